What follows belongs to an exercise in optimizing a design on an open flow for small area and a short achievable clock period; a production flow would make more cautious choices. Where RTL was checked, it was by simulation tests only, not by an equivalence proof against the original. The runs stand in the order in which they began. Some may have run side by side, so a run need not build on the results above it, and the first need not be the original design. Not every run is shown, and edits may drop behaviour that the tests do not exercise. For runs 1 to 15, 18 to 21, 23, 24, 26 to 29, 32, 35, 40 and 43, only the layout was checked, not whether the RTL still works. Power is estimated from default activity; no workload was simulated.

**design/flow/run.sh**
```bash
#!/bin/bash
# synth_recipe.tcl (not shown) runs the flow's synth.tcl, then flattens the netlist and writes it again
# the make line also repeats each setting of config.mk as NAME=value (left out here)
make -C /OpenROAD-flow-scripts/flow DESIGN_CONFIG=/design/flow/config.mk WORK_HOME=/design/flow/orfs CLKGATE_MAP_FILE= SYNTH_SCRIPT=/design/flow/synth_recipe.tcl finish
```
**design/flow/config.mk**
```make
export PLATFORM = sky130hd
export DESIGN_NAME = cordic_top
export DESIGN_NICKNAME = cordic_top
export VERILOG_FILES = /design/flow/design.v
export SDC_FILE = /design/flow/constraint.sdc
export NUM_CORES = 4
export LEC_CHECK = 0
export CAP_MARGIN = 20
export CORE_MARGIN = 2
export CORE_UTILIZATION = 45
export SLEW_MARGIN = 20
```
**design/flow/constraint.sdc**
```tcl
create_clock -name core_clock -period 3.3 [get_ports {clk}]
set_input_delay 0.6600 -clock core_clock [delete_from_list [all_inputs] [get_ports {clk}]]
set_output_delay 0.6600 -clock core_clock [all_outputs]
set_load 0.01 [all_outputs]
```
**design/flow/design.v**
```verilog
module CORDIC_pipelined #(parameter int LENGTH = 8, parameter logic signed[15:0] GAIN = 16'sd9949, parameter logic [16*LENGTH-1:0] ATAN_LUT = '0)(
    input clk,
    input logic signed[15:0] angle,
    output logic signed[15:0] sin, cos
);
logic signed[15:0] angle_diff_regs[LENGTH:0];
logic signed[15:0] x_regs[LENGTH:0];
logic signed[15:0] y_regs[LENGTH:0];
assign cos = x_regs[LENGTH];
assign sin = y_regs[LENGTH];
always_ff @(posedge clk) begin
    x_regs[0] <= GAIN;
    y_regs[0] <= '0;
    angle_diff_regs[0] <= ~angle + 1;  
    for (int i = 0; i < LENGTH; i++) begin
        if (angle_diff_regs[i] < 0) begin
            angle_diff_regs[i+1] <= angle_diff_regs[i] + $signed(ATAN_LUT[16*i +: 16]);
            x_regs[i+1] <= x_regs[i] - (y_regs[i] >>> i);
            y_regs[i+1] <= y_regs[i] + (x_regs[i] >>> i);
        end
        else begin
            angle_diff_regs[i+1] <= angle_diff_regs[i] - $signed(ATAN_LUT[16*i +: 16]);
            x_regs[i+1] <= x_regs[i] + (y_regs[i] >>> i);
            y_regs[i+1] <= y_regs[i] - (x_regs[i] >>> i);
        end
    end
end
endmodule
module cordic_top (
    input  logic clk,
    input  logic signed[15:0] angle,
    output logic signed[15:0] sin, cos
);
    localparam int LENGTH = 8;
    localparam logic [16*LENGTH-1:0] ATAN_LUT = {
        16'sd127,    
        16'sd255,    
        16'sd511,    
        16'sd1022,   
        16'sd2037,   
        16'sd4013,   
        16'sd7596,   
        16'sd12867   
    };
    localparam logic signed[15:0] GAIN = 16'sd9949;
    CORDIC_pipelined #(.GAIN(GAIN), .LENGTH(LENGTH), .ATAN_LUT(ATAN_LUT)) dut_basic(
        .clk(clk),
        .angle(angle),
        .sin(sin),
        .cos(cos)
    );
endmodule
```
==> results.sh, run 1 <==
export IMPL_outcome="no timing/DRC/antenna violations"
export IMPL_antenna_found_initial=0
export IMPL_drive_gt1_frac=0.0767
export IMPL_synth_most_common_cell="dfxtp_1"
export IMPL_synthTopCellsByCount="332 x dfxtp_1, 315 x ha_1, 245 x xnor2_1"
export IMPL_fmax_ghz=0.319
export IMPL_vias_per_cell=5.27
export IMPL_synthTopCellsByArea="dfxtp_1 31%, ha_1 18%, xnor2_1 9.9%"
export IMPL_gp_congestion=0.894
export IMPL_final_setup_tns_ns=0
export IMPL_initial_core_util=0.456
export IMPL_tightest_slew_ns=0.623
export IMPL_overflow=0
export IMPL_rsz0062_at_grt="no"
export IMPL_grt_use_total=0.190
export IMPL_min_period_ns=3.13
export IMPL_core_region_area_sq_um=47600
export IMPL_grt_pass1_vias=16700
export IMPL_critPathLaunchType="flip-flop"
export IMPL_drv_slew=0
export IMPL_critPathMaxFanout=3
export IMPL_cts_root_buf="clkbuf_16"
export IMPL_synth_top_area_frac=0.306
export IMPL_avgRoutedWirePerCell_um=15.0
export IMPL_async_flop_share=0
export IMPL_rows=80
export IMPL_post_route_period_util=0.949
export IMPL_cts_sinks=332
export IMPL_setup_worst_path_class="reg -> reg"
export IMPL_syn_area_sq_um=21700
export IMPL_clk_latency_ns=0.57
export IMPL_htree_levels=2
export IMPL_grt_max_degree=30
export IMPL_drt_iter0_drc=563
export IMPL_final_fill_count=4427
export IMPL_drc=0
export IMPL_die_h_um=224
export IMPL_postRouteAntennaNets=0
export IMPL_ctsLongestPathBuffers=3
export IMPL_crit_arrival_ns=3.63
export IMPL_fin_skew_ns=0.0110
export IMPL_synth_top_flop_cell="dfxtp_1"
export IMPL_synth_edf_count=0
export IMPL_via_count=16600
export IMPL_setup_viol=0
export IMPL_hold_viol=0
export IMPL_synth_distinct_cells=77
export IMPL_grt_pass1_wl_mm=78.2
export IMPL_postSynthAreaPerCell_sq_um=9.10
export IMPL_drt_wl_total_mm=47.3
export IMPL_relSlewSlack=0.581
export IMPL_antenna_cells=0
export IMPL_synth_cells=2387
export IMPL_areaGrowthSynthToFinish_pct=14.1
export IMPL_crit_path_end_kind="flip-flop"
export IMPL_holdBufCountCts=0
export IMPL_die_w_um=224
export IMPL_maxCapViolations=0
export IMPL_cts_tree="yes"
export IMPL_ys_ff_latch=332
export IMPL_io_pins=49
export IMPL_synth_seq_area_share=0.306
export IMPL_holdCritPathClass="reg -> reg"
export IMPL_dpl_hpwl_mm=38.7
export IMPL_dieArea_sq_um=50000
export IMPL_required_ns=3.80
export IMPL_holdWs_ns=0.327
export IMPL_synth_warnings=4
export IMPL_clk_pin_slew_worst_paths_ns=0.05
export IMPL_drt_first_pass_iters=5
export IMPL_cts_buffers_inserted=40
export IMPL_synth_fp_nets=2740
export IMPL_yosysTopAreaCell="dfxtp_1"
export IMPL_reg2reg_slack_ns=0.17
export IMPL_io_buffers=48
export IMPL_final_nets=2866
cell type report:
class                           instances  area (sq um)  area share
Timing Repair Buffer                  111           978      0.0395
Multi-Input combinational cell       1910         14600       0.589
Sequential cell                       332          6650       0.268
Inverter                              118           443      0.0179
Clock inverter                         16           199     0.00802
Clock buffer                           56          1150      0.0464
Tap cell                              615           769      0.0310
sequential cells by signal, summed over array words and instances, names as in the netlist:
signal and count:
dut_basic.x_regs 107, dut_basic.angle_diff_regs 113, dut_basic.y_regs 112
critical path: stages (launching register included):
cell      delay [ns]
dfxtp_1         0.33
inv_1           0.05
ha_1            0.27
mux2_2          0.30
fa_1            0.46
a211oi_1        0.25
o21bai_1        0.14
a31oi_2         0.37
o22ai_1         0.20
nor4_2          0.24
o41ai_1         0.14
a21oi_1         0.18
xnor2_1         0.13
per-stage QoR:
stage          utilization  setup WS (ns)  instance area, sq um  std cells
6_report             0.520          0.168                 24800       3158
3_5_place_dp         0.490         0.0402                 23400       3084
3_3_place_gp         0.490         0.0632                 23400       3084
4_1_cts              0.518         0.0102                 24700       3156
2_1_floorplan            -          0.187                 21700       2387
5_1_grt              0.520        0.00595                 24800       3158
worst paths after layout:
kind	startpoint	to	cells after the start
min reg2reg	dut_basic.angle_diff_regs[1][1]	dut_basic.angle_diff_regs[2][1]	0
min	dut_basic.angle_diff_regs[1][1]	dut_basic.angle_diff_regs[2][1]	0
max reg2reg	dut_basic.x_regs[4][4]	dut_basic.y_regs[5][14]	12
max	dut_basic.x_regs[4][4]	dut_basic.y_regs[5][14]	12
cell families after synthesis:
family                   after synthesis  share of synthesized area
AO/OA/AOI/OAI                        632                      0.186
XOR/XNOR                             359                      0.145
adder cells (fa/ha/maj)              336                      0.201
buffers and inverters                145                     0.0252
flip-flops                           332                      0.306
multiplexers                          21                     0.0105
other                                  1                   0.000173
AND/OR/NAND/NOR                      561                      0.126
timing repair:
action	CTS	global route
endpoints found under the setup margin	0	15
endpoints found under the hold margin	0	0
setup buffers	0	2
gates resized for setup	0	18
cell usage in the layout, fill, tap and decap left out, drive strengths merged, types with 8 or more instances in the layout:
| cell | n |
|---|---|
| o21ai | 84 |
| o211ai | 15 |
| o21bai | 26 |
| a31oi | 26 |
| or4 | 12 |
| o31ai | 9 |
| clkbuf | 56 |
| clkdlybuf4s50 | 48 |
| o21a | 56 |
| nand4 | 15 |
| inv | 122 |
| a21o | 87 |
| nand3 | 23 |
| a211oi | 25 |
| o41ai | 12 |
| ha | 315 |
| nor3 | 75 |
| dfxtp | 332 |
| fa | 21 |
| a21oi | 241 |
| buf | 63 |
| nor4 | 9 |
| nand2 | 95 |
| nand2b | 37 |
| clkinv | 8 |
| nor2b | 29 |
| xnor2 | 245 |
| and2 | 10 |
| xor2 | 113 |
| nor2 | 217 |
| mux2 | 14 |
routing by layer:
layer	global-route usage	vias up	part of all wire
li1	-	8712	-
met1	0.194	7577	0.40
met2	0.377	240	0.53
met3	0.0256	112	0.025
met4	0.0899	0	0.044
met5	0	-	0
Power of run 1 is left out: the tool's default activity adds up to more than one toggle a clock period on the data nets, which glitch-free logic cannot reach.
--- run 2: outline of the changes from run 1 ---
design/flow/design.v: 52 -> 2423 lines; modules unchanged: 0
  CORDIC_pipelined: edited, 28 -> 55 lines, not shown
  cordic_rom: new, 2356 lines, shown in part
  cordic_top: edited, 24 -> 12 lines
==> module cordic_rom as of run 2, first 26 of 2356 lines <==
module cordic_rom(d, q);
  input [7:0] d;
  wire [7:0] d;
  output [31:0] q;
  wire [31:0] q;
  wire _0_;
  wire _1000_;
  wire _1001_;
  wire _1002_;
  wire _1003_;
  wire _1004_;
  wire _1005_;
  wire _1006_;
  wire _1007_;
  wire _1008_;
  wire _1009_;
  wire _100_;
  wire _1010_;
  wire _1011_;
  wire _1012_;
  wire _1013_;
  wire _1014_;
  wire _1015_;
  wire _1016_;
  wire _1017_;
  wire _1018_;
==> module cordic_top as of run 2 <==
module cordic_top (
    input  logic clk,
    input  logic signed[15:0] angle,
    output logic signed[15:0] sin, cos
);
    CORDIC_pipelined dut_basic(
        .clk(clk),
        .angle(angle),
        .sin(sin),
        .cos(cos)
    );
endmodule
--- a/design/flow/config.mk
+++ b/design/flow/config.mk
@@ -6,4 +6,5 @@
 export NUM_CORES = 4
 export LEC_CHECK = 0
+export ABC_AREA = 1
 export CAP_MARGIN = 20
 export CORE_MARGIN = 2
==> run 2 against run 1 <==
  * Still clean on timing, DRC and antenna
  * Global-route usage up 25 points
  * Final area down 42%
  * Clock skew up 0.0066 ns
  * Via count down 16%
  * Register-to-register slack better by 0.15 ns
  * Worst hold slack better by 0.0035 ns
  * Largest cell class unchanged
==> results.sh, run 2 <==
export IMPL_via_count=14100
export IMPL_synth_warnings=1
export IMPL_synthTopCellsByCount="339 x nand2_1, 176 x inv_1, 173 x nor2_1"
export IMPL_clk_latency_ns=0.44
export IMPL_final_cell_mix="339 x nand2_1, 179 x buf_4, 176 x inv_1"
export IMPL_gp_congestion=1.16
export IMPL_setup_viol=0
export IMPL_synth_top_area_frac=0.283
export IMPL_grt_pass1_vias=13600
export IMPL_postSynthAreaPerCell_sq_um=6.93
export IMPL_tightest_slew_ns=0.998
export IMPL_overflow=0
export IMPL_rr_startpoint="dut_basic.d7_q[2]"
export IMPL_rows=58
export IMPL_holdCritPathClass="reg -> reg"
export IMPL_syn_area_sq_um=11600
export IMPL_outcome="no timing/DRC/antenna violations"
export IMPL_synth_most_common_cell="nand2_1"
export IMPL_cts_buffers_inserted=17
export IMPL_avgRoutedWirePerCell_um=26.7
export IMPL_top_usage_layer="met2"
export IMPL_htree_levels=4
export IMPL_initial_core_util=0.460
export IMPL_grt_use_total=0.441
export IMPL_layout_cells_non_filler=2234
export IMPL_rsz0062_at_grt="no"
export IMPL_synth_fp_nets=1795
export IMPL_drc=0
export IMPL_antenna_found_initial=4
export IMPL_hold_viol=0
export IMPL_drt_iter0_drc=1789
export IMPL_post_route_period_util=0.903
export IMPL_post_route_util=0.569
export IMPL_synth_top_flop_cell="dfxtp_1"
export IMPL_fmax_ghz=0.335
export IMPL_io_buffers=48
export IMPL_use_met2=0.704
export IMPL_grt_pass1_wl_mm=85.8
export IMPL_ctsLongestPathBuffers=2
export IMPL_drive_gt1_frac=0.141
export IMPL_final_common_cell="nand2_1"
export IMPL_min_period_ns=2.98
export IMPL_synth_seq_area_share=0.283
export IMPL_synth_edf_count=0
export IMPL_critPathLaunchType="flip-flop"
export IMPL_core_region_area_sq_um=25300
export IMPL_final_nets=2007
export IMPL_drv_slew=0
export IMPL_maxCapViolations=0
export IMPL_io_pins=49
export IMPL_holdWs_ns=0.331
export IMPL_cts_resized_gates=0
export IMPL_synth_cells=1676
export IMPL_setup_worst_path_class="reg -> reg"
export IMPL_cts_setup_buffers=0
export IMPL_vias_per_cell=6.29
export IMPL_synthTopCellsByArea="dfxtp_1 28%, nand2_1 11%, ha_1 10%"
export IMPL_async_flop_share=0
export IMPL_cts_sinks=164
export IMPL_postRouteAntennaNets=0
export IMPL_cts_root_buf="clkbuf_16"
export IMPL_ys_ff_latch=164
export IMPL_fin_skew_ns=0.0176
export IMPL_setup_worst_path_start="dut_basic.d7_q[2]"
export IMPL_relSlewSlack=0.335
export IMPL_die_h_um=165
export IMPL_drt_first_pass_iters=10
export IMPL_die_w_um=165
export IMPL_met1_usage=0.511
export IMPL_required_ns=3.64
export IMPL_critPathMaxFanout=8
export IMPL_grt_use_met3=0.128
export IMPL_place_inst=2199
export IMPL_synth_distinct_cells=57
export IMPL_areaGrowthSynthToFinish_pct=23.8
export IMPL_dpl_hpwl_mm=47.1
export IMPL_clk_pin_slew_worst_paths_ns=0.08
export IMPL_grt_max_degree=35
export IMPL_holdBufCountCts=0
export IMPL_cts_tree="yes"
export IMPL_hold_start="dut_basic.d3_q[2]"
export IMPL_crit_arrival_ns=3.32
export IMPL_crit_path_end_kind="flip-flop"
export IMPL_yosysTopAreaCell="dfxtp_1"
export IMPL_drt_wl_total_mm=59.7
export IMPL_final_setup_tns_ns=0
export IMPL_dieArea_sq_um=27100
-- run 2: layout make-up --
cell class / instances / area, sq um
diodes: 3 / 7.51
clock buffers: 17 / 425
clock inverters: 15 / 198
fillers: 2342 / 10900
inverters: 188 / 706
multi-input cells: 1287 / 7460
flip-flops and latches: 164 / 3280
well taps: 330 / 413
repair buffers: 230 / 1880
-- run 2: worst max-delay path, stage by stage, from the launching register on --
cell,delay [ns]
dfxtp_1,0.48
inv_1,0.22
ha_1,0.34
nand2_1,0.22
nor2_1,0.11
o31ai_1,0.35
nand2_1,0.25
o21ai_0,0.44
buf_4,0.20
nor2_1,0.04
buf_4,0.14
o21ai_0,0.09
-- run 2: cells by family after synthesis --
logic type | share of synthesized area
AND/OR/NAND/NOR | 0.276
buffers and inverters | 0.0749
XOR/XNOR | 0.0573
AO/OA/AOI/OAI | 0.196
adder cells (fa/ha/maj) | 0.113
flip-flops | 0.283
-- run 2: path summary, 6_finish.rpt --
kind | end | slack, ns | depth (start not counted)
setup / recovery | dut_basic.sin[3] | 0.32 | 11
hold / removal | dut_basic.d4_q[3] | 0.33 | 0
setup reg to reg | dut_basic.sin[3] | 0.32 | 11
hold reg to reg | dut_basic.d4_q[3] | 0.33 | 0
-- run 2: stage by stage --
stage | setup slack [ns] | cell area (sq um)
after global routing | 0.277 | 14400
after floorplan | 0.801 | 11600
after global placement | 0.430 | 13700
after CTS | 0.481 | 14400
after detailed placement | 0.486 | 13700
final | 0.319 | 14400
-- run 2: metal layers --
layer | part of all wire | up-vias
met2 | 0.44 | 1089
met5 | 0 | -
met3 | 0.12 | 293
met4 | 0.081 | 0
met1 | 0.36 | 6556
li1 | - | 6121
Power of run 2 is not shown: the default activity estimate is doubtful for this run.
==> inputs of run 3 (changes only) <==
--- a/design/flow/config.mk
+++ b/design/flow/config.mk
@@ -6,5 +6,4 @@
 export NUM_CORES = 4
 export LEC_CHECK = 0
-export ABC_AREA = 1
 export CAP_MARGIN = 20
 export CORE_MARGIN = 2
==> run 3 against run 2 <==
  * The layout now fails its checks (setup timing)
  * Critical path type unchanged
  * Via count decreased by 9.5%
  * Count of clock-buffer cells in the layout did not move
  * Wire length is 21% lower
  * Worst hold slack worse by 0.0071 ns
  * Non-clock buffer count down 35
  * Clock skew shrank 0.0021 ns
  * Die area is 0.51% higher
  * Sequential share of layout area grew 0.47 points
  * Maximum frequency fell by 28%
==> results.sh, run 3 <==
export IMPL_critPathLaunchType="flip-flop"
export IMPL_cts_sinks=164
export IMPL_drt_wl_total_mm=46.8
export IMPL_setup_worst_path_class="reg -> reg"
export IMPL_register_area_sq_um=3300
export IMPL_drv_slew=0
export IMPL_post_route_util=0.558
export IMPL_relSlewSlack=0.388
export IMPL_reg2reg_slack_ns=-0.86
export IMPL_final_common_cell="nor2_1"
export IMPL_synth_mux_area_frac=0.00804
export IMPL_synth_compound_area_frac=0.285
export IMPL_crit_path_end_kind="flip-flop"
export IMPL_synth_cells=1549
export IMPL_overflow=0
export IMPL_synth_distinct_cells=85
export IMPL_synth_xor_area_share=0.0626
export IMPL_final_setup_tns_ns=-5.19
export IMPL_required_ns=3.67
export IMPL_final_fill_count=2331
export IMPL_setup_ws_ns=-0.859
export IMPL_grt_pass1_wl_mm=69.8
export IMPL_min_period_ns=4.16
export IMPL_ys_ff_latch=164
export IMPL_synth_most_common_cell="nor2_1"
export IMPL_cts_root_buf="clkbuf_16"
export IMPL_holdBufCountCts=0
export IMPL_synthTopCellsByCount="180 x nor2_1, 164 x dfxtp_1, 146 x a21oi_1"
export IMPL_final_nets=1782
export IMPL_cts_tree="yes"
export IMPL_cts_buffers_inserted=17
export IMPL_synth_fp_nets=1668
export IMPL_rows=58
export IMPL_yosysTopAreaCell="dfxtp_1"
export IMPL_synth_top_family_by_area="compound AO/OA/AOI/OAI gates"
export IMPL_synth_warnings=1
export IMPL_dieArea_sq_um=27200
export IMPL_gp_congestion=1.10
export IMPL_htree_levels=4
export IMPL_synth_edf_count=0
export IMPL_synthAdderAreaFrac=0.113
export IMPL_multi_input_area_sq_um=7860
export IMPL_clk_pin_slew_worst_paths_ns=0.08
export IMPL_synth_top_area_frac=0.281
export IMPL_setup_viol=10
export IMPL_io_buffers=48
export IMPL_post_route_period_util=1.26
export IMPL_synthTopCellsByArea="dfxtp_1 28%, ha_1 10%, a21oi_1 6.3%"
export IMPL_die_w_um=165
export IMPL_fin_skew_ns=0.0155
export IMPL_core_region_area_sq_um=25300
export IMPL_avgRoutedWirePerCell_um=23.3
export IMPL_crit_path_max_incr_delay_ns=0.52
export IMPL_final_cell_mix="179 x nor2_1, 158 x dfxtp_1, 146 x a21oi_1"
export IMPL_areaGrowthSynthToFinish_pct=21.1
export IMPL_antenna_found_initial=1
export IMPL_drt_first_pass_iters=11
export IMPL_io_pins=49
export IMPL_grt_use_total=0.344
export IMPL_drc=0
export IMPL_vias_per_cell=6.34
export IMPL_holdCritPathClass="reg -> reg"
export IMPL_tightest_slew_ns=0.908
export IMPL_synth_simple_area_share=0.194
export IMPL_synth_top_flop_cell="dfxtp_1"
export IMPL_synth_seq_area_share=0.281
export IMPL_async_flop_share=0
export IMPL_check_failures="setup timing"
export IMPL_dpl_hpwl_mm=33.8
export IMPL_postRouteAntennaNets=0
export IMPL_die_h_um=165
export IMPL_hold_viol=0
export IMPL_fmax_ghz=0.240
export IMPL_crit_arrival_ns=4.53
export IMPL_rsz0062_at_grt="yes"
export IMPL_clk_latency_ns=0.44
export IMPL_crit_slowest_cell="or4_4"
export IMPL_drt_iter0_drc=1977
export IMPL_syn_area_sq_um=11700
export IMPL_crit_buf_inv=1
export IMPL_crit_family="simple AND/OR/NAND/NOR gates"
export IMPL_initial_core_util=0.461
export IMPL_drive_gt1_frac=0.134
export IMPL_ctsLongestPathBuffers=2
export IMPL_critPathMaxFanout=3
export IMPL_outcome="complete, but fails checks"
export IMPL_grt_max_degree=134
export IMPL_postSynthAreaPerCell_sq_um=7.54
export IMPL_grt_pass1_vias=11800
export IMPL_maxCapViolations=0
export IMPL_via_count=12700
export IMPL_path_cells="or4_4 -> or4_4 -> nor2_4 -> xnor2_4 -> clkinv_4 -> ha_4 -> a21o_1 -> a21o_1 -> a211o_1 -> and4_1 -> or3_4 -> o211ai_4 -> a21boi_2 -> o41ai_2 -> mux2i_1 -> xnor2_1"
## run 3: layout make-up
type	count	share of cell area
multi-input combinational	1216	0.556
timing repair buffer	195	0.119
clock buffer	17	0.0301
antenna	1	0.000177
sequential	164	0.233
tap	330	0.0292
clock inverter	15	0.0137
inverter	69	0.0187
## run 3: path summary, 6_finish.rpt
kind                        end  cells past startpoint              start
min reg2reg   dut_basic.d5_q[2]                      0  dut_basic.d4_q[1]
max reg2reg  dut_basic.z1_q[13]                     16   dut_basic.a_q[3]
max          dut_basic.z1_q[13]                     16   dut_basic.a_q[3]
min           dut_basic.d5_q[2]                      0  dut_basic.d4_q[1]
## run 3: stage by stage
step	std cells	instance area, sq um	hold WS (ns)	setup WS [ns]
after global placement	1961	13300	0.310	-0.804
after detailed placement	1961	13300	0.312	-0.831
final	2007	14100	0.324	-0.859
after CTS	1999	14000	0.324	-0.834
after floorplan	1549	11700	0.310	-0.924
after global routing	2006	14100	0.330	-0.995
## run 3: timing repair
| item | 4_1_cts | 5_1_grt |
|---|---|---|
| gates resized for setup | 14 | 7 |
| setup buffers | 6 | 7 |
| setup endpoints to repair | 10 | 10 |
| pin swaps | 8 | 7 |
## run 3: routing by layer
metal | share of wire | vias up | global-route usage
met5 | 0.0014 | - | 0
met4 | 0.053 | 4 | 0.166
met3 | 0.14 | 211 | 0.132
met2 | 0.40 | 906 | 0.487
met1 | 0.41 | 5781 | 0.456
li1 | - | 5823 | -
## run 3: cells by family (layout without fill, tap and decap cells)
kind of cell / count (synthesis) / in the layout
other: 0 / 1
muxes: 8 / 8
buffers and inverters: 169 / 296
AOI/OAI and AO/OA: 526 / 526
DFF: 164 / 164
and+or+nand+nor: 498 / 498
adders and majority gates: 103 / 103
xor gates and xnor gates: 81 / 81
Power of run 3 is not shown: the default activity estimate is doubtful for this run.
## Run 4: large edit since run 3, in outline
design/flow/design.v: 2423 -> 1703 lines; modules unchanged: 1
  CORDIC_pipelined: edited, 55 -> 79 lines, not shown
  cordic_rom: edited, 2356 -> 1612 lines, shown in part
==> module cordic_rom as of run 4, first 56 of 1612 lines <==
module cordic_rom(d, q);
  input [7:0] d;
  wire [7:0] d;
  output [31:0] q;
  wire [31:0] q;
  wire _0_;
  wire _100_;
  wire _101_;
  wire _102_;
  wire _103_;
  wire _104_;
  wire _105_;
  wire _106_;
  wire _107_;
  wire _108_;
  wire _109_;
  wire _10_;
  wire _110_;
  wire _111_;
  wire _112_;
  wire _113_;
  wire _114_;
  wire _115_;
  wire _116_;
  wire _117_;
  wire _118_;
  wire _119_;
  wire _11_;
  wire _120_;
  wire _121_;
  wire _122_;
  wire _123_;
  wire _124_;
  wire _125_;
  wire _126_;
  wire _127_;
  wire _128_;
  wire _129_;
  wire _12_;
  wire _130_;
  wire _131_;
  wire _132_;
  wire _133_;
  wire _134_;
  wire _135_;
  wire _136_;
  wire _137_;
  wire _138_;
  wire _139_;
  wire _13_;
  wire _140_;
  wire _141_;
  wire _142_;
  wire _143_;
  wire _144_;
  wire _145_;
==> run 4 against run 3 <==
  * Area after synthesis decreased by 19%
  * Via count is 29% lower
  * Critical path type unchanged
  * The run now finishes clean
  * Maximum frequency increased by 34%
  * First-iteration DRC count decreased by 45%
  * Final area shrank 20%
  * Flip-flop and latch count is the same
  * Cell count shrank 25%
==> results.sh, run 4 <==
export IMPL_synth_top_flop_cell="dfxtp_1"
export IMPL_final_setup_tns_ns=0
export IMPL_async_flop_share=0
export IMPL_synth_warnings=1
export IMPL_initial_core_util=0.454
export IMPL_grt_pass1_vias=8306
export IMPL_clk_pin_slew_worst_paths_ns=0.07
export IMPL_cts_root_buf="clkbuf_16"
export IMPL_grt_max_degree=54
export IMPL_io_buffers=48
export IMPL_drc=0
export IMPL_synthTopCellsByCount="164 x dfxtp_1, 97 x xnor2_1, 94 x nand2_1"
export IMPL_synth_cells=1156
export IMPL_syn_area_sq_um=9460
export IMPL_dieArea_sq_um=22200
export IMPL_postSynthAreaPerCell_sq_um=8.18
export IMPL_fmax_ghz=0.322
export IMPL_drt_wl_total_mm=32.2
export IMPL_ys_ff_latch=164
export IMPL_critPathMaxFanout=6
export IMPL_hold_viol=0
export IMPL_via_count=9087
export IMPL_yosysTopAreaCell="dfxtp_1"
export IMPL_required_ns=3.66
export IMPL_areaGrowthSynthToFinish_pct=19.5
export IMPL_grt_pass1_wl_mm=48.8
export IMPL_drt_first_pass_iters=6
export IMPL_drive_gt1_frac=0.129
export IMPL_total_power_w=0.0131
export IMPL_holdCritPathClass="reg -> reg"
export IMPL_fin_skew_ns=0.0115
export IMPL_core_region_area_sq_um=20800
export IMPL_holdBufCountCts=0
export IMPL_synth_top_area_frac=0.347
export IMPL_synth_fp_nets=1193
export IMPL_ctsLongestPathBuffers=2
export IMPL_leakage_nw=4.44
export IMPL_final_cell_mix="160 x dfxtp_1, 97 x xnor2_1, 94 x nand2_1"
export IMPL_cts_tree="yes"
export IMPL_dpl_hpwl_mm=23.7
export IMPL_synth_seq_area_share=0.347
export IMPL_relSlewSlack=0.331
export IMPL_antenna_found_initial=2
export IMPL_p_per_area_nw_per_um2=1160
export IMPL_maxCapViolations=0
export IMPL_avgRoutedWirePerCell_um=21.2
export IMPL_crit_arrival_ns=3.46
export IMPL_outcome="no timing/DRC/antenna violations"
export IMPL_die_w_um=149
export IMPL_vias_per_cell=6.00
export IMPL_drt_iter0_drc=1080
export IMPL_grt_use_total=0.291
export IMPL_cts_buffers_inserted=17
export IMPL_tightest_slew_ns=0.998
export IMPL_clk_latency_ns=0.43
export IMPL_final_nets=1263
export IMPL_postRouteAntennaNets=0
export IMPL_die_h_um=149
export IMPL_synth_most_common_cell="dfxtp_1"
export IMPL_overflow=0
export IMPL_post_route_period_util=0.940
export IMPL_synth_distinct_cells=81
export IMPL_io_pins=49
export IMPL_setup_worst_path_class="reg -> reg"
export IMPL_cts_sinks=164
export IMPL_setup_viol=0
export IMPL_gp_congestion=1.01
export IMPL_critPathLaunchType="flip-flop"
export IMPL_synthTopCellsByArea="dfxtp_1 35%, xnor2_1 9.0%, a21oi_1 4.1%"
export IMPL_rows=53
export IMPL_rsz0062_at_grt="no"
export IMPL_crit_path_end_kind="flip-flop"
export IMPL_ir_drop_mv=0.491
export IMPL_final_common_cell="dfxtp_1"
export IMPL_htree_levels=4
export IMPL_drv_slew=0
export IMPL_min_period_ns=3.10
export IMPL_synth_edf_count=0
run 4: repair_timing:
action | in CTS | in global routing
resized for setup | 0 | 9
setup buffers | 0 | 0
setup endpoints to repair | 0 | 11
run 4: final cells by class:
cell class	count	area, sq um
inverters	36	135
repair buffers	138	1210
clock buffers	20	457
clock inverters	12	136
multi-input cells	869	5730
flip-flops and latches	164	3290
diodes	1	2.50
well taps	275	344
fillers	2021	9520
run 4: cells by family after synthesis:
logic type,after synthesis,share of synthesized area
simple gates,387,0.211
compound gates,312,0.217
buf+inv,123,0.0524
fa+ha+maj,20,0.0265
xor+xnor,138,0.132
flops,164,0.347
mux,12,0.0131
run 4: layer usage:
metal / share of wire / vias to the layer above / GRT usage
li1: - / 4248 / -
met1: 0.42 / 4169 / 0.394
met2: 0.41 / 553 / 0.419
met3: 0.13 / 115 / 0.107
met4: 0.040 / 2 / 0.117
met5: 0.00040 / - / 0
run 4: power by group:
part           internal [W]  total [W]  switching (W)  leakage, nW
Combinational       0.00322    0.00782        0.00460         2.78
Sequential          0.00284    0.00332       0.000471         1.38
Clock               0.00111    0.00198       0.000874        0.285
Total               0.00717     0.0131        0.00595         4.44
run 4: path summary, 6_finish.rpt:
path                                         from           endpoint  slack [ns]  depth (start not counted)
worst min-delay path            dut_basic.e6_q[5]  dut_basic.e7_q[6]        0.33                          0
worst min register to register  dut_basic.e6_q[5]  dut_basic.e7_q[6]        0.33                          0
worst max-delay path             dut_basic.a_q[0]  dut_basic.u1_q[1]        0.20                         13
worst max register to register   dut_basic.a_q[0]  dut_basic.u1_q[1]        0.20                         13
run 4: worst max-delay path: stages, from the launching register on:
cell	delay, ns
dfxtp_1	0.33
nor4_2	0.29
and4_1	0.22
ha_1	0.25
inv_2	0.13
ha_2	0.21
and4b_2	0.23
a41o_1	0.26
o22ai_2	0.20
a31oi_2	0.14
nor3_4	0.27
xor2_4	0.18
buf_4	0.17
xor2_1	0.13
run 4: per-stage QoR:
| stage | worst slack, ns | utilization | hold slack (ns) | area (sq um) | std cells |
|---|---|---|---|---|---|
| after floorplan | 0.0134 | - | 0.310 | 9460 | 1156 |
| after detailed placement | 0.0794 | 0.512 | 0.312 | 10700 | 1482 |
| after global placement | 0.132 | 0.512 | 0.310 | 10700 | 1482 |
| final | 0.198 | 0.543 | 0.326 | 11300 | 1515 |
| after global routing | 0.0191 | 0.543 | 0.330 | 11300 | 1514 |
| after CTS | 0.0595 | 0.541 | 0.326 | 11300 | 1514 |
==> inputs of run 5 (changes only) <==
--- a/design/flow/config.mk
+++ b/design/flow/config.mk
@@ -6,4 +6,5 @@
 export NUM_CORES = 4
 export LEC_CHECK = 0
+export ABC_AREA = 1
 export CAP_MARGIN = 20
 export CORE_MARGIN = 2
==> run 5 against run 4 <==
  * Clock power up 5%
  * Highest routed layer is now met4
  * Final area down 4.8%
  * Utilization up 1.2 points
  * Area after synthesis down 6.2%
  * Non-clock buffer count down 7
  * Setup slack better by 0.083 ns
  * Flip-flop and latch count unchanged
==> results.sh, run 5 <==
export IMPL_outcome="no timing/DRC/antenna violations"
export IMPL_fin_skew_ns=0.0134
export IMPL_avgRoutedWirePerCell_um=21.0
export IMPL_crit_arrival_ns=3.35
export IMPL_postLayoutCellArea_sq_um=10800
export IMPL_synth_most_common_cell="nand2_1"
export IMPL_multi_input_area_sq_um=4880
export IMPL_setup_viol=0
export IMPL_areaGrowthSynthToFinish_pct=21.3
export IMPL_synth_top_area_frac=0.370
export IMPL_die_h_um=144
export IMPL_grt_use_total=0.336
export IMPL_initial_core_util=0.457
export IMPL_synth_mux_area_frac=0.00113
export IMPL_synth_top_family_by_area="simple AND/OR/NAND/NOR gates"
export IMPL_drv_slew=0
export IMPL_maxCapViolations=0
export IMPL_total_power_w=0.0117
export IMPL_gp_congestion=1.12
export IMPL_die_w_um=144
export IMPL_clk_latency_ns=0.44
export IMPL_grt_pass1_vias=8558
export IMPL_holdWs_ns=0.326
export IMPL_overflow=0
export IMPL_ir_drop_mv=0.521
export IMPL_p_comb_frac=0.543
export IMPL_synth_fp_nets=1263
export IMPL_grt_max_degree=26
export IMPL_drt_first_pass_iters=14
export IMPL_tightest_slew_ns=0.773
export IMPL_synth_compound_area_frac=0.122
export IMPL_crit_path_end_kind="flip-flop"
export IMPL_postSynthAreaPerCell_sq_um=7.24
export IMPL_holdPathStages=0
export IMPL_cts_sinks=164
export IMPL_antenna_found_initial=1
export IMPL_postRouteAntennaNets=0
export IMPL_relSlewSlack=0.484
export IMPL_htree_levels=4
export IMPL_synth_distinct_cells=51
export IMPL_synthAdderAreaFrac=0.0282
export IMPL_critPathMaxFanout=15
export IMPL_synthTopCellsByCount="285 x nand2_1, 164 x dfxtp_1, 135 x inv_1"
export IMPL_final_fill_count=1861
export IMPL_required_ns=3.63
export IMPL_ctsLongestPathBuffers=2
export IMPL_clk_pin_slew_worst_paths_ns=0.08
export IMPL_drc=0
export IMPL_layout_cells_non_filler=1611
export IMPL_place_inst=1579
export IMPL_syn_area_sq_um=8870
export IMPL_synth_simple_area_share=0.261
export IMPL_async_flop_share=0
export IMPL_io_pins=49
export IMPL_final_common_cell="nand2_1"
export IMPL_grt_pass1_wl_mm=51.5
export IMPL_p_per_area_nw_per_um2=1090
export IMPL_synth_seq_area_share=0.370
export IMPL_ys_ff_latch=164
export IMPL_synth_warnings=1
export IMPL_holdCritPathClass="reg -> reg"
export IMPL_fmax_ghz=0.331
export IMPL_drt_iter0_drc=1174
export IMPL_io_buffers=48
export IMPL_yosysTopAreaCell="dfxtp_1"
export IMPL_drt_wl_total_mm=33.8
export IMPL_swShare=0.456
export IMPL_cts_buffers_inserted=17
export IMPL_cts_tree="yes"
export IMPL_cts_root_buf="clkbuf_16"
export IMPL_critPathLaunchType="flip-flop"
export IMPL_antenna_cells=0
export IMPL_via_count=8960
export IMPL_synth_xor_area_share=0.135
export IMPL_leakage_nw=5.11
export IMPL_final_nets=1370
export IMPL_final_setup_tns_ns=0
export IMPL_rsz0062_at_grt="no"
export IMPL_power_internal_w=0.00638
export IMPL_post_route_period_util=0.915
export IMPL_final_cell_mix="285 x nand2_1, 164 x dfxtp_1, 135 x inv_1"
export IMPL_p_clk_frac=0.178
export IMPL_dpl_hpwl_mm=26.0
export IMPL_register_area_sq_um=3280
export IMPL_min_period_ns=3.02
export IMPL_synthTopCellsByArea="dfxtp_1 37%, nand2_1 12%, xor2_1 8.1%"
export IMPL_seqPwrFrac=0.279
export IMPL_holdBufCountCts=0
export IMPL_p_switching_w=0.00534
export IMPL_rows=51
export IMPL_placed_area_sq_um=10100
export IMPL_vias_per_cell=5.56
export IMPL_cts_setup_buffers=0
export IMPL_dieArea_sq_um=20900
export IMPL_hold_viol=0
export IMPL_setup_worst_path_class="reg -> reg"
export IMPL_drive_gt1_frac=0.105
export IMPL_core_region_area_sq_um=19400
export IMPL_synth_cells=1226
export IMPL_worstRegToRegCells=20
export IMPL_synth_top_flop_cell="dfxtp_1"
export IMPL_synth_edf_count=0
-- run 5: cell count changes after synthesis, moves of 23 or more --
cell / previous run / this run
nand2_1: 94 / 285
inv_1: 35 / 135
xnor2_1: 97 / 51
xor2_1: 38 / 82
clkbuf_1: 60 / 21
a21oi_1: 78 / 42
nand3_1: 40 / 73
nor2_1: 87 / 117
nand2b_1: 28 / 0
nor2b_1: 23 / 0
-- run 5: layout make-up --
class | count | share of cell area
multi-input combinational | 880 | 0.454
inverter | 139 | 0.0485
timing repair buffer | 131 | 0.103
sequential | 164 | 0.305
clock inverter | 15 | 0.0199
tap | 265 | 0.0308
clock buffer | 17 | 0.0395
-- run 5: final timing paths --
check / from / to / slack, ns
hold reg to reg: dut_basic.e2_q[1] / dut_basic.e3_q[2] / 0.33
setup reg to reg: dut_basic.a_q[5] / dut_basic.u1_q[3] / 0.28
setup / recovery: dut_basic.a_q[5] / dut_basic.u1_q[3] / 0.28
hold / removal: dut_basic.e2_q[1] / dut_basic.e3_q[2] / 0.33
-- run 5: stage by stage --
stage               worst slack (ns)   util
floorplan                      0.213      -
global placement               0.344  0.521
detailed placement             0.299  0.521
CTS                            0.244  0.554
global route                 0.00611  0.555
finish                         0.281  0.555
-- run 5: critical path, cell delays in order (launching register included) --
cell	delay (ns)
dfxtp_1	0.32
nor4_1	0.27
nand2_1	0.10
nor2_1	0.11
ha_1	0.26
inv_2	0.10
ha_1	0.25
xnor2_1	0.20
nor2_1	0.09
nor2_2	0.13
nand2_2	0.09
nand2_2	0.07
nand2_2	0.07
o21ai_2	0.19
nand2_2	0.11
nand2_4	0.11
nand2_2	0.07
nand2_2	0.09
nand2_4	0.12
nand2_1	0.10
nand2_1	0.06
-- run 5: cells by family after synthesis --
logic type,after synthesis
xor+xnor,135
flops,164
simple gates,548
compound gates,176
fa+ha+maj,20
mux,1
buf+inv,182
-- run 5: per-layer routing --
metal | global-route usage | vias to the layer above | part of all wire
met3 | 0.0970 | 157 | 0.12
met5 | 0 | - | 0
met4 | 0.185 | 0 | 0.066
met2 | 0.517 | 601 | 0.43
li1 | - | 4193 | -
met1 | 0.422 | 4009 | 0.39
-- run 5: what timing repair did --
item / 4_1_cts / 5_1_grt
resized for setup: 0 / 2
endpoints found under the setup margin: 0 / 14
endpoints found under the hold margin: 0 / 0
-- run 5: power by group through the flow --
stage | clock (W) | combinational [W] | sequential (W)
after floorplan | 0 | 0.00364 | 0.00330
after global placement | 0 | 0.00622 | 0.00329
after detailed placement | 0 | 0.00613 | 0.00331
after CTS | 0.00211 | 0.00616 | 0.00327
after global routing | 0.00220 | 0.00686 | 0.00337
final | 0.00208 | 0.00637 | 0.00327
==> inputs of run 6 (changes only) <==
--- a/design/flow/design.v
+++ b/design/flow/design.v
@@ -5,4 +5,5 @@
 );
 logic [15:0] a_q;
+logic s_q;
 logic [14:0] u1_q;
 logic [1:0] e1_q;    
@@ -19,6 +20,8 @@
 logic [7:0] e7_q;
 logic [31:0] rom_d;
+logic s_in;
+assign s_in = angle[15] ^ (|angle[14:0]);
 logic s0;
-assign s0 = a_q[15] ^ (|a_q[14:0]);
+assign s0 = s_q;
 logic [16:0] v0;
 assign v0 = (s0 ? {1'b0, a_q} : {~a_q[15], ~a_q}) - (s0 ? 17'd12868 : 17'd12866);
@@ -61,4 +64,5 @@
 always_ff @(posedge clk) begin
     a_q <= angle;
+    s_q <= s_in;
     u1_q <= u1;
     e1_q <= {s0, v0[16]};
--- a/design/flow/config.mk
+++ b/design/flow/config.mk
@@ -6,7 +6,8 @@
 export NUM_CORES = 4
 export LEC_CHECK = 0
-export ABC_AREA = 1
+export ABC_CLOCK_PERIOD_IN_PS = 2000
 export CAP_MARGIN = 20
 export CORE_MARGIN = 2
 export CORE_UTILIZATION = 45
+export SETUP_SLACK_MARGIN = 1.3
 export SLEW_MARGIN = 20
==> run 6 against run 5 <==
  * Setup slack improved by 0.35 ns
  * Die area rose by 4.9%
  * Flip-flop and latch count up 1
  * Final area up 30%
  * Wire length increased by 13%
  * Count of clock-buffer cells in the layout up 1
  * Maximum frequency up 13%
  * Non-clock buffer count rose by 134
  * Area after synthesis rose by 5.1%
  * Synthesized cell count fell by 6.8%
  * Cell count rose by 1.3%
==> results.sh, run 6 <==
export IMPL_outcome="no timing/DRC/antenna violations"
export IMPL_drive_gt1_frac=0.356
export IMPL_crit_slowest_cell="dfxtp_4"
export IMPL_grt_use_total=0.338
export IMPL_required_ns=3.64
export IMPL_yosysTopAreaCell="dfxtp_1"
export IMPL_final_common_cell="dfxtp_1"
export IMPL_min_period_ns=2.67
export IMPL_holdCritPathClass="reg -> reg"
export IMPL_synth_cells=1143
export IMPL_setup_viol=0
export IMPL_grt_pass1_vias=9587
export IMPL_final_nets=1386
export IMPL_initial_core_util=0.459
export IMPL_clk_pin_slew_worst_paths_ns=0.08
export IMPL_crit_arrival_ns=3.01
export IMPL_register_area_sq_um=3330
export IMPL_synth_fp_nets=1180
export IMPL_htree_levels=4
export IMPL_antenna_cells=0
export IMPL_crit_path_max_incr_delay_ns=0.45
export IMPL_synthTopCellsByArea="dfxtp_1 35%, xnor2_1 9.9%, o21ai_0 4.2%"
export IMPL_areaGrowthSynthToFinish_pct=49.8
export IMPL_cts_root_buf="clkbuf_16"
export IMPL_grt_pass1_wl_mm=56.1
export IMPL_syn_area_sq_um=9320
export IMPL_via_count=10200
export IMPL_postRouteAntennaNets=0
export IMPL_gp_congestion=1.12
export IMPL_ys_ff_latch=165
export IMPL_drc=0
export IMPL_drt_first_pass_iters=10
export IMPL_io_buffers=48
export IMPL_fin_skew_ns=0.0199
export IMPL_vias_per_cell=6.25
export IMPL_core_region_area_sq_um=20300
export IMPL_die_w_um=148
export IMPL_rows=52
export IMPL_multi_input_area_sq_um=6900
export IMPL_postSynthAreaPerCell_sq_um=8.16
export IMPL_synthTopCellsByCount="165 x dfxtp_1, 105 x nand2_1, 105 x xnor2_1"
export IMPL_antenna_found_initial=1
export IMPL_drv_slew=0
export IMPL_drt_iter0_drc=1390
export IMPL_ctsLongestPathBuffers=2
export IMPL_dieArea_sq_um=21900
export IMPL_drt_wl_total_mm=38.1
export IMPL_critPathMaxFanout=6
export IMPL_synth_top_area_frac=0.354
export IMPL_crit_buf_inv=3
export IMPL_relSlewSlack=0.341
export IMPL_cts_sinks=165
export IMPL_synth_most_common_cell="dfxtp_1"
export IMPL_crit_family="compound AO/OA/AOI/OAI gates"
export IMPL_die_h_um=148
export IMPL_cts_buffers_inserted=17
export IMPL_cts_tree="yes"
export IMPL_fmax_ghz=0.375
export IMPL_holdBufCountCts=0
export IMPL_critPathLaunchType="flip-flop"
export IMPL_synth_edf_count=0
export IMPL_rsz0062_at_grt="yes"
export IMPL_io_pins=49
export IMPL_hold_viol=0
export IMPL_clk_latency_ns=0.44
export IMPL_final_setup_tns_ns=0
export IMPL_final_fill_count=1568
export IMPL_avgRoutedWirePerCell_um=23.3
export IMPL_maxCapViolations=0
export IMPL_post_route_period_util=0.808
export IMPL_async_flop_share=0
export IMPL_synth_seq_area_share=0.354
export IMPL_synth_top_flop_cell="dfxtp_1"
export IMPL_crit_path_end_kind="flip-flop"
export IMPL_setup_worst_path_class="reg -> reg"
export IMPL_synth_warnings=1
export IMPL_overflow=0
export IMPL_tightest_slew_ns=0.983
export IMPL_grt_max_degree=40
export IMPL_synth_distinct_cells=83
export IMPL_dpl_hpwl_mm=23.8
export IMPL_final_cell_mix="156 x dfxtp_1, 144 x buf_4, 98 x xnor2_1"
export IMPL_path_cells="inv_4 -> buf_12 -> ha_4 -> inv_2 -> nor2_2 -> o211ai_1 -> o2111ai_2 -> o32ai_2 -> mux2i_2 -> mux2_4 -> a221oi_2"
==> run 6: changes by cell type in the layout (fill, tap and decap cells not counted), moves of 14 or more <==
cell / before / now
xor2_1: 82 / 31
buf_12: 0 / 14
nor2_1: 116 / 84
nand2_1: 285 / 87
nand3_1: 73 / 42
buf_6: 0 / 46
xnor2_1: 51 / 98
a21oi_1: 42 / 57
ha_1: 20 / 6
nand2b_1: 0 / 16
inv_1: 135 / 16
ha_4: 0 / 14
buf_4: 83 / 144
==> run 6: cells by family after synthesis <==
kind of cell | count (synthesis) | share of synthesized area
AO/OA/AOI/OAI | 314 | 0.224
XOR/XNOR | 139 | 0.136
adder cells (fa/ha/maj) | 20 | 0.0268
buffers and inverters | 112 | 0.0487
flip-flops | 165 | 0.354
multiplexers | 11 | 0.0121
AND/OR/NAND/NOR | 382 | 0.198
==> run 6: area by class of cell <==
type	instances	area share
clock buffers	18	0.0307
clock inverters	14	0.0113
inverters	33	0.0133
multi-input cells	867	0.494
flip-flops and latches	165	0.239
well taps	270	0.0242
repair buffers	265	0.188
==> run 6: stage by stage <==
stage               setup WS, ns  hold WS [ns]  std cells  cell area [sq um]   util
finish                     0.634         0.314       1632              14000  0.688
global route               0.615         0.331       1632              14000  0.688
CTS                        0.764         0.326       1607              13400  0.659
detailed placement         0.503         0.312       1455              10700  0.527
global placement           0.521         0.311       1455              10700  0.527
floorplan                  0.697         0.309       1143               9790      -
==> run 6: routing by layer <==
| metal | vias to the layer above | global-route usage | part of all wire |
|---|---|---|---|
| li1 | 4490 | - | - |
| met1 | 4582 | 0.421 | 0.37 |
| met2 | 796 | 0.471 | 0.40 |
| met3 | 335 | 0.160 | 0.15 |
| met4 | 4 | 0.195 | 0.083 |
| met5 | - | 0.0386 | 0.0016 |
==> run 6: worst paths after layout <==
path / startpoint / end / slack, ns / cells past startpoint
max: dut_basic.e7_q[5] / dut_basic.cos[6] / 0.63 / 11
min reg2reg: dut_basic.e5_q[1] / dut_basic.e6_q[2] / 0.31 / 0
min: dut_basic.e5_q[1] / dut_basic.e6_q[2] / 0.31 / 0
max reg2reg: dut_basic.e7_q[5] / dut_basic.cos[6] / 0.63 / 11
==> run 6: worst register-to-register path: stages (launching register included) <==
cell and delay [ns]:
dfxtp_4 0.45, inv_4 0.07, buf_12 0.12, ha_4 0.24, inv_2 0.19, nor2_2 0.10
o211ai_1 0.12, o2111ai_2 0.18, o32ai_2 0.22, mux2i_2 0.33, mux2_4 0.33, a221oi_2 0.22
==> run 6: timing repair <==
item | CTS | global route
endpoints found under the hold margin | 0 | 0
cloned | 6 | 0
setup buffers | 114 | 25
setup endpoints to repair | 63 | 83
pin swaps | 98 | 60
resized for setup | 244 | 106
Power of run 6 is not shown: the default activity estimate is doubtful for this run.
## Run 7: large edit since run 6, in outline
design/flow/design.v: 1707 -> 1565 lines; modules unchanged: 1
  CORDIC_pipelined: edited, 83 -> 83 lines, not shown
  cordic_rom: edited, 1612 -> 1470 lines, shown in part
==> module cordic_rom as of run 7, first 35 of 1470 lines <==
module cordic_rom(d, q);
  input [7:0] d;
  wire [7:0] d;
  output [31:0] q;
  wire [31:0] q;
  wire _0_;
  wire _100_;
  wire _101_;
  wire _102_;
  wire _103_;
  wire _104_;
  wire _105_;
  wire _106_;
  wire _107_;
  wire _108_;
  wire _109_;
  wire _10_;
  wire _110_;
  wire _111_;
  wire _112_;
  wire _113_;
  wire _114_;
  wire _115_;
  wire _116_;
  wire _117_;
  wire _118_;
  wire _119_;
  wire _11_;
  wire _120_;
  wire _121_;
  wire _122_;
  wire _123_;
  wire _124_;
  wire _125_;
  wire _126_;
--- a/design/flow/config.mk
+++ b/design/flow/config.mk
@@ -6,8 +6,7 @@
 export NUM_CORES = 4
 export LEC_CHECK = 0
-export ABC_CLOCK_PERIOD_IN_PS = 2000
+export ABC_AREA = 1
 export CAP_MARGIN = 20
 export CORE_MARGIN = 2
 export CORE_UTILIZATION = 45
-export SETUP_SLACK_MARGIN = 1.3
 export SLEW_MARGIN = 20
==> run 7 against run 6 <==
  * Area after synthesis decreased by 2.7%
  * Highest routed layer is now met4
  * Worst hold slack gained 0.00078 ns
  * Critical endpoint is now dut_basic.sin[8]
  * Via count fell by 18%
  * Non-clock buffer count is 191 lower
  * Flip-flop and latch count fell by 9
  * Wire length shrank 28%
  * Utilization decreased by 16 points
  * Cell count fell by 2.6%
  * Still clean
  * Sequential share of layout area up 6.2 points
==> results.sh, run 7 <==
export IMPL_drv_slew=0
export IMPL_postLayoutCellArea_sq_um=10400
export IMPL_grt_use_total=0.259
export IMPL_synthTopCellsByArea="dfxtp_1 34%, nand2_1 14%, xor2_1 9.0%"
export IMPL_place_inst=1558
export IMPL_rsz0062_at_grt="no"
export IMPL_clk_pin_slew_worst_paths_ns=0.08
export IMPL_hold_start="dut_basic.e6_q[5]"
export IMPL_relSlewSlack=0.478
export IMPL_drive_gt1_frac=0.0792
export IMPL_holdBufCountCts=0
export IMPL_drt_first_pass_iters=6
export IMPL_cts_setup_buffers=0
export IMPL_crit_family="simple AND/OR/NAND/NOR gates"
export IMPL_synth_top_flop_cell="dfxtp_1"
export IMPL_final_setup_tns_ns=0
export IMPL_synth_distinct_cells=50
export IMPL_drc=0
export IMPL_holdWs_ns=0.315
export IMPL_vias_per_cell=5.28
export IMPL_dpl_hpwl_mm=20.9
export IMPL_final_common_cell="nand2_1"
export IMPL_cts_tree="yes"
export IMPL_initial_core_util=0.462
export IMPL_core_region_area_sq_um=19700
export IMPL_syn_area_sq_um=9070
export IMPL_grt_pass1_vias=7865
export IMPL_reg2reg_slack_ns=0.98
export IMPL_synth_seq_area_share=0.344
export IMPL_drt_wl_total_mm=27.6
export IMPL_holdCritPathClass="reg -> reg"
export IMPL_fmax_ghz=0.430
export IMPL_postSynthAreaPerCell_sq_um=7.19
export IMPL_path_cells="inv_2 -> ha_1 -> nand2_1 -> nand3_1 -> nand2_1 -> nand2_1 -> nand2_1 -> nand2_1 -> nand3_1 -> nand2_1 -> nand2_1 -> nand2_1 -> nand3_1"
export IMPL_async_flop_share=0
export IMPL_antenna_found_initial=0
export IMPL_crit_buf_inv=1
export IMPL_placed_area_sq_um=9810
export IMPL_rows=51
export IMPL_outcome="no timing/DRC/antenna violations"
export IMPL_clk_latency_ns=0.44
export IMPL_required_ns=3.62
export IMPL_top_layer="met4"
export IMPL_worstReg2RegEnd="dut_basic.sin[8]"
export IMPL_synth_top_area_frac=0.344
export IMPL_cts_sinks=156
export IMPL_worstRegToRegCells=13
export IMPL_met2WireLength_mm=11.8
export IMPL_gp_congestion=1.12
export IMPL_layout_cells_non_filler=1590
export IMPL_synth_warnings=1
export IMPL_synth_most_common_cell="nand2_1"
export IMPL_htree_levels=4
export IMPL_critPathMaxFanout=12
export IMPL_crit_path_max_incr_delay_ns=0.33
export IMPL_cts_buffers_inserted=17
export IMPL_synth_fp_nets=1303
export IMPL_dieArea_sq_um=21300
export IMPL_hold_viol=0
export IMPL_die_w_um=146
export IMPL_areaGrowthSynthToFinish_pct=14.5
export IMPL_min_period_ns=2.32
export IMPL_post_route_period_util=0.704
export IMPL_ys_ff_latch=156
export IMPL_wl_met3_mm=2.74
export IMPL_critPathLaunchType="flip-flop"
export IMPL_die_h_um=146
export IMPL_grt_max_degree=39
export IMPL_cts_resized_gates=0
export IMPL_io_pins=49
export IMPL_largest_reg_flops=16
export IMPL_postRouteAntennaNets=0
export IMPL_crit_path_end_kind="flip-flop"
export IMPL_cts_root_buf="clkbuf_16"
export IMPL_yosysTopAreaCell="dfxtp_1"
export IMPL_io_buffers=48
export IMPL_crit_top_cell="nand2_1"
export IMPL_setup_worst_path_class="reg -> reg"
export IMPL_m1WireLength_mm=11.8
export IMPL_holdPathStages=0
export IMPL_rr_startpoint="dut_basic.e7_q[2]"
export IMPL_crit_arrival_ns=2.65
export IMPL_drt_iter0_drc=797
export IMPL_fin_skew_ns=0.0124
export IMPL_synth_edf_count=0
export IMPL_avgRoutedWirePerCell_um=17.4
export IMPL_grt_pass1_wl_mm=43.1
export IMPL_setup_viol=0
export IMPL_final_cell_mix="347 x nand2_1, 156 x dfxtp_1, 133 x nand3_1"
export IMPL_crit_slowest_cell="dfxtp_1"
export IMPL_hold_end="dut_basic.e7_q[6]"
export IMPL_ctsLongestPathBuffers=2
export IMPL_antenna_cells=0
export IMPL_overflow=0
export IMPL_tightest_slew_ns=0.782
export IMPL_via_count=8399
export IMPL_synthTopCellsByCount="347 x nand2_1, 156 x dfxtp_1, 133 x nand3_1"
export IMPL_maxCapViolations=0
export IMPL_final_nets=1354
export IMPL_synth_cells=1261
-- run 7: changes by cell type after synthesis, moves of 33 or more --
cell,change
nand3_1,+84
a21oi_1,-37
nand2_1,+242
clkbuf_1,-33
xor2_1,+62
inv_1,+74
xnor2_1,-59
-- run 7: final cells by class --
type | count | area, sq um
clock buffer | 17 | 425
inverter | 112 | 423
sequential | 156 | 3120
timing repair buffer | 74 | 676
tap | 265 | 332
fill | 2025 | 9270
clock inverter | 15 | 149
multi-input combinational | 951 | 5260
-- run 7: metrics by stage --
step                      worst slack (ns)   util
after floorplan                       1.34      -
after global placement               0.875  0.499
after detailed placement             0.815  0.499
after CTS                             1.09  0.528
after global routing                 0.846  0.528
final                                0.976  0.528
-- run 7: worst max-delay path by stage --
stage	start	end	cells after the start
finish	dut_basic.e7_q[2]	dut_basic.sin[8]	13
global route	dut_basic.e7_q[2]	dut_basic.sin[8]	13
global placement	angle[8]	dut_basic.u0_q[2]	8
floorplan	dut_basic.e7_q[2]	dut_basic.sin[5]	12
CTS	dut_basic.e7_q[2]	dut_basic.sin[8]	13
detailed placement	angle[7]	dut_basic.u0_q[5]	8
-- run 7: logic make-up (layout without fill, tap and decap cells) --
family                   count (synthesis)  count (layout)  share of synthesized area
buffers and inverters                  154             218                     0.0764
adder cells (fa/ha/maj)                 25              25                     0.0345
XOR/XNOR                               149             149                      0.153
AND/OR/NAND/NOR                        639             639                      0.305
AO/OA/AOI/OAI                          138             138                     0.0862
flip-flops                             156             156                      0.344
-- run 7: per-layer routing --
metal	GRT usage	up-vias
met5	0	-
met4	0.122	0
met3	0.0806	99
met2	0.392	436
met1	0.337	3719
li1	-	4145
Power of run 7 is not shown: the default activity estimate is doubtful for this run.
==> inputs of run 8 (changes only) <==
--- a/design/flow/config.mk
+++ b/design/flow/config.mk
@@ -6,7 +6,7 @@
 export NUM_CORES = 4
 export LEC_CHECK = 0
-export ABC_AREA = 1
 export CAP_MARGIN = 20
 export CORE_MARGIN = 2
 export CORE_UTILIZATION = 45
+export SETUP_SLACK_MARGIN = 0.6
 export SLEW_MARGIN = 20
==> run 8 against run 7 <==
  * Critical endpoint is now dut_basic.sin[5]
  * Critical path depth is 5 lower
  * Final area is 2.1% higher
  * Utilization is 1.5 points higher
  * Critical path type unchanged
  * Maximum frequency is 16% lower
==> results.sh, run 8 <==
export IMPL_outcome="no timing/DRC/antenna violations"
export IMPL_synth_top_flop_cell="dfxtp_1"
export IMPL_areaGrowthSynthToFinish_pct=18.1
export IMPL_worstReg2RegEnd="dut_basic.sin[5]"
export IMPL_die_h_um=145
export IMPL_grt_pass1_wl_mm=43.3
export IMPL_tightest_slew_ns=0.910
export IMPL_setup_worst_path_class="reg -> reg"
export IMPL_register_area_sq_um=3130
export IMPL_htree_levels=4
export IMPL_drt_iter0_drc=1164
export IMPL_yosysTopAreaCell="dfxtp_1"
export IMPL_critPathLaunchType="flip-flop"
export IMPL_grt_pass1_vias=7813
export IMPL_overflow=0
export IMPL_drt_wl_total_mm=27.5
export IMPL_layout_cells_non_filler=1384
export IMPL_cts_buffers_inserted=17
export IMPL_multi_input_area_sq_um=5560
export IMPL_endpoint="dut_basic.sin[5]"
export IMPL_initial_core_util=0.460
export IMPL_async_flop_share=0
export IMPL_final_cell_mix="152 x dfxtp_1, 123 x xnor2_1, 76 x nor2_1"
export IMPL_rr_startpoint="dut_basic.e7_q[0]"
export IMPL_io_buffers=48
export IMPL_setup_worst_path_start="dut_basic.e7_q[0]"
export IMPL_final_common_cell="dfxtp_1"
export IMPL_die_w_um=145
export IMPL_grt_use_total=0.258
export IMPL_core_region_area_sq_um=19500
export IMPL_setup_viol=0
export IMPL_ys_ff_latch=156
export IMPL_drt_first_pass_iters=6
export IMPL_preCtsSetupSlack_ns=0.187
export IMPL_crit_arrival_ns=2.97
export IMPL_min_period_ns=2.76
export IMPL_vias_per_cell=6.00
export IMPL_via_count=8306
export IMPL_holdCritPathClass="reg -> reg"
export IMPL_clk_pin_slew_worst_paths_ns=0.07
export IMPL_reg2reg_slack_ns=0.54
export IMPL_synth_seq_area_share=0.348
export IMPL_maxCapViolations=0
export IMPL_postRouteAntennaNets=0
export IMPL_cts_tree="yes"
export IMPL_final_setup_tns_ns=0
export IMPL_cts_sinks=156
export IMPL_avgRoutedWirePerCell_um=19.8
export IMPL_synth_edf_count=0
export IMPL_required_ns=3.51
export IMPL_rsz0062_at_grt="yes"
export IMPL_synth_warnings=1
export IMPL_post_route_period_util=0.837
export IMPL_relSlewSlack=0.392
export IMPL_worstRegToRegCells=8
export IMPL_place_inst=1350
export IMPL_synth_top_area_frac=0.348
export IMPL_antenna_cells=0
export IMPL_largest_reg_flops=16
export IMPL_final_nets=1148
export IMPL_synth_cells=1068
export IMPL_drv_slew=0
export IMPL_holdBufCountCts=0
export IMPL_hold_start="dut_basic.e6_q[6]"
export IMPL_io_pins=49
export IMPL_fin_skew_ns=0.0224
export IMPL_final_fill_count=1891
export IMPL_dieArea_sq_um=21100
export IMPL_syn_area_sq_um=8980
export IMPL_clk_latency_ns=0.42
export IMPL_drive_gt1_frac=0.113
export IMPL_postSynthAreaPerCell_sq_um=8.41
export IMPL_drc=0
export IMPL_synthTopCellsByCount="156 x dfxtp_1, 123 x xnor2_1, 76 x nor2_1"
export IMPL_fmax_ghz=0.362
export IMPL_crit_path_end_kind="flip-flop"
export IMPL_synth_distinct_cells=75
export IMPL_hold_viol=0
export IMPL_synthTopCellsByArea="dfxtp_1 35%, xnor2_1 12%, o21ai_0 3.6%"
export IMPL_antenna_found_initial=0
export IMPL_gp_congestion=1.08
export IMPL_grt_max_degree=100
export IMPL_cts_root_buf="clkbuf_16"
export IMPL_holdWs_ns=0.321
export IMPL_critPathMaxFanout=20
export IMPL_setup_ws_ns=0.539
export IMPL_synth_most_common_cell="dfxtp_1"
export IMPL_rows=51
export IMPL_synth_fp_nets=1110
export IMPL_dpl_hpwl_mm=19.4
export IMPL_ctsLongestPathBuffers=2
## run 8: changes by cell type in the layout (fill, tap and decap cells not counted), moves of 27 or more
| cell | before | now |
|---|---|---|
| nand3_1 | 133 | 36 |
| xor2_1 | 93 | 30 |
| xnor2_1 | 46 | 123 |
| nand2b_1 | 0 | 27 |
| nand2_1 | 347 | 72 |
| inv_1 | 103 | 22 |
## run 8: area by class of cell
type | instances | share of cell area
clock buffer | 18 | 0.0405
clock inverter | 14 | 0.0164
inverter | 24 | 0.00861
multi-input combinational | 812 | 0.524
sequential | 156 | 0.295
tap | 265 | 0.0313
timing repair buffer | 95 | 0.0838
## run 8: per-layer routing
layer,up-vias,global-route usage,routed length (um)
met1,3767,0.356,11700
met4,0,0.107,1020
met5,-,0,0
met2,524,0.369,11400
met3,90,0.0858,3320
li1,3925,-,-
## run 8: how the worst min path moves through the flow
stage                        endpoint  slack, ns  depth (start not counted)
floorplan           dut_basic.e1_q[1]       0.31                          0
global placement    dut_basic.e7_q[6]       0.31                          0
detailed placement  dut_basic.e5_q[2]       0.31                          0
CTS                 dut_basic.e7_q[7]       0.32                          0
global route        dut_basic.e7_q[7]       0.33                          0
finish              dut_basic.e7_q[7]       0.32                          0
## run 8: logic make-up after synthesis
group,after synthesis,share of synthesized area
adder cells (fa/ha/maj),25,0.0348
AO/OA/AOI/OAI,309,0.235
buffers and inverters,101,0.0450
AND/OR/NAND/NOR,314,0.174
XOR/XNOR,155,0.154
multiplexers,8,0.00975
flip-flops,156,0.348
## run 8: metrics by stage
stage                util  area (sq um)
finish              0.543         10600
global placement    0.506          9890
floorplan               -          8990
detailed placement  0.506          9890
global route        0.543         10600
CTS                 0.537         10500
## run 8: worst max-delay path, cell delays in order, from the launching register on
cell and delay [ns]:
dfxtp_2 0.43, buf_4 0.31, ha_1 0.34, nor2_1 0.11
a22oi_2 0.26, nor2_1 0.06, a2bb2o_1 0.36, o311ai_0 0.36
o311ai_0 0.32
## run 8: what timing repair did
action	in CTS	in global routing
resized for setup	1	19
setup endpoints to repair	1	30
buffers inserted	0	1
hold endpoints to repair	0	0
pin swaps	0	5
gates cloned	0	1
Power of run 8 is not shown: the default activity estimate is doubtful for this run.
==> inputs of run 9 (changes only) <==
--- a/design/flow/design.v
+++ b/design/flow/design.v
@@ -4,81 +4,41 @@
     output logic signed[15:0] sin, cos
 );
-logic [14:0] u0_q;
-logic s_q;
-logic [14:0] u1_q;
-logic [1:0] e1_q;    
-logic [13:0] u2_q;
-logic [2:0] e2_q;    
-logic [12:0] u3_q;
-logic [3:0] e3_q;    
-logic [11:0] u4_q;
-logic [4:0] e4_q;    
-logic [10:0] u5_q;
-logic [5:0] e5_q;    
-logic [8:0] u6_q;
-logic [6:0] e6_q;    
-logic [7:0] e7_q;
-logic [31:0] rom_d;
 logic [15:0] t_in;
 assign t_in = angle - 16'd1;
-logic s0;
-assign s0 = s_q;
+logic [14:0] u0_q;
+logic d0_q;
+logic [14:0] u1;
+logic [14:0] u1_q;
+logic [1:0] i1_q;    
 logic [15:0] v0;
 assign v0 = {1'b0, u0_q} - 16'd12867;
 logic [14:0] f1;
 assign f1 = v0[14:0] ^ {15{v0[15]}};
-logic [14:0] u1;
 assign u1 = f1;
-logic [15:0] v1;
-assign v1 = {1'b0, u1_q} - 16'd7596;
-logic [13:0] f2;
-assign f2 = v1[13:0] ^ {14{v1[15]}};
-logic [13:0] u2;
-assign u2 = f2;
-logic [14:0] v2;
-assign v2 = {1'b0, u2_q} - 15'd4013;
-logic [13:0] f3;
-assign f3 = v2[13:0] ^ {14{v2[14]}};
-logic [12:0] u3;
-assign u3 = {|f3[13:12], f3[11:0]};
-logic [13:0] v3;
-assign v3 = {1'b0, u3_q} - 14'd2037;
-logic [12:0] f4;
-assign f4 = v3[12:0] ^ {13{v3[13]}};
-logic [11:0] u4;
-assign u4 = {|f4[12:11], f4[10:0]};
-logic [12:0] v4;
-assign v4 = {1'b0, u4_q} - 13'd1022;
-logic [11:0] f5;
-assign f5 = v4[11:0] ^ {12{v4[12]}};
-logic [10:0] u5;
-assign u5 = {|f5[11:10], f5[9:0]};
-logic [11:0] v5;
-assign v5 = {1'b0, u5_q} - 12'd511;
-logic [10:0] f6;
-assign f6 = v5[10:0] ^ {11{v5[11]}};
-logic [8:0] u6;
-assign u6 = {|f6[10:8], f6[7:0]};
-logic [9:0] v6;
-assign v6 = {1'b0, u6_q} - 10'd255;
+logic [6:0] lpos;
+cordic_lpos lpos_i (.d(u1_q[14:7]), .q(lpos));
+logic [7:0] h_q;
+logic c_q;
+logic [1:0] iq_q;
+logic [5:0] late;
+cordic_qtab qtab_i (.d({h_q, c_q}), .q(late));
+logic [7:0] x0_q, x1_q, x2_q, x3_q, x4_q;    
+logic [31:0] rom_d;
+cordic_rom rom_i (.d(x4_q), .q(rom_d));
 always_ff @(posedge clk) begin
     u0_q <= t_in[14:0] ^ {15{t_in[15]}};
-    s_q <= ~t_in[15];
+    d0_q <= ~t_in[15];
     u1_q <= u1;
-    e1_q <= {s0, v0[15]};
-    u2_q <= u2;
-    e2_q <= {e1_q, v1[15]};
-    u3_q <= u3;
-    e3_q <= {e2_q, v2[14] ^ e2_q[0]};
-    u4_q <= u4;
-    e4_q <= {e3_q, v3[13] ^ e3_q[0]};
-    u5_q <= u5;
-    e5_q <= {e4_q, v4[12] ^ e4_q[0]};
-    u6_q <= u6;
-    e6_q <= {e5_q, v5[11] ^ e5_q[0]};
-    e7_q <= {e6_q, v6[9] ^ e6_q[0]};
+    i1_q <= {d0_q, v0[15]};
+    h_q <= u1_q[14:7];
+    c_q <= u1_q[6:0] >= lpos;
+    iq_q <= i1_q;
+    x0_q <= {iq_q, late};
+    x1_q <= x0_q;
+    x2_q <= x1_q;
+    x3_q <= x2_q;
+    x4_q <= x3_q;
     {sin, cos} <= rom_d;
 end
-cordic_rom rom_i (.d(e7_q), .q(rom_d));
 endmodule
 module cordic_rom(d, q);
@@ -1552,4 +1512,257 @@
   assign q[31] = q[30];
 endmodule
+module cordic_lpos(d, q);
+  input [7:0] d;
+  wire [7:0] d;
+  output [6:0] q;
+  wire [6:0] q;
+  wire _0_;
+  wire _10_;
+  wire _11_;
+  wire _12_;
+  wire _13_;
+  wire _14_;
+  wire _15_;
+  wire _16_;
+  wire _17_;
+  wire _18_;
+  wire _19_;
+  wire _1_;
+  wire _20_;
+  wire _21_;
+  wire _22_;
+  wire _23_;
+  wire _24_;
+  wire _25_;
+  wire _26_;
+  wire _27_;
+  wire _28_;
+  wire _29_;
+  wire _2_;
+  wire _30_;
+  wire _31_;
+  wire _32_;
+  wire _33_;
+  wire _34_;
+  wire _35_;
+  wire _36_;
+  wire _37_;
+  wire _38_;
+  wire _39_;
+  wire _3_;
+  wire _40_;
+  wire _41_;
+  wire _42_;
+  wire _43_;
+  wire _44_;
+  wire _45_;
+  wire _46_;
+  wire _47_;
+  wire _48_;
+  wire _49_;
+  wire _4_;
+  wire _50_;
+  wire _51_;
+  wire _52_;
+  wire _53_;
+  wire _54_;
+  wire _55_;
+  wire _56_;
+  wire _57_;
+  wire _58_;
+  wire _59_;
+  wire _5_;
+  wire _60_;
+  wire _61_;
+  wire _62_;
+  wire _63_;
+  wire _64_;
+  wire _6_;
+  wire _7_;
+  wire _8_;
+  wire _9_;
+  assign _14_ = _15_ | _16_;
+  assign _13_ = _14_ | ~(_18_);
+  assign q[6] = _13_ & ~(d[7]);
+  assign _12_ = q[6] | ~(_20_);
+  assign _11_ = d[6] & ~(_19_);
+  assign q[5] = _12_ & ~(_11_);
+  assign _10_ = _19_ | ~(q[6]);
+  assign q[4] = _20_ & ~(_10_);
+  assign q[3] = ~_21_;
+  assign _9_ = _25_ & ~(d[7]);
+  assign _8_ = d[4] & ~(d[2]);
+  assign _7_ = d[3] & ~(_8_);
+  assign _6_ = _9_ & ~(_7_);
+  assign _5_ = _6_ | _12_;
+  assign _4_ = ~(_47_ & _48_);
+  assign _3_ = ~d[3];
+  assign _2_ = _3_ & ~(_46_);
+  assign _1_ = _4_ & ~(_2_);
+  assign _0_ = _28_ & ~(_1_);
+  assign _64_ = d[1] & ~(d[6]);
+  assign _63_ = _37_ & ~(_64_);
+  assign _62_ = _63_ & ~(_25_);
+  assign _61_ = _62_ | _27_;
+  assign _60_ = _61_ | _0_;
+  assign q[2] = _5_ & ~(_60_);
+  assign _59_ = d[2] & d[4];
+  assign _58_ = _59_ | _3_;
+  assign _57_ = _9_ & ~(_58_);
+  assign _56_ = _4_ & ~(_46_);
+  assign _55_ = _56_ ^ _58_;
+  assign _54_ = q[6] & ~(_55_);
+  assign q[1] = _54_ | _57_;
+  assign _53_ = _9_ & _34_;
+  assign _52_ = _37_ | d[2];
+  assign _51_ = ~(_52_ & d[1]);
+  assign _50_ = q[6] & ~(_51_);
+  assign q[0] = _50_ | _53_;
+  assign _49_ = ~d[5];
+  assign _48_ = d[2] & d[1];
+  assign _47_ = ~(d[5] ^ d[0]);
+  assign _46_ = ~(_47_ | _48_);
+  assign _45_ = d[6] | ~(d[2]);
+  assign _44_ = _45_ | ~(_46_);
+  assign _43_ = d[5] | d[0];
+  assign _42_ = d[6] & ~(_43_);
+  assign _41_ = d[6] | ~(d[0]);
+  assign _40_ = _42_ | ~(_41_);
+  assign _39_ = d[2] | ~(d[1]);
+  assign _38_ = _40_ & ~(_39_);
+  assign _37_ = d[3] & d[4];
+  assign _36_ = d[0] | ~(d[5]);
+  assign _35_ = d[6] & ~(_36_);
+  assign _34_ = ~(d[2] | d[1]);
+  assign _33_ = _37_ & ~(_34_);
+  assign _32_ = _35_ & ~(_33_);
+  assign _31_ = _32_ | ~(_37_);
+  assign _30_ = _31_ | _38_;
+  assign _29_ = _30_ | ~(_44_);
+  assign _28_ = d[3] | d[4];
+  assign _27_ = _46_ & ~(_28_);
+  assign _26_ = _27_ | ~(_35_);
+  assign _25_ = ~(_43_ | d[6]);
+  assign _24_ = _25_ | _37_;
+  assign _23_ = _26_ & ~(_24_);
+  assign _22_ = _23_ | d[7];
+  assign _21_ = _22_ | ~(_29_);
+  assign _20_ = _21_ | _49_;
+  assign _19_ = _33_ ^ _49_;
+  assign _18_ = _19_ | _41_;
+  assign _17_ = _45_ | _36_;
+  assign _16_ = _33_ & ~(_17_);
+  assign _15_ = _32_ | _42_;
+endmodule
+module cordic_qtab(d, q);
+  input [8:0] d;
+  wire [8:0] d;
+  output [5:0] q;
+  wire [5:0] q;
+  wire _0_;
+  wire _10_;
+  wire _11_;
+  wire _12_;
+  wire _13_;
+  wire _14_;
+  wire _15_;
+  wire _16_;
+  wire _17_;
+  wire _18_;
+  wire _19_;
+  wire _1_;
+  wire _20_;
+  wire _21_;
+  wire _22_;
+  wire _23_;
+  wire _24_;
+  wire _25_;
+  wire _26_;
+  wire _27_;
+  wire _28_;
+  wire _29_;
+  wire _2_;
+  wire _30_;
+  wire _31_;
+  wire _32_;
+  wire _33_;
+  wire _34_;
+  wire _35_;
+  wire _36_;
+  wire _37_;
+  wire _38_;
+  wire _39_;
+  wire _3_;
+  wire _40_;
+  wire _41_;
+  wire _42_;
+  wire _43_;
+  wire _44_;
+  wire _45_;
+  wire _46_;
+  wire _47_;
+  wire _48_;
+  wire _4_;
+  wire _5_;
+  wire _6_;
+  wire _7_;
+  wire _8_;
+  wire _9_;
+  assign q[1] = _38_ ? _37_ : _35_;
+  assign _34_ = _42_ & ~(_44_);
+  assign q[0] = _38_ & ~(_34_);
+  assign q[5] = ~(_45_ | _17_);
+  assign _33_ = ~d[6];
+  assign _32_ = ~(d[4] & d[5]);
+  assign _31_ = ~d[3];
+  assign _30_ = ~(d[0] | d[1]);
+  assign _29_ = _30_ & ~(d[2]);
+  assign _28_ = _29_ | _31_;
+  assign _27_ = ~(d[0] & d[1]);
+  assign _26_ = d[2] & ~(_27_);
+  assign _25_ = _31_ & ~(_26_);
+  assign _24_ = d[6] & ~(_25_);
+  assign _23_ = _28_ & ~(_24_);
+  assign _22_ = ~d[4];
+  assign _21_ = ~(_25_ | _32_);
+  assign _20_ = _21_ | _22_;
+  assign _19_ = _23_ & ~(_20_);
+  assign _18_ = _22_ & ~(_23_);
+  assign _17_ = d[7] | d[8];
+  assign _16_ = _17_ | _18_;
+  assign _15_ = _16_ | _19_;
+  assign _14_ = d[2] & ~(_30_);
+  assign _13_ = _31_ & ~(_14_);
+  assign _12_ = _13_ ^ d[4];
+  assign _11_ = ~d[7];
+  assign _10_ = d[6] & ~(_32_);
+  assign _9_ = _10_ | d[8];
+  assign _8_ = _9_ | _11_;
+  assign _7_ = _12_ & ~(_8_);
+  assign _6_ = _15_ & ~(_7_);
+  assign _5_ = ~(_6_ | _32_);
+  assign _4_ = _5_ | _33_;
+  assign _3_ = _5_ & ~(d[6]);
+  assign _2_ = _3_ | d[8];
+  assign q[4] = _4_ & ~(_2_);
+  assign _1_ = _6_ | _22_;
+  assign _0_ = d[5] | d[8];
+  assign _48_ = _1_ & ~(_0_);
+  assign q[3] = _48_ | _5_;
+  assign q[2] = ~_6_;
+  assign _47_ = ~(_12_ | d[8]);
+  assign _46_ = _47_ | ~(_6_);
+  assign _45_ = _10_ & ~(_25_);
+  assign _44_ = _11_ & ~(_45_);
+  assign _43_ = _33_ & ~(_21_);
+  assign _42_ = ~(_14_ | _29_);
+  assign _41_ = _27_ ^ d[2];
+  assign _40_ = _43_ ? _42_ : _41_;
+  assign _39_ = _44_ & ~(_40_);
+  assign _38_ = _46_ & ~(_39_);
+  assign _37_ = _14_ ^ d[3];
+  assign _36_ = _29_ ^ d[3];
+  assign _35_ = _36_ & ~(_9_);
+endmodule
 module cordic_top (
     input  logic clk,
--- a/design/flow/config.mk
+++ b/design/flow/config.mk
@@ -6,7 +6,7 @@
 export NUM_CORES = 4
 export LEC_CHECK = 0
+export ABC_AREA = 1
 export CAP_MARGIN = 20
 export CORE_MARGIN = 2
 export CORE_UTILIZATION = 45
-export SETUP_SLACK_MARGIN = 0.6
 export SLEW_MARGIN = 20
==> run 9 against run 8 <==
  * Still clean on timing, DRC and antenna
  * Synthesized cell count rose by 1.9%
  * Cell count decreased by 1.6%
  * Maximum frequency decreased by 0.53%
==> results.sh, run 9 <==
export IMPL_setup_viol=0
export IMPL_synth_cells=1088
export IMPL_synth_seq_area_share=0.319
export IMPL_drt_wl_total_mm=25.3
export IMPL_cts_buffers_inserted=17
export IMPL_setup_worst_path_class="reg -> reg"
export IMPL_avgRoutedWirePerCell_um=18.6
export IMPL_cts_sinks=115
export IMPL_final_setup_tns_ns=0
export IMPL_grt_pass1_vias=7183
export IMPL_die_h_um=131
export IMPL_hold_viol=0
export IMPL_drv_slew=0
export IMPL_initial_core_util=0.458
export IMPL_cts_resized_gates=0
export IMPL_io_buffers=48
export IMPL_dieArea_sq_um=17100
export IMPL_tightest_slew_ns=0.689
export IMPL_synthTopCellsByCount="347 x nand2_1, 126 x nand3_1, 115 x dfxtp_1"
export IMPL_rsz0062_at_grt="no"
export IMPL_cts_setup_buffers=0
export IMPL_clk_latency_ns=0.42
export IMPL_ys_ff_latch=115
export IMPL_final_common_cell="nand2_1"
export IMPL_required_ns=3.62
export IMPL_synth_distinct_cells=44
export IMPL_critPathLaunchType="flip-flop"
export IMPL_drc=0
export IMPL_synthAdderAreaFrac=0.0659
export IMPL_cts_tree="yes"
export IMPL_postRouteAntennaNets=0
export IMPL_crit_arrival_ns=3.10
export IMPL_synth_fp_nets=1143
export IMPL_antenna_found_initial=0
export IMPL_ctsLongestPathBuffers=2
export IMPL_postSynthAreaPerCell_sq_um=6.64
export IMPL_crit_path_end_kind="flip-flop"
export IMPL_holdBufCountCts=0
export IMPL_synth_compound_area_frac=0.101
export IMPL_cts_root_buf="clkbuf_16"
export IMPL_antenna_cells=0
export IMPL_holdCritPathClass="reg -> reg"
export IMPL_grt_pass1_wl_mm=39.6
export IMPL_drt_iter0_drc=756
export IMPL_maxCapViolations=0
export IMPL_synth_top_flop_cell="dfxtp_1"
export IMPL_yosysTopAreaCell="dfxtp_1"
export IMPL_die_w_um=131
export IMPL_syn_area_sq_um=7220
export IMPL_final_cell_mix="347 x nand2_1, 126 x nand3_1, 113 x dfxtp_1"
export IMPL_drt_first_pass_iters=6
export IMPL_critPathMaxFanout=8
export IMPL_via_count=7492
export IMPL_synth_most_common_cell="nand2_1"
export IMPL_final_nets=1189
export IMPL_largest_reg_flops=16
export IMPL_synth_top_family_by_area="simple AND/OR/NAND/NOR gates"
export IMPL_rows=46
export IMPL_outcome="no timing/DRC/antenna violations"
export IMPL_clk_pin_slew_worst_paths_ns=0.06
export IMPL_grt_max_degree=43
export IMPL_gp_congestion=1.07
export IMPL_synth_mux_area_frac=0
export IMPL_fmax_ghz=0.360
export IMPL_async_flop_share=0
export IMPL_vias_per_cell=5.50
export IMPL_core_region_area_sq_um=15800
export IMPL_synth_edf_count=0
export IMPL_fin_skew_ns=0.00682
export IMPL_drive_gt1_frac=0.0812
export IMPL_synth_warnings=1
export IMPL_overflow=0
export IMPL_min_period_ns=2.78
export IMPL_io_pins=49
export IMPL_synthTopCellsByArea="dfxtp_1 32%, nand2_1 18%, nand3_1 8.7%"
export IMPL_areaGrowthSynthToFinish_pct=17.5
export IMPL_post_route_period_util=0.841
export IMPL_synth_xor_area_share=0.0678
export IMPL_grt_use_total=0.310
export IMPL_final_fill_count=1657
export IMPL_synth_simple_area_share=0.364
export IMPL_htree_levels=4
export IMPL_dpl_hpwl_mm=18.9
export IMPL_relSlewSlack=0.539
export IMPL_synth_top_area_frac=0.319
run 9: final cells by class:
class | count | area (sq um) | area share
inverter | 101 | 382 | 0.0450
clock inverter | 12 | 156 | 0.0184
multi-input combinational | 834 | 4320 | 0.509
tap | 216 | 270 | 0.0319
timing repair buffer | 65 | 608 | 0.0717
sequential | 115 | 2300 | 0.272
clock buffer | 19 | 443 | 0.0522
run 9: logic make-up after synthesis:
family | Yosys count
adders and majority gates | 38
AOI/OAI and AO/OA | 130
buffers and inverters | 139
DFF | 115
xor gates and xnor gates | 52
and+or+nand+nor | 614
run 9: per-layer routing:
metal,wire length (um),GRT usage
met2,11400,0.491
met4,1390,0.179
met3,2400,0.0770
met1,10200,0.385
met5,0,0
run 9: worst max-delay path: stages, from the launching register on:
cell and delay, ns:
dfxtp_1 0.43, buf_4 0.22, inv_2 0.13, ha_1 0.43, ha_1 0.24, nor2_1 0.31, inv_1 0.11, nand2_1 0.17
nand3_1 0.14, o21ai_0 0.18, nand2_1 0.09, nand2_1 0.08, nand2_1 0.05, nand2_1 0.05, nand2_1 0.04
run 9: worst paths after layout:
path                          start                end  slack, ns  cells after the start
hold reg to reg   dut_basic.x2_q[1]  dut_basic.x3_q[1]       0.32                      0
hold / removal    dut_basic.x2_q[1]  dut_basic.x3_q[1]       0.32                      0
setup reg to reg  dut_basic.x4_q[0]   dut_basic.sin[2]       0.52                     14
setup / recovery  dut_basic.x4_q[0]   dut_basic.sin[2]       0.52                     14
run 9: through the flow:
step	std cells	instance area, sq um	util	setup slack, ns	hold slack [ns]
after floorplan	1088	7220	-	1.06	0.310
after global placement	1331	7880	0.500	0.566	0.310
after detailed placement	1331	7880	0.500	0.676	0.312
after CTS	1362	8480	0.538	0.645	0.319
after global routing	1362	8480	0.538	0.380	0.329
final	1362	8480	0.538	0.525	0.321
Power of run 9 is not shown: the default activity estimate is doubtful for this run.
--- run 10: outline of the changes from run 9 ---
design/flow/design.v: 1778 -> 1104 lines; modules unchanged: 2
  CORDIC_pipelined: edited, 43 -> 827 lines, shown in part
  cordic_lpos: edited, 143 -> 155 lines, not shown
  removed: cordic_rom
==> module CORDIC_pipelined, changes in run 10, first 13 of 811 lines <==
@@ -20,10 +20,761 @@
 logic [7:0] h_q;
 logic c_q;
+logic [6:0] lo_q, lp_q;
+assign c_q = lo_q >= lp_q;
 logic [1:0] iq_q;
 logic [5:0] late;
 cordic_qtab qtab_i (.d({h_q, c_q}), .q(late));
-logic [7:0] x0_q, x1_q, x2_q, x3_q, x4_q;    
+logic [7:0] x0_q, x1_q, x2_q, x3_q;    
 logic [31:0] rom_d;
-cordic_rom rom_i (.d(x4_q), .q(rom_d));
+logic [32:0] rc_q;
==> run 10 against run 9 <==
  * Area after synthesis rose by 9.3%
  * Critical endpoint is now dut_basic.x0_q[1]
  * Setup slack improved by 0.36 ns
  * First-iteration DRC count decreased by 0.79%
  * Synthesized cell count grew 7.3%
  * Still clean on timing, DRC and antenna
  * Count of clock-buffer cells in the layout grew 2
  * Utilization shrank 0.74 points
  * Worst hold slack better by 0.0052 ns
  * Register-to-register slack better by 0.36 ns
  * Wire length is 2.5% higher
  * Clock skew increased by 0.0043 ns
  * Sequential share of layout area increased by 6.3 points
==> results.sh, run 10 <==
export IMPL_cts_setup_buffers=0
export IMPL_final_setup_tns_ns=0
export IMPL_postSynthAreaPerCell_sq_um=6.76
export IMPL_synthTopCellsByArea="dfxtp_1 39%, nand2_1 18%, nand3_1 7.9%"
export IMPL_cts_resized_gates=0
export IMPL_yosysTopAreaCell="dfxtp_1"
export IMPL_cts_tree="yes"
export IMPL_crit_path_max_incr_delay_ns=0.31
export IMPL_crit_top_cell="nand2_1"
export IMPL_min_period_ns=2.42
export IMPL_ys_ff_latch=153
export IMPL_setup_ws_ns=0.883
export IMPL_hold_start="dut_basic.x2_q[6]"
export IMPL_preCtsSetupSlack_ns=0.677
export IMPL_io_pins=49
export IMPL_hold_viol=0
export IMPL_top_layer="met4"
export IMPL_synth_distinct_cells=42
export IMPL_synth_cells=1167
export IMPL_wl_met3_mm=1.77
export IMPL_largest_reg_flops=33
export IMPL_p_per_area_nw_per_um2=1120
export IMPL_final_common_cell="nand2_1"
export IMPL_vias_per_cell=5.33
export IMPL_layout_cells_non_filler=1450
export IMPL_crit_arrival_ns=2.74
export IMPL_drt_wl_total_mm=26.0
export IMPL_holdWs_ns=0.326
export IMPL_antenna_cells=0
export IMPL_place_inst=1418
export IMPL_async_flop_share=0
export IMPL_postLayoutCellArea_sq_um=9140
export IMPL_drc=0
export IMPL_placed_area_sq_um=8570
export IMPL_dpl_hpwl_mm=19.7
export IMPL_fmax_ghz=0.414
export IMPL_initial_core_util=0.458
export IMPL_overflow=0
export IMPL_synth_edf_count=0
export IMPL_holdCritPathClass="reg -> reg"
export IMPL_grt_pass1_vias=7398
export IMPL_final_cell_mix="369 x nand2_1, 153 x dfxtp_1, 126 x inv_1"
export IMPL_m1WireLength_mm=10.4
export IMPL_synth_fp_nets=1208
export IMPL_synth_top_flop_cell="dfxtp_1"
export IMPL_rows=48
export IMPL_post_route_period_util=0.733
export IMPL_crit_family="simple AND/OR/NAND/NOR gates"
export IMPL_drt_iter0_drc=750
export IMPL_clk_pin_slew_worst_paths_ns=0.07
export IMPL_fin_skew_ns=0.0111
export IMPL_postRouteAntennaNets=0
export IMPL_met2WireLength_mm=11.9
export IMPL_maxCapViolations=0
export IMPL_core_region_area_sq_um=17200
export IMPL_drt_first_pass_iters=8
export IMPL_setup_worst_path_class="reg -> reg"
export IMPL_tightest_slew_ns=0.598
export IMPL_drive_gt1_frac=0.0506
export IMPL_crit_path_end_kind="flip-flop"
export IMPL_die_h_um=136
export IMPL_synthTopCellsByCount="369 x nand2_1, 153 x dfxtp_1, 126 x inv_1"
export IMPL_reg2reg_slack_ns=0.88
export IMPL_cts_sinks=153
export IMPL_rsz0062_at_grt="no"
export IMPL_synth_warnings=1
export IMPL_areaGrowthSynthToFinish_pct=15.8
export IMPL_ctsLongestPathBuffers=2
export IMPL_grt_max_degree=41
export IMPL_critPathMaxFanout=2
export IMPL_ir_drop_mv=0.457
export IMPL_holdBufCountCts=0
export IMPL_syn_area_sq_um=7890
export IMPL_antenna_found_initial=0
export IMPL_avgRoutedWirePerCell_um=17.9
export IMPL_grt_use_total=0.292
export IMPL_rr_startpoint="dut_basic.lp_q[2]"
export IMPL_relSlewSlack=0.597
export IMPL_crit_buf_inv=3
export IMPL_setup_worst_path_start="dut_basic.lp_q[2]"
export IMPL_clk_latency_ns=0.42
export IMPL_drv_slew=0
export IMPL_crit_slowest_cell="dfxtp_1"
export IMPL_setup_viol=0
export IMPL_synth_top_area_frac=0.388
export IMPL_io_buffers=48
export IMPL_gp_congestion=1.04
export IMPL_grt_pass1_wl_mm=40.6
export IMPL_path_cells="inv_1 -> ha_1 -> nand2_1 -> o21ai_0 -> nand4_1 -> o2111ai_1 -> nor2_1 -> inv_1 -> ha_1 -> inv_1 -> ha_1 -> xor2_1 -> or2_2 -> nand3_1 -> nand2_1 -> nand2_1 -> nand2_1"
export IMPL_outcome="no timing/DRC/antenna violations"
export IMPL_htree_levels=4
export IMPL_dieArea_sq_um=18600
export IMPL_via_count=7728
export IMPL_leakage_nw=4.55
export IMPL_cts_buffers_inserted=17
export IMPL_synth_seq_area_share=0.388
export IMPL_critPathLaunchType="flip-flop"
export IMPL_die_w_um=136
export IMPL_final_nets=1253
export IMPL_synth_most_common_cell="nand2_1"
export IMPL_required_ns=3.62
export IMPL_cts_root_buf="clkbuf_16"
run 10: cells by family after synthesis:
logic type / Yosys count / share of synthesized area
fa+ha+maj: 24 / 0.0380
compound gates: 135 / 0.0927
flops: 153 / 0.388
xor+xnor: 51 / 0.0590
buf+inv: 168 / 0.0873
simple gates: 636 / 0.335
run 10: worst paths after layout:
kind,to,cells after the start
worst max-delay path,dut_basic.x0_q[1],17
worst min-delay path,dut_basic.x3_q[6],0
worst max register to register,dut_basic.x0_q[1],17
worst min register to register,dut_basic.x3_q[6],0
run 10: worst reg2reg max path, delay by kind of cell, from the launching register on:
| kind | cells | cell delay, ns |
|---|---|---|
| buffers and inverters | 3 | 0.15 |
| AND/OR/NAND/NOR | 8 | 0.81 |
| AO/OA/AOI/OAI | 2 | 0.28 |
| adder cells (fa/ha/maj) | 3 | 0.60 |
| flip-flops | 1 | 0.31 |
| XOR/XNOR | 1 | 0.16 |
run 10: per-stage QoR:
stage           util  power (W)
2_1_floorplan      -    0.00633
3_3_place_gp   0.497    0.00832
3_5_place_dp   0.497    0.00824
4_1_cts        0.530     0.0101
5_1_grt        0.530     0.0110
6_report       0.530     0.0102
run 10: metal layers:
layer,global-route usage,up-vias
li1,-,3802
met1,0.350,3439
met2,0.468,387
met3,0.0608,100
met4,0.203,0
met5,0,-
run 10: cell type report:
| cell class | instances | area, sq um |
|---|---|---|
| sequential | 153 | 3060 |
| timing repair buffer | 63 | 593 |
| multi-input combinational | 846 | 4140 |
| inverter | 131 | 492 |
| tap | 225 | 282 |
| fill | 1731 | 8090 |
| clock buffer | 21 | 470 |
| clock inverter | 11 | 101 |
run 10: power by group:
group / total (W) / internal, W / switching [W]
sequential: 0.00314 / 0.00254 / 0.000596
clock: 0.00186 / 0.00105 / 0.000815
combinational: 0.00523 / 0.00173 / 0.00350
total: 0.0102 / 0.00533 / 0.00491
==> inputs of run 11 (changes only) <==
==> design/flow/design.v: back to that of run 9 <==
--- a/design/flow/config.mk
+++ b/design/flow/config.mk
@@ -6,5 +6,4 @@
 export NUM_CORES = 4
 export LEC_CHECK = 0
-export ABC_AREA = 1
 export CAP_MARGIN = 20
 export CORE_MARGIN = 2
==> run 11 against run 10 <==
  * First-iteration DRC count increased by 19%
  * Setup slack got worse by 0.44 ns
  * Wire length rose by 4.9%
  * Critical path depth is 9 lower
  * Register-to-register slack worse by 0.44 ns
  * Worst hold slack worse by 0.0024 ns
  * Area after synthesis down 7.0%
  * Non-clock buffer count is 57 higher
==> results.sh, run 11 <==
export IMPL_outcome="no timing/DRC/antenna violations"
export IMPL_synth_warnings=1
export IMPL_setup_worst_path_class="reg -> reg"
export IMPL_io_buffers=48
export IMPL_dieArea_sq_um=17400
export IMPL_die_h_um=132
export IMPL_synth_distinct_cells=77
export IMPL_holdCritPathClass="reg -> reg"
export IMPL_cts_resized_gates=0
export IMPL_wl_met3_mm=2.53
export IMPL_maxCapViolations=0
export IMPL_cts_setup_buffers=0
export IMPL_holdBufCountCts=0
export IMPL_die_w_um=132
export IMPL_required_ns=3.61
export IMPL_setup_ws_ns=0.440
export IMPL_final_setup_tns_ns=0
export IMPL_antenna_cells=0
export IMPL_rsz0062_at_grt="no"
export IMPL_preCtsSetupSlack_ns=0.322
export IMPL_critPathMaxFanout=15
export IMPL_postRouteAntennaNets=0
export IMPL_cts_sinks=115
export IMPL_m1WireLength_mm=10.1
export IMPL_synth_most_common_cell="dfxtp_1"
export IMPL_final_common_cell="dfxtp_1"
export IMPL_drt_iter0_drc=892
export IMPL_cts_buffers_inserted=17
export IMPL_syn_area_sq_um=7340
export IMPL_synthTopCellsByCount="115 x dfxtp_1, 66 x o21ai_0, 65 x a21oi_1, 65 x nor2_1, 51 x nand2_1"
export IMPL_dpl_hpwl_mm=19.4
export IMPL_via_count=7668
export IMPL_clk_latency_ns=0.42
export IMPL_gp_congestion=1.01
export IMPL_relSlewSlack=0.310
export IMPL_vias_per_cell=6.38
export IMPL_crit_path_max_incr_delay_ns=0.56
export IMPL_drt_wl_total_mm=27.2
export IMPL_holdWs_ns=0.323
export IMPL_grt_pass1_vias=7356
export IMPL_ys_ff_latch=115
export IMPL_async_flop_share=0
export IMPL_final_fill_count=1487
export IMPL_hold_start="dut_basic.x2_q[1]"
export IMPL_drt_first_pass_iters=5
export IMPL_tightest_slew_ns=1.03
export IMPL_fmax_ghz=0.350
export IMPL_avgRoutedWirePerCell_um=22.7
export IMPL_grt_use_total=0.308
export IMPL_min_period_ns=2.86
export IMPL_setup_worst_path_start="dut_basic.x4_q[1]"
export IMPL_synth_cells=905
export IMPL_path_cells="buf_4 -> ha_1 -> or4_1 -> a21oi_1 -> a22oi_1 -> nor2_1 -> nor3_1 -> a211o_1"
export IMPL_largest_reg_flops=16
export IMPL_core_region_area_sq_um=15900
export IMPL_htree_levels=4
export IMPL_hold_viol=0
export IMPL_cts_root_buf="clkbuf_16"
export IMPL_fin_skew_ns=0.0158
export IMPL_synth_top_flop_cell="dfxtp_1"
export IMPL_crit_arrival_ns=3.17
export IMPL_crit_path_end_kind="flip-flop"
export IMPL_crit_slowest_cell="or4_1"
export IMPL_rr_startpoint="dut_basic.x4_q[1]"
export IMPL_post_route_period_util=0.867
export IMPL_initial_core_util=0.460
export IMPL_grt_max_degree=91
export IMPL_synth_seq_area_share=0.314
export IMPL_drc=0
export IMPL_ctsLongestPathBuffers=2
export IMPL_critPathLaunchType="flip-flop"
export IMPL_antenna_found_initial=1
export IMPL_io_pins=49
export IMPL_final_cell_mix="111 x dfxtp_1, 69 x buf_4, 66 x o21ai_0"
export IMPL_drv_slew=0
export IMPL_final_nets=1027
export IMPL_grt_pass1_wl_mm=41.5
export IMPL_synth_fp_nets=960
export IMPL_rows=46
export IMPL_synth_edf_count=0
export IMPL_overflow=0
export IMPL_drive_gt1_frac=0.133
export IMPL_areaGrowthSynthToFinish_pct=22.5
export IMPL_clk_pin_slew_worst_paths_ns=0.06
export IMPL_setup_viol=0
export IMPL_cts_tree="yes"
export IMPL_met2WireLength_mm=12.9
export IMPL_synth_top_area_frac=0.314
export IMPL_yosysTopAreaCell="dfxtp_1"
export IMPL_synthTopCellsByArea="dfxtp_1 31%, ha_1 6.5%, xnor2_1 6.0%"
export IMPL_postSynthAreaPerCell_sq_um=8.11
export IMPL_top_layer="met5"
run 11: cell count changes after synthesis, moves of 38 or more:
cell / previous run / this run
clkbuf_1: 8 / 50
dfxtp_1: 153 / 115
inv_1: 126 / 27
nand2_1: 369 / 51
nand3_1: 124 / 16
nor2_1: 106 / 65
run 11: per-layer routing:
metal	up-vias	global-route usage
met2	503	0.504
met4	2	0.205
met3	122	0.0660
met5	-	0
li1	3466	-
met1	3575	0.363
run 11: layout make-up:
| cell class | count | area (sq um) | area share |
|---|---|---|---|
| Multi-Input combinational cell | 689 | 4630 | 0.515 |
| Clock buffer | 17 | 425 | 0.0473 |
| Timing Repair Buffer | 120 | 1060 | 0.118 |
| Clock inverter | 15 | 195 | 0.0217 |
| Inverter | 29 | 109 | 0.0121 |
| Sequential cell | 115 | 2310 | 0.256 |
| Tap cell | 216 | 270 | 0.0300 |
run 11: kinds of logic after synthesis:
group / synth area share
adders and majority gates: 0.0648
DFF: 0.314
AOI/OAI and AO/OA: 0.287
xor gates and xnor gates: 0.0750
buffers and inverters: 0.0562
and+or+nand+nor: 0.198
muxes: 0.00562
run 11: path summary, 6_finish.rpt:
| check | endpoint | slack (ns) | cells past startpoint |
|---|---|---|---|
| setup / recovery | dut_basic.sin[8] | 0.44 | 8 |
| hold / removal | dut_basic.x3_q[1] | 0.32 | 0 |
| setup reg to reg | dut_basic.sin[8] | 0.44 | 8 |
| hold reg to reg | dut_basic.x3_q[1] | 0.32 | 0 |
run 11: metrics by stage:
step | utilization | area [sq um] | std cells
3_5_place_dp | 0.525 | 8370 | 1169
5_1_grt | 0.564 | 9000 | 1201
2_1_floorplan | - | 7340 | 905
3_3_place_gp | 0.525 | 8370 | 1169
6_report | 0.564 | 9000 | 1201
4_1_cts | 0.564 | 8990 | 1201
run 11: critical path: cells and delay by family, from the launching register on:
kind | cells | cell delay, ns
simple gates | 3 | 0.80
buf+inv | 1 | 0.21
fa+ha+maj | 1 | 0.38
compound gates | 3 | 1.06
flops | 1 | 0.31
Power of run 11 is not shown: the default activity estimate is doubtful for this run.
==> inputs of run 12 (changes only) <==
--- a/design/flow/config.mk
+++ b/design/flow/config.mk
@@ -6,6 +6,8 @@
 export NUM_CORES = 4
 export LEC_CHECK = 0
+export ABC_AREA = 1
 export CAP_MARGIN = 20
 export CORE_MARGIN = 2
 export CORE_UTILIZATION = 45
+export SETUP_SLACK_MARGIN = 0.8
 export SLEW_MARGIN = 20
==> run 12 against run 11 <==
  * Still clean
  * Register-to-register slack improved by 0.46 ns
  * Flip-flop and latch count did not move
  * Die area fell by 1.6%
  * Area after synthesis fell by 1.7%
  * Worst hold slack got worse by 0.0035 ns
  * Sequential share of layout area rose by 1.3 points
  * Cell count rose by 14%
  * Critical path type unchanged
  * Critical endpoint is now dut_basic.c_q
==> results.sh, run 12 <==
export IMPL_rsz0062_at_grt="yes"
export IMPL_gp_congestion=1.07
export IMPL_overflow=0
export IMPL_fmax_ghz=0.417
export IMPL_largest_reg_flops=16
export IMPL_cts_root_buf="clkbuf_16"
export IMPL_outcome="no timing/DRC/antenna violations"
export IMPL_grt_pass1_wl_mm=39.7
export IMPL_clk_pin_slew_worst_paths_ns=0.06
export IMPL_setup_worst_path_class="reg -> reg"
export IMPL_placed_area_sq_um=7880
export IMPL_synthTopCellsByArea="dfxtp_1 32%, nand2_1 18%, nand3_1 8.7%"
export IMPL_avgRoutedWirePerCell_um=18.7
export IMPL_relSlewSlack=0.529
export IMPL_synth_cells=1088
export IMPL_holdCritPathClass="reg -> reg"
export IMPL_final_cell_mix="347 x nand2_1, 126 x nand3_1, 107 x dfxtp_1"
export IMPL_hold_viol=0
export IMPL_drive_gt1_frac=0.0973
export IMPL_dpl_hpwl_mm=18.9
export IMPL_crit_path_end_kind="flip-flop"
export IMPL_synth_seq_area_share=0.319
export IMPL_syn_area_sq_um=7220
export IMPL_critPathMaxFanout=3
export IMPL_drt_iter0_drc=725
export IMPL_die_w_um=131
export IMPL_maxCapViolations=0
export IMPL_final_nets=1194
export IMPL_vias_per_cell=5.52
export IMPL_io_buffers=48
export IMPL_tightest_slew_ns=0.703
export IMPL_crit_arrival_ns=2.67
export IMPL_dieArea_sq_um=17100
export IMPL_async_flop_share=0
export IMPL_htree_levels=4
export IMPL_met1_usage=0.386
export IMPL_use_met2=0.494
export IMPL_grt_use_met3=0.0770
export IMPL_cts_sinks=115
export IMPL_synth_top_flop_cell="dfxtp_1"
export IMPL_yosysTopAreaCell="dfxtp_1"
export IMPL_core_region_area_sq_um=15800
export IMPL_postRouteAntennaNets=0
export IMPL_preCtsSetupSlack_ns=0.676
export IMPL_drc=0
export IMPL_required_ns=3.58
export IMPL_postLayoutCellArea_sq_um=8570
export IMPL_post_route_period_util=0.726
export IMPL_setup_ws_ns=0.903
export IMPL_setup_viol=0
export IMPL_rows=46
export IMPL_holdBufCountCts=0
export IMPL_grt_max_degree=43
export IMPL_grt_pass1_vias=7207
export IMPL_top_usage_layer="met2"
export IMPL_clk_latency_ns=0.42
export IMPL_synth_top_area_frac=0.319
export IMPL_hold_end="dut_basic.x3_q[1]"
export IMPL_fin_skew_ns=0.00732
export IMPL_synth_distinct_cells=44
export IMPL_worstRegToRegCells=14
export IMPL_worstReg2RegEnd="dut_basic.c_q"
export IMPL_die_h_um=131
export IMPL_final_setup_tns_ns=0
export IMPL_via_count=7547
export IMPL_ctsLongestPathBuffers=2
export IMPL_min_period_ns=2.40
export IMPL_grt_use_total=0.311
export IMPL_synth_most_common_cell="nand2_1"
export IMPL_holdPathStages=0
export IMPL_synth_edf_count=0
export IMPL_synth_fp_nets=1143
export IMPL_postSynthAreaPerCell_sq_um=6.64
export IMPL_synthTopCellsByCount="347 x nand2_1, 126 x nand3_1, 115 x dfxtp_1"
export IMPL_cts_tree="yes"
export IMPL_hold_start="dut_basic.x2_q[1]"
export IMPL_areaGrowthSynthToFinish_pct=18.6
export IMPL_initial_core_util=0.458
export IMPL_drt_wl_total_mm=25.5
export IMPL_rr_startpoint="dut_basic.u1_q[7]"
export IMPL_cts_buffers_inserted=17
export IMPL_drt_first_pass_iters=6
export IMPL_io_pins=49
export IMPL_antenna_cells=0
export IMPL_reg2reg_slack_ns=0.90
export IMPL_synth_warnings=1
export IMPL_drv_slew=0
export IMPL_antenna_found_initial=0
export IMPL_critPathLaunchType="flip-flop"
export IMPL_ys_ff_latch=115
export IMPL_final_common_cell="nand2_1"
-- run 12: changes by cell type after synthesis, moves of 21 or more --
cell | before | now
o21ai_0 | 66 | 27
nor2_1 | 65 | 87
xnor2_1 | 50 | 13
o21ai_1 | 0 | 21
nand3_1 | 16 | 126
xor2_1 | 11 | 36
clkbuf_1 | 50 | 11
nand2b_1 | 28 | 0
nand2_1 | 51 | 347
nor3_1 | 31 | 6
nor2b_1 | 23 | 0
inv_1 | 27 | 85
-- run 12: stage by stage --
step	hold WS, ns	utilization	std cells
after global routing	0.329	0.543	1367
after floorplan	0.310	-	1088
final	0.320	0.543	1367
after CTS	0.319	0.541	1366
after global placement	0.310	0.500	1331
after detailed placement	0.312	0.500	1331
-- run 12: worst max-delay path by stage --
stage / from / endpoint / cells past startpoint
2_1_floorplan: dut_basic.u1_q[12] / dut_basic.c_q / 13
3_3_place_gp: dut_basic.x4_q[0] / dut_basic.sin[2] / 14
3_5_place_dp: dut_basic.x4_q[0] / dut_basic.sin[2] / 14
4_1_cts: dut_basic.u1_q[7] / dut_basic.c_q / 13
5_1_grt: dut_basic.u1_q[7] / dut_basic.c_q / 15
6_report: dut_basic.u1_q[7] / dut_basic.c_q / 14
-- run 12: kinds of logic after synthesis --
family | share of synthesized area
AND/OR/NAND/NOR | 0.364
AO/OA/AOI/OAI | 0.101
buffers and inverters | 0.0832
flip-flops | 0.319
adder cells (fa/ha/maj) | 0.0659
XOR/XNOR | 0.0678
-- run 12: metal layers --
layer,wire length [um],vias to the layer above
li1,-,3616
met1,10100,3396
met2,11500,426
met3,2560,109
met4,1310,0
met5,0,-
-- run 12: repair_timing --
item	4_1_cts	5_1_grt
endpoints found under the setup margin	4	8
pin swaps	2	3
buffers inserted	4	1
resized for setup	7	9
-- run 12: critical path, cell delays in order, from the launching register on --
cell and delay [ns]:
dfxtp_2 0.35, inv_2 0.06, ha_4 0.24, ha_2 0.19, nand2_1 0.08, nand3_1 0.07, a31oi_1 0.19, nand3_1 0.15
buf_4 0.17, nand2_1 0.06, nand2_1 0.05, ha_1 0.30, nand2_1 0.09, o21a_1 0.13, o221ai_1 0.13
-- run 12: final cells by class --
type	count	area, sq um
Fill cell	1647	7200
Multi-Input combinational cell	834	4360
Sequential cell	115	2310
Timing Repair Buffer	70	646
Clock buffer	19	443
Inverter	101	382
Tap cell	216	270
Clock inverter	12	156
Power of run 12 is not shown: the default activity estimate is doubtful for this run.
==> inputs of run 13 (changes only) <==
--- a/design/flow/config.mk
+++ b/design/flow/config.mk
@@ -10,4 +10,4 @@
 export CORE_MARGIN = 2
 export CORE_UTILIZATION = 45
-export SETUP_SLACK_MARGIN = 0.8
+export SETUP_SLACK_MARGIN = 1.2
 export SLEW_MARGIN = 20
==> run 13 against run 12 <==
  * Wire length decreased by 3.9%
  * Synthesized cell count unchanged
  * Maximum frequency increased by 10%
  * Global-route usage decreased by 0.77 points
  * Die area unchanged
  * Critical endpoint unchanged
  * Highest routed layer unchanged
==> results.sh, run 13 <==
export IMPL_antenna_cells=0
export IMPL_largest_reg_flops=16
export IMPL_fmax_ghz=0.460
export IMPL_min_period_ns=2.17
export IMPL_grt_pass1_vias=7186
export IMPL_syn_area_sq_um=7220
export IMPL_crit_path_end_kind="flip-flop"
export IMPL_maxCapViolations=0
export IMPL_synth_edf_count=0
export IMPL_hold_start="dut_basic.x3_q[0]"
export IMPL_setup_worst_path_start="dut_basic.u1_q[12]"
export IMPL_relSlewSlack=0.606
export IMPL_synth_distinct_cells=44
export IMPL_cts_tree="yes"
export IMPL_final_setup_tns_ns=0
export IMPL_clk_latency_ns=0.43
export IMPL_cts_root_buf="clkbuf_16"
export IMPL_htree_levels=4
export IMPL_ctsLongestPathBuffers=2
export IMPL_drive_gt1_frac=0.142
export IMPL_cts_sinks=115
export IMPL_postRouteAntennaNets=0
export IMPL_rows=46
export IMPL_grt_use_total=0.303
export IMPL_drt_first_pass_iters=6
export IMPL_rr_startpoint="dut_basic.u1_q[12]"
export IMPL_required_ns=3.60
export IMPL_overflow=0
export IMPL_die_w_um=131
export IMPL_holdCritPathClass="reg -> reg"
export IMPL_areaGrowthSynthToFinish_pct=22.4
export IMPL_critPathMaxFanout=3
export IMPL_synth_top_flop_cell="dfxtp_1"
export IMPL_synth_warnings=1
export IMPL_final_nets=1200
export IMPL_final_cell_mix="333 x nand2_1, 121 x nand3_1, 105 x dfxtp_1"
export IMPL_io_buffers=48
export IMPL_fin_skew_ns=0.0141
export IMPL_dieArea_sq_um=17100
export IMPL_setup_viol=0
export IMPL_final_common_cell="nand2_1"
export IMPL_yosysTopAreaCell="dfxtp_1"
export IMPL_critPathLaunchType="flip-flop"
export IMPL_outcome="no timing/DRC/antenna violations"
export IMPL_synth_seq_area_share=0.319
export IMPL_setup_worst_path_class="reg -> reg"
export IMPL_io_pins=49
export IMPL_synth_top_area_frac=0.319
export IMPL_synth_most_common_cell="nand2_1"
export IMPL_drt_wl_total_mm=24.5
export IMPL_dpl_hpwl_mm=18.2
export IMPL_drc=0
export IMPL_synthTopCellsByCount="347 x nand2_1, 126 x nand3_1, 115 x dfxtp_1"
export IMPL_via_count=7484
export IMPL_synth_cells=1088
export IMPL_rsz0062_at_grt="yes"
export IMPL_tightest_slew_ns=0.591
export IMPL_hold_viol=0
export IMPL_avgRoutedWirePerCell_um=17.9
export IMPL_ys_ff_latch=115
export IMPL_clk_pin_slew_worst_paths_ns=0.06
export IMPL_vias_per_cell=5.45
export IMPL_postSynthAreaPerCell_sq_um=6.64
export IMPL_initial_core_util=0.458
export IMPL_core_region_area_sq_um=15800
export IMPL_grt_pass1_wl_mm=39.0
export IMPL_drv_slew=0
export IMPL_synthTopCellsByArea="dfxtp_1 32%, nand2_1 18%, nand3_1 8.7%"
export IMPL_synth_fp_nets=1143
export IMPL_crit_arrival_ns=2.48
export IMPL_drt_iter0_drc=839
export IMPL_async_flop_share=0
export IMPL_grt_max_degree=36
export IMPL_die_h_um=131
export IMPL_gp_congestion=1.07
export IMPL_antenna_found_initial=0
export IMPL_cts_buffers_inserted=17
export IMPL_post_route_period_util=0.659
run 13: cell counts after synthesis:
Identical to the previous run, type by type.
run 13: critical path, cell delays in order, from the launching register on:
cell and delay (ns):
dfxtp_4 0.36, inv_4 0.05, ha_4 0.24, ha_4 0.16
buf_6 0.11, nand3_2 0.06, nand4_1 0.11, nand3_2 0.13
nand4_1 0.11, ha_1 0.35, a21oi_2 0.15, o21a_1 0.14
o221ai_2 0.09
run 13: metal layers:
metal,vias to the layer above,track usage,part of all wire
met4,0,0.175,0.058
met1,3352,0.370,0.40
met5,-,0,0
met2,406,0.489,0.46
met3,100,0.0757,0.086
li1,3626,-,-
run 13: repair_timing:
item | 4_1_cts | 5_1_grt
setup endpoints to repair | 40 | 26
setup buffers | 12 | 2
endpoints found under the hold margin | 0 | 0
resized for setup | 38 | 39
hold buffers | 0 | 0
pin swaps | 12 | 9
run 13: path summary, 6_finish.rpt:
check | to | slack (ns) | depth (start not counted)
worst min-delay path | dut_basic.x4_q[0] | 0.31 | 0
worst min register to register | dut_basic.x4_q[0] | 0.31 | 0
worst max-delay path | dut_basic.c_q | 1.13 | 12
worst max register to register | dut_basic.c_q | 1.13 | 12
run 13: metrics by stage:
stage               instances  instance area [sq um]  hold slack, ns   util  setup slack [ns]
floorplan                1088                   7250           0.310      -              1.21
global placement         1328                   7900           0.310  0.501             0.742
detailed placement       1328                   7900           0.312  0.501             0.705
CTS                      1371                   8670           0.316  0.550              1.15
global route             1373                   8830           0.322  0.560             0.987
finish                   1373                   8830           0.312  0.560              1.13
run 13: cells by family (layout without fill, tap and decap cells):
family	after synthesis	in the layout	synth area share
buffers and inverters	139	208	0.0832
AND/OR/NAND/NOR	614	614	0.364
AO/OA/AOI/OAI	130	130	0.101
XOR/XNOR	52	52	0.0678
adder cells (fa/ha/maj)	38	38	0.0659
flip-flops	115	115	0.319
run 13: cell type report:
type	count	area (sq um)
clock buffers	17	425
clock inverters	14	106
fillers	1594	6940
inverters	101	394
multi-input cells	834	4580
flip-flops and latches	115	2320
well taps	216	270
repair buffers	76	731
Power of run 13 is not shown: the default activity estimate is doubtful for this run.
==> run 14: too many edits to list; what changed since run 13 <==
design/flow/design.v: 1778 -> 1020 lines; modules unchanged: 1
  CORDIC_pipelined: edited, 43 -> 831 lines, shown in part
  cordic_htab: new, 177 lines, not shown
  removed: cordic_rom, cordic_lpos, cordic_qtab
==> module CORDIC_pipelined, changes in run 14, first 17 of 823 lines <==
@@ -17,13 +17,767 @@
 assign u1 = f1;
 logic [6:0] lpos;
-cordic_lpos lpos_i (.d(u1_q[14:7]), .q(lpos));
-logic [7:0] h_q;
+logic [5:0] q0;
+logic [5:0] tg;
+cordic_htab htab_i (.d(u1_q[14:7]), .q({lpos, q0, tg}));
+logic [5:0] q0_q;
+logic [5:0] tg_q;
 logic c_q;
+logic [6:0] lo_q, lp_q;
+assign c_q = lo_q >= lp_q;
 logic [1:0] iq_q;
 logic [5:0] late;
-cordic_qtab qtab_i (.d({h_q, c_q}), .q(late));
-logic [7:0] x0_q, x1_q, x2_q, x3_q, x4_q;    
--- a/design/flow/config.mk
+++ b/design/flow/config.mk
@@ -10,4 +10,4 @@
 export CORE_MARGIN = 2
 export CORE_UTILIZATION = 45
-export SETUP_SLACK_MARGIN = 1.2
+export SETUP_SLACK_MARGIN = 1.0
 export SLEW_MARGIN = 20
==> run 14 against run 13 <==
  * Still clean
  * Maximum frequency is 2.9% lower
  * Area after synthesis rose by 4.4%
  * Non-clock buffer count up 1
  * Via count down 1.9%
  * Global-route usage down 0.61 points
  * First-iteration DRC count decreased by 1.2%
  * Largest cell class unchanged
==> results.sh, run 14 <==
export IMPL_clk_pin_slew_worst_paths_ns=0.07
export IMPL_synth_seq_area_share=0.417
export IMPL_dpl_hpwl_mm=19.3
export IMPL_gp_congestion=1.10
export IMPL_ctsLongestPathBuffers=2
export IMPL_synth_top_family_by_area="simple AND/OR/NAND/NOR gates"
export IMPL_die_h_um=133
export IMPL_holdPathStages=0
export IMPL_synth_top_flop_cell="dfxtp_1"
export IMPL_die_w_um=133
export IMPL_maxCapViolations=0
export IMPL_synth_warnings=1
export IMPL_synth_distinct_cells=50
export IMPL_worstRegToRegCells=9
export IMPL_areaGrowthSynthToFinish_pct=21.7
export IMPL_holdCritPathClass="reg -> reg"
export IMPL_final_common_cell="nand2_1"
export IMPL_synth_top_area_frac=0.417
export IMPL_grt_use_total=0.297
export IMPL_outcome="no timing/DRC/antenna violations"
export IMPL_drive_gt1_frac=0.107
export IMPL_core_region_area_sq_um=16500
export IMPL_hold_viol=0
export IMPL_syn_area_sq_um=7530
export IMPL_reg2reg_slack_ns=1.06
export IMPL_via_count=7340
export IMPL_tightest_slew_ns=0.835
export IMPL_postRouteAntennaNets=0
export IMPL_setup_viol=0
export IMPL_critPathLaunchType="flip-flop"
export IMPL_async_flop_share=0
export IMPL_drt_wl_total_mm=25.9
export IMPL_synth_xor_area_share=0.0772
export IMPL_crit_arrival_ns=2.54
export IMPL_antenna_found_initial=0
export IMPL_rows=47
export IMPL_drv_slew=0
export IMPL_ys_ff_latch=157
export IMPL_hold_end="dut_basic.x0_q[6]"
export IMPL_synth_most_common_cell="nand2_1"
export IMPL_cts_buffers_inserted=17
export IMPL_synth_edf_count=0
export IMPL_cts_tree="yes"
export IMPL_grt_pass1_wl_mm=40.1
export IMPL_io_buffers=48
export IMPL_relSlewSlack=0.442
export IMPL_postSynthAreaPerCell_sq_um=7.43
export IMPL_rr_startpoint="dut_basic.rc_q[3]"
export IMPL_critPathMaxFanout=29
export IMPL_synthTopCellsByCount="206 x nand2_1, 157 x dfxtp_1, 126 x inv_1"
export IMPL_preCtsSetupSlack_ns=0.395
export IMPL_setup_ws_ns=1.06
export IMPL_synth_compound_area_frac=0.171
export IMPL_required_ns=3.60
export IMPL_final_nets=1110
export IMPL_final_setup_tns_ns=0
export IMPL_antenna_cells=0
export IMPL_setup_worst_path_start="dut_basic.rc_q[3]"
export IMPL_drt_first_pass_iters=7
export IMPL_synth_simple_area_share=0.221
export IMPL_io_pins=49
export IMPL_worstReg2RegEnd="dut_basic.cos[2]"
export IMPL_synthTopCellsByArea="dfxtp_1 42%, nand2_1 10%, inv_1 6.3%"
export IMPL_grt_pass1_vias=7061
export IMPL_synth_fp_nets=1048
export IMPL_holdBufCountCts=0
export IMPL_fmax_ghz=0.447
export IMPL_final_cell_mix="202 x nand2_1, 151 x dfxtp_1, 123 x inv_1"
export IMPL_htree_levels=4
export IMPL_cts_sinks=157
export IMPL_fin_skew_ns=0.0108
export IMPL_clk_latency_ns=0.44
export IMPL_vias_per_cell=5.61
export IMPL_post_route_period_util=0.678
export IMPL_crit_path_end_kind="flip-flop"
export IMPL_synthAdderAreaFrac=0.0282
export IMPL_hold_start="dut_basic.iq_q[0]"
export IMPL_overflow=0
export IMPL_setup_worst_path_class="reg -> reg"
export IMPL_largest_reg_flops=33
export IMPL_drt_iter0_drc=829
export IMPL_grt_max_degree=53
export IMPL_avgRoutedWirePerCell_um=19.8
export IMPL_dieArea_sq_um=17800
export IMPL_drc=0
export IMPL_min_period_ns=2.24
export IMPL_synth_cells=1014
export IMPL_yosysTopAreaCell="dfxtp_1"
export IMPL_initial_core_util=0.458
export IMPL_cts_root_buf="clkbuf_16"
export IMPL_rsz0062_at_grt="yes"
export IMPL_synth_mux_area_frac=0
[run 14: repair_timing]
| action | CTS | global route |
|---|---|---|
| endpoints found under the setup margin | 17 | 31 |
| cloned | 1 | 1 |
| gates resized for setup | 16 | 41 |
| pin swaps | 8 | 6 |
| buffers inserted | 4 | 5 |
| hold endpoints to repair | 0 | 0 |
[run 14: stage by stage]
step	hold WS (ns)	cells	util	area, sq um
after floorplan	0.310	1014	-	7530
after global placement	0.310	1266	0.503	8290
after detailed placement	0.312	1266	0.503	8290
after CTS	0.329	1303	0.546	9000
after global routing	0.331	1309	0.557	9170
final	0.326	1309	0.557	9170
[run 14: critical path: stages (launching register included)]
cell      delay [ns]
dfxtp_2         0.37
buf_8           0.19
nand2_2         0.16
inv_1           0.13
nor2_1          0.21
inv_1           0.19
nor4_1          0.35
a211oi_1        0.15
o21ai_1         0.22
o21ai_0         0.11
[run 14: per-layer routing]
layer / global-route usage / routed length (um) / share of wire
met5: 0 / 0 / 0
met4: 0.185 / 1760 / 0.068
met3: 0.0696 / 2130 / 0.082
met2: 0.500 / 12300 / 0.48
met1: 0.342 / 9660 / 0.37
[run 14: layout make-up]
cell class | instances | area, sq um
clock buffer | 18 | 439
fill | 1586 | 7300
inverter | 129 | 490
clock inverter | 14 | 190
timing repair buffer | 77 | 756
sequential | 157 | 3150
timing repair inverter | 1 | 7.51
tap | 220 | 275
multi-input combinational | 693 | 3860
[run 14: how the worst max path moves through the flow]
stage / to / slack [ns] / cells after the start
floorplan: dut_basic.u0_q[12] / 1.04 / 10
finish: dut_basic.cos[2] / 1.06 / 9
global route: dut_basic.lp_q[2] / 0.98 / 14
global placement: dut_basic.u0_q[0] / 0.46 / 11
detailed placement: dut_basic.u0_q[1] / 0.39 / 11
CTS: dut_basic.u0_q[12] / 0.99 / 9
[run 14: logic make-up (layout without fill, tap and decap cells)]
kind of cell,after synthesis,count (layout)
compound gates,215,215
xor+xnor,60,60
fa+ha+maj,17,17
buf+inv,164,239
flops,157,157
simple gates,401,401
Power of run 14 is not shown: the default activity estimate is doubtful for this run.
==> inputs of run 15 (changes only) <==
==> design/flow/design.v: back to that of run 9 <==
--- a/design/flow/config.mk
+++ b/design/flow/config.mk
@@ -10,4 +10,4 @@
 export CORE_MARGIN = 2
 export CORE_UTILIZATION = 45
-export SETUP_SLACK_MARGIN = 1.0
+export SETUP_SLACK_MARGIN = 1.5
 export SLEW_MARGIN = 20
==> run 15 against run 14 <==
  * Via count up 7.0%
  * Wire length up 3.8%
  * Final area up 11%
  * Clock skew down 0.0047 ns
  * Synthesized cell count up 7.3%
  * Flip-flop and latch count down 42
  * Count of clock-buffer cells in the layout up 1
  * Maximum frequency up 3.1%
  * Critical path depth up 4
  * Critical path type unchanged
  * Largest cell class unchanged
  * Highest routed layer unchanged
==> results.sh, run 15 <==
export IMPL_crit_path_end_kind="flip-flop"
export IMPL_maxCapViolations=0
export IMPL_critPathLaunchType="flip-flop"
export IMPL_synthTopCellsByCount="347 x nand2_1, 126 x nand3_1, 115 x dfxtp_1"
export IMPL_final_fill_count=1439
export IMPL_postSynthAreaPerCell_sq_um=6.64
export IMPL_tightest_slew_ns=0.627
export IMPL_grt_pass1_vias=7507
export IMPL_htree_levels=4
export IMPL_grt_use_total=0.319
export IMPL_io_pins=49
export IMPL_gp_congestion=1.04
export IMPL_dieArea_sq_um=17100
export IMPL_synth_fp_nets=1143
export IMPL_top_usage_layer="met2"
export IMPL_min_period_ns=2.17
export IMPL_relSlewSlack=0.582
export IMPL_critPathMaxFanout=3
export IMPL_synth_seq_area_share=0.319
export IMPL_grt_max_degree=42
export IMPL_clk_pin_slew_worst_paths_ns=0.06
export IMPL_hold_viol=0
export IMPL_holdCritPathClass="reg -> reg"
export IMPL_cts_buffers_inserted=17
export IMPL_post_route_util=0.645
export IMPL_synthTopCellsByArea="dfxtp_1 32%, nand2_1 18%, nand3_1 8.7%"
export IMPL_io_buffers=48
export IMPL_synth_edf_count=0
export IMPL_grt_pass1_wl_mm=40.6
export IMPL_post_route_period_util=0.658
export IMPL_preCtsSetupSlack_ns=0.686
export IMPL_async_flop_share=0
export IMPL_fmax_ghz=0.460
export IMPL_reg2reg_slack_ns=1.13
export IMPL_outcome="no timing/DRC/antenna violations"
export IMPL_setup_viol=0
export IMPL_die_w_um=131
export IMPL_overflow=0
export IMPL_core_region_area_sq_um=15800
export IMPL_multi_input_area_sq_um=5360
export IMPL_syn_area_sq_um=7220
export IMPL_drt_first_pass_iters=7
export IMPL_use_met2=0.511
export IMPL_setup_ws_ns=1.13
export IMPL_synth_warnings=1
export IMPL_postRouteAntennaNets=0
export IMPL_register_area_sq_um=2330
export IMPL_rows=46
export IMPL_met1_usage=0.374
export IMPL_cts_tree="yes"
export IMPL_layout_cells_non_filler=1413
export IMPL_synth_distinct_cells=44
export IMPL_vias_per_cell=5.56
export IMPL_setup_worst_path_class="reg -> reg"
export IMPL_antenna_cells=0
export IMPL_synth_cells=1088
export IMPL_drc=0
export IMPL_fin_skew_ns=0.00608
export IMPL_grt_use_met3=0.0790
export IMPL_avgRoutedWirePerCell_um=19.0
export IMPL_rr_startpoint="dut_basic.u1_q[12]"
export IMPL_initial_core_util=0.458
export IMPL_yosysTopAreaCell="dfxtp_1"
export IMPL_via_count=7853
export IMPL_final_common_cell="nand2_1"
export IMPL_antenna_found_initial=0
export IMPL_drv_slew=0
export IMPL_largest_reg_flops=16
export IMPL_holdPathStages=0
export IMPL_drive_gt1_frac=0.291
export IMPL_worstReg2RegEnd="dut_basic.c_q"
export IMPL_crit_arrival_ns=2.53
export IMPL_required_ns=3.66
export IMPL_hold_end="dut_basic.x1_q[7]"
export IMPL_final_cell_mix="284 x nand2_1, 103 x dfxtp_1, 102 x nand3_1"
export IMPL_drt_iter0_drc=703
export IMPL_rsz0062_at_grt="yes"
export IMPL_synth_most_common_cell="nand2_1"
export IMPL_holdBufCountCts=0
export IMPL_hold_start="dut_basic.x0_q[7]"
export IMPL_ys_ff_latch=115
export IMPL_synth_top_area_frac=0.319
export IMPL_die_h_um=131
export IMPL_place_inst=1325
export IMPL_final_nets=1239
export IMPL_cts_root_buf="clkbuf_16"
export IMPL_worstRegToRegCells=13
export IMPL_clk_latency_ns=0.43
export IMPL_areaGrowthSynthToFinish_pct=40.8
export IMPL_drt_wl_total_mm=26.9
export IMPL_final_setup_tns_ns=0
export IMPL_cts_sinks=115
export IMPL_ctsLongestPathBuffers=2
export IMPL_dpl_hpwl_mm=18.6
export IMPL_synth_top_flop_cell="dfxtp_1"
-- run 15: cell count changes after synthesis, sizes merged, moves of 13 or more --
cell,change
nand2,+145
nand3,+82
dfxtp,-42
o21ai,-41
inv,-30
ha,+21
buf,+17
nor2,-16
clkbuf,-14
nand4,+13
o22ai,-13
-- run 15: kinds of logic (layout without fill, tap and decap cells) --
| family | count (synthesis) | count (layout) | share of synthesized area |
|---|---|---|---|
| simple gates | 614 | 614 | 0.364 |
| buf+inv | 139 | 248 | 0.0832 |
| compound gates | 130 | 130 | 0.101 |
| flops | 115 | 115 | 0.319 |
| xor+xnor | 52 | 52 | 0.0678 |
| fa+ha+maj | 38 | 38 | 0.0659 |
-- run 15: area by class of cell --
class,count,area share
inverters,101,0.0438
clock buffers,19,0.0445
well taps,216,0.0266
clock inverters,13,0.0165
multi-input cells,834,0.527
repair buffers,115,0.112
flip-flops and latches,115,0.230
-- run 15: metrics by stage --
stage / area (sq um) / hold WS [ns]
after global placement: 7940 / 0.310
after floorplan: 7320 / 0.309
after CTS: 9380 / 0.322
final: 10200 / 0.323
after global routing: 10200 / 0.326
after detailed placement: 7940 / 0.312
-- run 15: worst max-delay path: stages (launching register included) --
cell and delay [ns]:
dfxtp_4 0.36, inv_4 0.04, ha_4 0.24, ha_4 0.16, nand2_2 0.07, nand3_2 0.08
a31oi_4 0.22, buf_4 0.13, buf_4 0.09, buf_4 0.10, nand2_2 0.07, ha_4 0.27
nand4_1 0.11, o221ai_2 0.17
-- run 15: timing repair --
item | CTS | global route
resized for setup | 190 | 165
cloned | 2 | 1
pin swaps | 43 | 70
buffers inserted | 35 | 18
endpoints found under the setup margin | 77 | 43
-- run 15: worst max-delay path by stage --
stage,start,endpoint,slack (ns),cells after the start
3_5_place_dp,angle[2],dut_basic.u0_q[10],0.69,7
4_1_cts,dut_basic.u1_q[12],dut_basic.c_q,1.13,13
6_report,dut_basic.u1_q[12],dut_basic.c_q,1.13,13
2_1_floorplan,dut_basic.u1_q[12],dut_basic.c_q,1.26,13
5_1_grt,dut_basic.u1_q[7],dut_basic.c_q,1.02,14
3_3_place_gp,angle[3],dut_basic.u0_q[9],0.75,7
-- run 15: routing by layer --
metal  wire [um]  share of wire
met1       10500           0.39
met2       12300           0.46
met3        1950          0.073
met4        2090          0.078
met5           0              0
Power of run 15 is not shown: the default activity estimate is doubtful for this run.
## Run 16: large edit since run 15, in outline
design/flow/design.v: 1778 -> 1019 lines; modules unchanged: 1
  CORDIC_pipelined: edited, 43 -> 832 lines, not shown
  cordic_htab: new, 175 lines, not shown
  removed: cordic_rom, cordic_lpos, cordic_qtab
--- a/design/flow/config.mk
+++ b/design/flow/config.mk
@@ -10,4 +10,4 @@
 export CORE_MARGIN = 2
 export CORE_UTILIZATION = 45
-export SETUP_SLACK_MARGIN = 1.5
+export SETUP_SLACK_MARGIN = 1.2
 export SLEW_MARGIN = 20
==> run 16 against run 15 <==
  * Still clean on timing, DRC and antenna
  * Critical path depth decreased by 5
  * Register-to-register slack improved by 0.11 ns
  * Sequential share of layout area grew 13 points
==> results.sh, run 16 <==
export IMPL_outcome="no timing/DRC/antenna violations"
export IMPL_postRouteAntennaNets=0
export IMPL_tightest_slew_ns=0.611
export IMPL_synth_distinct_cells=50
export IMPL_met1_usage=0.352
export IMPL_die_h_um=136
export IMPL_critPathLaunchType="flip-flop"
export IMPL_grt_max_degree=45
export IMPL_drt_first_pass_iters=8
export IMPL_htree_levels=4
export IMPL_hold_start="dut_basic.x1_q[7]"
export IMPL_grt_use_met3=0.0593
export IMPL_grt_use_total=0.295
export IMPL_crit_buf_inv=2
export IMPL_avgRoutedWirePerCell_um=19.8
export IMPL_ctsLongestPathBuffers=2
export IMPL_synth_seq_area_share=0.421
export IMPL_ys_ff_latch=165
export IMPL_holdCritPathClass="reg -> reg"
export IMPL_required_ns=3.62
export IMPL_worstRegToRegCells=8
export IMPL_final_cell_mix="245 x nand2_1, 157 x dfxtp_1, 113 x inv_1"
export IMPL_grt_pass1_vias=7055
export IMPL_gp_congestion=1.10
export IMPL_cts_root_buf="clkbuf_16"
export IMPL_synth_xor_area_share=0.0748
export IMPL_async_flop_share=0
export IMPL_drt_wl_total_mm=26.3
export IMPL_io_buffers=48
export IMPL_yosysTopAreaCell="dfxtp_1"
export IMPL_drc=0
export IMPL_core_region_area_sq_um=17200
export IMPL_synthTopCellsByCount="249 x nand2_1, 165 x dfxtp_1, 114 x inv_1"
export IMPL_setup_viol=0
export IMPL_fin_skew_ns=0.0139
export IMPL_crit_path_max_incr_delay_ns=0.45
export IMPL_holdBufCountCts=0
export IMPL_rows=48
export IMPL_io_pins=49
export IMPL_synthAdderAreaFrac=0.0319
export IMPL_synth_mux_area_frac=0
export IMPL_final_fill_count=1728
export IMPL_reg2reg_slack_ns=1.24
export IMPL_via_count=7487
export IMPL_min_period_ns=2.06
export IMPL_final_nets=1128
export IMPL_cts_sinks=165
export IMPL_top_usage_layer="met2"
export IMPL_synth_compound_area_frac=0.145
export IMPL_clk_latency_ns=0.44
export IMPL_drt_iter0_drc=940
export IMPL_setup_worst_path_class="reg -> reg"
export IMPL_holdPathStages=0
export IMPL_largest_reg_flops=33
export IMPL_antenna_found_initial=0
export IMPL_grt_pass1_wl_mm=40.4
export IMPL_drv_slew=0
export IMPL_crit_top_cell="nand3_1"
export IMPL_synth_edf_count=0
export IMPL_worstReg2RegEnd="dut_basic.cos[1]"
export IMPL_drive_gt1_frac=0.0870
export IMPL_synth_most_common_cell="nand2_1"
export IMPL_postSynthAreaPerCell_sq_um=7.48
export IMPL_synth_top_flop_cell="dfxtp_1"
export IMPL_synth_top_area_frac=0.421
export IMPL_antenna_cells=0
export IMPL_cts_tree="yes"
export IMPL_initial_core_util=0.457
export IMPL_synth_top_family_by_area="simple AND/OR/NAND/NOR gates"
export IMPL_dpl_hpwl_mm=19.7
export IMPL_final_common_cell="nand2_1"
export IMPL_use_met2=0.477
export IMPL_fmax_ghz=0.486
export IMPL_clk_pin_slew_worst_paths_ns=0.07
export IMPL_dieArea_sq_um=18500
export IMPL_path_cells="inv_4 -> nand2_1 -> inv_1 -> o21ai_1 -> a21boi_0 -> nand3_1 -> nand3_1 -> o21ai_0"
export IMPL_synth_fp_nets=1086
export IMPL_syn_area_sq_um=7840
export IMPL_maxCapViolations=0
export IMPL_post_route_period_util=0.624
export IMPL_areaGrowthSynthToFinish_pct=17.9
export IMPL_final_setup_tns_ns=0
export IMPL_cts_buffers_inserted=17
export IMPL_synth_simple_area_share=0.247
export IMPL_critPathMaxFanout=19
export IMPL_synthTopCellsByArea="dfxtp_1 42%, nand2_1 12%, o21ai_0 5.6%"
export IMPL_crit_path_end_kind="flip-flop"
export IMPL_vias_per_cell=5.63
export IMPL_overflow=0
export IMPL_crit_slowest_cell="dfxtp_2"
export IMPL_hold_end="dut_basic.x2_q[7]"
export IMPL_rr_startpoint="dut_basic.rc_q[3]"
export IMPL_relSlewSlack=0.588
export IMPL_rsz0062_at_grt="yes"
export IMPL_die_w_um=136
export IMPL_crit_arrival_ns=2.38
export IMPL_crit_family="compound AO/OA/AOI/OAI gates"
export IMPL_synth_warnings=1
export IMPL_hold_viol=0
export IMPL_synth_cells=1049
==> run 16: changes by cell type in the layout (fill, tap and decap cells not counted), sizes merged, moves of 23 or more <==
| cell | previous run | this run |
|---|---|---|
| dfxtp | 115 | 165 |
| nand2 | 353 | 255 |
| nand3 | 126 | 68 |
| buf | 65 | 11 |
| inv | 101 | 124 |
| dlygate4sd2 | 43 | 0 |
| o21ai | 49 | 94 |
| clkdlybuf4s50 | 3 | 48 |
==> run 16: how the worst max path moves through the flow <==
stage | cells after the start | slack, ns | end | startpoint
after floorplan | 16 | 1.47 | dut_basic.lp_q[4] | dut_basic.u1_q[12]
after global placement | 8 | 1.00 | dut_basic.sin[11] | dut_basic.rc_q[3]
after detailed placement | 15 | 1.10 | dut_basic.lp_q[4] | dut_basic.u1_q[12]
after CTS | 8 | 1.10 | dut_basic.sin[11] | dut_basic.rc_q[3]
after global routing | 11 | 1.14 | dut_basic.sin[8] | dut_basic.rc_q[3]
final | 8 | 1.24 | dut_basic.cos[1] | dut_basic.rc_q[3]
==> run 16: repair_timing <==
action	4_1_cts	5_1_grt
gates resized for setup	6	37
buffers inserted	0	2
setup endpoints to repair	14	32
cloned	0	1
==> run 16: per-layer routing <==
| metal | part of all wire | wire, um | vias to the layer above |
|---|---|---|---|
| met2 | 0.46 | 12000 | 430 |
| met3 | 0.080 | 2110 | 150 |
| li1 | - | - | 3513 |
| met4 | 0.081 | 2130 | 0 |
| met5 | 0 | 0 | - |
| met1 | 0.38 | 10000 | 3394 |
==> run 16: metrics by stage <==
step / utilization / instance area (sq um) / hold slack (ns) / setup WS [ns] / cells
2_1_floorplan: - / 7840 / 0.310 / 1.47 / 1049
3_3_place_gp: 0.495 / 8500 / 0.310 / 1.00 / 1294
3_5_place_dp: 0.495 / 8500 / 0.312 / 1.10 / 1294
4_1_cts: 0.531 / 9110 / 0.327 / 1.10 / 1326
5_1_grt: 0.539 / 9250 / 0.329 / 1.14 / 1329
6_report: 0.539 / 9250 / 0.323 / 1.24 / 1329
==> run 16: cells by family after synthesis <==
group                      count (synthesis)
and+or+nand+nor                          454
xor gates and xnor gates                  61
AOI/OAI and AO/OA                        195
buffers and inverters                    154
DFF                                      165
adders and majority gates                 20
==> run 16: final cells by class <==
class / count / area (sq um) / area share
inverter: 117 / 442 / 0.0477
timing repair buffer: 60 / 617 / 0.0667
clock buffer: 20 / 457 / 0.0494
multi-input combinational: 730 / 3980 / 0.431
tap: 225 / 282 / 0.0304
clock inverter: 12 / 155 / 0.0168
sequential: 165 / 3320 / 0.358
Power of run 16 is not shown: the default activity estimate is doubtful for this run.
==> inputs of run 17 (changes only) <==
--- a/design/flow/config.mk
+++ b/design/flow/config.mk
@@ -10,4 +10,4 @@
 export CORE_MARGIN = 2
 export CORE_UTILIZATION = 45
-export SETUP_SLACK_MARGIN = 1.2
+export SETUP_SLACK_MARGIN = 1.4
 export SLEW_MARGIN = 20
==> run 17 against run 16 <==
  * Setup slack better by 0.15 ns
  * Count of clock-buffer cells in the layout unchanged
  * Critical endpoint is now dut_basic.cos[5]
  * Flip-flop and latch count unchanged
  * Maximum frequency up 7.8%
  * Area after synthesis unchanged
  * Critical path depth unchanged
  * Global-route usage up 0.28 points
  * Wire length up 2.3%
  * Still clean on timing, DRC and antenna
  * Critical path type unchanged
  * Non-clock buffer count up 17
  * Register-to-register slack better by 0.15 ns
==> results.sh, run 17 <==
export IMPL_dpl_hpwl_mm=19.7
export IMPL_vias_per_cell=5.64
export IMPL_drc=0
export IMPL_holdBufCountCts=0
export IMPL_critPathLaunchType="flip-flop"
export IMPL_outcome="no timing/DRC/antenna violations"
export IMPL_yosysTopAreaCell="dfxtp_1"
export IMPL_holdCritPathClass="reg -> reg"
export IMPL_cts_root_buf="clkbuf_16"
export IMPL_synth_edf_count=0
export IMPL_drt_wl_total_mm=26.9
export IMPL_setup_worst_path_start="dut_basic.rc_q[3]"
export IMPL_synth_most_common_cell="nand2_1"
export IMPL_min_period_ns=1.91
export IMPL_final_nets=1145
export IMPL_postLayoutCellArea_sq_um=9640
export IMPL_ctsLongestPathBuffers=2
export IMPL_initial_core_util=0.457
export IMPL_fmax_ghz=0.524
export IMPL_post_route_period_util=0.579
export IMPL_largest_reg_flops=33
export IMPL_async_flop_share=0
export IMPL_synth_distinct_cells=50
export IMPL_io_pins=49
export IMPL_layout_cells_non_filler=1346
export IMPL_relSlewSlack=0.587
export IMPL_drt_iter0_drc=831
export IMPL_crit_path_end_kind="flip-flop"
export IMPL_rsz0062_at_grt="yes"
export IMPL_synth_top_area_frac=0.421
export IMPL_drive_gt1_frac=0.149
export IMPL_antenna_found_initial=0
export IMPL_drv_slew=0
export IMPL_postRouteAntennaNets=0
export IMPL_maxCapViolations=0
export IMPL_crit_arrival_ns=2.30
export IMPL_grt_pass1_vias=7124
export IMPL_place_inst=1294
export IMPL_core_region_area_sq_um=17200
export IMPL_die_w_um=136
export IMPL_critPathMaxFanout=8
export IMPL_fin_skew_ns=0.0153
export IMPL_areaGrowthSynthToFinish_pct=23.0
export IMPL_rows=48
export IMPL_cts_buffers_inserted=17
export IMPL_setup_worst_path_class="reg -> reg"
export IMPL_synthTopCellsByCount="249 x nand2_1, 165 x dfxtp_1, 114 x inv_1"
export IMPL_setup_viol=0
export IMPL_synth_top_flop_cell="dfxtp_1"
export IMPL_avgRoutedWirePerCell_um=20.0
export IMPL_tightest_slew_ns=0.619
export IMPL_required_ns=3.69
export IMPL_dieArea_sq_um=18500
export IMPL_placed_area_sq_um=8500
export IMPL_grt_use_total=0.298
export IMPL_postSynthAreaPerCell_sq_um=7.48
export IMPL_clk_pin_slew_worst_paths_ns=0.08
export IMPL_post_route_util=0.561
export IMPL_synth_warnings=1
export IMPL_antenna_cells=0
export IMPL_drt_first_pass_iters=8
export IMPL_ys_ff_latch=165
export IMPL_grt_max_degree=45
export IMPL_hold_start="dut_basic.x1_q[7]"
export IMPL_io_buffers=48
export IMPL_final_setup_tns_ns=0
export IMPL_overflow=0
export IMPL_final_fill_count=1704
export IMPL_final_cell_mix="232 x nand2_1, 149 x dfxtp_1, 108 x inv_1"
export IMPL_htree_levels=4
export IMPL_gp_congestion=1.10
export IMPL_synth_seq_area_share=0.421
export IMPL_synthTopCellsByArea="dfxtp_1 42%, nand2_1 12%, o21ai_0 5.6%"
export IMPL_cts_tree="yes"
export IMPL_hold_viol=0
export IMPL_rr_startpoint="dut_basic.rc_q[3]"
export IMPL_syn_area_sq_um=7840
export IMPL_grt_pass1_wl_mm=40.6
export IMPL_cts_sinks=165
export IMPL_synth_cells=1049
export IMPL_clk_latency_ns=0.44
export IMPL_via_count=7597
export IMPL_synth_fp_nets=1086
export IMPL_final_common_cell="nand2_1"
export IMPL_die_h_um=136
## run 17: cell counts after synthesis
Identical to the previous run, type by type.
## run 17: cells by family after synthesis
kind of cell | count (synthesis) | share of synthesized area
buf+inv | 154 | 0.0802
fa+ha+maj | 20 | 0.0319
xor+xnor | 61 | 0.0748
simple gates | 454 | 0.247
compound gates | 195 | 0.145
flops | 165 | 0.421
## run 17: what timing repair did
| item | CTS | global route |
|---|---|---|
| pin swaps | 1 | 19 |
| resized for setup | 71 | 88 |
| setup endpoints to repair | 69 | 58 |
| gates cloned | 0 | 2 |
| setup buffers | 2 | 16 |
## run 17: metrics by stage
stage / worst slack, ns / hold WS (ns)
6_report: 1.39 / 0.323
5_1_grt: 1.34 / 0.329
4_1_cts: 1.39 / 0.327
3_5_place_dp: 1.10 / 0.312
3_3_place_gp: 1.00 / 0.310
2_1_floorplan: 1.47 / 0.310
## run 17: metal layers
metal,part of all wire,routed length (um),vias to the layer above,track usage
met2,0.46,12300,437,0.478
li1,-,-,3538,-
met1,0.38,10100,3470,0.352
met4,0.084,2250,0,0.206
met3,0.084,2270,152,0.0686
met5,0,0,-,0
## run 17: area by class of cell
| cell class | instances | area, sq um | share of cell area |
|---|---|---|---|
| Clock buffer | 20 | 457 | 0.0474 |
| Timing Repair Buffer | 77 | 746 | 0.0773 |
| Clock inverter | 12 | 155 | 0.0161 |
| Sequential cell | 165 | 3340 | 0.346 |
| Multi-Input combinational cell | 730 | 4220 | 0.437 |
| Tap cell | 225 | 282 | 0.0292 |
| Inverter | 117 | 450 | 0.0467 |
## run 17: worst max-delay path, stage by stage (launching register included)
cell	delay (ns)
dfxtp_4	0.42
buf_12	0.16
nand2_1	0.16
o21ai_1	0.42
o21bai_1	0.20
o21ai_0	0.12
a21oi_1	0.21
o211ai_1	0.11
nand2_1	0.07
## run 17: path summary, 6_finish.rpt
path / endpoint / slack [ns] / cells past startpoint
setup / recovery: dut_basic.cos[5] / 1.39 / 8
hold / removal: dut_basic.x2_q[7] / 0.32 / 0
setup reg to reg: dut_basic.cos[5] / 1.39 / 8
hold reg to reg: dut_basic.x2_q[7] / 0.32 / 0
Power of run 17 is not shown: the default activity estimate is doubtful for this run.
==> inputs of run 18 (changes only) <==
==> design/flow/design.v: back to that of run 9 <==
--- a/design/flow/config.mk
+++ b/design/flow/config.mk
@@ -10,4 +10,6 @@
 export CORE_MARGIN = 2
 export CORE_UTILIZATION = 45
-export SETUP_SLACK_MARGIN = 1.4
+export CTS_BUF_LIST = sky130_fd_sc_hd__clkbuf_8
+export CTS_CLUSTER_SIZE = 30
+export SETUP_SLACK_MARGIN = 1.2
 export SLEW_MARGIN = 20
==> run 18 against run 17 <==
  * Still clean
  * Global-route usage increased by 0.36 points
  * Wire length decreased by 8.4%
  * Flip-flop and latch count decreased by 50
  * First-iteration DRC count increased by 4.9%
  * Count of clock-buffer cells in the layout decreased by 3
  * Critical path type unchanged
==> results.sh, run 18 <==
export IMPL_required_ns=3.63
export IMPL_outcome="no timing/DRC/antenna violations"
export IMPL_preCtsSetupSlack_ns=0.705
export IMPL_async_flop_share=0
export IMPL_synth_top_flop_cell="dfxtp_1"
export IMPL_synth_distinct_cells=44
export IMPL_setup_ws_ns=1.14
export IMPL_crit_family="adder cells"
export IMPL_grt_use_total=0.301
export IMPL_via_count=7506
export IMPL_die_w_um=131
export IMPL_final_cell_mix="334 x nand2_1, 121 x nand3_1, 105 x dfxtp_1"
export IMPL_setup_viol=0
export IMPL_ys_ff_latch=115
export IMPL_synth_warnings=1
export IMPL_holdBufCountCts=0
export IMPL_overflow=0
export IMPL_synthTopCellsByArea="dfxtp_1 32%, nand2_1 18%, nand3_1 8.7%"
export IMPL_avgRoutedWirePerCell_um=17.9
export IMPL_grt_pass1_wl_mm=38.7
export IMPL_reg2reg_slack_ns=1.14
export IMPL_die_h_um=131
export IMPL_drt_wl_total_mm=24.7
export IMPL_fin_skew_ns=0.0211
export IMPL_relSlewSlack=0.534
export IMPL_clk_pin_slew_worst_paths_ns=0.09
export IMPL_core_region_area_sq_um=15800
export IMPL_cts_sinks=115
export IMPL_maxCapViolations=0
export IMPL_synth_top_family_by_area="simple AND/OR/NAND/NOR gates"
export IMPL_drc=0
export IMPL_synth_most_common_cell="nand2_1"
export IMPL_rsz0062_at_grt="yes"
export IMPL_syn_area_sq_um=7220
export IMPL_synth_xor_area_share=0.0678
export IMPL_worst_path_stages=12
export IMPL_final_nets=1204
export IMPL_setup_worst_path_class="reg -> reg"
export IMPL_htree_levels=4
export IMPL_critPathMaxFanout=3
export IMPL_hold_viol=0
export IMPL_synthTopCellsByCount="347 x nand2_1, 126 x nand3_1, 115 x dfxtp_1"
export IMPL_io_buffers=48
export IMPL_cts_buffers_inserted=17
export IMPL_ctsLongestPathBuffers=2
export IMPL_synth_seq_area_share=0.319
export IMPL_dieArea_sq_um=17100
export IMPL_io_pins=49
export IMPL_clk_latency_ns=0.47
export IMPL_drive_gt1_frac=0.145
export IMPL_synth_edf_count=0
export IMPL_crit_slowest_cell="dfxtp_2"
export IMPL_synth_fp_nets=1143
export IMPL_crit_buf_inv=2
export IMPL_synth_simple_area_share=0.364
export IMPL_dpl_hpwl_mm=18.2
export IMPL_critPathLaunchType="flip-flop"
export IMPL_postRouteAntennaNets=0
export IMPL_rows=46
export IMPL_final_common_cell="nand2_1"
export IMPL_cts_root_buf="clkbuf_8"
export IMPL_grt_pass1_vias=7205
export IMPL_worstRegToRegCells=12
export IMPL_drt_first_pass_iters=6
export IMPL_endpoint="dut_basic.c_q"
export IMPL_path_cells="inv_2 -> ha_4 -> ha_4 -> buf_6 -> nand3_2 -> nand4_1 -> nand3_2 -> nand4_1 -> ha_1 -> a21oi_2 -> o21a_1 -> o221ai_2"
export IMPL_crit_arrival_ns=2.49
export IMPL_largest_reg_flops=16
export IMPL_yosysTopAreaCell="dfxtp_1"
export IMPL_synth_compound_area_frac=0.101
export IMPL_synth_cells=1088
export IMPL_post_route_util=0.551
export IMPL_setup_worst_path_start="dut_basic.u1_q[7]"
export IMPL_gp_congestion=1.07
export IMPL_initial_core_util=0.458
export IMPL_synth_mux_area_frac=0
export IMPL_rr_startpoint="dut_basic.u1_q[7]"
export IMPL_synth_top_area_frac=0.319
export IMPL_grt_max_degree=36
export IMPL_vias_per_cell=5.45
export IMPL_post_route_period_util=0.654
export IMPL_drv_slew=0
export IMPL_crit_path_end_kind="flip-flop"
export IMPL_holdCritPathClass="reg -> reg"
export IMPL_final_setup_tns_ns=0
export IMPL_min_period_ns=2.16
export IMPL_postSynthAreaPerCell_sq_um=6.64
export IMPL_crit_path_max_incr_delay_ns=0.35
export IMPL_antenna_cells=0
export IMPL_synthAdderAreaFrac=0.0659
export IMPL_areaGrowthSynthToFinish_pct=20.3
export IMPL_fmax_ghz=0.463
export IMPL_cts_tree="yes"
export IMPL_worstReg2RegEnd="dut_basic.c_q"
export IMPL_drt_iter0_drc=872
export IMPL_tightest_slew_ns=0.697
export IMPL_antenna_found_initial=0
[run 18: cell count changes after synthesis, sizes merged, moves of 14 or more]
cell	before	now
nand2	255	353
o211ai	21	7
dfxtp	165	115
nand3	68	126
o21ai	94	49
nor3	20	6
inv	116	98
a21oi	39	53
ha	20	38
[run 18: kinds of logic after synthesis]
family          Yosys count
xor+xnor                 52
simple gates            614
buf+inv                 139
fa+ha+maj                38
flops                   115
compound gates          130
[run 18: metal layers]
layer  track usage  up-vias  part of all wire
met5             0        -                 0
met4         0.178        0             0.062
met3        0.0708      113             0.079
met2         0.491      373              0.45
met1         0.363     3379              0.40
li1              -     3641                 -
[run 18: through the flow]
stage | cells | hold WS [ns] | cell area, sq um
floorplan | 1088 | 0.310 | 7250
global placement | 1328 | 0.310 | 7900
detailed placement | 1328 | 0.312 | 7900
CTS | 1371 | 0.311 | 8480
global route | 1377 | 0.318 | 8690
finish | 1377 | 0.303 | 8690
[run 18: how the worst min path moves through the flow]
stage / depth (start not counted) / to / startpoint / slack [ns]
floorplan: 0 / dut_basic.i1_q[1] / dut_basic.d0_q / 0.31
global placement: 0 / dut_basic.x3_q[0] / dut_basic.x2_q[0] / 0.31
detailed placement: 0 / dut_basic.x1_q[2] / dut_basic.x0_q[2] / 0.31
CTS: 0 / dut_basic.x4_q[0] / dut_basic.x3_q[0] / 0.31
global route: 0 / dut_basic.x2_q[4] / dut_basic.x1_q[4] / 0.32
finish: 0 / dut_basic.x4_q[0] / dut_basic.x3_q[0] / 0.30
[run 18: final cells by class]
type,count,area (sq um)
clock inverters,14,106
clock buffers,17,234
inverters,101,400
well taps,216,270
multi-input cells,834,4600
flip-flops and latches,115,2320
fillers,1632,7080
repair buffers,80,757
[run 18: repair_timing]
action / CTS / global route
setup buffers: 12 / 6
gates resized for setup: 38 / 41
endpoints found under the hold margin: 0 / 0
pin swaps: 12 / 13
setup endpoints to repair: 38 / 25
Power of run 18 is not shown: the default activity estimate is doubtful for this run.
## Run 19: large edit since run 18, in outline
design/flow/design.v: 1778 -> 1093 lines; modules unchanged: 3
  CORDIC_pipelined: edited, 43 -> 828 lines, shown in part
  removed: cordic_rom
==> module CORDIC_pipelined, changes in run 19, first 21 of 821 lines <==
@@ -5,5 +5,6 @@
 );
 logic [15:0] t_in;
-assign t_in = angle - 16'd1;
+logic [15:0] a_q;
+assign t_in = a_q - 16'd1;
 logic [14:0] u0_q;
 logic d0_q;
@@ -20,11 +21,763 @@
 logic [7:0] h_q;
 logic c_q;
+logic [6:0] lo_q, lp_q;
+assign c_q = lo_q >= lp_q;
 logic [1:0] iq_q;
 logic [5:0] late;
 cordic_qtab qtab_i (.d({h_q, c_q}), .q(late));
-logic [7:0] x0_q, x1_q, x2_q, x3_q, x4_q;    
+logic [7:0] x0_q, x1_q, x2_q;    
 logic [31:0] rom_d;
-cordic_rom rom_i (.d(x4_q), .q(rom_d));
+logic [32:0] rc_q;
--- a/design/flow/config.mk
+++ b/design/flow/config.mk
@@ -11,5 +11,4 @@
 export CORE_UTILIZATION = 45
 export CTS_BUF_LIST = sky130_fd_sc_hd__clkbuf_8
-export CTS_CLUSTER_SIZE = 30
-export SETUP_SLACK_MARGIN = 1.2
+export SETUP_SLACK_MARGIN = 1.4
 export SLEW_MARGIN = 20
==> run 19 against run 18 <==
  * Still clean on timing, DRC and antenna
  * Maximum frequency fell by 8.2%
  * Flip-flop and latch count is 46 higher
  * Area after synthesis is 11% higher
  * Via count increased by 6.7%
  * Critical path depth is 4 higher
  * Utilization decreased by 0.25 points
  * Critical path type unchanged
  * Critical endpoint is now dut_basic.x0_q[1]
==> results.sh, run 19 <==
export IMPL_relSlewSlack=0.661
export IMPL_placed_area_sq_um=8800
export IMPL_setup_worst_path_class="reg -> reg"
export IMPL_cts_tree="yes"
export IMPL_path_cells="inv_2 -> ha_4 -> nand2_1 -> or3_1 -> nand3_2 -> nor2_2 -> inv_1 -> ha_2 -> inv_2 -> ha_4 -> xor2_2 -> or2_4 -> nand3_2 -> nand2_2 -> nand2_1 -> nand2_1"
export IMPL_antenna_cells=0
export IMPL_grt_max_degree=50
export IMPL_synthTopCellsByCount="370 x nand2_1, 161 x dfxtp_1, 134 x nand3_1"
export IMPL_preCtsSetupSlack_ns=0.857
export IMPL_synthTopCellsByArea="dfxtp_1 40%, nand2_1 17%, nand3_1 8.4%"
export IMPL_drt_first_pass_iters=5
export IMPL_min_period_ns=2.35
export IMPL_final_cell_mix="358 x nand2_1, 149 x dfxtp_1, 131 x nand3_1"
export IMPL_required_ns=3.66
export IMPL_setup_viol=0
export IMPL_final_nets=1271
export IMPL_synth_distinct_cells=36
export IMPL_synth_edf_count=0
export IMPL_clk_latency_ns=0.46
export IMPL_dpl_hpwl_mm=21.2
export IMPL_die_w_um=137
export IMPL_fmax_ghz=0.425
export IMPL_drc=0
export IMPL_critPathLaunchType="flip-flop"
export IMPL_outcome="no timing/DRC/antenna violations"
export IMPL_postLayoutCellArea_sq_um=9480
export IMPL_initial_core_util=0.461
export IMPL_avgRoutedWirePerCell_um=18.9
export IMPL_critPathMaxFanout=3
export IMPL_top_usage_layer="met2"
export IMPL_syn_area_sq_um=7980
export IMPL_holdCritPathClass="reg -> reg"
export IMPL_final_setup_tns_ns=0
export IMPL_drt_wl_total_mm=27.9
export IMPL_yosysTopAreaCell="dfxtp_1"
export IMPL_post_route_period_util=0.713
export IMPL_synth_top_area_frac=0.404
export IMPL_crit_arrival_ns=2.71
export IMPL_vias_per_cell=5.45
export IMPL_io_buffers=48
export IMPL_synth_warnings=1
export IMPL_crit_path_end_kind="flip-flop"
export IMPL_crit_top_cell="nand2_1"
export IMPL_final_common_cell="nand2_1"
export IMPL_clk_pin_slew_worst_paths_ns=0.09
export IMPL_grt_pass1_wl_mm=42.6
export IMPL_largest_reg_flops=33
export IMPL_hold_viol=0
export IMPL_postRouteAntennaNets=0
export IMPL_cts_buffers_inserted=17
export IMPL_maxCapViolations=0
export IMPL_synth_fp_nets=1211
export IMPL_rows=48
export IMPL_drt_iter0_drc=679
export IMPL_dieArea_sq_um=18800
export IMPL_met1_usage=0.361
export IMPL_fin_skew_ns=0.0158
export IMPL_via_count=8010
export IMPL_tightest_slew_ns=0.504
export IMPL_io_pins=49
export IMPL_htree_levels=4
export IMPL_crit_path_max_incr_delay_ns=0.38
export IMPL_cts_sinks=161
export IMPL_core_region_area_sq_um=17300
export IMPL_areaGrowthSynthToFinish_pct=18.8
export IMPL_ctsLongestPathBuffers=2
export IMPL_synth_top_flop_cell="dfxtp_1"
export IMPL_synth_cells=1172
export IMPL_rsz0062_at_grt="yes"
export IMPL_use_met2=0.501
export IMPL_drive_gt1_frac=0.109
export IMPL_cts_root_buf="clkbuf_8"
export IMPL_setup_ws_ns=0.948
export IMPL_gp_congestion=1.02
export IMPL_postSynthAreaPerCell_sq_um=6.81
export IMPL_drv_slew=0
export IMPL_die_h_um=137
export IMPL_grt_pass1_vias=7653
export IMPL_synth_most_common_cell="nand2_1"
export IMPL_async_flop_share=0
export IMPL_overflow=0
export IMPL_grt_use_total=0.307
export IMPL_antenna_found_initial=0
export IMPL_synth_seq_area_share=0.404
export IMPL_crit_slowest_cell="or3_1"
export IMPL_grt_use_met3=0.0585
export IMPL_ys_ff_latch=161
-- run 19: cells by family (layout without fill, tap and decap cells) --
logic type      count (synthesis)  in the layout  synth area share
compound gates                133            133            0.0898
xor+xnor                       52             52            0.0571
fa+ha+maj                      22             22            0.0345
buf+inv                       163            236            0.0823
flops                         161            161             0.404
simple gates                  641            641             0.332
-- run 19: stage by stage --
step / util / hold slack (ns) / std cells
2_1_floorplan: - / 0.310 / 1172
3_5_place_dp: 0.509 / 0.312 / 1436
6_report: 0.548 / 0.331 / 1470
4_1_cts: 0.538 / 0.330 / 1468
5_1_grt: 0.548 / 0.336 / 1470
3_3_place_gp: 0.509 / 0.310 / 1436
-- run 19: path summary, 6_finish.rpt --
path                           from           endpoint  slack (ns)  cells after the start
setup reg to reg  dut_basic.lp_q[4]  dut_basic.x0_q[1]        0.95                     16
hold / removal    dut_basic.x1_q[7]  dut_basic.x2_q[7]        0.33                      0
hold reg to reg   dut_basic.x1_q[7]  dut_basic.x2_q[7]        0.33                      0
setup / recovery  dut_basic.lp_q[4]  dut_basic.x0_q[1]        0.95                     16
-- run 19: per-layer routing --
| layer | share of wire | routed length (um) |
|---|---|---|
| met5 | 0 | 0 |
| met4 | 0.070 | 1950 |
| met3 | 0.063 | 1750 |
| met2 | 0.47 | 13100 |
| met1 | 0.40 | 11100 |
-- run 19: layout make-up --
class | instances | area, sq um
inverters | 126 | 480
multi-input cells | 848 | 4360
clock inverters | 14 | 190
repair buffers | 78 | 683
clock buffers | 18 | 248
well taps | 225 | 282
fillers | 1733 | 7810
flip-flops and latches | 161 | 3240
-- run 19: repair_timing --
action | CTS | global route
pin swaps | 12 | 6
hold buffers | 0 | 0
gates resized for setup | 65 | 55
setup endpoints to repair | 66 | 37
setup buffers | 0 | 2
-- run 19: worst max-delay path: cells and delay by family, from the launching register on --
family                   cells  cell delay (ns)
adder cells (fa/ha/maj)      3             0.57
XOR/XNOR                     1             0.17
AND/OR/NAND/NOR              9             1.06
buffers and inverters        3             0.13
flip-flops                   1             0.33
Power of run 19 is not shown: the default activity estimate is doubtful for this run.
==> run 20: too many edits to list; what changed since run 19 <==
design/flow/design.v: 1093 -> 1032 lines; modules unchanged: 1
  CORDIC_pipelined: edited, 828 -> 845 lines, shown in part
  cordic_htab: new, 175 lines, not shown
  removed: cordic_lpos, cordic_qtab
==> module CORDIC_pipelined, changes in run 20, first 21 of 600 lines <==
@@ -18,6 +18,9 @@
 assign u1 = f1;
 logic [6:0] lpos;
-cordic_lpos lpos_i (.d(u1_q[14:7]), .q(lpos));
-logic [7:0] h_q;
+logic [5:0] q0;
+logic [5:0] tg;
+cordic_htab htab_i (.d(u1_q[14:7]), .q({lpos, q0, tg}));
+logic [5:0] q0_q;
+logic [5:0] tg_q;
 logic c_q;
 logic [6:0] lo_q, lp_q;
@@ -25,14 +28,18 @@
 logic [1:0] iq_q;
 logic [5:0] late;
-cordic_qtab qtab_i (.d({h_q, c_q}), .q(late));
+assign late = {(q0_q[5] ^ (c_q & tg_q[5])), (q0_q[4] ^ (c_q & tg_q[4])), (q0_q[3] ^ (c_q & tg_q[3])), (q0_q[2] ^ (c_q & tg_q[2])), (q0_q[1] ^ (c_q & tg_q[1])), (q0_q[0] ^ (c_q & tg_q[0]))};
 logic [7:0] x0_q, x1_q, x2_q;    
 logic [31:0] rom_d;
-logic [32:0] rc_q;
+logic [45:0] rc_q;
==> run 20 against run 19 <==
  * Utilization decreased by 0.51 points
  * Via count decreased by 5.9%
  * Critical endpoint is now dut_basic.cos[1]
  * Highest routed layer unchanged
  * Maximum frequency increased by 24%
  * Critical path type unchanged
  * Count of clock-buffer cells in the layout decreased by 1
==> results.sh, run 20 <==
export IMPL_outcome="no timing/DRC/antenna violations"
export IMPL_synthTopCellsByCount="212 x nand2_1, 178 x dfxtp_1, 131 x inv_1"
export IMPL_drt_iter0_drc=599
export IMPL_reg2reg_slack_ns=1.40
export IMPL_tightest_slew_ns=0.645
export IMPL_fmax_ghz=0.525
export IMPL_grt_pass1_vias=7748
export IMPL_synth_fp_nets=1101
export IMPL_final_fill_count=1764
export IMPL_drt_first_pass_iters=6
export IMPL_largest_reg_flops=46
export IMPL_via_count=7534
export IMPL_ctsLongestPathBuffers=2
export IMPL_async_flop_share=0
export IMPL_avgRoutedWirePerCell_um=20.7
export IMPL_post_route_period_util=0.577
export IMPL_clk_pin_slew_worst_paths_ns=0.12
export IMPL_postRouteAntennaNets=0
export IMPL_die_h_um=138
export IMPL_io_pins=49
export IMPL_final_common_cell="nand2_1"
export IMPL_synth_top_flop_cell="dfxtp_1"
export IMPL_synth_most_common_cell="nand2_1"
export IMPL_overflow=0
export IMPL_hold_start="dut_basic.u1_q[4]"
export IMPL_clk_latency_ns=0.48
export IMPL_setup_worst_path_start="dut_basic.rc_q[4]"
export IMPL_synth_distinct_cells=49
export IMPL_min_period_ns=1.90
export IMPL_endpoint="dut_basic.cos[1]"
export IMPL_synth_warnings=1
export IMPL_synth_simple_area_share=0.224
export IMPL_areaGrowthSynthToFinish_pct=19.5
export IMPL_dpl_hpwl_mm=21.5
export IMPL_worstReg2RegEnd="dut_basic.cos[1]"
export IMPL_holdCritPathClass="reg -> reg"
export IMPL_synthAdderAreaFrac=0.0339
export IMPL_crit_arrival_ns=2.34
export IMPL_synth_top_family_by_area="simple AND/OR/NAND/NOR gates"
export IMPL_critPathLaunchType="flip-flop"
export IMPL_grt_pass1_wl_mm=43.8
export IMPL_drc=0
export IMPL_drv_slew=0
export IMPL_dieArea_sq_um=19100
export IMPL_synth_seq_area_share=0.439
export IMPL_io_buffers=48
export IMPL_hold_viol=0
export IMPL_initial_core_util=0.455
export IMPL_rsz0062_at_grt="yes"
export IMPL_rr_startpoint="dut_basic.rc_q[4]"
export IMPL_maxCapViolations=0
export IMPL_relSlewSlack=0.570
export IMPL_ys_ff_latch=178
export IMPL_htree_levels=4
export IMPL_synth_edf_count=0
export IMPL_cts_tree="yes"
export IMPL_gp_congestion=1.10
export IMPL_worstRegToRegCells=8
export IMPL_synthTopCellsByArea="dfxtp_1 44%, nand2_1 9.8%, inv_1 6.1%"
export IMPL_synth_xor_area_share=0.0768
export IMPL_synth_mux_area_frac=0
export IMPL_yosysTopAreaCell="dfxtp_1"
export IMPL_postSynthAreaPerCell_sq_um=7.64
export IMPL_die_w_um=138
export IMPL_setup_worst_path_class="reg -> reg"
export IMPL_synth_compound_area_frac=0.140
export IMPL_fin_skew_ns=0.0231
export IMPL_grt_max_degree=33
export IMPL_cts_buffers_inserted=17
export IMPL_drt_wl_total_mm=28.4
export IMPL_synth_top_area_frac=0.439
export IMPL_synth_cells=1062
export IMPL_antenna_found_initial=0
export IMPL_final_nets=1168
export IMPL_antenna_cells=0
export IMPL_core_region_area_sq_um=17800
export IMPL_vias_per_cell=5.50
export IMPL_grt_use_total=0.303
export IMPL_cts_root_buf="clkbuf_8"
export IMPL_crit_path_end_kind="flip-flop"
export IMPL_critPathMaxFanout=14
export IMPL_cts_sinks=178
export IMPL_syn_area_sq_um=8110
export IMPL_rows=49
export IMPL_setup_viol=0
export IMPL_final_cell_mix="198 x nand2_1, 161 x dfxtp_1, 128 x inv_1"
export IMPL_drive_gt1_frac=0.146
export IMPL_required_ns=3.74
export IMPL_final_setup_tns_ns=0
[run 20: logic make-up after synthesis]
group	count (synthesis)
AND/OR/NAND/NOR	427
AO/OA/AOI/OAI	196
flip-flops	178
buffers and inverters	176
XOR/XNOR	63
adder cells (fa/ha/maj)	22
[run 20: routing by layer]
metal / global-route usage / up-vias / share of wire
met1: 0.329 / 3420 / 0.36
met2: 0.506 / 403 / 0.47
li1: - / 3573 / -
met3: 0.0762 / 138 / 0.077
met5: 0 / - / 0
met4: 0.234 / 0 / 0.086
[run 20: worst min path at each step]
| stage | endpoint | cells after the start |
|---|---|---|
| global placement | dut_basic.x1_q[6] | 0 |
| floorplan | dut_basic.i1_q[1] | 0 |
| detailed placement | dut_basic.rc_q[5] | 0 |
| CTS | dut_basic.rc_q[5] | 0 |
| finish | dut_basic.lo_q[4] | 0 |
| global route | dut_basic.lo_q[4] | 0 |
[run 20: repair_timing]
action,4_1_cts,5_1_grt
resized for setup,65,83
hold buffers,0,0
buffers inserted,6,8
pin swaps,2,14
setup endpoints to repair,95,43
[run 20: critical path, stage by stage, from the launching register on]
cell and delay, ns:
dfxtp_2 0.35, buf_4 0.21, nor2_2 0.28, a21oi_1 0.07, o21ai_0 0.46, inv_1 0.15
o311ai_1 0.15, nand3_1 0.12, nand2_1 0.07
[run 20: per-stage QoR]
step / hold slack, ns / setup WS, ns / utilization / cells / area (sq um)
floorplan: 0.310 / 1.44 / - / 1062 / 8110
global placement: 0.310 / 1.00 / 0.497 / 1325 / 8860
detailed placement: 0.312 / 1.08 / 0.497 / 1325 / 8860
CTS: 0.332 / 1.38 / 0.526 / 1363 / 9390
global route: 0.333 / 1.33 / 0.543 / 1371 / 9690
finish: 0.324 / 1.40 / 0.543 / 1371 / 9690
[run 20: layout make-up]
| class | count | area (sq um) | area share |
|---|---|---|---|
| Timing Repair Buffer | 81 | 733 | 0.0757 |
| Clock inverter | 15 | 189 | 0.0195 |
| Multi-Input combinational cell | 708 | 4100 | 0.423 |
| Sequential cell | 178 | 3590 | 0.371 |
| Inverter | 143 | 554 | 0.0572 |
| Tap cell | 229 | 287 | 0.0296 |
| Clock buffer | 17 | 234 | 0.0241 |
Power of run 20 is not shown: the default activity estimate is doubtful for this run.
==> inputs of run 21 (changes only) <==
--- a/design/flow/design.v
+++ b/design/flow/design.v
@@ -5,6 +5,5 @@
 );
 logic [15:0] t_in;
-logic [15:0] a_q;
-assign t_in = a_q - 16'd1;
+assign t_in = angle - 16'd1;
 logic [14:0] u0_q;
 logic d0_q;
@@ -29,45 +28,45 @@
 logic [5:0] late;
 assign late = {(q0_q[5] ^ (c_q & tg_q[5])), (q0_q[4] ^ (c_q & tg_q[4])), (q0_q[3] ^ (c_q & tg_q[3])), (q0_q[2] ^ (c_q & tg_q[2])), (q0_q[1] ^ (c_q & tg_q[1])), (q0_q[0] ^ (c_q & tg_q[0]))};
-logic [7:0] x0_q, x1_q, x2_q;    
+logic [7:0] x0_q, x1_q, x2_q, x3_q;    
 logic [31:0] rom_d;
 logic [45:0] rc_q;
 logic rn114, rn132, rn215, rn46, rn80, rn689, rn40, rn69, rn107, rn369, rn131, rn99, rn335, rn124, rn310, rn79, rn101, rn563, rn460, rn233, rn243, rn143, rn139, rn662, rn60, rn93, rn425, rn316, rn411, rn247, rn135, rn349, rn113, rn70, rn557, rn223, rn184, rn116, rn121, rn371, rn610, rn691, rn533, rn571, rn333, rn239, rn127, rn442, rn100, rn632, rn109, rn483, rn188, rn140, rn674, rn163, rn268, rn648, rn53, rn311, rn631, rn548, rn81, rn253, rn363, rn174, rn108, rn152, rn660, rn358, rn370, rn266, rn205, rn255, rn157, rn343, rn302, rn348, rn690, rn513, rn565, rn544, rn605, rn204, rn94, rn303, rn556, rn550, rn270, rn95, rn77, rn141, rn647, rn122, rn71, rn627, rn57, rn731, rn717, rn144, rn329, rn350, rn461, rn577, rn171, rn125, rn115, rn133, rn756, rn694, rn532, rn644, rn443, rn484, rn102, rn419, rn365, rn320, rn242, rn592, rn209, rn50, rn269, rn189, rn657, rn164, rn732, rn645, rn378, rn42, rn590, rn364, rn211, rn176, rn201, rn664, rn683, rn667, rn638, rn142, rn359, rn372, rn549, rn611, rn195, rn41, rn267, rn220, rn90, rn158, rn376, rn110, rn742, rn663, rn578, rn653, rn429, rn642, rn606, rn297, rn334, rn312, rn558, rn344, rn76, rn252, rn256, rn258, rn172, rn224, rn566, rn82, rn96, rn206, rn59, rn97, rn476, rn453, rn713, rn668, rn382, rn628, rn295, rn185, rn51, rn117, rn462, rn739, rn725, rn718, rn695, rn145, rn554, rn134, rn698, rn304, rn534, rn704, rn677, rn543, rn420, rn342, rn244, rn271, rn103, rn432, rn339, rn692, rn444, rn637, rn366, rn280, rn196, rn321, rn298, rn43, rn518, rn737, rn675, rn624, rn633, rn336, rn525, rn591, rn531, rn529, rn221, rn210, rn508, rn136, rn44, rn279, rn202, rn478, rn551, rn276, rn379, rn665, rn623, rn360, rn612, rn240, rn584, rn263, rn190, rn523, rn91, rn111, rn743, rn377, rn330, rn351, rn257, rn579, rn541, rn559, rn118, rn98, rn314, rn289, rn709, rn669, rn658, rn394, rn383, rn313, rn323, rn83, rn317, rn179, rn305, rn254, rn173, rn231, rn52, rn225, rn226, rn178, rn61, rn467, rn56, rn740, rn696, rn684, rn387, rn402, rn288, rn146, rn78, rn733, rn463, rn652, rn699, rn572, rn361, rn545, rn707, rn153, rn345, rn274, rn272, rn693, rn245, rn433, rn639, rn367, rn299, rn197, rn283, rn515, rn524, rn352, rn540, rn535, rn530, rn212, rn509, rn104, rn738, rn676, rn659, rn281, rn728, rn373, rn607, rn593, rn198, rn222, rn137, rn479, rn384, rn666, rn630, rn400, rn318, rn45, rn625, rn241, rn264, rn552, rn92, rn492, rn744, rn380, rn191, rn654, rn331, rn560, rn472, rn749, rn705, rn25, rn315, rn629, rn585, rn564, rn730, rn322, rn259, rn249, rn526, rn180, rn119, rn489, rn72, rn741, rn710, rn685, rn649, rn324, rn84, rn207, rn227, rn175, rn468, rn456, rn58, rn54, rn186, rn714, rn697, rn403, rn636, rn147, rn734, rn614, rn165, rn678, rn583, rn469, rn154, rn388, rn306, rn362, rn546, rn708, rn573, rn458, rn640, rn555, rn519, rn232, rn290, rn300, rn246, rn284, rn332, rn598, rn661, rn353, rn516, rn374, rn542, rn536, rn213, rn510, rn138, rn480, rn719, rn385, rn670, rn392, rn47, rn681, rn587, rn199, rn105, rn454, rn390, rn671, rn646, rn265, rn567, rn427, rn192, rn346, rn260, rn561, rn490, rn473, rn706, rn414, rn319, rn325, rn126, rn85, rn580, rn527, rn228, rn120, rn445, rn62, rn55, rn745, rn726, rn296, rn250, rn73, rn604, rn177, rn208, rn410, rn187, rn615, rn166, rn679, rn650, rn39, rn586, rn753, rn470, rn711, rn368, rn155, rn389, rn620, rn574, rn48, rn459, rn398, rn520, rn234, rn408, rn375, rn307, rn291, rn285, rn337, rn354, rn273, rn621, rn599, rn547, rn159, rn720, rn406, rn248, rn634, rn537, rn481, rn455, rn386, rn396, rn200, rn106, rn148, rn588, rn347, rn514, rn501, rn715, rn415, rn128, rn568, rn229, rn485, rn446, rn63, rn434, rn428, rn301, rn282, rn123, rn86, rn754, rn735, rn261, rn562, rn491, rn326, rn167, rn686, rn608, rn181, rn214, rn412, rn193, rn700, rn528, rn727, rn24, rn395, rn680, rn651, rn616, rn712, rn500, rn596, rn471, rn391, rn156, rn477, rn450, rn464, rn399, rn641, rn575, rn49, rn409, rn381, rn292, rn672, rn521, rn401, rn393, rn338, rn355, rn203, rn112, rn622, rn251, rn286, rn635, rn275, rn435, rn407, rn397, rn626, rn553, rn160, rn421, rn517, rn505, rn235, rn457, rn424, rn497, rn486, rn439, rn64, rn589, rn600, rn581, rn569, rn493, rn416, rn327, rn129, rn168, rn609, rn182, rn701, rn538, rn506, rn447, rn430, rn423, rn755, rn746, rn413, rn417, rn216, rn729, rn617, rn723, rn502, rn404, rn597, rn474, rn74, rn23, rn308, rn482, rn451, rn465, rn262, rn87, rn356, rn422, rn293, rn287, rn426, rn22, rn340, rn277, rn643, rn161, rn511, rn26, rn236, rn673, rn576, rn436, rn19, rn21, rn716, rn721, rn65, rn594, rn570, rn522, rn494, rn418, rn130, rn438, rn498, rn487, rn440, rn747, rn38, rn169, rn613, rn183, rn217, rn682, rn10, rn507, rn736, rn405, rn655, rn448, rn618, rn503, rn601, rn309, rn466, rn341, rn75, rn431, rn722, rn278, rn294, rn582, rn724, rn539, rn18, rn237, rn149, rn17, rn441, rn66, rn595, rn495, rn162, rn37, rn512, rn499, rn488, rn750, rn748, rn35, rn602, rn230, rn194, rn687, rn656, rn619, rn20, rn449, rn328, rn67, rn357, rn475, rn437, rn150, rn88, rn170, rn504, rn496, rn28, rn751, rn603, rn12, rn238, rn218, rn702, rn688, rn33, rn452, rn68, rn13, rn36, rn16, rn27, rn151, rn89, rn752, rn219, rn14, rn11, rn703, rn15, rn30, rn31, rn32, rn29, rn34;
-assign rn114 = ~x2_q[4];
-assign rn132 = ~x2_q[2];
-assign rn80 = ~x2_q[3];
-assign rn689 = ~x2_q[0];
-assign rn69 = ~(x2_q[2] | x2_q[1]);
-assign rn131 = ~(x2_q[1] & x2_q[0]);
-assign rn99 = ~(x2_q[1] | x2_q[0]);
-assign rn124 = ~(x2_q[2] & x2_q[1]);
-assign rn310 = ~(x2_q[0] | x2_q[3]);
-assign rn101 = x2_q[3] | ~x2_q[2];
-assign rn460 = x2_q[2] | ~x2_q[1];
-assign rn143 = x2_q[2] & ~x2_q[1];
-assign rn139 = x2_q[0] & ~x2_q[2];
-assign rn662 = x2_q[1] | ~x2_q[0];
-assign rn60 = x2_q[0] & ~x2_q[1];
-assign rn93 = x2_q[1] & ~x2_q[0];
-assign rn425 = x2_q[0] | ~x2_q[2];
-assign rn135 = x2_q[2] | x2_q[1];
-assign rn349 = x2_q[2] & x2_q[3];
-assign rn113 = x2_q[2] & x2_q[0];
-assign rn70 = x2_q[0] | x2_q[3];
-assign rn223 = x2_q[1] & x2_q[0];
-assign rn116 = x2_q[0] & x2_q[3];
-assign rn333 = x2_q[1] ? x2_q[2] : x2_q[0];
-assign rn109 = x2_q[2] & ~rn131;
+assign rn114 = ~x3_q[4];
+assign rn132 = ~x3_q[2];
+assign rn80 = ~x3_q[3];
+assign rn689 = ~x3_q[0];
+assign rn69 = ~(x3_q[2] | x3_q[1]);
+assign rn131 = ~(x3_q[1] & x3_q[0]);
+assign rn99 = ~(x3_q[1] | x3_q[0]);
+assign rn124 = ~(x3_q[2] & x3_q[1]);
+assign rn310 = ~(x3_q[0] | x3_q[3]);
+assign rn101 = x3_q[3] | ~x3_q[2];
+assign rn460 = x3_q[2] | ~x3_q[1];
+assign rn143 = x3_q[2] & ~x3_q[1];
+assign rn139 = x3_q[0] & ~x3_q[2];
+assign rn662 = x3_q[1] | ~x3_q[0];
+assign rn60 = x3_q[0] & ~x3_q[1];
+assign rn93 = x3_q[1] & ~x3_q[0];
+assign rn425 = x3_q[0] | ~x3_q[2];
+assign rn135 = x3_q[2] | x3_q[1];
+assign rn349 = x3_q[2] & x3_q[3];
+assign rn113 = x3_q[2] & x3_q[0];
+assign rn70 = x3_q[0] | x3_q[3];
+assign rn223 = x3_q[1] & x3_q[0];
+assign rn116 = x3_q[0] & x3_q[3];
+assign rn333 = x3_q[1] ? x3_q[2] : x3_q[0];
+assign rn109 = x3_q[2] & ~rn131;
 assign rn483 = rn689 & ~rn124;
 assign rn674 = rn80 & ~rn69;
 assign rn648 = rn132 & ~rn99;
-assign rn266 = x2_q[3] & ~rn460;
+assign rn266 = x3_q[3] & ~rn460;
 assign rn157 = rn662 & ~rn93;
-assign rn343 = x2_q[2] & ~rn662;
+assign rn343 = x3_q[2] & ~rn662;
 assign rn513 = rn132 & ~rn60;
 assign rn303 = rn60 | rn93;
 assign rn141 = rn132 & ~rn223;
-assign rn647 = rn425 | x2_q[1];
+assign rn647 = rn425 | x3_q[1];
 assign rn171 = rn116 | rn114;
-assign rn644 = x2_q[3] ? rn132 : rn135;
+assign rn644 = x3_q[3] ? rn132 : rn135;
 assign rn172 = rn513 | rn343;
 assign rn82 = rn648 | ~rn647;
@@ -782,5 +781,4 @@
 assign rom_d = {rn40, rn40, rn39, rn38, rn37, rn36, rn35, rn34, rn33, rn32, rn31, rn30, rn29, rn28, rn27, rn26, rn25, rn24, rn23, rn22, rn21, rn20, rn19, rn18, rn17, rn16, rn15, rn14, rn13, rn12, rn11, rn10};
 always_ff @(posedge clk) begin
-    a_q <= angle;
     u0_q <= t_in[14:0] ^ {15{t_in[15]}};
     d0_q <= ~t_in[15];
@@ -795,12 +793,13 @@
     x1_q <= x0_q;
     x2_q <= x1_q;
-    rc_q[0] <= x2_q[0];
-    rc_q[1] <= x2_q[1];
-    rc_q[2] <= x2_q[2];
-    rc_q[3] <= x2_q[3];
-    rc_q[4] <= x2_q[4];
-    rc_q[5] <= x2_q[5];
-    rc_q[6] <= x2_q[6];
-    rc_q[7] <= x2_q[7];
+    x3_q <= x2_q;
+    rc_q[0] <= x3_q[0];
+    rc_q[1] <= x3_q[1];
+    rc_q[2] <= x3_q[2];
+    rc_q[3] <= x3_q[3];
+    rc_q[4] <= x3_q[4];
+    rc_q[5] <= x3_q[5];
+    rc_q[6] <= x3_q[6];
+    rc_q[7] <= x3_q[7];
     rc_q[8] <= rn171;
     rc_q[9] <= rn114;
==> run 21 against run 20 <==
  * Cell count down 0.73%
  * Setup slack got worse by 0.085 ns
  * Highest routed layer unchanged
  * Still clean
  * First-iteration DRC count up 44%
==> results.sh, run 21 <==
export IMPL_htree_levels=4
export IMPL_reg2reg_slack_ns=1.31
export IMPL_avgRoutedWirePerCell_um=19.4
export IMPL_cts_buffers_inserted=17
export IMPL_synth_most_common_cell="nand2_1"
export IMPL_setup_worst_path_class="reg -> reg"
export IMPL_drv_slew=0
export IMPL_rr_startpoint="dut_basic.rc_q[4]"
export IMPL_drt_first_pass_iters=5
export IMPL_ys_ff_latch=170
export IMPL_outcome="no timing/DRC/antenna violations"
export IMPL_tightest_slew_ns=0.685
export IMPL_synth_edf_count=0
export IMPL_min_period_ns=1.99
export IMPL_rsz0062_at_grt="yes"
export IMPL_crit_path_max_incr_delay_ns=0.34
export IMPL_io_pins=49
export IMPL_gp_congestion=1.07
export IMPL_ctsLongestPathBuffers=2
export IMPL_fin_skew_ns=0.0180
export IMPL_fmax_ghz=0.503
export IMPL_synth_distinct_cells=49
export IMPL_clk_pin_slew_worst_paths_ns=0.10
export IMPL_relSlewSlack=0.542
export IMPL_final_nets=1162
export IMPL_cts_tree="yes"
export IMPL_rows=48
export IMPL_postSynthAreaPerCell_sq_um=7.54
export IMPL_maxCapViolations=0
export IMPL_grt_use_total=0.286
export IMPL_clk_latency_ns=0.46
export IMPL_drc=0
export IMPL_final_cell_mix="199 x nand2_1, 158 x dfxtp_1, 126 x inv_1"
export IMPL_io_buffers=48
export IMPL_die_w_um=137
export IMPL_critPathMaxFanout=20
export IMPL_layout_cells_non_filler=1361
export IMPL_endpoint="dut_basic.cos[3]"
export IMPL_synthTopCellsByCount="212 x nand2_1, 170 x dfxtp_1, 131 x inv_1"
export IMPL_synth_seq_area_share=0.428
export IMPL_initial_core_util=0.460
export IMPL_largest_reg_flops=46
export IMPL_setup_worst_path_start="dut_basic.rc_q[4]"
export IMPL_drt_iter0_drc=861
export IMPL_path_cells="inv_4 -> nand2_1 -> o21ai_0 -> o21ai_0 -> nand3_1 -> nand2_1 -> nor3_1 -> o31ai_1"
export IMPL_place_inst=1312
export IMPL_drt_wl_total_mm=26.4
export IMPL_worstRegToRegCells=8
export IMPL_postRouteAntennaNets=0
export IMPL_crit_slowest_cell="dfxtp_1"
export IMPL_grt_pass1_vias=7053
export IMPL_via_count=7444
export IMPL_holdBufCountCts=0
export IMPL_final_fill_count=1670
export IMPL_async_flop_share=0
export IMPL_drive_gt1_frac=0.143
export IMPL_cts_sinks=170
export IMPL_crit_path_end_kind="flip-flop"
export IMPL_antenna_cells=0
export IMPL_grt_pass1_wl_mm=39.4
export IMPL_yosysTopAreaCell="dfxtp_1"
export IMPL_synth_top_flop_cell="dfxtp_1"
export IMPL_antenna_found_initial=0
export IMPL_synth_warnings=1
export IMPL_dieArea_sq_um=18700
export IMPL_critPathLaunchType="flip-flop"
export IMPL_core_region_area_sq_um=17300
export IMPL_hold_viol=0
export IMPL_synth_top_area_frac=0.428
export IMPL_die_h_um=137
export IMPL_synthTopCellsByArea="dfxtp_1 43%, nand2_1 10%, inv_1 6.2%"
export IMPL_worstReg2RegEnd="dut_basic.cos[3]"
export IMPL_syn_area_sq_um=7950
export IMPL_final_setup_tns_ns=0
export IMPL_cts_root_buf="clkbuf_8"
export IMPL_post_route_period_util=0.603
export IMPL_dpl_hpwl_mm=19.9
export IMPL_vias_per_cell=5.47
export IMPL_synth_fp_nets=1093
export IMPL_grt_max_degree=46
export IMPL_areaGrowthSynthToFinish_pct=19.7
export IMPL_required_ns=3.66
export IMPL_overflow=0
export IMPL_synth_cells=1054
export IMPL_setup_viol=0
export IMPL_final_common_cell="nand2_1"
export IMPL_holdCritPathClass="reg -> reg"
export IMPL_crit_arrival_ns=2.34
[run 21: stage by stage]
stage / utilization / worst slack (ns) / hold slack [ns] / area [sq um]
finish: 0.550 / 1.31 / 0.328 / 9520
global route: 0.550 / 1.29 / 0.338 / 9520
CTS: 0.534 / 1.38 / 0.334 / 9240
detailed placement: 0.503 / 0.695 / 0.312 / 8690
global placement: 0.503 / 0.736 / 0.310 / 8690
floorplan: - / 1.32 / 0.310 / 7960
[run 21: worst min-delay path by stage]
stage	from	to	depth (start not counted)
2_1_floorplan	dut_basic.d0_q	dut_basic.i1_q[1]	0
3_3_place_gp	dut_basic.x0_q[2]	dut_basic.x1_q[2]	0
3_5_place_dp	dut_basic.u1_q[2]	dut_basic.lo_q[2]	0
4_1_cts	dut_basic.x2_q[5]	dut_basic.x3_q[5]	0
5_1_grt	dut_basic.x2_q[5]	dut_basic.x3_q[5]	0
6_report	dut_basic.x2_q[5]	dut_basic.x3_q[5]	0
[run 21: logic make-up after synthesis]
kind of cell	Yosys count	share of synthesized area
AO/OA/AOI/OAI	196	0.143
XOR/XNOR	63	0.0784
adder cells (fa/ha/maj)	22	0.0346
buffers and inverters	176	0.0873
flip-flops	170	0.428
AND/OR/NAND/NOR	427	0.229
[run 21: final cells by class]
| class | count | area [sq um] | area share |
|---|---|---|---|
| clock buffer | 18 | 248 | 0.0260 |
| clock inverter | 14 | 170 | 0.0179 |
| inverter | 143 | 549 | 0.0577 |
| multi-input combinational | 708 | 4080 | 0.429 |
| sequential | 170 | 3430 | 0.360 |
| tap | 225 | 282 | 0.0296 |
| timing repair buffer | 83 | 762 | 0.0801 |
[run 21: timing repair]
item / 4_1_cts / 5_1_grt
setup endpoints to repair: 92 / 48
gates cloned: 1 / 0
pin swaps: 7 / 16
gates resized for setup: 77 / 66
buffers inserted: 5 / 11
[run 21: critical path: cells and delay by family, from the launching register on]
family          cells  cell delay, ns
flops               1            0.34
compound gates      3            0.66
buf+inv             1            0.24
simple gates        4            0.63
[run 21: routing by layer]
layer	track usage	routed length, um
met1	0.344	10400
met2	0.465	12100
met3	0.0533	1940
met4	0.191	1840
met5	0	0
Power of run 21 is not shown: the default activity estimate is doubtful for this run.
==> inputs of run 22 (changes only) <==
==> design/flow/design.v: back to that of run 16 <==
--- a/design/flow/config.mk
+++ b/design/flow/config.mk
@@ -11,4 +11,4 @@
 export CORE_UTILIZATION = 45
 export CTS_BUF_LIST = sky130_fd_sc_hd__clkbuf_8
-export SETUP_SLACK_MARGIN = 1.4
+export SETUP_SLACK_MARGIN = 1.3
 export SLEW_MARGIN = 20
==> run 22 against run 21 <==
  * Sequential share of layout area is 0.075 points lower
  * Clock skew is 0.0036 ns higher
  * Setup slack better by 0.016 ns
  * Via count is 1.4% higher
  * Die area is 1.3% lower
  * Synthesized cell count is 0.47% lower
  * Final area is 2.7% lower
  * Count of clock-buffer cells in the layout is 1 higher
  * Global-route usage is 1.2 points higher
==> results.sh, run 22 <==
export IMPL_outcome="no timing/DRC/antenna violations"
export IMPL_fmax_ghz=0.507
export IMPL_final_nets=1141
export IMPL_synthTopCellsByArea="dfxtp_1 42%, nand2_1 12%, o21ai_0 5.6%"
export IMPL_dpl_hpwl_mm=19.7
export IMPL_antenna_cells=0
export IMPL_rsz0062_at_grt="yes"
export IMPL_yosysTopAreaCell="dfxtp_1"
export IMPL_crit_arrival_ns=2.36
export IMPL_final_setup_tns_ns=0
export IMPL_cts_buffers_inserted=17
export IMPL_holdBufCountCts=0
export IMPL_grt_max_degree=45
export IMPL_synth_edf_count=0
export IMPL_ys_ff_latch=165
export IMPL_clk_latency_ns=0.47
export IMPL_synth_top_flop_cell="dfxtp_1"
export IMPL_multi_input_area_sq_um=4050
export IMPL_synth_fp_nets=1086
export IMPL_crit_path_end_kind="flip-flop"
export IMPL_drt_wl_total_mm=26.8
export IMPL_fin_skew_ns=0.0216
export IMPL_met2WireLength_mm=12.0
export IMPL_setup_viol=0
export IMPL_hold_viol=0
export IMPL_die_w_um=136
export IMPL_synth_seq_area_share=0.421
export IMPL_postRouteAntennaNets=0
export IMPL_grt_pass1_wl_mm=40.6
export IMPL_rows=48
export IMPL_wl_met3_mm=2.43
export IMPL_synth_warnings=1
export IMPL_postSynthAreaPerCell_sq_um=7.48
export IMPL_preCtsSetupSlack_ns=1.10
export IMPL_setup_ws_ns=1.33
export IMPL_ctsLongestPathBuffers=2
export IMPL_drt_first_pass_iters=10
export IMPL_grt_pass1_vias=7151
export IMPL_cts_tree="yes"
export IMPL_io_pins=49
export IMPL_holdCritPathClass="reg -> reg"
export IMPL_final_common_cell="nand2_1"
export IMPL_m1WireLength_mm=10.1
export IMPL_relSlewSlack=0.472
export IMPL_top_layer="met5"
export IMPL_required_ns=3.69
export IMPL_io_buffers=48
export IMPL_final_fill_count=1762
export IMPL_dieArea_sq_um=18500
export IMPL_synth_most_common_cell="nand2_1"
export IMPL_drive_gt1_frac=0.118
export IMPL_setup_worst_path_class="reg -> reg"
export IMPL_areaGrowthSynthToFinish_pct=18.1
export IMPL_tightest_slew_ns=0.783
export IMPL_synth_distinct_cells=50
export IMPL_register_area_sq_um=3330
export IMPL_critPathLaunchType="flip-flop"
export IMPL_gp_congestion=1.10
export IMPL_clk_pin_slew_worst_paths_ns=0.10
export IMPL_final_cell_mix="238 x nand2_1, 154 x dfxtp_1, 111 x inv_1"
export IMPL_synth_cells=1049
export IMPL_vias_per_cell=5.63
export IMPL_min_period_ns=1.97
export IMPL_die_h_um=136
export IMPL_syn_area_sq_um=7840
export IMPL_post_route_util=0.539
export IMPL_via_count=7550
export IMPL_post_route_period_util=0.598
export IMPL_core_region_area_sq_um=17200
export IMPL_synthTopCellsByCount="249 x nand2_1, 165 x dfxtp_1, 114 x inv_1"
export IMPL_cts_root_buf="clkbuf_8"
export IMPL_maxCapViolations=0
export IMPL_drt_iter0_drc=809
export IMPL_largest_reg_flops=33
export IMPL_synth_top_area_frac=0.421
export IMPL_htree_levels=4
export IMPL_drc=0
export IMPL_overflow=0
export IMPL_drv_slew=0
export IMPL_avgRoutedWirePerCell_um=20.0
export IMPL_critPathMaxFanout=16
export IMPL_cts_sinks=165
export IMPL_async_flop_share=0
export IMPL_grt_use_total=0.298
export IMPL_initial_core_util=0.457
export IMPL_antenna_found_initial=1
run 22: layout make-up:
cell class                 count  area share
multi-input combinational    730       0.438
sequential                   165       0.359
timing repair buffer          73      0.0786
inverter                     117      0.0486
tap                          225      0.0304
clock buffer                  19      0.0282
clock inverter                13      0.0172
run 22: repair_timing:
| item | in CTS | in global routing |
|---|---|---|
| setup endpoints to repair | 50 | 54 |
| pin swaps | 0 | 7 |
| setup buffers | 0 | 15 |
| gates cloned | 0 | 1 |
| resized for setup | 44 | 64 |
run 22: worst max-delay path, cell delays in order, from the launching register on:
cell,delay (ns)
dfxtp_4,0.43
buf_12,0.18
nor2_2,0.07
inv_2,0.11
nand2_1,0.12
nand2_2,0.12
nand4_1,0.26
o21ai_1,0.17
nand2_1,0.09
nand3_1,0.09
o21ai_0,0.08
o21ai_0,0.19
run 22: cell families after synthesis:
family	count (synthesis)	synth area share
AND/OR/NAND/NOR	454	0.247
buffers and inverters	154	0.0802
AO/OA/AOI/OAI	195	0.145
XOR/XNOR	61	0.0748
flip-flops	165	0.421
adder cells (fa/ha/maj)	20	0.0319
run 22: routing by layer:
metal | vias to the layer above | GRT usage
li1 | 3533 | -
met1 | 3445 | 0.348
met2 | 426 | 0.470
met3 | 144 | 0.0790
met4 | 2 | 0.222
met5 | - | 0
run 22: worst paths after layout:
check / startpoint / endpoint / slack, ns / cells past startpoint
setup reg to reg: dut_basic.rc_q[3] / dut_basic.cos[2] / 1.33 / 11
setup / recovery: dut_basic.rc_q[3] / dut_basic.cos[2] / 1.33 / 11
hold / removal: dut_basic.x1_q[7] / dut_basic.x2_q[7] / 0.33 / 0
hold reg to reg: dut_basic.x1_q[7] / dut_basic.x2_q[7] / 0.33 / 0
run 22: through the flow:
step | instance area (sq um) | hold WS, ns | cells
floorplan | 7840 | 0.310 | 1049
global placement | 8500 | 0.310 | 1294
detailed placement | 8500 | 0.312 | 1294
CTS | 8940 | 0.333 | 1326
global route | 9260 | 0.335 | 1342
finish | 9260 | 0.331 | 1342
Power of run 22 is not shown: the default activity estimate is doubtful for this run.
==> run 23: too many edits to list; what changed since run 22 <==
design/flow/design.v: 1019 -> 1455 lines; modules unchanged: 1
  CORDIC_pipelined: edited, 832 -> 50 lines, not shown
  cordic_rom: new, 1216 lines, shown in part
  cordic_htab: edited, 175 -> 177 lines, not shown
==> module cordic_rom as of run 23, first 37 of 1216 lines <==
module cordic_rom(d, q);
  input [7:0] d;
  wire [7:0] d;
  output [31:0] q;
  wire [31:0] q;
  wire _0_;
  wire _100_;
  wire _101_;
  wire _102_;
  wire _103_;
  wire _104_;
  wire _105_;
  wire _106_;
  wire _107_;
  wire _108_;
  wire _109_;
  wire _10_;
  wire _110_;
  wire _111_;
  wire _112_;
  wire _113_;
  wire _114_;
  wire _115_;
  wire _116_;
  wire _117_;
  wire _118_;
  wire _119_;
  wire _11_;
  wire _120_;
  wire _121_;
  wire _122_;
  wire _123_;
  wire _124_;
  wire _125_;
  wire _126_;
  wire _127_;
  wire _128_;
--- a/design/flow/config.mk
+++ b/design/flow/config.mk
@@ -11,4 +11,4 @@
 export CORE_UTILIZATION = 45
 export CTS_BUF_LIST = sky130_fd_sc_hd__clkbuf_8
-export SETUP_SLACK_MARGIN = 1.3
+export SETUP_SLACK_MARGIN = 1.4
 export SLEW_MARGIN = 20
==> run 23 against run 22 <==
  * Wire length is 6.0% higher
  * Flip-flop and latch count is 33 lower
  * Clock skew is 0.0050 ns higher
  * Sequential share of layout area is 10 points lower
  * First-iteration DRC count is 4.8% higher
==> results.sh, run 23 <==
export IMPL_initial_core_util=0.464
export IMPL_crit_path_max_incr_delay_ns=0.39
export IMPL_final_nets=1217
export IMPL_ys_ff_latch=132
export IMPL_cts_sinks=132
export IMPL_drc=0
export IMPL_crit_buf_inv=3
export IMPL_synth_cells=1031
export IMPL_antenna_found_initial=1
export IMPL_worstRegToRegCells=11
export IMPL_min_period_ns=2.17
export IMPL_hold_end="dut_basic.x3_q[5]"
export IMPL_outcome="no timing/DRC/antenna violations"
export IMPL_maxCapViolations=0
export IMPL_synthTopCellsByCount="199 x nand2_1, 132 x dfxtp_1, 128 x nor2_1"
export IMPL_rsz0062_at_grt="yes"
export IMPL_htree_levels=4
export IMPL_synth_warnings=1
export IMPL_crit_path_end_kind="flip-flop"
export IMPL_hold_start="dut_basic.x2_q[5]"
export IMPL_required_ns=3.62
export IMPL_drt_first_pass_iters=8
export IMPL_setup_worst_path_class="reg -> reg"
export IMPL_ctsLongestPathBuffers=2
export IMPL_post_route_period_util=0.657
export IMPL_final_setup_tns_ns=0
export IMPL_postRouteAntennaNets=0
export IMPL_grt_max_degree=59
export IMPL_grt_use_total=0.317
export IMPL_post_route_util=0.649
export IMPL_rr_startpoint="dut_basic.x4_q[0]"
export IMPL_gp_congestion=1.05
export IMPL_path_cells="clkinvlp_4 -> buf_12 -> ha_4 -> inv_6 -> nor2_1 -> nor2_1 -> nor2_1 -> o21ai_0 -> o211ai_1 -> o211ai_1 -> nand2_1"
export IMPL_crit_arrival_ns=2.49
export IMPL_synth_top_area_frac=0.356
export IMPL_areaGrowthSynthToFinish_pct=40.0
export IMPL_synthTopCellsByArea="dfxtp_1 36%, nand2_1 10%, nor2_1 6.5%"
export IMPL_vias_per_cell=5.77
export IMPL_hold_viol=0
export IMPL_critPathMaxFanout=6
export IMPL_synth_seq_area_share=0.356
export IMPL_relSlewSlack=0.577
export IMPL_core_region_area_sq_um=16000
export IMPL_holdBufCountCts=0
export IMPL_tightest_slew_ns=0.630
export IMPL_synth_distinct_cells=51
export IMPL_synth_top_flop_cell="dfxtp_1"
export IMPL_die_w_um=132
export IMPL_crit_slowest_cell="dfxtp_4"
export IMPL_postSynthAreaPerCell_sq_um=7.20
export IMPL_synth_edf_count=0
export IMPL_fin_skew_ns=0.0266
export IMPL_antenna_cells=0
export IMPL_drv_slew=0
export IMPL_via_count=8066
export IMPL_io_buffers=48
export IMPL_rows=46
export IMPL_dpl_hpwl_mm=19.7
export IMPL_clk_latency_ns=0.46
export IMPL_cts_buffers_inserted=17
export IMPL_avgRoutedWirePerCell_um=20.3
export IMPL_die_h_um=132
export IMPL_drt_wl_total_mm=28.4
export IMPL_worstReg2RegEnd="dut_basic.cos[6]"
export IMPL_clk_pin_slew_worst_paths_ns=0.09
export IMPL_crit_family="simple AND/OR/NAND/NOR gates"
export IMPL_reg2reg_slack_ns=1.13
export IMPL_holdCritPathClass="reg -> reg"
export IMPL_cts_root_buf="clkbuf_8"
export IMPL_final_cell_mix="169 x nand2_1, 118 x dfxtp_1, 97 x buf_4"
export IMPL_fmax_ghz=0.461
export IMPL_yosysTopAreaCell="dfxtp_1"
export IMPL_critPathLaunchType="flip-flop"
export IMPL_cts_tree="yes"
export IMPL_setup_worst_path_start="dut_basic.x4_q[0]"
export IMPL_drt_iter0_drc=848
export IMPL_grt_pass1_wl_mm=42.8
export IMPL_grt_pass1_vias=7717
export IMPL_setup_viol=0
export IMPL_io_pins=49
export IMPL_final_common_cell="nand2_1"
export IMPL_largest_reg_flops=16
export IMPL_crit_top_cell="nor2_1"
export IMPL_syn_area_sq_um=7420
export IMPL_async_flop_share=0
export IMPL_holdPathStages=0
export IMPL_dieArea_sq_um=17500
export IMPL_synth_most_common_cell="nand2_1"
export IMPL_drive_gt1_frac=0.316
export IMPL_overflow=0
export IMPL_synth_fp_nets=1079
[run 23: cell types whose count changed after synthesis, moves of 10 or more]
cell / previous run / this run
a21oi_1: 39 / 59
buf_2: 12 / 0
clkbuf_1: 13 / 30
dfxtp_1: 165 / 132
ha_1: 20 / 30
inv_1: 114 / 99
nand2_1: 249 / 199
nand3_1: 65 / 51
nor2_1: 87 / 128
o21ai_0: 87 / 69
o21ai_1: 6 / 20
[run 23: per-layer routing]
| metal | vias to the layer above | wire [um] | global-route usage |
|---|---|---|---|
| met5 | - | 0 | 0 |
| met4 | 0 | 2130 | 0.214 |
| met3 | 154 | 2500 | 0.0681 |
| met2 | 483 | 13400 | 0.526 |
| met1 | 3703 | 10400 | 0.366 |
| li1 | 3726 | - | - |
[run 23: worst reg2reg max path, stage by stage, from the launching register on]
cell	delay, ns
dfxtp_4	0.39
clkinvlp_4	0.11
buf_12	0.15
ha_4	0.27
inv_6	0.10
nor2_1	0.07
nor2_1	0.32
nor2_1	0.11
o21ai_0	0.17
o211ai_1	0.11
o211ai_1	0.12
nand2_1	0.10
[run 23: through the flow]
step / std cells / instance area [sq um] / worst slack [ns] / hold WS (ns)
after detailed placement: 1276 / 8300 / 0.488 / 0.312
after CTS: 1360 / 9540 / 1.13 / 0.325
after global placement: 1276 / 8300 / 0.570 / 0.310
after floorplan: 1031 / 7540 / 1.06 / 0.309
final: 1398 / 10400 / 1.13 / 0.317
after global routing: 1398 / 10400 / 1.08 / 0.335
[run 23: final cells by class]
| cell class | instances | area, sq um |
|---|---|---|
| clock inverter | 13 | 170 |
| tap | 216 | 270 |
| clock buffer | 19 | 262 |
| sequential | 132 | 2680 |
| inverter | 108 | 437 |
| timing repair buffer | 164 | 1450 |
| multi-input combinational | 746 | 5120 |
| fill | 1450 | 5620 |
[run 23: cell families after synthesis]
logic type | share of synthesized area
AOI/OAI and AO/OA | 0.200
xor gates and xnor gates | 0.0808
adders and majority gates | 0.0533
buffers and inverters | 0.0806
DFF | 0.356
muxes | 0.00135
and+or+nand+nor | 0.227
[run 23: worst max path at each step]
stage | endpoint | cells past startpoint | slack [ns]
2_1_floorplan | dut_basic.u0_q[12] | 10 | 1.06
3_3_place_gp | dut_basic.u0_q[0] | 11 | 0.57
3_5_place_dp | dut_basic.u0_q[2] | 11 | 0.49
4_1_cts | dut_basic.sin[3] | 9 | 1.13
5_1_grt | dut_basic.cos[1] | 11 | 1.08
6_report | dut_basic.cos[6] | 11 | 1.13
[run 23: what timing repair did]
item / 4_1_cts / 5_1_grt
pin swaps: 44 / 75
gates resized for setup: 183 / 146
endpoints found under the setup margin: 98 / 67
gates cloned: 2 / 0
buffers inserted: 50 / 38
Power of run 23 is not shown: the default activity estimate is doubtful for this run.
==> inputs of run 24 (changes only) <==
--- a/design/flow/design.v
+++ b/design/flow/design.v
@@ -5,5 +5,6 @@
 );
 logic [15:0] t_in;
-assign t_in = angle - 16'd1;
+logic [15:0] a_q;
+assign t_in = a_q - 16'd1;
 logic [14:0] u0_q;
 logic d0_q;
@@ -28,8 +29,9 @@
 logic [5:0] late;
 assign late = {(q0_q[5] ^ (c_q & tg_q[5])), (q0_q[4] ^ (c_q & tg_q[4])), (q0_q[3] ^ (c_q & tg_q[3])), (q0_q[2] ^ (c_q & tg_q[2])), (q0_q[1] ^ (c_q & tg_q[1])), (q0_q[0] ^ (c_q & tg_q[0]))};
-logic [7:0] x0_q, x1_q, x2_q, x3_q, x4_q;    
+logic [7:0] x0_q, x1_q, x2_q, x3_q;    
 logic [31:0] rom_d;
-cordic_rom rom_i (.d(x4_q), .q(rom_d));
+cordic_rom rom_i (.d(x3_q), .q(rom_d));
 always_ff @(posedge clk) begin
+    a_q <= angle;
     u0_q <= t_in[14:0] ^ {15{t_in[15]}};
     d0_q <= ~t_in[15];
@@ -45,5 +47,4 @@
     x2_q <= x1_q;
     x3_q <= x2_q;
-    x4_q <= x3_q;
     {sin, cos} <= rom_d;
 end
@@ -1342,103 +1343,101 @@
   wire _73_;
   wire _74_;
-  wire _75_;
   wire _7_;
   wire _8_;
   wire _9_;
-  assign _24_ = ~(d[0] | d[5]);
-  assign _23_ = _24_ | d[6];
-  assign _22_ = _25_ & ~(_23_);
-  assign _21_ = _27_ & ~(_22_);
-  assign _20_ = ~(_21_ | _40_);
-  assign q[17] = _20_ & ~(_29_);
-  assign _19_ = _42_ | _26_;
-  assign _18_ = _19_ & _32_;
-  assign q[0] = _18_ | _38_;
-  assign _17_ = ~d[1];
-  assign _16_ = _21_ ^ _17_;
-  assign q[1] = q[0] & ~(_16_);
-  assign _15_ = _37_ | _43_;
-  assign _14_ = _15_ | ~(q[1]);
-  assign q[4] = ~(_14_ | _47_);
-  assign q[5] = q[4] & ~(_26_);
-  assign _13_ = q[0] & ~(_21_);
-  assign q[18] = _13_ & ~(q[5]);
-  assign _12_ = _30_ | ~(_25_);
+  assign _23_ = ~d[5];
+  assign _22_ = ~_47_;
+  assign q[0] = _25_ | _28_;
+  assign _21_ = _30_ & ~(_23_);
+  assign q[11] = _34_ & ~(_21_);
+  assign _20_ = q[11] & _29_;
+  assign _19_ = _20_ | _24_;
+  assign _18_ = d[6] & d[5];
+  assign _17_ = _18_ & ~(_47_);
+  assign _16_ = _17_ | d[7];
+  assign _15_ = d[1] & ~(_16_);
+  assign q[6] = _15_ ^ _19_;
+  assign q[1] = q[0] & ~(q[6]);
+  assign _14_ = ~(_42_ | _46_);
+  assign _13_ = ~(_14_ & q[1]);
+  assign q[4] = _22_ & ~(_13_);
+  assign q[5] = q[4] & ~(_23_);
+  assign q[18] = _24_ & ~(q[5]);
+  assign _12_ = _21_ | _37_;
   assign q[16] = q[18] & ~(_12_);
-  assign _11_ = _41_ | _48_;
-  assign _10_ = _17_ & ~(_11_);
-  assign _9_ = q[0] & ~(_10_);
-  assign _8_ = ~_47_;
-  assign _7_ = _21_ & ~(_8_);
-  assign _6_ = _7_ | _40_;
-  assign _5_ = _6_ | ~(_9_);
-  assign _4_ = _5_ & ~(_29_);
-  assign q[15] = _4_ | q[4];
-  assign _3_ = _40_ | ~(d[4]);
-  assign _2_ = d[6] & ~(_19_);
-  assign _1_ = _2_ | d[7];
-  assign _0_ = d[6] & d[1];
-  assign _75_ = _45_ & ~(_0_);
-  assign _74_ = _75_ | _1_;
-  assign _73_ = _74_ | ~(_14_);
-  assign _72_ = _8_ & ~(_73_);
-  assign _71_ = ~(d[5] | d[7]);
-  assign _70_ = ~_71_;
-  assign _69_ = _72_ ? _26_ : _70_;
-  assign _68_ = _69_ | d[6];
-  assign _67_ = _68_ & ~(_37_);
-  assign _66_ = ~d[3];
-  assign _65_ = _40_ ^ _66_;
-  assign _64_ = _65_ ^ _67_;
-  assign q[13] = _9_ & ~(_64_);
-  assign _63_ = _17_ & ~(q[13]);
-  assign _62_ = d[3] & ~(_63_);
-  assign _61_ = _62_ | _3_;
-  assign _60_ = d[3] & ~(_40_);
-  assign _59_ = d[4] ? _40_ : _60_;
-  assign _58_ = _59_ & q[13];
-  assign _57_ = _58_ | _29_;
-  assign q[14] = _61_ & ~(_57_);
-  assign _56_ = _42_ | d[5];
-  assign _55_ = _56_ & ~(_15_);
-  assign q[12] = q[1] & ~(_55_);
-  assign q[11] = _25_ & ~(_39_);
-  assign q[10] = ~_69_;
-  assign _54_ = _73_ | _66_;
+  assign _11_ = d[2] & ~(d[1]);
+  assign _10_ = ~(_11_ | _47_);
+  assign _9_ = _28_ & ~(_10_);
+  assign _8_ = _9_ | ~(_13_);
+  assign _7_ = _47_ & ~(_23_);
+  assign _6_ = _8_ & ~(_7_);
+  assign q[15] = _37_ ? d[5] : _6_;
+  assign _5_ = d[3] & ~(_41_);
+  assign _4_ = _5_ | d[4];
+  assign _3_ = ~(_5_ | _40_);
+  assign _2_ = _11_ & ~(_47_);
+  assign _1_ = ~(_2_ | _3_);
+  assign _0_ = ~(_1_ | d[1]);
+  assign _74_ = _22_ & ~(_0_);
+  assign _73_ = _4_ & ~(_74_);
+  assign _72_ = _28_ & ~(_73_);
+  assign _71_ = ~(_34_ | _42_);
+  assign _70_ = ~(_71_ | _29_);
+  assign _69_ = ~(_70_ & _1_);
+  assign _68_ = d[4] & ~(_40_);
+  assign _67_ = _68_ | _38_;
+  assign _66_ = _69_ & ~(_67_);
+  assign q[14] = _66_ | _72_;
+  assign _65_ = _70_ ^ _1_;
+  assign q[13] = q[0] & ~(_65_);
+  assign _64_ = _23_ & ~(_47_);
+  assign _63_ = _14_ & ~(_64_);
+  assign q[12] = q[1] & ~(_63_);
+  assign _62_ = ~(d[6] & d[1]);
+  assign _61_ = _62_ & ~(d[2]);
+  assign _60_ = _61_ | _16_;
+  assign _59_ = _60_ | ~(_13_);
+  assign _58_ = _22_ & ~(_59_);
+  assign _57_ = _58_ | _23_;
+  assign _56_ = _64_ & ~(_59_);
+  assign _55_ = _56_ | d[7];
+  assign q[10] = _57_ & ~(_55_);
+  assign _54_ = _59_ | ~(d[3]);
   assign _53_ = d[4] | d[7];
   assign _52_ = _54_ & ~(_53_);
-  assign q[9] = _52_ | _72_;
+  assign q[9] = _52_ | _58_;
   assign _51_ = ~(d[3] | d[7]);
-  assign q[8] = _73_ ? _51_ : d[3];
-  assign _50_ = _15_ & ~(q[11]);
-  assign _49_ = ~(_50_ | _74_);
-  assign q[7] = q[1] ? _15_ : _49_;
-  assign q[6] = _16_ & ~(_1_);
-  assign q[3] = d[3] & ~(_14_);
-  assign q[2] = ~_14_;
-  assign _48_ = ~(d[0] ^ d[5]);
+  assign q[8] = _59_ ? _51_ : d[3];
+  assign _50_ = q[1] & ~(_14_);
+  assign _49_ = _42_ & ~(q[11]);
+  assign _48_ = ~(_49_ | _59_);
+  assign q[7] = _48_ | _50_;
+  assign q[3] = d[3] & ~(_13_);
+  assign q[2] = ~_13_;
   assign _47_ = ~(d[3] & d[4]);
-  assign _46_ = d[2] & ~(_47_);
-  assign _45_ = ~d[2];
-  assign _44_ = _47_ | _45_;
-  assign _43_ = ~(d[2] | d[1]);
-  assign _42_ = _43_ | _47_;
-  assign _41_ = d[5] ? _44_ : _42_;
-  assign _40_ = _48_ ? _46_ : _41_;
-  assign _39_ = d[6] | d[7];
-  assign _38_ = ~(_39_ | _40_);
-  assign _37_ = d[2] & d[1];
-  assign _36_ = d[4] | ~(d[5]);
-  assign _35_ = _36_ | d[3];
-  assign _34_ = _35_ | _37_;
-  assign _33_ = d[0] | ~(d[6]);
-  assign _32_ = ~(_33_ | d[7]);
-  assign _31_ = ~(_32_ & _42_);
-  assign _30_ = _34_ & ~(_31_);
-  assign _29_ = ~(_30_ | _38_);
-  assign _28_ = _44_ & ~(d[6]);
-  assign _27_ = _28_ | d[0];
-  assign _26_ = ~d[5];
-  assign _25_ = _44_ | _26_;
+  assign _46_ = ~(d[2] | d[1]);
+  assign _45_ = _46_ | _47_;
+  assign _44_ = d[0] | d[7];
+  assign _43_ = d[6] & ~(_44_);
+  assign _42_ = d[2] & d[1];
+  assign _41_ = d[5] & ~(_42_);
+  assign _40_ = _41_ & ~(d[3]);
+  assign _39_ = _40_ & ~(d[4]);
+  assign _38_ = _39_ | ~(_43_);
+  assign _37_ = _45_ & ~(_38_);
+  assign _36_ = _37_ & ~(d[5]);
+  assign _35_ = ~(d[0] | d[5]);
+  assign _34_ = ~(d[6] | d[7]);
+  assign _33_ = d[0] ^ d[5];
+  assign _32_ = ~(d[2] | d[0]);
+  assign _31_ = _32_ | _45_;
+  assign _30_ = d[2] & ~(_47_);
+  assign _29_ = _33_ ? _31_ : _30_;
+  assign _28_ = _34_ & ~(_29_);
+  assign _27_ = _28_ & ~(_35_);
+  assign q[17] = _27_ | _36_;
+  assign _26_ = d[5] & ~(_45_);
+  assign _25_ = _43_ & ~(_26_);
+  assign _24_ = _25_ | _27_;
 endmodule
 module cordic_top (
==> run 24 against run 23 <==
  * Non-clock buffer count decreased by 50
  * First-iteration DRC count increased by 1.4%
  * Cell count increased by 0.50%
  * Via count increased by 1.2%
  * Clock skew decreased by 0.0032 ns
  * Synthesized cell count increased by 5.3%
  * Register-to-register slack improved by 0.05 ns
==> results.sh, run 24 <==
export IMPL_outcome="no timing/DRC/antenna violations"
export IMPL_postLayoutCellArea_sq_um=9870
export IMPL_ys_ff_latch=140
export IMPL_endpoint="dut_basic.cos[6]"
export IMPL_min_period_ns=2.12
export IMPL_rows=47
export IMPL_overflow=0
export IMPL_synth_fp_nets=1137
export IMPL_cts_tree="yes"
export IMPL_maxCapViolations=0
export IMPL_final_fill_count=1566
export IMPL_clk_latency_ns=0.46
export IMPL_setup_worst_path_class="reg -> reg"
export IMPL_drv_slew=0
export IMPL_synthTopCellsByArea="dfxtp_1 36%, nand2_1 13%, o21ai_0 6.6%"
export IMPL_final_common_cell="nand2_1"
export IMPL_dieArea_sq_um=18300
export IMPL_postRouteAntennaNets=0
export IMPL_critPathMaxFanout=5
export IMPL_die_w_um=135
export IMPL_grt_pass1_wl_mm=45.1
export IMPL_antenna_found_initial=0
export IMPL_final_nets=1223
export IMPL_crit_arrival_ns=2.51
export IMPL_io_buffers=48
export IMPL_areaGrowthSynthToFinish_pct=27.4
export IMPL_via_count=8159
export IMPL_final_cell_mix="227 x nand2_1, 129 x dfxtp_1, 95 x inv_1"
export IMPL_drt_iter0_drc=860
export IMPL_postSynthAreaPerCell_sq_um=7.13
export IMPL_setup_ws_ns=1.18
export IMPL_rsz0062_at_grt="yes"
export IMPL_ctsLongestPathBuffers=2
export IMPL_cts_buffers_inserted=17
export IMPL_rr_startpoint="dut_basic.x3_q[2]"
export IMPL_grt_use_total=0.333
export IMPL_synth_cells=1086
export IMPL_fmax_ghz=0.471
export IMPL_placed_area_sq_um=8490
export IMPL_drt_first_pass_iters=5
export IMPL_synth_most_common_cell="nand2_1"
export IMPL_synth_top_area_frac=0.362
export IMPL_synth_distinct_cells=53
export IMPL_required_ns=3.68
export IMPL_core_region_area_sq_um=16700
export IMPL_multi_input_area_sq_um=4850
export IMPL_yosysTopAreaCell="dfxtp_1"
export IMPL_critPathLaunchType="flip-flop"
export IMPL_holdBufCountCts=0
export IMPL_post_route_period_util=0.643
export IMPL_async_flop_share=0
export IMPL_avgRoutedWirePerCell_um=21.5
export IMPL_dpl_hpwl_mm=21.8
export IMPL_fin_skew_ns=0.0234
export IMPL_relSlewSlack=0.347
export IMPL_synth_edf_count=0
export IMPL_setup_worst_path_start="dut_basic.x3_q[2]"
export IMPL_gp_congestion=1.05
export IMPL_preCtsSetupSlack_ns=0.827
export IMPL_antenna_cells=0
export IMPL_final_setup_tns_ns=0
export IMPL_setup_viol=0
export IMPL_io_pins=49
export IMPL_crit_path_end_kind="flip-flop"
export IMPL_vias_per_cell=5.81
export IMPL_die_h_um=135
export IMPL_synth_warnings=1
export IMPL_drive_gt1_frac=0.225
export IMPL_worstRegToRegCells=7
export IMPL_hold_viol=0
export IMPL_synthTopCellsByCount="259 x nand2_1, 140 x dfxtp_1, 112 x inv_1"
export IMPL_cts_root_buf="clkbuf_8"
export IMPL_worstReg2RegEnd="dut_basic.cos[6]"
export IMPL_grt_pass1_vias=7723
export IMPL_syn_area_sq_um=7740
export IMPL_cts_sinks=140
export IMPL_tightest_slew_ns=0.979
export IMPL_grt_max_degree=35
export IMPL_synth_seq_area_share=0.362
export IMPL_holdCritPathClass="reg -> reg"
export IMPL_reg2reg_slack_ns=1.18
export IMPL_register_area_sq_um=2840
export IMPL_clk_pin_slew_worst_paths_ns=0.10
export IMPL_htree_levels=4
export IMPL_synth_top_flop_cell="dfxtp_1"
export IMPL_drt_wl_total_mm=30.2
export IMPL_initial_core_util=0.464
export IMPL_drc=0
[run 24: cell count changes in the layout (fill, tap and decap cells not counted), moves of 9 or more]
| cell | previous run | this run |
|---|---|---|
| clkdlybuf4s50_1 | 6 | 16 |
| nor2_4 | 22 | 12 |
| o21ai_0 | 44 | 65 |
| nor2_1 | 83 | 70 |
| nand3_1 | 39 | 63 |
| inv_1 | 81 | 95 |
| nor2_2 | 25 | 16 |
| buf_4 | 97 | 54 |
| dfxtp_1 | 118 | 129 |
| nand2_1 | 169 | 227 |
[run 24: critical path: stages (launching register included)]
cell and delay, ns:
dfxtp_4 0.44, clkinv_8 0.08, buf_4 0.15, a21oi_1 0.38, o21ai_0 0.24, a21oi_1 0.41
o41ai_1 0.16, o21ai_0 0.20
[run 24: logic make-up (layout without fill, tap and decap cells)]
family / count (synthesis) / after routing / share of synthesized area
AND/OR/NAND/NOR: 458 / 459 / 0.248
buffers and inverters: 169 / 267 / 0.0889
XOR/XNOR: 56 / 56 / 0.0711
flip-flops: 140 / 140 / 0.362
AO/OA/AOI/OAI: 229 / 229 / 0.174
adder cells (fa/ha/maj): 34 / 34 / 0.0559
[run 24: how the worst min path moves through the flow]
stage	from	to	slack (ns)	cells past startpoint
after CTS	dut_basic.u1_q[0]	dut_basic.lo_q[0]	0.32	0
final	dut_basic.u1_q[0]	dut_basic.lo_q[0]	0.31	0
after global routing	dut_basic.x1_q[1]	dut_basic.x2_q[1]	0.32	0
after floorplan	dut_basic.x2_q[0]	dut_basic.x3_q[0]	0.31	0
after global placement	dut_basic.x2_q[5]	dut_basic.x3_q[5]	0.31	0
after detailed placement	dut_basic.x2_q[0]	dut_basic.x3_q[0]	0.31	0
[run 24: area by class of cell]
class                   count  share of cell area
repair buffers            114               0.103
multi-input cells         778               0.491
clock buffers              18              0.0251
well taps                 220              0.0279
clock inverters            14              0.0148
flip-flops and latches    140               0.287
inverters                 121              0.0506
[run 24: timing repair]
item                       in CTS  in global routing
setup endpoints to repair      76                 64
gates resized for setup       162                 98
gates cloned                    0                  1
pin swaps                      23                 40
setup buffers                  25                 15
[run 24: through the flow]
step / hold slack [ns] / util / cells
floorplan: 0.310 / - / 1086
global placement: 0.310 / 0.508 / 1332
detailed placement: 0.312 / 0.508 / 1332
CTS: 0.317 / 0.565 / 1389
global route: 0.321 / 0.591 / 1405
finish: 0.307 / 0.591 / 1405
[run 24: metal layers]
metal,track usage,share of wire,up-vias
met1,0.379,0.36,3790
met5,0,0,-
met2,0.551,0.48,489
li1,-,-,3753
met4,0.232,0.076,0
met3,0.0808,0.083,127
Power of run 24 is not shown: the default activity estimate is doubtful for this run.
==> inputs of run 25 (changes only) <==
==> design/flow/design.v: back to that of run 16 <==
--- a/design/flow/config.mk
+++ b/design/flow/config.mk
@@ -11,4 +11,4 @@
 export CORE_UTILIZATION = 45
 export CTS_BUF_LIST = sky130_fd_sc_hd__clkbuf_8
-export SETUP_SLACK_MARGIN = 1.4
+export SETUP_SLACK_MARGIN = 1.5
 export SLEW_MARGIN = 20
==> run 25 against run 24 <==
  * Critical endpoint is now dut_basic.cos[2]
  * Sequential share of layout area is 4.9 points higher
  * Area after synthesis is 1.3% higher
  * Highest routed layer unchanged
  * Cell count is 2.2% lower
  * Worst hold slack better by 0.025 ns
  * Non-clock buffer count is 10 lower
  * Count of clock-buffer cells in the layout is 1 higher
  * Maximum frequency is 14% higher
  * Register-to-register slack better by 0.26 ns
  * Final area is 1.1% higher
  * First-iteration DRC count is 14% lower
  * Clock skew is 0.0022 ns higher
  * Via count is 3.9% lower
==> results.sh, run 25 <==
export IMPL_rr_startpoint="dut_basic.rc_q[23]"
export IMPL_io_pins=49
export IMPL_crit_family="simple AND/OR/NAND/NOR gates"
export IMPL_yosysTopAreaCell="dfxtp_1"
export IMPL_largest_reg_flops=33
export IMPL_htree_levels=4
export IMPL_synth_most_common_cell="nand2_1"
export IMPL_async_flop_share=0
export IMPL_drc=0
export IMPL_fmax_ghz=0.536
export IMPL_overflow=0
export IMPL_synth_top_area_frac=0.421
export IMPL_relSlewSlack=0.603
export IMPL_hold_start="dut_basic.x2_q[7]"
export IMPL_drt_iter0_drc=737
export IMPL_final_nets=1173
export IMPL_drt_first_pass_iters=6
export IMPL_synth_cells=1049
export IMPL_crit_path_end_kind="flip-flop"
export IMPL_syn_area_sq_um=7840
export IMPL_synthTopCellsByArea="dfxtp_1 42%, nand2_1 12%, o21ai_0 5.6%"
export IMPL_antenna_cells=0
export IMPL_areaGrowthSynthToFinish_pct=27.1
export IMPL_setup_worst_path_class="reg -> reg"
export IMPL_worstReg2RegEnd="dut_basic.cos[2]"
export IMPL_synth_fp_nets=1086
export IMPL_fin_skew_ns=0.0256
export IMPL_tightest_slew_ns=0.595
export IMPL_cts_sinks=165
export IMPL_synth_distinct_cells=50
export IMPL_postSynthAreaPerCell_sq_um=7.48
export IMPL_reg2reg_slack_ns=1.43
export IMPL_holdWs_ns=0.332
export IMPL_final_setup_tns_ns=0
export IMPL_post_route_period_util=0.565
export IMPL_drive_gt1_frac=0.222
export IMPL_vias_per_cell=5.70
export IMPL_hold_viol=0
export IMPL_die_h_um=136
export IMPL_synth_seq_area_share=0.421
export IMPL_multi_input_area_sq_um=4460
export IMPL_clk_latency_ns=0.47
export IMPL_postRouteAntennaNets=0
export IMPL_min_period_ns=1.87
export IMPL_required_ns=3.66
export IMPL_initial_core_util=0.457
export IMPL_drv_slew=0
export IMPL_critPathMaxFanout=5
export IMPL_antenna_found_initial=0
export IMPL_clk_pin_slew_worst_paths_ns=0.11
export IMPL_avgRoutedWirePerCell_um=21.7
export IMPL_ctsLongestPathBuffers=2
export IMPL_crit_arrival_ns=2.22
export IMPL_placed_area_sq_um=8500
export IMPL_rows=48
export IMPL_hold_end="dut_basic.rc_q[7]"
export IMPL_holdCritPathClass="reg -> reg"
export IMPL_synth_top_flop_cell="dfxtp_1"
export IMPL_gp_congestion=1.07
export IMPL_crit_buf_inv=1
export IMPL_worstRegToRegCells=9
export IMPL_cts_tree="yes"
export IMPL_path_cells="inv_1 -> nand2_2 -> nand2_4 -> nand2_1 -> nand2_1 -> o21ai_1 -> o21ai_0 -> nand3_1 -> o21ai_0"
export IMPL_holdPathStages=0
export IMPL_crit_path_max_incr_delay_ns=0.36
export IMPL_synth_edf_count=0
export IMPL_critPathLaunchType="flip-flop"
export IMPL_ys_ff_latch=165
export IMPL_register_area_sq_um=3350
export IMPL_rsz0062_at_grt="yes"
export IMPL_drt_wl_total_mm=29.8
export IMPL_setup_viol=0
export IMPL_dieArea_sq_um=18500
export IMPL_io_buffers=48
export IMPL_cts_buffers_inserted=17
export IMPL_via_count=7838
export IMPL_final_common_cell="nand2_1"
export IMPL_synthTopCellsByCount="249 x nand2_1, 165 x dfxtp_1, 114 x inv_1"
export IMPL_crit_slowest_cell="dfxtp_1"
export IMPL_grt_max_degree=39
export IMPL_outcome="no timing/DRC/antenna violations"
export IMPL_dpl_hpwl_mm=20.6
export IMPL_grt_use_total=0.315
export IMPL_final_fill_count=1604
export IMPL_grt_pass1_vias=7307
export IMPL_maxCapViolations=0
export IMPL_synth_warnings=1
export IMPL_die_w_um=136
export IMPL_cts_root_buf="clkbuf_8"
export IMPL_postLayoutCellArea_sq_um=9970
export IMPL_grt_pass1_wl_mm=42.8
export IMPL_core_region_area_sq_um=17200
export IMPL_final_cell_mix="214 x nand2_1, 143 x dfxtp_1, 97 x inv_1"
export IMPL_holdBufCountCts=0
-- run 25: logic make-up after synthesis --
| kind of cell | count (synthesis) | synth area share |
|---|---|---|
| AO/OA/AOI/OAI | 195 | 0.145 |
| XOR/XNOR | 61 | 0.0748 |
| adder cells (fa/ha/maj) | 20 | 0.0319 |
| buffers and inverters | 154 | 0.0802 |
| flip-flops | 165 | 0.421 |
| AND/OR/NAND/NOR | 454 | 0.247 |
-- run 25: worst register-to-register path: stages, from the launching register on --
cell     delay, ns
dfxtp_1       0.36
inv_1         0.07
nand2_2       0.21
nand2_4       0.11
nand2_1       0.28
nand2_1       0.14
o21ai_1       0.22
o21ai_0       0.12
nand3_1       0.13
o21ai_0       0.12
-- run 25: layout make-up --
class | instances | area share
Multi-Input combinational cell | 731 | 0.448
Inverter | 117 | 0.0465
Sequential cell | 165 | 0.336
Timing Repair Buffer | 104 | 0.102
Clock inverter | 13 | 0.0130
Clock buffer | 19 | 0.0262
Tap cell | 225 | 0.0282
-- run 25: through the flow --
stage	worst slack [ns]	util	cells
floorplan	1.51	-	1049
global placement	0.932	0.495	1295
detailed placement	1.03	0.495	1295
CTS	1.46	0.541	1347
global route	1.35	0.581	1374
finish	1.43	0.581	1374
-- run 25: how the worst max path moves through the flow --
stage               slack [ns]          startpoint  cells after the start                end
detailed placement        1.03   dut_basic.rc_q[3]                     12   dut_basic.sin[7]
global placement          0.93   dut_basic.rc_q[3]                     12   dut_basic.sin[8]
floorplan                 1.51  dut_basic.u1_q[12]                     16  dut_basic.lp_q[4]
CTS                       1.46   dut_basic.rc_q[3]                      9   dut_basic.sin[7]
finish                    1.43  dut_basic.rc_q[23]                      9   dut_basic.cos[2]
global route              1.35  dut_basic.u1_q[14]                     12  dut_basic.lp_q[4]
-- run 25: metal layers --
metal  part of all wire  vias to the layer above  routed length [um]  track usage
met5                  0                        -                   0            0
met4              0.068                        0                2040        0.216
met3              0.082                      124                2450       0.0623
met2               0.48                      452               14400        0.526
met1               0.37                     3664               10900        0.364
li1                   -                     3598                   -            -
-- run 25: repair_timing --
| item | 4_1_cts | 5_1_grt |
|---|---|---|
| pin swaps | 15 | 36 |
| buffers inserted | 18 | 24 |
| setup endpoints to repair | 98 | 70 |
| gates resized for setup | 115 | 141 |
| gates cloned | 2 | 3 |
Power of run 25 is not shown: the default activity estimate is doubtful for this run.
==> inputs of run 26 (changes only) <==
--- a/design/flow/design.v
+++ b/design/flow/design.v
@@ -4,16 +4,15 @@
     output logic signed[15:0] sin, cos
 );
-logic [15:0] t_in;
-logic [15:0] a_q;
-assign t_in = a_q - 16'd1;
-logic [14:0] u0_q;
+logic s_in;
+assign s_in = angle[15] ^ (|angle[14:0]);
+logic [16:0] b_q;
 logic d0_q;
 logic [14:0] u1;
 logic [14:0] u1_q;
 logic [1:0] i1_q;    
-logic [15:0] v0;
-assign v0 = {1'b0, u0_q} - 16'd12867;
+logic [16:0] v0;
+assign v0 = b_q - (d0_q ? 17'd12868 : 17'd12866);
 logic [14:0] f1;
-assign f1 = v0[14:0] ^ {15{v0[15]}};
+assign f1 = v0[14:0] ^ {15{v0[16]}};
 assign u1 = f1;
 logic [6:0] lpos;
@@ -29,33 +28,33 @@
 logic [5:0] late;
 assign late = {(q0_q[5] ^ (c_q & tg_q[5])), (q0_q[4] ^ (c_q & tg_q[4])), (q0_q[3] ^ (c_q & tg_q[3])), (q0_q[2] ^ (c_q & tg_q[2])), (q0_q[1] ^ (c_q & tg_q[1])), (q0_q[0] ^ (c_q & tg_q[0]))};
-logic [7:0] x0_q, x1_q, x2_q;    
+logic [7:0] x0_q, x1_q, x2_q, x3_q;    
 logic [31:0] rom_d;
 logic [32:0] rc_q;
 logic rn114, rn132, rn215, rn46, rn80, rn689, rn40, rn69, rn107, rn369, rn131, rn99, rn335, rn124, rn310, rn79, rn101, rn563, rn460, rn233, rn243, rn143, rn139, rn662, rn60, rn93, rn425, rn316, rn411, rn247, rn135, rn349, rn113, rn70, rn557, rn223, rn184, rn116, rn121, rn371, rn610, rn691, rn533, rn571, rn333, rn239, rn127, rn442, rn100, rn632, rn109, rn483, rn188, rn140, rn674, rn163, rn268, rn648, rn53, rn311, rn631, rn548, rn81, rn253, rn363, rn174, rn108, rn152, rn660, rn358, rn370, rn266, rn205, rn255, rn157, rn343, rn302, rn348, rn690, rn513, rn565, rn544, rn605, rn204, rn94, rn303, rn556, rn550, rn270, rn95, rn77, rn141, rn647, rn122, rn71, rn627, rn57, rn731, rn717, rn144, rn329, rn350, rn461, rn577, rn171, rn125, rn115, rn133, rn756, rn694, rn532, rn644, rn443, rn484, rn102, rn419, rn365, rn320, rn242, rn592, rn209, rn50, rn269, rn189, rn657, rn164, rn732, rn645, rn378, rn42, rn590, rn364, rn211, rn176, rn201, rn664, rn683, rn667, rn638, rn142, rn359, rn372, rn549, rn611, rn195, rn41, rn267, rn220, rn90, rn158, rn376, rn110, rn742, rn663, rn578, rn653, rn429, rn642, rn606, rn297, rn334, rn312, rn558, rn344, rn76, rn252, rn256, rn258, rn172, rn224, rn566, rn82, rn96, rn206, rn59, rn97, rn476, rn453, rn713, rn668, rn382, rn628, rn295, rn185, rn51, rn117, rn462, rn739, rn725, rn718, rn695, rn145, rn554, rn134, rn698, rn304, rn534, rn704, rn677, rn543, rn420, rn342, rn244, rn271, rn103, rn432, rn339, rn692, rn444, rn637, rn366, rn280, rn196, rn321, rn298, rn43, rn518, rn737, rn675, rn624, rn633, rn336, rn525, rn591, rn531, rn529, rn221, rn210, rn508, rn136, rn44, rn279, rn202, rn478, rn551, rn276, rn379, rn665, rn623, rn360, rn612, rn240, rn584, rn263, rn190, rn523, rn91, rn111, rn743, rn377, rn330, rn351, rn257, rn579, rn541, rn559, rn118, rn98, rn314, rn289, rn709, rn669, rn658, rn394, rn383, rn313, rn323, rn83, rn317, rn179, rn305, rn254, rn173, rn231, rn52, rn225, rn226, rn178, rn61, rn467, rn56, rn740, rn696, rn684, rn387, rn402, rn288, rn146, rn78, rn733, rn463, rn652, rn699, rn572, rn361, rn545, rn707, rn153, rn345, rn274, rn272, rn693, rn245, rn433, rn639, rn367, rn299, rn197, rn283, rn515, rn524, rn352, rn540, rn535, rn530, rn212, rn509, rn104, rn738, rn676, rn659, rn281, rn728, rn373, rn607, rn593, rn198, rn222, rn137, rn479, rn384, rn666, rn630, rn400, rn318, rn45, rn625, rn241, rn264, rn552, rn92, rn492, rn744, rn380, rn191, rn654, rn331, rn560, rn472, rn749, rn705, rn25, rn315, rn629, rn585, rn564, rn730, rn322, rn259, rn249, rn526, rn180, rn119, rn489, rn72, rn741, rn710, rn685, rn649, rn324, rn84, rn207, rn227, rn175, rn468, rn456, rn58, rn54, rn186, rn714, rn697, rn403, rn636, rn147, rn734, rn614, rn165, rn678, rn583, rn469, rn154, rn388, rn306, rn362, rn546, rn708, rn573, rn458, rn640, rn555, rn519, rn232, rn290, rn300, rn246, rn284, rn332, rn598, rn661, rn353, rn516, rn374, rn542, rn536, rn213, rn510, rn138, rn480, rn719, rn385, rn670, rn392, rn47, rn681, rn587, rn199, rn105, rn454, rn390, rn671, rn646, rn265, rn567, rn427, rn192, rn346, rn260, rn561, rn490, rn473, rn706, rn414, rn319, rn325, rn126, rn85, rn580, rn527, rn228, rn120, rn445, rn62, rn55, rn745, rn726, rn296, rn250, rn73, rn604, rn177, rn208, rn410, rn187, rn615, rn166, rn679, rn650, rn39, rn586, rn753, rn470, rn711, rn368, rn155, rn389, rn620, rn574, rn48, rn459, rn398, rn520, rn234, rn408, rn375, rn307, rn291, rn285, rn337, rn354, rn273, rn621, rn599, rn547, rn159, rn720, rn406, rn248, rn634, rn537, rn481, rn455, rn386, rn396, rn200, rn106, rn148, rn588, rn347, rn514, rn501, rn715, rn415, rn128, rn568, rn229, rn485, rn446, rn63, rn434, rn428, rn301, rn282, rn123, rn86, rn754, rn735, rn261, rn562, rn491, rn326, rn167, rn686, rn608, rn181, rn214, rn412, rn193, rn700, rn528, rn727, rn24, rn395, rn680, rn651, rn616, rn712, rn500, rn596, rn471, rn391, rn156, rn477, rn450, rn464, rn399, rn641, rn575, rn49, rn409, rn381, rn292, rn672, rn521, rn401, rn393, rn338, rn355, rn203, rn112, rn622, rn251, rn286, rn635, rn275, rn435, rn407, rn397, rn626, rn553, rn160, rn421, rn517, rn505, rn235, rn457, rn424, rn497, rn486, rn439, rn64, rn589, rn600, rn581, rn569, rn493, rn416, rn327, rn129, rn168, rn609, rn182, rn701, rn538, rn506, rn447, rn430, rn423, rn755, rn746, rn413, rn417, rn216, rn729, rn617, rn723, rn502, rn404, rn597, rn474, rn74, rn23, rn308, rn482, rn451, rn465, rn262, rn87, rn356, rn422, rn293, rn287, rn426, rn22, rn340, rn277, rn643, rn161, rn511, rn26, rn236, rn673, rn576, rn436, rn19, rn21, rn716, rn721, rn65, rn594, rn570, rn522, rn494, rn418, rn130, rn438, rn498, rn487, rn440, rn747, rn38, rn169, rn613, rn183, rn217, rn682, rn10, rn507, rn736, rn405, rn655, rn448, rn618, rn503, rn601, rn309, rn466, rn341, rn75, rn431, rn722, rn278, rn294, rn582, rn724, rn539, rn18, rn237, rn149, rn17, rn441, rn66, rn595, rn495, rn162, rn37, rn512, rn499, rn488, rn750, rn748, rn35, rn602, rn230, rn194, rn687, rn656, rn619, rn20, rn449, rn328, rn67, rn357, rn475, rn437, rn150, rn88, rn170, rn504, rn496, rn28, rn751, rn603, rn12, rn238, rn218, rn702, rn688, rn33, rn452, rn68, rn13, rn36, rn16, rn27, rn151, rn89, rn752, rn219, rn14, rn11, rn703, rn15, rn30, rn31, rn32, rn29, rn34;
-assign rn132 = ~x2_q[2];
-assign rn69 = ~(x2_q[2] | x2_q[1]);
-assign rn131 = ~(x2_q[1] & x2_q[0]);
-assign rn99 = ~(x2_q[1] | x2_q[0]);
-assign rn124 = ~(x2_q[2] & x2_q[1]);
-assign rn101 = x2_q[3] | ~x2_q[2];
-assign rn460 = x2_q[2] | ~x2_q[1];
-assign rn143 = x2_q[2] & ~x2_q[1];
-assign rn139 = x2_q[0] & ~x2_q[2];
-assign rn662 = x2_q[1] | ~x2_q[0];
-assign rn60 = x2_q[0] & ~x2_q[1];
-assign rn93 = x2_q[1] & ~x2_q[0];
-assign rn425 = x2_q[0] | ~x2_q[2];
-assign rn135 = x2_q[2] | x2_q[1];
-assign rn70 = x2_q[0] | x2_q[3];
-assign rn223 = x2_q[1] & x2_q[0];
-assign rn116 = x2_q[0] & x2_q[3];
-assign rn109 = x2_q[2] & ~rn131;
-assign rn266 = x2_q[3] & ~rn460;
-assign rn343 = x2_q[2] & ~rn662;
+assign rn132 = ~x3_q[2];
+assign rn69 = ~(x3_q[2] | x3_q[1]);
+assign rn131 = ~(x3_q[1] & x3_q[0]);
+assign rn99 = ~(x3_q[1] | x3_q[0]);
+assign rn124 = ~(x3_q[2] & x3_q[1]);
+assign rn101 = x3_q[3] | ~x3_q[2];
+assign rn460 = x3_q[2] | ~x3_q[1];
+assign rn143 = x3_q[2] & ~x3_q[1];
+assign rn139 = x3_q[0] & ~x3_q[2];
+assign rn662 = x3_q[1] | ~x3_q[0];
+assign rn60 = x3_q[0] & ~x3_q[1];
+assign rn93 = x3_q[1] & ~x3_q[0];
+assign rn425 = x3_q[0] | ~x3_q[2];
+assign rn135 = x3_q[2] | x3_q[1];
+assign rn70 = x3_q[0] | x3_q[3];
+assign rn223 = x3_q[1] & x3_q[0];
+assign rn116 = x3_q[0] & x3_q[3];
+assign rn109 = x3_q[2] & ~rn131;
+assign rn266 = x3_q[3] & ~rn460;
+assign rn343 = x3_q[2] & ~rn662;
 assign rn513 = rn132 & ~rn60;
 assign rn303 = rn60 | rn93;
 assign rn141 = rn132 & ~rn223;
-assign rn647 = rn425 | x2_q[1];
-assign rn644 = x2_q[3] ? rn132 : rn135;
+assign rn647 = rn425 | x3_q[1];
+assign rn644 = x3_q[3] ? rn132 : rn135;
 assign rn114 = ~rc_q[4];
 assign rn215 = ~rc_q[6];
@@ -782,9 +781,8 @@
 assign rom_d = {rn40, rn40, rn39, rn38, rn37, rn36, rn35, rn34, rn33, rn32, rn31, rn30, rn29, rn28, rn27, rn26, rn25, rn24, rn23, rn22, rn21, rn20, rn19, rn18, rn17, rn16, rn15, rn14, rn13, rn12, rn11, rn10};
 always_ff @(posedge clk) begin
-    a_q <= angle;
-    u0_q <= t_in[14:0] ^ {15{t_in[15]}};
-    d0_q <= ~t_in[15];
+    b_q <= s_in ? {1'b0, angle} : {~angle[15], ~angle};
+    d0_q <= s_in;
     u1_q <= u1;
-    i1_q <= {d0_q, v0[15]};
+    i1_q <= {d0_q, v0[16]};
     q0_q <= q0;
     tg_q <= tg;
@@ -795,12 +793,13 @@
     x1_q <= x0_q;
     x2_q <= x1_q;
-    rc_q[0] <= x2_q[0];
-    rc_q[1] <= x2_q[1];
-    rc_q[2] <= x2_q[2];
-    rc_q[3] <= x2_q[3];
-    rc_q[4] <= x2_q[4];
-    rc_q[5] <= x2_q[5];
-    rc_q[6] <= x2_q[6];
-    rc_q[7] <= x2_q[7];
+    x3_q <= x2_q;
+    rc_q[0] <= x3_q[0];
+    rc_q[1] <= x3_q[1];
+    rc_q[2] <= x3_q[2];
+    rc_q[3] <= x3_q[3];
+    rc_q[4] <= x3_q[4];
+    rc_q[5] <= x3_q[5];
+    rc_q[6] <= x3_q[6];
+    rc_q[7] <= x3_q[7];
     rc_q[8] <= rn99;
     rc_q[9] <= rn132;
@@ -908,101 +907,103 @@
   wire _73_;
   wire _74_;
+  wire _75_;
   wire _7_;
   wire _8_;
   wire _9_;
-  assign _23_ = ~d[5];
-  assign _22_ = ~_47_;
-  assign q[0] = _25_ | _28_;
-  assign _21_ = _30_ & ~(_23_);
-  assign q[11] = _34_ & ~(_21_);
-  assign _20_ = q[11] & _29_;
-  assign _19_ = _20_ | _24_;
-  assign _18_ = d[6] & d[5];
-  assign _17_ = _18_ & ~(_47_);
-  assign _16_ = _17_ | d[7];
-  assign _15_ = d[1] & ~(_16_);
-  assign q[6] = _15_ ^ _19_;
-  assign q[1] = q[0] & ~(q[6]);
-  assign _14_ = ~(_42_ | _46_);
-  assign _13_ = ~(_14_ & q[1]);
-  assign q[4] = _22_ & ~(_13_);
-  assign q[5] = q[4] & ~(_23_);
-  assign q[18] = _24_ & ~(q[5]);
-  assign _12_ = _21_ | _37_;
+  assign _24_ = ~(d[0] | d[5]);
+  assign _23_ = _24_ | d[6];
+  assign _22_ = _25_ & ~(_23_);
+  assign _21_ = _27_ & ~(_22_);
+  assign _20_ = ~(_21_ | _40_);
+  assign q[17] = _20_ & ~(_29_);
+  assign _19_ = _42_ | _26_;
+  assign _18_ = _19_ & _32_;
+  assign q[0] = _18_ | _38_;
+  assign _17_ = ~d[1];
+  assign _16_ = _21_ ^ _17_;
+  assign q[1] = q[0] & ~(_16_);
+  assign _15_ = _37_ | _43_;
+  assign _14_ = _15_ | ~(q[1]);
+  assign q[4] = ~(_14_ | _47_);
+  assign q[5] = q[4] & ~(_26_);
+  assign _13_ = q[0] & ~(_21_);
+  assign q[18] = _13_ & ~(q[5]);
+  assign _12_ = _30_ | ~(_25_);
   assign q[16] = q[18] & ~(_12_);
-  assign _11_ = d[2] & ~(d[1]);
-  assign _10_ = ~(_11_ | _47_);
-  assign _9_ = _28_ & ~(_10_);
-  assign _8_ = _9_ | ~(_13_);
-  assign _7_ = _47_ & ~(_23_);
-  assign _6_ = _8_ & ~(_7_);
-  assign q[15] = _37_ ? d[5] : _6_;
-  assign _5_ = d[3] & ~(_41_);
-  assign _4_ = _5_ | d[4];
-  assign _3_ = ~(_5_ | _40_);
-  assign _2_ = _11_ & ~(_47_);
-  assign _1_ = ~(_2_ | _3_);
-  assign _0_ = ~(_1_ | d[1]);
-  assign _74_ = _22_ & ~(_0_);
-  assign _73_ = _4_ & ~(_74_);
-  assign _72_ = _28_ & ~(_73_);
-  assign _71_ = ~(_34_ | _42_);
-  assign _70_ = ~(_71_ | _29_);
-  assign _69_ = ~(_70_ & _1_);
-  assign _68_ = d[4] & ~(_40_);
-  assign _67_ = _68_ | _38_;
-  assign _66_ = _69_ & ~(_67_);
-  assign q[14] = _66_ | _72_;
-  assign _65_ = _70_ ^ _1_;
-  assign q[13] = q[0] & ~(_65_);
-  assign _64_ = _23_ & ~(_47_);
-  assign _63_ = _14_ & ~(_64_);
-  assign q[12] = q[1] & ~(_63_);
-  assign _62_ = ~(d[6] & d[1]);
-  assign _61_ = _62_ & ~(d[2]);
-  assign _60_ = _61_ | _16_;
-  assign _59_ = _60_ | ~(_13_);
-  assign _58_ = _22_ & ~(_59_);
-  assign _57_ = _58_ | _23_;
-  assign _56_ = _64_ & ~(_59_);
-  assign _55_ = _56_ | d[7];
-  assign q[10] = _57_ & ~(_55_);
-  assign _54_ = _59_ | ~(d[3]);
+  assign _11_ = _41_ | _48_;
+  assign _10_ = _17_ & ~(_11_);
+  assign _9_ = q[0] & ~(_10_);
+  assign _8_ = ~_47_;
+  assign _7_ = _21_ & ~(_8_);
+  assign _6_ = _7_ | _40_;
+  assign _5_ = _6_ | ~(_9_);
+  assign _4_ = _5_ & ~(_29_);
+  assign q[15] = _4_ | q[4];
+  assign _3_ = _40_ | ~(d[4]);
+  assign _2_ = d[6] & ~(_19_);
+  assign _1_ = _2_ | d[7];
+  assign _0_ = d[6] & d[1];
+  assign _75_ = _45_ & ~(_0_);
+  assign _74_ = _75_ | _1_;
+  assign _73_ = _74_ | ~(_14_);
+  assign _72_ = _8_ & ~(_73_);
+  assign _71_ = ~(d[5] | d[7]);
+  assign _70_ = ~_71_;
+  assign _69_ = _72_ ? _26_ : _70_;
+  assign _68_ = _69_ | d[6];
+  assign _67_ = _68_ & ~(_37_);
+  assign _66_ = ~d[3];
+  assign _65_ = _40_ ^ _66_;
+  assign _64_ = _65_ ^ _67_;
+  assign q[13] = _9_ & ~(_64_);
+  assign _63_ = _17_ & ~(q[13]);
+  assign _62_ = d[3] & ~(_63_);
+  assign _61_ = _62_ | _3_;
+  assign _60_ = d[3] & ~(_40_);
+  assign _59_ = d[4] ? _40_ : _60_;
+  assign _58_ = _59_ & q[13];
+  assign _57_ = _58_ | _29_;
+  assign q[14] = _61_ & ~(_57_);
+  assign _56_ = _42_ | d[5];
+  assign _55_ = _56_ & ~(_15_);
+  assign q[12] = q[1] & ~(_55_);
+  assign q[11] = _25_ & ~(_39_);
+  assign q[10] = ~_69_;
+  assign _54_ = _73_ | _66_;
   assign _53_ = d[4] | d[7];
   assign _52_ = _54_ & ~(_53_);
-  assign q[9] = _52_ | _58_;
+  assign q[9] = _52_ | _72_;
   assign _51_ = ~(d[3] | d[7]);
-  assign q[8] = _59_ ? _51_ : d[3];
-  assign _50_ = q[1] & ~(_14_);
-  assign _49_ = _42_ & ~(q[11]);
-  assign _48_ = ~(_49_ | _59_);
-  assign q[7] = _48_ | _50_;
-  assign q[3] = d[3] & ~(_13_);
-  assign q[2] = ~_13_;
+  assign q[8] = _73_ ? _51_ : d[3];
+  assign _50_ = _15_ & ~(q[11]);
+  assign _49_ = ~(_50_ | _74_);
+  assign q[7] = q[1] ? _15_ : _49_;
+  assign q[6] = _16_ & ~(_1_);
+  assign q[3] = d[3] & ~(_14_);
+  assign q[2] = ~_14_;
+  assign _48_ = ~(d[0] ^ d[5]);
   assign _47_ = ~(d[3] & d[4]);
-  assign _46_ = ~(d[2] | d[1]);
-  assign _45_ = _46_ | _47_;
-  assign _44_ = d[0] | d[7];
-  assign _43_ = d[6] & ~(_44_);
-  assign _42_ = d[2] & d[1];
-  assign _41_ = d[5] & ~(_42_);
-  assign _40_ = _41_ & ~(d[3]);
-  assign _39_ = _40_ & ~(d[4]);
-  assign _38_ = _39_ | ~(_43_);
-  assign _37_ = _45_ & ~(_38_);
-  assign _36_ = _37_ & ~(d[5]);
-  assign _35_ = ~(d[0] | d[5]);
-  assign _34_ = ~(d[6] | d[7]);
-  assign _33_ = d[0] ^ d[5];
-  assign _32_ = ~(d[2] | d[0]);
-  assign _31_ = _32_ | _45_;
-  assign _30_ = d[2] & ~(_47_);
-  assign _29_ = _33_ ? _31_ : _30_;
-  assign _28_ = _34_ & ~(_29_);
-  assign _27_ = _28_ & ~(_35_);
-  assign q[17] = _27_ | _36_;
-  assign _26_ = d[5] & ~(_45_);
-  assign _25_ = _43_ & ~(_26_);
-  assign _24_ = _25_ | _27_;
+  assign _46_ = d[2] & ~(_47_);
+  assign _45_ = ~d[2];
+  assign _44_ = _47_ | _45_;
+  assign _43_ = ~(d[2] | d[1]);
+  assign _42_ = _43_ | _47_;
+  assign _41_ = d[5] ? _44_ : _42_;
+  assign _40_ = _48_ ? _46_ : _41_;
+  assign _39_ = d[6] | d[7];
+  assign _38_ = ~(_39_ | _40_);
+  assign _37_ = d[2] & d[1];
+  assign _36_ = d[4] | ~(d[5]);
+  assign _35_ = _36_ | d[3];
+  assign _34_ = _35_ | _37_;
+  assign _33_ = d[0] | ~(d[6]);
+  assign _32_ = ~(_33_ | d[7]);
+  assign _31_ = ~(_32_ & _42_);
+  assign _30_ = _34_ & ~(_31_);
+  assign _29_ = ~(_30_ | _38_);
+  assign _28_ = _44_ & ~(d[6]);
+  assign _27_ = _28_ | d[0];
+  assign _26_ = ~d[5];
+  assign _25_ = _44_ | _26_;
 endmodule
 module cordic_top (
--- a/design/flow/config.mk
+++ b/design/flow/config.mk
@@ -11,4 +11,4 @@
 export CORE_UTILIZATION = 45
 export CTS_BUF_LIST = sky130_fd_sc_hd__clkbuf_8
-export SETUP_SLACK_MARGIN = 1.5
+export SETUP_SLACK_MARGIN = 1.3
 export SLEW_MARGIN = 20
==> run 26 against run 25 <==
  * Final area down 5.3%
  * Setup slack worse by 0.23 ns
  * First-iteration DRC count down 2.0%
  * Highest routed layer unchanged
==> results.sh, run 26 <==
export IMPL_synthTopCellsByCount="198 x nand2_1, 159 x dfxtp_1, 122 x inv_1"
export IMPL_final_cell_mix="173 x nand2_1, 139 x dfxtp_1, 110 x inv_1"
export IMPL_register_area_sq_um=3220
export IMPL_setup_ws_ns=1.20
export IMPL_final_common_cell="nand2_1"
export IMPL_initial_core_util=0.464
export IMPL_crit_slowest_cell="dfxtp_2"
export IMPL_reg2reg_slack_ns=1.20
export IMPL_synth_top_area_frac=0.431
export IMPL_preCtsSetupSlack_ns=0.852
export IMPL_crit_path_max_incr_delay_ns=0.34
export IMPL_overflow=0
export IMPL_critPathMaxFanout=10
export IMPL_fin_skew_ns=0.0285
export IMPL_htree_levels=4
export IMPL_m1WireLength_mm=9.76
export IMPL_drt_first_pass_iters=7
export IMPL_drv_slew=0
export IMPL_vias_per_cell=5.71
export IMPL_core_region_area_sq_um=15900
export IMPL_crit_arrival_ns=2.48
export IMPL_path_cells="inv_2 -> ha_2 -> or2_1 -> a21oi_2 -> nand2_2 -> a21oi_4 -> nand2_2 -> nand2_4 -> a21oi_4 -> nor2_4 -> xor2_4 -> buf_12 -> xor2_2"
export IMPL_setup_viol=0
export IMPL_clk_pin_slew_worst_paths_ns=0.09
export IMPL_drive_gt1_frac=0.207
export IMPL_holdCritPathClass="reg -> reg"
export IMPL_min_period_ns=2.10
export IMPL_fmax_ghz=0.477
export IMPL_gp_congestion=1.06
export IMPL_placed_area_sq_um=8170
export IMPL_drc=0
export IMPL_clk_latency_ns=0.47
export IMPL_dieArea_sq_um=17500
export IMPL_synth_top_flop_cell="dfxtp_1"
export IMPL_die_w_um=132
export IMPL_outcome="no timing/DRC/antenna violations"
export IMPL_met2WireLength_mm=12.7
export IMPL_final_setup_tns_ns=0
export IMPL_post_route_period_util=0.635
export IMPL_grt_pass1_wl_mm=40.4
export IMPL_cts_root_buf="clkbuf_8"
export IMPL_async_flop_share=0
export IMPL_tightest_slew_ns=0.634
export IMPL_hold_viol=0
export IMPL_grt_use_total=0.303
export IMPL_synth_fp_nets=1013
export IMPL_cts_tree="yes"
export IMPL_yosysTopAreaCell="dfxtp_1"
export IMPL_top_layer="met4"
export IMPL_largest_reg_flops=33
export IMPL_ctsLongestPathBuffers=2
export IMPL_synth_cells=978
export IMPL_grt_pass1_vias=7174
export IMPL_synthTopCellsByArea="dfxtp_1 43%, nand2_1 10%, inv_1 6.2%"
export IMPL_cts_buffers_inserted=17
export IMPL_postRouteAntennaNets=0
export IMPL_die_h_um=132
export IMPL_synth_warnings=1
export IMPL_avgRoutedWirePerCell_um=20.6
export IMPL_setup_worst_path_class="reg -> reg"
export IMPL_io_buffers=48
export IMPL_relSlewSlack=0.577
export IMPL_holdBufCountCts=0
export IMPL_drt_iter0_drc=722
export IMPL_io_pins=49
export IMPL_critPathLaunchType="flip-flop"
export IMPL_final_fill_count=1525
export IMPL_via_count=7432
export IMPL_drt_wl_total_mm=26.8
export IMPL_required_ns=3.68
export IMPL_synth_edf_count=0
export IMPL_synth_seq_area_share=0.431
export IMPL_areaGrowthSynthToFinish_pct=27.7
export IMPL_postSynthAreaPerCell_sq_um=7.56
export IMPL_crit_family="simple AND/OR/NAND/NOR gates"
export IMPL_antenna_found_initial=0
export IMPL_rows=46
export IMPL_maxCapViolations=0
export IMPL_synth_distinct_cells=51
export IMPL_cts_sinks=159
export IMPL_postLayoutCellArea_sq_um=9440
export IMPL_dpl_hpwl_mm=19.3
export IMPL_final_nets=1109
export IMPL_rsz0062_at_grt="yes"
export IMPL_crit_path_end_kind="flip-flop"
export IMPL_grt_max_degree=31
export IMPL_wl_met3_mm=2.20
export IMPL_synth_most_common_cell="nand2_1"
export IMPL_ys_ff_latch=159
export IMPL_antenna_cells=0
export IMPL_crit_buf_inv=2
export IMPL_syn_area_sq_um=7390
export IMPL_multi_input_area_sq_um=4030
==> run 26: changes by cell type after synthesis, moves of 7 or more <==
| cell | delta |
|---|---|
| nand2_1 | -51 |
| xor2_1 | -10 |
| nor2_2 | -7 |
| clkbuf_1 | +12 |
| buf_2 | -11 |
| inv_1 | +8 |
| nand3_1 | -19 |
| nor2_1 | +15 |
| o311ai_0 | +7 |
==> run 26: area by class of cell <==
| cell class | count | share of cell area |
|---|---|---|
| clock buffer | 18 | 0.0262 |
| tap | 216 | 0.0286 |
| clock inverter | 13 | 0.0159 |
| timing repair buffer | 110 | 0.111 |
| multi-input combinational | 663 | 0.427 |
| sequential | 159 | 0.341 |
| inverter | 123 | 0.0500 |
==> run 26: per-layer routing <==
layer  track usage  up-vias
li1              -     3418
met1         0.350     3407
met2         0.508      457
met3        0.0588      150
met4         0.205        0
met5             0        -
==> run 26: worst paths after layout <==
check,start,to,cells past startpoint
setup / recovery,dut_basic.d0_q,dut_basic.u1_q[11],13
hold / removal,dut_basic.x3_q[5],dut_basic.rc_q[5],0
setup reg to reg,dut_basic.d0_q,dut_basic.u1_q[11],13
hold reg to reg,dut_basic.x3_q[5],dut_basic.rc_q[5],0
==> run 26: cells by family (layout without fill, tap and decap cells) <==
group	Yosys count	in the layout	share of synthesized area
AO/OA/AOI/OAI	209	209	0.172
adder cells (fa/ha/maj)	18	18	0.0315
AND/OR/NAND/NOR	382	382	0.212
buffers and inverters	156	264	0.0821
flip-flops	159	159	0.431
XOR/XNOR	54	54	0.0716
==> run 26: per-stage QoR <==
step	instances	util	hold WS, ns
finish	1302	0.592	0.329
global route	1302	0.592	0.334
CTS	1280	0.558	0.332
detailed placement	1229	0.513	0.312
global placement	1229	0.513	0.309
floorplan	978	-	0.310
==> run 26: timing repair <==
item	4_1_cts	5_1_grt
gates resized for setup	80	132
hold endpoints to repair	0	0
pin swaps	11	33
gates cloned	0	2
setup buffers	20	20
endpoints found under the setup margin	65	71
Power of run 26 is not shown: the default activity estimate is doubtful for this run.
==> run 27: too many edits to list; what changed since run 26 <==
design/flow/design.v: 1020 -> 1710 lines; modules unchanged: 2
  CORDIC_pipelined: edited, 831 -> 51 lines, not shown
  cordic_rom: new, 1470 lines, shown in part
==> module cordic_rom as of run 27, first 56 of 1470 lines <==
module cordic_rom(d, q);
  input [7:0] d;
  wire [7:0] d;
  output [31:0] q;
  wire [31:0] q;
  wire _0_;
  wire _100_;
  wire _101_;
  wire _102_;
  wire _103_;
  wire _104_;
  wire _105_;
  wire _106_;
  wire _107_;
  wire _108_;
  wire _109_;
  wire _10_;
  wire _110_;
  wire _111_;
  wire _112_;
  wire _113_;
  wire _114_;
  wire _115_;
  wire _116_;
  wire _117_;
  wire _118_;
  wire _119_;
  wire _11_;
  wire _120_;
  wire _121_;
  wire _122_;
  wire _123_;
  wire _124_;
  wire _125_;
  wire _126_;
  wire _127_;
  wire _128_;
  wire _129_;
  wire _12_;
  wire _130_;
  wire _131_;
  wire _132_;
  wire _133_;
  wire _134_;
  wire _135_;
  wire _136_;
  wire _137_;
  wire _138_;
  wire _139_;
  wire _13_;
  wire _140_;
  wire _141_;
  wire _142_;
  wire _143_;
  wire _144_;
  wire _145_;
==> run 27 against run 26 <==
  * Wire length is 3.9% lower
  * Count of clock-buffer cells in the layout unchanged
  * Final area rose by 5.3%
  * Worst hold slack lost 0.0067 ns
  * Clock skew decreased by 0.016 ns
  * Utilization is 3.6 points higher
  * Register-to-register slack got worse by 0.07 ns
  * First-iteration DRC count grew 17%
  * Setup slack worse by 0.074 ns
  * Critical path type unchanged
==> results.sh, run 27 <==
export IMPL_drt_first_pass_iters=8
export IMPL_ctsLongestPathBuffers=2
export IMPL_synth_top_area_frac=0.386
export IMPL_met2WireLength_mm=12.3
export IMPL_worst_path_stages=11
export IMPL_fin_skew_ns=0.0123
export IMPL_syn_area_sq_um=7250
export IMPL_async_flop_share=0
export IMPL_synth_edf_count=0
export IMPL_antenna_cells=0
export IMPL_cts_root_buf="clkbuf_8"
export IMPL_required_ns=3.65
export IMPL_multi_input_area_sq_um=4640
export IMPL_gp_congestion=1.08
export IMPL_min_period_ns=2.17
export IMPL_cts_sinks=140
export IMPL_critPathMaxFanout=6
export IMPL_register_area_sq_um=2830
export IMPL_wl_met3_mm=2.16
export IMPL_die_w_um=131
export IMPL_post_route_util=0.628
export IMPL_htree_levels=4
export IMPL_worstRegToRegCells=11
export IMPL_rows=46
export IMPL_holdCritPathClass="reg -> reg"
export IMPL_drive_gt1_frac=0.293
export IMPL_synthTopCellsByCount="160 x nand2_1, 140 x dfxtp_1, 119 x nor2_1"
export IMPL_cts_tree="yes"
export IMPL_outcome="no timing/DRC/antenna violations"
export IMPL_grt_use_total=0.303
export IMPL_path_cells="inv_4 -> ha_4 -> inv_4 -> ha_4 -> nor2_2 -> or2_4 -> o21ai_4 -> nand2_1 -> nand2_2 -> nand3_1 -> a32o_1"
export IMPL_grt_pass1_vias=7214
export IMPL_final_nets=1124
export IMPL_crit_family="adder cells"
export IMPL_synthTopCellsByArea="dfxtp_1 39%, nand2_1 8.3%, nor2_1 6.2%"
export IMPL_holdPathStages=0
export IMPL_io_pins=49
export IMPL_synth_seq_area_share=0.386
export IMPL_final_common_cell="nand2_1"
export IMPL_clk_latency_ns=0.46
export IMPL_setup_worst_path_class="reg -> reg"
export IMPL_areaGrowthSynthToFinish_pct=37.0
export IMPL_fmax_ghz=0.461
export IMPL_via_count=7429
export IMPL_synth_fp_nets=1014
export IMPL_drc=0
export IMPL_grt_max_degree=39
export IMPL_ys_ff_latch=140
export IMPL_overflow=0
export IMPL_synth_warnings=1
export IMPL_synth_cells=964
export IMPL_top_layer="met4"
export IMPL_core_region_area_sq_um=15800
export IMPL_drt_iter0_drc=844
export IMPL_m1WireLength_mm=9.32
export IMPL_setup_viol=0
export IMPL_crit_path_max_incr_delay_ns=0.41
export IMPL_postSynthAreaPerCell_sq_um=7.52
export IMPL_placed_area_sq_um=8030
export IMPL_crit_slowest_cell="dfxtp_4"
export IMPL_relSlewSlack=0.579
export IMPL_final_fill_count=1356
export IMPL_rsz0062_at_grt="yes"
export IMPL_dpl_hpwl_mm=18.2
export IMPL_final_setup_tns_ns=0
export IMPL_clk_pin_slew_worst_paths_ns=0.09
export IMPL_synth_most_common_cell="nand2_1"
export IMPL_synth_distinct_cells=51
export IMPL_critPathLaunchType="flip-flop"
export IMPL_die_h_um=131
export IMPL_antenna_found_initial=0
export IMPL_drt_wl_total_mm=25.8
export IMPL_holdBufCountCts=0
export IMPL_hold_viol=0
export IMPL_postLayoutCellArea_sq_um=9940
export IMPL_crit_arrival_ns=2.52
export IMPL_tightest_slew_ns=0.630
export IMPL_drv_slew=0
export IMPL_dieArea_sq_um=17100
export IMPL_post_route_period_util=0.657
export IMPL_maxCapViolations=0
export IMPL_postRouteAntennaNets=0
export IMPL_initial_core_util=0.458
export IMPL_synth_top_flop_cell="dfxtp_1"
export IMPL_final_cell_mix="135 x nand2_1, 128 x dfxtp_1, 90 x inv_1"
export IMPL_io_buffers=48
export IMPL_grt_pass1_wl_mm=38.9
export IMPL_avgRoutedWirePerCell_um=19.8
export IMPL_crit_path_end_kind="flip-flop"
export IMPL_vias_per_cell=5.70
export IMPL_yosysTopAreaCell="dfxtp_1"
export IMPL_crit_buf_inv=2
export IMPL_cts_buffers_inserted=17
run 27: repair_timing:
item	CTS	global route
buffers inserted	42	17
pin swaps	33	34
gates resized for setup	203	109
endpoints found under the setup margin	67	90
hold endpoints to repair	0	0
gates cloned	1	0
run 27: routing by layer:
metal  vias up  track usage
li1       3418            -
met1      3411        0.344
met2       444        0.502
met3       156       0.0672
met4         0        0.223
met5         -            0
run 27: worst reg2reg max path, cell delays in order, from the launching register on:
cell and delay (ns):
dfxtp_4 0.41, inv_4 0.08, ha_4 0.32, inv_4 0.05, ha_4 0.27, nor2_2 0.04, or2_4 0.25, o21ai_4 0.18
nand2_1 0.09, nand2_2 0.08, nand3_1 0.07, a32o_1 0.24
run 27: logic make-up after synthesis:
kind of cell	count (synthesis)	synth area share
buffers and inverters	155	0.0844
muxes	1	0.00138
and+or+nand+nor	370	0.218
DFF	140	0.386
adders and majority gates	33	0.0569
xor gates and xnor gates	61	0.0825
AOI/OAI and AO/OA	204	0.171
run 27: worst paths after layout:
| path | start | end | slack [ns] |
|---|---|---|---|
| setup reg to reg | dut_basic.x3_q[0] | dut_basic.cos[5] | 1.13 |
| hold / removal | dut_basic.x2_q[5] | dut_basic.x3_q[5] | 0.32 |
| hold reg to reg | dut_basic.x2_q[5] | dut_basic.x3_q[5] | 0.32 |
| setup / recovery | dut_basic.x3_q[0] | dut_basic.cos[5] | 1.13 |
run 27: layout make-up:
| type | count | area share |
|---|---|---|
| Clock buffer | 18 | 0.0249 |
| Clock inverter | 14 | 0.0258 |
| Inverter | 120 | 0.0492 |
| Multi-Input combinational cell | 669 | 0.467 |
| Sequential cell | 140 | 0.285 |
| Tap cell | 216 | 0.0272 |
| Timing Repair Buffer | 126 | 0.121 |
run 27: through the flow:
step / hold WS, ns / cells / setup WS [ns]
2_1_floorplan: 0.309 / 964 / 1.23
3_3_place_gp: 0.311 / 1211 / 0.445
3_5_place_dp: 0.312 / 1211 / 0.470
4_1_cts: 0.329 / 1286 / 1.16
5_1_grt: 0.331 / 1303 / 1.08
6_report: 0.323 / 1303 / 1.13
Power of run 27 is not shown: the default activity estimate is doubtful for this run.
==> inputs of run 28 (changes only) <==
--- a/design/flow/config.mk
+++ b/design/flow/config.mk
@@ -11,4 +11,4 @@
 export CORE_UTILIZATION = 45
 export CTS_BUF_LIST = sky130_fd_sc_hd__clkbuf_8
-export SETUP_SLACK_MARGIN = 1.3
+export SETUP_SLACK_MARGIN = 1.4
 export SLEW_MARGIN = 20
==> run 28 against run 27 <==
  * Critical path type unchanged
  * Via count grew 1.4%
  * Worst hold slack improved by 0.0046 ns
  * Sequential share of layout area decreased by 0.75 points
  * Area after synthesis unchanged
  * Register-to-register slack got worse by 0.02 ns
  * Critical endpoint unchanged
  * Still clean
  * Non-clock buffer count is 19 higher
  * Utilization up 1.7 points
  * Count of clock-buffer cells in the layout is 1 lower
  * Global-route usage rose by 0.66 points
  * Flip-flop and latch count is the same
  * Final area is 2.7% higher
==> results.sh, run 28 <==
export IMPL_outcome="no timing/DRC/antenna violations"
export IMPL_cts_tree="yes"
export IMPL_grt_pass1_vias=7051
export IMPL_hold_start="dut_basic.x1_q[3]"
export IMPL_fin_skew_ns=0.0157
export IMPL_synth_warnings=1
export IMPL_holdBufCountCts=0
export IMPL_synth_top_flop_cell="dfxtp_1"
export IMPL_async_flop_share=0
export IMPL_holdPathStages=0
export IMPL_rsz0062_at_grt="yes"
export IMPL_setup_worst_path_start="dut_basic.x3_q[0]"
export IMPL_post_route_period_util=0.662
export IMPL_drive_gt1_frac=0.333
export IMPL_crit_arrival_ns=2.53
export IMPL_final_fill_count=1354
export IMPL_clk_pin_slew_worst_paths_ns=0.08
export IMPL_final_nets=1143
export IMPL_ctsLongestPathBuffers=2
export IMPL_critPathLaunchType="flip-flop"
export IMPL_drv_slew=0
export IMPL_initial_core_util=0.458
export IMPL_critPathMaxFanout=7
export IMPL_min_period_ns=2.19
export IMPL_vias_per_cell=5.70
export IMPL_synth_top_area_frac=0.386
export IMPL_synth_simple_area_share=0.218
export IMPL_yosysTopAreaCell="dfxtp_1"
export IMPL_io_buffers=48
export IMPL_synth_seq_area_share=0.386
export IMPL_final_setup_tns_ns=0
export IMPL_antenna_found_initial=0
export IMPL_avgRoutedWirePerCell_um=20.3
export IMPL_required_ns=3.65
export IMPL_gp_congestion=1.07
export IMPL_crit_path_end_kind="flip-flop"
export IMPL_dieArea_sq_um=17100
export IMPL_final_common_cell="nand2_1"
export IMPL_synth_compound_area_frac=0.171
export IMPL_crit_family="compound AO/OA/AOI/OAI gates"
export IMPL_cts_sinks=140
export IMPL_grt_pass1_wl_mm=39.1
export IMPL_setup_worst_path_class="reg -> reg"
export IMPL_antenna_cells=0
export IMPL_crit_buf_inv=5
export IMPL_synth_most_common_cell="nand2_1"
export IMPL_areaGrowthSynthToFinish_pct=40.8
export IMPL_synth_cells=964
export IMPL_final_cell_mix="126 x nand2_1, 125 x dfxtp_1, 84 x inv_1"
export IMPL_grt_max_degree=40
export IMPL_synthTopCellsByCount="160 x nand2_1, 140 x dfxtp_1, 119 x nor2_1"
export IMPL_drt_iter0_drc=870
export IMPL_synth_mux_area_frac=0.00138
export IMPL_holdCritPathClass="reg -> reg"
export IMPL_postRouteAntennaNets=0
export IMPL_synth_edf_count=0
export IMPL_synth_fp_nets=1014
export IMPL_crit_top_cell="buf_4"
export IMPL_maxCapViolations=0
export IMPL_tightest_slew_ns=0.699
export IMPL_worst_path_stages=10
export IMPL_ys_ff_latch=140
export IMPL_io_pins=49
export IMPL_die_w_um=131
export IMPL_cts_root_buf="clkbuf_8"
export IMPL_die_h_um=131
export IMPL_drc=0
export IMPL_syn_area_sq_um=7250
export IMPL_synth_top_family_by_area="simple AND/OR/NAND/NOR gates"
export IMPL_setup_viol=0
export IMPL_synthAdderAreaFrac=0.0569
export IMPL_grt_use_total=0.310
export IMPL_rows=46
export IMPL_rr_startpoint="dut_basic.x3_q[0]"
export IMPL_synthTopCellsByArea="dfxtp_1 39%, nand2_1 8.3%, nor2_1 6.2%"
export IMPL_synth_xor_area_share=0.0825
export IMPL_relSlewSlack=0.532
export IMPL_path_cells="buf_12 -> ha_4 -> buf_4 -> o21ai_2 -> inv_1 -> a211oi_2 -> buf_4 -> buf_4 -> o2111ai_1 -> a32o_1"
export IMPL_drt_wl_total_mm=26.8
export IMPL_dpl_hpwl_mm=18.9
export IMPL_cts_buffers_inserted=17
export IMPL_htree_levels=4
export IMPL_via_count=7534
export IMPL_overflow=0
export IMPL_synth_distinct_cells=51
export IMPL_fmax_ghz=0.458
export IMPL_crit_path_max_incr_delay_ns=0.40
export IMPL_drt_first_pass_iters=8
export IMPL_postSynthAreaPerCell_sq_um=7.52
export IMPL_core_region_area_sq_um=15800
export IMPL_crit_slowest_cell="dfxtp_4"
export IMPL_clk_latency_ns=0.45
export IMPL_hold_viol=0
export IMPL_worstRegToRegCells=10
[run 28: layout make-up]
type	instances	area, sq um	area share
Tap cell	216	270	0.0265
Clock buffer	17	234	0.0229
Timing Repair Buffer	145	1340	0.132
Inverter	120	497	0.0486
Sequential cell	140	2830	0.278
Multi-Input combinational cell	669	4890	0.479
Clock inverter	14	144	0.0141
[run 28: repair_timing]
action                     CTS  global route
pin swaps                   25            69
resized for setup          160           207
setup endpoints to repair  101            64
gates cloned                 1             1
buffers inserted            31            43
[run 28: path summary, 6_finish.rpt]
kind	endpoint	slack (ns)
setup reg to reg	dut_basic.cos[5]	1.11
hold reg to reg	dut_basic.x2_q[3]	0.33
hold / removal	dut_basic.x2_q[3]	0.33
setup / recovery	dut_basic.cos[5]	1.11
[run 28: layer usage]
metal | wire length, um | GRT usage
met1 | 9420 | 0.345
met3 | 2420 | 0.0831
met2 | 13000 | 0.530
met4 | 1910 | 0.185
met5 | 0 | 0
[run 28: per-stage QoR]
step                      cells   util  setup slack, ns  hold slack (ns)  cell area [sq um]
after CTS                  1277  0.575             1.16            0.330               9100
after global routing       1321  0.645             1.04            0.330              10200
after floorplan             964      -             1.25            0.309               7340
after global placement     1214  0.511            0.134            0.310               8080
final                      1321  0.645             1.11            0.327              10200
after detailed placement   1214  0.511            0.257            0.312               8080
[run 28: cell families (layout without fill, tap and decap cells)]
logic type,count (synthesis),after routing
and+or+nand+nor,370,370
adders and majority gates,33,33
DFF,140,140
muxes,1,1
xor gates and xnor gates,61,61
buffers and inverters,155,296
AOI/OAI and AO/OA,204,204
Power of run 28 is not shown: the default activity estimate is doubtful for this run.
==> inputs of run 29 (changes only) <==
==> design/flow/design.v: back to that of run 14 <==
--- a/design/flow/config.mk
+++ b/design/flow/config.mk
@@ -11,4 +11,4 @@
 export CORE_UTILIZATION = 45
 export CTS_BUF_LIST = sky130_fd_sc_hd__clkbuf_8
-export SETUP_SLACK_MARGIN = 1.4
+export SETUP_SLACK_MARGIN = 1.3
 export SLEW_MARGIN = 20
==> run 29 against run 28 <==
  * Cell count rose by 2.0%
  * Area after synthesis rose by 3.9%
  * Still clean on timing, DRC and antenna
  * Utilization fell by 5.9 points
  * Via count rose by 0.61%
  * Maximum frequency rose by 6.7%
  * Worst hold slack got worse by 0.00079 ns
  * Setup slack improved by 0.14 ns
  * Count of clock-buffer cells in the layout did not move
  * Critical endpoint is now dut_basic.cos[4]
  * Largest cell class unchanged
  * Final area fell by 5.5%
==> results.sh, run 29 <==
export IMPL_critPathMaxFanout=3
export IMPL_synth_top_area_frac=0.417
export IMPL_relSlewSlack=0.624
export IMPL_crit_path_max_incr_delay_ns=0.38
export IMPL_worstReg2RegEnd="dut_basic.cos[4]"
export IMPL_grt_max_degree=37
export IMPL_antenna_found_initial=0
export IMPL_yosysTopAreaCell="dfxtp_1"
export IMPL_layout_cells_non_filler=1348
export IMPL_fmax_ghz=0.488
export IMPL_holdPathStages=0
export IMPL_post_route_period_util=0.621
export IMPL_drt_first_pass_iters=7
export IMPL_synth_distinct_cells=50
export IMPL_areaGrowthSynthToFinish_pct=28.0
export IMPL_clk_latency_ns=0.46
export IMPL_synth_top_flop_cell="dfxtp_1"
export IMPL_cts_buffers_inserted=17
export IMPL_avgRoutedWirePerCell_um=20.7
export IMPL_hold_end="dut_basic.x1_q[4]"
export IMPL_crit_slowest_cell="dfxtp_2"
export IMPL_hold_viol=0
export IMPL_path_cells="inv_2 -> nor2_4 -> clkinvlp_4 -> buf_4 -> nor2_1 -> a22o_1 -> nand2_1 -> a32o_1"
export IMPL_cts_tree="yes"
export IMPL_synth_most_common_cell="nand2_1"
export IMPL_cts_root_buf="clkbuf_8"
export IMPL_holdCritPathClass="reg -> reg"
export IMPL_worstRegToRegCells=8
export IMPL_place_inst=1269
export IMPL_holdBufCountCts=0
export IMPL_synth_cells=1014
export IMPL_io_pins=49
export IMPL_rr_startpoint="dut_basic.rc_q[4]"
export IMPL_grt_use_total=0.315
export IMPL_initial_core_util=0.458
export IMPL_gp_congestion=1.08
export IMPL_synth_warnings=1
export IMPL_crit_arrival_ns=2.39
export IMPL_core_region_area_sq_um=16500
export IMPL_critPathLaunchType="flip-flop"
export IMPL_final_setup_tns_ns=0
export IMPL_ctsLongestPathBuffers=2
export IMPL_grt_pass1_vias=7386
export IMPL_final_nets=1149
export IMPL_die_h_um=133
export IMPL_antenna_cells=0
export IMPL_clk_pin_slew_worst_paths_ns=0.11
export IMPL_io_buffers=48
export IMPL_synth_seq_area_share=0.417
export IMPL_grt_pass1_wl_mm=42.1
export IMPL_drive_gt1_frac=0.193
export IMPL_postLayoutCellArea_sq_um=9650
export IMPL_hold_start="dut_basic.x0_q[4]"
export IMPL_final_fill_count=1515
export IMPL_rows=47
export IMPL_outcome="no timing/DRC/antenna violations"
export IMPL_synth_edf_count=0
export IMPL_min_period_ns=2.05
export IMPL_drt_wl_total_mm=27.9
export IMPL_cts_sinks=157
export IMPL_register_area_sq_um=3170
export IMPL_vias_per_cell=5.62
export IMPL_dpl_hpwl_mm=20.0
export IMPL_drv_slew=0
export IMPL_setup_ws_ns=1.25
export IMPL_required_ns=3.65
export IMPL_synthTopCellsByCount="206 x nand2_1, 157 x dfxtp_1, 126 x inv_1"
export IMPL_async_flop_share=0
export IMPL_synthTopCellsByArea="dfxtp_1 42%, nand2_1 10%, inv_1 6.3%"
export IMPL_postSynthAreaPerCell_sq_um=7.43
export IMPL_setup_worst_path_class="reg -> reg"
export IMPL_setup_viol=0
export IMPL_maxCapViolations=0
export IMPL_placed_area_sq_um=8310
export IMPL_reg2reg_slack_ns=1.25
export IMPL_crit_path_end_kind="flip-flop"
export IMPL_rsz0062_at_grt="yes"
export IMPL_ys_ff_latch=157
export IMPL_largest_reg_flops=33
export IMPL_drc=0
export IMPL_post_route_util=0.586
export IMPL_syn_area_sq_um=7530
export IMPL_final_common_cell="nand2_1"
export IMPL_overflow=0
export IMPL_dieArea_sq_um=17800
export IMPL_via_count=7580
export IMPL_htree_levels=4
export IMPL_synth_fp_nets=1048
export IMPL_preCtsSetupSlack_ns=0.404
export IMPL_postRouteAntennaNets=0
export IMPL_multi_input_area_sq_um=4090
export IMPL_drt_iter0_drc=697
export IMPL_fin_skew_ns=0.0172
export IMPL_die_w_um=133
export IMPL_tightest_slew_ns=0.557
export IMPL_final_cell_mix="187 x nand2_1, 142 x dfxtp_1, 116 x inv_1"
export IMPL_holdWs_ns=0.326
-- run 29: cell types whose count changed in the layout (fill, tap and decap cells not counted), moves of 8 or more --
cell | before | now
dfxtp_1 | 125 | 142
ha_4 | 14 | 2
inv_2 | 22 | 8
nand2_1 | 126 | 187
dlygate4sd2_1 | 32 | 8
a21oi_2 | 14 | 4
o21ai_0 | 34 | 68
nor2_1 | 72 | 98
nand2_2 | 28 | 20
nor2_4 | 29 | 7
buf_4 | 81 | 56
o22ai_1 | 7 | 16
dlymetal6s2s_1 | 0 | 19
inv_1 | 84 | 116
-- run 29: area by class of cell --
type / instances / share of cell area
clock buffer: 17 / 0.0243
inverter: 129 / 0.0515
timing repair buffer: 116 / 0.122
multi-input combinational: 693 / 0.424
tap: 220 / 0.0285
timing repair inverter: 1 / 0.000778
sequential: 157 / 0.329
clock inverter: 15 / 0.0195
-- run 29: worst max path at each step --
stage / start / end / slack, ns / cells after the start
2_1_floorplan: angle[1] / dut_basic.u0_q[12] / 1.06 / 10
3_3_place_gp: angle[2] / dut_basic.u0_q[0] / 0.49 / 11
3_5_place_dp: angle[2] / dut_basic.u0_q[8] / 0.40 / 11
4_1_cts: angle[2] / dut_basic.u0_q[10] / 1.29 / 12
5_1_grt: dut_basic.u1_q[8] / dut_basic.lp_q[2] / 1.21 / 14
6_report: dut_basic.rc_q[4] / dut_basic.cos[4] / 1.25 / 8
-- run 29: routing by layer --
| metal | vias to the layer above | GRT usage | wire length [um] |
|---|---|---|---|
| met3 | 148 | 0.0628 | 2360 |
| met5 | - | 0 | 0 |
| met1 | 3444 | 0.361 | 10100 |
| met4 | 0 | 0.250 | 2470 |
| li1 | 3518 | - | - |
| met2 | 470 | 0.513 | 13000 |
-- run 29: what timing repair did --
item	CTS	global route
cloned	3	0
setup buffers	23	21
pin swaps	20	26
resized for setup	109	102
setup endpoints to repair	61	76
endpoints found under the hold margin	0	0
-- run 29: kinds of logic after synthesis --
| logic type | after synthesis | synth area share |
|---|---|---|
| XOR/XNOR | 60 | 0.0772 |
| flip-flops | 157 | 0.417 |
| AO/OA/AOI/OAI | 215 | 0.171 |
| adder cells (fa/ha/maj) | 17 | 0.0282 |
| buffers and inverters | 164 | 0.0852 |
| AND/OR/NAND/NOR | 401 | 0.221 |
-- run 29: worst max-delay path, delay by kind of cell (launching register included) --
kind | cells | cell delay, ns
compound gates | 2 | 0.50
buf+inv | 3 | 0.44
flops | 1 | 0.38
simple gates | 3 | 0.61
Power of run 29 is not shown: the default activity estimate is doubtful for this run.
==> inputs of run 30 (changes only) <==
==> design/flow/design.v: back to that of run 16 <==
==> design/flow/flow/run.sh (new file) <==
#!/bin/bash
# The standard layout (standard.sh: the standard flow's synthesis and ORFS flow, unchanged), except
# that the port buffers ORFS puts on every input and output are plain buffers
# (sky130_fd_sc_hd__buf_2) instead of the delay buffer buffer_ports picks by default.
set -euo pipefail
export BUFFER_PORTS_ARGS="-buffer_cell sky130_fd_sc_hd__buf_2"
bash standard.sh > standard.log 2>&1
==> design/flow/standard.sh (new file) <==
#!/bin/bash
# synth_recipe.tcl (not shown) runs the flow's synth.tcl, then flattens the netlist and writes it again
# the make line also repeats each setting of config.mk as NAME=value (left out here)
make -C /OpenROAD-flow-scripts/flow DESIGN_CONFIG=/design/flow/config.mk WORK_HOME=/design/flow/orfs CLKGATE_MAP_FILE= SYNTH_SCRIPT=/design/flow/synth_recipe.tcl "${@:-finish}"
removed: design/flow/run.sh
==> run 30 against run 29 <==
  * Still clean
  * Cell count about the same
  * Maximum frequency rose by 2.5%
  * Synthesized cell count is 3.5% higher
  * Critical path depth rose by 1
  * First-iteration DRC count is 4.9% higher
  * Setup slack gained 0.050 ns
  * Final area decreased by 6.3%
  * Count of clock-buffer cells in the layout unchanged
  * Highest routed layer unchanged
==> results.sh, run 30 <==
export IMPL_cts_sinks=165
export IMPL_drc=0
export IMPL_via_count=7545
export IMPL_holdPathStages=1
export IMPL_setup_worst_path_class="reg -> reg"
export IMPL_cts_root_buf="clkbuf_8"
export IMPL_drv_slew=0
export IMPL_initial_core_util=0.457
export IMPL_drt_iter0_drc=731
export IMPL_preCtsSetupSlack_ns=0.961
export IMPL_io_pins=49
export IMPL_gp_congestion=1.08
export IMPL_async_flop_share=0
export IMPL_critPathMaxFanout=14
export IMPL_postSynthAreaPerCell_sq_um=7.48
export IMPL_dieArea_sq_um=18500
export IMPL_maxCapViolations=0
export IMPL_required_ns=3.64
export IMPL_areaGrowthSynthToFinish_pct=15.2
export IMPL_post_route_period_util=0.606
export IMPL_cts_tree="yes"
export IMPL_rows=48
export IMPL_antenna_found_initial=0
export IMPL_synth_edf_count=0
export IMPL_core_region_area_sq_um=17200
export IMPL_avgRoutedWirePerCell_um=19.9
export IMPL_synth_top_area_frac=0.421
export IMPL_postRouteAntennaNets=0
export IMPL_clk_pin_slew_worst_paths_ns=0.10
export IMPL_cts_buffers_inserted=17
export IMPL_io_buffers=48
export IMPL_final_cell_mix="237 x nand2_1, 155 x dfxtp_1, 112 x inv_1"
export IMPL_synth_distinct_cells=50
export IMPL_grt_pass1_wl_mm=41.0
export IMPL_synthTopCellsByArea="dfxtp_1 42%, nand2_1 12%, o21ai_0 5.6%"
export IMPL_final_fill_count=1749
export IMPL_synth_seq_area_share=0.421
export IMPL_die_w_um=136
export IMPL_holdCritPathClass="in -> reg"
export IMPL_tightest_slew_ns=0.801
export IMPL_rr_startpoint="dut_basic.rc_q[3]"
export IMPL_grt_max_degree=40
export IMPL_drive_gt1_frac=0.171
export IMPL_crit_path_end_kind="flip-flop"
export IMPL_fmax_ghz=0.500
export IMPL_postLayoutCellArea_sq_um=9040
export IMPL_multi_input_area_sq_um=4100
export IMPL_setup_viol=0
export IMPL_path_cells="buf_8 -> inv_4 -> buf_6 -> or2_4 -> nand2_1 -> nor3_2 -> o21ai_1 -> a211oi_1 -> o21ai_0"
export IMPL_setup_ws_ns=1.30
export IMPL_synth_most_common_cell="nand2_1"
export IMPL_synth_fp_nets=1086
export IMPL_rsz0062_at_grt="yes"
export IMPL_drt_first_pass_iters=6
export IMPL_holdBufCountCts=0
export IMPL_final_nets=1145
export IMPL_hold_start="angle[2]"
export IMPL_outcome="no timing/DRC/antenna violations"
export IMPL_crit_slowest_cell="dfxtp_2"
export IMPL_fin_skew_ns=0.0203
export IMPL_hold_end="dut_basic.a_q[2]"
export IMPL_relSlewSlack=0.460
export IMPL_grt_use_total=0.301
export IMPL_final_common_cell="nand2_1"
export IMPL_synth_warnings=1
export IMPL_critPathLaunchType="flip-flop"
export IMPL_clk_latency_ns=0.47
export IMPL_synth_cells=1049
export IMPL_vias_per_cell=5.60
export IMPL_ctsLongestPathBuffers=2
export IMPL_htree_levels=4
export IMPL_dpl_hpwl_mm=20.6
export IMPL_hold_viol=0
export IMPL_reg2reg_slack_ns=1.30
export IMPL_worstRegToRegCells=9
export IMPL_drt_wl_total_mm=26.9
export IMPL_grt_pass1_vias=7323
export IMPL_ys_ff_latch=165
export IMPL_die_h_um=136
export IMPL_crit_path_max_incr_delay_ns=0.36
export IMPL_crit_arrival_ns=2.34
export IMPL_synth_top_flop_cell="dfxtp_1"
export IMPL_overflow=0
export IMPL_register_area_sq_um=3320
export IMPL_synthTopCellsByCount="249 x nand2_1, 165 x dfxtp_1, 114 x inv_1"
export IMPL_syn_area_sq_um=7840
export IMPL_worstReg2RegEnd="dut_basic.cos[2]"
export IMPL_largest_reg_flops=33
export IMPL_yosysTopAreaCell="dfxtp_1"
export IMPL_min_period_ns=2.00
export IMPL_placed_area_sq_um=8300
export IMPL_final_setup_tns_ns=0
run 30: critical path, delay by kind of cell (launching register included):
| kind | cells | cell delay [ns] |
|---|---|---|
| compound gates | 3 | 0.53 |
| simple gates | 3 | 0.48 |
| buf+inv | 3 | 0.50 |
| flops | 1 | 0.36 |
run 30: stage by stage:
step,std cells,hold WS [ns],util
2_1_floorplan,1049,0.310,-
3_3_place_gp,1302,0.310,0.483
3_5_place_dp,1302,0.312,0.483
4_1_cts,1334,0.256,0.509
5_1_grt,1346,0.258,0.526
6_report,1347,0.287,0.526
run 30: worst max-delay path by stage:
stage,startpoint,end,depth (start not counted)
4_1_cts,dut_basic.rc_q[5],dut_basic.sin[10],8
6_report,dut_basic.rc_q[3],dut_basic.cos[2],9
5_1_grt,dut_basic.rc_q[3],dut_basic.sin[1],8
2_1_floorplan,dut_basic.u1_q[12],dut_basic.lp_q[4],16
3_5_place_dp,dut_basic.rc_q[3],dut_basic.cos[2],9
3_3_place_gp,dut_basic.rc_q[3],dut_basic.cos[2],9
run 30: layer usage:
layer	up-vias	GRT usage	routed length, um
li1	3542	-	-
met1	3415	0.335	9990
met2	428	0.488	12400
met3	160	0.0712	1970
met4	0	0.249	2520
met5	-	0	0
run 30: cells by family (layout without fill, tap and decap cells):
kind of cell | after synthesis | after routing | share of synthesized area
buffers and inverters | 154 | 225 | 0.0802
XOR/XNOR | 61 | 61 | 0.0748
AO/OA/AOI/OAI | 195 | 195 | 0.145
AND/OR/NAND/NOR | 454 | 455 | 0.247
other | 0 | 1 | 0
adder cells (fa/ha/maj) | 20 | 20 | 0.0319
flip-flops | 165 | 165 | 0.421
run 30: area by class of cell:
cell class	count	share of cell area
Clock inverter	15	0.0173
Sequential cell	165	0.368
Tap cell	225	0.0312
Timing Repair Buffer	76	0.0543
Multi-Input combinational cell	731	0.454
Clock buffer	17	0.0259
Antenna cell	1	0.000277
Inverter	117	0.0493
run 30: timing repair:
item | 4_1_cts | 5_1_grt
pin swaps | 0 | 10
setup endpoints to repair | 32 | 47
gates resized for setup | 22 | 66
cloned | 0 | 1
setup buffers | 0 | 11
Power of run 30 is not shown: the default activity estimate is doubtful for this run.
==> inputs of run 31 (changes only) <==
--- a/design/flow/config.mk
+++ b/design/flow/config.mk
@@ -13,2 +13,3 @@
 export SETUP_SLACK_MARGIN = 1.3
 export SLEW_MARGIN = 20
+export TNS_END_PERCENT = 0
==> run 31 against run 30 <==
  * Still clean
  * Clock skew is 0.0015 ns higher
  * Area after synthesis unchanged
  * Wire length is 0.37% lower
  * Global-route usage hardly changed
  * Setup slack worse by 0.046 ns
  * Maximum frequency decreased by 2.3%
  * Via count down 0.38%
  * Flip-flop and latch count did not move
  * Register-to-register slack worse by 0.05 ns
  * Critical path depth decreased by 1
  * Cell count decreased by 0.45%
  * Sequential share of layout area is 0.51 points higher
==> results.sh, run 31 <==
export IMPL_maxCapViolations=0
export IMPL_holdCritPathClass="in -> reg"
export IMPL_cts_sinks=165
export IMPL_overflow=0
export IMPL_hold_viol=0
export IMPL_setup_viol=0
export IMPL_top_layer="met4"
export IMPL_yosysTopAreaCell="dfxtp_1"
export IMPL_rsz0062_at_grt="yes"
export IMPL_rr_startpoint="dut_basic.rc_q[4]"
export IMPL_hold_start="angle[2]"
export IMPL_synth_edf_count=0
export IMPL_outcome="no timing/DRC/antenna violations"
export IMPL_syn_area_sq_um=7840
export IMPL_drv_slew=0
export IMPL_cts_tree="yes"
export IMPL_fmax_ghz=0.489
export IMPL_synth_top_flop_cell="dfxtp_1"
export IMPL_final_setup_tns_ns=0
export IMPL_fin_skew_ns=0.0218
export IMPL_drc=0
export IMPL_clk_latency_ns=0.47
export IMPL_wl_met3_mm=1.89
export IMPL_place_inst=1302
export IMPL_min_period_ns=2.05
export IMPL_synthTopCellsByArea="dfxtp_1 42%, nand2_1 12%, o21ai_0 5.6%"
export IMPL_post_route_period_util=0.620
export IMPL_setup_worst_path_class="reg -> reg"
export IMPL_required_ns=3.70
export IMPL_critPathLaunchType="flip-flop"
export IMPL_final_nets=1139
export IMPL_worstReg2RegEnd="dut_basic.sin[2]"
export IMPL_ctsLongestPathBuffers=2
export IMPL_crit_path_end_kind="flip-flop"
export IMPL_postRouteAntennaNets=0
export IMPL_reg2reg_slack_ns=1.25
export IMPL_die_w_um=136
export IMPL_io_pins=49
export IMPL_dieArea_sq_um=18500
export IMPL_drive_gt1_frac=0.146
export IMPL_drt_wl_total_mm=26.8
export IMPL_setup_worst_path_start="dut_basic.rc_q[4]"
export IMPL_setup_ws_ns=1.25
export IMPL_post_route_util=0.518
export IMPL_async_flop_share=0
export IMPL_drt_first_pass_iters=6
export IMPL_synth_fp_nets=1086
export IMPL_drt_iter0_drc=649
export IMPL_grt_pass1_wl_mm=41.0
export IMPL_grt_pass1_vias=7289
export IMPL_ys_ff_latch=165
export IMPL_critPathMaxFanout=13
export IMPL_initial_core_util=0.457
export IMPL_relSlewSlack=0.462
export IMPL_htree_levels=4
export IMPL_postSynthAreaPerCell_sq_um=7.48
export IMPL_antenna_found_initial=0
export IMPL_avgRoutedWirePerCell_um=20.0
export IMPL_via_count=7516
export IMPL_rows=48
export IMPL_synth_most_common_cell="nand2_1"
export IMPL_grt_max_degree=40
export IMPL_vias_per_cell=5.60
export IMPL_die_h_um=136
export IMPL_crit_arrival_ns=2.45
export IMPL_synth_warnings=1
export IMPL_synth_seq_area_share=0.421
export IMPL_synth_distinct_cells=50
export IMPL_layout_cells_non_filler=1341
export IMPL_worstRegToRegCells=8
export IMPL_cts_buffers_inserted=17
export IMPL_m1WireLength_mm=10.0
export IMPL_tightest_slew_ns=0.799
export IMPL_met2WireLength_mm=12.3
export IMPL_core_region_area_sq_um=17200
export IMPL_cts_root_buf="clkbuf_8"
export IMPL_areaGrowthSynthToFinish_pct=13.3
export IMPL_largest_reg_flops=33
export IMPL_synth_top_area_frac=0.421
export IMPL_dpl_hpwl_mm=20.6
export IMPL_grt_use_total=0.301
export IMPL_preCtsSetupSlack_ns=0.961
export IMPL_endpoint="dut_basic.sin[2]"
export IMPL_synth_cells=1049
export IMPL_synthTopCellsByCount="249 x nand2_1, 165 x dfxtp_1, 114 x inv_1"
export IMPL_final_cell_mix="244 x nand2_1, 158 x dfxtp_1, 115 x inv_1"
export IMPL_io_buffers=48
export IMPL_clk_pin_slew_worst_paths_ns=0.10
export IMPL_gp_congestion=1.08
export IMPL_final_common_cell="nand2_1"
[run 31: how the worst min path moves through the flow]
| stage | endpoint | slack, ns | cells past startpoint |
|---|---|---|---|
| final | dut_basic.a_q[2] | 0.29 | 1 |
| after CTS | dut_basic.a_q[15] | 0.26 | 1 |
| after detailed placement | dut_basic.lo_q[2] | 0.31 | 0 |
| after floorplan | dut_basic.i1_q[1] | 0.31 | 0 |
| after global placement | dut_basic.x1_q[2] | 0.31 | 0 |
| after global routing | dut_basic.a_q[13] | 0.26 | 1 |
[run 31: logic make-up after synthesis]
family          count (synthesis)  synth area share
compound gates                195             0.145
xor+xnor                       61            0.0748
fa+ha+maj                      20            0.0319
buf+inv                       154            0.0802
flops                         165             0.421
simple gates                  454             0.247
[run 31: per-stage QoR]
stage               instance area, sq um  hold WS [ns]
floorplan                           7840         0.310
global placement                    8300         0.310
detailed placement                  8300         0.312
CTS                                 8720         0.256
global route                        8890         0.258
finish                              8890         0.287
[run 31: timing repair]
item,CTS,global route
gates resized for setup,13,40
setup buffers,0,5
hold buffers,0,0
pin swaps,0,2
setup endpoints to repair,32,51
gates cloned,0,1
[run 31: layout make-up]
class	count	area [sq um]
diodes	1	2.50
clock buffers	17	234
clock inverters	15	156
fillers	1757	8290
inverters	117	445
multi-input cells	731	4040
flip-flops and latches	165	3310
well taps	225	282
repair buffers	70	417
[run 31: critical path: stages, from the launching register on]
cell and delay (ns):
dfxtp_2 0.45, buf_4 0.25, buf_4 0.24, nand2_1 0.18, nor3_1 0.46, o21ai_0 0.17, nand2_1 0.09, nand2_1 0.04
o21ai_0 0.08
[run 31: layer usage]
metal | vias up | global-route usage
li1 | 3528 | -
met1 | 3413 | 0.334
met2 | 411 | 0.490
met3 | 164 | 0.0735
met4 | 0 | 0.244
met5 | - | 0
Power of run 31 is not shown: the default activity estimate is doubtful for this run.
--- run 32: outline of the changes from run 31 ---
design/flow/design.v: 1019 -> 1034 lines; modules unchanged: 1
  CORDIC_pipelined: edited, 832 -> 845 lines, shown in part
  cordic_htab: edited, 175 -> 177 lines, not shown
==> module CORDIC_pipelined as of run 32, first 7 of 845 lines <==
module CORDIC_pipelined (
    input clk,
    input logic signed[15:0] angle,
    output logic signed[15:0] sin, cos
);
logic [15:0] t_in;
logic [15:0] a_q;
==> design/flow/flow/run.sh (replaced) <==
#!/bin/bash
# The standard layout (standard.sh: the standard flow's synthesis and ORFS flow, unchanged), except:
# - the port buffers ORFS puts on every input and output are plain buffers
#   (sky130_fd_sc_hd__buf_2) instead of the delay buffer buffer_ports picks by default;
# - clock tree synthesis gets ORFS's usual arguments plus -dont_use_dummy_load, so it
#   adds no load-only inverters to the clock tree.
set -euo pipefail
export BUFFER_PORTS_ARGS="-buffer_cell sky130_fd_sc_hd__buf_2"
export CTS_ARGS="-sink_clustering_enable -repair_clock_nets -buf_list sky130_fd_sc_hd__clkbuf_8 -dont_use_dummy_load"
bash standard.sh > standard.log 2>&1
--- a/design/flow/config.mk
+++ b/design/flow/config.mk
@@ -13,3 +13,2 @@
 export SETUP_SLACK_MARGIN = 1.3
 export SLEW_MARGIN = 20
-export TNS_END_PERCENT = 0
==> run 32 against run 31 <==
  * Maximum frequency up 1.1%
  * Area after synthesis up 1.9%
  * Utilization up 1.9 points
  * Critical path depth up 1
  * Flip-flop and latch count up 13
  * Cell count down 1.5%
  * Final area up 4.7%
  * Critical path type unchanged
  * Largest cell class unchanged
  * Highest routed layer unchanged
==> results.sh, run 32 <==
export IMPL_ys_ff_latch=178
export IMPL_cts_buffers_inserted=17
export IMPL_holdCritPathClass="in -> reg"
export IMPL_critPathLaunchType="flip-flop"
export IMPL_preCtsSetupSlack_ns=0.940
export IMPL_drt_wl_total_mm=28.3
export IMPL_fmax_ghz=0.494
export IMPL_setup_worst_path_class="reg -> reg"
export IMPL_drv_slew=0
export IMPL_io_pins=49
export IMPL_synth_seq_area_share=0.446
export IMPL_largest_reg_flops=46
export IMPL_synth_distinct_cells=49
export IMPL_final_cell_mix="162 x dfxtp_1, 149 x nand2_1, 133 x inv_1"
export IMPL_cts_sinks=178
export IMPL_final_setup_tns_ns=0
export IMPL_synth_fp_nets=1066
export IMPL_dieArea_sq_um=18800
export IMPL_yosysTopAreaCell="dfxtp_1"
export IMPL_overflow=0
export IMPL_syn_area_sq_um=7990
export IMPL_tightest_slew_ns=0.667
export IMPL_avgRoutedWirePerCell_um=21.5
export IMPL_clk_latency_ns=0.47
export IMPL_final_common_cell="dfxtp_1"
export IMPL_drc=0
export IMPL_synth_cells=1030
export IMPL_critPathMaxFanout=4
export IMPL_synth_warnings=1
export IMPL_ctsLongestPathBuffers=2
export IMPL_hold_viol=0
export IMPL_postSynthAreaPerCell_sq_um=7.76
export IMPL_min_period_ns=2.02
export IMPL_via_count=7616
export IMPL_outcome="no timing/DRC/antenna violations"
export IMPL_fin_skew_ns=0.0401
export IMPL_path_cells="inv_1 -> o21ai_4 -> o2111ai_2 -> nand3_1 -> o311ai_0 -> nand2_1 -> nand2_1 -> nand2_1 -> o211ai_1"
export IMPL_antenna_found_initial=0
export IMPL_io_buffers=48
export IMPL_drt_first_pass_iters=6
export IMPL_clk_pin_slew_worst_paths_ns=0.11
export IMPL_crit_path_end_kind="flip-flop"
export IMPL_cts_root_buf="clkbuf_8"
export IMPL_post_route_period_util=0.613
export IMPL_crit_path_max_incr_delay_ns=0.48
export IMPL_setup_ws_ns=1.28
export IMPL_async_flop_share=0
export IMPL_postRouteAntennaNets=0
export IMPL_vias_per_cell=5.77
export IMPL_core_region_area_sq_um=17400
export IMPL_cts_tree="yes"
export IMPL_maxCapViolations=0
export IMPL_synthTopCellsByCount="178 x dfxtp_1, 170 x nand2_1, 140 x inv_1"
export IMPL_synthTopCellsByArea="dfxtp_1 45%, nand2_1 8.0%, inv_1 6.6%"
export IMPL_initial_core_util=0.460
export IMPL_grt_pass1_vias=7275
export IMPL_synth_top_flop_cell="dfxtp_1"
export IMPL_synth_most_common_cell="dfxtp_1"
export IMPL_setup_viol=0
export IMPL_areaGrowthSynthToFinish_pct=16.5
export IMPL_grt_use_total=0.307
export IMPL_final_nets=1134
export IMPL_rows=48
export IMPL_synth_edf_count=0
export IMPL_crit_arrival_ns=2.33
export IMPL_grt_pass1_wl_mm=41.9
export IMPL_required_ns=3.61
export IMPL_die_w_um=137
export IMPL_relSlewSlack=0.554
export IMPL_crit_top_cell="nand2_1"
export IMPL_synth_top_area_frac=0.446
export IMPL_die_h_um=137
export IMPL_drive_gt1_frac=0.195
export IMPL_rsz0062_at_grt="yes"
export IMPL_grt_max_degree=49
export IMPL_htree_levels=4
export IMPL_crit_slowest_cell="dfxtp_1"
export IMPL_holdBufCountCts=0
export IMPL_drt_iter0_drc=722
export IMPL_dpl_hpwl_mm=20.9
export IMPL_antenna_cells=0
export IMPL_gp_congestion=1.11
==> run 32: per-stage QoR <==
| stage | area, sq um | hold WS, ns | std cells | utilization |
|---|---|---|---|---|
| CTS | 8960 | 0.262 | 1317 | 0.516 |
| finish | 9310 | 0.284 | 1321 | 0.536 |
| floorplan | 8000 | 0.310 | 1030 | - |
| detailed placement | 8530 | 0.312 | 1291 | 0.491 |
| global route | 9310 | 0.251 | 1321 | 0.536 |
| global placement | 8530 | 0.310 | 1291 | 0.491 |
==> run 32: critical path, delay by kind of cell, from the launching register on <==
kind | cells | cell delay [ns]
simple gates | 4 | 0.44
compound gates | 4 | 0.81
flops | 1 | 0.48
buf+inv | 1 | 0.17
==> run 32: area by class of cell <==
class	instances	area (sq um)
multi-input combinational	675	4140
timing repair buffer	81	520
clock buffer	17	234
sequential	178	3590
fill	1653	8050
inverter	145	549
tap	225	282
==> run 32: per-layer routing <==
| layer | vias to the layer above | global-route usage | share of wire |
|---|---|---|---|
| met2 | 449 | 0.537 | 0.49 |
| met1 | 3506 | 0.327 | 0.35 |
| met4 | 0 | 0.207 | 0.083 |
| met5 | - | 0 | 0 |
| li1 | 3502 | - | - |
| met3 | 159 | 0.0736 | 0.084 |
==> run 32: cells by family after synthesis <==
kind of cell | count (synthesis) | share of synthesized area
simple gates | 380 | 0.202
compound gates | 215 | 0.161
buf+inv | 178 | 0.0868
flops | 178 | 0.446
xor+xnor | 60 | 0.0738
fa+ha+maj | 19 | 0.0298
==> run 32: worst paths after layout <==
| kind | cells past startpoint | slack [ns] | to | from |
|---|---|---|---|---|
| max | 9 | 1.28 | dut_basic.sin[8] | dut_basic.rc_q[21] |
| min | 1 | 0.28 | dut_basic.a_q[2] | angle[2] |
| max reg2reg | 9 | 1.28 | dut_basic.sin[8] | dut_basic.rc_q[21] |
| min reg2reg | 0 | 0.31 | dut_basic.x1_q[1] | dut_basic.x0_q[1] |
==> run 32: timing repair <==
action / 4_1_cts / 5_1_grt
pin swaps: 10 / 24
endpoints found under the hold margin: 0 / 0
gates cloned: 0 / 1
setup buffers: 9 / 3
gates resized for setup: 42 / 96
endpoints found under the setup margin: 60 / 58
Power of run 32 is not shown: the default activity estimate is doubtful for this run.
==> inputs of run 33 (changes only) <==
==> design/flow/design.v: back to that of run 16 <==
--- a/design/flow/flow/run.sh
+++ b/design/flow/flow/run.sh
@@ -7,4 +7,4 @@
 set -euo pipefail
 export BUFFER_PORTS_ARGS="-buffer_cell sky130_fd_sc_hd__buf_2"
-export CTS_ARGS="-sink_clustering_enable -repair_clock_nets -buf_list sky130_fd_sc_hd__clkbuf_8 -dont_use_dummy_load"
+export CTS_ARGS="-sink_clustering_enable -repair_clock_nets -buf_list sky130_fd_sc_hd__clkbuf_8 -dont_use_dummy_load -sink_clustering_size 30 -sink_clustering_max_diameter 200"
 bash standard.sh > standard.log 2>&1
==> run 33 against run 32 <==
  * Synthesized cell count is 1.8% higher
  * Area after synthesis decreased by 1.8%
  * Flip-flop and latch count is 13 lower
  * Largest cell class unchanged
  * Final area down 3.8%
  * Count of clock-buffer cells in the layout is the same
==> results.sh, run 33 <==
export IMPL_outcome="no timing/DRC/antenna violations"
export IMPL_crit_slowest_cell="dfxtp_1"
export IMPL_crit_arrival_ns=2.36
export IMPL_final_nets=1152
export IMPL_cts_tree="yes"
export IMPL_die_w_um=136
export IMPL_setup_worst_path_class="reg -> reg"
export IMPL_areaGrowthSynthToFinish_pct=14.2
export IMPL_rows=48
export IMPL_synth_cells=1049
export IMPL_synthAdderAreaFrac=0.0319
export IMPL_clk_latency_ns=0.45
export IMPL_tightest_slew_ns=0.785
export IMPL_synth_top_area_frac=0.421
export IMPL_final_cell_mix="239 x nand2_1, 156 x dfxtp_1, 109 x inv_1"
export IMPL_ctsLongestPathBuffers=2
export IMPL_critPathMaxFanout=18
export IMPL_setup_viol=0
export IMPL_fmax_ghz=0.500
export IMPL_crit_path_end_kind="flip-flop"
export IMPL_synth_warnings=1
export IMPL_required_ns=3.66
export IMPL_synth_seq_area_share=0.421
export IMPL_ys_ff_latch=165
export IMPL_fin_skew_ns=0.0285
export IMPL_io_pins=49
export IMPL_dpl_hpwl_mm=20.6
export IMPL_min_period_ns=2.00
export IMPL_critPathLaunchType="flip-flop"
export IMPL_synth_top_flop_cell="dfxtp_1"
export IMPL_largest_reg_flops=33
export IMPL_hold_viol=0
export IMPL_drv_slew=0
export IMPL_layout_cells_non_filler=1338
export IMPL_antenna_found_initial=0
export IMPL_holdCritPathClass="in -> reg"
export IMPL_htree_levels=4
export IMPL_synth_fp_nets=1086
export IMPL_dieArea_sq_um=18500
export IMPL_drt_wl_total_mm=26.8
export IMPL_grt_pass1_wl_mm=40.5
export IMPL_yosysTopAreaCell="dfxtp_1"
export IMPL_synth_compound_area_frac=0.145
export IMPL_grt_pass1_vias=7228
export IMPL_rsz0062_at_grt="yes"
export IMPL_final_common_cell="nand2_1"
export IMPL_postRouteAntennaNets=0
export IMPL_path_cells="buf_12 -> nor2_2 -> inv_2 -> nand2_1 -> nand2_2 -> nand4_1 -> o21ai_0 -> nand2_1 -> nand3_1 -> o21ai_0 -> o21ai_0"
export IMPL_avgRoutedWirePerCell_um=20.0
export IMPL_antenna_cells=0
export IMPL_synth_most_common_cell="nand2_1"
export IMPL_synthTopCellsByArea="dfxtp_1 42%, nand2_1 12%, o21ai_0 5.6%"
export IMPL_async_flop_share=0
export IMPL_cts_root_buf="clkbuf_8"
export IMPL_vias_per_cell=5.61
export IMPL_initial_core_util=0.457
export IMPL_crit_path_max_incr_delay_ns=0.41
export IMPL_crit_top_cell="o21ai_0"
export IMPL_synth_mux_area_frac=0
export IMPL_post_route_period_util=0.606
export IMPL_synthTopCellsByCount="249 x nand2_1, 165 x dfxtp_1, 114 x inv_1"
export IMPL_relSlewSlack=0.471
export IMPL_place_inst=1302
export IMPL_cts_sinks=165
export IMPL_maxCapViolations=0
export IMPL_crit_family="simple AND/OR/NAND/NOR gates"
export IMPL_placed_area_sq_um=8300
export IMPL_synth_simple_area_share=0.247
export IMPL_die_h_um=136
export IMPL_overflow=0
export IMPL_synth_distinct_cells=50
export IMPL_io_buffers=48
export IMPL_crit_buf_inv=2
export IMPL_via_count=7503
export IMPL_drt_iter0_drc=644
export IMPL_drive_gt1_frac=0.169
export IMPL_postLayoutCellArea_sq_um=8950
export IMPL_final_setup_tns_ns=0
export IMPL_grt_max_degree=40
export IMPL_cts_buffers_inserted=17
export IMPL_synth_edf_count=0
export IMPL_core_region_area_sq_um=17200
export IMPL_synth_xor_area_share=0.0748
export IMPL_postSynthAreaPerCell_sq_um=7.48
export IMPL_holdBufCountCts=0
export IMPL_gp_congestion=1.08
export IMPL_drc=0
export IMPL_grt_use_total=0.297
export IMPL_clk_pin_slew_worst_paths_ns=0.09
export IMPL_syn_area_sq_um=7840
export IMPL_synth_top_family_by_area="simple AND/OR/NAND/NOR gates"
export IMPL_drt_first_pass_iters=6
-- run 33: worst register-to-register path: stages (launching register included) --
cell	delay, ns
dfxtp_1	0.41
buf_12	0.19
nor2_2	0.07
inv_2	0.15
nand2_1	0.17
nand2_2	0.18
nand4_1	0.19
o21ai_0	0.14
nand2_1	0.10
nand3_1	0.07
o21ai_0	0.07
o21ai_0	0.20
-- run 33: kinds of logic (layout without fill, tap and decap cells) --
logic type / Yosys count / in the layout
AND/OR/NAND/NOR: 454 / 455
AO/OA/AOI/OAI: 195 / 195
flip-flops: 165 / 165
buffers and inverters: 154 / 217
XOR/XNOR: 61 / 61
adder cells (fa/ha/maj): 20 / 20
-- run 33: final cells by class --
type                       count  area, sq um
clock buffer                  17          234
fill                        1763         8220
inverter                     117          449
multi-input combinational    731         4130
sequential                   165         3320
tap                          225          282
timing repair buffer          83          543
-- run 33: metal layers --
metal / part of all wire / GRT usage / wire length (um) / up-vias
met5: 0 / 0 / 0 / -
met4: 0.094 / 0.256 / 2500 / 0
met2: 0.46 / 0.480 / 12300 / 404
met3: 0.073 / 0.0652 / 1940 / 152
li1: - / - / - / 3536
met1: 0.37 / 0.330 / 9990 / 3411
-- run 33: what timing repair did --
item	4_1_cts	5_1_grt
cloned	0	1
gates resized for setup	19	68
pin swaps	0	14
endpoints found under the setup margin	30	43
setup buffers	0	18
-- run 33: through the flow --
stage / utilization / hold slack, ns / setup WS (ns)
6_report: 0.521 / 0.298 / 1.30
5_1_grt: 0.521 / 0.275 / 1.24
4_1_cts: 0.499 / 0.265 / 1.25
3_5_place_dp: 0.483 / 0.312 / 0.961
3_3_place_gp: 0.483 / 0.310 / 0.834
2_1_floorplan: - / 0.310 / 1.47
-- run 33: final timing paths --
path,startpoint,end,slack [ns],cells after the start
min reg2reg,dut_basic.i1_q[0],dut_basic.iq_q[0],0.31,0
max reg2reg,dut_basic.rc_q[3],dut_basic.cos[2],1.30,11
max,dut_basic.rc_q[3],dut_basic.cos[2],1.30,11
min,angle[2],dut_basic.a_q[2],0.30,1
Power of run 33 is not shown: the default activity estimate is doubtful for this run.
==> inputs of run 34 (changes only) <==
--- a/design/flow/flow/run.sh
+++ b/design/flow/flow/run.sh
@@ -7,4 +7,4 @@
 set -euo pipefail
 export BUFFER_PORTS_ARGS="-buffer_cell sky130_fd_sc_hd__buf_2"
-export CTS_ARGS="-sink_clustering_enable -repair_clock_nets -buf_list sky130_fd_sc_hd__clkbuf_8 -dont_use_dummy_load -sink_clustering_size 30 -sink_clustering_max_diameter 200"
+export CTS_ARGS="-sink_clustering_enable -repair_clock_nets -buf_list sky130_fd_sc_hd__clkbuf_8 -dont_use_dummy_load"
 bash standard.sh > standard.log 2>&1
==> run 34 against run 33 <==
  * Critical endpoint unchanged
  * Area after synthesis is the same
  * Via count is the same
  * Global-route usage is the same
  * Still clean on timing, DRC and antenna
  * Setup slack is the same
  * Largest cell class unchanged
  * Wire length is the same
  * Cell count is the same
==> results.sh, run 34 <==
export IMPL_dieArea_sq_um=18500
export IMPL_cts_sinks=165
export IMPL_hold_viol=0
export IMPL_setup_ws_ns=1.30
export IMPL_grt_pass1_wl_mm=40.5
export IMPL_largest_reg_flops=33
export IMPL_crit_path_max_incr_delay_ns=0.41
export IMPL_synth_seq_area_share=0.421
export IMPL_rr_startpoint="dut_basic.rc_q[3]"
export IMPL_clk_latency_ns=0.45
export IMPL_fmax_ghz=0.500
export IMPL_die_w_um=136
export IMPL_path_cells="buf_12 -> nor2_2 -> inv_2 -> nand2_1 -> nand2_2 -> nand4_1 -> o21ai_0 -> nand2_1 -> nand3_1 -> o21ai_0 -> o21ai_0"
export IMPL_ys_ff_latch=165
export IMPL_use_met2=0.480
export IMPL_dpl_hpwl_mm=20.6
export IMPL_clk_pin_slew_worst_paths_ns=0.09
export IMPL_drt_iter0_drc=644
export IMPL_areaGrowthSynthToFinish_pct=14.2
export IMPL_synth_xor_area_share=0.0748
export IMPL_hold_start="angle[2]"
export IMPL_synth_top_family_by_area="simple AND/OR/NAND/NOR gates"
export IMPL_synth_simple_area_share=0.247
export IMPL_postLayoutCellArea_sq_um=8950
export IMPL_grt_pass1_vias=7228
export IMPL_synth_edf_count=0
export IMPL_ctsLongestPathBuffers=2
export IMPL_grt_max_degree=40
export IMPL_postSynthAreaPerCell_sq_um=7.48
export IMPL_yosysTopAreaCell="dfxtp_1"
export IMPL_core_region_area_sq_um=17200
export IMPL_synth_fp_nets=1086
export IMPL_via_count=7503
export IMPL_synth_warnings=1
export IMPL_layout_cells_non_filler=1338
export IMPL_initial_core_util=0.457
export IMPL_crit_slowest_cell="dfxtp_1"
export IMPL_final_setup_tns_ns=0
export IMPL_cts_root_buf="clkbuf_8"
export IMPL_vias_per_cell=5.61
export IMPL_setup_worst_path_start="dut_basic.rc_q[3]"
export IMPL_drt_wl_total_mm=26.8
export IMPL_crit_path_end_kind="flip-flop"
export IMPL_avgRoutedWirePerCell_um=20.0
export IMPL_final_cell_mix="239 x nand2_1, 156 x dfxtp_1, 109 x inv_1"
export IMPL_drive_gt1_frac=0.169
export IMPL_preCtsSetupSlack_ns=0.961
export IMPL_antenna_found_initial=0
export IMPL_required_ns=3.66
export IMPL_io_buffers=48
export IMPL_critPathLaunchType="flip-flop"
export IMPL_met1_usage=0.330
export IMPL_critPathMaxFanout=18
export IMPL_cts_tree="yes"
export IMPL_holdCritPathClass="in -> reg"
export IMPL_setup_viol=0
export IMPL_setup_worst_path_class="reg -> reg"
export IMPL_synth_cells=1049
export IMPL_crit_top_cell="o21ai_0"
export IMPL_synth_most_common_cell="nand2_1"
export IMPL_drv_slew=0
export IMPL_outcome="no timing/DRC/antenna violations"
export IMPL_tightest_slew_ns=0.785
export IMPL_maxCapViolations=0
export IMPL_htree_levels=4
export IMPL_synthTopCellsByCount="249 x nand2_1, 165 x dfxtp_1, 114 x inv_1"
export IMPL_placed_area_sq_um=8300
export IMPL_synth_compound_area_frac=0.145
export IMPL_rows=48
export IMPL_synth_distinct_cells=50
export IMPL_synth_mux_area_frac=0
export IMPL_drt_first_pass_iters=6
export IMPL_synthAdderAreaFrac=0.0319
export IMPL_async_flop_share=0
export IMPL_synthTopCellsByArea="dfxtp_1 42%, nand2_1 12%, o21ai_0 5.6%"
export IMPL_fin_skew_ns=0.0285
export IMPL_rsz0062_at_grt="yes"
export IMPL_syn_area_sq_um=7840
export IMPL_top_usage_layer="met2"
export IMPL_crit_arrival_ns=2.36
export IMPL_min_period_ns=2.00
export IMPL_cts_buffers_inserted=17
export IMPL_final_common_cell="nand2_1"
export IMPL_final_nets=1152
export IMPL_holdBufCountCts=0
export IMPL_antenna_cells=0
export IMPL_synth_top_flop_cell="dfxtp_1"
export IMPL_die_h_um=136
export IMPL_gp_congestion=1.08
export IMPL_grt_use_total=0.297
export IMPL_io_pins=49
export IMPL_grt_use_met3=0.0652
export IMPL_postRouteAntennaNets=0
export IMPL_place_inst=1302
export IMPL_relSlewSlack=0.471
export IMPL_overflow=0
export IMPL_synth_top_area_frac=0.421
export IMPL_drc=0
export IMPL_post_route_period_util=0.606
-- run 34: cell counts in the layout (fill, tap and decap cells not counted) --
Identical to the previous run, type by type.
-- run 34: routing by layer --
metal,vias up,wire length [um]
met5,-,0
met4,0,2500
met1,3411,9990
met2,404,12300
met3,152,1940
li1,3536,-
-- run 34: what timing repair did --
item / 4_1_cts / 5_1_grt
resized for setup: 19 / 68
endpoints found under the setup margin: 30 / 43
pin swaps: 0 / 14
cloned: 0 / 1
setup buffers: 0 / 18
-- run 34: critical path: cells and delay by family (launching register included) --
| kind | cells | cell delay (ns) |
|---|---|---|
| flip-flops | 1 | 0.41 |
| AND/OR/NAND/NOR | 6 | 0.78 |
| AO/OA/AOI/OAI | 3 | 0.41 |
| buffers and inverters | 2 | 0.33 |
-- run 34: stage by stage --
stage                     utilization  hold WS (ns)
final                           0.521         0.298
after global routing            0.521         0.275
after CTS                       0.499         0.265
after detailed placement        0.483         0.312
after global placement          0.483         0.310
after floorplan                     -         0.310
-- run 34: area by class of cell --
type,count,area (sq um)
fill,1763,8220
timing repair buffer,83,543
sequential,165,3320
tap,225,282
inverter,117,449
multi-input combinational,731,4130
clock buffer,17,234
-- run 34: final timing paths --
kind | cells past startpoint | endpoint | slack, ns
setup / recovery | 11 | dut_basic.cos[2] | 1.30
hold / removal | 1 | dut_basic.a_q[2] | 0.30
setup reg to reg | 11 | dut_basic.cos[2] | 1.30
hold reg to reg | 0 | dut_basic.iq_q[0] | 0.31
-- run 34: cell families after synthesis --
| group | Yosys count |
|---|---|
| simple gates | 454 |
| compound gates | 195 |
| flops | 165 |
| buf+inv | 154 |
| xor+xnor | 61 |
| fa+ha+maj | 20 |
Power of run 34 is not shown: the default activity estimate is doubtful for this run.
## Run 35: large edit since run 34, in outline
design/flow/design.v: 1019 -> 1045 lines; modules unchanged: 1
  CORDIC_pipelined: edited, 832 -> 820 lines, shown in part
  cordic_htab: edited, 175 -> 213 lines, not shown
==> module CORDIC_pipelined as of run 35, first 29 of 820 lines <==
module CORDIC_pipelined (
    input clk,
    input logic signed[15:0] angle,
    output logic signed[15:0] sin, cos
);
logic [15:0] t_in;
logic [15:0] a_q;
assign t_in = a_q - 16'd1;
logic [14:0] u0_q;
logic d0_q;
logic [14:0] u1;
logic [14:0] u1_q;
logic [1:0] i1_q;    
logic [15:0] v0;
assign v0 = {1'b0, u0_q} - 16'd12867;
logic [14:0] f1;
assign f1 = v0[14:0] ^ {15{v0[15]}};
assign u1 = f1;
logic [6:0] lpos;
logic [5:0] q0;
logic [5:0] tg;
cordic_htab htab_i (.d(u1_q[14:7]), .q({lpos, q0, tg}));
logic [5:0] q0_q;
logic [5:0] tg_q;
logic c_q;
logic [6:0] lo_q, lp_q;
assign c_q = lo_q >= lp_q;
logic [1:0] iq_q;
logic [5:0] late;
==> run 35 against run 34 <==
  * Area after synthesis is 1.6% higher
  * Final area grew 4.1%
  * Die area is 1.6% higher
  * Critical endpoint is now dut_basic.sin[2]
  * Highest routed layer unchanged
==> results.sh, run 35 <==
export IMPL_async_flop_share=0
export IMPL_fin_skew_ns=0.0361
export IMPL_maxCapViolations=0
export IMPL_avgRoutedWirePerCell_um=23.6
export IMPL_cts_tree="yes"
export IMPL_drive_gt1_frac=0.215
export IMPL_holdPathStages=1
export IMPL_cts_root_buf="clkbuf_8"
export IMPL_postSynthAreaPerCell_sq_um=7.49
export IMPL_areaGrowthSynthToFinish_pct=17.0
export IMPL_synth_edf_count=0
export IMPL_postLayoutCellArea_sq_um=9330
export IMPL_clk_latency_ns=0.47
export IMPL_drt_iter0_drc=810
export IMPL_critPathMaxFanout=5
export IMPL_syn_area_sq_um=7970
export IMPL_crit_arrival_ns=2.40
export IMPL_worstRegToRegCells=11
export IMPL_dpl_hpwl_mm=25.4
export IMPL_drt_wl_total_mm=32.5
export IMPL_outcome="no timing/DRC/antenna violations"
export IMPL_die_h_um=137
export IMPL_synth_fp_nets=1096
export IMPL_synthTopCellsByCount="245 x nand2_1, 167 x dfxtp_1, 128 x nor2_1"
export IMPL_fmax_ghz=0.495
export IMPL_core_region_area_sq_um=17300
export IMPL_synth_cells=1065
export IMPL_setup_worst_path_class="reg -> reg"
export IMPL_grt_pass1_vias=7755
export IMPL_cts_sinks=167
export IMPL_largest_reg_flops=35
export IMPL_vias_per_cell=5.72
export IMPL_synthTopCellsByArea="dfxtp_1 42%, nand2_1 12%, nor2_1 6.0%"
export IMPL_synth_top_flop_cell="dfxtp_1"
export IMPL_ys_ff_latch=167
export IMPL_grt_max_degree=19
export IMPL_synth_warnings=1
export IMPL_crit_path_end_kind="flip-flop"
export IMPL_die_w_um=137
export IMPL_placed_area_sq_um=8540
export IMPL_relSlewSlack=0.399
export IMPL_rsz0062_at_grt="yes"
export IMPL_antenna_cells=0
export IMPL_holdCritPathClass="in -> reg"
export IMPL_synth_most_common_cell="nand2_1"
export IMPL_final_setup_tns_ns=0
export IMPL_drc=0
export IMPL_synth_top_area_frac=0.419
export IMPL_holdBufCountCts=0
export IMPL_tightest_slew_ns=0.901
export IMPL_final_common_cell="nand2_1"
export IMPL_holdWs_ns=0.279
export IMPL_via_count=7872
export IMPL_min_period_ns=2.02
export IMPL_post_route_period_util=0.612
export IMPL_synth_distinct_cells=57
export IMPL_yosysTopAreaCell="dfxtp_1"
export IMPL_final_cell_mix="233 x nand2_1, 147 x dfxtp_1, 113 x nor2_1"
export IMPL_critPathLaunchType="flip-flop"
export IMPL_io_pins=49
export IMPL_hold_viol=0
export IMPL_postRouteAntennaNets=0
export IMPL_drv_slew=0
export IMPL_drt_first_pass_iters=6
export IMPL_gp_congestion=1.11
export IMPL_reg2reg_slack_ns=1.28
export IMPL_rows=48
export IMPL_grt_use_total=0.359
export IMPL_setup_ws_ns=1.28
export IMPL_cts_buffers_inserted=17
export IMPL_grt_pass1_wl_mm=48.0
export IMPL_preCtsSetupSlack_ns=0.437
export IMPL_setup_viol=0
export IMPL_initial_core_util=0.461
export IMPL_io_buffers=48
export IMPL_required_ns=3.68
export IMPL_clk_pin_slew_worst_paths_ns=0.10
export IMPL_synth_seq_area_share=0.419
export IMPL_htree_levels=4
export IMPL_dieArea_sq_um=18800
export IMPL_antenna_found_initial=0
export IMPL_overflow=0
export IMPL_final_nets=1185
export IMPL_ctsLongestPathBuffers=2
==> run 35: changes by cell type after synthesis, moves of 14 or more <==
cell | previous run | this run
inv_2 | 2 | 16
xor2_1 | 42 | 26
o211ai_1 | 21 | 7
o21ai_0 | 87 | 65
nor2_1 | 87 | 128
==> run 35: worst paths after layout <==
kind	from	endpoint
setup / recovery	dut_basic.rc_q[4]	dut_basic.sin[2]
hold / removal	angle[9]	dut_basic.a_q[9]
setup reg to reg	dut_basic.rc_q[4]	dut_basic.sin[2]
hold reg to reg	dut_basic.x0_q[3]	dut_basic.x1_q[3]
==> run 35: cell type report <==
class	instances	area (sq um)
Fill cell	1696	7970
Multi-Input combinational cell	748	4290
Sequential cell	167	3390
Timing Repair Buffer	95	637
Inverter	125	495
Tap cell	225	282
Clock buffer	17	234
==> run 35: layer usage <==
| metal | up-vias | share of wire | track usage |
|---|---|---|---|
| met1 | 3656 | 0.37 | 0.422 |
| met2 | 465 | 0.46 | 0.575 |
| met4 | 0 | 0.082 | 0.262 |
| li1 | 3602 | - | - |
| met3 | 149 | 0.083 | 0.0793 |
| met5 | - | 0 | 0 |
==> run 35: logic make-up (layout without fill, tap and decap cells) <==
logic type / after synthesis / count (layout) / share of synthesized area
mux: 1 / 1 / 0.00126
fa+ha+maj: 14 / 14 / 0.0220
simple gates: 503 / 503 / 0.271
buf+inv: 150 / 237 / 0.0777
compound gates: 169 / 169 / 0.124
xor+xnor: 61 / 61 / 0.0854
flops: 167 / 167 / 0.419
==> run 35: worst max-delay path, stage by stage, from the launching register on <==
cell	delay, ns
dfxtp_4	0.37
buf_4	0.15
ha_4	0.20
inv_1	0.08
nor2_1	0.05
inv_1	0.16
o21ai_0	0.15
nor4_1	0.34
o21ai_1	0.13
nand2_1	0.14
nand3_1	0.08
o21ai_1	0.10
==> run 35: repair_timing <==
item                                    CTS  global route
hold endpoints to repair                  0             0
pin swaps                                 4            16
resized for setup                        46            77
setup buffers                            10            11
endpoints found under the setup margin   33            27
==> run 35: metrics by stage <==
| step | std cells | util |
|---|---|---|
| 2_1_floorplan | 1065 | - |
| 3_3_place_gp | 1339 | 0.494 |
| 3_5_place_dp | 1339 | 0.494 |
| 4_1_cts | 1366 | 0.520 |
| 5_1_grt | 1377 | 0.539 |
| 6_report | 1377 | 0.539 |
Power of run 35 is not shown: the default activity estimate is doubtful for this run.
==> inputs of run 36 (changes only) <==
==> design/flow/design.v: back to that of run 16 <==
==> design/flow/flow/run.sh (replaced) <==
#!/bin/bash
# The standard layout (standard.sh: the standard flow's synthesis and ORFS flow, unchanged), except:
# - the port buffers ORFS puts on every input and output are plain buffers
#   (sky130_fd_sc_hd__buf_1) instead of the delay buffer buffer_ports picks by default;
# - clock tree synthesis gets ORFS's usual arguments plus -dont_use_dummy_load, so it
#   adds no load-only inverters to the clock tree.
set -euo pipefail
export BUFFER_PORTS_ARGS="-buffer_cell sky130_fd_sc_hd__buf_1"
export CTS_ARGS="-sink_clustering_enable -repair_clock_nets -buf_list sky130_fd_sc_hd__clkbuf_8 -dont_use_dummy_load"
bash standard.sh > standard.log 2>&1
==> run 36 against run 35 <==
  * Area after synthesis shrank 1.6%
  * Setup slack improved by 0.026 ns
  * Global-route usage fell by 5.9 points
  * Worst hold slack improved by 0.0070 ns
  * Wire length shrank 17%
  * First-iteration DRC count is 1.1% lower
  * Cell count fell by 3.5%
  * Register-to-register slack improved by 0.03 ns
  * Non-clock buffer count shrank 20
==> results.sh, run 36 <==
export IMPL_synthTopCellsByArea="dfxtp_1 42%, nand2_1 12%, o21ai_0 5.6%"
export IMPL_antenna_found_initial=0
export IMPL_relSlewSlack=0.503
export IMPL_synth_top_flop_cell="dfxtp_1"
export IMPL_synth_fp_nets=1086
export IMPL_synth_cells=1049
export IMPL_dieArea_sq_um=18500
export IMPL_outcome="no timing/DRC/antenna violations"
export IMPL_cts_sinks=165
export IMPL_drt_first_pass_iters=6
export IMPL_cts_root_buf="clkbuf_8"
export IMPL_drt_iter0_drc=801
export IMPL_crit_path_max_incr_delay_ns=0.38
export IMPL_die_w_um=136
export IMPL_clk_pin_slew_worst_paths_ns=0.09
export IMPL_synth_most_common_cell="nand2_1"
export IMPL_synth_top_area_frac=0.421
export IMPL_post_route_period_util=0.604
export IMPL_drv_slew=0
export IMPL_core_region_area_sq_um=17200
export IMPL_synthTopCellsByCount="249 x nand2_1, 165 x dfxtp_1, 114 x inv_1"
export IMPL_avgRoutedWirePerCell_um=20.3
export IMPL_rows=48
export IMPL_setup_viol=0
export IMPL_holdBufCountCts=0
export IMPL_vias_per_cell=5.65
export IMPL_grt_pass1_vias=7035
export IMPL_drc=0
export IMPL_io_buffers=48
export IMPL_yosysTopAreaCell="dfxtp_1"
export IMPL_postSynthAreaPerCell_sq_um=7.48
export IMPL_reg2reg_slack_ns=1.31
export IMPL_final_nets=1143
export IMPL_synth_seq_area_share=0.421
export IMPL_cts_buffers_inserted=17
export IMPL_drive_gt1_frac=0.117
export IMPL_clk_latency_ns=0.46
export IMPL_htree_levels=4
export IMPL_cts_tree="yes"
export IMPL_placed_area_sq_um=8230
export IMPL_synth_warnings=1
export IMPL_required_ns=3.62
export IMPL_setup_worst_path_class="reg -> reg"
export IMPL_dpl_hpwl_mm=20.5
export IMPL_min_period_ns=1.99
export IMPL_syn_area_sq_um=7840
export IMPL_gp_congestion=1.12
export IMPL_antenna_cells=0
export IMPL_die_h_um=136
export IMPL_fin_skew_ns=0.0336
export IMPL_critPathLaunchType="flip-flop"
export IMPL_drt_wl_total_mm=26.9
export IMPL_overflow=0
export IMPL_final_common_cell="nand2_1"
export IMPL_io_pins=49
export IMPL_ys_ff_latch=165
export IMPL_synth_edf_count=0
export IMPL_grt_max_degree=50
export IMPL_ctsLongestPathBuffers=2
export IMPL_postRouteAntennaNets=0
export IMPL_synth_distinct_cells=50
export IMPL_maxCapViolations=0
export IMPL_largest_reg_flops=33
export IMPL_critPathMaxFanout=5
export IMPL_post_route_util=0.512
export IMPL_path_cells="inv_1 -> nand2_2 -> nand2_4 -> nand2_1 -> nand2_1 -> a21boi_0 -> nand3_1 -> nand3_1 -> o21ai_0"
export IMPL_via_count=7513
export IMPL_grt_pass1_wl_mm=40.8
export IMPL_hold_viol=0
export IMPL_holdCritPathClass="in -> reg"
export IMPL_initial_core_util=0.457
export IMPL_crit_arrival_ns=2.31
export IMPL_crit_path_end_kind="flip-flop"
export IMPL_crit_slowest_cell="dfxtp_1"
export IMPL_final_cell_mix="236 x nand2_1, 152 x dfxtp_1, 111 x inv_1"
export IMPL_final_setup_tns_ns=0
export IMPL_postLayoutCellArea_sq_um=8790
export IMPL_areaGrowthSynthToFinish_pct=12.1
export IMPL_grt_use_total=0.300
export IMPL_rsz0062_at_grt="yes"
export IMPL_tightest_slew_ns=0.741
export IMPL_async_flop_share=0
export IMPL_fmax_ghz=0.501
## run 36: cell count changes in the layout (fill, tap and decap cells not counted), moves of 16 or more
cell / change
buf_1: +48
nor2_1: -39
xor2_1: +16
o21ai_0: +21
buf_2: -48
buf_4: -20
## run 36: final timing paths
check | startpoint | to | depth (start not counted)
worst min register to register | dut_basic.x1_q[4] | dut_basic.x2_q[4] | 0
worst max register to register | dut_basic.rc_q[23] | dut_basic.cos[1] | 9
worst max-delay path | dut_basic.rc_q[23] | dut_basic.cos[1] | 9
worst min-delay path | angle[2] | dut_basic.a_q[2] | 1
## run 36: area by class of cell
type	instances	area, sq um
multi-input cells	730	4090
well taps	225	282
inverters	117	442
flip-flops and latches	165	3340
clock buffers	17	234
fillers	1803	8390
repair buffers	75	409
## run 36: stage by stage
step	hold WS, ns	cells	setup slack, ns
after global placement	0.310	1300	0.727
after global routing	0.254	1329	1.23
after detailed placement	0.312	1300	0.775
after floorplan	0.310	1049	1.47
final	0.286	1329	1.31
after CTS	0.263	1319	1.24
## run 36: metal layers
metal  vias to the layer above  wire length (um)  global-route usage
met5                         -                 0                   0
met4                         0              1960               0.198
met3                       129              2280              0.0708
met2                       413             12600               0.494
met1                      3455             10100               0.348
li1                       3516                 -                   -
## run 36: worst max-delay path: cells and delay by family (launching register included)
kind	cells	cell delay [ns]
buffers and inverters	1	0.08
flip-flops	1	0.38
AND/OR/NAND/NOR	6	0.98
AO/OA/AOI/OAI	2	0.44
## run 36: cells by family (layout without fill, tap and decap cells)
kind of cell,Yosys count,in the layout,synth area share
AOI/OAI and AO/OA,195,195,0.145
xor gates and xnor gates,61,61,0.0748
adders and majority gates,20,20,0.0319
buffers and inverters,154,209,0.0802
DFF,165,165,0.421
and+or+nand+nor,454,454,0.247
## run 36: repair_timing
item,CTS,global route
endpoints found under the hold margin,0,0
gates resized for setup,18,71
pin swaps,1,12
setup buffers,2,10
endpoints found under the setup margin,40,31
gates cloned,0,0
Power of run 36 is not shown: the default activity estimate is doubtful for this run.
==> inputs of run 37 (changes only) <==
==> design/flow/flow/run.sh (replaced) <==
#!/bin/bash
# The standard layout (standard.sh: the standard flow's synthesis and ORFS flow, unchanged), except:
# - the port buffers ORFS puts on every input and output are plain buffers
#   (sky130_fd_sc_hd__buf_2) instead of the delay buffer buffer_ports picks by default;
# - clock tree synthesis gets ORFS's usual arguments plus -dont_use_dummy_load, so it
#   adds no load-only inverters to the clock tree.
set -euo pipefail
export BUFFER_PORTS_ARGS="-buffer_cell sky130_fd_sc_hd__buf_2"
export CTS_ARGS="-sink_clustering_enable -repair_clock_nets -buf_list sky130_fd_sc_hd__clkbuf_8 -dont_use_dummy_load"
bash standard.sh > standard.log 2>&1
--- a/design/flow/config.mk
+++ b/design/flow/config.mk
@@ -11,4 +11,4 @@
 export CORE_UTILIZATION = 45
 export CTS_BUF_LIST = sky130_fd_sc_hd__clkbuf_8
-export SETUP_SLACK_MARGIN = 1.3
+export SETUP_SLACK_MARGIN = 1.2
 export SLEW_MARGIN = 20
==> run 37 against run 36 <==
  * First-iteration DRC count fell by 14%
  * Register-to-register slack lost 0.13 ns
  * Final area is 1.3% lower
  * Setup slack lost 0.13 ns
  * Maximum frequency shrank 6.3%
  * Area after synthesis did not move
  * Wire length is 1.6% lower
  * Synthesized cell count is the same
  * Sequential share of layout area is 0.25 points higher
  * Worst hold slack better by 0.017 ns
  * Via count down 0.69%
  * Utilization down 0.66 points
==> results.sh, run 37 <==
export IMPL_outcome="no timing/DRC/antenna violations"
export IMPL_async_flop_share=0
export IMPL_largest_reg_flops=33
export IMPL_areaGrowthSynthToFinish_pct=10.6
export IMPL_postLayoutCellArea_sq_um=8680
export IMPL_holdPathStages=1
export IMPL_grt_pass1_vias=7220
export IMPL_synth_most_common_cell="nand2_1"
export IMPL_grt_max_degree=40
export IMPL_clk_pin_slew_worst_paths_ns=0.09
export IMPL_path_cells="buf_4 -> nand2_1 -> o21ai_1 -> o21bai_1 -> o21ai_0 -> a21oi_1 -> o211ai_1 -> nand2_1"
export IMPL_cts_sinks=165
export IMPL_hold_start="angle[2]"
export IMPL_final_setup_tns_ns=0
export IMPL_synth_distinct_cells=50
export IMPL_drive_gt1_frac=0.133
export IMPL_ys_ff_latch=165
export IMPL_post_route_util=0.505
export IMPL_cts_tree="yes"
export IMPL_met2WireLength_mm=12.2
export IMPL_cts_root_buf="clkbuf_8"
export IMPL_final_cell_mix="244 x nand2_1, 157 x dfxtp_1, 111 x inv_1"
export IMPL_fin_skew_ns=0.0279
export IMPL_clk_latency_ns=0.45
export IMPL_drc=0
export IMPL_htree_levels=4
export IMPL_grt_use_total=0.297
export IMPL_synth_edf_count=0
export IMPL_initial_core_util=0.457
export IMPL_antenna_cells=0
export IMPL_postRouteAntennaNets=0
export IMPL_dieArea_sq_um=18500
export IMPL_critPathLaunchType="flip-flop"
export IMPL_rows=48
export IMPL_synth_warnings=1
export IMPL_avgRoutedWirePerCell_um=20.0
export IMPL_final_nets=1137
export IMPL_crit_top_cell="nand2_1"
export IMPL_crit_path_end_kind="flip-flop"
export IMPL_final_common_cell="nand2_1"
export IMPL_synthTopCellsByArea="dfxtp_1 42%, nand2_1 12%, o21ai_0 5.6%"
export IMPL_io_buffers=48
export IMPL_top_layer="met4"
export IMPL_postSynthAreaPerCell_sq_um=7.48
export IMPL_holdCritPathClass="in -> reg"
export IMPL_cts_buffers_inserted=17
export IMPL_crit_slowest_cell="o21ai_1"
export IMPL_critPathMaxFanout=18
export IMPL_rr_startpoint="dut_basic.rc_q[3]"
export IMPL_crit_path_max_incr_delay_ns=0.49
export IMPL_setup_worst_path_class="reg -> reg"
export IMPL_core_region_area_sq_um=17200
export IMPL_rsz0062_at_grt="yes"
export IMPL_placed_area_sq_um=8300
export IMPL_synth_seq_area_share=0.421
export IMPL_via_count=7461
export IMPL_worstRegToRegCells=8
export IMPL_synth_top_area_frac=0.421
export IMPL_place_inst=1302
export IMPL_required_ns=3.67
export IMPL_maxCapViolations=0
export IMPL_setup_worst_path_start="dut_basic.rc_q[3]"
export IMPL_drt_first_pass_iters=6
export IMPL_yosysTopAreaCell="dfxtp_1"
export IMPL_hold_viol=0
export IMPL_relSlewSlack=0.456
export IMPL_min_period_ns=2.13
export IMPL_synth_top_flop_cell="dfxtp_1"
export IMPL_syn_area_sq_um=7840
export IMPL_synthTopCellsByCount="249 x nand2_1, 165 x dfxtp_1, 114 x inv_1"
export IMPL_gp_congestion=1.08
export IMPL_synth_fp_nets=1086
export IMPL_die_w_um=136
export IMPL_post_route_period_util=0.645
export IMPL_final_fill_count=1789
export IMPL_drt_iter0_drc=687
export IMPL_tightest_slew_ns=0.808
export IMPL_setup_viol=0
export IMPL_layout_cells_non_filler=1323
export IMPL_io_pins=49
export IMPL_crit_arrival_ns=2.50
export IMPL_overflow=0
export IMPL_synth_cells=1049
export IMPL_dpl_hpwl_mm=20.6
export IMPL_m1WireLength_mm=9.92
export IMPL_antenna_found_initial=0
export IMPL_fmax_ghz=0.470
export IMPL_drt_wl_total_mm=26.5
export IMPL_die_h_um=136
export IMPL_ctsLongestPathBuffers=2
export IMPL_wl_met3_mm=1.88
export IMPL_vias_per_cell=5.64
export IMPL_grt_pass1_wl_mm=40.5
export IMPL_drv_slew=0
==> run 37: cell counts after synthesis <==
No cell type changed its count.
==> run 37: metal layers <==
layer	track usage	vias to the layer above
li1	-	3499
met1	0.330	3375
met4	0.251	0
met5	0	-
met2	0.483	425
met3	0.0634	162
==> run 37: final cells by class <==
type | count | area (sq um) | area share
multi-input combinational | 730 | 4000 | 0.461
sequential | 165 | 3320 | 0.382
inverter | 117 | 445 | 0.0513
timing repair buffer | 69 | 402 | 0.0463
tap | 225 | 282 | 0.0324
clock buffer | 17 | 234 | 0.0270
==> run 37: kinds of logic after synthesis <==
family	count (synthesis)	synth area share
and+or+nand+nor	454	0.247
AOI/OAI and AO/OA	195	0.145
DFF	165	0.421
buffers and inverters	154	0.0802
xor gates and xnor gates	61	0.0748
adders and majority gates	20	0.0319
==> run 37: what timing repair did <==
item / in CTS / in global routing
hold buffers: 0 / 0
resized for setup: 8 / 38
setup endpoints to repair: 17 / 28
setup buffers: 0 / 4
endpoints found under the hold margin: 0 / 0
==> run 37: worst paths after layout <==
kind                                          end  slack [ns]
worst max register to register   dut_basic.cos[5]        1.17
worst min-delay path             dut_basic.a_q[2]        0.30
worst max-delay path             dut_basic.cos[5]        1.17
worst min register to register  dut_basic.iq_q[0]        0.31
==> run 37: critical path, delay by kind of cell, from the launching register on <==
family | cells | cell delay, ns
simple gates | 2 | 0.28
compound gates | 5 | 1.15
flops | 1 | 0.36
buf+inv | 1 | 0.28
==> run 37: stage by stage <==
step,hold slack [ns],setup slack [ns]
after global placement,0.310,0.834
final,0.304,1.17
after detailed placement,0.312,0.961
after CTS,0.265,1.16
after floorplan,0.310,1.47
after global routing,0.275,1.16
Power of run 37 is not shown: the default activity estimate is doubtful for this run.
==> inputs of run 38 (changes only) <==
==> design/flow/flow/run.sh (replaced) <==
#!/bin/bash
# The standard layout (standard.sh: the standard flow's synthesis and ORFS flow, unchanged), except:
# - the port buffers ORFS puts on every input and output are plain buffers
#   (sky130_fd_sc_hd__buf_1) instead of the delay buffer buffer_ports picks by default;
# - clock tree synthesis gets ORFS's usual arguments plus -dont_use_dummy_load, so it
#   adds no load-only inverters to the clock tree.
set -euo pipefail
export BUFFER_PORTS_ARGS="-buffer_cell sky130_fd_sc_hd__buf_1"
export CTS_ARGS="-sink_clustering_enable -repair_clock_nets -buf_list sky130_fd_sc_hd__clkbuf_8 -dont_use_dummy_load"
bash standard.sh > standard.log 2>&1
--- a/design/flow/config.mk
+++ b/design/flow/config.mk
@@ -11,4 +11,4 @@
 export CORE_UTILIZATION = 45
 export CTS_BUF_LIST = sky130_fd_sc_hd__clkbuf_8
-export SETUP_SLACK_MARGIN = 1.2
+export SETUP_SLACK_MARGIN = 1.4
 export SLEW_MARGIN = 20
==> run 38 against run 37 <==
  * Still clean
  * Area after synthesis did not move
  * Global-route usage increased by 0.52 points
  * Utilization increased by 2.2 points
  * Count of clock-buffer cells in the layout stayed put
  * Via count is 1.2% higher
  * Maximum frequency is 12% higher
  * Synthesized cell count stayed put
  * Final area grew 4.4%
  * Setup slack improved by 0.23 ns
  * Sequential share of layout area down 1.3 points
  * Cell count increased by 1.4%
==> results.sh, run 38 <==
export IMPL_postRouteAntennaNets=0
export IMPL_tightest_slew_ns=0.701
export IMPL_synth_top_area_frac=0.421
export IMPL_final_nets=1155
export IMPL_die_h_um=136
export IMPL_final_common_cell="nand2_1"
export IMPL_cts_buffers_inserted=17
export IMPL_clk_latency_ns=0.45
export IMPL_synth_edf_count=0
export IMPL_setup_worst_path_start="dut_basic.rc_q[22]"
export IMPL_post_route_period_util=0.576
export IMPL_relSlewSlack=0.530
export IMPL_via_count=7549
export IMPL_dieArea_sq_um=18500
export IMPL_io_buffers=48
export IMPL_min_period_ns=1.90
export IMPL_yosysTopAreaCell="dfxtp_1"
export IMPL_async_flop_share=0
export IMPL_synth_warnings=1
export IMPL_ys_ff_latch=165
export IMPL_holdCritPathClass="in -> reg"
export IMPL_dpl_hpwl_mm=20.5
export IMPL_areaGrowthSynthToFinish_pct=15.5
export IMPL_final_cell_mix="227 x nand2_1, 149 x dfxtp_1, 106 x inv_1"
export IMPL_rows=48
export IMPL_grt_use_total=0.302
export IMPL_syn_area_sq_um=7840
export IMPL_fin_skew_ns=0.0324
export IMPL_hold_end="dut_basic.a_q[2]"
export IMPL_cts_tree="yes"
export IMPL_synth_seq_area_share=0.421
export IMPL_setup_viol=0
export IMPL_setup_worst_path_class="reg -> reg"
export IMPL_largest_reg_flops=33
export IMPL_maxCapViolations=0
export IMPL_initial_core_util=0.457
export IMPL_synth_top_flop_cell="dfxtp_1"
export IMPL_reg2reg_slack_ns=1.40
export IMPL_final_setup_tns_ns=0
export IMPL_crit_slowest_cell="dfxtp_1"
export IMPL_drt_iter0_drc=747
export IMPL_worstRegToRegCells=9
export IMPL_vias_per_cell=5.63
export IMPL_required_ns=3.64
export IMPL_outcome="no timing/DRC/antenna violations"
export IMPL_synthTopCellsByCount="249 x nand2_1, 165 x dfxtp_1, 114 x inv_1"
export IMPL_critPathLaunchType="flip-flop"
export IMPL_crit_path_max_incr_delay_ns=0.55
export IMPL_drc=0
export IMPL_holdPathStages=1
export IMPL_drive_gt1_frac=0.151
export IMPL_drt_wl_total_mm=27.2
export IMPL_hold_start="angle[2]"
export IMPL_fmax_ghz=0.527
export IMPL_grt_pass1_wl_mm=41.0
export IMPL_ctsLongestPathBuffers=2
export IMPL_holdBufCountCts=0
export IMPL_path_cells="inv_1 -> nand2_1 -> nor2_1 -> inv_1 -> nand3_1 -> a31oi_1 -> o21ai_0 -> nand3_1 -> o21ai_0"
export IMPL_core_region_area_sq_um=17200
export IMPL_grt_max_degree=50
export IMPL_synth_cells=1049
export IMPL_grt_pass1_vias=7012
export IMPL_antenna_found_initial=0
export IMPL_synthTopCellsByArea="dfxtp_1 42%, nand2_1 12%, o21ai_0 5.6%"
export IMPL_io_pins=49
export IMPL_overflow=0
export IMPL_htree_levels=4
export IMPL_rsz0062_at_grt="yes"
export IMPL_worstReg2RegEnd="dut_basic.cos[2]"
export IMPL_crit_arrival_ns=2.24
export IMPL_critPathMaxFanout=5
export IMPL_drv_slew=0
export IMPL_clk_pin_slew_worst_paths_ns=0.09
export IMPL_final_fill_count=1780
export IMPL_synth_fp_nets=1086
export IMPL_hold_viol=0
export IMPL_cts_root_buf="clkbuf_8"
export IMPL_antenna_cells=0
export IMPL_drt_first_pass_iters=9
export IMPL_die_w_um=136
export IMPL_gp_congestion=1.12
export IMPL_synth_most_common_cell="nand2_1"
export IMPL_rr_startpoint="dut_basic.rc_q[22]"
export IMPL_avgRoutedWirePerCell_um=20.3
export IMPL_postSynthAreaPerCell_sq_um=7.48
export IMPL_crit_path_end_kind="flip-flop"
export IMPL_cts_sinks=165
export IMPL_synth_distinct_cells=50
==> run 38: how the worst max path moves through the flow <==
stage | end | depth (start not counted)
after global placement | dut_basic.cos[6] | 9
after detailed placement | dut_basic.cos[1] | 9
after global routing | dut_basic.sin[8] | 11
after CTS | dut_basic.cos[1] | 9
final | dut_basic.cos[2] | 9
after floorplan | dut_basic.lp_q[4] | 16
==> run 38: what timing repair did <==
action,in CTS,in global routing
buffers inserted,5,19
pin swaps,2,20
resized for setup,39,107
endpoints found under the setup margin,44,45
==> run 38: layout make-up <==
class | instances | area [sq um] | share of cell area
multi-input cells | 730 | 4230 | 0.466
flip-flops and latches | 165 | 3340 | 0.369
repair buffers | 87 | 532 | 0.0587
inverters | 117 | 447 | 0.0493
well taps | 225 | 282 | 0.0311
clock buffers | 17 | 234 | 0.0258
==> run 38: cells by family (layout without fill, tap and decap cells) <==
logic type / count (synthesis) / count (layout) / synth area share
AOI/OAI and AO/OA: 195 / 195 / 0.145
and+or+nand+nor: 454 / 454 / 0.247
buffers and inverters: 154 / 221 / 0.0802
xor gates and xnor gates: 61 / 61 / 0.0748
adders and majority gates: 20 / 20 / 0.0319
DFF: 165 / 165 / 0.421
==> run 38: routing by layer <==
metal | global-route usage | wire length (um)
met1 | 0.358 | 10200
met2 | 0.493 | 12700
met3 | 0.0649 | 2120
met4 | 0.196 | 2190
met5 | 0 | 0
==> run 38: worst max-delay path: cells and delay by family, from the launching register on <==
kind,cells,cell delay [ns]
AO/OA/AOI/OAI,3,0.38
AND/OR/NAND/NOR,4,0.50
flip-flops,1,0.55
buffers and inverters,2,0.37
==> run 38: per-stage QoR <==
stage	cell area, sq um	utilization	setup WS [ns]	instances	hold WS (ns)
after detailed placement	8230	0.479	0.775	1300	0.312
final	9060	0.528	1.40	1341	0.289
after floorplan	7840	-	1.47	1049	0.310
after global placement	8230	0.479	0.727	1300	0.310
after global routing	9060	0.528	1.35	1341	0.254
after CTS	8600	0.501	1.38	1322	0.263
Power of run 38 is not shown: the default activity estimate is doubtful for this run.
==> inputs of run 39 (changes only) <==
--- a/design/flow/config.mk
+++ b/design/flow/config.mk
@@ -9,5 +9,5 @@
 export CAP_MARGIN = 20
 export CORE_MARGIN = 2
-export CORE_UTILIZATION = 45
+export CORE_UTILIZATION = 55
 export CTS_BUF_LIST = sky130_fd_sc_hd__clkbuf_8
 export SETUP_SLACK_MARGIN = 1.4
==> run 39 against run 38 <==
  * Flip-flop and latch count did not move
  * Still clean on timing, DRC and antenna
  * Sequential share of layout area increased by 0.17 points
  * Non-clock buffer count up 2
  * Count of clock-buffer cells in the layout unchanged
  * Utilization grew 12 points
  * Maximum frequency down 6.2%
==> results.sh, run 39 <==
export IMPL_outcome="no timing/DRC/antenna violations"
export IMPL_synth_top_area_frac=0.421
export IMPL_drt_wl_total_mm=28.9
export IMPL_worstRegToRegCells=8
export IMPL_drive_gt1_frac=0.151
export IMPL_synth_distinct_cells=50
export IMPL_fmax_ghz=0.494
export IMPL_initial_core_util=0.565
export IMPL_required_ns=3.65
export IMPL_cts_root_buf="clkbuf_8"
export IMPL_avgRoutedWirePerCell_um=22.2
export IMPL_die_h_um=123
export IMPL_synth_most_common_cell="nand2_1"
export IMPL_holdCritPathClass="in -> reg"
export IMPL_relSlewSlack=0.580
export IMPL_crit_family="simple AND/OR/NAND/NOR gates"
export IMPL_vias_per_cell=6.08
export IMPL_dieArea_sq_um=15200
export IMPL_grt_use_total=0.365
export IMPL_antenna_found_initial=0
export IMPL_gp_congestion=1.08
export IMPL_async_flop_share=0
export IMPL_cts_buffers_inserted=17
export IMPL_rows=43
export IMPL_die_w_um=123
export IMPL_tightest_slew_ns=0.629
export IMPL_grt_pass1_wl_mm=40.5
export IMPL_placed_area_sq_um=8170
export IMPL_crit_top_cell="inv_1"
export IMPL_synth_cells=1049
export IMPL_critPathMaxFanout=3
export IMPL_ys_ff_latch=165
export IMPL_postRouteAntennaNets=0
export IMPL_synthTopCellsByArea="dfxtp_1 42%, nand2_1 12%, o21ai_0 5.6%"
export IMPL_final_common_cell="nand2_1"
export IMPL_synth_fp_nets=1086
export IMPL_core_region_area_sq_um=13900
export IMPL_drc=0
export IMPL_crit_path_max_incr_delay_ns=0.33
export IMPL_synth_warnings=1
export IMPL_synthTopCellsByCount="249 x nand2_1, 165 x dfxtp_1, 114 x inv_1"
export IMPL_final_nets=1158
export IMPL_holdPathStages=1
export IMPL_path_cells="inv_1 -> ha_1 -> nand3_1 -> nor3_2 -> inv_1 -> nor3_1 -> xor2_1 -> xor2_2"
export IMPL_largest_reg_flops=33
export IMPL_setup_worst_path_class="reg -> reg"
export IMPL_clk_latency_ns=0.47
export IMPL_drt_first_pass_iters=7
export IMPL_post_route_period_util=0.614
export IMPL_htree_levels=4
export IMPL_dpl_hpwl_mm=20.3
export IMPL_grt_max_degree=36
export IMPL_crit_arrival_ns=2.38
export IMPL_critPathLaunchType="flip-flop"
export IMPL_hold_viol=0
export IMPL_crit_buf_inv=2
export IMPL_worst_path_stages=8
export IMPL_overflow=0
export IMPL_io_buffers=48
export IMPL_maxCapViolations=0
export IMPL_areaGrowthSynthToFinish_pct=15.0
export IMPL_cts_tree="yes"
export IMPL_rsz0062_at_grt="yes"
export IMPL_synth_top_flop_cell="dfxtp_1"
export IMPL_grt_pass1_vias=7242
export IMPL_ctsLongestPathBuffers=2
export IMPL_setup_viol=0
export IMPL_syn_area_sq_um=7840
export IMPL_postLayoutCellArea_sq_um=9020
export IMPL_clk_pin_slew_worst_paths_ns=0.10
export IMPL_synth_edf_count=0
export IMPL_crit_path_end_kind="flip-flop"
export IMPL_final_cell_mix="232 x nand2_1, 150 x dfxtp_1, 105 x inv_1"
export IMPL_postSynthAreaPerCell_sq_um=7.48
export IMPL_crit_slowest_cell="dfxtp_1"
export IMPL_yosysTopAreaCell="dfxtp_1"
export IMPL_io_pins=49
export IMPL_synth_seq_area_share=0.421
export IMPL_min_period_ns=2.03
export IMPL_drt_iter0_drc=808
export IMPL_antenna_cells=0
export IMPL_via_count=7898
export IMPL_final_setup_tns_ns=0
export IMPL_fin_skew_ns=0.0291
export IMPL_drv_slew=0
export IMPL_cts_sinks=165
-- run 39: cell counts after synthesis --
Identical to the previous run, type by type.
-- run 39: worst paths after layout --
| check | start | to | slack (ns) |
|---|---|---|---|
| min | angle[2] | dut_basic.a_q[2] | 0.28 |
| max reg2reg | dut_basic.a_q[1] | dut_basic.u0_q[8] | 1.27 |
| max | dut_basic.a_q[1] | dut_basic.u0_q[8] | 1.27 |
| min reg2reg | dut_basic.x0_q[0] | dut_basic.x1_q[0] | 0.32 |
-- run 39: kinds of logic (layout without fill, tap and decap cells) --
group	count (synthesis)	count (layout)	synth area share
buffers and inverters	154	223	0.0802
AO/OA/AOI/OAI	195	195	0.145
XOR/XNOR	61	61	0.0748
AND/OR/NAND/NOR	454	455	0.247
adder cells (fa/ha/maj)	20	20	0.0319
flip-flops	165	165	0.421
-- run 39: final cells by class --
cell class | instances | area [sq um]
Multi-Input combinational cell | 731 | 4250
Clock buffer | 17 | 234
Sequential cell | 165 | 3340
Inverter | 117 | 449
Timing Repair Buffer | 89 | 519
Tap cell | 180 | 225
Fill cell | 1164 | 4860
-- run 39: what timing repair did --
action                                  4_1_cts  5_1_grt
endpoints found under the setup margin       48       61
pin swaps                                     4       17
cloned                                        0        1
buffers inserted                              8       18
gates resized for setup                      35       94
hold buffers                                  0        0
-- run 39: routing by layer --
| layer | track usage | routed length [um] | share of wire |
|---|---|---|---|
| met5 | 0 | 0 | 0 |
| met2 | 0.594 | 13700 | 0.47 |
| met3 | 0.0899 | 2930 | 0.10 |
| met1 | 0.417 | 9920 | 0.34 |
| met4 | 0.263 | 2350 | 0.082 |
-- run 39: stage by stage --
stage | util | setup slack (ns) | hold WS (ns) | std cells
floorplan | - | 1.47 | 0.310 | 1049
global placement | 0.589 | 0.785 | 0.310 | 1255
detailed placement | 0.589 | 0.852 | 0.312 | 1255
CTS | 0.615 | 1.34 | 0.262 | 1280
global route | 0.650 | 1.23 | 0.261 | 1299
finish | 0.650 | 1.27 | 0.282 | 1299
-- run 39: worst reg2reg max path, cell delays in order (launching register included) --
cell	delay [ns]
dfxtp_1	0.33
inv_1	0.13
ha_1	0.22
nand3_1	0.16
nor3_2	0.23
inv_1	0.13
nor3_1	0.29
xor2_1	0.32
xor2_2	0.11
Power of run 39 is not shown: the default activity estimate is doubtful for this run.
==> inputs of run 40 (changes only) <==
==> design/flow/design.v: back to that of run 14 <==
--- a/design/flow/config.mk
+++ b/design/flow/config.mk
@@ -9,5 +9,5 @@
 export CAP_MARGIN = 20
 export CORE_MARGIN = 2
-export CORE_UTILIZATION = 55
+export CORE_UTILIZATION = 45
 export CTS_BUF_LIST = sky130_fd_sc_hd__clkbuf_8
 export SETUP_SLACK_MARGIN = 1.4
==> run 40 against run 39 <==
  * Die area grew 17%
  * Count of clock-buffer cells in the layout did not move
  * Via count is 2.5% lower
  * Critical path depth grew 1
  * Wire length down 3.1%
  * Non-clock buffer count rose by 29
  * Critical path type unchanged
  * Area after synthesis decreased by 4.0%
==> results.sh, run 40 <==
export IMPL_syn_area_sq_um=7530
export IMPL_synth_fp_nets=1048
export IMPL_final_fill_count=1582
export IMPL_reg2reg_slack_ns=1.34
export IMPL_synth_most_common_cell="nand2_1"
export IMPL_io_buffers=48
export IMPL_drt_wl_total_mm=28.0
export IMPL_antenna_cells=0
export IMPL_gp_congestion=1.11
export IMPL_overflow=0
export IMPL_setup_worst_path_class="reg -> reg"
export IMPL_async_flop_share=0
export IMPL_rsz0062_at_grt="yes"
export IMPL_worstReg2RegEnd="dut_basic.sin[5]"
export IMPL_via_count=7701
export IMPL_relSlewSlack=0.673
export IMPL_outcome="no timing/DRC/antenna violations"
export IMPL_holdCritPathClass="reg -> reg"
export IMPL_dieArea_sq_um=17800
export IMPL_synth_warnings=1
export IMPL_tightest_slew_ns=0.487
export IMPL_rr_startpoint="dut_basic.rc_q[8]"
export IMPL_io_pins=49
export IMPL_synth_xor_area_share=0.0772
export IMPL_synth_distinct_cells=50
export IMPL_fmax_ghz=0.511
export IMPL_initial_core_util=0.458
export IMPL_synth_cells=1014
export IMPL_maxCapViolations=0
export IMPL_postRouteAntennaNets=0
export IMPL_final_common_cell="nand2_1"
export IMPL_drt_first_pass_iters=6
export IMPL_crit_slowest_cell="dfxtp_2"
export IMPL_final_cell_mix="175 x nand2_1, 138 x dfxtp_1, 106 x inv_1"
export IMPL_setup_ws_ns=1.34
export IMPL_critPathLaunchType="flip-flop"
export IMPL_core_region_area_sq_um=16500
export IMPL_crit_arrival_ns=2.27
export IMPL_synth_seq_area_share=0.417
export IMPL_cts_sinks=157
export IMPL_antenna_found_initial=0
export IMPL_cts_buffers_inserted=17
export IMPL_final_setup_tns_ns=0
export IMPL_clk_pin_slew_worst_paths_ns=0.07
export IMPL_setup_viol=0
export IMPL_grt_max_degree=37
export IMPL_clk_latency_ns=0.47
export IMPL_hold_start="dut_basic.x3_q[7]"
export IMPL_drt_iter0_drc=690
export IMPL_post_route_period_util=0.593
export IMPL_post_route_util=0.572
export IMPL_synth_top_flop_cell="dfxtp_1"
export IMPL_postSynthAreaPerCell_sq_um=7.43
export IMPL_cts_tree="yes"
export IMPL_crit_path_max_incr_delay_ns=0.43
export IMPL_rows=47
export IMPL_hold_end="dut_basic.rc_q[7]"
export IMPL_cts_root_buf="clkbuf_8"
export IMPL_dpl_hpwl_mm=20.2
export IMPL_synth_top_family_by_area="simple AND/OR/NAND/NOR gates"
export IMPL_ctsLongestPathBuffers=2
export IMPL_synthTopCellsByCount="206 x nand2_1, 157 x dfxtp_1, 126 x inv_1"
export IMPL_die_h_um=133
export IMPL_avgRoutedWirePerCell_um=21.0
export IMPL_htree_levels=4
export IMPL_synth_simple_area_share=0.221
export IMPL_grt_pass1_vias=7334
export IMPL_synthTopCellsByArea="dfxtp_1 42%, nand2_1 10%, inv_1 6.3%"
export IMPL_die_w_um=133
export IMPL_crit_buf_inv=2
export IMPL_yosysTopAreaCell="dfxtp_1"
export IMPL_areaGrowthSynthToFinish_pct=25.0
export IMPL_grt_use_total=0.313
export IMPL_vias_per_cell=5.77
export IMPL_ys_ff_latch=157
export IMPL_synth_edf_count=0
export IMPL_critPathMaxFanout=5
export IMPL_holdPathStages=0
export IMPL_synth_mux_area_frac=0
export IMPL_hold_viol=0
export IMPL_synth_compound_area_frac=0.171
export IMPL_holdBufCountCts=0
export IMPL_fin_skew_ns=0.0346
export IMPL_drc=0
export IMPL_min_period_ns=1.96
export IMPL_crit_family="compound AO/OA/AOI/OAI gates"
export IMPL_path_cells="inv_1 -> nand2_1 -> nand2_1 -> inv_1 -> nor2_2 -> o21ai_2 -> o22ai_2 -> o311ai_1 -> o21ai_0"
export IMPL_grt_pass1_wl_mm=41.5
export IMPL_drive_gt1_frac=0.232
export IMPL_required_ns=3.62
export IMPL_synthAdderAreaFrac=0.0282
export IMPL_largest_reg_flops=33
export IMPL_synth_top_area_frac=0.417
export IMPL_worstRegToRegCells=9
export IMPL_drv_slew=0
export IMPL_final_nets=1150
export IMPL_preCtsSetupSlack_ns=0.808
export IMPL_crit_path_end_kind="flip-flop"
run 40: cell count changes after synthesis, sizes merged, moves of 6 or more:
| cell | before | now |
|---|---|---|
| buf | 23 | 10 |
| dfxtp | 165 | 157 |
| nand2 | 255 | 208 |
| nand4 | 10 | 4 |
| nand3 | 68 | 44 |
| xor2 | 49 | 37 |
| o22ai | 5 | 16 |
| clkbuf | 14 | 25 |
| inv | 116 | 128 |
| xnor2 | 12 | 23 |
| a31oi | 14 | 8 |
| nor2 | 95 | 120 |
run 40: worst max path at each step:
stage                       from            endpoint  depth (start not counted)
4_1_cts        dut_basic.rc_q[3]    dut_basic.sin[5]                          9
3_5_place_dp            angle[2]   dut_basic.u0_q[4]                         11
2_1_floorplan           angle[1]  dut_basic.u0_q[12]                         10
3_3_place_gp   dut_basic.rc_q[0]    dut_basic.cos[3]                          7
6_report       dut_basic.rc_q[8]    dut_basic.sin[5]                          9
5_1_grt        dut_basic.u1_q[8]   dut_basic.lp_q[2]                         16
run 40: logic make-up after synthesis:
group / after synthesis
DFF: 157
AOI/OAI and AO/OA: 215
buffers and inverters: 164
adders and majority gates: 17
xor gates and xnor gates: 60
and+or+nand+nor: 401
run 40: area by class of cell:
type | count | area [sq um] | area share
flip-flops and latches | 157 | 3190 | 0.339
well taps | 220 | 275 | 0.0292
inverters | 129 | 494 | 0.0525
clock buffers | 17 | 234 | 0.0249
repair buffers | 118 | 871 | 0.0925
multi-input cells | 693 | 4350 | 0.462
run 40: routing by layer:
metal,vias to the layer above,GRT usage,part of all wire
li1,3502,-,-
met1,3518,0.346,0.35
met2,538,0.532,0.48
met3,143,0.0772,0.094
met4,0,0.216,0.074
met5,-,0,0
run 40: repair_timing:
action | 4_1_cts | 5_1_grt
pin swaps | 13 | 36
setup endpoints to repair | 61 | 62
resized for setup | 103 | 151
buffers inserted | 22 | 28
cloned | 1 | 1
run 40: through the flow:
step           cell area (sq um)  std cells  hold WS [ns]
2_1_floorplan               7560       1014         0.310
3_3_place_gp                7990       1265         0.310
3_5_place_dp                7990       1265         0.312
4_1_cts                     8710       1305         0.316
5_1_grt                     9420       1334         0.315
6_report                    9420       1334         0.315
Power of run 40 is not shown: the default activity estimate is doubtful for this run.
==> inputs of run 41 (changes only) <==
==> design/flow/design.v: back to that of run 16 <==
--- a/design/flow/config.mk
+++ b/design/flow/config.mk
@@ -11,4 +11,5 @@
 export CORE_UTILIZATION = 45
 export CTS_BUF_LIST = sky130_fd_sc_hd__clkbuf_8
+export PLACE_DENSITY = 0.8
 export SETUP_SLACK_MARGIN = 1.4
 export SLEW_MARGIN = 20
==> run 41 against run 40 <==
  * Critical path type unchanged
  * Still clean
  * Highest routed layer unchanged
  * Via count down 2.5%
  * Clock skew up 0.00072 ns
  * Area after synthesis up 4.1%
  * Largest cell class unchanged
  * Die area up 4.0%
==> results.sh, run 41 <==
export IMPL_rows=48
export IMPL_grt_max_degree=42
export IMPL_final_fill_count=1690
export IMPL_largest_reg_flops=33
export IMPL_vias_per_cell=5.61
export IMPL_areaGrowthSynthToFinish_pct=15.1
export IMPL_fin_skew_ns=0.0354
export IMPL_avgRoutedWirePerCell_um=20.0
export IMPL_synth_cells=1049
export IMPL_m1WireLength_mm=10.2
export IMPL_holdCritPathClass="in -> reg"
export IMPL_fmax_ghz=0.519
export IMPL_dieArea_sq_um=18500
export IMPL_htree_levels=4
export IMPL_postRouteAntennaNets=0
export IMPL_ctsLongestPathBuffers=2
export IMPL_synth_top_flop_cell="dfxtp_1"
export IMPL_met2WireLength_mm=13.1
export IMPL_clk_pin_slew_worst_paths_ns=0.09
export IMPL_tightest_slew_ns=0.639
export IMPL_relSlewSlack=0.571
export IMPL_synth_simple_area_share=0.247
export IMPL_synth_mux_area_frac=0
export IMPL_hold_viol=0
export IMPL_antenna_cells=0
export IMPL_worstRegToRegCells=12
export IMPL_critPathMaxFanout=6
export IMPL_synth_fp_nets=1086
export IMPL_drt_wl_total_mm=26.8
export IMPL_async_flop_share=0
export IMPL_maxCapViolations=0
export IMPL_holdPathStages=1
export IMPL_synth_compound_area_frac=0.145
export IMPL_io_buffers=48
export IMPL_synthTopCellsByCount="249 x nand2_1, 165 x dfxtp_1, 114 x inv_1"
export IMPL_outcome="no timing/DRC/antenna violations"
export IMPL_synth_distinct_cells=50
export IMPL_synth_xor_area_share=0.0748
export IMPL_reg2reg_slack_ns=1.37
export IMPL_postLayoutCellArea_sq_um=9030
export IMPL_final_common_cell="nand2_1"
export IMPL_synth_most_common_cell="nand2_1"
export IMPL_final_setup_tns_ns=0
export IMPL_synthAdderAreaFrac=0.0319
export IMPL_die_w_um=136
export IMPL_critPathLaunchType="flip-flop"
export IMPL_clk_latency_ns=0.46
export IMPL_top_layer="met4"
export IMPL_drt_iter0_drc=691
export IMPL_gp_congestion=1.06
export IMPL_synth_warnings=1
export IMPL_core_region_area_sq_um=17200
export IMPL_drv_slew=0
export IMPL_postSynthAreaPerCell_sq_um=7.48
export IMPL_multi_input_area_sq_um=4220
export IMPL_syn_area_sq_um=7840
export IMPL_cts_buffers_inserted=17
export IMPL_cts_root_buf="clkbuf_8"
export IMPL_crit_path_end_kind="flip-flop"
export IMPL_rsz0062_at_grt="yes"
export IMPL_grt_pass1_vias=6957
export IMPL_synth_seq_area_share=0.421
export IMPL_via_count=7509
export IMPL_setup_worst_path_class="reg -> reg"
export IMPL_register_area_sq_um=3340
export IMPL_yosysTopAreaCell="dfxtp_1"
export IMPL_io_pins=49
export IMPL_placed_area_sq_um=8230
export IMPL_cts_tree="yes"
export IMPL_antenna_found_initial=0
export IMPL_grt_pass1_wl_mm=39.3
export IMPL_crit_arrival_ns=2.25
export IMPL_post_route_period_util=0.584
export IMPL_synth_top_family_by_area="simple AND/OR/NAND/NOR gates"
export IMPL_final_cell_mix="233 x nand2_1, 148 x dfxtp_1, 105 x inv_1"
export IMPL_synth_edf_count=0
export IMPL_initial_core_util=0.457
export IMPL_drive_gt1_frac=0.151
export IMPL_overflow=0
export IMPL_die_h_um=136
export IMPL_wl_met3_mm=1.89
export IMPL_ys_ff_latch=165
export IMPL_drc=0
export IMPL_drt_first_pass_iters=5
export IMPL_synthTopCellsByArea="dfxtp_1 42%, nand2_1 12%, o21ai_0 5.6%"
export IMPL_synth_top_area_frac=0.421
export IMPL_final_nets=1153
export IMPL_setup_viol=0
export IMPL_required_ns=3.62
export IMPL_dpl_hpwl_mm=19.8
export IMPL_holdWs_ns=0.300
export IMPL_cts_sinks=165
export IMPL_grt_use_total=0.286
export IMPL_min_period_ns=1.93
[run 41: path summary, 6_finish.rpt]
kind,from,endpoint
min,angle[0],dut_basic.a_q[0]
max reg2reg,dut_basic.rc_q[3],dut_basic.sin[8]
max,dut_basic.rc_q[3],dut_basic.sin[8]
min reg2reg,dut_basic.x0_q[6],dut_basic.x1_q[6]
[run 41: what timing repair did]
item / 4_1_cts / 5_1_grt
hold buffers: 0 / 0
endpoints found under the setup margin: 39 / 50
cloned: 0 / 3
pin swaps: 3 / 22
resized for setup: 29 / 109
endpoints found under the hold margin: 0 / 0
buffers inserted: 4 / 15
[run 41: metal layers]
layer	global-route usage	vias up
met1	0.337	3445
met4	0.163	0
li1	-	3552
met2	0.480	410
met5	0	-
met3	0.0641	102
[run 41: logic make-up after synthesis]
| family | after synthesis |
|---|---|
| flops | 165 |
| xor+xnor | 61 |
| simple gates | 454 |
| fa+ha+maj | 20 |
| buf+inv | 154 |
| compound gates | 195 |
[run 41: area by class of cell]
type | instances | area share
clock buffers | 17 | 0.0259
inverters | 117 | 0.0499
multi-input cells | 732 | 0.467
flip-flops and latches | 165 | 0.370
well taps | 225 | 0.0312
repair buffers | 83 | 0.0559
[run 41: stage by stage]
| stage | setup slack [ns] | std cells | utilization |
|---|---|---|---|
| detailed placement | 1.06 | 1300 | 0.479 |
| global route | 1.32 | 1339 | 0.526 |
| CTS | 1.31 | 1321 | 0.499 |
| global placement | 0.965 | 1300 | 0.479 |
| finish | 1.37 | 1339 | 0.526 |
| floorplan | 1.47 | 1049 | - |
[run 41: worst max-delay path, cell delays in order, from the launching register on]
cell and delay (ns):
dfxtp_4 0.39, buf_6 0.15, buf_8 0.13, nor2_4 0.10, o211ai_1 0.26, nand2_1 0.17
nand2_1 0.06, nand2_1 0.07, nand2_2 0.07, o21ai_2 0.19, nand2_1 0.07, nand2_1 0.06
o211ai_1 0.08
Power of run 41 is not shown: the default activity estimate is doubtful for this run.
==> inputs of run 42 (changes only) <==
--- a/design/flow/flow/run.sh
+++ b/design/flow/flow/run.sh
@@ -7,4 +7,4 @@
 set -euo pipefail
 export BUFFER_PORTS_ARGS="-buffer_cell sky130_fd_sc_hd__buf_1"
-export CTS_ARGS="-sink_clustering_enable -repair_clock_nets -buf_list sky130_fd_sc_hd__clkbuf_8 -dont_use_dummy_load"
+export CTS_ARGS="-sink_clustering_enable -repair_clock_nets -buf_list sky130_fd_sc_hd__clkbuf_8 -dont_use_dummy_load -sink_buffer_max_cap_derate 0.03"
 bash standard.sh > standard.log 2>&1
--- a/design/flow/config.mk
+++ b/design/flow/config.mk
@@ -11,5 +11,4 @@
 export CORE_UTILIZATION = 45
 export CTS_BUF_LIST = sky130_fd_sc_hd__clkbuf_8
-export PLACE_DENSITY = 0.8
 export SETUP_SLACK_MARGIN = 1.4
 export SLEW_MARGIN = 20
==> run 42 against run 41 <==
  * Still clean on timing, DRC and antenna
  * Non-clock buffer count grew 4
  * Global-route usage grew 1.6 points
  * Die area is the same
  * Register-to-register slack improved by 0.03 ns
  * Maximum frequency increased by 1.4%
  * Utilization rose by 0.20 points
  * Final area up 0.37%
  * Count of clock-buffer cells in the layout is the same
  * Clock skew fell by 0.0029 ns
  * Worst hold slack worse by 0.011 ns
  * First-iteration DRC count grew 8.1%
  * Critical path type unchanged
  * Highest routed layer unchanged
==> results.sh, run 42 <==
export IMPL_areaGrowthSynthToFinish_pct=15.5
export IMPL_setup_worst_path_class="reg -> reg"
export IMPL_vias_per_cell=5.63
export IMPL_clk_pin_slew_worst_paths_ns=0.09
export IMPL_outcome="no timing/DRC/antenna violations"
export IMPL_die_w_um=136
export IMPL_crit_buf_inv=2
export IMPL_drt_iter0_drc=747
export IMPL_holdCritPathClass="in -> reg"
export IMPL_endpoint="dut_basic.cos[2]"
export IMPL_synth_edf_count=0
export IMPL_antenna_cells=0
export IMPL_syn_area_sq_um=7840
export IMPL_die_h_um=136
export IMPL_synth_top_area_frac=0.421
export IMPL_synthTopCellsByCount="249 x nand2_1, 165 x dfxtp_1, 114 x inv_1"
export IMPL_ys_ff_latch=165
export IMPL_synth_seq_area_share=0.421
export IMPL_crit_path_max_incr_delay_ns=0.55
export IMPL_hold_viol=0
export IMPL_gp_congestion=1.12
export IMPL_avgRoutedWirePerCell_um=20.3
export IMPL_dieArea_sq_um=18500
export IMPL_final_cell_mix="227 x nand2_1, 149 x dfxtp_1, 106 x inv_1"
export IMPL_crit_arrival_ns=2.24
export IMPL_maxCapViolations=0
export IMPL_overflow=0
export IMPL_worst_path_stages=9
export IMPL_yosysTopAreaCell="dfxtp_1"
export IMPL_synthTopCellsByArea="dfxtp_1 42%, nand2_1 12%, o21ai_0 5.6%"
export IMPL_synth_top_flop_cell="dfxtp_1"
export IMPL_setup_viol=0
export IMPL_via_count=7549
export IMPL_crit_slowest_cell="dfxtp_1"
export IMPL_rsz0062_at_grt="yes"
export IMPL_ctsLongestPathBuffers=2
export IMPL_min_period_ns=1.90
export IMPL_reg2reg_slack_ns=1.40
export IMPL_drive_gt1_frac=0.151
export IMPL_core_region_area_sq_um=17200
export IMPL_initial_core_util=0.457
export IMPL_cts_sinks=165
export IMPL_tightest_slew_ns=0.701
export IMPL_drc=0
export IMPL_synth_distinct_cells=50
export IMPL_grt_pass1_vias=7012
export IMPL_synth_fp_nets=1086
export IMPL_layout_cells_non_filler=1341
export IMPL_final_common_cell="nand2_1"
export IMPL_largest_reg_flops=33
export IMPL_grt_pass1_wl_mm=41.0
export IMPL_final_setup_tns_ns=0
export IMPL_cts_root_buf="clkbuf_8"
export IMPL_critPathMaxFanout=5
export IMPL_async_flop_share=0
export IMPL_crit_path_end_kind="flip-flop"
export IMPL_drt_first_pass_iters=9
export IMPL_holdBufCountCts=0
export IMPL_drt_wl_total_mm=27.2
export IMPL_final_nets=1155
export IMPL_antenna_found_initial=0
export IMPL_io_buffers=48
export IMPL_crit_family="flip-flops"
export IMPL_critPathLaunchType="flip-flop"
export IMPL_postRouteAntennaNets=0
export IMPL_cts_buffers_inserted=17
export IMPL_grt_max_degree=50
export IMPL_relSlewSlack=0.530
export IMPL_postSynthAreaPerCell_sq_um=7.48
export IMPL_synth_most_common_cell="nand2_1"
export IMPL_drv_slew=0
export IMPL_synth_cells=1049
export IMPL_place_inst=1300
export IMPL_htree_levels=4
export IMPL_io_pins=49
export IMPL_fin_skew_ns=0.0324
export IMPL_fmax_ghz=0.527
export IMPL_rows=48
export IMPL_cts_tree="yes"
export IMPL_worstRegToRegCells=9
export IMPL_post_route_period_util=0.576
export IMPL_required_ns=3.64
export IMPL_grt_use_total=0.302
export IMPL_worstReg2RegEnd="dut_basic.cos[2]"
export IMPL_rr_startpoint="dut_basic.rc_q[22]"
export IMPL_setup_worst_path_start="dut_basic.rc_q[22]"
export IMPL_path_cells="inv_1 -> nand2_1 -> nor2_1 -> inv_1 -> nand3_1 -> a31oi_1 -> o21ai_0 -> nand3_1 -> o21ai_0"
export IMPL_clk_latency_ns=0.45
export IMPL_synth_warnings=1
export IMPL_dpl_hpwl_mm=20.5
==> run 42: worst min-delay path by stage <==
| stage | depth (start not counted) | from | end | slack, ns |
|---|---|---|---|---|
| 2_1_floorplan | 0 | dut_basic.d0_q | dut_basic.i1_q[1] | 0.31 |
| 3_3_place_gp | 0 | dut_basic.x0_q[3] | dut_basic.x1_q[3] | 0.31 |
| 3_5_place_dp | 0 | dut_basic.u1_q[1] | dut_basic.lo_q[1] | 0.31 |
| 4_1_cts | 1 | angle[2] | dut_basic.a_q[2] | 0.26 |
| 5_1_grt | 1 | angle[13] | dut_basic.a_q[13] | 0.25 |
| 6_report | 1 | angle[2] | dut_basic.a_q[2] | 0.29 |
==> run 42: logic make-up (layout without fill, tap and decap cells) <==
family,Yosys count,count (layout),share of synthesized area
xor+xnor,61,61,0.0748
compound gates,195,195,0.145
buf+inv,154,221,0.0802
simple gates,454,454,0.247
flops,165,165,0.421
fa+ha+maj,20,20,0.0319
==> run 42: metrics by stage <==
| step | instance area [sq um] | hold slack [ns] | setup slack (ns) | utilization |
|---|---|---|---|---|
| finish | 9060 | 0.289 | 1.40 | 0.528 |
| CTS | 8600 | 0.263 | 1.38 | 0.501 |
| floorplan | 7840 | 0.310 | 1.47 | - |
| detailed placement | 8230 | 0.312 | 0.775 | 0.479 |
| global placement | 8230 | 0.310 | 0.727 | 0.479 |
| global route | 9060 | 0.254 | 1.35 | 0.528 |
==> run 42: area by class of cell <==
cell class | instances | area (sq um)
Fill cell | 1780 | 8120
Multi-Input combinational cell | 730 | 4230
Sequential cell | 165 | 3340
Timing Repair Buffer | 87 | 532
Inverter | 117 | 447
Tap cell | 225 | 282
Clock buffer | 17 | 234
==> run 42: timing repair <==
item / in CTS / in global routing
pin swaps: 2 / 20
resized for setup: 39 / 107
buffers inserted: 5 / 19
endpoints found under the setup margin: 44 / 45
cloned: 0 / 0
==> run 42: routing by layer <==
metal  track usage  up-vias  wire [um]
met2         0.493      446      12700
met1         0.358     3418      10200
met3        0.0649      142       2120
met4         0.196        0       2190
li1              -     3543          -
met5             0        -          0
Power of run 42 is not shown: the default activity estimate is doubtful for this run.
==> inputs of run 43 (changes only) <==
==> design/flow/design.v: back to that of run 20 <==
--- a/design/flow/flow/run.sh
+++ b/design/flow/flow/run.sh
@@ -7,4 +7,4 @@
 set -euo pipefail
 export BUFFER_PORTS_ARGS="-buffer_cell sky130_fd_sc_hd__buf_1"
-export CTS_ARGS="-sink_clustering_enable -repair_clock_nets -buf_list sky130_fd_sc_hd__clkbuf_8 -dont_use_dummy_load -sink_buffer_max_cap_derate 0.03"
+export CTS_ARGS="-sink_clustering_enable -repair_clock_nets -buf_list sky130_fd_sc_hd__clkbuf_8 -dont_use_dummy_load"
 bash standard.sh > standard.log 2>&1
==> run 43 against run 42 <==
  * Sequential share of layout area grew 2.0 points
  * Area after synthesis is 3.4% higher
  * Setup slack worse by 0.019 ns
  * Critical endpoint is now dut_basic.cos[3]
  * Highest routed layer unchanged
==> results.sh, run 43 <==
export IMPL_postRouteAntennaNets=0
export IMPL_yosysTopAreaCell="dfxtp_1"
export IMPL_final_nets=1171
export IMPL_io_pins=49
export IMPL_drv_slew=0
export IMPL_cts_root_buf="clkbuf_8"
export IMPL_synth_distinct_cells=49
export IMPL_clk_pin_slew_worst_paths_ns=0.10
export IMPL_final_cell_mix="200 x nand2_1, 162 x dfxtp_1, 129 x inv_1"
export IMPL_worst_path_stages=7
export IMPL_crit_buf_inv=1
export IMPL_largest_reg_flops=46
export IMPL_synth_cells=1062
export IMPL_tightest_slew_ns=0.607
export IMPL_via_count=7657
export IMPL_grt_max_degree=33
export IMPL_synth_seq_area_share=0.439
export IMPL_drt_first_pass_iters=7
export IMPL_htree_levels=4
export IMPL_grt_pass1_vias=7404
export IMPL_synth_warnings=1
export IMPL_required_ns=3.66
export IMPL_dieArea_sq_um=19100
export IMPL_crit_family="compound AO/OA/AOI/OAI gates"
export IMPL_maxCapViolations=0
export IMPL_dpl_hpwl_mm=22.0
export IMPL_holdPathStages=1
export IMPL_async_flop_share=0
export IMPL_post_route_period_util=0.581
export IMPL_synth_top_flop_cell="dfxtp_1"
export IMPL_relSlewSlack=0.595
export IMPL_cts_sinks=178
export IMPL_synthTopCellsByArea="dfxtp_1 44%, nand2_1 9.8%, inv_1 6.1%"
export IMPL_drive_gt1_frac=0.138
export IMPL_outcome="no timing/DRC/antenna violations"
export IMPL_crit_slowest_cell="dfxtp_4"
export IMPL_crit_path_end_kind="flip-flop"
export IMPL_drt_wl_total_mm=29.0
export IMPL_min_period_ns=1.92
export IMPL_synth_top_area_frac=0.439
export IMPL_drt_iter0_drc=756
export IMPL_crit_path_max_incr_delay_ns=0.46
export IMPL_setup_viol=0
export IMPL_multi_input_area_sq_um=4100
export IMPL_io_buffers=48
export IMPL_fin_skew_ns=0.0378
export IMPL_initial_core_util=0.455
export IMPL_hold_viol=0
export IMPL_ctsLongestPathBuffers=2
export IMPL_antenna_cells=0
export IMPL_postSynthAreaPerCell_sq_um=7.64
export IMPL_final_common_cell="nand2_1"
export IMPL_rsz0062_at_grt="yes"
export IMPL_final_fill_count=1808
export IMPL_drc=0
export IMPL_syn_area_sq_um=8110
export IMPL_path_cells="buf_4 -> nand2_1 -> o21ai_0 -> nand3_1 -> nand2_1 -> nor3_1 -> o31ai_1"
export IMPL_register_area_sq_um=3600
export IMPL_die_w_um=138
export IMPL_worstRegToRegCells=7
export IMPL_setup_worst_path_class="reg -> reg"
export IMPL_rows=49
export IMPL_gp_congestion=1.04
export IMPL_cts_tree="yes"
export IMPL_avgRoutedWirePerCell_um=21.3
export IMPL_core_region_area_sq_um=17800
export IMPL_synthTopCellsByCount="212 x nand2_1, 178 x dfxtp_1, 131 x inv_1"
export IMPL_vias_per_cell=5.63
export IMPL_postLayoutCellArea_sq_um=9260
export IMPL_synth_most_common_cell="nand2_1"
export IMPL_die_h_um=138
export IMPL_areaGrowthSynthToFinish_pct=14.2
export IMPL_placed_area_sq_um=8550
export IMPL_grt_use_total=0.302
export IMPL_overflow=0
export IMPL_ys_ff_latch=178
export IMPL_clk_latency_ns=0.48
export IMPL_holdCritPathClass="in -> reg"
export IMPL_antenna_found_initial=0
export IMPL_final_setup_tns_ns=0
export IMPL_grt_pass1_wl_mm=43.6
export IMPL_crit_top_cell="nand2_1"
export IMPL_fmax_ghz=0.521
export IMPL_synth_edf_count=0
export IMPL_cts_buffers_inserted=17
export IMPL_critPathMaxFanout=11
export IMPL_crit_arrival_ns=2.27
export IMPL_synth_fp_nets=1101
export IMPL_critPathLaunchType="flip-flop"
## run 43: cell families after synthesis
| family | Yosys count | synth area share |
|---|---|---|
| AOI/OAI and AO/OA | 196 | 0.140 |
| xor gates and xnor gates | 63 | 0.0768 |
| adders and majority gates | 22 | 0.0339 |
| buffers and inverters | 176 | 0.0856 |
| DFF | 178 | 0.439 |
| and+or+nand+nor | 427 | 0.224 |
## run 43: stage by stage
step | util | hold WS (ns) | setup slack [ns] | std cells
6_report | 0.519 | 0.275 | 1.38 | 1359
3_5_place_dp | 0.479 | 0.312 | 0.986 | 1324
2_1_floorplan | - | 0.310 | 1.44 | 1062
3_3_place_gp | 0.479 | 0.310 | 0.928 | 1324
5_1_grt | 0.519 | 0.250 | 1.32 | 1359
4_1_cts | 0.502 | 0.254 | 1.32 | 1347
## run 43: path summary, 6_finish.rpt
path	start	slack [ns]	endpoint
worst max-delay path	dut_basic.rc_q[3]	1.38	dut_basic.cos[3]
worst min-delay path	angle[13]	0.28	dut_basic.a_q[13]
worst max register to register	dut_basic.rc_q[3]	1.38	dut_basic.cos[3]
worst min register to register	dut_basic.x1_q[6]	0.29	dut_basic.x2_q[6]
## run 43: routing by layer
metal | GRT usage | wire, um | vias to the layer above
met5 | 0 | 0 | -
met4 | 0.213 | 2410 | 0
met3 | 0.0634 | 2280 | 139
met2 | 0.515 | 13700 | 436
met1 | 0.338 | 10600 | 3512
li1 | - | - | 3570
## run 43: cell type report
cell class,instances,share of cell area
Sequential cell,178,0.389
Multi-Input combinational cell,708,0.443
Timing Repair Buffer,84,0.0526
Tap cell,229,0.0309
Inverter,143,0.0599
Clock buffer,17,0.0253
## run 43: what timing repair did
| action | 4_1_cts | 5_1_grt |
|---|---|---|
| setup buffers | 6 | 12 |
| endpoints found under the setup margin | 74 | 39 |
| resized for setup | 36 | 78 |
| hold buffers | 0 | 0 |
| pin swaps | 1 | 13 |
Power of run 43 is not shown: the default activity estimate is doubtful for this run.
==> run 44: too many edits to list; what changed since run 43 <==
design/flow/design.v: 1032 -> 1023 lines; modules unchanged: 2
  CORDIC_pipelined: edited, 845 -> 836 lines, not shown
--- a/design/flow/config.mk
+++ b/design/flow/config.mk
@@ -11,4 +11,5 @@
 export CORE_UTILIZATION = 45
 export CTS_BUF_LIST = sky130_fd_sc_hd__clkbuf_8
+export PLACE_DENSITY = 0.8
 export SETUP_SLACK_MARGIN = 1.4
 export SLEW_MARGIN = 20
==> run 44 against run 43 <==
  * Still clean
  * Global-route usage shrank 1.3 points
  * Critical path depth grew 1
  * Synthesized cell count decreased by 0.38%
  * Via count is essentially flat
  * Die area decreased by 2.6%
  * Register-to-register slack lost 0.02 ns
  * Wire length fell by 7.2%
  * Cell count down 0.15%
  * Area after synthesis fell by 2.7%
  * Critical endpoint is now dut_basic.sin[9]
==> results.sh, run 44 <==
export IMPL_outcome="no timing/DRC/antenna violations"
export IMPL_setup_viol=0
export IMPL_fmax_ghz=0.515
export IMPL_avgRoutedWirePerCell_um=19.8
export IMPL_holdPathStages=1
export IMPL_synthTopCellsByCount="229 x nand2_1, 169 x dfxtp_1, 136 x inv_1"
export IMPL_drt_first_pass_iters=9
export IMPL_top_usage_layer="met2"
export IMPL_die_h_um=136
export IMPL_largest_reg_flops=37
export IMPL_cts_buffers_inserted=17
export IMPL_grt_max_degree=51
export IMPL_dieArea_sq_um=18600
export IMPL_hold_viol=0
export IMPL_crit_path_end_kind="flip-flop"
export IMPL_synth_edf_count=0
export IMPL_via_count=7664
export IMPL_grt_pass1_vias=7329
export IMPL_synth_warnings=1
export IMPL_syn_area_sq_um=7890
export IMPL_core_region_area_sq_um=17200
export IMPL_final_nets=1171
export IMPL_synth_distinct_cells=45
export IMPL_die_w_um=136
export IMPL_clk_pin_slew_worst_paths_ns=0.10
export IMPL_async_flop_share=0
export IMPL_drive_gt1_frac=0.176
export IMPL_setup_worst_path_class="reg -> reg"
export IMPL_overflow=0
export IMPL_drt_wl_total_mm=26.9
export IMPL_maxCapViolations=0
export IMPL_ys_ff_latch=169
export IMPL_htree_levels=4
export IMPL_antenna_cells=0
export IMPL_postRouteAntennaNets=0
export IMPL_grt_pass1_wl_mm=40.1
export IMPL_cts_root_buf="clkbuf_8"
export IMPL_required_ns=3.68
export IMPL_synth_fp_nets=1095
export IMPL_grt_use_total=0.289
export IMPL_areaGrowthSynthToFinish_pct=18.5
export IMPL_crit_arrival_ns=2.32
export IMPL_worstRegToRegCells=8
export IMPL_drv_slew=0
export IMPL_dpl_hpwl_mm=19.7
export IMPL_fin_skew_ns=0.0317
export IMPL_initial_core_util=0.458
export IMPL_holdBufCountCts=0
export IMPL_critPathLaunchType="flip-flop"
export IMPL_synth_cells=1058
export IMPL_relSlewSlack=0.590
export IMPL_post_route_period_util=0.588
export IMPL_final_common_cell="nand2_1"
export IMPL_grt_use_met3=0.0716
export IMPL_vias_per_cell=5.65
export IMPL_ctsLongestPathBuffers=2
export IMPL_rows=48
export IMPL_synthTopCellsByArea="dfxtp_1 43%, nand2_1 11%, inv_1 6.5%"
export IMPL_cts_tree="yes"
export IMPL_drc=0
export IMPL_io_pins=49
export IMPL_rsz0062_at_grt="yes"
export IMPL_drt_iter0_drc=727
export IMPL_final_fill_count=1621
export IMPL_min_period_ns=1.94
export IMPL_clk_latency_ns=0.46
export IMPL_final_setup_tns_ns=0
export IMPL_antenna_found_initial=1
export IMPL_synth_top_flop_cell="dfxtp_1"
export IMPL_io_buffers=48
export IMPL_critPathMaxFanout=5
export IMPL_postSynthAreaPerCell_sq_um=7.46
export IMPL_tightest_slew_ns=0.608
export IMPL_synth_seq_area_share=0.429
export IMPL_holdCritPathClass="in -> reg"
export IMPL_final_cell_mix="200 x nand2_1, 153 x dfxtp_1, 120 x inv_1"
export IMPL_cts_sinks=169
export IMPL_synth_top_area_frac=0.429
export IMPL_yosysTopAreaCell="dfxtp_1"
export IMPL_use_met2=0.460
export IMPL_synth_most_common_cell="nand2_1"
export IMPL_gp_congestion=1.11
export IMPL_met1_usage=0.363
-- run 44: cell types whose count changed after synthesis, moves of 4 or more --
cell	delta
nor2_1	-5
o21ai_0	+9
nand3_1	+4
o21ai_1	-18
nand2_1	+17
inv_2	-12
nand4_1	+4
inv_1	+5
dfxtp_1	-9
-- run 44: through the flow --
stage | setup slack (ns) | hold WS (ns) | instances | instance area (sq um) | util
floorplan | 1.43 | 0.310 | 1058 | 7900 | -
global placement | 0.726 | 0.310 | 1308 | 8280 | 0.480
detailed placement | 0.844 | 0.312 | 1308 | 8280 | 0.480
CTS | 1.33 | 0.260 | 1338 | 8810 | 0.511
global route | 1.33 | 0.249 | 1357 | 9350 | 0.543
finish | 1.36 | 0.279 | 1357 | 9350 | 0.543
-- run 44: layout make-up --
type	instances	area [sq um]	area share
clock buffers	17	234	0.0250
inverters	137	536	0.0573
multi-input cells	718	4290	0.458
flip-flops and latches	169	3410	0.365
well taps	225	282	0.0301
repair buffers	91	604	0.0646
-- run 44: worst paths after layout --
kind                                         start                end  slack, ns
worst max-delay path            dut_basic.rc_q[26]   dut_basic.sin[9]       1.36
worst min-delay path                      angle[4]   dut_basic.a_q[4]       0.28
worst max register to register  dut_basic.rc_q[26]   dut_basic.sin[9]       1.36
worst min register to register   dut_basic.x2_q[6]  dut_basic.rc_q[6]       0.31
-- run 44: cells by family (layout without fill, tap and decap cells) --
logic type	count (synthesis)	in the layout	synth area share
compound gates	189	189	0.138
xor+xnor	61	61	0.0753
fa+ha+maj	20	20	0.0317
buf+inv	173	245	0.0870
flops	169	169	0.429
simple gates	446	448	0.239
-- run 44: critical path: stages, from the launching register on --
cell     delay (ns)
dfxtp_1        0.30
inv_1          0.30
nand2_1        0.26
nor2_2         0.30
o21ai_2        0.15
o22ai_2        0.24
nand2_1        0.07
o21ai_0        0.10
xor2_1         0.15
-- run 44: timing repair --
| item | CTS | global route |
|---|---|---|
| resized for setup | 61 | 132 |
| endpoints found under the setup margin | 57 | 66 |
| pin swaps | 5 | 29 |
| buffers inserted | 12 | 17 |
| gates cloned | 1 | 2 |
-- run 44: metal layers --
layer  wire [um]  vias to the layer above
met3        2720                      126
met5          13                        -
met4        1480                        2
li1            -                     3563
met1       10600                     3484
met2       12100                      489
Power of run 44 is not shown: the default activity estimate is doubtful for this run.
==> inputs of run 45 (changes only) <==
--- a/design/flow/config.mk
+++ b/design/flow/config.mk
@@ -11,5 +11,4 @@
 export CORE_UTILIZATION = 45
 export CTS_BUF_LIST = sky130_fd_sc_hd__clkbuf_8
-export PLACE_DENSITY = 0.8
 export SETUP_SLACK_MARGIN = 1.4
 export SLEW_MARGIN = 20
==> run 45 against run 44 <==
  * Wire length fell by 2.3%
  * Cell count decreased by 1.5%
  * Setup slack improved by 0.036 ns
  * Critical path depth did not move
  * Flip-flop and latch count stayed put
  * Maximum frequency grew 1.9%
  * Via count shrank 2.7%
  * Sequential share of layout area increased by 1.2 points
  * Worst hold slack improved by 0.0027 ns
  * Die area is the same
  * Critical path type unchanged
==> results.sh, run 45 <==
export IMPL_antenna_found_initial=0
export IMPL_final_setup_tns_ns=0
export IMPL_top_layer="met4"
export IMPL_grt_max_degree=51
export IMPL_hold_viol=0
export IMPL_synth_edf_count=0
export IMPL_fin_skew_ns=0.0410
export IMPL_crit_path_end_kind="flip-flop"
export IMPL_die_h_um=136
export IMPL_largest_reg_flops=37
export IMPL_synthTopCellsByCount="229 x nand2_1, 169 x dfxtp_1, 136 x inv_1"
export IMPL_dpl_hpwl_mm=19.9
export IMPL_synth_fp_nets=1095
export IMPL_m1WireLength_mm=10.1
export IMPL_ctsLongestPathBuffers=2
export IMPL_final_fill_count=1659
export IMPL_areaGrowthSynthToFinish_pct=14.5
export IMPL_placed_area_sq_um=8270
export IMPL_synthTopCellsByArea="dfxtp_1 43%, nand2_1 11%, inv_1 6.5%"
export IMPL_critPathLaunchType="flip-flop"
export IMPL_io_buffers=48
export IMPL_crit_path_max_incr_delay_ns=0.39
export IMPL_async_flop_share=0
export IMPL_required_ns=3.63
export IMPL_crit_arrival_ns=2.24
export IMPL_io_pins=49
export IMPL_clk_latency_ns=0.47
export IMPL_tightest_slew_ns=0.562
export IMPL_rr_startpoint="dut_basic.rc_q[4]"
export IMPL_post_route_util=0.524
export IMPL_synth_top_area_frac=0.429
export IMPL_holdPathStages=1
export IMPL_worstReg2RegEnd="dut_basic.cos[5]"
export IMPL_syn_area_sq_um=7890
export IMPL_hold_start="angle[6]"
export IMPL_relSlewSlack=0.620
export IMPL_dieArea_sq_um=18600
export IMPL_cts_tree="yes"
export IMPL_maxCapViolations=0
export IMPL_synth_top_flop_cell="dfxtp_1"
export IMPL_setup_worst_path_class="reg -> reg"
export IMPL_drt_first_pass_iters=6
export IMPL_synth_warnings=1
export IMPL_postRouteAntennaNets=0
export IMPL_htree_levels=4
export IMPL_drt_iter0_drc=774
export IMPL_path_cells="buf_12 -> o21ai_0 -> inv_1 -> o21ai_0 -> o22ai_1 -> nand3_1 -> nand3_1 -> a22oi_1"
export IMPL_synth_seq_area_share=0.429
export IMPL_cts_sinks=169
export IMPL_cts_buffers_inserted=17
export IMPL_rsz0062_at_grt="yes"
export IMPL_final_cell_mix="204 x nand2_1, 156 x dfxtp_1, 123 x inv_1"
export IMPL_drc=0
export IMPL_core_region_area_sq_um=17200
export IMPL_final_common_cell="nand2_1"
export IMPL_rows=48
export IMPL_grt_use_total=0.290
export IMPL_crit_buf_inv=2
export IMPL_wl_met3_mm=1.94
export IMPL_final_nets=1151
export IMPL_ys_ff_latch=169
export IMPL_drive_gt1_frac=0.137
export IMPL_vias_per_cell=5.58
export IMPL_drv_slew=0
export IMPL_crit_slowest_cell="dfxtp_1"
export IMPL_hold_end="dut_basic.a_q[6]"
export IMPL_setup_viol=0
export IMPL_postSynthAreaPerCell_sq_um=7.46
export IMPL_worstRegToRegCells=8
export IMPL_clk_pin_slew_worst_paths_ns=0.09
export IMPL_grt_pass1_vias=6939
export IMPL_crit_family="compound AO/OA/AOI/OAI gates"
export IMPL_avgRoutedWirePerCell_um=19.7
export IMPL_critPathMaxFanout=39
export IMPL_overflow=0
export IMPL_synth_cells=1058
export IMPL_fmax_ghz=0.525
export IMPL_drt_wl_total_mm=26.3
export IMPL_die_w_um=136
export IMPL_postLayoutCellArea_sq_um=9040
export IMPL_synth_most_common_cell="nand2_1"
export IMPL_synth_distinct_cells=45
export IMPL_yosysTopAreaCell="dfxtp_1"
export IMPL_cts_root_buf="clkbuf_8"
export IMPL_reg2reg_slack_ns=1.40
export IMPL_via_count=7457
export IMPL_grt_pass1_wl_mm=39.6
export IMPL_post_route_period_util=0.577
export IMPL_holdCritPathClass="in -> reg"
export IMPL_initial_core_util=0.458
export IMPL_met2WireLength_mm=12.3
export IMPL_outcome="no timing/DRC/antenna violations"
export IMPL_holdBufCountCts=0
export IMPL_min_period_ns=1.90
export IMPL_antenna_cells=0
export IMPL_gp_congestion=1.09
export IMPL_holdWs_ns=0.282
-- run 45: logic make-up after synthesis --
kind of cell,after synthesis,synth area share
flip-flops,169,0.429
XOR/XNOR,61,0.0753
buffers and inverters,173,0.0870
AND/OR/NAND/NOR,446,0.239
adder cells (fa/ha/maj),20,0.0317
AO/OA/AOI/OAI,189,0.138
-- run 45: worst max-delay path by stage --
stage | slack (ns) | from | cells after the start | end
3_3_place_gp | 0.94 | dut_basic.rc_q[4] | 9 | dut_basic.sin[10]
5_1_grt | 1.34 | dut_basic.rc_q[4] | 8 | dut_basic.sin[4]
2_1_floorplan | 1.43 | dut_basic.u1_q[12] | 16 | dut_basic.lp_q[4]
6_report | 1.40 | dut_basic.rc_q[4] | 8 | dut_basic.cos[5]
4_1_cts | 1.39 | dut_basic.u1_q[7] | 15 | dut_basic.lp_q[4]
3_5_place_dp | 0.99 | dut_basic.u1_q[12] | 15 | dut_basic.lp_q[4]
-- run 45: cell type report --
class                      instances  area, sq um  share of cell area
timing repair buffer              71          419              0.0464
tap                              225          282              0.0311
clock buffer                      17          234              0.0259
multi-input combinational        718         4170               0.462
sequential                       169         3410               0.377
inverter                         137          524              0.0580
-- run 45: metrics by stage --
stage          setup slack [ns]  cells
4_1_cts                    1.39   1329
2_1_floorplan              1.43   1058
5_1_grt                    1.34   1337
6_report                   1.40   1337
3_3_place_gp              0.941   1307
3_5_place_dp              0.988   1307
-- run 45: timing repair --
action	in CTS	in global routing
setup buffers	5	5
gates cloned	0	3
pin swaps	1	19
resized for setup	46	98
setup endpoints to repair	50	59
-- run 45: per-layer routing --
layer,vias up,track usage
met5,-,0
met4,0,0.207
met3,123,0.0552
met2,394,0.474
met1,3410,0.341
li1,3530,-
Power of run 45 is not shown: the default activity estimate is doubtful for this run.
==> inputs of run 46 (changes only) <==
--- a/design/flow/config.mk
+++ b/design/flow/config.mk
@@ -11,4 +11,4 @@
 export CORE_UTILIZATION = 45
 export CTS_BUF_LIST = sky130_fd_sc_hd__clkbuf_8
-export SETUP_SLACK_MARGIN = 1.4
+export SETUP_SLACK_MARGIN = 1.5
 export SLEW_MARGIN = 20
==> run 46 against run 45 <==
  * Count of clock-buffer cells in the layout is the same
  * Highest routed layer unchanged
  * Wire length grew 7.1%
  * Cell count grew 2.5%
  * Non-clock buffer count grew 33
  * Worst hold slack is essentially flat
  * Flip-flop and latch count is the same
  * Maximum frequency grew 0.75%
  * Global-route usage grew 0.79 points
  * Setup slack gained 0.014 ns
  * Clock skew shrank 0.0092 ns
  * Register-to-register slack is essentially flat
  * Die area is the same
==> results.sh, run 46 <==
export IMPL_outcome="no timing/DRC/antenna violations"
export IMPL_synth_most_common_cell="nand2_1"
export IMPL_crit_family="compound AO/OA/AOI/OAI gates"
export IMPL_setup_viol=0
export IMPL_crit_arrival_ns=2.27
export IMPL_synth_simple_area_share=0.239
export IMPL_rows=48
export IMPL_syn_area_sq_um=7890
export IMPL_maxCapViolations=0
export IMPL_drt_wl_total_mm=28.2
export IMPL_critPathMaxFanout=8
export IMPL_cts_buffers_inserted=17
export IMPL_io_buffers=48
export IMPL_grt_use_total=0.298
export IMPL_final_cell_mix="189 x nand2_1, 147 x dfxtp_1, 119 x inv_1"
export IMPL_synthTopCellsByArea="dfxtp_1 43%, nand2_1 11%, inv_1 6.5%"
export IMPL_holdCritPathClass="in -> reg"
export IMPL_register_area_sq_um=3430
export IMPL_crit_buf_inv=2
export IMPL_ctsLongestPathBuffers=2
export IMPL_initial_core_util=0.458
export IMPL_drv_slew=0
export IMPL_fin_skew_ns=0.0318
export IMPL_antenna_cells=0
export IMPL_final_nets=1184
export IMPL_async_flop_share=0
export IMPL_synth_distinct_cells=45
export IMPL_synth_top_area_frac=0.429
export IMPL_crit_top_cell="o21ai_1"
export IMPL_multi_input_area_sq_um=4430
export IMPL_dpl_hpwl_mm=20.4
export IMPL_vias_per_cell=5.63
export IMPL_final_common_cell="nand2_1"
export IMPL_cts_sinks=169
export IMPL_crit_path_max_incr_delay_ns=0.43
export IMPL_synth_top_family_by_area="simple AND/OR/NAND/NOR gates"
export IMPL_min_period_ns=1.89
export IMPL_clk_pin_slew_worst_paths_ns=0.09
export IMPL_htree_levels=4
export IMPL_relSlewSlack=0.626
export IMPL_path_cells="clkinvlp_4 -> clkbuf_16 -> nand2_2 -> nand2_1 -> o21ai_0 -> o311ai_1 -> nand3_1 -> o21ai_1 -> o21ai_1"
export IMPL_crit_slowest_cell="dfxtp_4"
export IMPL_gp_congestion=1.10
export IMPL_drt_iter0_drc=731
export IMPL_drt_first_pass_iters=5
export IMPL_synth_warnings=1
export IMPL_antenna_found_initial=0
export IMPL_setup_worst_path_class="reg -> reg"
export IMPL_synth_edf_count=0
export IMPL_avgRoutedWirePerCell_um=20.6
export IMPL_crit_path_end_kind="flip-flop"
export IMPL_yosysTopAreaCell="dfxtp_1"
export IMPL_final_setup_tns_ns=0
export IMPL_synthAdderAreaFrac=0.0317
export IMPL_rsz0062_at_grt="yes"
export IMPL_cts_tree="yes"
export IMPL_synth_fp_nets=1095
export IMPL_tightest_slew_ns=0.561
export IMPL_synth_cells=1058
export IMPL_grt_pass1_vias=7238
export IMPL_via_count=7709
export IMPL_holdBufCountCts=0
export IMPL_grt_max_degree=34
export IMPL_cts_root_buf="clkbuf_8"
export IMPL_largest_reg_flops=37
export IMPL_ys_ff_latch=169
export IMPL_die_w_um=136
export IMPL_drc=0
export IMPL_grt_pass1_wl_mm=41.0
export IMPL_synth_top_flop_cell="dfxtp_1"
export IMPL_required_ns=3.68
export IMPL_io_pins=49
export IMPL_synth_mux_area_frac=0
export IMPL_core_region_area_sq_um=17200
export IMPL_clk_latency_ns=0.47
export IMPL_synth_seq_area_share=0.429
export IMPL_post_route_period_util=0.573
export IMPL_dieArea_sq_um=18600
export IMPL_areaGrowthSynthToFinish_pct=21.5
export IMPL_fmax_ghz=0.529
export IMPL_hold_viol=0
export IMPL_postSynthAreaPerCell_sq_um=7.46
export IMPL_overflow=0
export IMPL_postRouteAntennaNets=0
export IMPL_final_fill_count=1646
export IMPL_critPathLaunchType="flip-flop"
export IMPL_drive_gt1_frac=0.216
export IMPL_synth_xor_area_share=0.0753
export IMPL_die_h_um=136
export IMPL_synth_compound_area_frac=0.138
export IMPL_synthTopCellsByCount="229 x nand2_1, 169 x dfxtp_1, 136 x inv_1"
==> run 46: cell counts after synthesis <==
Identical to the previous run, type by type.
==> run 46: cells by family (layout without fill, tap and decap cells) <==
logic type,count (synthesis),in the layout
compound gates,189,189
xor+xnor,61,61
fa+ha+maj,20,20
buf+inv,173,258
flops,169,169
simple gates,446,448
==> run 46: path summary, 6_finish.rpt <==
path	from	end	slack, ns	cells past startpoint
setup reg to reg	dut_basic.rc_q[4]	dut_basic.cos[2]	1.41	9
hold reg to reg	dut_basic.u1_q[3]	dut_basic.lo_q[3]	0.32	0
hold / removal	angle[12]	dut_basic.a_q[12]	0.28	1
setup / recovery	dut_basic.rc_q[4]	dut_basic.cos[2]	1.41	9
==> run 46: final cells by class <==
| class | count | share of cell area |
|---|---|---|
| clock buffer | 17 | 0.0244 |
| sequential | 169 | 0.358 |
| tap | 225 | 0.0294 |
| multi-input combinational | 718 | 0.462 |
| timing repair buffer | 104 | 0.0713 |
| inverter | 137 | 0.0551 |
==> run 46: what timing repair did <==
item / in CTS / in global routing
pin swaps: 9 / 41
gates cloned: 0 / 4
setup endpoints to repair: 63 / 63
setup buffers: 10 / 28
gates resized for setup: 63 / 167
==> run 46: through the flow <==
step	worst slack [ns]	instance area (sq um)	hold WS, ns	util	std cells
final	1.41	9590	0.281	0.556	1370
after global routing	1.38	9590	0.258	0.556	1370
after CTS	1.43	8800	0.263	0.511	1338
after detailed placement	0.858	8330	0.312	0.484	1311
after global placement	0.797	8330	0.310	0.484	1311
after floorplan	1.50	7930	0.310	-	1058
==> run 46: metal layers <==
| metal | track usage | wire length, um | share of wire | up-vias |
|---|---|---|---|---|
| met5 | 0 | 0 | 0 | - |
| met4 | 0.209 | 2170 | 0.077 | 0 |
| met3 | 0.0600 | 2190 | 0.078 | 149 |
| met2 | 0.491 | 13200 | 0.47 | 440 |
| met1 | 0.346 | 10600 | 0.38 | 3520 |
| li1 | - | - | - | 3600 |
Power of run 46 is not shown: the default activity estimate is doubtful for this run.
==> inputs of run 47 (changes only) <==
==> design/flow/run.sh (new file) <==
#!/bin/bash
# synth_recipe.tcl (not shown) runs the flow's synth.tcl, then flattens the netlist and writes it again
# the make line also repeats each setting of config.mk as NAME=value (left out here)
make -C /OpenROAD-flow-scripts/flow DESIGN_CONFIG=/design/flow/config.mk WORK_HOME=/design/flow/orfs CLKGATE_MAP_FILE= SYNTH_SCRIPT=/design/flow/synth_recipe.tcl finish
--- a/design/flow/config.mk
+++ b/design/flow/config.mk
@@ -11,4 +11,4 @@
 export CORE_UTILIZATION = 45
 export CTS_BUF_LIST = sky130_fd_sc_hd__clkbuf_8
-export SETUP_SLACK_MARGIN = 1.5
+export SETUP_SLACK_MARGIN = 1.4
 export SLEW_MARGIN = 20
removed: design/flow/flow/run.sh
removed: design/flow/standard.sh
==> run 47 against run 46 <==
  * Die area unchanged
  * Final area down 0.10%
  * Critical endpoint is now dut_basic.sin[8]
  * Still clean on timing, DRC and antenna
  * Via count down 1.6%
==> results.sh, run 47 <==
export IMPL_grt_pass1_wl_mm=41.2
export IMPL_tightest_slew_ns=0.617
export IMPL_rows=48
export IMPL_drive_gt1_frac=0.160
export IMPL_synth_compound_area_frac=0.138
export IMPL_core_region_area_sq_um=17200
export IMPL_drt_iter0_drc=775
export IMPL_synth_fp_nets=1095
export IMPL_fin_skew_ns=0.0164
export IMPL_synth_distinct_cells=45
export IMPL_worstRegToRegCells=10
export IMPL_critPathLaunchType="flip-flop"
export IMPL_postRouteAntennaNets=0
export IMPL_avgRoutedWirePerCell_um=20.2
export IMPL_fmax_ghz=0.532
export IMPL_syn_area_sq_um=7890
export IMPL_antenna_cells=0
export IMPL_synth_xor_area_share=0.0753
export IMPL_synthTopCellsByArea="dfxtp_1 43%, nand2_1 11%, inv_1 6.5%"
export IMPL_setup_worst_path_class="reg -> reg"
export IMPL_cts_tree="yes"
export IMPL_grt_pass1_vias=7206
export IMPL_io_pins=49
export IMPL_drv_slew=0
export IMPL_synth_top_flop_cell="dfxtp_1"
export IMPL_synth_simple_area_share=0.239
export IMPL_synth_top_area_frac=0.429
export IMPL_synth_seq_area_share=0.429
export IMPL_synth_mux_area_frac=0
export IMPL_holdCritPathClass="reg -> reg"
export IMPL_htree_levels=4
export IMPL_via_count=7583
export IMPL_vias_per_cell=5.56
export IMPL_yosysTopAreaCell="dfxtp_1"
export IMPL_die_w_um=136
export IMPL_required_ns=3.65
export IMPL_final_nets=1162
export IMPL_ctsLongestPathBuffers=2
export IMPL_ys_ff_latch=169
export IMPL_gp_congestion=1.12
export IMPL_largest_reg_flops=37
export IMPL_dpl_hpwl_mm=20.7
export IMPL_areaGrowthSynthToFinish_pct=21.4
export IMPL_overflow=0
export IMPL_final_setup_tns_ns=0
export IMPL_clk_pin_slew_worst_paths_ns=0.10
export IMPL_crit_arrival_ns=2.23
export IMPL_synth_top_family_by_area="simple AND/OR/NAND/NOR gates"
export IMPL_min_period_ns=1.88
export IMPL_relSlewSlack=0.588
export IMPL_synthAdderAreaFrac=0.0317
export IMPL_synth_edf_count=0
export IMPL_clk_latency_ns=0.47
export IMPL_antenna_found_initial=0
export IMPL_cts_buffers_inserted=17
export IMPL_die_h_um=136
export IMPL_drt_wl_total_mm=27.5
export IMPL_hold_viol=0
export IMPL_async_flop_share=0
export IMPL_setup_viol=0
export IMPL_final_cell_mix="207 x nand2_1, 154 x dfxtp_1, 123 x inv_1"
export IMPL_post_route_period_util=0.569
export IMPL_dieArea_sq_um=18600
export IMPL_synth_cells=1058
export IMPL_drc=0
export IMPL_final_common_cell="nand2_1"
export IMPL_synth_most_common_cell="nand2_1"
export IMPL_rsz0062_at_grt="yes"
export IMPL_crit_path_end_kind="flip-flop"
export IMPL_critPathMaxFanout=4
export IMPL_initial_core_util=0.458
export IMPL_io_buffers=48
export IMPL_holdPathStages=0
export IMPL_maxCapViolations=0
export IMPL_synthTopCellsByCount="229 x nand2_1, 169 x dfxtp_1, 136 x inv_1"
export IMPL_outcome="no timing/DRC/antenna violations"
export IMPL_cts_root_buf="clkbuf_8"
export IMPL_postSynthAreaPerCell_sq_um=7.46
export IMPL_drt_first_pass_iters=6
export IMPL_grt_use_total=0.300
export IMPL_cts_sinks=169
export IMPL_grt_max_degree=34
export IMPL_synth_warnings=1
==> run 47: per-stage QoR <==
step	setup WS [ns]	utilization	instance area, sq um	std cells	hold WS, ns
floorplan	1.43	-	7900	1058	0.310
finish	1.42	0.556	9580	1363	0.326
global route	1.36	0.556	9580	1363	0.338
detailed placement	1.02	0.499	8600	1311	0.312
global placement	0.879	0.499	8600	1311	0.310
CTS	1.33	0.529	9110	1344	0.329
==> run 47: timing repair <==
| item | 4_1_cts | 5_1_grt |
|---|---|---|
| pin swaps | 3 | 28 |
| setup buffers | 1 | 17 |
| resized for setup | 70 | 109 |
| gates cloned | 0 | 2 |
| hold buffers | 0 | 0 |
| setup endpoints to repair | 85 | 57 |
==> run 47: final timing paths <==
| kind | from | endpoint | slack [ns] |
|---|---|---|---|
| max | dut_basic.rc_q[11] | dut_basic.sin[8] | 1.42 |
| min | dut_basic.iq_q[1] | dut_basic.x0_q[7] | 0.33 |
| max reg2reg | dut_basic.rc_q[11] | dut_basic.sin[8] | 1.42 |
| min reg2reg | dut_basic.iq_q[1] | dut_basic.x0_q[7] | 0.33 |
==> run 47: cell type report <==
cell class	instances	area, sq um
repair buffers	82	727
inverters	137	524
well taps	225	282
clock inverters	15	200
clock buffers	17	234
fillers	1657	7660
multi-input cells	718	4200
flip-flops and latches	169	3410
==> run 47: critical path: stages (launching register included) <==
cell	delay, ns
dfxtp_1	0.31
inv_1	0.28
nand2_1	0.25
inv_1	0.14
a21oi_1	0.08
a21oi_1	0.27
nor2_1	0.07
nand2_1	0.13
nand2_1	0.07
nand2_1	0.06
o211ai_1	0.09
==> run 47: per-layer routing <==
layer | global-route usage | vias to the layer above | share of wire
met5 | 0 | - | 0
met1 | 0.349 | 3447 | 0.38
met4 | 0.203 | 0 | 0.067
li1 | - | 3563 | -
met2 | 0.496 | 438 | 0.48
met3 | 0.0634 | 135 | 0.077
==> run 47: cell families (layout without fill, tap and decap cells) <==
logic type	Yosys count	in the layout
and+or+nand+nor	446	448
adders and majority gates	20	20
DFF	169	169
xor gates and xnor gates	61	61
buffers and inverters	173	251
AOI/OAI and AO/OA	189	189
Power of run 47 is not shown: the default activity estimate is doubtful for this run.
==> inputs of run 48 (changes only) <==
==> design/flow/flow/run.sh (new file) <==
#!/bin/bash
# The standard layout (standard.sh: the standard flow's synthesis and ORFS flow, unchanged), except:
# - the port buffers ORFS puts on every input and output are plain buffers
#   (sky130_fd_sc_hd__buf_1) instead of the delay buffer buffer_ports picks by default;
# - clock tree synthesis gets ORFS's usual arguments plus -dont_use_dummy_load, so it
#   adds no load-only inverters to the clock tree.
set -euo pipefail
export BUFFER_PORTS_ARGS="-buffer_cell sky130_fd_sc_hd__buf_1"
export CTS_ARGS="-sink_clustering_enable -repair_clock_nets -buf_list sky130_fd_sc_hd__clkbuf_8 -dont_use_dummy_load"
bash standard.sh > standard.log 2>&1
==> design/flow/standard.sh (new file) <==
#!/bin/bash
# synth_recipe.tcl (not shown) runs the flow's synth.tcl, then flattens the netlist and writes it again
# the make line also repeats each setting of config.mk as NAME=value (left out here)
make -C /OpenROAD-flow-scripts/flow DESIGN_CONFIG=/design/flow/config.mk WORK_HOME=/design/flow/orfs CLKGATE_MAP_FILE= SYNTH_SCRIPT=/design/flow/synth_recipe.tcl "${@:-finish}"
--- a/design/flow/config.mk
+++ b/design/flow/config.mk
@@ -7,4 +7,5 @@
 export LEC_CHECK = 0
 export ABC_AREA = 1
+export ABC_CLOCK_PERIOD_IN_PS = 1500
 export CAP_MARGIN = 20
 export CORE_MARGIN = 2
removed: design/flow/run.sh
==> run 48 against run 47 <==
  * Still clean
  * Count of clock-buffer cells in the layout did not move
  * Via count fell by 1.7%
  * Final area down 5.6%
==> results.sh, run 48 <==
export IMPL_outcome="no timing/DRC/antenna violations"
export IMPL_cts_root_buf="clkbuf_8"
export IMPL_syn_area_sq_um=7890
export IMPL_dieArea_sq_um=18600
export IMPL_io_pins=49
export IMPL_relSlewSlack=0.620
export IMPL_yosysTopAreaCell="dfxtp_1"
export IMPL_drt_iter0_drc=774
export IMPL_drc=0
export IMPL_synth_top_area_frac=0.429
export IMPL_overflow=0
export IMPL_synth_top_flop_cell="dfxtp_1"
export IMPL_via_count=7457
export IMPL_drt_first_pass_iters=6
export IMPL_ys_ff_latch=169
export IMPL_dpl_hpwl_mm=19.9
export IMPL_io_buffers=48
export IMPL_holdWs_ns=0.282
export IMPL_synthTopCellsByArea="dfxtp_1 43%, nand2_1 11%, inv_1 6.5%"
export IMPL_synth_fp_nets=1095
export IMPL_holdBufCountCts=0
export IMPL_initial_core_util=0.458
export IMPL_core_region_area_sq_um=17200
export IMPL_largest_reg_flops=37
export IMPL_die_h_um=136
export IMPL_htree_levels=4
export IMPL_synthTopCellsByCount="229 x nand2_1, 169 x dfxtp_1, 136 x inv_1"
export IMPL_grt_pass1_wl_mm=39.6
export IMPL_clk_latency_ns=0.47
export IMPL_cts_tree="yes"
export IMPL_final_fill_count=1659
export IMPL_fin_skew_ns=0.0410
export IMPL_ctsLongestPathBuffers=2
export IMPL_rsz0062_at_grt="yes"
export IMPL_synth_distinct_cells=45
export IMPL_crit_path_end_kind="flip-flop"
export IMPL_setup_viol=0
export IMPL_grt_pass1_vias=6939
export IMPL_synth_most_common_cell="nand2_1"
export IMPL_grt_use_total=0.290
export IMPL_multi_input_area_sq_um=4170
export IMPL_post_route_util=0.524
export IMPL_holdCritPathClass="in -> reg"
export IMPL_clk_pin_slew_worst_paths_ns=0.09
export IMPL_final_nets=1151
export IMPL_maxCapViolations=0
export IMPL_drive_gt1_frac=0.137
export IMPL_postRouteAntennaNets=0
export IMPL_antenna_found_initial=0
export IMPL_drt_wl_total_mm=26.3
export IMPL_crit_arrival_ns=2.24
export IMPL_final_setup_tns_ns=0
export IMPL_die_w_um=136
export IMPL_vias_per_cell=5.58
export IMPL_cts_sinks=169
export IMPL_synth_warnings=1
export IMPL_min_period_ns=1.90
export IMPL_cts_buffers_inserted=17
export IMPL_setup_worst_path_class="reg -> reg"
export IMPL_grt_max_degree=51
export IMPL_fmax_ghz=0.525
export IMPL_hold_viol=0
export IMPL_synth_edf_count=0
export IMPL_synth_cells=1058
export IMPL_post_route_period_util=0.577
export IMPL_tightest_slew_ns=0.562
export IMPL_antenna_cells=0
export IMPL_final_common_cell="nand2_1"
export IMPL_rows=48
export IMPL_required_ns=3.63
export IMPL_drv_slew=0
export IMPL_synth_seq_area_share=0.429
export IMPL_critPathMaxFanout=39
export IMPL_async_flop_share=0
export IMPL_avgRoutedWirePerCell_um=19.7
export IMPL_postSynthAreaPerCell_sq_um=7.46
export IMPL_register_area_sq_um=3410
export IMPL_final_cell_mix="204 x nand2_1, 156 x dfxtp_1, 123 x inv_1"
export IMPL_gp_congestion=1.09
export IMPL_critPathLaunchType="flip-flop"
export IMPL_areaGrowthSynthToFinish_pct=14.5
==> run 48: cell counts after synthesis <==
No cell type changed its count.
==> run 48: critical path: stages, from the launching register on <==
cell and delay, ns:
dfxtp_1 0.39, buf_12 0.23, o21ai_0 0.12, inv_1 0.12, o21ai_0 0.23, o22ai_1 0.32, nand3_1 0.11, nand3_1 0.13
a22oi_1 0.10
==> run 48: final timing paths <==
| path | slack [ns] | to | start | cells after the start |
|---|---|---|---|---|
| setup / recovery | 1.40 | dut_basic.cos[5] | dut_basic.rc_q[4] | 8 |
| hold / removal | 0.28 | dut_basic.a_q[6] | angle[6] | 1 |
| setup reg to reg | 1.40 | dut_basic.cos[5] | dut_basic.rc_q[4] | 8 |
| hold reg to reg | 0.32 | dut_basic.rc_q[6] | dut_basic.x2_q[6] | 0 |
==> run 48: per-stage QoR <==
step | instance area [sq um] | setup slack (ns) | instances
detailed placement | 8270 | 0.988 | 1307
global route | 9040 | 1.34 | 1337
finish | 9040 | 1.40 | 1337
CTS | 8680 | 1.39 | 1329
global placement | 8270 | 0.941 | 1307
floorplan | 7900 | 1.43 | 1058
==> run 48: area by class of cell <==
class / count / share of cell area
Timing Repair Buffer: 71 / 0.0464
Sequential cell: 169 / 0.377
Multi-Input combinational cell: 718 / 0.462
Tap cell: 225 / 0.0311
Clock buffer: 17 / 0.0259
Inverter: 137 / 0.0580
==> run 48: timing repair <==
| action | 4_1_cts | 5_1_grt |
|---|---|---|
| gates cloned | 0 | 3 |
| resized for setup | 46 | 98 |
| buffers inserted | 5 | 5 |
| setup endpoints to repair | 50 | 59 |
| pin swaps | 1 | 19 |
==> run 48: cell families (layout without fill, tap and decap cells) <==
group                      count (synthesis)  count (layout)  share of synthesized area
adders and majority gates                 20              20                     0.0317
and+or+nand+nor                          446             448                      0.239
AOI/OAI and AO/OA                        189             189                      0.138
buffers and inverters                    173             225                     0.0870
DFF                                      169             169                      0.429
xor gates and xnor gates                  61              61                     0.0753
==> run 48: metal layers <==
| metal | global-route usage | vias up | wire, um |
|---|---|---|---|
| li1 | - | 3530 | - |
| met1 | 0.341 | 3410 | 10100 |
| met2 | 0.474 | 394 | 12300 |
| met3 | 0.0552 | 123 | 1940 |
| met4 | 0.207 | 0 | 2030 |
| met5 | 0 | - | 0 |
Power of run 48 is not shown: the default activity estimate is doubtful for this run.
==> inputs of run 49 (changes only) <==
--- a/design/flow/config.mk
+++ b/design/flow/config.mk
@@ -7,5 +7,5 @@
 export LEC_CHECK = 0
 export ABC_AREA = 1
-export ABC_CLOCK_PERIOD_IN_PS = 1500
+export ABC_CLOCK_PERIOD_IN_PS = 2500
 export CAP_MARGIN = 20
 export CORE_MARGIN = 2
==> run 49 against run 48 <==
  * Sequential share of layout area is the same
  * Global-route usage is the same
  * Critical endpoint unchanged
  * Die area is the same
==> results.sh, run 49 <==
export IMPL_synth_mux_area_frac=0
export IMPL_fmax_ghz=0.525
export IMPL_synthAdderAreaFrac=0.0317
export IMPL_final_setup_tns_ns=0
export IMPL_synth_fp_nets=1095
export IMPL_grt_pass1_wl_mm=39.6
export IMPL_cts_tree="yes"
export IMPL_postRouteAntennaNets=0
export IMPL_synth_simple_area_share=0.239
export IMPL_critPathMaxFanout=39
export IMPL_tightest_slew_ns=0.562
export IMPL_avgRoutedWirePerCell_um=19.7
export IMPL_ctsLongestPathBuffers=2
export IMPL_postSynthAreaPerCell_sq_um=7.46
export IMPL_vias_per_cell=5.58
export IMPL_postLayoutCellArea_sq_um=9040
export IMPL_critPathLaunchType="flip-flop"
export IMPL_cts_root_buf="clkbuf_8"
export IMPL_antenna_cells=0
export IMPL_synth_compound_area_frac=0.138
export IMPL_core_region_area_sq_um=17200
export IMPL_rsz0062_at_grt="yes"
export IMPL_fin_skew_ns=0.0410
export IMPL_dpl_hpwl_mm=19.9
export IMPL_gp_congestion=1.09
export IMPL_synth_top_flop_cell="dfxtp_1"
export IMPL_maxCapViolations=0
export IMPL_setup_worst_path_class="reg -> reg"
export IMPL_outcome="no timing/DRC/antenna violations"
export IMPL_worstRegToRegCells=8
export IMPL_overflow=0
export IMPL_grt_use_total=0.290
export IMPL_hold_viol=0
export IMPL_rows=48
export IMPL_final_common_cell="nand2_1"
export IMPL_htree_levels=4
export IMPL_drv_slew=0
export IMPL_grt_max_degree=51
export IMPL_syn_area_sq_um=7890
export IMPL_post_route_period_util=0.577
export IMPL_crit_arrival_ns=2.24
export IMPL_initial_core_util=0.458
export IMPL_ys_ff_latch=169
export IMPL_io_pins=49
export IMPL_placed_area_sq_um=8270
export IMPL_holdPathStages=1
export IMPL_die_h_um=136
export IMPL_synthTopCellsByArea="dfxtp_1 43%, nand2_1 11%, inv_1 6.5%"
export IMPL_drt_wl_total_mm=26.3
export IMPL_crit_path_end_kind="flip-flop"
export IMPL_clk_latency_ns=0.47
export IMPL_synth_xor_area_share=0.0753
export IMPL_post_route_util=0.524
export IMPL_min_period_ns=1.90
export IMPL_synth_seq_area_share=0.429
export IMPL_dieArea_sq_um=18600
export IMPL_drt_iter0_drc=774
export IMPL_areaGrowthSynthToFinish_pct=14.5
export IMPL_reg2reg_slack_ns=1.40
export IMPL_clk_pin_slew_worst_paths_ns=0.09
export IMPL_worstReg2RegEnd="dut_basic.cos[5]"
export IMPL_cts_sinks=169
export IMPL_drc=0
export IMPL_synth_edf_count=0
export IMPL_async_flop_share=0
export IMPL_rr_startpoint="dut_basic.rc_q[4]"
export IMPL_via_count=7457
export IMPL_largest_reg_flops=37
export IMPL_preCtsSetupSlack_ns=0.988
export IMPL_synthTopCellsByCount="229 x nand2_1, 169 x dfxtp_1, 136 x inv_1"
export IMPL_yosysTopAreaCell="dfxtp_1"
export IMPL_grt_pass1_vias=6939
export IMPL_die_w_um=136
export IMPL_final_cell_mix="204 x nand2_1, 156 x dfxtp_1, 123 x inv_1"
export IMPL_synth_warnings=1
export IMPL_relSlewSlack=0.620
export IMPL_synth_most_common_cell="nand2_1"
export IMPL_synth_distinct_cells=45
export IMPL_drt_first_pass_iters=6
export IMPL_setup_viol=0
export IMPL_required_ns=3.63
export IMPL_hold_end="dut_basic.a_q[6]"
export IMPL_synth_top_area_frac=0.429
export IMPL_holdBufCountCts=0
export IMPL_setup_ws_ns=1.40
export IMPL_holdCritPathClass="in -> reg"
export IMPL_hold_start="angle[6]"
export IMPL_drive_gt1_frac=0.137
export IMPL_cts_buffers_inserted=17
export IMPL_io_buffers=48
export IMPL_synth_cells=1058
export IMPL_final_nets=1151
export IMPL_synth_top_family_by_area="simple AND/OR/NAND/NOR gates"
export IMPL_antenna_found_initial=0
## run 49: worst max-delay path by stage
| stage | start | to | slack, ns | depth (start not counted) |
|---|---|---|---|---|
| final | dut_basic.rc_q[4] | dut_basic.cos[5] | 1.40 | 8 |
| after global placement | dut_basic.rc_q[4] | dut_basic.sin[10] | 0.94 | 9 |
| after CTS | dut_basic.u1_q[7] | dut_basic.lp_q[4] | 1.39 | 15 |
| after global routing | dut_basic.rc_q[4] | dut_basic.sin[4] | 1.34 | 8 |
| after floorplan | dut_basic.u1_q[12] | dut_basic.lp_q[4] | 1.43 | 16 |
| after detailed placement | dut_basic.u1_q[12] | dut_basic.lp_q[4] | 0.99 | 15 |
## run 49: area by class of cell
cell class | count | area [sq um]
Tap cell | 225 | 282
Timing Repair Buffer | 71 | 419
Sequential cell | 169 | 3410
Multi-Input combinational cell | 718 | 4170
Clock buffer | 17 | 234
Fill cell | 1659 | 8200
Inverter | 137 | 524
## run 49: what timing repair did
item,4_1_cts,5_1_grt
setup endpoints to repair,50,59
gates cloned,0,3
buffers inserted,5,5
gates resized for setup,46,98
pin swaps,1,19
## run 49: stage by stage
step	std cells	hold slack, ns
floorplan	1058	0.310
global placement	1307	0.310
detailed placement	1307	0.312
CTS	1329	0.261
global route	1337	0.251
finish	1337	0.282
## run 49: kinds of logic after synthesis
kind of cell / after synthesis
XOR/XNOR: 61
AND/OR/NAND/NOR: 446
AO/OA/AOI/OAI: 189
flip-flops: 169
buffers and inverters: 173
adder cells (fa/ha/maj): 20
## run 49: critical path, cell delays in order (launching register included)
cell and delay (ns):
dfxtp_1 0.39, buf_12 0.23, o21ai_0 0.12, inv_1 0.12, o21ai_0 0.23, o22ai_1 0.32, nand3_1 0.11, nand3_1 0.13
a22oi_1 0.10
## run 49: metal layers
layer / vias to the layer above / share of wire / wire [um] / track usage
met3: 123 / 0.074 / 1940 / 0.0552
met5: - / 0 / 0 / 0
met4: 0 / 0.077 / 2030 / 0.207
met1: 3410 / 0.38 / 10100 / 0.341
li1: 3530 / - / - / -
met2: 394 / 0.47 / 12300 / 0.474
Power of run 49 is not shown: the default activity estimate is doubtful for this run.

## what the ideal ports hide
The flow's constraints put no driver on any port. The routed layouts listed below were extracted and timed again, unchanged, in two steps. Step 1 assumes that a clkbuf_16 drives the clock port and a buf_2 every other input. Step 2 adds t to the input delays and takes it off the output delays; t is the mean of the earliest and latest rising clock arrival at the registers after step 1. Input paths then give back, and output paths get back, about the clock's delay inside the block. Slacks: ideal / step 1 / step 2; pairs: ideal / step 1.
run	shift t [ns]	setup slack, ns	clock arrival spread, ns
run 1	0.621	0.168 / 0.168 / 0.168	0.018 / 0.018
run 2	0.477	0.319 / 0.319 / 0.319	0.018 / 0.018
run 3	0.481	-0.859 / -0.859 / -0.859	0.020 / 0.019
run 4	0.467	0.198 / 0.198 / 0.198	0.012 / 0.012
run 5	0.479	0.281 / 0.281 / 0.281	0.014 / 0.013
run 6	0.473	0.634 / 0.634 / 0.634	0.020 / 0.021
run 7	0.477	0.976 / 0.976 / 0.823	0.013 / 0.013
run 8	0.452	0.539 / 0.539 / 0.270	0.022 / 0.023
run 9	0.467	0.525 / 0.525 / 0.525	0.008 / 0.007
run 10	0.464	0.883 / 0.883 / 0.683	0.012 / 0.011
run 11	0.460	0.440 / 0.440 / 0.324	0.016 / 0.016
run 12	0.464	0.903 / 0.903 / 0.722	0.008 / 0.008
run 13	0.470	1.125 / 1.125 / 0.923	0.014 / 0.014
run 14	0.474	1.061 / 1.061 / 0.670	0.011 / 0.011
run 15	0.476	1.128 / 1.128 / 1.108	0.007 / 0.007
run 16	0.476	1.242 / 1.226 / 1.242	0.017 / 0.017
run 17	0.473	1.391 / 1.391 / 1.391	0.016 / 0.016
run 18	0.496	1.141 / 1.141 / 0.924	0.022 / 0.022
run 19	0.490	0.948 / 0.948 / 0.948	0.017 / 0.017
run 20	0.510	1.397 / 1.397 / 1.397	0.025 / 0.025
run 21	0.496	1.311 / 1.311 / 0.991	0.018 / 0.018
run 22	0.498	1.327 / 1.327 / 1.327	0.024 / 0.024
run 23	0.489	1.130 / 1.130 / 0.859	0.027 / 0.027
run 24	0.489	1.177 / 1.177 / 1.177	0.024 / 0.024
run 25	0.500	1.435 / 1.435 / 1.435	0.026 / 0.026
run 26	0.496	1.204 / 1.204 / 0.930	0.029 / 0.029
run 27	0.491	1.130 / 1.130 / 1.130	0.014 / 0.013
run 28	0.477	1.115 / 1.115 / 1.115	0.016 / 0.016
run 29	0.492	1.252 / 1.252 / 0.877	0.018 / 0.018
run 30	0.501	1.301 / 1.301 / 1.301	0.022 / 0.022
run 31	0.500	1.255 / 1.255 / 1.255	0.021 / 0.022
run 32	0.484	1.278 / 1.278 / 1.278	0.041 / 0.041
run 33	0.482	1.301 / 1.301 / 1.301	0.030 / 0.031
run 34	0.482	1.301 / 1.301 / 1.301	0.030 / 0.031
run 35	0.499	1.279 / 1.279 / 1.279	0.038 / 0.038
run 36	0.480	1.305 / 1.305 / 1.305	0.034 / 0.033
run 37	0.477	1.172 / 1.172 / 1.172	0.029 / 0.029
run 38	0.475	1.401 / 1.401 / 1.401	0.032 / 0.032
run 39	0.490	1.275 / 1.275 / 1.275	0.031 / 0.031
run 40	0.490	1.344 / 1.344 / 0.887	0.036 / 0.035
run 41	0.479	1.374 / 1.374 / 1.374	0.036 / 0.037
run 42	0.475	1.401 / 1.401 / 1.401	0.032 / 0.032
run 43	0.495	1.382 / 1.382 / 1.382	0.040 / 0.040
run 44	0.480	1.360 / 1.360 / 1.360	0.036 / 0.036
run 45	0.492	1.396 / 1.396 / 1.396	0.041 / 0.042
run 46	0.489	1.410 / 1.410 / 1.410	0.042 / 0.041
run 47	0.502	1.421 / 1.421 / 1.421	0.017 / 0.017
run 48	0.492	1.396 / 1.396 / 1.396	0.041 / 0.042
run 49	0.492	1.396 / 1.396 / 1.396	0.041 / 0.042
The setup slack of run 40, which loses most, moves by 0.000 ns with the drivers and by -0.457 ns with both steps.
